What follows belongs to an exercise in optimizing a design on an open flow for small area and a short achievable clock period; a production flow would make more cautious choices. RTL that was checked went through simulation tests only; none was proved equivalent to the original. Order is by start time. A run may have started before the one above it ended, and the first run may already hold edits. Some runs may be left out. An edit can pass the tests and still lose a function that they never use. Function not checked in runs 2 to 6: the RTL went through the layout flow alone. No activity file was given, so power comes from the tool's default toggle rates.

<file path="config.mk">
export PLATFORM = sky130hd
export DESIGN_NAME = fc2
export DESIGN_NICKNAME = fc2
export VERILOG_FILES = /design/flow/design.v
export SDC_FILE = /design/flow/constraint.sdc
export NUM_CORES = 8
export LEC_CHECK = 0
export CAP_MARGIN = 20
export CORE_MARGIN = 2
export CORE_UTILIZATION = 45
export SLEW_MARGIN = 20
</file>
<file path="constraint.sdc">
create_clock -name core_clock -period 8.0 [get_ports {clk}]
set_input_delay 1.6000 -clock core_clock [delete_from_list [all_inputs] [get_ports {clk}]]
set_output_delay 1.6000 -clock core_clock [all_outputs]
set_load 0.01 [all_outputs]
</file>
<file path="design.v">
module fc2_column (
    input clk,
    input rst_n,
    input out_valid,
    input logic signed [7:0] weight,
    input  logic signed [10:0] in_data,
    input  logic signed [7:0] bias,
    input logic [8:0] in_count,
    output logic signed [24:0] sum
);
logic signed[17:0] mul_reg, mul;
logic signed[24:0] sum_n;
logic signed [15:0] bias_extended;
logic signed [10:0] in_data_reg;
logic signed [7:0] weight_reg;
logic signed [7:0] bias_reg;
logic signed [23:0] sum_first, sum_first_n;
assign bias_extended = {bias_reg, 8'b0} ;
always_comb begin
    mul = in_data_reg * weight_reg;
    sum_n = sum;
    if(in_count < 257)begin
        if(in_count == 5 && sum_first)begin
            sum_n = sum_first + mul_reg;
        end else begin
            sum_n = sum + mul_reg;
        end
    end else if(in_count == 257)begin
        sum_n = sum + bias_extended; 
    end else if(in_count == 258)begin
        sum_n = sum>>>8;
        if(sum[7])begin
            if(sum[6:0] || sum[8])begin
                sum_n = (sum>>>8) + 1;
            end
        end
    end else if(in_count == 259)begin
        sum_n = sum;
    end else begin
        sum_n = 0;
    end
end
always_comb begin
    sum_first_n = 0;
    if(in_count >= 257)begin
        sum_first_n = sum_first + mul_reg;
    end
end
always_ff @(posedge clk or negedge rst_n)begin
    if(!rst_n)begin
        mul_reg <= 0;
        sum <= 0;
        in_data_reg <= 0;
        weight_reg <= 0;
        bias_reg <= 0;
        sum_first <= 0;
    end else begin
        mul_reg <= mul;
        sum <= sum_n;
        in_data_reg <= in_data;
        weight_reg <= weight;
        bias_reg <= bias;
        sum_first <= sum_first_n;
    end
end
endmodule
module fc2 (
    input clk,
    input rst_n,
    input logic [511:0] weight ,
    input  logic [10:0] in_data,
    input in_valid,
    output logic out_valid,
    output logic [15:0] sum
);
logic signed [15:0] sum_temp [0:63], sum_temp_n[0:63];
logic signed [24:0] sum_wire [0:63];
logic signed [15:0] sum_n;
logic out_valid_n;
logic [8:0] in_count, in_count_n;    
logic [8:0] count[0:63], count_n[0:63];  
logic [7:0] out_count, out_count_n;  
localparam logic [511:0] BIAS_FLAT = {
    8'h24, 8'h0E, 8'h01, 8'h02, 8'h1F, 8'h12, 8'hFE, 8'hEF,
    8'h1A, 8'hE5, 8'h08, 8'h19, 8'h3E, 8'hD0, 8'h25, 8'h07,
    8'h12, 8'hF0, 8'hBC, 8'hF6, 8'hFF, 8'h06, 8'hF7, 8'hFD,
    8'h0E, 8'h01, 8'hD4, 8'hE7, 8'hF4, 8'hE0, 8'hD1, 8'h3E,
    8'h09, 8'h20, 8'hC6, 8'hFA, 8'hFD, 8'h17, 8'hF4, 8'hF0,
    8'h12, 8'h17, 8'hF3, 8'h12, 8'h01, 8'h12, 8'h01, 8'h19,
    8'h23, 8'hB9, 8'hFB, 8'h12, 8'hD8, 8'hB2, 8'h19, 8'hE9,
    8'hE9, 8'h16, 8'h11, 8'hC5, 8'h1C, 8'h01, 8'h26, 8'hD8
};
typedef enum logic [1:0] {
    IDLE,
    INPUT,
    OUTPUT
} state_t;
state_t state, state_n;
genvar i;
generate
    for (i = 0; i < 64; i = i + 1) begin          
        fc2_column fc (
            .clk(clk),
            .rst_n (rst_n),
            .weight (weight[(8*i)+7:8*i]),
            .in_data (in_data),
            .out_valid (out_valid),
            .bias(BIAS_FLAT[(63-i)*8 +: 8]),
            .in_count(count[i]),
            .sum (sum_wire[i])
        );    
    end
endgenerate
always_comb begin
    if(in_count==260 )begin
        for (int k=0;k<=63;k=k+1) begin
            sum_temp_n[k]=sum_wire[k];
        end
    end else begin
        for (int k=0;k<63;k=k+1) begin
            sum_temp_n[k]=sum_temp[k+1];
        end
        sum_temp_n[63] = 25'b0;
    end
end
always_comb begin
    case (state)
        IDLE:  state_n = (in_valid)?        INPUT : state;
        INPUT: state_n = (in_count == 260)?  OUTPUT : state;
        OUTPUT: state_n = (out_count == 64)? INPUT : state;
        default: state_n = IDLE;
    endcase
end
always_comb begin
    in_count_n = in_count;
    for (int j=0;j<64;j=j+1) begin
        count_n[j]=count[j];
    end
    out_count_n = out_count;
    out_valid_n = out_valid; 
    sum_n = 0;
    case (state)
        IDLE: begin
            in_count_n = 0;
            out_count_n = 0;
            out_valid_n = 0;
            sum_n = 0;
            for (int j=0;j<64;j=j+1) begin
                count_n[j]=0;
            end
        end
        INPUT: begin
            if (in_count == 260) begin
                out_valid_n = 0;
                in_count_n = 5;
                for (int j=0;j<64;j=j+1) begin
                    count_n[j]=5;
                end
            end else begin
                in_count_n = in_count + 1;
                for (int j=0;j<64;j=j+1) begin
                    count_n[j]=count[j]+1;
                end
            end
        end
        OUTPUT: begin
            in_count_n = in_count + 1;
            out_valid_n = 1'b1;
            out_count_n = out_count + 1;
            sum_n = sum_temp[0];
            for (int j=0;j<64;j=j+1) begin
                count_n[j]=count[j] + 1;
            end
            if (out_count == 64) begin
                out_count_n = 0;
                out_valid_n = 0;
            end 
        end
    endcase
end
always_ff @(posedge clk or negedge rst_n) begin
    if (!rst_n) begin
        state <= IDLE;
        in_count <= 0;
        for (int j=0;j<64;j=j+1) begin
            count[j]<=0;
        end
        out_count <= 0;
        out_valid <= 1'b0; 
        sum<=0;
        for (int j=0;j<64;j=j+1) begin
            sum_temp[j]<=0;
        end
    end else begin
        state <= state_n;
        in_count <= in_count_n;
        for (int j=0;j<64;j=j+1) begin
            count[j]<=count_n[j];
        end
        out_count <= out_count_n;
        out_valid <= out_valid_n;
        sum <= sum_n;
        for (int j=0;j<64;j=j+1) begin
            sum_temp[j] <= sum_temp_n[j];
        end
    end
end
endmodule
</file>
<file path="run.sh">
#!/bin/bash
# synth_recipe.tcl (not shown) runs the flow's synth.tcl, then flattens the netlist and writes it again
# the make line also repeats each setting of config.mk as NAME=value (left out here)
make -C /OpenROAD-flow-scripts/flow DESIGN_CONFIG=/design/flow/config.mk WORK_HOME=/design/flow/orfs CLKGATE_MAP_FILE= SYNTH_SCRIPT=/design/flow/synth_recipe.tcl finish
</file>
==> results of run 1 <==
routing by layer:
metal,wire length [microns],GRT usage (%)
met5,147,0
met4,80720,10.15
met3,85950,2.705
met2,864100,42.58
met1,811500,34.68
cells by family after synthesis:
group / synth area share, %
AOI/OAI and AO/OA: 13.01
xor gates and xnor gates: 7.752
adders and majority gates: 26.43
buffers and inverters: 6.168
DFF: 25.62
muxes: 3.236
other: 0.0005953
and+or+nand+nor: 17.79
power groups by stage:
stage                     combinational [mW]  sequential (mW)  clock (mW)
after floorplan                          121             48.0           0
after global placement                   146             57.5           0
after detailed placement                 147             57.3           0
after CTS                                148             56.8        41.4
after global routing                     168             58.1        42.6
final                                    148             57.1        40.4
path summary, 6_finish.rpt:
| kind | start | endpoint | depth (start not counted) |
|---|---|---|---|
| min | sum_temp[43][13] | sum_temp[42][13] | 2 |
| max | genblk1[51].fc.in_data_reg[4] | genblk1[25].fc.mul_reg[17] | 22 |
| min in group asynchronous | rst_n | genblk1[27].fc.sum_first[20] | 1 |
| min reg2reg | sum_temp[43][13] | sum_temp[42][13] | 2 |
| max in group asynchronous | rst_n | genblk1[37].fc.sum_first[23] | 4 |
| max reg2reg | genblk1[51].fc.in_data_reg[4] | genblk1[25].fc.mul_reg[17] | 22 |
worst max-delay path, stage by stage (launching register included):
cell      delay (ns)
dfrtp_4         1.01
buf_12          0.28
buf_12          0.24
buf_4           0.23
nand2_1         0.09
fa_1            0.57
inv_1           0.04
ha_1            0.28
inv_1           0.07
fa_1            0.42
fa_1            0.50
inv_1           0.05
ha_1            0.31
a21oi_1         0.23
o21bai_1        0.09
a21oi_1         0.23
o21bai_1        0.09
a21oi_1         0.20
o21ai_0         0.13
or4_1           0.43
a41o_1          0.24
a21oi_1         0.23
xnor2_1         0.14
final cells by class:
| class | instances | area (sq um) |
|---|---|---|
| timing repair buffer | 1176 | 11950 |
| inverter | 7609 | 28570 |
| sequential | 6448 | 161400 |
| multi-input combinational | 54250 | 430500 |
| antenna | 658 | 1647 |
| fill | 132900 | 709800 |
| clock buffer | 1077 | 22920 |
| tap | 18530 | 23180 |
| clock inverter | 422 | 6143 |
layout by cell type (no fill, tap or decap), types with 238 or more instances in the layout:
master,synthesis,routed
xnor2_1,3109,3109
mux2_2,1619,1619
diode_2,0,658
fa_1,4636,4636
nand3_1,1170,1170
a21o_1,1271,1271
dfrtp_1,6448,6436
xor2_1,2466,2466
o221ai_1,243,243
o21bai_1,365,365
o21a_1,543,543
buf_4,2,494
a21oi_1,3539,3535
inv_1,7552,7551
a211oi_1,334,334
nor3_1,1209,1206
nand2b_1,678,677
o21ai_0,3091,3090
nand4_1,614,614
nor4_1,550,550
o22ai_1,317,317
nor2b_1,747,747
and2_1,3712,3709
or3_1,366,366
and3_1,567,567
nand2_1,7624,7620
a22oi_1,326,326
o211ai_1,238,238
clkbuf_16,0,815
clkdlybuf4s50_1,0,541
ha_1,5890,5889
a31oi_1,445,422
nor2_1,5472,5471
==> results_dict.tcl, run 1 <==
set metrics [dict create \
    maxSlewHeadroom_pct 5.375 \
    start_kind "flop" \
    synth_top_area_share_pct 25.62 \
    grt_overflow 0 \
    ys.warnings.count 11 \
    antenna_found_initial 179 \
    rows 434 \
    tightest_slew_ns 1.415 \
    clkPwrFrac_pct 16.5 \
    synth_cells 71040 \
    cts_tree "built" \
    ctsHoldBuffers 0 \
    holdCritPathClass "flop to flop" \
    cts_setup_buffers 0 \
    io_pins 543 \
    grt_max_degree 165 \
    clk_pin_slew_ns 0.06 \
    cts_buffers 808 \
    dieWidth_microns 1187 \
    fin_ws_ns 1.546 \
    vias 496000 \
    start_util_pct 45.12 \
    required_ns 9.10 \
    syn_area_sq_um 629900 \
    crit_fanout 46 \
    fin_area_sq_um 686300 \
    whs_ns 0.3903 \
    cts-resized-gates 0 \
    crit_type "flop to flop" \
    synth_area_leaders "dfrtp_1, fa_1, ha_1, nand2_1, inv_1" \
    critPathArrivalTime_ns 7.55 \
    die_h_microns 1187 \
    yosys_most_used_dff "dfrtp_1" \
    drtIter0Drc 34710 \
    largest_reg_flops 1600 \
    finalNonFillerCells 90170 \
    drtPass1Iterations 9 \
    synth_edf_count 0 \
    max_cap_violations 0 \
    pre_cts_ws_ns 1.643 \
    post-route-drc-count 0 \
    hpwlAfterDp_microns 1415000 \
    fin_skew_ns 0.1379 \
    grt_pass1_wl_microns 2897000 \
    wl_microns 1842000 \
    status "complete, no violations" \
    clock_path_buffers 5 \
    dp_cells 88010 \
    p_comb_share_pct 60.3 \
    htreeDepth 6 \
    core_area_sq_um 1396000 \
    wl_per_cell_microns 20.43 \
    placed_area_sq_um 655500 \
    grt_pass1_vias 494100 \
    ant_nets 0 \
    via_per_inst 5.500 \
    switching_share_pct 45.34 \
    max_freq_ghz 0.1549 \
    grtUsageTotal_pct 25.72 \
    drive_above_1_share_pct 5.876 \
    syn_avg_cell_area_sq_um 8.867 \
    synthArstFlopShare_pct 100.0 \
    endpoint_kind "flop" \
    r2r_setup_slack_ns 1.55 \
    synth_top_area_cell "dfrtp_1" \
    io_buffer_count 542 \
    yosysMostFrequentCell "nand2_1" \
    clock_latency_ns 1.29 \
    finalCritPeriodShare_pct 80.67 \
    p_sw_mw 111.3 \
    period_minus_slack_ns 6.454 \
    p_leak_nw 327.6 \
    clock-root-buffer "clkbuf_16" \
    power-per-cell-area_nw_per_um2 357.6 \
    globalplace.congestion 0.9150 \
    setup_viol 0 \
    utilization_pct 49.16 \
    tns_ns 0 \
    cts.sinks 6448 \
    ys_top_cells_by_count "nand2_1, inv_1, dfrtp_1" \
    fin_nets 81340 \
    synth-seq-area-share_pct 25.62 \
    fp.dieArea_sq_um 1409000 \
    total_power_mw 245.4 \
    synthDistinctLibCells 113 \
    finalHoldViolCount 0 \
    ys_ff_latch 6448 \
    rsz0062_at_grt "no" \
    cellInternalPower_mw 134.1 \
    p_seq_share_pct 23.3 \
    syn2layout_area_growth_pct 8.950 \
    ir_worst_vdd_mv 0.2561 \
    slew_viol_final 0 \
]
==> inputs of run 2 (changes only) <==
==> design.v (replaced) <==
module fc2_column #(
    parameter logic [7:0] BIAS = 8'h00
) (
    input  logic              clk,
    input  logic [7:0]        weight,
    input  logic signed [10:0] x,
    input  logic              first,
    output logic [15:0]       res
);
    localparam logic [23:0] INIT = {{8{BIAS[7]}}, BIAS, 8'h80};
    logic signed [7:0] w_r;
    logic [17:0] p_r;
    logic [23:0] acc;
    logic signed [18:0] prod;
    assign prod = x * w_r;
    always_ff @(posedge clk) begin
        w_r <= weight;
        p_r <= {~prod[17], prod[16:0]};
        acc <= (first ? INIT : acc) + {6'd0, p_r};
    end
    assign res = {acc[23:9], acc[8] & (|acc[7:0])};
endmodule
module fc2 (
    input clk,
    input rst_n,
    input logic [511:0] weight ,
    input  logic [10:0] in_data,
    input in_valid,
    output logic out_valid,
    output logic [15:0] sum
);
localparam logic [511:0] BIAS_FLAT = {
    8'h24, 8'h0E, 8'h01, 8'h02, 8'h1F, 8'h12, 8'hFE, 8'hEF,
    8'h1A, 8'hE5, 8'h08, 8'h19, 8'h3E, 8'hD0, 8'h25, 8'h07,
    8'h12, 8'hF0, 8'hBC, 8'hF6, 8'hFF, 8'h06, 8'hF7, 8'hFD,
    8'h0E, 8'h01, 8'hD4, 8'hE7, 8'hF4, 8'hE0, 8'hD1, 8'h3E,
    8'h09, 8'h20, 8'hC6, 8'hFA, 8'hFD, 8'h17, 8'hF4, 8'hF0,
    8'h12, 8'h17, 8'hF3, 8'h12, 8'h01, 8'h12, 8'h01, 8'h19,
    8'h23, 8'hB9, 8'hFB, 8'h12, 8'hD8, 8'hB2, 8'h19, 8'hE9,
    8'hE9, 8'h16, 8'h11, 8'hC5, 8'h1C, 8'h01, 8'h26, 8'hD8
};
logic       run, primed;
logic [7:0] ph;
logic       load;
always_ff @(posedge clk or negedge rst_n) begin
    if (!rst_n) begin
        run <= 1'b0;
        ph <= 8'd0;
        primed <= 1'b0;
        out_valid <= 1'b0;
    end else begin
        if (in_valid) run <= 1'b1;
        if (run) ph <= ph + 8'd1;
        if (run && ph == 8'd255) primed <= 1'b1;
        out_valid <= primed && (ph >= 8'd5) && (ph <= 8'd68);
    end
end
assign load = (ph == 8'd1);
logic signed [10:0] x_r;
always_ff @(posedge clk) x_r <= in_data;
logic [15:0] res [0:63];
genvar i;
generate
    for (i = 0; i < 64; i = i + 1) begin : col
        fc2_column #(.BIAS(BIAS_FLAT[(63-i)*8 +: 8])) fc (
            .clk(clk),
            .weight(weight[8*i +: 8]),
            .x(x_r),
            .first(load),
            .res(res[i])
        );
    end
endgenerate
logic [15:0] sr [0:67];
always_ff @(posedge clk) begin
    for (int k = 0; k < 4; k = k + 1) sr[k] <= sr[k+1];
    for (int k = 4; k < 67; k = k + 1) sr[k] <= load ? res[k-4] : sr[k+1];
    sr[67] <= load ? res[63] : 16'd0;
end
assign sum = sr[0];
endmodule
==> run 2 against run 1 <==
First-iteration DRC count fell by 62%; clock skew fell by 0.072 ns; via count fell by 47%; hold slack got worse by 0.072 ns; die area fell by 42%; routed wire length fell by 50%; final cell count fell by 43%; flip-flop and latch count fell by 2138; clock-buffer cell count fell by 370; synthesized area fell by 42%; design area fell by 42%; still clean on timing, DRC and antenna; critical path depth fell by 2.
==> results_dict.tcl, run 2 <==
set metrics [dict create \
    rsz0062_at_grt "no" \
    wl_microns 914900 \
    ys_top_cells_by_count "inv_1, nand2_1, fa_1" \
    slew_viol_final 0 \
    grtUsageTotal_pct 22.52 \
    crit_fanout 42 \
    clock_path_buffers 4 \
    grt_pass1_wl_microns 1482000 \
    cts.sinks 4310 \
    htreeDepth 6 \
    cts_setup_buffers 0 \
    finalCritPeriodShare_pct 74.42 \
    period_minus_slack_ns 5.953 \
    ys_ff_latch 4310 \
    cp_slowest_cell "dfxtp_4" \
    maxSlewHeadroom_pct 27.59 \
    clock_latency_ns 1.11 \
    synth_area_leaders "fa_1, dfxtp_1, ha_1, and2_1, inv_1" \
    antenna_found_initial 90 \
    synth-seq-area-share_pct 23.71 \
    dieWidth_microns 903.5 \
    layout_commonest_cell "inv_1" \
    setup_viol 0 \
    io_buffer_count 542 \
    synth_cells 40600 \
    max_stage_delay_ns 1.00 \
    ir_worst_vdd_mv 0.2914 \
    critPathTopFamily "adder cells" \
    grt_pass1_vias 273300 \
    syn2layout_area_growth_pct 9.751 \
    drive_above_1_share_pct 3.450 \
    status "complete, no violations" \
    num-fill-cells 76050 \
    wl_per_cell_microns 17.67 \
    synth_top_area_share_pct 24.98 \
    grt_max_degree 206 \
    yosys_most_used_dff "dfxtp_1" \
    clock-root-buffer "clkbuf_16" \
    tns_ns 0 \
    crit_type "flop to flop" \
    largest-register "col.fc.acc" \
    cts_tree "built" \
    multi_input_area_sq_um 247300 \
    start_util_pct 45.13 \
    crit_path_cell_trace "buf_12 -> buf_4 -> nand2_1 -> fa_1 -> inv_1 -> fa_1 -> inv_1 -> fa_1 -> fa_1 -> inv_1 -> ha_1 -> nor2b_1 -> o21ai_0 -> a21boi_0 -> o21a_1 -> o21ai_0 -> nand2b_1 -> a41oi_1 -> a21oi_1 -> xor2_1" \
    globalplace.congestion 0.8672 \
    synthArstFlopShare_pct 0.2552 \
    start_kind "flop" \
    yosysMostFrequentCell "inv_1" \
    fp.dieArea_sq_um 816300 \
    synthDistinctLibCells 96 \
    total_power_mw 165.2 \
    drtPass1Iterations 6 \
    synth_top_area_cell "fa_1" \
    drtIter0Drc 13300 \
    critPathArrivalTime_ns 6.94 \
    syn_area_sq_um 364100 \
    hpwlAfterDp_microns 708500 \
    via_per_inst 5.029 \
    syn_avg_cell_area_sq_um 8.968 \
    finalHoldViolCount 0 \
    register_area_sq_um 86380 \
    tightest_slew_ns 1.086 \
    cts-resized-gates 0 \
    endpoint_kind "flop" \
    timing.critical_path.mode_cell "fa_1" \
    power-per-cell-area_nw_per_um2 413.4 \
    crit_buf_inv 5 \
    synth_edf_count 0 \
    required_ns 8.99 \
    p_leak_nw 192.0 \
    core_area_sq_um 806800 \
    ys.warnings.count 49 \
    clk_pin_slew_ns 0.07 \
    ant_nets 0 \
    grt_overflow 0 \
    max_cap_violations 0 \
    fin_nets 48770 \
    fin_skew_ns 0.06546 \
    largest_reg_flops 1536 \
    cts_buffers 535 \
    ctsHoldBuffers 0 \
    die_h_microns 903.5 \
    max_freq_ghz 0.1680 \
    post-route-drc-count 0 \
    vias 260500 \
    final_cell_mix "inv_1, nand2_1, fa_1, and2_1, dfxtp_1" \
    rows 330 \
    io_pins 543 \
    holdCritPathClass "flop to flop" \
]
[run 2: cell types whose count changed after synthesis, moves of 1902 or more]
cell	delta
xor2_1	-1902
nand2_1	-2379
nor2_1	-3552
a21oi_1	-2207
ha_1	-2623
dfrtp_1	-6437
o21ai_0	-2277
dfxtp_1	+4299
[run 2: worst paths after layout]
kind,start,to,slack (ns),depth (start not counted)
worst min register to register,sr[3][8],sr[2][8],0.32,0
min in group asynchronous,rst_n,ph[3],0.89,1
worst min-delay path,sr[3][8],sr[2][8],0.32,0
max in group asynchronous,rst_n,ph[0],6.76,1
worst max-delay path,x_r[3],col[35].fc.p_r[16],2.05,20
worst max register to register,x_r[3],col[35].fc.p_r[16],2.05,20
[run 2: worst reg2reg max path, cell delays in order (launching register included)]
cell	delay, ns
dfxtp_4	1.00
buf_12	0.44
buf_4	0.31
nand2_1	0.12
fa_1	0.43
inv_1	0.07
fa_1	0.40
inv_1	0.09
fa_1	0.41
fa_1	0.50
inv_1	0.04
ha_1	0.30
nor2b_1	0.14
o21ai_0	0.20
a21boi_0	0.17
o21a_1	0.20
o21ai_0	0.26
nand2b_1	0.13
a41oi_1	0.29
a21oi_1	0.12
xor2_1	0.24
[run 2: logic make-up after synthesis]
kind of cell	Yosys count	synth area share [%]
adder cells (fa/ha/maj)	7811	36.21
XOR/XNOR	2202	5.297
buffers and inverters	8101	8.380
AO/OA/AOI/OAI	4244	7.543
flip-flops	4310	23.71
multiplexers	19	0.05258
AND/OR/NAND/NOR	13910	18.80
[run 2: where the power goes]
group	total (mW)	internal, mW	leakage [nW]	switching, mW
registers	38.1	32.6	36.2	5.53
clock network	25.7	15.1	9.11	10.6
logic	101	45.8	147	55.6
[run 2: metal layers]
layer	vias to the layer above	GRT usage (%)	share of wire, %
met5	-	0	0.012
met4	16	6.662	3.0
met3	1146	2.607	4.4
met2	4819	37.75	47
met1	129000	30.73	46
li1	125500	-	-
[run 2: final cells by class]
cell class	count	share of cell area (%)
timing repair buffer	805	2.137
tap	10790	3.378
sequential	4310	21.62
clock inverter	265	0.9412
multi-input combinational	28190	61.88
clock buffer	707	3.774
inverter	6592	6.192
antenna	134	0.08391
[run 2: through the flow]
step | cell area [sq um] | hold slack, ns | worst slack, ns | util [%] | instances
final | 399600 | 0.3181 | 2.047 | 49.53 | 51790
after global routing | 399500 | 0.3255 | 1.614 | 49.52 | 51760
after CTS | 399300 | 0.3205 | 2.031 | 49.49 | 51660
after detailed placement | 380400 | 0.3121 | 2.075 | 47.15 | 50690
after global placement | 380400 | 0.3144 | 2.015 | 47.15 | 50680
after floorplan | 364100 | 0.3096 | 2.471 | - | 40600
==> inputs of run 3 (changes only) <==
==> design.v (replaced) <==
module fc2_column #(
    parameter logic [7:0] BIAS = 8'h00
) (
    input  logic        clk,
    input  logic [7:0]  weight,
    input  logic [10:0] x,
    input  logic        xmin,
    input  logic        first,
    output logic [15:0] res
);
    localparam logic [23:0] INIT = {{8{BIAS[7]}}, BIAS, 8'h80} + 24'd5767168;
    logic [7:0] w;
    logic [23:0] acc_s, acc_c;
    logic [23:0] s_in, c_in, sa, sb, r;
    logic ovf;
    logic one0, two0, neg0;
    logic pp1;
    logic pp2;
    logic pp3;
    logic pp4;
    logic pp5;
    logic pp6;
    logic pp7;
    logic pp8;
    logic pp9;
    logic pp10;
    logic pp11;
    logic pp12;
    logic one1, two1, neg1;
    logic pp13;
    logic pp14;
    logic pp15;
    logic pp16;
    logic pp17;
    logic pp18;
    logic pp19;
    logic pp20;
    logic pp21;
    logic pp22;
    logic pp23;
    logic pp24;
    logic one2, two2, neg2;
    logic pp25;
    logic pp26;
    logic pp27;
    logic pp28;
    logic pp29;
    logic pp30;
    logic pp31;
    logic pp32;
    logic pp33;
    logic pp34;
    logic pp35;
    logic pp36;
    logic one3, two3, neg3;
    logic pp37;
    logic pp38;
    logic pp39;
    logic pp40;
    logic pp41;
    logic pp42;
    logic pp43;
    logic pp44;
    logic pp45;
    logic pp46;
    logic pp47;
    logic pp48;
    logic s49;
    logic c50;
    logic s51;
    logic c52;
    logic s53;
    logic c54;
    logic s55;
    logic c56;
    logic s57;
    logic c58;
    logic s59;
    logic c60;
    logic s61;
    logic c62;
    logic s63;
    logic c64;
    logic s65;
    logic c66;
    logic s67;
    logic c68;
    logic s69;
    logic c70;
    logic s71;
    logic c72;
    logic s73;
    logic c74;
    logic s75;
    logic c76;
    logic s77;
    logic c78;
    logic s79;
    logic c80;
    logic s81;
    logic c82;
    logic s83;
    logic c84;
    logic s85;
    logic c86;
    logic s87;
    logic c88;
    logic s89;
    logic c90;
    logic s91;
    logic c92;
    logic s93;
    logic c94;
    logic s95;
    logic c96;
    logic s97;
    logic c98;
    logic s99;
    logic c100;
    logic s101;
    logic c102;
    logic s103;
    logic c104;
    logic s105;
    logic c106;
    logic s107;
    logic c108;
    logic s109;
    logic c110;
    logic s111;
    logic c112;
    logic s113;
    logic c114;
    logic s115;
    logic c116;
    logic s117;
    logic c118;
    logic s119;
    logic c120;
    logic s121;
    logic c122;
    logic s123;
    logic c124;
    logic s125;
    logic c126;
    logic s127;
    logic c128;
    logic s129;
    logic c130;
    logic s131;
    logic c132;
    logic s133;
    logic c134;
    logic s135;
    logic c136;
    logic s137;
    logic c138;
    logic s139;
    logic c140;
    logic s141;
    logic c142;
    logic s143;
    logic c144;
    logic s145;
    logic c146;
    logic s147;
    logic c148;
    logic s149;
    logic c150;
    logic s151;
    logic c152;
    logic s153;
    logic c154;
    logic s155;
    logic c156;
    logic s157;
    logic c158;
    logic s159;
    logic c160;
    logic s161;
    logic c162;
    logic s163;
    logic c164;
    logic s165;
    logic c166;
    logic s167;
    logic c168;
    logic s169;
    logic c170;
    logic s171;
    logic c172;
    logic s173;
    logic c174;
    logic s175;
    logic c176;
    logic s177;
    logic c178;
    logic s179;
    logic c180;
    logic s181;
    logic c182;
    logic s183;
    logic c184;
    logic s185;
    logic c186;
    logic s187;
    logic c188;
    logic s189;
    logic c190;
    logic s191;
    logic c192;
    logic s193;
    logic p194;
    logic p195;
    logic p196;
    logic p197;
    logic p198;
    logic p199;
    logic p200;
    logic p201;
    logic p202;
    logic p203;
    logic p204;
    logic p205;
    logic p206;
    logic p207;
    logic p208;
    logic p209;
    logic p210;
    logic p211;
    logic p212;
    logic p213;
    logic p214;
    logic p215;
    logic p216;
    logic p217;
    logic g218;
    logic g219;
    logic g220;
    logic g221;
    logic g222;
    logic g223;
    logic g224;
    logic g225;
    logic g226;
    logic g227;
    logic g228;
    logic g229;
    logic g230;
    logic g231;
    logic g232;
    logic g233;
    logic g234;
    logic g235;
    logic g236;
    logic g237;
    logic g238;
    logic g239;
    logic g240;
    logic g241;
    logic gg242;
    logic pp_243;
    logic gg244;
    logic pp_245;
    logic gg246;
    logic pp_247;
    logic gg248;
    logic pp_249;
    logic gg250;
    logic pp_251;
    logic gg252;
    logic pp_253;
    logic gg254;
    logic pp_255;
    logic gg256;
    logic pp_257;
    logic gg258;
    logic pp_259;
    logic gg260;
    logic pp_261;
    logic gg262;
    logic pp_263;
    logic gg264;
    logic pp_265;
    logic gg266;
    logic pp_267;
    logic gg268;
    logic pp_269;
    logic gg270;
    logic pp_271;
    logic gg272;
    logic pp_273;
    logic gg274;
    logic pp_275;
    logic gg276;
    logic pp_277;
    logic gg278;
    logic pp_279;
    logic gg280;
    logic pp_281;
    logic gg282;
    logic pp_283;
    logic gg284;
    logic pp_285;
    logic gg286;
    logic pp_287;
    logic gg288;
    logic pp_289;
    logic gg290;
    logic pp_291;
    logic gg292;
    logic pp_293;
    logic gg294;
    logic pp_295;
    logic gg296;
    logic pp_297;
    logic gg298;
    logic pp_299;
    logic gg300;
    logic pp_301;
    logic gg302;
    logic pp_303;
    logic gg304;
    logic pp_305;
    logic gg306;
    logic pp_307;
    logic gg308;
    logic pp_309;
    logic gg310;
    logic pp_311;
    logic gg312;
    logic pp_313;
    logic gg314;
    logic pp_315;
    logic gg316;
    logic pp_317;
    logic gg318;
    logic pp_319;
    logic gg320;
    logic pp_321;
    logic gg322;
    logic pp_323;
    logic gg324;
    logic pp_325;
    logic gg326;
    logic pp_327;
    logic gg328;
    logic pp_329;
    logic gg330;
    logic pp_331;
    logic gg332;
    logic pp_333;
    logic gg334;
    logic pp_335;
    logic gg336;
    logic pp_337;
    logic ys338;
    logic ys339;
    logic ys340;
    logic ys341;
    logic ys342;
    logic ys343;
    logic ys344;
    logic ys345;
    logic ys346;
    logic ys347;
    logic ys348;
    logic ys349;
    logic ys350;
    logic ys351;
    logic ys352;
    logic ys353;
    logic ys354;
    logic ys355;
    logic ys356;
    logic ys357;
    logic ys358;
    logic ys359;
    logic ys360;
    assign one0 = w[0];
    assign two0 = w[1] & ~w[0];
    assign neg0 = w[1];
    assign pp1 = ((one0 & x[0]) ^ neg0);
    assign pp2 = (((one0 & x[1]) | (two0 & x[0])) ^ neg0);
    assign pp3 = (((one0 & x[2]) | (two0 & x[1])) ^ neg0);
    assign pp4 = (((one0 & x[3]) | (two0 & x[2])) ^ neg0);
    assign pp5 = (((one0 & x[4]) | (two0 & x[3])) ^ neg0);
    assign pp6 = (((one0 & x[5]) | (two0 & x[4])) ^ neg0);
    assign pp7 = (((one0 & x[6]) | (two0 & x[5])) ^ neg0);
    assign pp8 = (((one0 & x[7]) | (two0 & x[6])) ^ neg0);
    assign pp9 = (((one0 & x[8]) | (two0 & x[7])) ^ neg0);
    assign pp10 = (((one0 & x[9]) | (two0 & x[8])) ^ neg0);
    assign pp11 = (((one0 & x[10]) | (two0 & x[9])) ^ neg0);
    assign pp12 = ~(((one0 & x[10]) | (two0 & x[10])) ^ neg0);
    assign one1 = w[2] ^ w[1];
    assign two1 = (w[3] & ~w[2] & ~w[1]) | (~w[3] & w[2] & w[1]);
    assign neg1 = w[3];
    assign pp13 = ((one1 & x[0]) ^ neg1);
    assign pp14 = (((one1 & x[1]) | (two1 & x[0])) ^ neg1);
    assign pp15 = (((one1 & x[2]) | (two1 & x[1])) ^ neg1);
    assign pp16 = (((one1 & x[3]) | (two1 & x[2])) ^ neg1);
    assign pp17 = (((one1 & x[4]) | (two1 & x[3])) ^ neg1);
    assign pp18 = (((one1 & x[5]) | (two1 & x[4])) ^ neg1);
    assign pp19 = (((one1 & x[6]) | (two1 & x[5])) ^ neg1);
    assign pp20 = (((one1 & x[7]) | (two1 & x[6])) ^ neg1);
    assign pp21 = (((one1 & x[8]) | (two1 & x[7])) ^ neg1);
    assign pp22 = (((one1 & x[9]) | (two1 & x[8])) ^ neg1);
    assign pp23 = (((one1 & x[10]) | (two1 & x[9])) ^ neg1);
    assign pp24 = ~(((one1 & x[10]) | (two1 & x[10])) ^ neg1);
    assign one2 = w[4] ^ w[3];
    assign two2 = (w[5] & ~w[4] & ~w[3]) | (~w[5] & w[4] & w[3]);
    assign neg2 = w[5];
    assign pp25 = ((one2 & x[0]) ^ neg2);
    assign pp26 = (((one2 & x[1]) | (two2 & x[0])) ^ neg2);
    assign pp27 = (((one2 & x[2]) | (two2 & x[1])) ^ neg2);
    assign pp28 = (((one2 & x[3]) | (two2 & x[2])) ^ neg2);
    assign pp29 = (((one2 & x[4]) | (two2 & x[3])) ^ neg2);
    assign pp30 = (((one2 & x[5]) | (two2 & x[4])) ^ neg2);
    assign pp31 = (((one2 & x[6]) | (two2 & x[5])) ^ neg2);
    assign pp32 = (((one2 & x[7]) | (two2 & x[6])) ^ neg2);
    assign pp33 = (((one2 & x[8]) | (two2 & x[7])) ^ neg2);
    assign pp34 = (((one2 & x[9]) | (two2 & x[8])) ^ neg2);
    assign pp35 = (((one2 & x[10]) | (two2 & x[9])) ^ neg2);
    assign pp36 = ~(((one2 & x[10]) | (two2 & x[10])) ^ neg2);
    assign one3 = w[6] ^ w[5];
    assign two3 = (w[7] & ~w[6] & ~w[5]) | (~w[7] & w[6] & w[5]);
    assign neg3 = w[7];
    assign pp37 = ((one3 & x[0]) ^ neg3);
    assign pp38 = (((one3 & x[1]) | (two3 & x[0])) ^ neg3);
    assign pp39 = (((one3 & x[2]) | (two3 & x[1])) ^ neg3);
    assign pp40 = (((one3 & x[3]) | (two3 & x[2])) ^ neg3);
    assign pp41 = (((one3 & x[4]) | (two3 & x[3])) ^ neg3);
    assign pp42 = (((one3 & x[5]) | (two3 & x[4])) ^ neg3);
    assign pp43 = (((one3 & x[6]) | (two3 & x[5])) ^ neg3);
    assign pp44 = (((one3 & x[7]) | (two3 & x[6])) ^ neg3);
    assign pp45 = (((one3 & x[8]) | (two3 & x[7])) ^ neg3);
    assign pp46 = (((one3 & x[9]) | (two3 & x[8])) ^ neg3);
    assign pp47 = (((one3 & x[10]) | (two3 & x[9])) ^ neg3);
    assign pp48 = ~(((one3 & x[10]) | (two3 & x[10])) ^ neg3);
    assign ovf = xmin & (w == 8'h80);
    assign s_in = first ? INIT : acc_s;
    assign c_in = first ? 24'd0 : acc_c;
    assign s49 = neg3 ^ s_in[6];
    assign c50 = neg3 & s_in[6];
    assign s51 = s_in[7] ^ c_in[7];
    assign c52 = s_in[7] & c_in[7];
    assign s53 = s_in[8] ^ c_in[8];
    assign c54 = s_in[8] & c_in[8];
    assign s55 = s_in[9] ^ c_in[9];
    assign c56 = s_in[9] & c_in[9];
    assign s57 = s_in[10] ^ c_in[10];
    assign c58 = s_in[10] & c_in[10];
    assign s59 = s_in[11] ^ c_in[11];
    assign c60 = s_in[11] & c_in[11];
    assign s61 = neg1 ^ s_in[2];
    assign c62 = neg1 & s_in[2];
    assign s63 = s_in[3] ^ c_in[3];
    assign c64 = s_in[3] & c_in[3];
    assign s65 = neg2 ^ s_in[4] ^ c_in[4];
    assign c66 = (neg2 & s_in[4]) | (c_in[4] & (neg2 ^ s_in[4]));
    assign s67 = pp5 ^ pp15;
    assign c68 = pp5 & pp15;
    assign s69 = s_in[5] ^ c_in[5] ^ pp6;
    assign c70 = (s_in[5] & c_in[5]) | (pp6 & (s_in[5] ^ c_in[5]));
    assign s71 = pp16 ^ pp26;
    assign c72 = pp16 & pp26;
    assign s73 = c_in[6] ^ pp7 ^ pp17;
    assign c74 = (c_in[6] & pp7) | (pp17 & (c_in[6] ^ pp7));
    assign s75 = pp27 ^ pp37 ^ s49;
    assign c76 = (pp27 & pp37) | (s49 & (pp27 ^ pp37));
    assign s77 = c50 ^ pp8 ^ pp18;
    assign c78 = (c50 & pp8) | (pp18 & (c50 ^ pp8));
    assign s79 = pp28 ^ pp38 ^ s51;
    assign c80 = (pp28 & pp38) | (s51 & (pp28 ^ pp38));
    assign s81 = c52 ^ pp9 ^ pp19;
    assign c82 = (c52 & pp9) | (pp19 & (c52 ^ pp9));
    assign s83 = pp29 ^ pp39 ^ s53;
    assign c84 = (pp29 & pp39) | (s53 & (pp29 ^ pp39));
    assign s85 = c54 ^ pp10 ^ pp20;
    assign c86 = (c54 & pp10) | (pp20 & (c54 ^ pp10));
    assign s87 = pp30 ^ pp40 ^ s55;
    assign c88 = (pp30 & pp40) | (s55 & (pp30 ^ pp40));
    assign s89 = c56 ^ pp11 ^ pp21;
    assign c90 = (c56 & pp11) | (pp21 & (c56 ^ pp11));
    assign s91 = pp31 ^ pp41 ^ s57;
    assign c92 = (pp31 & pp41) | (s57 & (pp31 ^ pp41));
    assign s93 = c58 ^ pp12 ^ pp22;
    assign c94 = (c58 & pp12) | (pp22 & (c58 ^ pp12));
    assign s95 = pp32 ^ pp42 ^ s59;
    assign c96 = (pp32 & pp42) | (s59 & (pp32 ^ pp42));
    assign s97 = s_in[12] ^ c_in[12] ^ c60;
    assign c98 = (s_in[12] & c_in[12]) | (c60 & (s_in[12] ^ c_in[12]));
    assign s99 = pp23 ^ pp33 ^ pp43;
    assign c100 = (pp23 & pp33) | (pp43 & (pp23 ^ pp33));
    assign s101 = s_in[13] ^ c_in[13] ^ pp24;
    assign c102 = (s_in[13] & c_in[13]) | (pp24 & (s_in[13] ^ c_in[13]));
    assign s103 = pp34 ^ pp44;
    assign c104 = pp34 & pp44;
    assign s105 = s_in[14] ^ c_in[14] ^ pp35;
    assign c106 = (s_in[14] & c_in[14]) | (pp35 & (s_in[14] ^ c_in[14]));
    assign s107 = s_in[15] ^ c_in[15];
    assign c108 = s_in[15] & c_in[15];
    assign s109 = neg0 ^ s_in[0];
    assign c110 = neg0 & s_in[0];
    assign s111 = s_in[1] ^ c_in[1];
    assign c112 = s_in[1] & c_in[1];
    assign s113 = c_in[2] ^ pp3 ^ pp13;
    assign c114 = (c_in[2] & pp3) | (pp13 & (c_in[2] ^ pp3));
    assign s115 = c62 ^ pp4 ^ pp14;
    assign c116 = (c62 & pp4) | (pp14 & (c62 ^ pp4));
    assign s117 = c64 ^ pp25 ^ s65;
    assign c118 = (c64 & pp25) | (s65 & (c64 ^ pp25));
    assign s119 = c66 ^ c68 ^ s71;
    assign c120 = (c66 & c68) | (s71 & (c66 ^ c68));
    assign s121 = c72 ^ c70 ^ s73;
    assign c122 = (c72 & c70) | (s73 & (c72 ^ c70));
    assign s123 = c74 ^ s77 ^ c76;
    assign c124 = (c74 & s77) | (c76 & (c74 ^ s77));
    assign s125 = c78 ^ s81 ^ c80;
    assign c126 = (c78 & s81) | (c80 & (c78 ^ s81));
    assign s127 = c82 ^ s85 ^ c84;
    assign c128 = (c82 & s85) | (c84 & (c82 ^ s85));
    assign s129 = c86 ^ s89 ^ c88;
    assign c130 = (c86 & s89) | (c88 & (c86 ^ s89));
    assign s131 = c90 ^ s93 ^ c92;
    assign c132 = (c90 & s93) | (c92 & (c90 ^ s93));
    assign s133 = c94 ^ s97 ^ s99;
    assign c134 = (c94 & s97) | (s99 & (c94 ^ s97));
    assign s135 = s103 ^ c98 ^ c100;
    assign c136 = (s103 & c98) | (c100 & (s103 ^ c98));
    assign s137 = pp45 ^ c104 ^ c102;
    assign c138 = (pp45 & c104) | (c102 & (pp45 ^ c104));
    assign s139 = pp36 ^ pp46 ^ s107;
    assign c140 = (pp36 & pp46) | (s107 & (pp36 ^ pp46));
    assign s141 = s_in[16] ^ c_in[16] ^ c108;
    assign c142 = (s_in[16] & c_in[16]) | (c108 & (s_in[16] ^ c_in[16]));
    assign s143 = s_in[17] ^ c_in[17];
    assign c144 = s_in[17] & c_in[17];
    assign s145 = s_in[18] ^ c_in[18];
    assign c146 = s_in[18] & c_in[18];
    assign s147 = c_in[0] ^ pp1;
    assign c148 = c_in[0] & pp1;
    assign s149 = c110 ^ pp2 ^ s111;
    assign c150 = (c110 & pp2) | (s111 & (c110 ^ pp2));
    assign s151 = c112 ^ s61 ^ s113;
    assign c152 = (c112 & s61) | (s113 & (c112 ^ s61));
    assign s153 = s63 ^ c114 ^ s115;
    assign c154 = (s63 & c114) | (s115 & (s63 ^ c114));
    assign s155 = s67 ^ c116 ^ s117;
    assign c156 = (s67 & c116) | (s117 & (s67 ^ c116));
    assign s157 = s69 ^ c118 ^ s119;
    assign c158 = (s69 & c118) | (s119 & (s69 ^ c118));
    assign s159 = s75 ^ c120 ^ s121;
    assign c160 = (s75 & c120) | (s121 & (s75 ^ c120));
    assign s161 = s79 ^ c122 ^ s123;
    assign c162 = (s79 & c122) | (s123 & (s79 ^ c122));
    assign s163 = s83 ^ c124 ^ s125;
    assign c164 = (s83 & c124) | (s125 & (s83 ^ c124));
    assign s165 = s87 ^ c126 ^ s127;
    assign c166 = (s87 & c126) | (s127 & (s87 ^ c126));
    assign s167 = s91 ^ c128 ^ s129;
    assign c168 = (s91 & c128) | (s129 & (s91 ^ c128));
    assign s169 = s95 ^ c130 ^ s131;
    assign c170 = (s95 & c130) | (s131 & (s95 ^ c130));
    assign s171 = c96 ^ c132 ^ s133;
    assign c172 = (c96 & c132) | (s133 & (c96 ^ c132));
    assign s173 = s101 ^ c134 ^ s135;
    assign c174 = (s101 & c134) | (s135 & (s101 ^ c134));
    assign s175 = s105 ^ c136 ^ s137;
    assign c176 = (s105 & c136) | (s137 & (s105 ^ c136));
    assign s177 = c106 ^ s139 ^ c138;
    assign c178 = (c106 & s139) | (c138 & (c106 ^ s139));
    assign s179 = pp47 ^ s141 ^ c140;
    assign c180 = (pp47 & s141) | (c140 & (pp47 ^ s141));
    assign s181 = pp48 ^ s143 ^ c142;
    assign c182 = (pp48 & s143) | (c142 & (pp48 ^ s143));
    assign s183 = ~ovf ^ c144 ^ s145;
    assign c184 = (~ovf & c144) | (s145 & (~ovf ^ c144));
    assign s185 = s_in[19] ^ c_in[19] ^ c146;
    assign c186 = (s_in[19] & c_in[19]) | (c146 & (s_in[19] ^ c_in[19]));
    assign s187 = s_in[20] ^ c_in[20];
    assign c188 = s_in[20] & c_in[20];
    assign s189 = s_in[21] ^ c_in[21];
    assign c190 = s_in[21] & c_in[21];
    assign s191 = s_in[22] ^ c_in[22];
    assign c192 = s_in[22] & c_in[22];
    assign s193 = s_in[23] ^ c_in[23];
    assign sa = {c192, c190, c188, c186, c184, c182, c180, c178, c176, c174, c172, c170, c168, c166, c164, c162, c160, c158, c156, c154, c152, c150, c148, s109};
    assign sb = {s193, s191, s189, s187, s185, s183, s181, s179, s177, s175, s173, s171, s169, s167, s165, s163, s161, s159, s157, s155, s153, s151, s149, s147};
    assign p194 = acc_s[0] ^ acc_c[0];
    assign p195 = acc_s[1] ^ acc_c[1];
    assign p196 = acc_s[2] ^ acc_c[2];
    assign p197 = acc_s[3] ^ acc_c[3];
    assign p198 = acc_s[4] ^ acc_c[4];
    assign p199 = acc_s[5] ^ acc_c[5];
    assign p200 = acc_s[6] ^ acc_c[6];
    assign p201 = acc_s[7] ^ acc_c[7];
    assign p202 = acc_s[8] ^ acc_c[8];
    assign p203 = acc_s[9] ^ acc_c[9];
    assign p204 = acc_s[10] ^ acc_c[10];
    assign p205 = acc_s[11] ^ acc_c[11];
    assign p206 = acc_s[12] ^ acc_c[12];
    assign p207 = acc_s[13] ^ acc_c[13];
    assign p208 = acc_s[14] ^ acc_c[14];
    assign p209 = acc_s[15] ^ acc_c[15];
    assign p210 = acc_s[16] ^ acc_c[16];
    assign p211 = acc_s[17] ^ acc_c[17];
    assign p212 = acc_s[18] ^ acc_c[18];
    assign p213 = acc_s[19] ^ acc_c[19];
    assign p214 = acc_s[20] ^ acc_c[20];
    assign p215 = acc_s[21] ^ acc_c[21];
    assign p216 = acc_s[22] ^ acc_c[22];
    assign p217 = acc_s[23] ^ acc_c[23];
    assign g218 = acc_s[0] & acc_c[0];
    assign g219 = acc_s[1] & acc_c[1];
    assign g220 = acc_s[2] & acc_c[2];
    assign g221 = acc_s[3] & acc_c[3];
    assign g222 = acc_s[4] & acc_c[4];
    assign g223 = acc_s[5] & acc_c[5];
    assign g224 = acc_s[6] & acc_c[6];
    assign g225 = acc_s[7] & acc_c[7];
    assign g226 = acc_s[8] & acc_c[8];
    assign g227 = acc_s[9] & acc_c[9];
    assign g228 = acc_s[10] & acc_c[10];
    assign g229 = acc_s[11] & acc_c[11];
    assign g230 = acc_s[12] & acc_c[12];
    assign g231 = acc_s[13] & acc_c[13];
    assign g232 = acc_s[14] & acc_c[14];
    assign g233 = acc_s[15] & acc_c[15];
    assign g234 = acc_s[16] & acc_c[16];
    assign g235 = acc_s[17] & acc_c[17];
    assign g236 = acc_s[18] & acc_c[18];
    assign g237 = acc_s[19] & acc_c[19];
    assign g238 = acc_s[20] & acc_c[20];
    assign g239 = acc_s[21] & acc_c[21];
    assign g240 = acc_s[22] & acc_c[22];
    assign g241 = acc_s[23] & acc_c[23];
    assign gg242 = g219 | (p195 & g218);
    assign pp_243 = p195 & p194;
    assign gg244 = g221 | (p197 & g220);
    assign pp_245 = p197 & p196;
    assign gg246 = g223 | (p199 & g222);
    assign pp_247 = p199 & p198;
    assign gg248 = g225 | (p201 & g224);
    assign pp_249 = p201 & p200;
    assign gg250 = g227 | (p203 & g226);
    assign pp_251 = p203 & p202;
    assign gg252 = g229 | (p205 & g228);
    assign pp_253 = p205 & p204;
    assign gg254 = g231 | (p207 & g230);
    assign pp_255 = p207 & p206;
    assign gg256 = g233 | (p209 & g232);
    assign pp_257 = p209 & p208;
    assign gg258 = g235 | (p211 & g234);
    assign pp_259 = p211 & p210;
    assign gg260 = g237 | (p213 & g236);
    assign pp_261 = p213 & p212;
    assign gg262 = g239 | (p215 & g238);
    assign pp_263 = p215 & p214;
    assign gg264 = g220 | (p196 & gg242);
    assign pp_265 = p196 & pp_243;
    assign gg266 = gg244 | (pp_245 & gg242);
    assign pp_267 = pp_245 & pp_243;
    assign gg268 = g224 | (p200 & gg246);
    assign pp_269 = p200 & pp_247;
    assign gg270 = gg248 | (pp_249 & gg246);
    assign pp_271 = pp_249 & pp_247;
    assign gg272 = g228 | (p204 & gg250);
    assign pp_273 = p204 & pp_251;
    assign gg274 = gg252 | (pp_253 & gg250);
    assign pp_275 = pp_253 & pp_251;
    assign gg276 = g232 | (p208 & gg254);
    assign pp_277 = p208 & pp_255;
    assign gg278 = gg256 | (pp_257 & gg254);
    assign pp_279 = pp_257 & pp_255;
    assign gg280 = g236 | (p212 & gg258);
    assign pp_281 = p212 & pp_259;
    assign gg282 = gg260 | (pp_261 & gg258);
    assign pp_283 = pp_261 & pp_259;
    assign gg284 = g240 | (p216 & gg262);
    assign pp_285 = p216 & pp_263;
    assign gg286 = g222 | (p198 & gg266);
    assign pp_287 = p198 & pp_267;
    assign gg288 = gg246 | (pp_247 & gg266);
    assign pp_289 = pp_247 & pp_267;
    assign gg290 = gg268 | (pp_269 & gg266);
    assign pp_291 = pp_269 & pp_267;
    assign gg292 = gg270 | (pp_271 & gg266);
    assign pp_293 = pp_271 & pp_267;
    assign gg294 = g230 | (p206 & gg274);
    assign pp_295 = p206 & pp_275;
    assign gg296 = gg254 | (pp_255 & gg274);
    assign pp_297 = pp_255 & pp_275;
    assign gg298 = gg276 | (pp_277 & gg274);
    assign pp_299 = pp_277 & pp_275;
    assign gg300 = gg278 | (pp_279 & gg274);
    assign pp_301 = pp_279 & pp_275;
    assign gg302 = g238 | (p214 & gg282);
    assign pp_303 = p214 & pp_283;
    assign gg304 = gg262 | (pp_263 & gg282);
    assign pp_305 = pp_263 & pp_283;
    assign gg306 = gg284 | (pp_285 & gg282);
    assign pp_307 = pp_285 & pp_283;
    assign gg308 = g226 | (p202 & gg292);
    assign pp_309 = p202 & pp_293;
    assign gg310 = gg250 | (pp_251 & gg292);
    assign pp_311 = pp_251 & pp_293;
    assign gg312 = gg272 | (pp_273 & gg292);
    assign pp_313 = pp_273 & pp_293;
    assign gg314 = gg274 | (pp_275 & gg292);
    assign pp_315 = pp_275 & pp_293;
    assign gg316 = gg294 | (pp_295 & gg292);
    assign pp_317 = pp_295 & pp_293;
    assign gg318 = gg296 | (pp_297 & gg292);
    assign pp_319 = pp_297 & pp_293;
    assign gg320 = gg298 | (pp_299 & gg292);
    assign pp_321 = pp_299 & pp_293;
    assign gg322 = gg300 | (pp_301 & gg292);
    assign pp_323 = pp_301 & pp_293;
    assign gg324 = g234 | (p210 & gg322);
    assign pp_325 = p210 & pp_323;
    assign gg326 = gg258 | (pp_259 & gg322);
    assign pp_327 = pp_259 & pp_323;
    assign gg328 = gg280 | (pp_281 & gg322);
    assign pp_329 = pp_281 & pp_323;
    assign gg330 = gg282 | (pp_283 & gg322);
    assign pp_331 = pp_283 & pp_323;
    assign gg332 = gg302 | (pp_303 & gg322);
    assign pp_333 = pp_303 & pp_323;
    assign gg334 = gg304 | (pp_305 & gg322);
    assign pp_335 = pp_305 & pp_323;
    assign gg336 = gg306 | (pp_307 & gg322);
    assign pp_337 = pp_307 & pp_323;
    assign ys338 = p195 ^ g218;
    assign ys339 = p196 ^ gg242;
    assign ys340 = p197 ^ gg264;
    assign ys341 = p198 ^ gg266;
    assign ys342 = p199 ^ gg286;
    assign ys343 = p200 ^ gg288;
    assign ys344 = p201 ^ gg290;
    assign ys345 = p202 ^ gg292;
    assign ys346 = p203 ^ gg308;
    assign ys347 = p204 ^ gg310;
    assign ys348 = p205 ^ gg312;
    assign ys349 = p206 ^ gg314;
    assign ys350 = p207 ^ gg316;
    assign ys351 = p208 ^ gg318;
    assign ys352 = p209 ^ gg320;
    assign ys353 = p210 ^ gg322;
    assign ys354 = p211 ^ gg324;
    assign ys355 = p212 ^ gg326;
    assign ys356 = p213 ^ gg328;
    assign ys357 = p214 ^ gg330;
    assign ys358 = p215 ^ gg332;
    assign ys359 = p216 ^ gg334;
    assign ys360 = p217 ^ gg336;
    assign r = {ys360, ys359, ys358, ys357, ys356, ys355, ys354, ys353, ys352, ys351, ys350, ys349, ys348, ys347, ys346, ys345, ys344, ys343, ys342, ys341, ys340, ys339, ys338, p194};
    always_ff @(posedge clk) begin
        w <= weight;
        acc_s <= sa;
        acc_c <= sb;
    end
    assign res = {r[23:9], r[8] & (|r[7:0])};
endmodule
module fc2 (
    input clk,
    input rst_n,
    input logic [511:0] weight ,
    input  logic [10:0] in_data,
    input in_valid,
    output logic out_valid,
    output logic [15:0] sum
);
localparam logic [511:0] BIAS_FLAT = {
    8'h24, 8'h0E, 8'h01, 8'h02, 8'h1F, 8'h12, 8'hFE, 8'hEF,
    8'h1A, 8'hE5, 8'h08, 8'h19, 8'h3E, 8'hD0, 8'h25, 8'h07,
    8'h12, 8'hF0, 8'hBC, 8'hF6, 8'hFF, 8'h06, 8'hF7, 8'hFD,
    8'h0E, 8'h01, 8'hD4, 8'hE7, 8'hF4, 8'hE0, 8'hD1, 8'h3E,
    8'h09, 8'h20, 8'hC6, 8'hFA, 8'hFD, 8'h17, 8'hF4, 8'hF0,
    8'h12, 8'h17, 8'hF3, 8'h12, 8'h01, 8'h12, 8'h01, 8'h19,
    8'h23, 8'hB9, 8'hFB, 8'h12, 8'hD8, 8'hB2, 8'h19, 8'hE9,
    8'hE9, 8'h16, 8'h11, 8'hC5, 8'h1C, 8'h01, 8'h26, 8'hD8
};
logic       run, primed;
logic [7:0] ph;
logic       load;
always_ff @(posedge clk or negedge rst_n) begin
    if (!rst_n) begin
        run <= 1'b0;
        ph <= 8'd255;
        primed <= 1'b0;
        out_valid <= 1'b0;
    end else begin
        if (in_valid) run <= 1'b1;
        if (run || in_valid) ph <= ph + 8'd1;
        if (run && ph == 8'd255) primed <= 1'b1;
        out_valid <= primed && (ph >= 8'd5) && (ph <= 8'd68);
    end
end
assign load = (ph == 8'd0);
logic [10:0] x_r;
logic        xmin_r;
always_ff @(posedge clk) begin
    x_r <= in_data;
    xmin_r <= (in_data == 11'h400);
end
logic [15:0] res [0:63];
genvar i;
generate
    for (i = 0; i < 64; i = i + 1) begin : col
        fc2_column #(.BIAS(BIAS_FLAT[(63-i)*8 +: 8])) fc (
            .clk(clk),
            .weight(weight[8*i +: 8]),
            .x(x_r),
            .xmin(xmin_r),
            .first(load),
            .res(res[i])
        );
    end
endgenerate
logic [15:0] sr [0:68];
always_ff @(posedge clk) begin
    for (int k = 0; k < 5; k = k + 1) sr[k] <= sr[k+1];
    for (int k = 5; k < 68; k = k + 1) sr[k] <= load ? res[k-5] : sr[k+1];
    sr[68] <= load ? res[63] : 16'd0;
end
assign sum = sr[0];
endmodule
==> run 3 against run 2 <==
Combinational power about the same; non-clock buffer count rose by 163; clock power grew 8%; setup slack gained 1.1 ns; hold slack got worse by 0.0043 ns; synthesized area decreased by 1.7%; fmax increased by 22%; critical path depth is 8 lower; flip-flop and latch count rose by 401; routed wire length up 8.1%; critical path type unchanged.
==> results_dict.tcl, run 3 <==
set metrics [dict create \
    placed_area_sq_um 368900 \
    period_minus_slack_ns 4.892 \
    p_seq_share_pct 25.1 \
    clock_latency_ns 1.14 \
    cts-resized-gates 0 \
    clkPwrFrac_pct 16.1 \
    fin_nets 45910 \
    layout_commonest_cell "nand2_1" \
    dieWidth_microns 895.9 \
    rows 327 \
    post-route-drc-count 0 \
    tightest_slew_ns 1.199 \
    cts_tree "built" \
    p_comb_share_pct 58.8 \
    p_sw_mw 74.08 \
    cts_buffers 576 \
    maxSlewHeadroom_pct 20.09 \
    slew_viol_final 0 \
    power-per-cell-area_nw_per_um2 440.5 \
    synth_area_leaders "dfxtp_1, fa_1, ha_1, nand2_1, inv_1" \
    status "complete, no violations" \
    fin_skew_ns 0.07407 \
    synth_cells 40740 \
    fp.dieArea_sq_um 802600 \
    max_cap_violations 0 \
    ctsHoldBuffers 0 \
    finalHoldViolCount 0 \
    ys.warnings.count 49 \
    start_util_pct 45.14 \
    io_pins 543 \
    ir_worst_vdd_mv 0.2549 \
    ys_top_cells_by_count "nand2_1, dfxtp_1, inv_1" \
    finalCritPeriodShare_pct 61.14 \
    required_ns 8.98 \
    syn_avg_cell_area_sq_um 8.785 \
    rsz0062_at_grt "no" \
    endpoint_kind "flop" \
    tns_ns 0 \
    fin_area_sq_um 389500 \
    drtIter0Drc 20890 \
    setup_viol 0 \
    clk_pin_slew_ns 0.06 \
    crit_type "flop to flop" \
    yosysMostFrequentCell "nand2_1" \
    ant_nets 0 \
    io_buffer_count 542 \
    synthDistinctLibCells 89 \
    synth_top_area_cell "dfxtp_1" \
    yosys_most_used_dff "dfxtp_1" \
    synthArstFlopShare_pct 0.2335 \
    grt_pass1_vias 274800 \
    die_h_microns 895.9 \
    clock-root-buffer "clkbuf_16" \
    clock_path_buffers 4 \
    core_area_sq_um 792900 \
    critPathArrivalTime_ns 5.87 \
    globalplace.congestion 0.8694 \
    ys_ff_latch 4711 \
    dp_cells 48990 \
    cts_setup_buffers 0 \
    final_cell_mix "nand2_1, dfxtp_1, inv_1, fa_1, ha_1" \
    p_leak_nw 174.5 \
    max_freq_ghz 0.2044 \
    synth_edf_count 0 \
    via_per_inst 5.458 \
    hpwlAfterDp_microns 723500 \
    vias 274000 \
    start_kind "flop" \
    grt_overflow 0 \
    grt_pass1_wl_microns 1565000 \
    cts.sinks 4711 \
    syn2layout_area_growth_pct 8.817 \
    antenna_found_initial 100 \
    switching_share_pct 43.18 \
    grt_max_degree 175 \
    drtPass1Iterations 9 \
    holdCritPathClass "flop to flop" \
    total_power_mw 171.6 \
    htreeDepth 6 \
    wl_microns 988700 \
    cellInternalPower_mw 97.49 \
    drive_above_1_share_pct 4.161 \
    synth-seq-area-share_pct 26.37 \
    syn_area_sq_um 358000 \
    synth_top_area_share_pct 26.29 \
    wl_per_cell_microns 19.70 \
    grtUsageTotal_pct 24.21 \
    crit_fanout 137 \
    finalNonFillerCells 50190 \
    r2r_setup_slack_ns 3.11 \
]
## run 3: cell count changes in the layout (fill, tap and decap cells not counted), moves of 758 or more
cell / before / now
xnor2_1: 1638 / 807
mux2i_1: 18 / 776
fa_1: 4544 / 3648
inv_1: 6539 / 3889
and2_1: 4321 / 2205
a21oi_1: 1332 / 2360
a22oi_1: 5 / 1201
o21ai_0: 814 / 1887
a221oi_1: 7 / 1133
## run 3: cell families after synthesis
family,after synthesis,synth area share [%]
AOI/OAI and AO/OA,8189,14.76
adders and majority gates,6523,30.32
DFF,4711,26.37
buffers and inverters,7142,7.494
and+or+nand+nor,11890,15.14
xor gates and xnor gates,1436,3.514
muxes,850,2.403
## run 3: through the flow
stage               util, %  hold WS (ns)  setup slack [ns]
CTS                   49.05        0.3174             3.118
finish                49.12        0.3139             3.108
floorplan                 -        0.3096             3.813
global placement      46.51        0.3104             2.825
global route          49.11        0.3184             2.873
detailed placement    46.52        0.3121             3.136
## run 3: final timing paths
path	startpoint	endpoint	depth (start not counted)
max in group asynchronous	rst_n	ph[6]	1
min in group asynchronous	rst_n	run	1
worst max register to register	ph[4]	col[19].fc.acc_c[7]	12
worst min-delay path	sr[2][2]	sr[1][2]	0
worst max-delay path	ph[4]	col[19].fc.acc_c[7]	12
worst min register to register	sr[2][2]	sr[1][2]	0
## run 3: critical path, stage by stage, from the launching register on
cell     delay (ns)
dfstp_2        0.39
or3_1          0.43
or4_4          0.77
buf_16         0.27
buf_12         0.27
buf_12         0.33
and2_1         0.27
ha_1           0.19
inv_1          0.07
fa_1           0.41
fa_1           0.53
inv_1          0.05
fa_1           0.43
## run 3: power by group through the flow
| stage | logic (mW) | clock network [mW] | registers, mW |
|---|---|---|---|
| floorplan | 77.4 | 0 | 40.5 |
| global placement | 96.4 | 0 | 43.4 |
| detailed placement | 102 | 0 | 43.4 |
| CTS | 103 | 28.4 | 43.1 |
| global route | 119 | 29.3 | 44.3 |
| finish | 101 | 27.7 | 43.1 |
## run 3: layout make-up
cell class                 count  area [sq um]
fill                       73630        403400
multi-input combinational  28890        237000
sequential                  4711         94420
clock buffer                 783         16280
inverter                    3891         14610
tap                        10530         13170
timing repair buffer         968          9861
clock inverter               265          3799
antenna                      154         385.4
## run 3: layer usage
| layer | vias to the layer above | track usage, % | routed length, microns |
|---|---|---|---|
| met1 | 133900 | 32.97 | 438000 |
| met3 | 1534 | 2.790 | 52810 |
| met5 | - | 0 | 137 |
| met2 | 7619 | 39.60 | 456800 |
| li1 | 130900 | - | - |
| met4 | 22 | 9.307 | 40990 |
==> inputs of run 4 (changes only) <==
==> design.v (replaced) <==
module fc2_column #(
    parameter logic [7:0] BIAS = 8'h00
) (
    input  logic        clk,
    input  logic [7:0]  weight,
    input  logic [10:0] x,
    input  logic        xmin,
    input  logic        first,
    output logic [15:0] res
);
    localparam logic [23:0] INIT = {{8{BIAS[7]}}, BIAS, 8'h80} + 24'd294912;
    logic [7:0] w;
    logic [23:0] acc;
    logic [23:0] acc_in, sa, sb, acc_d;
    logic ovf;
    logic pp1;
    logic pp2;
    logic pp3;
    logic pp4;
    logic pp5;
    logic pp6;
    logic pp7;
    logic pp8;
    logic pp9;
    logic pp10;
    logic pp11;
    logic pp12;
    logic pp13;
    logic pp14;
    logic pp15;
    logic pp16;
    logic pp17;
    logic pp18;
    logic pp19;
    logic pp20;
    logic pp21;
    logic pp22;
    logic pp23;
    logic pp24;
    logic pp25;
    logic pp26;
    logic pp27;
    logic pp28;
    logic pp29;
    logic pp30;
    logic pp31;
    logic pp32;
    logic pp33;
    logic pp34;
    logic pp35;
    logic pp36;
    logic pp37;
    logic pp38;
    logic pp39;
    logic pp40;
    logic pp41;
    logic pp42;
    logic pp43;
    logic pp44;
    logic pp45;
    logic pp46;
    logic pp47;
    logic pp48;
    logic pp49;
    logic pp50;
    logic pp51;
    logic pp52;
    logic pp53;
    logic pp54;
    logic pp55;
    logic pp56;
    logic pp57;
    logic pp58;
    logic pp59;
    logic pp60;
    logic pp61;
    logic pp62;
    logic pp63;
    logic pp64;
    logic pp65;
    logic pp66;
    logic pp67;
    logic pp68;
    logic pp69;
    logic pp70;
    logic pp71;
    logic pp72;
    logic pp73;
    logic pp74;
    logic pp75;
    logic pp76;
    logic pp77;
    logic pp78;
    logic pp79;
    logic pp80;
    logic pp81;
    logic pp82;
    logic pp83;
    logic pp84;
    logic pp85;
    logic pp86;
    logic pp87;
    logic pp88;
    logic s89;
    logic c90;
    logic s91;
    logic c92;
    logic s93;
    logic c94;
    logic s95;
    logic c96;
    logic s97;
    logic c98;
    logic s99;
    logic c100;
    logic s101;
    logic c102;
    logic s103;
    logic c104;
    logic s105;
    logic c106;
    logic s107;
    logic c108;
    logic s109;
    logic c110;
    logic s111;
    logic c112;
    logic s113;
    logic c114;
    logic s115;
    logic c116;
    logic s117;
    logic c118;
    logic s119;
    logic c120;
    logic s121;
    logic c122;
    logic s123;
    logic c124;
    logic s125;
    logic c126;
    logic s127;
    logic c128;
    logic s129;
    logic c130;
    logic s131;
    logic c132;
    logic s133;
    logic c134;
    logic s135;
    logic c136;
    logic s137;
    logic c138;
    logic s139;
    logic c140;
    logic s141;
    logic c142;
    logic s143;
    logic c144;
    logic s145;
    logic c146;
    logic s147;
    logic c148;
    logic s149;
    logic c150;
    logic s151;
    logic c152;
    logic s153;
    logic c154;
    logic s155;
    logic c156;
    logic s157;
    logic c158;
    logic s159;
    logic c160;
    logic s161;
    logic c162;
    logic s163;
    logic c164;
    logic s165;
    logic c166;
    logic s167;
    logic c168;
    logic s169;
    logic c170;
    logic s171;
    logic c172;
    logic s173;
    logic c174;
    logic s175;
    logic c176;
    logic s177;
    logic c178;
    logic s179;
    logic c180;
    logic s181;
    logic c182;
    logic s183;
    logic c184;
    logic s185;
    logic c186;
    logic s187;
    logic c188;
    logic s189;
    logic c190;
    logic s191;
    logic c192;
    logic s193;
    logic c194;
    logic s195;
    logic c196;
    logic s197;
    logic c198;
    logic s199;
    logic c200;
    logic s201;
    logic c202;
    logic s203;
    logic c204;
    logic s205;
    logic c206;
    logic s207;
    logic c208;
    logic s209;
    logic c210;
    logic s211;
    logic c212;
    logic s213;
    logic c214;
    logic s215;
    logic c216;
    logic s217;
    logic c218;
    logic s219;
    logic c220;
    logic s221;
    logic c222;
    logic s223;
    logic c224;
    logic s225;
    logic c226;
    logic s227;
    logic c228;
    logic s229;
    logic c230;
    logic s231;
    logic c232;
    logic s233;
    logic c234;
    logic s235;
    logic c236;
    logic s237;
    logic c238;
    logic s239;
    logic c240;
    logic s241;
    logic c242;
    logic s243;
    logic c244;
    logic p245;
    logic p246;
    logic p247;
    logic p248;
    logic p249;
    logic p250;
    logic p251;
    logic p252;
    logic p253;
    logic p254;
    logic p255;
    logic p256;
    logic p257;
    logic p258;
    logic p259;
    logic p260;
    logic p261;
    logic p262;
    logic p263;
    logic p264;
    logic p265;
    logic p266;
    logic p267;
    logic p268;
    logic g269;
    logic g270;
    logic g271;
    logic g272;
    logic g273;
    logic g274;
    logic g275;
    logic g276;
    logic g277;
    logic g278;
    logic g279;
    logic g280;
    logic g281;
    logic g282;
    logic g283;
    logic g284;
    logic g285;
    logic g286;
    logic g287;
    logic g288;
    logic g289;
    logic g290;
    logic g291;
    logic g292;
    logic gg293;
    logic pp_294;
    logic gg295;
    logic pp_296;
    logic gg297;
    logic pp_298;
    logic gg299;
    logic pp_300;
    logic gg301;
    logic pp_302;
    logic gg303;
    logic pp_304;
    logic gg305;
    logic pp_306;
    logic gg307;
    logic pp_308;
    logic gg309;
    logic pp_310;
    logic gg311;
    logic pp_312;
    logic gg313;
    logic pp_314;
    logic gg315;
    logic pp_316;
    logic gg317;
    logic pp_318;
    logic gg319;
    logic pp_320;
    logic gg321;
    logic pp_322;
    logic gg323;
    logic pp_324;
    logic gg325;
    logic pp_326;
    logic gg327;
    logic pp_328;
    logic gg329;
    logic pp_330;
    logic gg331;
    logic pp_332;
    logic gg333;
    logic pp_334;
    logic gg335;
    logic pp_336;
    logic gg337;
    logic pp_338;
    logic gg339;
    logic pp_340;
    logic gg341;
    logic pp_342;
    logic gg343;
    logic pp_344;
    logic gg345;
    logic pp_346;
    logic gg347;
    logic pp_348;
    logic gg349;
    logic pp_350;
    logic gg351;
    logic pp_352;
    logic gg353;
    logic pp_354;
    logic gg355;
    logic pp_356;
    logic gg357;
    logic pp_358;
    logic gg359;
    logic pp_360;
    logic gg361;
    logic pp_362;
    logic gg363;
    logic pp_364;
    logic gg365;
    logic pp_366;
    logic gg367;
    logic pp_368;
    logic gg369;
    logic pp_370;
    logic gg371;
    logic pp_372;
    logic gg373;
    logic pp_374;
    logic gg375;
    logic pp_376;
    logic gg377;
    logic pp_378;
    logic gg379;
    logic pp_380;
    logic gg381;
    logic pp_382;
    logic gg383;
    logic pp_384;
    logic gg385;
    logic pp_386;
    logic gg387;
    logic pp_388;
    logic ys389;
    logic ys390;
    logic ys391;
    logic ys392;
    logic ys393;
    logic ys394;
    logic ys395;
    logic ys396;
    logic ys397;
    logic ys398;
    logic ys399;
    logic ys400;
    logic ys401;
    logic ys402;
    logic ys403;
    logic ys404;
    logic ys405;
    logic ys406;
    logic ys407;
    logic ys408;
    logic ys409;
    logic ys410;
    logic ys411;
    assign w = weight;
    assign pp1 = x[0] & w[0];
    assign pp2 = x[0] & w[1];
    assign pp3 = x[0] & w[2];
    assign pp4 = x[0] & w[3];
    assign pp5 = x[0] & w[4];
    assign pp6 = x[0] & w[5];
    assign pp7 = x[0] & w[6];
    assign pp8 = ~(x[0] & w[7]);
    assign pp9 = x[1] & w[0];
    assign pp10 = x[1] & w[1];
    assign pp11 = x[1] & w[2];
    assign pp12 = x[1] & w[3];
    assign pp13 = x[1] & w[4];
    assign pp14 = x[1] & w[5];
    assign pp15 = x[1] & w[6];
    assign pp16 = ~(x[1] & w[7]);
    assign pp17 = x[2] & w[0];
    assign pp18 = x[2] & w[1];
    assign pp19 = x[2] & w[2];
    assign pp20 = x[2] & w[3];
    assign pp21 = x[2] & w[4];
    assign pp22 = x[2] & w[5];
    assign pp23 = x[2] & w[6];
    assign pp24 = ~(x[2] & w[7]);
    assign pp25 = x[3] & w[0];
    assign pp26 = x[3] & w[1];
    assign pp27 = x[3] & w[2];
    assign pp28 = x[3] & w[3];
    assign pp29 = x[3] & w[4];
    assign pp30 = x[3] & w[5];
    assign pp31 = x[3] & w[6];
    assign pp32 = ~(x[3] & w[7]);
    assign pp33 = x[4] & w[0];
    assign pp34 = x[4] & w[1];
    assign pp35 = x[4] & w[2];
    assign pp36 = x[4] & w[3];
    assign pp37 = x[4] & w[4];
    assign pp38 = x[4] & w[5];
    assign pp39 = x[4] & w[6];
    assign pp40 = ~(x[4] & w[7]);
    assign pp41 = x[5] & w[0];
    assign pp42 = x[5] & w[1];
    assign pp43 = x[5] & w[2];
    assign pp44 = x[5] & w[3];
    assign pp45 = x[5] & w[4];
    assign pp46 = x[5] & w[5];
    assign pp47 = x[5] & w[6];
    assign pp48 = ~(x[5] & w[7]);
    assign pp49 = x[6] & w[0];
    assign pp50 = x[6] & w[1];
    assign pp51 = x[6] & w[2];
    assign pp52 = x[6] & w[3];
    assign pp53 = x[6] & w[4];
    assign pp54 = x[6] & w[5];
    assign pp55 = x[6] & w[6];
    assign pp56 = ~(x[6] & w[7]);
    assign pp57 = x[7] & w[0];
    assign pp58 = x[7] & w[1];
    assign pp59 = x[7] & w[2];
    assign pp60 = x[7] & w[3];
    assign pp61 = x[7] & w[4];
    assign pp62 = x[7] & w[5];
    assign pp63 = x[7] & w[6];
    assign pp64 = ~(x[7] & w[7]);
    assign pp65 = x[8] & w[0];
    assign pp66 = x[8] & w[1];
    assign pp67 = x[8] & w[2];
    assign pp68 = x[8] & w[3];
    assign pp69 = x[8] & w[4];
    assign pp70 = x[8] & w[5];
    assign pp71 = x[8] & w[6];
    assign pp72 = ~(x[8] & w[7]);
    assign pp73 = x[9] & w[0];
    assign pp74 = x[9] & w[1];
    assign pp75 = x[9] & w[2];
    assign pp76 = x[9] & w[3];
    assign pp77 = x[9] & w[4];
    assign pp78 = x[9] & w[5];
    assign pp79 = x[9] & w[6];
    assign pp80 = ~(x[9] & w[7]);
    assign pp81 = ~(x[10] & w[0]);
    assign pp82 = ~(x[10] & w[1]);
    assign pp83 = ~(x[10] & w[2]);
    assign pp84 = ~(x[10] & w[3]);
    assign pp85 = ~(x[10] & w[4]);
    assign pp86 = ~(x[10] & w[5]);
    assign pp87 = ~(x[10] & w[6]);
    assign pp88 = x[10] & w[7];
    assign ovf = xmin & (w == 8'h80);
    assign acc_in = first ? INIT : acc;
    assign s89 = pp6 ^ pp13;
    assign c90 = pp6 & pp13;
    assign s91 = pp7 ^ pp14 ^ pp21;
    assign c92 = (pp7 & pp14) | (pp21 & (pp7 ^ pp14));
    assign s93 = pp28 ^ pp35;
    assign c94 = pp28 & pp35;
    assign s95 = pp8 ^ pp15 ^ pp22;
    assign c96 = (pp8 & pp15) | (pp22 & (pp8 ^ pp15));
    assign s97 = pp29 ^ pp36 ^ pp43;
    assign c98 = (pp29 & pp36) | (pp43 & (pp29 ^ pp36));
    assign s99 = pp50 ^ pp57;
    assign c100 = pp50 & pp57;
    assign s101 = pp16 ^ pp23 ^ pp30;
    assign c102 = (pp16 & pp23) | (pp30 & (pp16 ^ pp23));
    assign s103 = pp37 ^ pp44 ^ pp51;
    assign c104 = (pp37 & pp44) | (pp51 & (pp37 ^ pp44));
    assign s105 = pp58 ^ pp65 ^ acc_in[8];
    assign c106 = (pp58 & pp65) | (acc_in[8] & (pp58 ^ pp65));
    assign s107 = pp24 ^ pp31 ^ pp38;
    assign c108 = (pp24 & pp31) | (pp38 & (pp24 ^ pp31));
    assign s109 = pp45 ^ pp52 ^ pp59;
    assign c110 = (pp45 & pp52) | (pp59 & (pp45 ^ pp52));
    assign s111 = pp66 ^ pp73 ^ acc_in[9];
    assign c112 = (pp66 & pp73) | (acc_in[9] & (pp66 ^ pp73));
    assign s113 = pp32 ^ pp39 ^ pp46;
    assign c114 = (pp32 & pp39) | (pp46 & (pp32 ^ pp39));
    assign s115 = pp53 ^ pp60 ^ pp67;
    assign c116 = (pp53 & pp60) | (pp67 & (pp53 ^ pp60));
    assign s117 = pp74 ^ pp81 ^ acc_in[10];
    assign c118 = (pp74 & pp81) | (acc_in[10] & (pp74 ^ pp81));
    assign s119 = pp40 ^ pp47 ^ pp54;
    assign c120 = (pp40 & pp47) | (pp54 & (pp40 ^ pp47));
    assign s121 = pp61 ^ pp68 ^ pp75;
    assign c122 = (pp61 & pp68) | (pp75 & (pp61 ^ pp68));
    assign s123 = pp82 ^ acc_in[11];
    assign c124 = pp82 & acc_in[11];
    assign s125 = pp48 ^ pp55 ^ pp62;
    assign c126 = (pp48 & pp55) | (pp62 & (pp48 ^ pp55));
    assign s127 = pp69 ^ pp76 ^ pp83;
    assign c128 = (pp69 & pp76) | (pp83 & (pp69 ^ pp76));
    assign s129 = pp56 ^ pp63 ^ pp70;
    assign c130 = (pp56 & pp63) | (pp70 & (pp56 ^ pp63));
    assign s131 = pp4 ^ pp11;
    assign c132 = pp4 & pp11;
    assign s133 = pp5 ^ pp12 ^ pp19;
    assign c134 = (pp5 & pp12) | (pp19 & (pp5 ^ pp12));
    assign s135 = pp26 ^ pp33;
    assign c136 = pp26 & pp33;
    assign s137 = pp20 ^ pp27 ^ pp34;
    assign c138 = (pp20 & pp27) | (pp34 & (pp20 ^ pp27));
    assign s139 = pp41 ^ acc_in[5] ^ s89;
    assign c140 = (pp41 & acc_in[5]) | (s89 & (pp41 ^ acc_in[5]));
    assign s141 = pp42 ^ pp49 ^ acc_in[6];
    assign c142 = (pp42 & pp49) | (acc_in[6] & (pp42 ^ pp49));
    assign s143 = c90 ^ s93 ^ s91;
    assign c144 = (c90 & s93) | (s91 & (c90 ^ s93));
    assign s145 = acc_in[7] ^ c94 ^ s99;
    assign c146 = (acc_in[7] & c94) | (s99 & (acc_in[7] ^ c94));
    assign s147 = c92 ^ s95 ^ s97;
    assign c148 = (c92 & s95) | (s97 & (c92 ^ s95));
    assign s149 = c100 ^ c96 ^ c98;
    assign c150 = (c100 & c96) | (c98 & (c100 ^ c96));
    assign s151 = s101 ^ s103 ^ s105;
    assign c152 = (s101 & s103) | (s105 & (s101 ^ s103));
    assign s153 = c102 ^ c104 ^ c106;
    assign c154 = (c102 & c104) | (c106 & (c102 ^ c104));
    assign s155 = s107 ^ s109 ^ s111;
    assign c156 = (s107 & s109) | (s111 & (s107 ^ s109));
    assign s157 = c108 ^ c110 ^ c112;
    assign c158 = (c108 & c110) | (c112 & (c108 ^ c110));
    assign s159 = s113 ^ s115 ^ s117;
    assign c160 = (s113 & s115) | (s117 & (s113 ^ s115));
    assign s161 = s123 ^ c114 ^ c116;
    assign c162 = (s123 & c114) | (c116 & (s123 ^ c114));
    assign s163 = c118 ^ s119 ^ s121;
    assign c164 = (c118 & s119) | (s121 & (c118 ^ s119));
    assign s165 = acc_in[12] ^ c124 ^ c120;
    assign c166 = (acc_in[12] & c124) | (c120 & (acc_in[12] ^ c124));
    assign s167 = c122 ^ s125 ^ s127;
    assign c168 = (c122 & s125) | (s127 & (c122 ^ s125));
    assign s169 = pp77 ^ pp84 ^ acc_in[13];
    assign c170 = (pp77 & pp84) | (acc_in[13] & (pp77 ^ pp84));
    assign s171 = c126 ^ c128 ^ s129;
    assign c172 = (c126 & c128) | (s129 & (c126 ^ c128));
    assign s173 = pp64 ^ pp71 ^ pp78;
    assign c174 = (pp64 & pp71) | (pp78 & (pp64 ^ pp71));
    assign s175 = pp85 ^ acc_in[14] ^ c130;
    assign c176 = (pp85 & acc_in[14]) | (c130 & (pp85 ^ acc_in[14]));
    assign s177 = pp72 ^ pp79 ^ pp86;
    assign c178 = (pp72 & pp79) | (pp86 & (pp72 ^ pp79));
    assign s179 = pp3 ^ pp10;
    assign c180 = pp3 & pp10;
    assign s181 = pp18 ^ pp25 ^ acc_in[3];
    assign c182 = (pp18 & pp25) | (acc_in[3] & (pp18 ^ pp25));
    assign s183 = acc_in[4] ^ c132 ^ s135;
    assign c184 = (acc_in[4] & c132) | (s135 & (acc_in[4] ^ c132));
    assign s185 = c136 ^ c134 ^ s137;
    assign c186 = (c136 & c134) | (s137 & (c136 ^ c134));
    assign s187 = c138 ^ s141 ^ c140;
    assign c188 = (c138 & s141) | (c140 & (c138 ^ s141));
    assign s189 = c142 ^ s145 ^ c144;
    assign c190 = (c142 & s145) | (c144 & (c142 ^ s145));
    assign s191 = c146 ^ s149 ^ c148;
    assign c192 = (c146 & s149) | (c148 & (c146 ^ s149));
    assign s193 = c150 ^ s153 ^ c152;
    assign c194 = (c150 & s153) | (c152 & (c150 ^ s153));
    assign s195 = c154 ^ s157 ^ c156;
    assign c196 = (c154 & s157) | (c156 & (c154 ^ s157));
    assign s197 = c158 ^ s161 ^ c160;
    assign c198 = (c158 & s161) | (c160 & (c158 ^ s161));
    assign s199 = c162 ^ s165 ^ c164;
    assign c200 = (c162 & s165) | (c164 & (c162 ^ s165));
    assign s201 = s169 ^ c166 ^ c168;
    assign c202 = (s169 & c166) | (c168 & (s169 ^ c166));
    assign s203 = c170 ^ s173 ^ s175;
    assign c204 = (c170 & s173) | (s175 & (c170 ^ s173));
    assign s205 = acc_in[15] ^ c174 ^ s177;
    assign c206 = (acc_in[15] & c174) | (s177 & (acc_in[15] ^ c174));
    assign s207 = pp80 ^ pp87 ^ acc_in[16];
    assign c208 = (pp80 & pp87) | (acc_in[16] & (pp80 ^ pp87));
    assign s209 = pp2 ^ pp9;
    assign c210 = pp2 & pp9;
    assign s211 = pp17 ^ acc_in[2] ^ s179;
    assign c212 = (pp17 & acc_in[2]) | (s179 & (pp17 ^ acc_in[2]));
    assign s213 = c180 ^ s131 ^ s181;
    assign c214 = (c180 & s131) | (s181 & (c180 ^ s131));
    assign s215 = c182 ^ s133 ^ s183;
    assign c216 = (c182 & s133) | (s183 & (c182 ^ s133));
    assign s217 = c184 ^ s139 ^ s185;
    assign c218 = (c184 & s139) | (s185 & (c184 ^ s139));
    assign s219 = c186 ^ s143 ^ s187;
    assign c220 = (c186 & s143) | (s187 & (c186 ^ s143));
    assign s221 = s147 ^ c188 ^ s189;
    assign c222 = (s147 & c188) | (s189 & (s147 ^ c188));
    assign s223 = s151 ^ c190 ^ s191;
    assign c224 = (s151 & c190) | (s191 & (s151 ^ c190));
    assign s225 = s155 ^ c192 ^ s193;
    assign c226 = (s155 & c192) | (s193 & (s155 ^ c192));
    assign s227 = s159 ^ c194 ^ s195;
    assign c228 = (s159 & c194) | (s195 & (s159 ^ c194));
    assign s229 = s163 ^ c196 ^ s197;
    assign c230 = (s163 & c196) | (s197 & (s163 ^ c196));
    assign s231 = s167 ^ c198 ^ s199;
    assign c232 = (s167 & c198) | (s199 & (s167 ^ c198));
    assign s233 = s171 ^ c200 ^ s201;
    assign c234 = (s171 & c200) | (s201 & (s171 ^ c200));
    assign s235 = c172 ^ c202 ^ s203;
    assign c236 = (c172 & c202) | (s203 & (c172 ^ c202));
    assign s237 = c176 ^ s205 ^ c204;
    assign c238 = (c176 & s205) | (c204 & (c176 ^ s205));
    assign s239 = c178 ^ s207 ^ c206;
    assign c240 = (c178 & s207) | (c206 & (c178 ^ s207));
    assign s241 = pp88 ^ acc_in[17] ^ c208;
    assign c242 = (pp88 & acc_in[17]) | (c208 & (pp88 ^ acc_in[17]));
    assign s243 = acc_in[18] ^ ~ovf;
    assign c244 = acc_in[18] & ~ovf;
    assign sa = {acc_in[23], acc_in[22], acc_in[21], acc_in[20], acc_in[19], c242, c240, c238, c236, c234, c232, c230, c228, c226, c224, c222, c220, c218, c216, c214, c212, c210, acc_in[1], pp1};
    assign sb = {1'b0, 1'b0, 1'b0, 1'b0, c244, s243, s241, s239, s237, s235, s233, s231, s229, s227, s225, s223, s221, s219, s217, s215, s213, s211, s209, acc_in[0]};
    assign p245 = sa[0] ^ sb[0];
    assign p246 = sa[1] ^ sb[1];
    assign p247 = sa[2] ^ sb[2];
    assign p248 = sa[3] ^ sb[3];
    assign p249 = sa[4] ^ sb[4];
    assign p250 = sa[5] ^ sb[5];
    assign p251 = sa[6] ^ sb[6];
    assign p252 = sa[7] ^ sb[7];
    assign p253 = sa[8] ^ sb[8];
    assign p254 = sa[9] ^ sb[9];
    assign p255 = sa[10] ^ sb[10];
    assign p256 = sa[11] ^ sb[11];
    assign p257 = sa[12] ^ sb[12];
    assign p258 = sa[13] ^ sb[13];
    assign p259 = sa[14] ^ sb[14];
    assign p260 = sa[15] ^ sb[15];
    assign p261 = sa[16] ^ sb[16];
    assign p262 = sa[17] ^ sb[17];
    assign p263 = sa[18] ^ sb[18];
    assign p264 = sa[19] ^ sb[19];
    assign p265 = sa[20] ^ sb[20];
    assign p266 = sa[21] ^ sb[21];
    assign p267 = sa[22] ^ sb[22];
    assign p268 = sa[23] ^ sb[23];
    assign g269 = sa[0] & sb[0];
    assign g270 = sa[1] & sb[1];
    assign g271 = sa[2] & sb[2];
    assign g272 = sa[3] & sb[3];
    assign g273 = sa[4] & sb[4];
    assign g274 = sa[5] & sb[5];
    assign g275 = sa[6] & sb[6];
    assign g276 = sa[7] & sb[7];
    assign g277 = sa[8] & sb[8];
    assign g278 = sa[9] & sb[9];
    assign g279 = sa[10] & sb[10];
    assign g280 = sa[11] & sb[11];
    assign g281 = sa[12] & sb[12];
    assign g282 = sa[13] & sb[13];
    assign g283 = sa[14] & sb[14];
    assign g284 = sa[15] & sb[15];
    assign g285 = sa[16] & sb[16];
    assign g286 = sa[17] & sb[17];
    assign g287 = sa[18] & sb[18];
    assign g288 = sa[19] & sb[19];
    assign g289 = sa[20] & sb[20];
    assign g290 = sa[21] & sb[21];
    assign g291 = sa[22] & sb[22];
    assign g292 = sa[23] & sb[23];
    assign gg293 = g270 | (p246 & g269);
    assign pp_294 = p246 & p245;
    assign gg295 = g272 | (p248 & g271);
    assign pp_296 = p248 & p247;
    assign gg297 = g274 | (p250 & g273);
    assign pp_298 = p250 & p249;
    assign gg299 = g276 | (p252 & g275);
    assign pp_300 = p252 & p251;
    assign gg301 = g278 | (p254 & g277);
    assign pp_302 = p254 & p253;
    assign gg303 = g280 | (p256 & g279);
    assign pp_304 = p256 & p255;
    assign gg305 = g282 | (p258 & g281);
    assign pp_306 = p258 & p257;
    assign gg307 = g284 | (p260 & g283);
    assign pp_308 = p260 & p259;
    assign gg309 = g286 | (p262 & g285);
    assign pp_310 = p262 & p261;
    assign gg311 = g288 | (p264 & g287);
    assign pp_312 = p264 & p263;
    assign gg313 = g290 | (p266 & g289);
    assign pp_314 = p266 & p265;
    assign gg315 = g271 | (p247 & gg293);
    assign pp_316 = p247 & pp_294;
    assign gg317 = gg295 | (pp_296 & gg293);
    assign pp_318 = pp_296 & pp_294;
    assign gg319 = g275 | (p251 & gg297);
    assign pp_320 = p251 & pp_298;
    assign gg321 = gg299 | (pp_300 & gg297);
    assign pp_322 = pp_300 & pp_298;
    assign gg323 = g279 | (p255 & gg301);
    assign pp_324 = p255 & pp_302;
    assign gg325 = gg303 | (pp_304 & gg301);
    assign pp_326 = pp_304 & pp_302;
    assign gg327 = g283 | (p259 & gg305);
    assign pp_328 = p259 & pp_306;
    assign gg329 = gg307 | (pp_308 & gg305);
    assign pp_330 = pp_308 & pp_306;
    assign gg331 = g287 | (p263 & gg309);
    assign pp_332 = p263 & pp_310;
    assign gg333 = gg311 | (pp_312 & gg309);
    assign pp_334 = pp_312 & pp_310;
    assign gg335 = g291 | (p267 & gg313);
    assign pp_336 = p267 & pp_314;
    assign gg337 = g273 | (p249 & gg317);
    assign pp_338 = p249 & pp_318;
    assign gg339 = gg297 | (pp_298 & gg317);
    assign pp_340 = pp_298 & pp_318;
    assign gg341 = gg319 | (pp_320 & gg317);
    assign pp_342 = pp_320 & pp_318;
    assign gg343 = gg321 | (pp_322 & gg317);
    assign pp_344 = pp_322 & pp_318;
    assign gg345 = g281 | (p257 & gg325);
    assign pp_346 = p257 & pp_326;
    assign gg347 = gg305 | (pp_306 & gg325);
    assign pp_348 = pp_306 & pp_326;
    assign gg349 = gg327 | (pp_328 & gg325);
    assign pp_350 = pp_328 & pp_326;
    assign gg351 = gg329 | (pp_330 & gg325);
    assign pp_352 = pp_330 & pp_326;
    assign gg353 = g289 | (p265 & gg333);
    assign pp_354 = p265 & pp_334;
    assign gg355 = gg313 | (pp_314 & gg333);
    assign pp_356 = pp_314 & pp_334;
    assign gg357 = gg335 | (pp_336 & gg333);
    assign pp_358 = pp_336 & pp_334;
    assign gg359 = g277 | (p253 & gg343);
    assign pp_360 = p253 & pp_344;
    assign gg361 = gg301 | (pp_302 & gg343);
    assign pp_362 = pp_302 & pp_344;
    assign gg363 = gg323 | (pp_324 & gg343);
    assign pp_364 = pp_324 & pp_344;
    assign gg365 = gg325 | (pp_326 & gg343);
    assign pp_366 = pp_326 & pp_344;
    assign gg367 = gg345 | (pp_346 & gg343);
    assign pp_368 = pp_346 & pp_344;
    assign gg369 = gg347 | (pp_348 & gg343);
    assign pp_370 = pp_348 & pp_344;
    assign gg371 = gg349 | (pp_350 & gg343);
    assign pp_372 = pp_350 & pp_344;
    assign gg373 = gg351 | (pp_352 & gg343);
    assign pp_374 = pp_352 & pp_344;
    assign gg375 = g285 | (p261 & gg373);
    assign pp_376 = p261 & pp_374;
    assign gg377 = gg309 | (pp_310 & gg373);
    assign pp_378 = pp_310 & pp_374;
    assign gg379 = gg331 | (pp_332 & gg373);
    assign pp_380 = pp_332 & pp_374;
    assign gg381 = gg333 | (pp_334 & gg373);
    assign pp_382 = pp_334 & pp_374;
    assign gg383 = gg353 | (pp_354 & gg373);
    assign pp_384 = pp_354 & pp_374;
    assign gg385 = gg355 | (pp_356 & gg373);
    assign pp_386 = pp_356 & pp_374;
    assign gg387 = gg357 | (pp_358 & gg373);
    assign pp_388 = pp_358 & pp_374;
    assign ys389 = p246 ^ g269;
    assign ys390 = p247 ^ gg293;
    assign ys391 = p248 ^ gg315;
    assign ys392 = p249 ^ gg317;
    assign ys393 = p250 ^ gg337;
    assign ys394 = p251 ^ gg339;
    assign ys395 = p252 ^ gg341;
    assign ys396 = p253 ^ gg343;
    assign ys397 = p254 ^ gg359;
    assign ys398 = p255 ^ gg361;
    assign ys399 = p256 ^ gg363;
    assign ys400 = p257 ^ gg365;
    assign ys401 = p258 ^ gg367;
    assign ys402 = p259 ^ gg369;
    assign ys403 = p260 ^ gg371;
    assign ys404 = p261 ^ gg373;
    assign ys405 = p262 ^ gg375;
    assign ys406 = p263 ^ gg377;
    assign ys407 = p264 ^ gg379;
    assign ys408 = p265 ^ gg381;
    assign ys409 = p266 ^ gg383;
    assign ys410 = p267 ^ gg385;
    assign ys411 = p268 ^ gg387;
    assign acc_d = {ys411, ys410, ys409, ys408, ys407, ys406, ys405, ys404, ys403, ys402, ys401, ys400, ys399, ys398, ys397, ys396, ys395, ys394, ys393, ys392, ys391, ys390, ys389, p245};
    always_ff @(posedge clk) begin
        acc <= acc_d;
    end
    assign res = {acc[23:9], acc[8] & (|acc[7:0])};
endmodule
module fc2 (
    input clk,
    input rst_n,
    input logic [511:0] weight ,
    input  logic [10:0] in_data,
    input in_valid,
    output logic out_valid,
    output logic [15:0] sum
);
localparam logic [511:0] BIAS_FLAT = {
    8'h24, 8'h0E, 8'h01, 8'h02, 8'h1F, 8'h12, 8'hFE, 8'hEF,
    8'h1A, 8'hE5, 8'h08, 8'h19, 8'h3E, 8'hD0, 8'h25, 8'h07,
    8'h12, 8'hF0, 8'hBC, 8'hF6, 8'hFF, 8'h06, 8'hF7, 8'hFD,
    8'h0E, 8'h01, 8'hD4, 8'hE7, 8'hF4, 8'hE0, 8'hD1, 8'h3E,
    8'h09, 8'h20, 8'hC6, 8'hFA, 8'hFD, 8'h17, 8'hF4, 8'hF0,
    8'h12, 8'h17, 8'hF3, 8'h12, 8'h01, 8'h12, 8'h01, 8'h19,
    8'h23, 8'hB9, 8'hFB, 8'h12, 8'hD8, 8'hB2, 8'h19, 8'hE9,
    8'hE9, 8'h16, 8'h11, 8'hC5, 8'h1C, 8'h01, 8'h26, 8'hD8
};
logic       run, primed;
logic [7:0] ph;
logic       load;
always_ff @(posedge clk or negedge rst_n) begin
    if (!rst_n) begin
        run <= 1'b0;
        ph <= 8'd255;
        primed <= 1'b0;
        out_valid <= 1'b0;
    end else begin
        if (in_valid) run <= 1'b1;
        if (run || in_valid) ph <= ph + 8'd1;
        if (run && ph == 8'd255) primed <= 1'b1;
        out_valid <= primed && (ph >= 8'd5) && (ph <= 8'd68);
    end
end
assign load = (ph == 8'd255);
logic [15:0] res [0:63];
genvar i;
generate
    for (i = 0; i < 64; i = i + 1) begin : col
        fc2_column #(.BIAS(BIAS_FLAT[(63-i)*8 +: 8])) fc (
            .clk(clk),
            .weight(weight[8*i +: 8]),
            .x(in_data),
            .xmin((in_data == 11'h400)),
            .first(load),
            .res(res[i])
        );
    end
endgenerate
logic [15:0] sr [0:69];
always_ff @(posedge clk) begin
    for (int k = 0; k < 6; k = k + 1) sr[k] <= sr[k+1];
    for (int k = 6; k < 69; k = k + 1) sr[k] <= load ? res[k-6] : sr[k+1];
    sr[69] <= load ? res[63] : 16'd0;
end
assign sum = sr[0];
endmodule
==> run 4 against run 3 <==
Non-clock buffer count up 55; fmax down 26%; design area down 25%; flip-flop and latch count down 2044; setup slack worse by 1.8 ns; synthesized area down 25%; die area down 25%; critical path depth up 10; clock skew down 0.00099 ns; final cell count down 25%; sequential share of layout area down 6.0 points; via count down 29%; still clean on timing, DRC and antenna.
==> results_dict.tcl, run 4 <==
set metrics [dict create \
    r2r-end "col[41].fc.acc[23]" \
    synth_edf_count 0 \
    synth-seq-area-share_pct 20.02 \
    finalHoldViolCount 0 \
    cts_buffers 338 \
    final_cell_mix "nand2_1, fa_1, inv_1, dfxtp_1, and2_1" \
    r2r_setup_slack_ns 1.36 \
    max_cap_violations 0 \
    tightest_slew_ns 0.9614 \
    utilization_pct 49.77 \
    ant_nets 0 \
    finalCritPeriodShare_pct 83.04 \
    cts-resized-gates 0 \
    setup_viol 0 \
    wl_microns 732300 \
    syn_area_sq_um 267000 \
    clk_pin_slew_ns 0.06 \
    cts_tree "built" \
    crit_fanout 31 \
    drive_above_1_share_pct 3.740 \
    grtUsageTotal_pct 24.74 \
    clock-root-buffer "clkbuf_16" \
    crit_type "flop to flop" \
    start_util_pct 45.23 \
    maxSlewHeadroom_pct 35.91 \
    post-route-drc-count 0 \
    grt_overflow 0 \
    status "complete, no violations" \
    grt_max_degree 89 \
    synth_cells 29820 \
    synthArstFlopShare_pct 0.4124 \
    largest_reg_flops 1536 \
    dp_cells 37110 \
    wl_per_cell_microns 19.37 \
    vias 193400 \
    period_minus_slack_ns 6.643 \
    layout_commonest_cell "nand2_1" \
    holdCritPathClass "flop to flop" \
    r2r-start "ph[0]" \
    yosys_most_used_dff "dfxtp_1" \
    hold_path_end "sr[0][5]" \
    die_h_microns 774.2 \
    ys.warnings.count 49 \
    synth_top_area_cell "fa_1" \
    num-fill-cells 55440 \
    clock_path_buffers 4 \
    required_ns 8.84 \
    cts.sinks 2667 \
    synth_fa_ha_area_share_pct 43.93 \
    synth_top_family_by_area "adder cells" \
    via_per_inst 5.115 \
    clock_latency_ns 1.02 \
    core_area_sq_um 590300 \
    dieWidth_microns 774.2 \
    holdPathStages 0 \
    fp.dieArea_sq_um 599400 \
    tns_ns 0 \
    drtPass1Iterations 6 \
    fin_area_sq_um 293800 \
    synthDistinctLibCells 80 \
    fin_nets 36700 \
    largest-register "col.fc.acc" \
    io_buffer_count 542 \
    antenna_found_initial 168 \
    htreeDepth 5 \
    ys_ff_latch 2667 \
    min_from "sr[1][5]" \
    synth_area_leaders "fa_1, dfxtp_1, nand2_1, ha_1, inv_1" \
    globalplace.congestion 0.8720 \
    placed_area_sq_um 281600 \
    ff2ff_path_depth 22 \
    drtIter0Drc 10740 \
    syn2layout_area_growth_pct 10.05 \
    grt_pass1_vias 208800 \
    synth_simple_gate_area_share_pct 20.52 \
    synth-compound-area-share_pct 4.080 \
    grt_pass1_wl_microns 1177000 \
    synth-xor-area-share_pct 3.366 \
    rows 282 \
    endpoint_kind "flop" \
    slew_viol_final 0 \
    ctsHoldBuffers 0 \
    start_kind "flop" \
    finalNonFillerCells 37820 \
    syn_avg_cell_area_sq_um 8.953 \
    multi_input_area_sq_um 191900 \
    ys_top_cells_by_count "nand2_1, fa_1, inv_1" \
    synth_top_area_share_pct 35.51 \
    cts_setup_buffers 0 \
    yosysMostFrequentCell "nand2_1" \
    critPathArrivalTime_ns 7.49 \
    rsz0062_at_grt "no" \
    max_freq_ghz 0.1505 \
    hpwlAfterDp_microns 561200 \
    io_pins 543 \
    register_area_sq_um 53460 \
    synth_mux_area_share_pct 0.003749 \
    fin_skew_ns 0.07308 \
]
[run 4: changes by cell type in the layout (fill, tap and decap cells not counted), sizes merged, moves of 339 or more]
cell and change:
mux2i -775, clkbuf -339, nand2 +1808, nor2 -1364
dfxtp -2044, fa +1088, a21oi -1822, a22oi -1197
o21ai -1685, nand2b -393, a221oi -1118, ha -897
[run 4: layer usage]
layer / vias to the layer above / global-route usage (%) / wire length [microns] / share of wire [%]
met2: 5012 / 42.00 / 352900 / 48
met5: - / 0 / 486 / 0.066
met4: 78 / 7.593 / 23380 / 3.2
met1: 97590 / 32.63 / 310900 / 42
li1: 89540 / - / - / -
met3: 1219 / 3.787 / 44570 / 6.1
[run 4: layout make-up]
| cell class | instances | share of cell area, % |
|---|---|---|
| clock buffer | 444 | 3.182 |
| antenna | 84 | 0.07155 |
| inverter | 4206 | 5.374 |
| tap | 7810 | 3.326 |
| sequential | 2667 | 18.20 |
| clock inverter | 179 | 0.8973 |
| timing repair buffer | 1023 | 3.621 |
| multi-input combinational | 21400 | 65.33 |
[run 4: per-stage QoR]
stage          setup slack, ns  hold WS [ns]
3_3_place_gp            0.5105        0.3119
6_report                 1.357        0.3202
5_1_grt                  1.001        0.3265
4_1_cts                  1.331        0.3184
3_5_place_dp            0.5291        0.3121
2_1_floorplan            1.443        0.3096
[run 4: kinds of logic after synthesis]
kind of cell | Yosys count
fa+ha+maj | 6531
flops | 2667
compound gates | 1663
mux | 1
simple gates | 12180
buf+inv | 5749
xor+xnor | 1026
[run 4: how the worst max path moves through the flow]
stage / end / startpoint / slack [ns]
floorplan: col[1].fc.acc[21] / in_data[4] / 1.44
global placement: col[4].fc.acc[23] / weight[38] / 0.51
detailed placement: col[4].fc.acc[23] / weight[38] / 0.53
CTS: col[59].fc.acc[22] / ph[0] / 1.33
global route: col[59].fc.acc[22] / ph[0] / 1.00
finish: col[41].fc.acc[23] / ph[0] / 1.36
[run 4: worst max-delay path, cell delays in order (launching register included)]
cell,delay (ns)
dfstp_2,0.56
ha_1,0.18
nand3_1,0.15
nor2_4,0.58
buf_12,0.27
buf_12,0.28
buf_4,0.25
nor2_1,0.08
fa_1,0.39
fa_1,0.49
fa_1,0.54
inv_1,0.06
fa_1,0.37
ha_1,0.36
a21oi_1,0.17
o21ai_0,0.13
a21oi_1,0.15
o21ai_1,0.15
a211oi_1,0.58
o21ai_1,0.26
nand4_1,0.16
xor2_1,0.16
nor2_1,0.05
Power of run 4 is not shown: the default activity estimate is doubtful for this run.
==> inputs of run 5 (changes only) <==
==> design.v (replaced) <==
module fc2_column #(
    parameter logic [7:0] BIAS = 8'h00
) (
    input  logic        clk,
    input  logic [7:0]  weight,
    input  logic [10:0] x,
    input  logic        xmin,
    input  logic        first,
    output logic [15:0] res
);
    localparam logic [23:0] INIT = {{8{BIAS[7]}}, BIAS, 8'h80} + 24'd294912;
    logic [7:0] w;
    logic [23:0] acc;    
    logic [23:0] acc_in, sa, sb, acc_d, r;
    logic ovf;
    logic pp1;
    logic pp2;
    logic pp3;
    logic pp4;
    logic pp5;
    logic pp6;
    logic pp7;
    logic pp8;
    logic pp9;
    logic pp10;
    logic pp11;
    logic pp12;
    logic pp13;
    logic pp14;
    logic pp15;
    logic pp16;
    logic pp17;
    logic pp18;
    logic pp19;
    logic pp20;
    logic pp21;
    logic pp22;
    logic pp23;
    logic pp24;
    logic pp25;
    logic pp26;
    logic pp27;
    logic pp28;
    logic pp29;
    logic pp30;
    logic pp31;
    logic pp32;
    logic pp33;
    logic pp34;
    logic pp35;
    logic pp36;
    logic pp37;
    logic pp38;
    logic pp39;
    logic pp40;
    logic pp41;
    logic pp42;
    logic pp43;
    logic pp44;
    logic pp45;
    logic pp46;
    logic pp47;
    logic pp48;
    logic pp49;
    logic pp50;
    logic pp51;
    logic pp52;
    logic pp53;
    logic pp54;
    logic pp55;
    logic pp56;
    logic pp57;
    logic pp58;
    logic pp59;
    logic pp60;
    logic pp61;
    logic pp62;
    logic pp63;
    logic pp64;
    logic pp65;
    logic pp66;
    logic pp67;
    logic pp68;
    logic pp69;
    logic pp70;
    logic pp71;
    logic pp72;
    logic pp73;
    logic pp74;
    logic pp75;
    logic pp76;
    logic pp77;
    logic pp78;
    logic pp79;
    logic pp80;
    logic pp81;
    logic pp82;
    logic pp83;
    logic pp84;
    logic pp85;
    logic pp86;
    logic pp87;
    logic pp88;
    logic s89;
    logic c90;
    logic s92;
    logic c93;
    logic s95;
    logic c96;
    logic s98;
    logic c99;
    logic s101;
    logic c102;
    logic s104;
    logic c105;
    logic s107;
    logic c108;
    logic s110;
    logic c111;
    logic s113;
    logic c114;
    logic s116;
    logic c117;
    logic s119;
    logic c120;
    logic s122;
    logic c123;
    logic s125;
    logic c126;
    logic s128;
    logic c129;
    logic s131;
    logic c132;
    logic s134;
    logic c135;
    logic s137;
    logic c138;
    logic s140;
    logic c141;
    logic s143;
    logic c144;
    logic s146;
    logic c147;
    logic s149;
    logic c150;
    logic s152;
    logic c153;
    logic s155;
    logic c156;
    logic s158;
    logic c159;
    logic s161;
    logic c162;
    logic s164;
    logic c165;
    logic s167;
    logic c168;
    logic s170;
    logic c171;
    logic s173;
    logic c174;
    logic s176;
    logic c177;
    logic s179;
    logic c180;
    logic s182;
    logic c183;
    logic s185;
    logic c186;
    logic s188;
    logic c189;
    logic s191;
    logic c192;
    logic s194;
    logic c195;
    logic s197;
    logic c198;
    logic s200;
    logic c201;
    logic s203;
    logic c204;
    logic s206;
    logic c207;
    logic s209;
    logic c210;
    logic s212;
    logic c213;
    logic s215;
    logic c216;
    logic s218;
    logic c219;
    logic s221;
    logic c222;
    logic s224;
    logic c225;
    logic s227;
    logic c228;
    logic s230;
    logic c231;
    logic s233;
    logic c234;
    logic s236;
    logic c237;
    logic s239;
    logic c240;
    logic s242;
    logic c243;
    logic s245;
    logic c246;
    logic s248;
    logic c249;
    logic s251;
    logic c252;
    logic s254;
    logic c255;
    logic s257;
    logic c258;
    logic s260;
    logic c261;
    logic s263;
    logic c264;
    logic s266;
    logic c267;
    logic s269;
    logic c270;
    logic s272;
    logic c273;
    logic s275;
    logic c276;
    logic s278;
    logic c279;
    logic s281;
    logic c282;
    logic s284;
    logic c285;
    logic s287;
    logic c288;
    logic s290;
    logic c291;
    logic s293;
    logic c294;
    logic s296;
    logic c297;
    logic s299;
    logic c300;
    logic s302;
    logic c303;
    logic s305;
    logic c306;
    logic s308;
    logic c309;
    logic s311;
    logic c312;
    logic s314;
    logic c315;
    logic s317;
    logic c318;
    logic s320;
    logic c321;
    logic p323;
    logic p324;
    logic p325;
    logic p326;
    logic p327;
    logic p328;
    logic p329;
    logic p330;
    logic p331;
    logic p332;
    logic p333;
    logic p334;
    logic p335;
    logic p336;
    logic p337;
    logic p338;
    logic p339;
    logic p340;
    logic p341;
    logic p342;
    logic p343;
    logic p344;
    logic p345;
    logic p346;
    logic g347;
    logic g348;
    logic g349;
    logic g350;
    logic g351;
    logic g352;
    logic g353;
    logic g354;
    logic g355;
    logic g356;
    logic g357;
    logic g358;
    logic g359;
    logic g360;
    logic g361;
    logic g362;
    logic g363;
    logic g364;
    logic g365;
    logic g366;
    logic g367;
    logic g368;
    logic g369;
    logic g370;
    logic gg371;
    logic pq372;
    logic gg373;
    logic pq374;
    logic gg375;
    logic pq376;
    logic gg377;
    logic pq378;
    logic gg379;
    logic pq380;
    logic gg381;
    logic pq382;
    logic gg383;
    logic pq384;
    logic gg385;
    logic pq386;
    logic gg387;
    logic pq388;
    logic gg389;
    logic pq390;
    logic gg391;
    logic pq392;
    logic gg393;
    logic pq394;
    logic gg395;
    logic pq396;
    logic gg397;
    logic pq398;
    logic gg399;
    logic pq400;
    logic gg401;
    logic pq402;
    logic gg403;
    logic pq404;
    logic gg405;
    logic pq406;
    logic gg407;
    logic pq408;
    logic gg409;
    logic pq410;
    logic gg411;
    logic pq412;
    logic gg413;
    logic pq414;
    logic gg415;
    logic pq416;
    logic gg417;
    logic pq418;
    logic gg419;
    logic pq420;
    logic gg421;
    logic pq422;
    logic gg423;
    logic pq424;
    logic gg425;
    logic pq426;
    logic gg427;
    logic pq428;
    logic gg429;
    logic pq430;
    logic gg431;
    logic pq432;
    logic gg433;
    logic pq434;
    logic gg435;
    logic pq436;
    logic gg437;
    logic pq438;
    logic gg439;
    logic pq440;
    logic gg441;
    logic pq442;
    logic gg443;
    logic pq444;
    logic gg445;
    logic pq446;
    logic gg447;
    logic pq448;
    logic gg449;
    logic pq450;
    logic gg451;
    logic pq452;
    logic gg453;
    logic pq454;
    logic gg455;
    logic pq456;
    logic gg457;
    logic pq458;
    logic gg459;
    logic pq460;
    logic gg461;
    logic pq462;
    logic gg463;
    logic pq464;
    logic gg465;
    logic pq466;
    logic ys467;
    logic ys468;
    logic ys469;
    logic ys470;
    logic ys471;
    logic ys472;
    logic ys473;
    logic ys474;
    logic ys475;
    logic ys476;
    logic ys477;
    logic ys478;
    logic ys479;
    logic ys480;
    logic ys481;
    logic ys482;
    logic ys483;
    logic ys484;
    logic ys485;
    logic ys486;
    logic ys487;
    logic ys488;
    logic ys489;
    assign pp1 = ~(x[0] & w[0]);
    assign pp2 = ~(x[0] & w[1]);
    assign pp3 = ~(x[0] & w[2]);
    assign pp4 = ~(x[0] & w[3]);
    assign pp5 = ~(x[0] & w[4]);
    assign pp6 = ~(x[0] & w[5]);
    assign pp7 = ~(x[0] & w[6]);
    assign pp8 = ~(~(x[0] & w[7]));
    assign pp9 = ~(x[1] & w[0]);
    assign pp10 = ~(x[1] & w[1]);
    assign pp11 = ~(x[1] & w[2]);
    assign pp12 = ~(x[1] & w[3]);
    assign pp13 = ~(x[1] & w[4]);
    assign pp14 = ~(x[1] & w[5]);
    assign pp15 = ~(x[1] & w[6]);
    assign pp16 = ~(~(x[1] & w[7]));
    assign pp17 = ~(x[2] & w[0]);
    assign pp18 = ~(x[2] & w[1]);
    assign pp19 = ~(x[2] & w[2]);
    assign pp20 = ~(x[2] & w[3]);
    assign pp21 = ~(x[2] & w[4]);
    assign pp22 = ~(x[2] & w[5]);
    assign pp23 = ~(x[2] & w[6]);
    assign pp24 = ~(~(x[2] & w[7]));
    assign pp25 = ~(x[3] & w[0]);
    assign pp26 = ~(x[3] & w[1]);
    assign pp27 = ~(x[3] & w[2]);
    assign pp28 = ~(x[3] & w[3]);
    assign pp29 = ~(x[3] & w[4]);
    assign pp30 = ~(x[3] & w[5]);
    assign pp31 = ~(x[3] & w[6]);
    assign pp32 = ~(~(x[3] & w[7]));
    assign pp33 = ~(x[4] & w[0]);
    assign pp34 = ~(x[4] & w[1]);
    assign pp35 = ~(x[4] & w[2]);
    assign pp36 = ~(x[4] & w[3]);
    assign pp37 = ~(x[4] & w[4]);
    assign pp38 = ~(x[4] & w[5]);
    assign pp39 = ~(x[4] & w[6]);
    assign pp40 = ~(~(x[4] & w[7]));
    assign pp41 = ~(x[5] & w[0]);
    assign pp42 = ~(x[5] & w[1]);
    assign pp43 = ~(x[5] & w[2]);
    assign pp44 = ~(x[5] & w[3]);
    assign pp45 = ~(x[5] & w[4]);
    assign pp46 = ~(x[5] & w[5]);
    assign pp47 = ~(x[5] & w[6]);
    assign pp48 = ~(~(x[5] & w[7]));
    assign pp49 = ~(x[6] & w[0]);
    assign pp50 = ~(x[6] & w[1]);
    assign pp51 = ~(x[6] & w[2]);
    assign pp52 = ~(x[6] & w[3]);
    assign pp53 = ~(x[6] & w[4]);
    assign pp54 = ~(x[6] & w[5]);
    assign pp55 = ~(x[6] & w[6]);
    assign pp56 = ~(~(x[6] & w[7]));
    assign pp57 = ~(x[7] & w[0]);
    assign pp58 = ~(x[7] & w[1]);
    assign pp59 = ~(x[7] & w[2]);
    assign pp60 = ~(x[7] & w[3]);
    assign pp61 = ~(x[7] & w[4]);
    assign pp62 = ~(x[7] & w[5]);
    assign pp63 = ~(x[7] & w[6]);
    assign pp64 = ~(~(x[7] & w[7]));
    assign pp65 = ~(x[8] & w[0]);
    assign pp66 = ~(x[8] & w[1]);
    assign pp67 = ~(x[8] & w[2]);
    assign pp68 = ~(x[8] & w[3]);
    assign pp69 = ~(x[8] & w[4]);
    assign pp70 = ~(x[8] & w[5]);
    assign pp71 = ~(x[8] & w[6]);
    assign pp72 = ~(~(x[8] & w[7]));
    assign pp73 = ~(x[9] & w[0]);
    assign pp74 = ~(x[9] & w[1]);
    assign pp75 = ~(x[9] & w[2]);
    assign pp76 = ~(x[9] & w[3]);
    assign pp77 = ~(x[9] & w[4]);
    assign pp78 = ~(x[9] & w[5]);
    assign pp79 = ~(x[9] & w[6]);
    assign pp80 = ~(~(x[9] & w[7]));
    assign pp81 = ~(~(x[10] & w[0]));
    assign pp82 = ~(~(x[10] & w[1]));
    assign pp83 = ~(~(x[10] & w[2]));
    assign pp84 = ~(~(x[10] & w[3]));
    assign pp85 = ~(~(x[10] & w[4]));
    assign pp86 = ~(~(x[10] & w[5]));
    assign pp87 = ~(~(x[10] & w[6]));
    assign pp88 = ~(x[10] & w[7]);
    assign ovf = xmin & (w == 8'h80);
    assign acc_in = first ? ~INIT : acc;
    fc2_han ha91 (.a(pp6), .b(pp13), .sn(s89), .con(c90));
    fc2_fa fa94 (.a(pp7), .b(pp14), .c(pp21), .s(s92), .co(c93));
    fc2_han ha97 (.a(pp28), .b(pp35), .sn(s95), .con(c96));
    fc2_fa fa100 (.a(pp8), .b(pp15), .c(pp22), .s(s98), .co(c99));
    fc2_fa fa103 (.a(pp29), .b(pp36), .c(pp43), .s(s101), .co(c102));
    fc2_han ha106 (.a(pp50), .b(pp57), .sn(s104), .con(c105));
    fc2_fa fa109 (.a(pp16), .b(pp23), .c(pp30), .s(s107), .co(c108));
    fc2_fa fa112 (.a(pp37), .b(pp44), .c(pp51), .s(s110), .co(c111));
    fc2_fa fa115 (.a(pp58), .b(pp65), .c(acc_in[8]), .s(s113), .co(c114));
    fc2_fa fa118 (.a(pp24), .b(pp31), .c(pp38), .s(s116), .co(c117));
    fc2_fa fa121 (.a(pp45), .b(pp52), .c(pp59), .s(s119), .co(c120));
    fc2_fa fa124 (.a(pp66), .b(pp73), .c(acc_in[9]), .s(s122), .co(c123));
    fc2_fa fa127 (.a(pp32), .b(pp39), .c(pp46), .s(s125), .co(c126));
    fc2_fa fa130 (.a(pp53), .b(pp60), .c(pp67), .s(s128), .co(c129));
    fc2_fa fa133 (.a(pp74), .b(pp81), .c(acc_in[10]), .s(s131), .co(c132));
    fc2_fa fa136 (.a(pp40), .b(pp47), .c(pp54), .s(s134), .co(c135));
    fc2_fa fa139 (.a(pp61), .b(pp68), .c(pp75), .s(s137), .co(c138));
    fc2_han ha142 (.a(pp82), .b(acc_in[11]), .sn(s140), .con(c141));
    fc2_fa fa145 (.a(pp48), .b(pp55), .c(pp62), .s(s143), .co(c144));
    fc2_fa fa148 (.a(pp69), .b(pp76), .c(pp83), .s(s146), .co(c147));
    fc2_fa fa151 (.a(pp56), .b(pp63), .c(pp70), .s(s149), .co(c150));
    fc2_han ha154 (.a(pp4), .b(pp11), .sn(s152), .con(c153));
    fc2_fa fa157 (.a(pp5), .b(pp12), .c(pp19), .s(s155), .co(c156));
    fc2_han ha160 (.a(pp26), .b(pp33), .sn(s158), .con(c159));
    fc2_fa fa163 (.a(pp20), .b(pp27), .c(pp34), .s(s161), .co(c162));
    fc2_fa fa166 (.a(pp41), .b(acc_in[5]), .c(s89), .s(s164), .co(c165));
    fc2_fa fa169 (.a(pp42), .b(pp49), .c(acc_in[6]), .s(s167), .co(c168));
    fc2_fa fa172 (.a(c90), .b(s95), .c(s92), .s(s170), .co(c171));
    fc2_fa fa175 (.a(acc_in[7]), .b(c96), .c(s104), .s(s173), .co(c174));
    fc2_fa fa178 (.a(c93), .b(s98), .c(s101), .s(s176), .co(c177));
    fc2_fa fa181 (.a(c105), .b(c99), .c(c102), .s(s179), .co(c180));
    fc2_fa fa184 (.a(s107), .b(s110), .c(s113), .s(s182), .co(c183));
    fc2_fa fa187 (.a(c108), .b(c111), .c(c114), .s(s185), .co(c186));
    fc2_fa fa190 (.a(s116), .b(s119), .c(s122), .s(s188), .co(c189));
    fc2_fa fa193 (.a(c117), .b(c120), .c(c123), .s(s191), .co(c192));
    fc2_fa fa196 (.a(s125), .b(s128), .c(s131), .s(s194), .co(c195));
    fc2_fa fa199 (.a(s140), .b(c126), .c(c129), .s(s197), .co(c198));
    fc2_fa fa202 (.a(c132), .b(s134), .c(s137), .s(s200), .co(c201));
    fc2_fa fa205 (.a(acc_in[12]), .b(c141), .c(c135), .s(s203), .co(c204));
    fc2_fa fa208 (.a(c138), .b(s143), .c(s146), .s(s206), .co(c207));
    fc2_fa fa211 (.a(pp77), .b(pp84), .c(acc_in[13]), .s(s209), .co(c210));
    fc2_fa fa214 (.a(c144), .b(c147), .c(s149), .s(s212), .co(c213));
    fc2_fa fa217 (.a(pp64), .b(pp71), .c(pp78), .s(s215), .co(c216));
    fc2_fa fa220 (.a(pp85), .b(acc_in[14]), .c(c150), .s(s218), .co(c219));
    fc2_fa fa223 (.a(pp72), .b(pp79), .c(pp86), .s(s221), .co(c222));
    fc2_han ha226 (.a(pp3), .b(pp10), .sn(s224), .con(c225));
    fc2_fa fa229 (.a(pp18), .b(pp25), .c(acc_in[3]), .s(s227), .co(c228));
    fc2_fa fa232 (.a(acc_in[4]), .b(c153), .c(s158), .s(s230), .co(c231));
    fc2_fa fa235 (.a(c159), .b(c156), .c(s161), .s(s233), .co(c234));
    fc2_fa fa238 (.a(c162), .b(s167), .c(c165), .s(s236), .co(c237));
    fc2_fa fa241 (.a(c168), .b(s173), .c(c171), .s(s239), .co(c240));
    fc2_fa fa244 (.a(c174), .b(s179), .c(c177), .s(s242), .co(c243));
    fc2_fa fa247 (.a(c180), .b(s185), .c(c183), .s(s245), .co(c246));
    fc2_fa fa250 (.a(c186), .b(s191), .c(c189), .s(s248), .co(c249));
    fc2_fa fa253 (.a(c192), .b(s197), .c(c195), .s(s251), .co(c252));
    fc2_fa fa256 (.a(c198), .b(s203), .c(c201), .s(s254), .co(c255));
    fc2_fa fa259 (.a(s209), .b(c204), .c(c207), .s(s257), .co(c258));
    fc2_fa fa262 (.a(c210), .b(s215), .c(s218), .s(s260), .co(c261));
    fc2_fa fa265 (.a(acc_in[15]), .b(c216), .c(s221), .s(s263), .co(c264));
    fc2_fa fa268 (.a(pp80), .b(pp87), .c(acc_in[16]), .s(s266), .co(c267));
    fc2_han ha271 (.a(pp2), .b(pp9), .sn(s269), .con(c270));
    fc2_fa fa274 (.a(pp17), .b(acc_in[2]), .c(s224), .s(s272), .co(c273));
    fc2_fa fa277 (.a(c225), .b(s152), .c(s227), .s(s275), .co(c276));
    fc2_fa fa280 (.a(c228), .b(s155), .c(s230), .s(s278), .co(c279));
    fc2_fa fa283 (.a(c231), .b(s164), .c(s233), .s(s281), .co(c282));
    fc2_fa fa286 (.a(c234), .b(s170), .c(s236), .s(s284), .co(c285));
    fc2_fa fa289 (.a(s176), .b(c237), .c(s239), .s(s287), .co(c288));
    fc2_fa fa292 (.a(s182), .b(c240), .c(s242), .s(s290), .co(c291));
    fc2_fa fa295 (.a(s188), .b(c243), .c(s245), .s(s293), .co(c294));
    fc2_fa fa298 (.a(s194), .b(c246), .c(s248), .s(s296), .co(c297));
    fc2_fa fa301 (.a(s200), .b(c249), .c(s251), .s(s299), .co(c300));
    fc2_fa fa304 (.a(s206), .b(c252), .c(s254), .s(s302), .co(c303));
    fc2_fa fa307 (.a(s212), .b(c255), .c(s257), .s(s305), .co(c306));
    fc2_fa fa310 (.a(c213), .b(c258), .c(s260), .s(s308), .co(c309));
    fc2_fa fa313 (.a(c219), .b(s263), .c(c261), .s(s311), .co(c312));
    fc2_fa fa316 (.a(c222), .b(s266), .c(c264), .s(s314), .co(c315));
    fc2_fa fa319 (.a(pp88), .b(acc_in[17]), .c(c267), .s(s317), .co(c318));
    fc2_han ha322 (.a(acc_in[18]), .b(~(~ovf)), .sn(s320), .con(c321));
    assign sa = {acc_in[23], acc_in[22], acc_in[21], acc_in[20], acc_in[19], c318, c315, c312, c309, c306, c303, c300, c297, c294, c291, c288, c285, c282, c279, c276, c273, c270, acc_in[1], pp1};
    assign sb = {1'b1, 1'b1, 1'b1, 1'b1, c321, s320, s317, s314, s311, s308, s305, s302, s299, s296, s293, s290, s287, s284, s281, s278, s275, s272, s269, acc_in[0]};
    assign p323 = sa[0] ^ sb[0];
    assign p324 = sa[1] ^ sb[1];
    assign p325 = sa[2] ^ sb[2];
    assign p326 = sa[3] ^ sb[3];
    assign p327 = sa[4] ^ sb[4];
    assign p328 = sa[5] ^ sb[5];
    assign p329 = sa[6] ^ sb[6];
    assign p330 = sa[7] ^ sb[7];
    assign p331 = sa[8] ^ sb[8];
    assign p332 = sa[9] ^ sb[9];
    assign p333 = sa[10] ^ sb[10];
    assign p334 = sa[11] ^ sb[11];
    assign p335 = sa[12] ^ sb[12];
    assign p336 = sa[13] ^ sb[13];
    assign p337 = sa[14] ^ sb[14];
    assign p338 = sa[15] ^ sb[15];
    assign p339 = sa[16] ^ sb[16];
    assign p340 = sa[17] ^ sb[17];
    assign p341 = sa[18] ^ sb[18];
    assign p342 = sa[19] ^ sb[19];
    assign p343 = sa[20] ^ sb[20];
    assign p344 = sa[21] ^ sb[21];
    assign p345 = sa[22] ^ sb[22];
    assign p346 = sa[23] ^ sb[23];
    assign g347 = sa[0] | sb[0];
    assign g348 = sa[1] & sb[1];
    assign g349 = sa[2] & sb[2];
    assign g350 = sa[3] & sb[3];
    assign g351 = sa[4] & sb[4];
    assign g352 = sa[5] & sb[5];
    assign g353 = sa[6] & sb[6];
    assign g354 = sa[7] & sb[7];
    assign g355 = sa[8] & sb[8];
    assign g356 = sa[9] & sb[9];
    assign g357 = sa[10] & sb[10];
    assign g358 = sa[11] & sb[11];
    assign g359 = sa[12] & sb[12];
    assign g360 = sa[13] & sb[13];
    assign g361 = sa[14] & sb[14];
    assign g362 = sa[15] & sb[15];
    assign g363 = sa[16] & sb[16];
    assign g364 = sa[17] & sb[17];
    assign g365 = sa[18] & sb[18];
    assign g366 = sa[19] & sb[19];
    assign g367 = sa[20] & sb[20];
    assign g368 = sa[21] & sb[21];
    assign g369 = sa[22] & sb[22];
    assign g370 = sa[23] & sb[23];
    assign gg371 = g348 | (p324 & g347);
    assign pq372 = p324 & p323;
    assign gg373 = g350 | (p326 & g349);
    assign pq374 = p326 & p325;
    assign gg375 = g352 | (p328 & g351);
    assign pq376 = p328 & p327;
    assign gg377 = g354 | (p330 & g353);
    assign pq378 = p330 & p329;
    assign gg379 = g356 | (p332 & g355);
    assign pq380 = p332 & p331;
    assign gg381 = g358 | (p334 & g357);
    assign pq382 = p334 & p333;
    assign gg383 = g360 | (p336 & g359);
    assign pq384 = p336 & p335;
    assign gg385 = g362 | (p338 & g361);
    assign pq386 = p338 & p337;
    assign gg387 = g364 | (p340 & g363);
    assign pq388 = p340 & p339;
    assign gg389 = g366 | (p342 & g365);
    assign pq390 = p342 & p341;
    assign gg391 = g368 | (p344 & g367);
    assign pq392 = p344 & p343;
    assign gg393 = g349 | (p325 & gg371);
    assign pq394 = p325 & pq372;
    assign gg395 = gg373 | (pq374 & gg371);
    assign pq396 = pq374 & pq372;
    assign gg397 = g353 | (p329 & gg375);
    assign pq398 = p329 & pq376;
    assign gg399 = gg377 | (pq378 & gg375);
    assign pq400 = pq378 & pq376;
    assign gg401 = g357 | (p333 & gg379);
    assign pq402 = p333 & pq380;
    assign gg403 = gg381 | (pq382 & gg379);
    assign pq404 = pq382 & pq380;
    assign gg405 = g361 | (p337 & gg383);
    assign pq406 = p337 & pq384;
    assign gg407 = gg385 | (pq386 & gg383);
    assign pq408 = pq386 & pq384;
    assign gg409 = g365 | (p341 & gg387);
    assign pq410 = p341 & pq388;
    assign gg411 = gg389 | (pq390 & gg387);
    assign pq412 = pq390 & pq388;
    assign gg413 = g369 | (p345 & gg391);
    assign pq414 = p345 & pq392;
    assign gg415 = g351 | (p327 & gg395);
    assign pq416 = p327 & pq396;
    assign gg417 = gg375 | (pq376 & gg395);
    assign pq418 = pq376 & pq396;
    assign gg419 = gg397 | (pq398 & gg395);
    assign pq420 = pq398 & pq396;
    assign gg421 = gg399 | (pq400 & gg395);
    assign pq422 = pq400 & pq396;
    assign gg423 = g359 | (p335 & gg403);
    assign pq424 = p335 & pq404;
    assign gg425 = gg383 | (pq384 & gg403);
    assign pq426 = pq384 & pq404;
    assign gg427 = gg405 | (pq406 & gg403);
    assign pq428 = pq406 & pq404;
    assign gg429 = gg407 | (pq408 & gg403);
    assign pq430 = pq408 & pq404;
    assign gg431 = g367 | (p343 & gg411);
    assign pq432 = p343 & pq412;
    assign gg433 = gg391 | (pq392 & gg411);
    assign pq434 = pq392 & pq412;
    assign gg435 = gg413 | (pq414 & gg411);
    assign pq436 = pq414 & pq412;
    assign gg437 = g355 | (p331 & gg421);
    assign pq438 = p331 & pq422;
    assign gg439 = gg379 | (pq380 & gg421);
    assign pq440 = pq380 & pq422;
    assign gg441 = gg401 | (pq402 & gg421);
    assign pq442 = pq402 & pq422;
    assign gg443 = gg403 | (pq404 & gg421);
    assign pq444 = pq404 & pq422;
    assign gg445 = gg423 | (pq424 & gg421);
    assign pq446 = pq424 & pq422;
    assign gg447 = gg425 | (pq426 & gg421);
    assign pq448 = pq426 & pq422;
    assign gg449 = gg427 | (pq428 & gg421);
    assign pq450 = pq428 & pq422;
    assign gg451 = gg429 | (pq430 & gg421);
    assign pq452 = pq430 & pq422;
    assign gg453 = g363 | (p339 & gg451);
    assign pq454 = p339 & pq452;
    assign gg455 = gg387 | (pq388 & gg451);
    assign pq456 = pq388 & pq452;
    assign gg457 = gg409 | (pq410 & gg451);
    assign pq458 = pq410 & pq452;
    assign gg459 = gg411 | (pq412 & gg451);
    assign pq460 = pq412 & pq452;
    assign gg461 = gg431 | (pq432 & gg451);
    assign pq462 = pq432 & pq452;
    assign gg463 = gg433 | (pq434 & gg451);
    assign pq464 = pq434 & pq452;
    assign gg465 = gg435 | (pq436 & gg451);
    assign pq466 = pq436 & pq452;
    assign ys467 = p324 ^ g347;
    assign ys468 = p325 ^ gg371;
    assign ys469 = p326 ^ gg393;
    assign ys470 = p327 ^ gg395;
    assign ys471 = p328 ^ gg415;
    assign ys472 = p329 ^ gg417;
    assign ys473 = p330 ^ gg419;
    assign ys474 = p331 ^ gg421;
    assign ys475 = p332 ^ gg437;
    assign ys476 = p333 ^ gg439;
    assign ys477 = p334 ^ gg441;
    assign ys478 = p335 ^ gg443;
    assign ys479 = p336 ^ gg445;
    assign ys480 = p337 ^ gg447;
    assign ys481 = p338 ^ gg449;
    assign ys482 = p339 ^ gg451;
    assign ys483 = p340 ^ gg453;
    assign ys484 = p341 ^ gg455;
    assign ys485 = p342 ^ gg457;
    assign ys486 = p343 ^ gg459;
    assign ys487 = p344 ^ gg461;
    assign ys488 = p345 ^ gg463;
    assign ys489 = p346 ^ gg465;
    assign acc_d = {ys489, ys488, ys487, ys486, ys485, ys484, ys483, ys482, ys481, ys480, ys479, ys478, ys477, ys476, ys475, ys474, ys473, ys472, ys471, ys470, ys469, ys468, ys467, ~p323};
    assign r = ~acc;
    always_ff @(posedge clk) begin
        w <= weight;
        acc <= acc_d;
    end
    assign res = {r[23:9], r[8] & (|r[7:0])};
endmodule
module fc2_fa (
    input  logic a, b, c,
    output logic s, co
);
    assign s = a ^ b ^ c;
    assign co = (a & b) | (c & (a ^ b));
endmodule
module fc2_ha (
    input  logic a, b,
    output logic s, co
);
    assign s = a ^ b;
    assign co = a & b;
endmodule
module fc2_han (
    input  logic a, b,
    output logic sn, con
);
    assign sn = ~(a ^ b);
    assign con = a | b;
endmodule
module fc2 (
    input clk,
    input rst_n,
    input logic [511:0] weight ,
    input  logic [10:0] in_data,
    input in_valid,
    output logic out_valid,
    output logic [15:0] sum
);
localparam logic [511:0] BIAS_FLAT = {
    8'h24, 8'h0E, 8'h01, 8'h02, 8'h1F, 8'h12, 8'hFE, 8'hEF,
    8'h1A, 8'hE5, 8'h08, 8'h19, 8'h3E, 8'hD0, 8'h25, 8'h07,
    8'h12, 8'hF0, 8'hBC, 8'hF6, 8'hFF, 8'h06, 8'hF7, 8'hFD,
    8'h0E, 8'h01, 8'hD4, 8'hE7, 8'hF4, 8'hE0, 8'hD1, 8'h3E,
    8'h09, 8'h20, 8'hC6, 8'hFA, 8'hFD, 8'h17, 8'hF4, 8'hF0,
    8'h12, 8'h17, 8'hF3, 8'h12, 8'h01, 8'h12, 8'h01, 8'h19,
    8'h23, 8'hB9, 8'hFB, 8'h12, 8'hD8, 8'hB2, 8'h19, 8'hE9,
    8'hE9, 8'h16, 8'h11, 8'hC5, 8'h1C, 8'h01, 8'h26, 8'hD8
};
logic       run, primed;
logic [7:0] ph, ph_n;
logic       load;
assign ph_n = (run || in_valid) ? ph + 8'd1 : ph;
always_ff @(posedge clk or negedge rst_n) begin
    if (!rst_n) begin
        run <= 1'b0;
        ph <= 8'd255;
        load <= 1'b0;
        primed <= 1'b0;
        out_valid <= 1'b0;
    end else begin
        if (in_valid) run <= 1'b1;
        ph <= ph_n;
        load <= (ph_n == 8'd0);
        if (run && ph == 8'd255) primed <= 1'b1;
        out_valid <= primed && (ph >= 8'd5) && (ph <= 8'd68);
    end
end
logic [10:0] x_r;
logic        xmin_r;
always_ff @(posedge clk) begin
    x_r <= in_data;
    xmin_r <= (in_data == 11'h400);
end
logic [15:0] res [0:63];
genvar i;
generate
    for (i = 0; i < 64; i = i + 1) begin : col
        fc2_column #(.BIAS(BIAS_FLAT[(63-i)*8 +: 8])) fc (
            .clk(clk),
            .weight(weight[8*i +: 8]),
            .x(x_r),
            .xmin(xmin_r),
            .first(load),
            .res(res[i])
        );
    end
endgenerate
logic [15:0] sr [0:68];
always_ff @(posedge clk) begin
    for (int k = 0; k < 5; k = k + 1) sr[k] <= sr[k+1];
    for (int k = 5; k < 68; k = k + 1) sr[k] <= load ? res[k-5] : sr[k+1];
    sr[68] <= load ? res[63] : 16'd0;
end
assign sum = sr[0];
endmodule
--- a/config.mk
+++ b/config.mk
@@ -8,4 +8,6 @@
 export CAP_MARGIN = 20
 export CORE_MARGIN = 2
 export CORE_UTILIZATION = 45
+export SETUP_SLACK_MARGIN = 3.5
 export SLEW_MARGIN = 20
+export SYNTH_HIERARCHICAL = 1
==> run 5 against run 4 <==
Still clean on timing, DRC and antenna; final cell count increased by 2.9%; synthesized area increased by 3.2%; register-to-register slack improved by 1.2 ns; critical path type unchanged; critical endpoint is now col[10].fc.acc[21]; highest routed layer unchanged.
==> results_dict.tcl, run 5 <==
set metrics [dict create \
    finalHoldViolCount 0 \
    largest_reg_flops 1536 \
    clk_pin_slew_ns 0.06 \
    vias 207800 \
    start_kind "flop" \
    tightest_slew_ns 0.8809 \
    maxSlewHeadroom_pct 40.44 \
    synth-seq-area-share_pct 23.11 \
    crit_type "flop to flop" \
    drtPass1Iterations 7 \
    holdCritPathClass "flop to flop" \
    fp.dieArea_sq_um 618300 \
    fin_ws_ns 2.582 \
    critPathTopFamily "adder cells" \
    ys_top_cells_by_count "nand2_1, fa_1, inv_1" \
    cp.depth 19 \
    cts.sinks 3176 \
    grt_pass1_vias 223000 \
    globalplace.congestion 0.8768 \
    core_area_sq_um 610500 \
    ys.warnings.count 55 \
    finalCritPeriodShare_pct 67.73 \
    synth_area_leaders "fa_1, dfxtp_1, ha_1, nand2_1, inv_1" \
    final_cell_mix "nand2_1, inv_1, fa_1, dfxtp_1, buf_4" \
    antenna_found_initial 84 \
    status "complete, no violations" \
    tns_ns 0 \
    finalNonFillerCells 38900 \
    ant_nets 0 \
    rsz0062_at_grt "yes" \
    syn2layout_area_growth_pct 28.87 \
    pre_cts_ws_ns 1.924 \
    rows 287 \
    synth_edf_count 0 \
    clock_latency_ns 1.05 \
    grt_pass1_wl_microns 1349000 \
    grt_overflow 0 \
    cp_slowest_cell "fa_1" \
    fin_skew_ns 0.08172 \
    post-route-drc-count 0 \
    wl_per_cell_microns 23.76 \
    cts_buffers 388 \
    cts_tree "built" \
    yosys_most_used_dff "dfxtp_1" \
    dp_cells 35860 \
    max_cap_violations 0 \
    crit_path_cell_trace "buf_4 -> buf_6 -> buf_12 -> buf_16 -> buf_8 -> buf_16 -> or2_4 -> fa_2 -> fa_1 -> fa_1 -> fa_1 -> ha_4 -> a21oi_4 -> o21ai_2 -> a221oi_2 -> o221ai_2 -> o32a_1 -> o21ai_1 -> or3b_1" \
    required_ns 8.90 \
    synth_cells 28150 \
    max_freq_ghz 0.1846 \
    critPathArrivalTime_ns 6.32 \
    ys_ff_latch 3176 \
    drtIter0Drc 13200 \
    syn_avg_cell_area_sq_um 9.785 \
    slew_viol_final 0 \
    clock_path_buffers 4 \
    grtUsageTotal_pct 28.67 \
    timing.critical_path.mode_cell "fa_1" \
    synthArstFlopShare_pct 0.3778 \
    largest-register "col.fc.acc" \
    layout_commonest_cell "nand2_1" \
    die_h_microns 786.3 \
    wl_microns 924200 \
    synth_top_area_cell "fa_1" \
    period_minus_slack_ns 5.418 \
    grt_max_degree 93 \
    ff2ff_path_depth 19 \
    dieWidth_microns 786.3 \
    synth_top_area_share_pct 34.43 \
    endpoint_kind "flop" \
    synthDistinctLibCells 68 \
    num-fill-cells 49830 \
    start_util_pct 45.11 \
    holdPathStages 0 \
    via_per_inst 5.343 \
    max_stage_delay_ns 0.56 \
    crit_buf_inv 6 \
    clock-root-buffer "clkbuf_16" \
    setup_viol 0 \
    crit_fanout 6 \
    fin_nets 37450 \
    yosysMostFrequentCell "nand2_1" \
    hpwlAfterDp_microns 544000 \
    drive_above_1_share_pct 27.77 \
    io_buffer_count 542 \
    io_pins 543 \
    htreeDepth 5 \
    syn_area_sq_um 275400 \
]
==> run 5: cell types whose count changed after synthesis, sizes merged, moves of 130 or more <==
| cell | previous run | this run |
|---|---|---|
| nand2b | 144 | 2 |
| clkbuf | 1536 | 1058 |
| o21ai | 285 | 449 |
| nor4 | 199 | 69 |
| and2 | 2465 | 1234 |
| mux2 | 0 | 1008 |
| or2 | 12 | 549 |
| xnor2 | 650 | 520 |
| nor3 | 146 | 321 |
| nand2 | 7491 | 5228 |
| dfxtp | 2656 | 3164 |
==> run 5: final timing paths <==
path / start / to / slack (ns)
max in group asynchronous: rst_n / load / 6.43
worst min register to register: sr[3][1] / sr[2][1] / 0.32
worst max-delay path: load / col[10].fc.acc[21] / 2.58
worst min-delay path: sr[3][1] / sr[2][1] / 0.32
worst max register to register: load / col[10].fc.acc[21] / 2.58
min in group asynchronous: rst_n / run / 1.01
==> run 5: routing by layer <==
| metal | global-route usage, % | vias up | share of wire, % |
|---|---|---|---|
| met4 | 15.44 | 32 | 7.1 |
| met3 | 4.829 | 2381 | 6.9 |
| met1 | 34.86 | 106300 | 38 |
| met5 | 0 | - | 0.020 |
| met2 | 48.70 | 7330 | 48 |
| li1 | - | 91840 | - |
==> run 5: cell type report <==
cell class / instances / area (sq um) / area share, %
sequential: 3176 / 63700 / 17.95
clock inverter: 221 / 2826 / 0.7964
inverter: 4226 / 16190 / 4.562
clock buffer: 493 / 10700 / 3.016
timing repair buffer: 3026 / 37940 / 10.69
antenna: 90 / 225.2 / 0.06346
multi-input combinational: 19570 / 213200 / 60.07
tap: 8092 / 10120 / 2.853
==> run 5: timing repair <==
action	CTS	global route
cloned	231	52
setup endpoints to repair	1032	1027
hold buffers	0	0
resized for setup	3698	1993
setup buffers	1230	715
pin swaps	1614	1840
==> run 5: cell families (layout without fill, tap and decap cells) <==
group	after synthesis	after routing	synth area share [%]
flops	3176	3176	23.11
mux	1008	1008	4.121
buf+inv	5399	7966	7.449
other cells	0	90	0
fa+ha+maj	6531	6531	42.58
simple gates	9323	9323	15.48
compound gates	1932	1932	4.780
xor+xnor	778	778	2.474
==> run 5: modules after synthesis (local to each module, per instance), excerpt <==
module / area (sq um) / cells
fc2: 35150 / 2320
fc2_fa: 20.02 / 1
fc2_han: 27.53 / 5
==> run 5: metrics by stage <==
stage,area (sq um),hold slack (ns),utilization (%)
detailed placement,291100,0.3121,47.69
global route,354800,0.3277,58.12
finish,354900,0.3219,58.14
global placement,291100,0.3097,47.68
CTS,339100,0.3260,55.54
floorplan,277100,0.3096,-
Power of run 5 is left out: the tool's default activity adds up to more than one toggle a clock period on the data nets, which glitch-free logic cannot reach.
==> inputs of run 6 (changes only) <==
==> design.v (replaced) <==
module fc2_column #(
    parameter logic [7:0] BIAS = 8'h00
) (
    input  logic        clk,
    input  logic [7:0]  weight,
    input  logic [12:0] m1, m2, m3, n1, n2,
    input  logic        xmin,
    input  logic        first,
    output logic [17:0] res
);
    localparam logic [23:0] INIT = {{8{BIAS[7]}}, BIAS, 8'h80} + 24'd11534336;
    logic [7:0] w;
    logic [23:0] acc, acc_in, acc_d;    
    logic [1:0] cb, cb_in, cb_d;    
    logic ovf;
    logic sel0_0, sel0_1, sel0_2;
    logic sn1;
    logic sn3;
    logic sn5;
    logic sn7;
    logic sn9;
    logic sn11;
    logic sn13;
    logic sn15;
    logic sn17;
    logic sn19;
    logic sn21;
    logic sn23;
    logic sn25;
    logic pp27;
    logic sel1_0, sel1_1, sel1_2;
    logic sn28;
    logic sn30;
    logic sn32;
    logic sn34;
    logic sn36;
    logic sn38;
    logic sn40;
    logic sn42;
    logic sn44;
    logic sn46;
    logic sn48;
    logic sn50;
    logic sn52;
    logic pp54;
    logic sel2_0, sel2_1, sel2_2;
    logic sn55;
    logic sn57;
    logic sn59;
    logic sn61;
    logic sn63;
    logic sn65;
    logic sn67;
    logic sn69;
    logic sn71;
    logic sn73;
    logic sn75;
    logic sn77;
    logic sn79;
    logic pp81;
    logic sel3_0, sel3_1, sel3_2;
    logic sn82;
    logic sn84;
    logic sn86;
    logic sn88;
    logic sn90;
    logic sn92;
    logic sn94;
    logic sn96;
    logic sn98;
    logic sn100;
    logic sn102;
    logic sn104;
    logic sn106;
    logic pp108;
    logic s109;
    logic c110;
    logic s112;
    logic c113;
    logic s115;
    logic c116;
    logic s118;
    logic c119;
    logic s121;
    logic c122;
    logic s124;
    logic c125;
    logic s127;
    logic c128;
    logic s130;
    logic c131;
    logic s133;
    logic c134;
    logic s136;
    logic c137;
    logic s139;
    logic c140;
    logic s142;
    logic c143;
    logic s145;
    logic c146;
    logic s148;
    logic c149;
    logic s151;
    logic c152;
    logic s154;
    logic c155;
    logic s157;
    logic c158;
    logic s160;
    logic c161;
    logic s163;
    logic c164;
    logic s166;
    logic c167;
    logic s169;
    logic c170;
    logic s172;
    logic c173;
    logic s175;
    logic c176;
    logic s178;
    logic c179;
    logic s181;
    logic c182;
    logic s184;
    logic c185;
    logic s187;
    logic c188;
    logic s190;
    logic c191;
    logic s193;
    logic c194;
    logic s196;
    logic c197;
    logic s199;
    logic c200;
    logic s202;
    logic c203;
    logic s205;
    logic c206;
    logic s208;
    logic c209;
    logic s211;
    logic c212;
    logic s214;
    logic c215;
    logic s217;
    logic c218;
    logic s220;
    logic c221;
    logic s223;
    logic c224;
    logic s226;
    logic c227;
    logic s229;
    logic c230;
    logic s232;
    logic c233;
    logic s235;
    logic c236;
    logic s238;
    logic c239;
    logic s241;
    logic c242;
    logic s244;
    logic c245;
    logic p247;
    logic p248;
    logic p249;
    logic p250;
    logic p251;
    logic p252;
    logic p253;
    logic p254;
    logic p255;
    logic g256;
    logic g257;
    logic g258;
    logic g259;
    logic g260;
    logic g261;
    logic g262;
    logic g263;
    logic g264;
    logic gg265;
    logic pq266;
    logic gg267;
    logic pq268;
    logic gg269;
    logic pq270;
    logic gg271;
    logic pq272;
    logic gg273;
    logic pq274;
    logic gg275;
    logic pq276;
    logic gg277;
    logic pq278;
    logic gg279;
    logic pq280;
    logic gg281;
    logic pq282;
    logic gg283;
    logic pq284;
    logic gg285;
    logic pq286;
    logic gg287;
    logic pq288;
    logic gg289;
    logic pq290;
    logic p291;
    logic p292;
    logic p293;
    logic p294;
    logic p295;
    logic p296;
    logic p297;
    logic p298;
    logic g299;
    logic g300;
    logic g301;
    logic g302;
    logic g303;
    logic g304;
    logic g305;
    logic g306;
    logic gg307;
    logic pq308;
    logic gg309;
    logic pq310;
    logic gg311;
    logic pq312;
    logic gg313;
    logic pq314;
    logic gg315;
    logic pq316;
    logic gg317;
    logic pq318;
    logic gg319;
    logic pq320;
    logic gg321;
    logic pq322;
    logic gg323;
    logic pq324;
    logic gg325;
    logic pq326;
    logic gg327;
    logic pq328;
    logic gg329;
    logic pq330;
    logic p331;
    logic p332;
    logic p333;
    logic p334;
    logic p335;
    logic p336;
    logic p337;
    logic g338;
    logic g339;
    logic g340;
    logic g341;
    logic g342;
    logic g343;
    logic g344;
    logic gg345;
    logic pq346;
    logic gg347;
    logic pq348;
    logic gg349;
    logic pq350;
    logic gg351;
    logic pq352;
    logic gg353;
    logic pq354;
    logic gg355;
    logic pq356;
    logic gg357;
    logic pq358;
    logic gg359;
    logic pq360;
    logic gg361;
    logic pq362;
    assign sel0_0 = ~w[1] & w[0];
    assign sel0_1 = w[1] & ~w[0];
    assign sel0_2 = w[1] & w[0];
    fc2_sel sl2 (.s0(sel0_0), .s1(sel0_1), .s2(sel0_2), .a(m1[0]), .b(m2[0]), .c(m3[0]), .yn(sn1));
    fc2_sel sl4 (.s0(sel0_0), .s1(sel0_1), .s2(sel0_2), .a(m1[1]), .b(m2[1]), .c(m3[1]), .yn(sn3));
    fc2_sel sl6 (.s0(sel0_0), .s1(sel0_1), .s2(sel0_2), .a(m1[2]), .b(m2[2]), .c(m3[2]), .yn(sn5));
    fc2_sel sl8 (.s0(sel0_0), .s1(sel0_1), .s2(sel0_2), .a(m1[3]), .b(m2[3]), .c(m3[3]), .yn(sn7));
    fc2_sel sl10 (.s0(sel0_0), .s1(sel0_1), .s2(sel0_2), .a(m1[4]), .b(m2[4]), .c(m3[4]), .yn(sn9));
    fc2_sel sl12 (.s0(sel0_0), .s1(sel0_1), .s2(sel0_2), .a(m1[5]), .b(m2[5]), .c(m3[5]), .yn(sn11));
    fc2_sel sl14 (.s0(sel0_0), .s1(sel0_1), .s2(sel0_2), .a(m1[6]), .b(m2[6]), .c(m3[6]), .yn(sn13));
    fc2_sel sl16 (.s0(sel0_0), .s1(sel0_1), .s2(sel0_2), .a(m1[7]), .b(m2[7]), .c(m3[7]), .yn(sn15));
    fc2_sel sl18 (.s0(sel0_0), .s1(sel0_1), .s2(sel0_2), .a(m1[8]), .b(m2[8]), .c(m3[8]), .yn(sn17));
    fc2_sel sl20 (.s0(sel0_0), .s1(sel0_1), .s2(sel0_2), .a(m1[9]), .b(m2[9]), .c(m3[9]), .yn(sn19));
    fc2_sel sl22 (.s0(sel0_0), .s1(sel0_1), .s2(sel0_2), .a(m1[10]), .b(m2[10]), .c(m3[10]), .yn(sn21));
    fc2_sel sl24 (.s0(sel0_0), .s1(sel0_1), .s2(sel0_2), .a(m1[11]), .b(m2[11]), .c(m3[11]), .yn(sn23));
    fc2_sel sl26 (.s0(sel0_0), .s1(sel0_1), .s2(sel0_2), .a(m1[12]), .b(m2[12]), .c(m3[12]), .yn(sn25));
    assign pp27 = ~sn25;
    assign sel1_0 = ~w[3] & w[2];
    assign sel1_1 = w[3] & ~w[2];
    assign sel1_2 = w[3] & w[2];
    fc2_sel sl29 (.s0(sel1_0), .s1(sel1_1), .s2(sel1_2), .a(m1[0]), .b(m2[0]), .c(m3[0]), .yn(sn28));
    fc2_sel sl31 (.s0(sel1_0), .s1(sel1_1), .s2(sel1_2), .a(m1[1]), .b(m2[1]), .c(m3[1]), .yn(sn30));
    fc2_sel sl33 (.s0(sel1_0), .s1(sel1_1), .s2(sel1_2), .a(m1[2]), .b(m2[2]), .c(m3[2]), .yn(sn32));
    fc2_sel sl35 (.s0(sel1_0), .s1(sel1_1), .s2(sel1_2), .a(m1[3]), .b(m2[3]), .c(m3[3]), .yn(sn34));
    fc2_sel sl37 (.s0(sel1_0), .s1(sel1_1), .s2(sel1_2), .a(m1[4]), .b(m2[4]), .c(m3[4]), .yn(sn36));
    fc2_sel sl39 (.s0(sel1_0), .s1(sel1_1), .s2(sel1_2), .a(m1[5]), .b(m2[5]), .c(m3[5]), .yn(sn38));
    fc2_sel sl41 (.s0(sel1_0), .s1(sel1_1), .s2(sel1_2), .a(m1[6]), .b(m2[6]), .c(m3[6]), .yn(sn40));
    fc2_sel sl43 (.s0(sel1_0), .s1(sel1_1), .s2(sel1_2), .a(m1[7]), .b(m2[7]), .c(m3[7]), .yn(sn42));
    fc2_sel sl45 (.s0(sel1_0), .s1(sel1_1), .s2(sel1_2), .a(m1[8]), .b(m2[8]), .c(m3[8]), .yn(sn44));
    fc2_sel sl47 (.s0(sel1_0), .s1(sel1_1), .s2(sel1_2), .a(m1[9]), .b(m2[9]), .c(m3[9]), .yn(sn46));
    fc2_sel sl49 (.s0(sel1_0), .s1(sel1_1), .s2(sel1_2), .a(m1[10]), .b(m2[10]), .c(m3[10]), .yn(sn48));
    fc2_sel sl51 (.s0(sel1_0), .s1(sel1_1), .s2(sel1_2), .a(m1[11]), .b(m2[11]), .c(m3[11]), .yn(sn50));
    fc2_sel sl53 (.s0(sel1_0), .s1(sel1_1), .s2(sel1_2), .a(m1[12]), .b(m2[12]), .c(m3[12]), .yn(sn52));
    assign pp54 = ~sn52;
    assign sel2_0 = ~w[5] & w[4];
    assign sel2_1 = w[5] & ~w[4];
    assign sel2_2 = w[5] & w[4];
    fc2_sel sl56 (.s0(sel2_0), .s1(sel2_1), .s2(sel2_2), .a(m1[0]), .b(m2[0]), .c(m3[0]), .yn(sn55));
    fc2_sel sl58 (.s0(sel2_0), .s1(sel2_1), .s2(sel2_2), .a(m1[1]), .b(m2[1]), .c(m3[1]), .yn(sn57));
    fc2_sel sl60 (.s0(sel2_0), .s1(sel2_1), .s2(sel2_2), .a(m1[2]), .b(m2[2]), .c(m3[2]), .yn(sn59));
    fc2_sel sl62 (.s0(sel2_0), .s1(sel2_1), .s2(sel2_2), .a(m1[3]), .b(m2[3]), .c(m3[3]), .yn(sn61));
    fc2_sel sl64 (.s0(sel2_0), .s1(sel2_1), .s2(sel2_2), .a(m1[4]), .b(m2[4]), .c(m3[4]), .yn(sn63));
    fc2_sel sl66 (.s0(sel2_0), .s1(sel2_1), .s2(sel2_2), .a(m1[5]), .b(m2[5]), .c(m3[5]), .yn(sn65));
    fc2_sel sl68 (.s0(sel2_0), .s1(sel2_1), .s2(sel2_2), .a(m1[6]), .b(m2[6]), .c(m3[6]), .yn(sn67));
    fc2_sel sl70 (.s0(sel2_0), .s1(sel2_1), .s2(sel2_2), .a(m1[7]), .b(m2[7]), .c(m3[7]), .yn(sn69));
    fc2_sel sl72 (.s0(sel2_0), .s1(sel2_1), .s2(sel2_2), .a(m1[8]), .b(m2[8]), .c(m3[8]), .yn(sn71));
    fc2_sel sl74 (.s0(sel2_0), .s1(sel2_1), .s2(sel2_2), .a(m1[9]), .b(m2[9]), .c(m3[9]), .yn(sn73));
    fc2_sel sl76 (.s0(sel2_0), .s1(sel2_1), .s2(sel2_2), .a(m1[10]), .b(m2[10]), .c(m3[10]), .yn(sn75));
    fc2_sel sl78 (.s0(sel2_0), .s1(sel2_1), .s2(sel2_2), .a(m1[11]), .b(m2[11]), .c(m3[11]), .yn(sn77));
    fc2_sel sl80 (.s0(sel2_0), .s1(sel2_1), .s2(sel2_2), .a(m1[12]), .b(m2[12]), .c(m3[12]), .yn(sn79));
    assign pp81 = ~sn79;
    assign sel3_0 = ~w[7] & w[6];
    assign sel3_1 = w[7] & ~w[6];
    assign sel3_2 = w[7] & w[6];
    fc2_sel sl83 (.s0(sel3_0), .s1(sel3_1), .s2(sel3_2), .a(m1[0]), .b(n2[0]), .c(n1[0]), .yn(sn82));
    fc2_sel sl85 (.s0(sel3_0), .s1(sel3_1), .s2(sel3_2), .a(m1[1]), .b(n2[1]), .c(n1[1]), .yn(sn84));
    fc2_sel sl87 (.s0(sel3_0), .s1(sel3_1), .s2(sel3_2), .a(m1[2]), .b(n2[2]), .c(n1[2]), .yn(sn86));
    fc2_sel sl89 (.s0(sel3_0), .s1(sel3_1), .s2(sel3_2), .a(m1[3]), .b(n2[3]), .c(n1[3]), .yn(sn88));
    fc2_sel sl91 (.s0(sel3_0), .s1(sel3_1), .s2(sel3_2), .a(m1[4]), .b(n2[4]), .c(n1[4]), .yn(sn90));
    fc2_sel sl93 (.s0(sel3_0), .s1(sel3_1), .s2(sel3_2), .a(m1[5]), .b(n2[5]), .c(n1[5]), .yn(sn92));
    fc2_sel sl95 (.s0(sel3_0), .s1(sel3_1), .s2(sel3_2), .a(m1[6]), .b(n2[6]), .c(n1[6]), .yn(sn94));
    fc2_sel sl97 (.s0(sel3_0), .s1(sel3_1), .s2(sel3_2), .a(m1[7]), .b(n2[7]), .c(n1[7]), .yn(sn96));
    fc2_sel sl99 (.s0(sel3_0), .s1(sel3_1), .s2(sel3_2), .a(m1[8]), .b(n2[8]), .c(n1[8]), .yn(sn98));
    fc2_sel sl101 (.s0(sel3_0), .s1(sel3_1), .s2(sel3_2), .a(m1[9]), .b(n2[9]), .c(n1[9]), .yn(sn100));
    fc2_sel sl103 (.s0(sel3_0), .s1(sel3_1), .s2(sel3_2), .a(m1[10]), .b(n2[10]), .c(n1[10]), .yn(sn102));
    fc2_sel sl105 (.s0(sel3_0), .s1(sel3_1), .s2(sel3_2), .a(m1[11]), .b(n2[11]), .c(n1[11]), .yn(sn104));
    fc2_sel sl107 (.s0(sel3_0), .s1(sel3_1), .s2(sel3_2), .a(m1[12]), .b(n2[12]), .c(n1[12]), .yn(sn106));
    assign pp108 = ~sn106;
    assign ovf = xmin & (w == 8'h80);
    assign acc_in = first ? ~INIT : acc;
    assign cb_in = first ? ~2'd0 : cb;
    fc2_xnor hx111 (.a(acc_in[6]), .b(sn13), .y(s109));
    fc2_or ho111 (.a(acc_in[6]), .b(sn13), .y(c110));
    fc2_fa fa114 (.a(acc_in[7]), .b(sn15), .c(sn38), .s(s112), .co(c113));
    fc2_fa fa117 (.a(acc_in[8]), .b(sn17), .c(sn40), .s(s115), .co(c116));
    fc2_fa fa120 (.a(acc_in[9]), .b(cb_in[0]), .c(sn19), .s(s118), .co(c119));
    fc2_xnor hx123 (.a(sn42), .b(sn65), .y(s121));
    fc2_or ho123 (.a(sn42), .b(sn65), .y(c122));
    fc2_fa fa126 (.a(acc_in[10]), .b(sn21), .c(sn44), .s(s124), .co(c125));
    fc2_xnor hx129 (.a(sn67), .b(sn90), .y(s127));
    fc2_or ho129 (.a(sn67), .b(sn90), .y(c128));
    fc2_fa fa132 (.a(acc_in[11]), .b(sn23), .c(sn46), .s(s130), .co(c131));
    fc2_xnor hx135 (.a(sn69), .b(sn92), .y(s133));
    fc2_or ho135 (.a(sn69), .b(sn92), .y(c134));
    fc2_fa fa138 (.a(acc_in[12]), .b(pp27), .c(sn48), .s(s136), .co(c137));
    fc2_xnor hx141 (.a(sn71), .b(sn94), .y(s139));
    fc2_or ho141 (.a(sn71), .b(sn94), .y(c140));
    fc2_fa fa144 (.a(acc_in[13]), .b(sn50), .c(sn73), .s(s142), .co(c143));
    fc2_xnor hx147 (.a(acc_in[14]), .b(pp54), .y(s145));
    fc2_or ho147 (.a(acc_in[14]), .b(pp54), .y(c146));
    fc2_xnor hx150 (.a(acc_in[4]), .b(sn9), .y(s148));
    fc2_or ho150 (.a(acc_in[4]), .b(sn9), .y(c149));
    fc2_fa fa153 (.a(acc_in[5]), .b(sn11), .c(sn34), .s(s151), .co(c152));
    fc2_fa fa156 (.a(sn36), .b(sn59), .c(sn82), .s(s154), .co(c155));
    fc2_fa fa159 (.a(sn61), .b(sn84), .c(c110), .s(s157), .co(c158));
    fc2_fa fa162 (.a(sn63), .b(sn86), .c(c113), .s(s160), .co(c161));
    fc2_fa fa165 (.a(sn88), .b(s121), .c(c116), .s(s163), .co(c164));
    fc2_fa fa168 (.a(c122), .b(s127), .c(c119), .s(s166), .co(c167));
    fc2_fa fa171 (.a(c128), .b(s133), .c(c125), .s(s169), .co(c170));
    fc2_fa fa174 (.a(c134), .b(s139), .c(c131), .s(s172), .co(c173));
    fc2_fa fa177 (.a(sn96), .b(c140), .c(c137), .s(s175), .co(c176));
    fc2_fa fa180 (.a(sn75), .b(sn98), .c(s145), .s(s178), .co(c179));
    fc2_fa fa183 (.a(acc_in[15]), .b(sn77), .c(sn100), .s(s181), .co(c182));
    fc2_xnor hx186 (.a(acc_in[16]), .b(pp81), .y(s184));
    fc2_or ho186 (.a(acc_in[16]), .b(pp81), .y(c185));
    fc2_xnor hx189 (.a(acc_in[17]), .b(cb_in[1]), .y(s187));
    fc2_or ho189 (.a(acc_in[17]), .b(cb_in[1]), .y(c188));
    fc2_xnor hx192 (.a(acc_in[18]), .b(pp108), .y(s190));
    fc2_or ho192 (.a(acc_in[18]), .b(pp108), .y(c191));
    fc2_xnor hx195 (.a(acc_in[2]), .b(sn5), .y(s193));
    fc2_or ho195 (.a(acc_in[2]), .b(sn5), .y(c194));
    fc2_fa fa198 (.a(acc_in[3]), .b(sn7), .c(sn30), .s(s196), .co(c197));
    fc2_fa fa201 (.a(sn32), .b(sn55), .c(s148), .s(s199), .co(c200));
    fc2_fa fa204 (.a(sn57), .b(c149), .c(s151), .s(s202), .co(c203));
    fc2_fa fa207 (.a(s109), .b(c152), .c(s154), .s(s205), .co(c206));
    fc2_fa fa210 (.a(c155), .b(s112), .c(s157), .s(s208), .co(c209));
    fc2_fa fa213 (.a(s115), .b(c158), .c(s160), .s(s211), .co(c212));
    fc2_fa fa216 (.a(s118), .b(c161), .c(s163), .s(s214), .co(c215));
    fc2_fa fa219 (.a(s124), .b(c164), .c(s166), .s(s217), .co(c218));
    fc2_fa fa222 (.a(s130), .b(c167), .c(s169), .s(s220), .co(c221));
    fc2_fa fa225 (.a(s136), .b(c170), .c(s172), .s(s223), .co(c224));
    fc2_fa fa228 (.a(s142), .b(c173), .c(s175), .s(s226), .co(c227));
    fc2_fa fa231 (.a(c143), .b(s178), .c(c176), .s(s229), .co(c230));
    fc2_fa fa234 (.a(c146), .b(s181), .c(c179), .s(s232), .co(c233));
    fc2_fa fa237 (.a(sn102), .b(s184), .c(c182), .s(s235), .co(c236));
    fc2_fa fa240 (.a(sn104), .b(s187), .c(c185), .s(s238), .co(c239));
    fc2_fa fa243 (.a(c188), .b(~(~ovf)), .c(s190), .s(s241), .co(c242));
    fc2_xnor hx246 (.a(acc_in[19]), .b(c191), .y(s244));
    fc2_or ho246 (.a(acc_in[19]), .b(c191), .y(c245));
    assign p247 = acc_in[0] ^ sn1;
    assign p248 = acc_in[1] ^ sn3;
    assign p249 = sn28 ^ s193;
    assign p250 = c194 ^ s196;
    assign p251 = c197 ^ s199;
    assign p252 = c200 ^ s202;
    assign p253 = c203 ^ s205;
    assign p254 = c206 ^ s208;
    assign p255 = c209 ^ s211;
    assign g256 = acc_in[0] | sn1;
    assign g257 = acc_in[1] & sn3;
    assign g258 = sn28 & s193;
    assign g259 = c194 & s196;
    assign g260 = c197 & s199;
    assign g261 = c200 & s202;
    assign g262 = c203 & s205;
    assign g263 = c206 & s208;
    assign g264 = c209 & s211;
    assign gg265 = g257 | (p248 & g256);
    assign pq266 = p248 & p247;
    assign gg267 = g259 | (p250 & g258);
    assign pq268 = p250 & p249;
    assign gg269 = g261 | (p252 & g260);
    assign pq270 = p252 & p251;
    assign gg271 = g263 | (p254 & g262);
    assign pq272 = p254 & p253;
    assign gg273 = g258 | (p249 & gg265);
    assign pq274 = p249 & pq266;
    assign gg275 = gg267 | (pq268 & gg265);
    assign pq276 = pq268 & pq266;
    assign gg277 = g262 | (p253 & gg269);
    assign pq278 = p253 & pq270;
    assign gg279 = gg271 | (pq272 & gg269);
    assign pq280 = pq272 & pq270;
    assign gg281 = g260 | (p251 & gg275);
    assign pq282 = p251 & pq276;
    assign gg283 = gg269 | (pq270 & gg275);
    assign pq284 = pq270 & pq276;
    assign gg285 = gg277 | (pq278 & gg275);
    assign pq286 = pq278 & pq276;
    assign gg287 = gg279 | (pq280 & gg275);
    assign pq288 = pq280 & pq276;
    assign gg289 = g264 | (p255 & gg287);
    assign pq290 = p255 & pq288;
    assign p291 = c212 ^ s214;
    assign p292 = c215 ^ s217;
    assign p293 = c218 ^ s220;
    assign p294 = c221 ^ s223;
    assign p295 = c224 ^ s226;
    assign p296 = c227 ^ s229;
    assign p297 = c230 ^ s232;
    assign p298 = c233 ^ s235;
    assign g299 = c212 | s214;
    assign g300 = c215 & s217;
    assign g301 = c218 & s220;
    assign g302 = c221 & s223;
    assign g303 = c224 & s226;
    assign g304 = c227 & s229;
    assign g305 = c230 & s232;
    assign g306 = c233 & s235;
    assign gg307 = g300 | (p292 & g299);
    assign pq308 = p292 & p291;
    assign gg309 = g302 | (p294 & g301);
    assign pq310 = p294 & p293;
    assign gg311 = g304 | (p296 & g303);
    assign pq312 = p296 & p295;
    assign gg313 = g306 | (p298 & g305);
    assign pq314 = p298 & p297;
    assign gg315 = g301 | (p293 & gg307);
    assign pq316 = p293 & pq308;
    assign gg317 = gg309 | (pq310 & gg307);
    assign pq318 = pq310 & pq308;
    assign gg319 = g305 | (p297 & gg311);
    assign pq320 = p297 & pq312;
    assign gg321 = gg313 | (pq314 & gg311);
    assign pq322 = pq314 & pq312;
    assign gg323 = g303 | (p295 & gg317);
    assign pq324 = p295 & pq318;
    assign gg325 = gg311 | (pq312 & gg317);
    assign pq326 = pq312 & pq318;
    assign gg327 = gg319 | (pq320 & gg317);
    assign pq328 = pq320 & pq318;
    assign gg329 = gg321 | (pq322 & gg317);
    assign pq330 = pq322 & pq318;
    assign p331 = c236 ^ s238;
    assign p332 = c239 ^ s241;
    assign p333 = c242 ^ s244;
    assign p334 = acc_in[20] ^ c245;
    assign p335 = acc_in[21] ^ 1'b1;
    assign p336 = acc_in[22] ^ 1'b1;
    assign p337 = acc_in[23] ^ 1'b1;
    assign g338 = c236 | s238;
    assign g339 = c239 & s241;
    assign g340 = c242 & s244;
    assign g341 = acc_in[20] & c245;
    assign g342 = acc_in[21] & 1'b1;
    assign g343 = acc_in[22] & 1'b1;
    assign g344 = acc_in[23] & 1'b1;
    assign gg345 = g339 | (p332 & g338);
    assign pq346 = p332 & p331;
    assign gg347 = g341 | (p334 & g340);
    assign pq348 = p334 & p333;
    assign gg349 = g343 | (p336 & g342);
    assign pq350 = p336 & p335;
    assign gg351 = g340 | (p333 & gg345);
    assign pq352 = p333 & pq346;
    assign gg353 = gg347 | (pq348 & gg345);
    assign pq354 = pq348 & pq346;
    assign gg355 = g344 | (p337 & gg349);
    assign pq356 = p337 & pq350;
    assign gg357 = g342 | (p335 & gg353);
    assign pq358 = p335 & pq354;
    assign gg359 = gg349 | (pq350 & gg353);
    assign pq360 = pq350 & pq354;
    assign gg361 = gg355 | (pq356 & gg353);
    assign pq362 = pq356 & pq354;
    assign acc_d = {p337 ^ gg359, p336 ^ gg357, p335 ^ gg353, p334 ^ gg351, p333 ^ gg345, p332 ^ g338, ~p331, p298 ^ gg327, p297 ^ gg325, p296 ^ gg323, p295 ^ gg317, p294 ^ gg315, p293 ^ gg307, p292 ^ g299, ~p291, p255 ^ gg287, p254 ^ gg285, p253 ^ gg283, p252 ^ gg281, p251 ^ gg275, p250 ^ gg273, p249 ^ gg265, p248 ^ g256, ~p247};
    assign cb_d = {gg329, gg289};
    always_ff @(posedge clk) begin
        w <= weight;
        acc <= acc_d;
        cb <= cb_d;
    end
    assign res = {acc[23:9], cb, ~acc[8] & ~(&acc[7:0])};
endmodule
module fc2_fa (
    input  logic a, b, c,
    output logic s, co
);
    assign s = a ^ b ^ c;
    assign co = (a & b) | (c & (a ^ b));
endmodule
module fc2_ha (
    input  logic a, b,
    output logic s, co
);
    assign s = a ^ b;
    assign co = a & b;
endmodule
module fc2_sel (
    input  logic s0, s1, s2, a, b, c,
    output logic yn
);
    assign yn = ~((s0 & a) | (s1 & b) | (s2 & c));
endmodule
module fc2_xnor (
    input  logic a, b,
    output logic y
);
    assign y = ~(a ^ b);
endmodule
module fc2_or (
    input  logic a, b,
    output logic y
);
    assign y = a | b;
endmodule
module fc2 (
    input clk,
    input rst_n,
    input logic [511:0] weight ,
    input  logic [10:0] in_data,
    input in_valid,
    output logic out_valid,
    output logic [15:0] sum
);
localparam logic [511:0] BIAS_FLAT = {
    8'h24, 8'h0E, 8'h01, 8'h02, 8'h1F, 8'h12, 8'hFE, 8'hEF,
    8'h1A, 8'hE5, 8'h08, 8'h19, 8'h3E, 8'hD0, 8'h25, 8'h07,
    8'h12, 8'hF0, 8'hBC, 8'hF6, 8'hFF, 8'h06, 8'hF7, 8'hFD,
    8'h0E, 8'h01, 8'hD4, 8'hE7, 8'hF4, 8'hE0, 8'hD1, 8'h3E,
    8'h09, 8'h20, 8'hC6, 8'hFA, 8'hFD, 8'h17, 8'hF4, 8'hF0,
    8'h12, 8'h17, 8'hF3, 8'h12, 8'h01, 8'h12, 8'h01, 8'h19,
    8'h23, 8'hB9, 8'hFB, 8'h12, 8'hD8, 8'hB2, 8'h19, 8'hE9,
    8'hE9, 8'h16, 8'h11, 8'hC5, 8'h1C, 8'h01, 8'h26, 8'hD8
};
logic       run, primed;
logic [7:0] ph, ph_n;
logic       load;
assign ph_n = (run || in_valid) ? ph + 8'd1 : ph;
always_ff @(posedge clk or negedge rst_n) begin
    if (!rst_n) begin
        run <= 1'b0;
        ph <= 8'd255;
        load <= 1'b0;
        primed <= 1'b0;
        out_valid <= 1'b0;
    end else begin
        if (in_valid) run <= 1'b1;
        ph <= ph_n;
        load <= (ph_n == 8'd0);
        if (run && ph == 8'd255) primed <= 1'b1;
        out_valid <= primed && (ph >= 8'd5) && (ph <= 8'd68);
    end
end
logic [12:0] xe, x1, x3, xn1;
logic        xmin;
assign xe = {{2{in_data[10]}}, in_data};
always_ff @(posedge clk) begin
    x1 <= xe;
    x3 <= xe + {xe[11:0], 1'b0};
    xn1 <= -xe;
    xmin <= (in_data == 11'h400);
end
logic [17:0] res [0:63];
genvar i;
generate
    for (i = 0; i < 64; i = i + 1) begin : col
        fc2_column #(.BIAS(BIAS_FLAT[(63-i)*8 +: 8])) fc (
            .clk(clk),
            .weight(weight[8*i +: 8]),
            .m1(x1),
            .m2({x1[11:0], 1'b0}),
            .m3(x3),
            .n1(xn1),
            .n2({xn1[11:0], 1'b0}),
            .xmin(xmin),
            .first(load),
            .res(res[i])
        );
    end
endgenerate
logic [17:0] sr [1:68];
logic [15:0] sr0;
logic [14:0] hi, t;
logic [1:0] cbt;
assign hi = ~sr[1][17:3];
assign cbt = ~sr[1][2:1];
assign t = hi + ({14'd0, cbt[0]} << 0) + ({14'd0, cbt[1]} << 8);
always_ff @(posedge clk) begin
    for (int k = 1; k < 5; k = k + 1) sr[k] <= sr[k+1];
    for (int k = 5; k < 68; k = k + 1) sr[k] <= load ? res[k-5] : sr[k+1];
    sr[68] <= load ? res[63] : 18'd0;
    sr0 <= {t, sr[1][0]};
end
assign sum = sr0;
endmodule
--- a/config.mk
+++ b/config.mk
@@ -7,7 +7,7 @@
 export LEC_CHECK = 0
 export CAP_MARGIN = 20
 export CORE_MARGIN = 2
-export CORE_UTILIZATION = 45
-export SETUP_SLACK_MARGIN = 3.5
+export CORE_UTILIZATION = 50
+export SETUP_SLACK_MARGIN = 4.0
 export SLEW_MARGIN = 20
 export SYNTH_HIERARCHICAL = 1
==> run 6 against run 5 <==
Still clean; register-to-register slack gained 0.93 ns; hold slack lost 0.0063 ns; non-clock buffer count shrank 806; critical path depth shrank 4; fmax grew 21%; synthesized cell count shrank 22%; setup slack gained 0.93 ns; clock skew shrank 0.012 ns; core utilization grew 2.6 points; final cell count shrank 21%; critical path type unchanged; critical endpoint is now col[35].fc.acc[14].
==> results_dict.tcl, run 6 <==
set metrics [dict create \
    syn2layout_area_growth_pct 21.29 \
    largest_reg_flops 1536 \
    clock-root-buffer "clkbuf_16" \
    vias 202200 \
    wl_per_cell_microns 30.65 \
    top_usage_layer "met2" \
    hold_path_end "sr0[0]" \
    gr-usage-met1_pct 43.33 \
    tightest_slew_ns 1.233 \
    max_freq_ghz 0.2227 \
    crit_fanout 7 \
    r2r-start "load" \
    grtUsageTotal_pct 34.61 \
    largest-register "col.fc.acc" \
    clock_latency_ns 1.06 \
    ys.warnings.count 55 \
    htreeDepth 5 \
    synthDistinctLibCells 52 \
    finalCritPeriodShare_pct 56.13 \
    ant_nets 0 \
    hpwlAfterDp_microns 526200 \
    cts.sinks 3462 \
    grt_max_degree 154 \
    yosys_most_used_dff "dfxtp_1" \
    ff2ff_path_depth 15 \
    grt_pass1_vias 199900 \
    synth_edf_count 0 \
    status "complete, no violations" \
    synth_mux_area_share_pct 5.178 \
    setup_viol 0 \
    layout_commonest_cell "dfxtp_1" \
    min_from "sr[1][0]" \
    max_cap_violations 0 \
    r2r-end "col[35].fc.acc[14]" \
    synth-compound-area-share_pct 17.25 \
    pre_cts_ws_ns 2.759 \
    slew_viol_final 0 \
    holdPathStages 0 \
    crit_type "flop to flop" \
    synth-xor-area-share_pct 5.091 \
    drtIter0Drc 41710 \
    synth_cells 22020 \
    r2r_setup_slack_ns 3.51 \
    die_h_microns 709.4 \
    fin_skew_ns 0.07016 \
    ys_top_cells_by_count "dfxtp_1, a222oi_1, fa_1" \
    synth-seq-area-share_pct 27.89 \
    syn_area_sq_um 248800 \
    rows 259 \
    clock_path_buffers 4 \
    cts_buffers 403 \
    wl_microns 943300 \
    drive_above_1_share_pct 26.62 \
    critPathArrivalTime_ns 5.41 \
    cts_tree "built" \
    rsz0062_at_grt "yes" \
    antenna_found_initial 97 \
    via_per_inst 6.568 \
    synth_top_area_cell "dfxtp_1" \
    fin_ws_ns 3.509 \
    core_area_sq_um 496500 \
    synth_fa_ha_area_share_pct 28.08 \
    grt_overflow 0 \
    fp.dieArea_sq_um 503200 \
    final_cell_mix "dfxtp_1, a222oi_1, fa_1, inv_1, mux2_2" \
    globalplace.congestion 0.8875 \
    holdCritPathClass "flop to flop" \
    yosysMostFrequentCell "dfxtp_1" \
    io_pins 543 \
    synth_area_leaders "dfxtp_1, fa_1, a222oi_1, ha_1, mux2_2" \
    use_met3_pct 9.425 \
    synth_simple_gate_area_share_pct 10.29 \
    io_buffer_count 542 \
    period_minus_slack_ns 4.491 \
    maxSlewHeadroom_pct 17.04 \
    clk_pin_slew_ns 0.06 \
    fin_nets 28140 \
    start_kind "flop" \
    start_util_pct 50.11 \
    finalHoldViolCount 0 \
    use_met2_pct 53.22 \
    endpoint_kind "flop" \
    post-route-drc-count 0 \
    required_ns 8.92 \
    drtPass1Iterations 19 \
    syn_avg_cell_area_sq_um 11.30 \
    synthArstFlopShare_pct 0.3466 \
    ys_ff_latch 3462 \
    synth_top_family_by_area "adder cells" \
    synth_top_area_share_pct 27.76 \
    grt_pass1_wl_microns 1313000 \
    dieWidth_microns 709.4 \
]
==> run 6: changes by cell type after synthesis, moves of 617 or more <==
cell      delta
or2_1      +706
fa_1      -1983
buf_4      +954
and2_1     -958
nand2_1   -5010
nor2b_1    +885
ha_1       -617
a222oi_1  +3328
clkbuf_1   -921
inv_1     -2328
==> run 6: critical path, stage by stage (launching register included) <==
cell       delay (ns)
dfrtp_4          0.58
buf_12           0.19
clkbuf_16        0.19
buf_8            0.13
buf_6            0.12
buf_8            0.12
buf_16           0.13
or2_4            0.25
fa_2             0.40
fa_1             0.55
fa_1             0.43
fa_2             0.38
a21o_1           0.18
a21o_1           0.18
fa_2             0.34
xor2_1           0.16
==> run 6: logic make-up (layout without fill, tap and decap cells) <==
| logic type | Yosys count | in the layout |
|---|---|---|
| xor gates and xnor gates | 1446 | 1446 |
| DFF | 3462 | 3462 |
| buffers and inverters | 3102 | 4851 |
| AOI/OAI and AO/OA | 4611 | 4611 |
| adders and majority gates | 3931 | 3931 |
| other | 1 | 354 |
| muxes | 1145 | 1145 |
| and+or+nand+nor | 4324 | 4324 |
==> run 6: worst max-delay path by stage <==
stage | end | startpoint | cells after the start | slack (ns)
floorplan | col[0].fc.acc[14] | x1[10] | 9 | -2.36
global placement | col[62].fc.acc[14] | load | 12 | 2.81
detailed placement | col[62].fc.acc[14] | load | 12 | 2.76
CTS | col[31].fc.acc[14] | load | 15 | 3.50
global route | col[35].fc.acc[14] | load | 17 | 3.42
finish | col[35].fc.acc[14] | load | 15 | 3.51
==> run 6: per-module statistics from Yosys, one instance, submodules excluded, excerpt <==
module	flops+latches	cell area, sq um	cells inside
fc2_sel	0	10.01	1
fc2_xnor	0	8.758	1
fc2_or	0	6.256	1
fc2	1286	40710	2747
fc2_fa	0	20.02	1
==> run 6: cell type report <==
| cell class | instances | area [sq um] |
|---|---|---|
| diodes | 98 | 245.2 |
| clock buffers | 519 | 11320 |
| well taps | 6655 | 8327 |
| flip-flops and latches | 3462 | 69520 |
| fillers | 40070 | 194700 |
| clock inverters | 228 | 3193 |
| repair buffers | 2220 | 27970 |
| inverters | 1884 | 7114 |
| multi-input cells | 15710 | 174000 |
==> run 6: per-stage QoR <==
step | area (sq um) | setup TNS (ns) | std cells | hold slack (ns) | util, %
final | 301700 | 0 | 30780 | 0.3156 | 60.77
after detailed placement | 260700 | 0 | 28810 | 0.3121 | 52.51
after global placement | 260700 | 0 | 28810 | 0.3102 | 52.50
after global routing | 301600 | 0 | 30730 | 0.3299 | 60.75
after floorplan | 249700 | -2418.03 | 22280 | 0.3096 | -
after CTS | 288200 | 0 | 30100 | 0.3219 | 58.04
==> run 6: metal layers <==
layer  part of all wire [%]  wire length [microns]
met5                  0.054                    507
met2                     44                 413000
met4                    7.5                  70970
met3                     13                 119600
met1                     36                 339300
==> run 6: repair_timing <==
item / 4_1_cts / 5_1_grt
buffers inserted: 424 / 477
resized for setup: 1225 / 1811
pin swaps: 399 / 1555
gates cloned: 119 / 101
setup endpoints to repair: 1038 / 751
hold buffers: 0 / 0
Power of run 6 is not shown: the default activity estimate is doubtful for this run.
==> inputs of run 7 (changes only) <==
--- a/design.v
+++ b/design.v
@@ -6,12 +6,12 @@
     input  logic [12:0] m1, m2, m3, n1, n2,
     input  logic        xmin,
     input  logic        first,
-    output logic [17:0] res
+    output logic [19:0] res
 );
     localparam logic [23:0] INIT = {{8{BIAS[7]}}, BIAS, 8'h80} + 24'd11534336;
     logic [7:0] w;
     logic [23:0] acc, acc_in, acc_d;    
-    logic [1:0] cb, cb_in, cb_d;    
+    logic [3:0] cb, cb_in, cb_d;    
     logic ovf;
     logic sel0_0, sel0_1, sel0_2;
     logic sn1;
@@ -165,122 +165,110 @@
     logic c242;
     logic s244;
     logic c245;
-    logic p247;
-    logic p248;
-    logic p249;
+    logic s247;
+    logic c248;
     logic p250;
     logic p251;
     logic p252;
     logic p253;
     logic p254;
     logic p255;
-    logic g256;
-    logic g257;
-    logic g258;
+    logic p256;
+    logic p257;
+    logic p258;
     logic g259;
     logic g260;
     logic g261;
     logic g262;
     logic g263;
     logic g264;
-    logic gg265;
-    logic pq266;
-    logic gg267;
-    logic pq268;
-    logic gg269;
-    logic pq270;
-    logic gg271;
-    logic pq272;
-    logic gg273;
-    logic pq274;
-    logic gg275;
-    logic pq276;
-    logic gg277;
-    logic pq278;
-    logic gg279;
-    logic pq280;
-    logic gg281;
-    logic pq282;
-    logic gg283;
-    logic pq284;
-    logic gg285;
-    logic pq286;
-    logic gg287;
-    logic pq288;
-    logic gg289;
-    logic pq290;
-    logic p291;
-    logic p292;
-    logic p293;
+    logic g265;
+    logic g266;
+    logic g267;
+    logic gg268;
+    logic pq269;
+    logic gg270;
+    logic pq271;
+    logic gg272;
+    logic pq273;
+    logic gg274;
+    logic pq275;
+    logic gg276;
+    logic pq277;
+    logic gg278;
+    logic pq279;
+    logic gg280;
+    logic pq281;
+    logic gg282;
+    logic pq283;
+    logic gg284;
+    logic pq285;
+    logic gg286;
+    logic pq287;
+    logic gg288;
+    logic pq289;
+    logic gg290;
+    logic pq291;
+    logic gg292;
+    logic pq293;
     logic p294;
     logic p295;
     logic p296;
     logic p297;
-    logic p298;
+    logic g298;
     logic g299;
     logic g300;
     logic g301;
-    logic g302;
-    logic g303;
-    logic g304;
-    logic g305;
-    logic g306;
-    logic gg307;
-    logic pq308;
-    logic gg309;
-    logic pq310;
-    logic gg311;
-    logic pq312;
-    logic gg313;
-    logic pq314;
-    logic gg315;
-    logic pq316;
-    logic gg317;
-    logic pq318;
-    logic gg319;
-    logic pq320;
-    logic gg321;
-    logic pq322;
-    logic gg323;
-    logic pq324;
-    logic gg325;
-    logic pq326;
-    logic gg327;
-    logic pq328;
-    logic gg329;
-    logic pq330;
-    logic p331;
-    logic p332;
-    logic p333;
-    logic p334;
-    logic p335;
-    logic p336;
-    logic p337;
-    logic g338;
-    logic g339;
-    logic g340;
-    logic g341;
-    logic g342;
-    logic g343;
-    logic g344;
-    logic gg345;
-    logic pq346;
-    logic gg347;
-    logic pq348;
-    logic gg349;
-    logic pq350;
-    logic gg351;
-    logic pq352;
-    logic gg353;
-    logic pq354;
-    logic gg355;
-    logic pq356;
-    logic gg357;
-    logic pq358;
-    logic gg359;
-    logic pq360;
-    logic gg361;
-    logic pq362;
+    logic gg302;
+    logic pq303;
+    logic gg304;
+    logic pq305;
+    logic gg306;
+    logic pq307;
+    logic gg308;
+    logic pq309;
+    logic p310;
+    logic p311;
+    logic p312;
+    logic p313;
+    logic g314;
+    logic g315;
+    logic g316;
+    logic g317;
+    logic gg318;
+    logic pq319;
+    logic gg320;
+    logic pq321;
+    logic gg322;
+    logic pq323;
+    logic gg324;
+    logic pq325;
+    logic p326;
+    logic p327;
+    logic p328;
+    logic p329;
+    logic g330;
+    logic g331;
+    logic g332;
+    logic g333;
+    logic gg334;
+    logic pq335;
+    logic gg336;
+    logic pq337;
+    logic gg338;
+    logic pq339;
+    logic gg340;
+    logic pq341;
+    logic p342;
+    logic p343;
+    logic p344;
+    logic g345;
+    logic g346;
+    logic g347;
+    logic gg348;
+    logic pq349;
+    logic gg350;
+    logic pq351;
     assign sel0_0 = ~w[1] & w[0];
     assign sel0_1 = w[1] & ~w[0];
     assign sel0_2 = w[1] & w[0];
@@ -351,7 +339,7 @@
     assign pp108 = ~sn106;
     assign ovf = xmin & (w == 8'h80);
     assign acc_in = first ? ~INIT : acc;
-    assign cb_in = first ? ~2'd0 : cb;
+    assign cb_in = first ? ~4'd0 : cb;
     fc2_xnor hx111 (.a(acc_in[6]), .b(sn13), .y(s109));
     fc2_or ho111 (.a(acc_in[6]), .b(sn13), .y(c110));
     fc2_fa fa114 (.a(acc_in[7]), .b(sn15), .c(sn38), .s(s112), .co(c113));
@@ -368,166 +356,153 @@
     fc2_fa fa138 (.a(acc_in[12]), .b(pp27), .c(sn48), .s(s136), .co(c137));
     fc2_xnor hx141 (.a(sn71), .b(sn94), .y(s139));
     fc2_or ho141 (.a(sn71), .b(sn94), .y(c140));
-    fc2_fa fa144 (.a(acc_in[13]), .b(sn50), .c(sn73), .s(s142), .co(c143));
-    fc2_xnor hx147 (.a(acc_in[14]), .b(pp54), .y(s145));
-    fc2_or ho147 (.a(acc_in[14]), .b(pp54), .y(c146));
-    fc2_xnor hx150 (.a(acc_in[4]), .b(sn9), .y(s148));
-    fc2_or ho150 (.a(acc_in[4]), .b(sn9), .y(c149));
-    fc2_fa fa153 (.a(acc_in[5]), .b(sn11), .c(sn34), .s(s151), .co(c152));
-    fc2_fa fa156 (.a(sn36), .b(sn59), .c(sn82), .s(s154), .co(c155));
-    fc2_fa fa159 (.a(sn61), .b(sn84), .c(c110), .s(s157), .co(c158));
-    fc2_fa fa162 (.a(sn63), .b(sn86), .c(c113), .s(s160), .co(c161));
-    fc2_fa fa165 (.a(sn88), .b(s121), .c(c116), .s(s163), .co(c164));
-    fc2_fa fa168 (.a(c122), .b(s127), .c(c119), .s(s166), .co(c167));
-    fc2_fa fa171 (.a(c128), .b(s133), .c(c125), .s(s169), .co(c170));
-    fc2_fa fa174 (.a(c134), .b(s139), .c(c131), .s(s172), .co(c173));
-    fc2_fa fa177 (.a(sn96), .b(c140), .c(c137), .s(s175), .co(c176));
-    fc2_fa fa180 (.a(sn75), .b(sn98), .c(s145), .s(s178), .co(c179));
-    fc2_fa fa183 (.a(acc_in[15]), .b(sn77), .c(sn100), .s(s181), .co(c182));
-    fc2_xnor hx186 (.a(acc_in[16]), .b(pp81), .y(s184));
-    fc2_or ho186 (.a(acc_in[16]), .b(pp81), .y(c185));
-    fc2_xnor hx189 (.a(acc_in[17]), .b(cb_in[1]), .y(s187));
-    fc2_or ho189 (.a(acc_in[17]), .b(cb_in[1]), .y(c188));
-    fc2_xnor hx192 (.a(acc_in[18]), .b(pp108), .y(s190));
-    fc2_or ho192 (.a(acc_in[18]), .b(pp108), .y(c191));
-    fc2_xnor hx195 (.a(acc_in[2]), .b(sn5), .y(s193));
-    fc2_or ho195 (.a(acc_in[2]), .b(sn5), .y(c194));
-    fc2_fa fa198 (.a(acc_in[3]), .b(sn7), .c(sn30), .s(s196), .co(c197));
-    fc2_fa fa201 (.a(sn32), .b(sn55), .c(s148), .s(s199), .co(c200));
-    fc2_fa fa204 (.a(sn57), .b(c149), .c(s151), .s(s202), .co(c203));
-    fc2_fa fa207 (.a(s109), .b(c152), .c(s154), .s(s205), .co(c206));
-    fc2_fa fa210 (.a(c155), .b(s112), .c(s157), .s(s208), .co(c209));
-    fc2_fa fa213 (.a(s115), .b(c158), .c(s160), .s(s211), .co(c212));
-    fc2_fa fa216 (.a(s118), .b(c161), .c(s163), .s(s214), .co(c215));
-    fc2_fa fa219 (.a(s124), .b(c164), .c(s166), .s(s217), .co(c218));
-    fc2_fa fa222 (.a(s130), .b(c167), .c(s169), .s(s220), .co(c221));
-    fc2_fa fa225 (.a(s136), .b(c170), .c(s172), .s(s223), .co(c224));
-    fc2_fa fa228 (.a(s142), .b(c173), .c(s175), .s(s226), .co(c227));
-    fc2_fa fa231 (.a(c143), .b(s178), .c(c176), .s(s229), .co(c230));
-    fc2_fa fa234 (.a(c146), .b(s181), .c(c179), .s(s232), .co(c233));
-    fc2_fa fa237 (.a(sn102), .b(s184), .c(c182), .s(s235), .co(c236));
-    fc2_fa fa240 (.a(sn104), .b(s187), .c(c185), .s(s238), .co(c239));
-    fc2_fa fa243 (.a(c188), .b(~(~ovf)), .c(s190), .s(s241), .co(c242));
-    fc2_xnor hx246 (.a(acc_in[19]), .b(c191), .y(s244));
-    fc2_or ho246 (.a(acc_in[19]), .b(c191), .y(c245));
-    assign p247 = acc_in[0] ^ sn1;
-    assign p248 = acc_in[1] ^ sn3;
-    assign p249 = sn28 ^ s193;
-    assign p250 = c194 ^ s196;
-    assign p251 = c197 ^ s199;
-    assign p252 = c200 ^ s202;
-    assign p253 = c203 ^ s205;
-    assign p254 = c206 ^ s208;
-    assign p255 = c209 ^ s211;
-    assign g256 = acc_in[0] | sn1;
-    assign g257 = acc_in[1] & sn3;
-    assign g258 = sn28 & s193;
-    assign g259 = c194 & s196;
-    assign g260 = c197 & s199;
-    assign g261 = c200 & s202;
-    assign g262 = c203 & s205;
-    assign g263 = c206 & s208;
-    assign g264 = c209 & s211;
-    assign gg265 = g257 | (p248 & g256);
-    assign pq266 = p248 & p247;
-    assign gg267 = g259 | (p250 & g258);
-    assign pq268 = p250 & p249;
-    assign gg269 = g261 | (p252 & g260);
-    assign pq270 = p252 & p251;
-    assign gg271 = g263 | (p254 & g262);
-    assign pq272 = p254 & p253;
-    assign gg273 = g258 | (p249 & gg265);
-    assign pq274 = p249 & pq266;
-    assign gg275 = gg267 | (pq268 & gg265);
-    assign pq276 = pq268 & pq266;
-    assign gg277 = g262 | (p253 & gg269);
-    assign pq278 = p253 & pq270;
-    assign gg279 = gg271 | (pq272 & gg269);
-    assign pq280 = pq272 & pq270;
-    assign gg281 = g260 | (p251 & gg275);
-    assign pq282 = p251 & pq276;
-    assign gg283 = gg269 | (pq270 & gg275);
-    assign pq284 = pq270 & pq276;
-    assign gg285 = gg277 | (pq278 & gg275);
-    assign pq286 = pq278 & pq276;
-    assign gg287 = gg279 | (pq280 & gg275);
-    assign pq288 = pq280 & pq276;
-    assign gg289 = g264 | (p255 & gg287);
-    assign pq290 = p255 & pq288;
-    assign p291 = c212 ^ s214;
-    assign p292 = c215 ^ s217;
-    assign p293 = c218 ^ s220;
-    assign p294 = c221 ^ s223;
-    assign p295 = c224 ^ s226;
-    assign p296 = c227 ^ s229;
-    assign p297 = c230 ^ s232;
-    assign p298 = c233 ^ s235;
-    assign g299 = c212 | s214;
-    assign g300 = c215 & s217;
-    assign g301 = c218 & s220;
-    assign g302 = c221 & s223;
-    assign g303 = c224 & s226;
-    assign g304 = c227 & s229;
-    assign g305 = c230 & s232;
-    assign g306 = c233 & s235;
-    assign gg307 = g300 | (p292 & g299);
-    assign pq308 = p292 & p291;
-    assign gg309 = g302 | (p294 & g301);
-    assign pq310 = p294 & p293;
-    assign gg311 = g304 | (p296 & g303);
-    assign pq312 = p296 & p295;
-    assign gg313 = g306 | (p298 & g305);
-    assign pq314 = p298 & p297;
-    assign gg315 = g301 | (p293 & gg307);
-    assign pq316 = p293 & pq308;
-    assign gg317 = gg309 | (pq310 & gg307);
-    assign pq318 = pq310 & pq308;
-    assign gg319 = g305 | (p297 & gg311);
-    assign pq320 = p297 & pq312;
-    assign gg321 = gg313 | (pq314 & gg311);
-    assign pq322 = pq314 & pq312;
-    assign gg323 = g303 | (p295 & gg317);
-    assign pq324 = p295 & pq318;
-    assign gg325 = gg311 | (pq312 & gg317);
-    assign pq326 = pq312 & pq318;
-    assign gg327 = gg319 | (pq320 & gg317);
-    assign pq328 = pq320 & pq318;
-    assign gg329 = gg321 | (pq322 & gg317);
-    assign pq330 = pq322 & pq318;
-    assign p331 = c236 ^ s238;
-    assign p332 = c239 ^ s241;
-    assign p333 = c242 ^ s244;
-    assign p334 = acc_in[20] ^ c245;
-    assign p335 = acc_in[21] ^ 1'b1;
-    assign p336 = acc_in[22] ^ 1'b1;
-    assign p337 = acc_in[23] ^ 1'b1;
-    assign g338 = c236 | s238;
-    assign g339 = c239 & s241;
-    assign g340 = c242 & s244;
-    assign g341 = acc_in[20] & c245;
-    assign g342 = acc_in[21] & 1'b1;
-    assign g343 = acc_in[22] & 1'b1;
-    assign g344 = acc_in[23] & 1'b1;
-    assign gg345 = g339 | (p332 & g338);
-    assign pq346 = p332 & p331;
-    assign gg347 = g341 | (p334 & g340);
-    assign pq348 = p334 & p333;
-    assign gg349 = g343 | (p336 & g342);
-    assign pq350 = p336 & p335;
-    assign gg351 = g340 | (p333 & gg345);
-    assign pq352 = p333 & pq346;
-    assign gg353 = gg347 | (pq348 & gg345);
-    assign pq354 = pq348 & pq346;
-    assign gg355 = g344 | (p337 & gg349);
-    assign pq356 = p337 & pq350;
-    assign gg357 = g342 | (p335 & gg353);
-    assign pq358 = p335 & pq354;
-    assign gg359 = gg349 | (pq350 & gg353);
-    assign pq360 = pq350 & pq354;
-    assign gg361 = gg355 | (pq356 & gg353);
-    assign pq362 = pq356 & pq354;
-    assign acc_d = {p337 ^ gg359, p336 ^ gg357, p335 ^ gg353, p334 ^ gg351, p333 ^ gg345, p332 ^ g338, ~p331, p298 ^ gg327, p297 ^ gg325, p296 ^ gg323, p295 ^ gg317, p294 ^ gg315, p293 ^ gg307, p292 ^ g299, ~p291, p255 ^ gg287, p254 ^ gg285, p253 ^ gg283, p252 ^ gg281, p251 ^ gg275, p250 ^ gg273, p249 ^ gg265, p248 ^ g256, ~p247};
-    assign cb_d = {gg329, gg289};
+    fc2_fa fa144 (.a(acc_in[13]), .b(cb_in[1]), .c(sn50), .s(s142), .co(c143));
+    fc2_xnor hx147 (.a(sn73), .b(sn96), .y(s145));
+    fc2_or ho147 (.a(sn73), .b(sn96), .y(c146));
+    fc2_fa fa150 (.a(acc_in[14]), .b(pp54), .c(sn75), .s(s148), .co(c149));
+    fc2_xnor hx153 (.a(acc_in[4]), .b(sn9), .y(s151));
+    fc2_or ho153 (.a(acc_in[4]), .b(sn9), .y(c152));
+    fc2_fa fa156 (.a(acc_in[5]), .b(sn11), .c(sn34), .s(s154), .co(c155));
+    fc2_fa fa159 (.a(sn36), .b(sn59), .c(sn82), .s(s157), .co(c158));
+    fc2_fa fa162 (.a(sn61), .b(sn84), .c(c110), .s(s160), .co(c161));
+    fc2_fa fa165 (.a(sn63), .b(sn86), .c(c113), .s(s163), .co(c164));
+    fc2_fa fa168 (.a(sn88), .b(s121), .c(c116), .s(s166), .co(c167));
+    fc2_fa fa171 (.a(c122), .b(s127), .c(c119), .s(s169), .co(c170));
+    fc2_fa fa174 (.a(c128), .b(s133), .c(c125), .s(s172), .co(c173));
+    fc2_fa fa177 (.a(c134), .b(s139), .c(c131), .s(s175), .co(c176));
+    fc2_fa fa180 (.a(c140), .b(s145), .c(c137), .s(s178), .co(c179));
+    fc2_fa fa183 (.a(sn98), .b(c146), .c(c143), .s(s181), .co(c182));
+    fc2_fa fa186 (.a(acc_in[15]), .b(sn77), .c(sn100), .s(s184), .co(c185));
+    fc2_xnor hx189 (.a(acc_in[16]), .b(pp81), .y(s187));
+    fc2_or ho189 (.a(acc_in[16]), .b(pp81), .y(c188));
+    fc2_xnor hx192 (.a(acc_in[17]), .b(cb_in[2]), .y(s190));
+    fc2_or ho192 (.a(acc_in[17]), .b(cb_in[2]), .y(c191));
+    fc2_xnor hx195 (.a(acc_in[18]), .b(pp108), .y(s193));
+    fc2_or ho195 (.a(acc_in[18]), .b(pp108), .y(c194));
+    fc2_xnor hx198 (.a(acc_in[2]), .b(sn5), .y(s196));
+    fc2_or ho198 (.a(acc_in[2]), .b(sn5), .y(c197));
+    fc2_fa fa201 (.a(acc_in[3]), .b(sn7), .c(sn30), .s(s199), .co(c200));
+    fc2_fa fa204 (.a(sn32), .b(sn55), .c(s151), .s(s202), .co(c203));
+    fc2_fa fa207 (.a(sn57), .b(c152), .c(s154), .s(s205), .co(c206));
+    fc2_fa fa210 (.a(s109), .b(c155), .c(s157), .s(s208), .co(c209));
+    fc2_fa fa213 (.a(c158), .b(s112), .c(s160), .s(s211), .co(c212));
+    fc2_fa fa216 (.a(s115), .b(c161), .c(s163), .s(s214), .co(c215));
+    fc2_fa fa219 (.a(s118), .b(c164), .c(s166), .s(s217), .co(c218));
+    fc2_fa fa222 (.a(s124), .b(c167), .c(s169), .s(s220), .co(c221));
+    fc2_fa fa225 (.a(s130), .b(c170), .c(s172), .s(s223), .co(c224));
+    fc2_fa fa228 (.a(s136), .b(c173), .c(s175), .s(s226), .co(c227));
+    fc2_fa fa231 (.a(s142), .b(c176), .c(s178), .s(s229), .co(c230));
+    fc2_fa fa234 (.a(s148), .b(c179), .c(s181), .s(s232), .co(c233));
+    fc2_fa fa237 (.a(c149), .b(s184), .c(c182), .s(s235), .co(c236));
+    fc2_fa fa240 (.a(sn102), .b(s187), .c(c185), .s(s238), .co(c239));
+    fc2_fa fa243 (.a(sn104), .b(s190), .c(c188), .s(s241), .co(c242));
+    fc2_fa fa246 (.a(c191), .b(~(~ovf)), .c(s193), .s(s244), .co(c245));
+    fc2_xnor hx249 (.a(acc_in[19]), .b(c194), .y(s247));
+    fc2_or ho249 (.a(acc_in[19]), .b(c194), .y(c248));
+    assign p250 = acc_in[0] ^ sn1;
+    assign p251 = acc_in[1] ^ sn3;
+    assign p252 = sn28 ^ s196;
+    assign p253 = c197 ^ s199;
+    assign p254 = c200 ^ s202;
+    assign p255 = c203 ^ s205;
+    assign p256 = c206 ^ s208;
+    assign p257 = c209 ^ s211;
+    assign p258 = c212 ^ s214;
+    assign g259 = acc_in[0] | sn1;
+    assign g260 = acc_in[1] & sn3;
+    assign g261 = sn28 & s196;
+    assign g262 = c197 & s199;
+    assign g263 = c200 & s202;
+    assign g264 = c203 & s205;
+    assign g265 = c206 & s208;
+    assign g266 = c209 & s211;
+    assign g267 = c212 & s214;
+    assign gg268 = g260 | (p251 & g259);
+    assign pq269 = p251 & p250;
+    assign gg270 = g262 | (p253 & g261);
+    assign pq271 = p253 & p252;
+    assign gg272 = g264 | (p255 & g263);
+    assign pq273 = p255 & p254;
+    assign gg274 = g266 | (p257 & g265);
+    assign pq275 = p257 & p256;
+    assign gg276 = g261 | (p252 & gg268);
+    assign pq277 = p252 & pq269;
+    assign gg278 = gg270 | (pq271 & gg268);
+    assign pq279 = pq271 & pq269;
+    assign gg280 = g265 | (p256 & gg272);
+    assign pq281 = p256 & pq273;
+    assign gg282 = gg274 | (pq275 & gg272);
+    assign pq283 = pq275 & pq273;
+    assign gg284 = g263 | (p254 & gg278);
+    assign pq285 = p254 & pq279;
+    assign gg286 = gg272 | (pq273 & gg278);
+    assign pq287 = pq273 & pq279;
+    assign gg288 = gg280 | (pq281 & gg278);
+    assign pq289 = pq281 & pq279;
+    assign gg290 = gg282 | (pq283 & gg278);
+    assign pq291 = pq283 & pq279;
+    assign gg292 = g267 | (p258 & gg290);
+    assign pq293 = p258 & pq291;
+    assign p294 = c215 ^ s217;
+    assign p295 = c218 ^ s220;
+    assign p296 = c221 ^ s223;
+    assign p297 = c224 ^ s226;
+    assign g298 = c215 | s217;
+    assign g299 = c218 & s220;
+    assign g300 = c221 & s223;
+    assign g301 = c224 & s226;
+    assign gg302 = g299 | (p295 & g298);
+    assign pq303 = p295 & p294;
+    assign gg304 = g301 | (p297 & g300);
+    assign pq305 = p297 & p296;
+    assign gg306 = g300 | (p296 & gg302);
+    assign pq307 = p296 & pq303;
+    assign gg308 = gg304 | (pq305 & gg302);
+    assign pq309 = pq305 & pq303;
+    assign p310 = c227 ^ s229;
+    assign p311 = c230 ^ s232;
+    assign p312 = c233 ^ s235;
+    assign p313 = c236 ^ s238;
+    assign g314 = c227 | s229;
+    assign g315 = c230 & s232;
+    assign g316 = c233 & s235;
+    assign g317 = c236 & s238;
+    assign gg318 = g315 | (p311 & g314);
+    assign pq319 = p311 & p310;
+    assign gg320 = g317 | (p313 & g316);
+    assign pq321 = p313 & p312;
+    assign gg322 = g316 | (p312 & gg318);
+    assign pq323 = p312 & pq319;
+    assign gg324 = gg320 | (pq321 & gg318);
+    assign pq325 = pq321 & pq319;
+    assign p326 = c239 ^ s241;
+    assign p327 = c242 ^ s244;
+    assign p328 = c245 ^ s247;
+    assign p329 = acc_in[20] ^ c248;
+    assign g330 = c239 | s241;
+    assign g331 = c242 & s244;
+    assign g332 = c245 & s247;
+    assign g333 = acc_in[20] & c248;
+    assign gg334 = g331 | (p327 & g330);
+    assign pq335 = p327 & p326;
+    assign gg336 = g333 | (p329 & g332);
+    assign pq337 = p329 & p328;
+    assign gg338 = g332 | (p328 & gg334);
+    assign pq339 = p328 & pq335;
+    assign gg340 = gg336 | (pq337 & gg334);
+    assign pq341 = pq337 & pq335;
+    assign p342 = acc_in[21] ^ cb_in[3];
+    assign p343 = acc_in[22] ^ 1'b1;
+    assign p344 = acc_in[23] ^ 1'b1;
+    assign g345 = acc_in[21] | cb_in[3];
+    assign g346 = acc_in[22] & 1'b1;
+    assign g347 = acc_in[23] & 1'b1;
+    assign gg348 = g346 | (p343 & g345);
+    assign pq349 = p343 & p342;
+    assign gg350 = g347 | (p344 & gg348);
+    assign pq351 = p344 & pq349;
+    assign acc_d = {p344 ^ gg348, p343 ^ g345, ~p342, p329 ^ gg338, p328 ^ gg334, p327 ^ g330, ~p326, p313 ^ gg322, p312 ^ gg318, p311 ^ g314, ~p310, p297 ^ gg306, p296 ^ gg302, p295 ^ g298, ~p294, p258 ^ gg290, p257 ^ gg288, p256 ^ gg286, p255 ^ gg284, p254 ^ gg278, p253 ^ gg276, p252 ^ gg268, p251 ^ g259, ~p250};
+    assign cb_d = {gg340, gg324, gg308, gg292};
     always_ff @(posedge clk) begin
         w <= weight;
         acc <= acc_d;
@@ -614,7 +589,7 @@
     xn1 <= -xe;
     xmin <= (in_data == 11'h400);
 end
-logic [17:0] res [0:63];
+logic [19:0] res [0:63];
 genvar i;
 generate
     for (i = 0; i < 64; i = i + 1) begin : col
@@ -632,17 +607,17 @@
         );
     end
 endgenerate
-logic [17:0] sr [1:68];
+logic [19:0] sr [1:68];
 logic [15:0] sr0;
 logic [14:0] hi, t;
-logic [1:0] cbt;
-assign hi = ~sr[1][17:3];
-assign cbt = ~sr[1][2:1];
-assign t = hi + ({14'd0, cbt[0]} << 0) + ({14'd0, cbt[1]} << 8);
+logic [3:0] cbt;
+assign hi = ~sr[1][19:5];
+assign cbt = ~sr[1][4:1];
+assign t = hi + ({14'd0, cbt[0]} << 0) + ({14'd0, cbt[1]} << 4) + ({14'd0, cbt[2]} << 8) + ({14'd0, cbt[3]} << 12);
 always_ff @(posedge clk) begin
     for (int k = 1; k < 5; k = k + 1) sr[k] <= sr[k+1];
     for (int k = 5; k < 68; k = k + 1) sr[k] <= load ? res[k-5] : sr[k+1];
-    sr[68] <= load ? res[63] : 18'd0;
+    sr[68] <= load ? res[63] : 20'd0;
     sr0 <= {t, sr[1][0]};
 end
 assign sum = sr0;
==> run 7 against run 6 <==
Synthesized area is 2.4% higher; clock-buffer cell count is 47 higher; register-to-register slack better by 0.20 ns; routed wire length is 1.5% lower; first-iteration DRC count is 1.5% lower; core utilization is 1.2 points lower; final cell count hardly changed; die area is 2.4% higher; still clean on timing, DRC and antenna; critical path depth is 4 lower; critical endpoint is now col[28].fc.acc[8]; global-route usage is 1.7 points lower; synthesized cell count is 0.44% higher; clock skew is 0.014 ns higher.
==> results_dict.tcl, run 7 <==
set metrics [dict create \
    max_freq_ghz 0.2329 \
    grt_overflow 0 \
    antenna_found_initial 91 \
    register_area_sq_um 74790 \
    period_minus_slack_ns 4.294 \
    fp.dieArea_sq_um 515200 \
    post-route-drc-count 0 \
    clock_latency_ns 1.08 \
    synth_area_leaders "dfxtp_1, fa_1, a222oi_1, ha_1, mux2_2" \
    maxSlewHeadroom_pct 15.02 \
    drtIter0Drc 41080 \
    grt_max_degree 142 \
    rows 262 \
    synth_cells 22120 \
    drive_above_1_share_pct 25.77 \
    whs_ns 0.3202 \
    critPathArrivalTime_ns 5.23 \
    synthArstFlopShare_pct 0.3221 \
    setup_viol 0 \
    clock-root-buffer "clkbuf_16" \
    ys.warnings.count 55 \
    start_kind "flop" \
    multi_input_area_sq_um 172200 \
    grtUsageTotal_pct 32.89 \
    largest-register "col.fc.acc" \
    clk_pin_slew_ns 0.06 \
    max_cap_violations 0 \
    num-fill-cells 41570 \
    tightest_slew_ns 1.263 \
    max_stage_delay_ns 0.76 \
    yosys_most_used_dff "dfxtp_1" \
    cts_buffers 427 \
    drtPass1Iterations 17 \
    ys_ff_latch 3726 \
    globalplace.congestion 0.8610 \
    syn_area_sq_um 254700 \
    syn_avg_cell_area_sq_um 11.52 \
    power-per-cell-area_nw_per_um2 475.5 \
    yosysMostFrequentCell "dfxtp_1" \
    endpoint_kind "flop" \
    ant_nets 0 \
    start_util_pct 50.10 \
    ir_worst_vdd_mv 0.3094 \
    grt_pass1_wl_microns 1293000 \
    layout_commonest_cell "dfxtp_1" \
    crit_fanout 68 \
    slew_viol_final 0 \
    grt_pass1_vias 200400 \
    finalHoldViolCount 0 \
    required_ns 8.94 \
    via_per_inst 6.515 \
    finalCritPeriodShare_pct 53.67 \
    fin_skew_ns 0.08457 \
    fin_area_sq_um 303100 \
    synthDistinctLibCells 57 \
    cts.sinks 3726 \
    synth_top_area_share_pct 29.19 \
    tns_ns 0 \
    core_area_sq_um 508400 \
    timing.critical_path.mode_cell "fa_1" \
    ys_top_cells_by_count "dfxtp_1, a222oi_1, fa_1" \
    wl_per_cell_microns 30.17 \
    p_leak_nw 121.7 \
    rsz0062_at_grt "yes" \
    crit_type "flop to flop" \
    wl_microns 929200 \
    die_h_microns 717.8 \
    synth_top_area_cell "dfxtp_1" \
    vias 200700 \
    crit_path_cell_trace "buf_12 -> a222oi_1 -> fa_1 -> fa_1 -> ha_4 -> o211ai_2 -> a21oi_2 -> nor2_2 -> o21a_1 -> fa_1 -> inv_1" \
    htreeDepth 5 \
    placed_area_sq_um 266100 \
    syn2layout_area_growth_pct 18.98 \
    largest_reg_flops 1536 \
    cp_slowest_cell "a222oi_1" \
    clock_path_buffers 4 \
    final_cell_mix "dfxtp_1, a222oi_1, fa_1, inv_1, mux2_2" \
    hpwlAfterDp_microns 524600 \
    io_buffer_count 542 \
    dieWidth_microns 717.8 \
    cts_tree "built" \
    ctsHoldBuffers 0 \
    holdCritPathClass "flop to flop" \
    io_pins 543 \
    fin_nets 27990 \
    status "complete, no violations" \
    synth-seq-area-share_pct 29.31 \
    synth_edf_count 0 \
]
==> run 7: where the power goes <==
part	leakage [nW]	switching, mW	internal, mW
combinational	83.3	45.8	44.9
sequential	31.0	4.05	28.1
clock	7.35	8.80	12.5
==> run 7: per-module statistics from Yosys, one instance, submodules excluded, a selection <==
module	cell area, sq um	copies in the design	flops+latches
fc2_or	6.256	768	0
fc2_sel	10.01	3328	0
fc2_fa	20.02	2240	0
fc2	44890	1	1422
fc2_xnor	8.758	768	0
==> run 7: cell families (layout without fill, tap and decap cells) <==
kind of cell / Yosys count / in the layout / share of synthesized area [%]
AOI/OAI and AO/OA: 4290 / 4290 / 15.94
xor gates and xnor gates: 1255 / 1255 / 4.315
adders and majority gates: 4061 / 4061 / 28.44
buffers and inverters: 3183 / 4578 / 6.180
DFF: 3726 / 3726 / 29.31
muxes: 1274 / 1274 / 5.625
other: 1 / 557 / 0.001472
and+or+nand+nor: 4328 / 4328 / 10.19
==> run 7: layer usage <==
metal / up-vias / GRT usage [%] / part of all wire [%]
met5: - / 0 / 0.063
met4: 21 / 18.56 / 6.6
met3: 2829 / 8.842 / 13
met2: 14250 / 49.94 / 44
met1: 99010 / 42.48 / 37
li1: 84560 / - / -
==> run 7: critical path, delay by kind of cell, from the launching register on <==
kind | cells | cell delay, ns
AND/OR/NAND/NOR | 1 | 0.07
flip-flops | 1 | 0.38
buffers and inverters | 2 | 0.22
adder cells (fa/ha/maj) | 4 | 1.85
AO/OA/AOI/OAI | 4 | 1.22
==> run 7: area by class of cell <==
| class | instances | share of cell area, % |
|---|---|---|
| antenna | 301 | 0.2485 |
| clock buffer | 566 | 3.984 |
| clock inverter | 230 | 1.021 |
| inverter | 1951 | 2.416 |
| multi-input combinational | 15460 | 56.83 |
| sequential | 3726 | 24.68 |
| tap | 6732 | 2.779 |
| timing repair buffer | 1831 | 8.043 |
==> run 7: worst paths after layout <==
check,from,slack [ns],cells after the start,endpoint
worst min-delay path,sr[5][1],0.32,0,sr[4][1]
worst min register to register,sr[5][1],0.32,0,sr[4][1]
min in group asynchronous,rst_n,0.95,1,out_valid
worst max register to register,x3[5],3.71,11,col[28].fc.acc[8]
worst max-delay path,x3[5],3.71,11,col[28].fc.acc[8]
max in group asynchronous,rst_n,6.59,1,load
==> run 7: stage by stage <==
stage	std cells	util (%)	power, mW	setup slack [ns]
floorplan	22370	-	95.31	-2.231
global placement	28830	52.33	108.3	3.027
detailed placement	28830	52.34	110.7	3.221
CTS	29970	57.08	135.6	3.712
global route	30760	59.59	157.6	3.656
finish	30800	59.61	144.1	3.706
==> run 7: repair_timing <==
action,CTS,global route
endpoints found under the hold margin,0,0
setup buffers,225,414
gates resized for setup,680,1620
pin swaps,135,915
gates cloned,112,119
endpoints found under the setup margin,847,551
==> inputs of run 8 (changes only) <==
--- a/design.v
+++ b/design.v
@@ -6,12 +6,14 @@
     input  logic [12:0] m1, m2, m3, n1, n2,
     input  logic        xmin,
     input  logic        first,
-    output logic [19:0] res
+    output logic [23:0] acc,    
+    output logic [3:0] cb,    
+    output logic        rb     
 );
     localparam logic [23:0] INIT = {{8{BIAS[7]}}, BIAS, 8'h80} + 24'd11534336;
     logic [7:0] w;
-    logic [23:0] acc, acc_in, acc_d;    
-    logic [3:0] cb, cb_in, cb_d;    
+    logic [23:0] acc_in, acc_d;
+    logic [3:0] cb_in, cb_d;
     logic ovf;
     logic sel0_0, sel0_1, sel0_2;
     logic sn1;
@@ -167,108 +169,108 @@
     logic c245;
     logic s247;
     logic c248;
-    logic p250;
-    logic p251;
-    logic p252;
-    logic p253;
+    logic g250;
+    logic ys251;
     logic p254;
-    logic p255;
-    logic p256;
+    logic g255;
     logic p257;
-    logic p258;
-    logic g259;
-    logic g260;
+    logic g258;
+    logic p260;
     logic g261;
-    logic g262;
-    logic g263;
+    logic p263;
     logic g264;
-    logic g265;
-    logic g266;
+    logic p266;
     logic g267;
-    logic gg268;
-    logic pq269;
-    logic gg270;
-    logic pq271;
-    logic gg272;
-    logic pq273;
-    logic gg274;
-    logic pq275;
-    logic gg276;
-    logic pq277;
+    logic p269;
+    logic g270;
+    logic p272;
+    logic g273;
+    logic p275;
+    logic g276;
     logic gg278;
-    logic pq279;
     logic gg280;
     logic pq281;
-    logic gg282;
-    logic pq283;
-    logic gg284;
-    logic pq285;
+    logic gg283;
+    logic pq284;
     logic gg286;
     logic pq287;
-    logic gg288;
-    logic pq289;
-    logic gg290;
-    logic pq291;
-    logic gg292;
-    logic pq293;
-    logic p294;
-    logic p295;
-    logic p296;
-    logic p297;
-    logic g298;
-    logic g299;
-    logic g300;
-    logic g301;
-    logic gg302;
-    logic pq303;
-    logic gg304;
-    logic pq305;
-    logic gg306;
-    logic pq307;
-    logic gg308;
-    logic pq309;
-    logic p310;
-    logic p311;
-    logic p312;
-    logic p313;
-    logic g314;
-    logic g315;
-    logic g316;
-    logic g317;
-    logic gg318;
-    logic pq319;
-    logic gg320;
-    logic pq321;
-    logic gg322;
-    logic pq323;
-    logic gg324;
-    logic pq325;
-    logic p326;
-    logic p327;
-    logic p328;
+    logic gg289;
+    logic gg291;
+    logic gg293;
+    logic pq294;
+    logic gg296;
+    logic pq297;
+    logic gg299;
+    logic gg301;
+    logic gg303;
+    logic gg305;
+    logic gg307;
+    logic ys309;
+    logic ys311;
+    logic ys313;
+    logic ys315;
+    logic ys317;
+    logic ys319;
+    logic ys321;
+    logic ys323;
+    logic g325;
+    logic ys326;
     logic p329;
     logic g330;
-    logic g331;
-    logic g332;
+    logic p332;
     logic g333;
-    logic gg334;
-    logic pq335;
-    logic gg336;
-    logic pq337;
+    logic p335;
+    logic g336;
     logic gg338;
-    logic pq339;
     logic gg340;
     logic pq341;
-    logic p342;
-    logic p343;
-    logic p344;
-    logic g345;
-    logic g346;
-    logic g347;
-    logic gg348;
-    logic pq349;
-    logic gg350;
-    logic pq351;
+    logic gg343;
+    logic gg345;
+    logic ys347;
+    logic ys349;
+    logic ys351;
+    logic g353;
+    logic ys354;
+    logic p357;
+    logic g358;
+    logic p360;
+    logic g361;
+    logic p363;
+    logic g364;
+    logic gg366;
+    logic gg368;
+    logic pq369;
+    logic gg371;
+    logic gg373;
+    logic ys375;
+    logic ys377;
+    logic ys379;
+    logic g381;
+    logic ys382;
+    logic p385;
+    logic g386;
+    logic p388;
+    logic g389;
+    logic p391;
+    logic g392;
+    logic gg394;
+    logic gg396;
+    logic pq397;
+    logic gg399;
+    logic gg401;
+    logic ys403;
+    logic ys405;
+    logic ys407;
+    logic g409;
+    logic ys410;
+    logic p413;
+    logic g414;
+    logic p416;
+    logic g417;
+    logic gg419;
+    logic gg421;
+    logic ys423;
+    logic ys425;
     assign sel0_0 = ~w[1] & w[0];
     assign sel0_1 = w[1] & ~w[0];
     assign sel0_2 = w[1] & w[0];
@@ -399,116 +401,132 @@
     fc2_fa fa246 (.a(c191), .b(~(~ovf)), .c(s193), .s(s244), .co(c245));
     fc2_xnor hx249 (.a(acc_in[19]), .b(c194), .y(s247));
     fc2_or ho249 (.a(acc_in[19]), .b(c194), .y(c248));
-    assign p250 = acc_in[0] ^ sn1;
-    assign p251 = acc_in[1] ^ sn3;
-    assign p252 = sn28 ^ s196;
-    assign p253 = c197 ^ s199;
-    assign p254 = c200 ^ s202;
-    assign p255 = c203 ^ s205;
-    assign p256 = c206 ^ s208;
-    assign p257 = c209 ^ s211;
-    assign p258 = c212 ^ s214;
-    assign g259 = acc_in[0] | sn1;
-    assign g260 = acc_in[1] & sn3;
-    assign g261 = sn28 & s196;
-    assign g262 = c197 & s199;
-    assign g263 = c200 & s202;
-    assign g264 = c203 & s205;
-    assign g265 = c206 & s208;
-    assign g266 = c209 & s211;
-    assign g267 = c212 & s214;
-    assign gg268 = g260 | (p251 & g259);
-    assign pq269 = p251 & p250;
-    assign gg270 = g262 | (p253 & g261);
-    assign pq271 = p253 & p252;
-    assign gg272 = g264 | (p255 & g263);
-    assign pq273 = p255 & p254;
-    assign gg274 = g266 | (p257 & g265);
-    assign pq275 = p257 & p256;
-    assign gg276 = g261 | (p252 & gg268);
-    assign pq277 = p252 & pq269;
-    assign gg278 = gg270 | (pq271 & gg268);
-    assign pq279 = pq271 & pq269;
-    assign gg280 = g265 | (p256 & gg272);
-    assign pq281 = p256 & pq273;
-    assign gg282 = gg274 | (pq275 & gg272);
-    assign pq283 = pq275 & pq273;
-    assign gg284 = g263 | (p254 & gg278);
-    assign pq285 = p254 & pq279;
-    assign gg286 = gg272 | (pq273 & gg278);
-    assign pq287 = pq273 & pq279;
-    assign gg288 = gg280 | (pq281 & gg278);
-    assign pq289 = pq281 & pq279;
-    assign gg290 = gg282 | (pq283 & gg278);
-    assign pq291 = pq283 & pq279;
-    assign gg292 = g267 | (p258 & gg290);
-    assign pq293 = p258 & pq291;
-    assign p294 = c215 ^ s217;
-    assign p295 = c218 ^ s220;
-    assign p296 = c221 ^ s223;
-    assign p297 = c224 ^ s226;
-    assign g298 = c215 | s217;
-    assign g299 = c218 & s220;
-    assign g300 = c221 & s223;
-    assign g301 = c224 & s226;
-    assign gg302 = g299 | (p295 & g298);
-    assign pq303 = p295 & p294;
-    assign gg304 = g301 | (p297 & g300);
-    assign pq305 = p297 & p296;
-    assign gg306 = g300 | (p296 & gg302);
-    assign pq307 = p296 & pq303;
-    assign gg308 = gg304 | (pq305 & gg302);
-    assign pq309 = pq305 & pq303;
-    assign p310 = c227 ^ s229;
-    assign p311 = c230 ^ s232;
-    assign p312 = c233 ^ s235;
-    assign p313 = c236 ^ s238;
-    assign g314 = c227 | s229;
-    assign g315 = c230 & s232;
-    assign g316 = c233 & s235;
-    assign g317 = c236 & s238;
-    assign gg318 = g315 | (p311 & g314);
-    assign pq319 = p311 & p310;
-    assign gg320 = g317 | (p313 & g316);
-    assign pq321 = p313 & p312;
-    assign gg322 = g316 | (p312 & gg318);
-    assign pq323 = p312 & pq319;
-    assign gg324 = gg320 | (pq321 & gg318);
-    assign pq325 = pq321 & pq319;
-    assign p326 = c239 ^ s241;
-    assign p327 = c242 ^ s244;
-    assign p328 = c245 ^ s247;
-    assign p329 = acc_in[20] ^ c248;
-    assign g330 = c239 | s241;
-    assign g331 = c242 & s244;
-    assign g332 = c245 & s247;
-    assign g333 = acc_in[20] & c248;
-    assign gg334 = g331 | (p327 & g330);
-    assign pq335 = p327 & p326;
-    assign gg336 = g333 | (p329 & g332);
-    assign pq337 = p329 & p328;
-    assign gg338 = g332 | (p328 & gg334);
-    assign pq339 = p328 & pq335;
-    assign gg340 = gg336 | (pq337 & gg334);
-    assign pq341 = pq337 & pq335;
-    assign p342 = acc_in[21] ^ cb_in[3];
-    assign p343 = acc_in[22] ^ 1'b1;
-    assign p344 = acc_in[23] ^ 1'b1;
-    assign g345 = acc_in[21] | cb_in[3];
-    assign g346 = acc_in[22] & 1'b1;
-    assign g347 = acc_in[23] & 1'b1;
-    assign gg348 = g346 | (p343 & g345);
-    assign pq349 = p343 & p342;
-    assign gg350 = g347 | (p344 & gg348);
-    assign pq351 = p344 & pq349;
-    assign acc_d = {p344 ^ gg348, p343 ^ g345, ~p342, p329 ^ gg338, p328 ^ gg334, p327 ^ g330, ~p326, p313 ^ gg322, p312 ^ gg318, p311 ^ g314, ~p310, p297 ^ gg306, p296 ^ gg302, p295 ^ g298, ~p294, p258 ^ gg290, p257 ^ gg288, p256 ^ gg286, p255 ^ gg284, p254 ^ gg278, p253 ^ gg276, p252 ^ gg268, p251 ^ g259, ~p250};
-    assign cb_d = {gg340, gg324, gg308, gg292};
+    fc2_or u252 (.a(acc_in[0]), .b(sn1), .y(g250));
+    fc2_xnor u253 (.a(acc_in[0]), .b(sn1), .y(ys251));
+    fc2_ha u256 (.a(acc_in[1]), .b(sn3), .s(p254), .co(g255));
+    fc2_ha u259 (.a(sn28), .b(s196), .s(p257), .co(g258));
+    fc2_ha u262 (.a(c197), .b(s199), .s(p260), .co(g261));
+    fc2_ha u265 (.a(c200), .b(s202), .s(p263), .co(g264));
+    fc2_ha u268 (.a(c203), .b(s205), .s(p266), .co(g267));
+    fc2_ha u271 (.a(c206), .b(s208), .s(p269), .co(g270));
+    fc2_ha u274 (.a(c209), .b(s211), .s(p272), .co(g273));
+    fc2_ha u277 (.a(c212), .b(s214), .s(p275), .co(g276));
+    fc2_g u279 (.gh(g255), .ph(p254), .gl(g250), .g(gg278));
+    fc2_gp u282 (.gh(g261), .ph(p260), .gl(g258), .pl(p257), .g(gg280), .p(pq281));
+    fc2_gp u285 (.gh(g267), .ph(p266), .gl(g264), .pl(p263), .g(gg283), .p(pq284));
+    fc2_gp u288 (.gh(g273), .ph(p272), .gl(g270), .pl(p269), .g(gg286), .p(pq287));
+    fc2_g u290 (.gh(g258), .ph(p257), .gl(gg278), .g(gg289));
+    fc2_g u292 (.gh(gg280), .ph(pq281), .gl(gg278), .g(gg291));
+    fc2_gp u295 (.gh(g270), .ph(p269), .gl(gg283), .pl(pq284), .g(gg293), .p(pq294));
+    fc2_gp u298 (.gh(gg286), .ph(pq287), .gl(gg283), .pl(pq284), .g(gg296), .p(pq297));
+    fc2_g u300 (.gh(g264), .ph(p263), .gl(gg291), .g(gg299));
+    fc2_g u302 (.gh(gg283), .ph(pq284), .gl(gg291), .g(gg301));
+    fc2_g u304 (.gh(gg293), .ph(pq294), .gl(gg291), .g(gg303));
+    fc2_g u306 (.gh(gg296), .ph(pq297), .gl(gg291), .g(gg305));
+    fc2_g u308 (.gh(g276), .ph(p275), .gl(gg305), .g(gg307));
+    fc2_xor u310 (.a(p254), .b(g250), .y(ys309));
+    fc2_xor u312 (.a(p257), .b(gg278), .y(ys311));
+    fc2_xor u314 (.a(p260), .b(gg289), .y(ys313));
+    fc2_xor u316 (.a(p263), .b(gg291), .y(ys315));
+    fc2_xor u318 (.a(p266), .b(gg299), .y(ys317));
+    fc2_xor u320 (.a(p269), .b(gg301), .y(ys319));
+    fc2_xor u322 (.a(p272), .b(gg303), .y(ys321));
+    fc2_xor u324 (.a(p275), .b(gg305), .y(ys323));
+    fc2_or u327 (.a(c215), .b(s217), .y(g325));
+    fc2_xnor u328 (.a(c215), .b(s217), .y(ys326));
+    fc2_ha u331 (.a(c218), .b(s220), .s(p329), .co(g330));
+    fc2_ha u334 (.a(c221), .b(s223), .s(p332), .co(g333));
+    fc2_ha u337 (.a(c224), .b(s226), .s(p335), .co(g336));
+    fc2_g u339 (.gh(g330), .ph(p329), .gl(g325), .g(gg338));
+    fc2_gp u342 (.gh(g336), .ph(p335), .gl(g333), .pl(p332), .g(gg340), .p(pq341));
+    fc2_g u344 (.gh(g333), .ph(p332), .gl(gg338), .g(gg343));
+    fc2_g u346 (.gh(gg340), .ph(pq341), .gl(gg338), .g(gg345));
+    fc2_xor u348 (.a(p329), .b(g325), .y(ys347));
+    fc2_xor u350 (.a(p332), .b(gg338), .y(ys349));
+    fc2_xor u352 (.a(p335), .b(gg343), .y(ys351));
+    fc2_or u355 (.a(c227), .b(s229), .y(g353));
+    fc2_xnor u356 (.a(c227), .b(s229), .y(ys354));
+    fc2_ha u359 (.a(c230), .b(s232), .s(p357), .co(g358));
+    fc2_ha u362 (.a(c233), .b(s235), .s(p360), .co(g361));
+    fc2_ha u365 (.a(c236), .b(s238), .s(p363), .co(g364));
+    fc2_g u367 (.gh(g358), .ph(p357), .gl(g353), .g(gg366));
+    fc2_gp u370 (.gh(g364), .ph(p363), .gl(g361), .pl(p360), .g(gg368), .p(pq369));
+    fc2_g u372 (.gh(g361), .ph(p360), .gl(gg366), .g(gg371));
+    fc2_g u374 (.gh(gg368), .ph(pq369), .gl(gg366), .g(gg373));
+    fc2_xor u376 (.a(p357), .b(g353), .y(ys375));
+    fc2_xor u378 (.a(p360), .b(gg366), .y(ys377));
+    fc2_xor u380 (.a(p363), .b(gg371), .y(ys379));
+    fc2_or u383 (.a(c239), .b(s241), .y(g381));
+    fc2_xnor u384 (.a(c239), .b(s241), .y(ys382));
+    fc2_ha u387 (.a(c242), .b(s244), .s(p385), .co(g386));
+    fc2_ha u390 (.a(c245), .b(s247), .s(p388), .co(g389));
+    fc2_ha u393 (.a(acc_in[20]), .b(c248), .s(p391), .co(g392));
+    fc2_g u395 (.gh(g386), .ph(p385), .gl(g381), .g(gg394));
+    fc2_gp u398 (.gh(g392), .ph(p391), .gl(g389), .pl(p388), .g(gg396), .p(pq397));
+    fc2_g u400 (.gh(g389), .ph(p388), .gl(gg394), .g(gg399));
+    fc2_g u402 (.gh(gg396), .ph(pq397), .gl(gg394), .g(gg401));
+    fc2_xor u404 (.a(p385), .b(g381), .y(ys403));
+    fc2_xor u406 (.a(p388), .b(gg394), .y(ys405));
+    fc2_xor u408 (.a(p391), .b(gg399), .y(ys407));
+    fc2_or u411 (.a(acc_in[21]), .b(cb_in[3]), .y(g409));
+    fc2_xnor u412 (.a(acc_in[21]), .b(cb_in[3]), .y(ys410));
+    fc2_ha u415 (.a(acc_in[22]), .b(1'b1), .s(p413), .co(g414));
+    fc2_ha u418 (.a(acc_in[23]), .b(1'b1), .s(p416), .co(g417));
+    fc2_g u420 (.gh(g414), .ph(p413), .gl(g409), .g(gg419));
+    fc2_g u422 (.gh(g417), .ph(p416), .gl(gg419), .g(gg421));
+    fc2_xor u424 (.a(p413), .b(g409), .y(ys423));
+    fc2_xor u426 (.a(p416), .b(gg419), .y(ys425));
+    assign acc_d = {ys425, ys423, ys410, ys407, ys405, ys403, ys382, ys379, ys377, ys375, ys354, ys351, ys349, ys347, ys326, ys323, ys321, ys319, ys317, ys315, ys313, ys311, ys309, ys251};
+    assign cb_d = {gg401, gg373, gg345, gg307};
     always_ff @(posedge clk) begin
         w <= weight;
         acc <= acc_d;
         cb <= cb_d;
     end
-    assign res = {acc[23:9], cb, ~acc[8] & ~(&acc[7:0])};
+    assign rb = ~acc[8] & ~(&acc[7:0]);
+endmodule
+module fc2_group #(
+    parameter logic [63:0] BIASES = '0    
+) (
+    input  logic        clk,
+    input  logic [63:0] weight,
+    input  logic [10:0] in_data,
+    input  logic        load_n,
+    output logic [159:0] res
+);
+    logic [12:0] xe, x1, x3, xn1;
+    logic        xmin, load;
+    logic [23:0] acc [0:7];
+    logic [3:0] cb [0:7];
+    logic [7:0] rb;
+    assign xe = {{2{in_data[10]}}, in_data};
+    always_ff @(posedge clk) begin
+        x1 <= xe;
+        x3 <= xe + {xe[11:0], 1'b0};
+        xn1 <= -xe;
+        xmin <= (in_data == 11'h400);
+        load <= load_n;
+    end
+    genvar j;
+    generate
+        for (j = 0; j < 8; j = j + 1) begin : col
+            fc2_column #(.BIAS(BIASES[(7-j)*8 +: 8])) fc (
+                .clk(clk),
+                .weight(weight[8*j +: 8]),
+                .m1(x1),
+                .m2({x1[11:0], 1'b0}),
+                .m3(x3),
+                .n1(xn1),
+                .n2({xn1[11:0], 1'b0}),
+                .xmin(xmin),
+                .first(load),
+                .acc(acc[j]),
+                .cb(cb[j]),
+                .rb(rb[j])
+            );
+            assign res[20*j +: 20] = {acc[j][23:9], cb[j], rb[j]};
+        end
+    endgenerate
 endmodule
 module fc2_fa (
     input  logic a, b, c,
@@ -524,6 +542,25 @@
     assign s = a ^ b;
     assign co = a & b;
 endmodule
+module fc2_xor (
+    input  logic a, b,
+    output logic y
+);
+    assign y = a ^ b;
+endmodule
+module fc2_gp (
+    input  logic gh, ph, gl, pl,
+    output logic g, p
+);
+    assign g = gh | (ph & gl);
+    assign p = ph & pl;
+endmodule
+module fc2_g (
+    input  logic gh, ph, gl,
+    output logic g
+);
+    assign g = gh | (ph & gl);
+endmodule
 module fc2_sel (
     input  logic s0, s1, s2, a, b, c,
     output logic yn
@@ -580,31 +617,21 @@
         out_valid <= primed && (ph >= 8'd5) && (ph <= 8'd68);
     end
 end
-logic [12:0] xe, x1, x3, xn1;
-logic        xmin;
-assign xe = {{2{in_data[10]}}, in_data};
-always_ff @(posedge clk) begin
-    x1 <= xe;
-    x3 <= xe + {xe[11:0], 1'b0};
-    xn1 <= -xe;
-    xmin <= (in_data == 11'h400);
-end
 logic [19:0] res [0:63];
-genvar i;
+genvar g;
 generate
-    for (i = 0; i < 64; i = i + 1) begin : col
-        fc2_column #(.BIAS(BIAS_FLAT[(63-i)*8 +: 8])) fc (
+    for (g = 0; g < 8; g = g + 1) begin : grp
+        logic [159:0] gres;
+        fc2_group #(.BIASES(BIAS_FLAT[(7 - g)*64 +: 64])) fg (
             .clk(clk),
-            .weight(weight[8*i +: 8]),
-            .m1(x1),
-            .m2({x1[11:0], 1'b0}),
-            .m3(x3),
-            .n1(xn1),
-            .n2({xn1[11:0], 1'b0}),
-            .xmin(xmin),
-            .first(load),
-            .res(res[i])
+            .weight(weight[64*g +: 64]),
+            .in_data(in_data),
+            .load_n(ph_n == 8'd0),
+            .res(gres)
         );
+        for (genvar j = 0; j < 8; j = j + 1) begin : ch
+            assign res[8*g + j] = gres[20*j +: 20];
+        end
     end
 endgenerate
 logic [19:0] sr [1:68];
@@ -616,8 +643,8 @@
 assign t = hi + ({14'd0, cbt[0]} << 0) + ({14'd0, cbt[1]} << 4) + ({14'd0, cbt[2]} << 8) + ({14'd0, cbt[3]} << 12);
 always_ff @(posedge clk) begin
     for (int k = 1; k < 5; k = k + 1) sr[k] <= sr[k+1];
-    for (int k = 5; k < 68; k = k + 1) sr[k] <= load ? res[k-5] : sr[k+1];
-    sr[68] <= load ? res[63] : 20'd0;
+    for (int k = 5; k < 68; k = k + 1) sr[k] <= ({20{load}} & res[k-5]) | sr[k+1];
+    sr[68] <= {20{load}} & res[63];
     sr0 <= {t, sr[1][0]};
 end
 assign sum = sr0;
--- a/config.mk
+++ b/config.mk
@@ -7,7 +7,7 @@
 export LEC_CHECK = 0
 export CAP_MARGIN = 20
 export CORE_MARGIN = 2
-export CORE_UTILIZATION = 50
-export SETUP_SLACK_MARGIN = 4.0
+export CORE_UTILIZATION = 45
+export SETUP_SLACK_MARGIN = 4.3
 export SLEW_MARGIN = 20
 export SYNTH_HIERARCHICAL = 1
==> run 8 against run 7 <==
Fmax rose by 17%; die area rose by 11%; core utilization fell by 8.0 points; synthesized cell count fell by 0.56%; routed wire length fell by 12%; clock skew fell by 0.020 ns; via count fell by 2.7%; global-route usage fell by 5.6 points; sequential share of layout area rose by 2.8 points; critical path depth fell by 3.
==> results_dict.tcl, run 8 <==
set metrics [dict create \
    synth_top_area_cell "dfxtp_1" \
    register_area_sq_um 79960 \
    grt_pass1_wl_microns 1225000 \
    drive_above_1_share_pct 9.135 \
    yosys_most_used_dff "dfxtp_1" \
    finalCritPeriodShare_pct 45.94 \
    rows 276 \
    clock_latency_ns 1.06 \
    max_freq_ghz 0.2721 \
    critPathArrivalTime_ns 4.58 \
    r2r_setup_slack_ns 4.33 \
    tightest_slew_ns 1.177 \
    fin_skew_ns 0.06487 \
    vias 195200 \
    core_area_sq_um 564600 \
    crit_fanout 24 \
    start_util_pct 45.15 \
    max_cap_violations 0 \
    holdCritPathClass "flop to flop" \
    slew_viol_final 0 \
    start_kind "flop" \
    num-fill-cells 49760 \
    globalplace.congestion 0.8914 \
    synth_cells 21990 \
    hold_path_end "sr[4][14]" \
    use_met3_pct 6.116 \
    layout_commonest_cell "dfxtp_1" \
    wl_microns 813300 \
    largest-register "grp.fg.col.fc.acc" \
    grt_overflow 0 \
    drtPass1Iterations 17 \
    yosysMostFrequentCell "dfxtp_1" \
    endpoint_kind "flop" \
    multi_input_area_sq_um 175000 \
    syn_avg_cell_area_sq_um 11.59 \
    status "complete, no violations" \
    cts.sinks 3972 \
    gr-usage-met1_pct 35.80 \
    maxSlewHeadroom_pct 21.41 \
    dieWidth_microns 756.7 \
    r2r-end "grp[6].fg.col[3].fc.acc[12]" \
    via_per_inst 6.231 \
    hpwlAfterDp_microns 533300 \
    cts_buffers 452 \
    clk_pin_slew_ns 0.07 \
    critPathLaunch "grp[6].fg.x3[8]" \
    ys_top_cells_by_count "dfxtp_1, a222oi_1, a21o_1" \
    ys_ff_latch 3972 \
    synthArstFlopShare_pct 0.3021 \
    antenna_found_initial 68 \
    die_h_microns 756.7 \
    cts_tree "built" \
    ff2ff_path_depth 8 \
    top_usage_layer "met2" \
    synth_area_leaders "dfxtp_1, fa_1, a222oi_1, a21o_1, ha_1" \
    ant_nets 0 \
    io_buffer_count 542 \
    ctsHoldBuffers 0 \
    synth_top_area_share_pct 31.09 \
    grt_pass1_vias 201100 \
    fin_nets 27500 \
    grt_max_degree 167 \
    tns_ns 0 \
    clock-root-buffer "clkbuf_16" \
    synth-seq-area-share_pct 31.22 \
    synthDistinctLibCells 62 \
    io_pins 543 \
    crit_type "flop to flop" \
    fp.dieArea_sq_um 572600 \
    min_from "sr[5][14]" \
    finalHoldViolCount 0 \
    largest_reg_flops 1536 \
    wl_per_cell_microns 25.96 \
    post-route-drc-count 0 \
    synth_edf_count 0 \
    final_cell_mix "dfxtp_1, a222oi_1, a21o_1, fa_1, or2_1" \
    htreeDepth 5 \
    ys.warnings.count 78 \
    required_ns 8.90 \
    syn_area_sq_um 254900 \
    drtIter0Drc 33890 \
    syn2layout_area_growth_pct 14.22 \
    holdPathStages 0 \
    rsz0062_at_grt "yes" \
    setup_viol 0 \
    period_minus_slack_ns 3.675 \
    r2r-start "grp[6].fg.x3[8]" \
    grtUsageTotal_pct 27.31 \
    clock_path_buffers 4 \
    use_met2_pct 43.13 \
]
-- run 8: cell count changes after synthesis, moves of 898 or more --
cell	delta
mux2_2	-1260
xor2_1	+925
or2_1	+1474
inv_1	-1564
or2_2	-898
a21o_1	+2495
buf_4	-960
-- run 8: cells by family (layout without fill, tap and decap cells) --
group	Yosys count	in the layout	share of synthesized area, %
XOR/XNOR	2466	2466	8.472
adder cells (fa/ha/maj)	3632	3632	24.44
flip-flops	3972	3972	31.22
AND/OR/NAND/NOR	4715	4715	12.09
other	72	488	0.1060
buffers and inverters	658	2074	1.407
AO/OA/AOI/OAI	6479	6479	22.27
-- run 8: per-module statistics from Yosys (local to each module, per instance), a selection --
module    cells inside  area (sq um)  flip-flops and latches
fc2_sel              1         10.01                       0
fc2               2910         38820                    1388
fc2_g                1         7.507                       0
fc2_xnor             1         8.758                       0
fc2_fa               1         20.02                       0
fc2_gp               2         13.76                       0
-- run 8: cell type report --
cell class                 instances  share of cell area (%)
clock buffer                     596                   4.384
multi-input combinational      17680                   60.11
antenna                          104                 0.08937
sequential                      3972                   27.46
inverter                         387                  0.4989
timing repair buffer             852                   3.117
clock inverter                   239                   1.113
tap                             7506                   3.225
-- run 8: worst max path at each step --
stage               slack (ns)  cells after the start                           to
floorplan                 4.31                      8  grp[0].fg.col[0].fc.acc[12]
global placement          3.66                      9  grp[1].fg.col[0].fc.acc[12]
detailed placement        3.63                      9  grp[1].fg.col[0].fc.acc[12]
CTS                       4.26                      9  grp[0].fg.col[5].fc.acc[12]
global route              4.27                      9  grp[5].fg.col[2].fc.acc[16]
finish                    4.33                      8  grp[6].fg.col[3].fc.acc[12]
-- run 8: repair_timing --
action	4_1_cts	5_1_grt
endpoints found under the hold margin	0	0
gates resized for setup	408	441
endpoints found under the setup margin	574	376
buffers inserted	16	38
pin swaps	0	4
gates cloned	5	7
-- run 8: routing by layer --
layer | share of wire (%) | vias up
met5 | 0.032 | -
met4 | 4.6 | 34
met3 | 10 | 1853
met2 | 45 | 10620
met1 | 40 | 95620
li1 | - | 87110
-- run 8: per-stage QoR --
step                std cells  cell area [sq um]  hold slack (ns)  util, %  worst slack [ns]
finish                  31330             291200           0.2791    51.57             4.325
detailed placement      30330             271100           0.3121    48.01             3.629
floorplan               22310             256200           0.3096        -             4.306
global placement        30330             271000           0.3119    48.00             3.659
global route            31310             291100           0.2971    51.56             4.267
CTS                     31180             288700           0.2918    51.13             4.260
-- run 8: critical path, stage by stage (launching register included) --
cell,delay (ns)
dfxtp_2,0.96
a222oi_1,0.27
fa_1,0.49
fa_1,0.55
fa_1,0.46
or2_1,0.27
a21o_1,0.20
a21o_1,0.17
xor2_1,0.15
Power of run 8 is not shown: the default activity estimate is doubtful for this run.
==> inputs of run 9 (changes only) <==
--- a/design.v
+++ b/design.v
@@ -11,11 +11,10 @@
     output logic        rb     
 );
     localparam logic [23:0] INIT = {{8{BIAS[7]}}, BIAS, 8'h80} + 24'd11534336;
-    logic [7:0] w;
+    logic [11:0] sel, sel_d;
     logic [23:0] acc_in, acc_d;
     logic [3:0] cb_in, cb_d;
     logic ovf;
-    logic sel0_0, sel0_1, sel0_2;
     logic sn1;
     logic sn3;
     logic sn5;
@@ -30,7 +29,6 @@
     logic sn23;
     logic sn25;
     logic pp27;
-    logic sel1_0, sel1_1, sel1_2;
     logic sn28;
     logic sn30;
     logic sn32;
@@ -45,7 +43,6 @@
     logic sn50;
     logic sn52;
     logic pp54;
-    logic sel2_0, sel2_1, sel2_2;
     logic sn55;
     logic sn57;
     logic sn59;
@@ -60,7 +57,6 @@
     logic sn77;
     logic sn79;
     logic pp81;
-    logic sel3_0, sel3_1, sel3_2;
     logic sn82;
     logic sn84;
     logic sn86;
@@ -271,75 +267,68 @@
     logic gg421;
     logic ys423;
     logic ys425;
-    assign sel0_0 = ~w[1] & w[0];
-    assign sel0_1 = w[1] & ~w[0];
-    assign sel0_2 = w[1] & w[0];
-    fc2_sel sl2 (.s0(sel0_0), .s1(sel0_1), .s2(sel0_2), .a(m1[0]), .b(m2[0]), .c(m3[0]), .yn(sn1));
-    fc2_sel sl4 (.s0(sel0_0), .s1(sel0_1), .s2(sel0_2), .a(m1[1]), .b(m2[1]), .c(m3[1]), .yn(sn3));
-    fc2_sel sl6 (.s0(sel0_0), .s1(sel0_1), .s2(sel0_2), .a(m1[2]), .b(m2[2]), .c(m3[2]), .yn(sn5));
-    fc2_sel sl8 (.s0(sel0_0), .s1(sel0_1), .s2(sel0_2), .a(m1[3]), .b(m2[3]), .c(m3[3]), .yn(sn7));
-    fc2_sel sl10 (.s0(sel0_0), .s1(sel0_1), .s2(sel0_2), .a(m1[4]), .b(m2[4]), .c(m3[4]), .yn(sn9));
-    fc2_sel sl12 (.s0(sel0_0), .s1(sel0_1), .s2(sel0_2), .a(m1[5]), .b(m2[5]), .c(m3[5]), .yn(sn11));
-    fc2_sel sl14 (.s0(sel0_0), .s1(sel0_1), .s2(sel0_2), .a(m1[6]), .b(m2[6]), .c(m3[6]), .yn(sn13));
-    fc2_sel sl16 (.s0(sel0_0), .s1(sel0_1), .s2(sel0_2), .a(m1[7]), .b(m2[7]), .c(m3[7]), .yn(sn15));
-    fc2_sel sl18 (.s0(sel0_0), .s1(sel0_1), .s2(sel0_2), .a(m1[8]), .b(m2[8]), .c(m3[8]), .yn(sn17));
-    fc2_sel sl20 (.s0(sel0_0), .s1(sel0_1), .s2(sel0_2), .a(m1[9]), .b(m2[9]), .c(m3[9]), .yn(sn19));
-    fc2_sel sl22 (.s0(sel0_0), .s1(sel0_1), .s2(sel0_2), .a(m1[10]), .b(m2[10]), .c(m3[10]), .yn(sn21));
-    fc2_sel sl24 (.s0(sel0_0), .s1(sel0_1), .s2(sel0_2), .a(m1[11]), .b(m2[11]), .c(m3[11]), .yn(sn23));
-    fc2_sel sl26 (.s0(sel0_0), .s1(sel0_1), .s2(sel0_2), .a(m1[12]), .b(m2[12]), .c(m3[12]), .yn(sn25));
+    for (genvar k = 0; k < 4; k = k + 1) begin : dig
+        assign sel_d[3*k]     = ~weight[2*k+1] &  weight[2*k];
+        assign sel_d[3*k + 1] =  weight[2*k+1] & ~weight[2*k];
+        assign sel_d[3*k + 2] =  weight[2*k+1] &  weight[2*k];
+    end
+    fc2_sel sl2 (.s0(sel[0]), .s1(sel[1]), .s2(sel[2]), .a(m1[0]), .b(m2[0]), .c(m3[0]), .yn(sn1));
+    fc2_sel sl4 (.s0(sel[0]), .s1(sel[1]), .s2(sel[2]), .a(m1[1]), .b(m2[1]), .c(m3[1]), .yn(sn3));
+    fc2_sel sl6 (.s0(sel[0]), .s1(sel[1]), .s2(sel[2]), .a(m1[2]), .b(m2[2]), .c(m3[2]), .yn(sn5));
+    fc2_sel sl8 (.s0(sel[0]), .s1(sel[1]), .s2(sel[2]), .a(m1[3]), .b(m2[3]), .c(m3[3]), .yn(sn7));
+    fc2_sel sl10 (.s0(sel[0]), .s1(sel[1]), .s2(sel[2]), .a(m1[4]), .b(m2[4]), .c(m3[4]), .yn(sn9));
+    fc2_sel sl12 (.s0(sel[0]), .s1(sel[1]), .s2(sel[2]), .a(m1[5]), .b(m2[5]), .c(m3[5]), .yn(sn11));
+    fc2_sel sl14 (.s0(sel[0]), .s1(sel[1]), .s2(sel[2]), .a(m1[6]), .b(m2[6]), .c(m3[6]), .yn(sn13));
+    fc2_sel sl16 (.s0(sel[0]), .s1(sel[1]), .s2(sel[2]), .a(m1[7]), .b(m2[7]), .c(m3[7]), .yn(sn15));
+    fc2_sel sl18 (.s0(sel[0]), .s1(sel[1]), .s2(sel[2]), .a(m1[8]), .b(m2[8]), .c(m3[8]), .yn(sn17));
+    fc2_sel sl20 (.s0(sel[0]), .s1(sel[1]), .s2(sel[2]), .a(m1[9]), .b(m2[9]), .c(m3[9]), .yn(sn19));
+    fc2_sel sl22 (.s0(sel[0]), .s1(sel[1]), .s2(sel[2]), .a(m1[10]), .b(m2[10]), .c(m3[10]), .yn(sn21));
+    fc2_sel sl24 (.s0(sel[0]), .s1(sel[1]), .s2(sel[2]), .a(m1[11]), .b(m2[11]), .c(m3[11]), .yn(sn23));
+    fc2_sel sl26 (.s0(sel[0]), .s1(sel[1]), .s2(sel[2]), .a(m1[12]), .b(m2[12]), .c(m3[12]), .yn(sn25));
     assign pp27 = ~sn25;
-    assign sel1_0 = ~w[3] & w[2];
-    assign sel1_1 = w[3] & ~w[2];
-    assign sel1_2 = w[3] & w[2];
-    fc2_sel sl29 (.s0(sel1_0), .s1(sel1_1), .s2(sel1_2), .a(m1[0]), .b(m2[0]), .c(m3[0]), .yn(sn28));
-    fc2_sel sl31 (.s0(sel1_0), .s1(sel1_1), .s2(sel1_2), .a(m1[1]), .b(m2[1]), .c(m3[1]), .yn(sn30));
-    fc2_sel sl33 (.s0(sel1_0), .s1(sel1_1), .s2(sel1_2), .a(m1[2]), .b(m2[2]), .c(m3[2]), .yn(sn32));
-    fc2_sel sl35 (.s0(sel1_0), .s1(sel1_1), .s2(sel1_2), .a(m1[3]), .b(m2[3]), .c(m3[3]), .yn(sn34));
-    fc2_sel sl37 (.s0(sel1_0), .s1(sel1_1), .s2(sel1_2), .a(m1[4]), .b(m2[4]), .c(m3[4]), .yn(sn36));
-    fc2_sel sl39 (.s0(sel1_0), .s1(sel1_1), .s2(sel1_2), .a(m1[5]), .b(m2[5]), .c(m3[5]), .yn(sn38));
-    fc2_sel sl41 (.s0(sel1_0), .s1(sel1_1), .s2(sel1_2), .a(m1[6]), .b(m2[6]), .c(m3[6]), .yn(sn40));
-    fc2_sel sl43 (.s0(sel1_0), .s1(sel1_1), .s2(sel1_2), .a(m1[7]), .b(m2[7]), .c(m3[7]), .yn(sn42));
-    fc2_sel sl45 (.s0(sel1_0), .s1(sel1_1), .s2(sel1_2), .a(m1[8]), .b(m2[8]), .c(m3[8]), .yn(sn44));
-    fc2_sel sl47 (.s0(sel1_0), .s1(sel1_1), .s2(sel1_2), .a(m1[9]), .b(m2[9]), .c(m3[9]), .yn(sn46));
-    fc2_sel sl49 (.s0(sel1_0), .s1(sel1_1), .s2(sel1_2), .a(m1[10]), .b(m2[10]), .c(m3[10]), .yn(sn48));
-    fc2_sel sl51 (.s0(sel1_0), .s1(sel1_1), .s2(sel1_2), .a(m1[11]), .b(m2[11]), .c(m3[11]), .yn(sn50));
-    fc2_sel sl53 (.s0(sel1_0), .s1(sel1_1), .s2(sel1_2), .a(m1[12]), .b(m2[12]), .c(m3[12]), .yn(sn52));
+    fc2_sel sl29 (.s0(sel[3]), .s1(sel[4]), .s2(sel[5]), .a(m1[0]), .b(m2[0]), .c(m3[0]), .yn(sn28));
+    fc2_sel sl31 (.s0(sel[3]), .s1(sel[4]), .s2(sel[5]), .a(m1[1]), .b(m2[1]), .c(m3[1]), .yn(sn30));
+    fc2_sel sl33 (.s0(sel[3]), .s1(sel[4]), .s2(sel[5]), .a(m1[2]), .b(m2[2]), .c(m3[2]), .yn(sn32));
+    fc2_sel sl35 (.s0(sel[3]), .s1(sel[4]), .s2(sel[5]), .a(m1[3]), .b(m2[3]), .c(m3[3]), .yn(sn34));
+    fc2_sel sl37 (.s0(sel[3]), .s1(sel[4]), .s2(sel[5]), .a(m1[4]), .b(m2[4]), .c(m3[4]), .yn(sn36));
+    fc2_sel sl39 (.s0(sel[3]), .s1(sel[4]), .s2(sel[5]), .a(m1[5]), .b(m2[5]), .c(m3[5]), .yn(sn38));
+    fc2_sel sl41 (.s0(sel[3]), .s1(sel[4]), .s2(sel[5]), .a(m1[6]), .b(m2[6]), .c(m3[6]), .yn(sn40));
+    fc2_sel sl43 (.s0(sel[3]), .s1(sel[4]), .s2(sel[5]), .a(m1[7]), .b(m2[7]), .c(m3[7]), .yn(sn42));
+    fc2_sel sl45 (.s0(sel[3]), .s1(sel[4]), .s2(sel[5]), .a(m1[8]), .b(m2[8]), .c(m3[8]), .yn(sn44));
+    fc2_sel sl47 (.s0(sel[3]), .s1(sel[4]), .s2(sel[5]), .a(m1[9]), .b(m2[9]), .c(m3[9]), .yn(sn46));
+    fc2_sel sl49 (.s0(sel[3]), .s1(sel[4]), .s2(sel[5]), .a(m1[10]), .b(m2[10]), .c(m3[10]), .yn(sn48));
+    fc2_sel sl51 (.s0(sel[3]), .s1(sel[4]), .s2(sel[5]), .a(m1[11]), .b(m2[11]), .c(m3[11]), .yn(sn50));
+    fc2_sel sl53 (.s0(sel[3]), .s1(sel[4]), .s2(sel[5]), .a(m1[12]), .b(m2[12]), .c(m3[12]), .yn(sn52));
     assign pp54 = ~sn52;
-    assign sel2_0 = ~w[5] & w[4];
-    assign sel2_1 = w[5] & ~w[4];
-    assign sel2_2 = w[5] & w[4];
-    fc2_sel sl56 (.s0(sel2_0), .s1(sel2_1), .s2(sel2_2), .a(m1[0]), .b(m2[0]), .c(m3[0]), .yn(sn55));
-    fc2_sel sl58 (.s0(sel2_0), .s1(sel2_1), .s2(sel2_2), .a(m1[1]), .b(m2[1]), .c(m3[1]), .yn(sn57));
-    fc2_sel sl60 (.s0(sel2_0), .s1(sel2_1), .s2(sel2_2), .a(m1[2]), .b(m2[2]), .c(m3[2]), .yn(sn59));
-    fc2_sel sl62 (.s0(sel2_0), .s1(sel2_1), .s2(sel2_2), .a(m1[3]), .b(m2[3]), .c(m3[3]), .yn(sn61));
-    fc2_sel sl64 (.s0(sel2_0), .s1(sel2_1), .s2(sel2_2), .a(m1[4]), .b(m2[4]), .c(m3[4]), .yn(sn63));
-    fc2_sel sl66 (.s0(sel2_0), .s1(sel2_1), .s2(sel2_2), .a(m1[5]), .b(m2[5]), .c(m3[5]), .yn(sn65));
-    fc2_sel sl68 (.s0(sel2_0), .s1(sel2_1), .s2(sel2_2), .a(m1[6]), .b(m2[6]), .c(m3[6]), .yn(sn67));
-    fc2_sel sl70 (.s0(sel2_0), .s1(sel2_1), .s2(sel2_2), .a(m1[7]), .b(m2[7]), .c(m3[7]), .yn(sn69));
-    fc2_sel sl72 (.s0(sel2_0), .s1(sel2_1), .s2(sel2_2), .a(m1[8]), .b(m2[8]), .c(m3[8]), .yn(sn71));
-    fc2_sel sl74 (.s0(sel2_0), .s1(sel2_1), .s2(sel2_2), .a(m1[9]), .b(m2[9]), .c(m3[9]), .yn(sn73));
-    fc2_sel sl76 (.s0(sel2_0), .s1(sel2_1), .s2(sel2_2), .a(m1[10]), .b(m2[10]), .c(m3[10]), .yn(sn75));
-    fc2_sel sl78 (.s0(sel2_0), .s1(sel2_1), .s2(sel2_2), .a(m1[11]), .b(m2[11]), .c(m3[11]), .yn(sn77));
-    fc2_sel sl80 (.s0(sel2_0), .s1(sel2_1), .s2(sel2_2), .a(m1[12]), .b(m2[12]), .c(m3[12]), .yn(sn79));
+    fc2_sel sl56 (.s0(sel[6]), .s1(sel[7]), .s2(sel[8]), .a(m1[0]), .b(m2[0]), .c(m3[0]), .yn(sn55));
+    fc2_sel sl58 (.s0(sel[6]), .s1(sel[7]), .s2(sel[8]), .a(m1[1]), .b(m2[1]), .c(m3[1]), .yn(sn57));
+    fc2_sel sl60 (.s0(sel[6]), .s1(sel[7]), .s2(sel[8]), .a(m1[2]), .b(m2[2]), .c(m3[2]), .yn(sn59));
+    fc2_sel sl62 (.s0(sel[6]), .s1(sel[7]), .s2(sel[8]), .a(m1[3]), .b(m2[3]), .c(m3[3]), .yn(sn61));
+    fc2_sel sl64 (.s0(sel[6]), .s1(sel[7]), .s2(sel[8]), .a(m1[4]), .b(m2[4]), .c(m3[4]), .yn(sn63));
+    fc2_sel sl66 (.s0(sel[6]), .s1(sel[7]), .s2(sel[8]), .a(m1[5]), .b(m2[5]), .c(m3[5]), .yn(sn65));
+    fc2_sel sl68 (.s0(sel[6]), .s1(sel[7]), .s2(sel[8]), .a(m1[6]), .b(m2[6]), .c(m3[6]), .yn(sn67));
+    fc2_sel sl70 (.s0(sel[6]), .s1(sel[7]), .s2(sel[8]), .a(m1[7]), .b(m2[7]), .c(m3[7]), .yn(sn69));
+    fc2_sel sl72 (.s0(sel[6]), .s1(sel[7]), .s2(sel[8]), .a(m1[8]), .b(m2[8]), .c(m3[8]), .yn(sn71));
+    fc2_sel sl74 (.s0(sel[6]), .s1(sel[7]), .s2(sel[8]), .a(m1[9]), .b(m2[9]), .c(m3[9]), .yn(sn73));
+    fc2_sel sl76 (.s0(sel[6]), .s1(sel[7]), .s2(sel[8]), .a(m1[10]), .b(m2[10]), .c(m3[10]), .yn(sn75));
+    fc2_sel sl78 (.s0(sel[6]), .s1(sel[7]), .s2(sel[8]), .a(m1[11]), .b(m2[11]), .c(m3[11]), .yn(sn77));
+    fc2_sel sl80 (.s0(sel[6]), .s1(sel[7]), .s2(sel[8]), .a(m1[12]), .b(m2[12]), .c(m3[12]), .yn(sn79));
     assign pp81 = ~sn79;
-    assign sel3_0 = ~w[7] & w[6];
-    assign sel3_1 = w[7] & ~w[6];
-    assign sel3_2 = w[7] & w[6];
-    fc2_sel sl83 (.s0(sel3_0), .s1(sel3_1), .s2(sel3_2), .a(m1[0]), .b(n2[0]), .c(n1[0]), .yn(sn82));
-    fc2_sel sl85 (.s0(sel3_0), .s1(sel3_1), .s2(sel3_2), .a(m1[1]), .b(n2[1]), .c(n1[1]), .yn(sn84));
-    fc2_sel sl87 (.s0(sel3_0), .s1(sel3_1), .s2(sel3_2), .a(m1[2]), .b(n2[2]), .c(n1[2]), .yn(sn86));
-    fc2_sel sl89 (.s0(sel3_0), .s1(sel3_1), .s2(sel3_2), .a(m1[3]), .b(n2[3]), .c(n1[3]), .yn(sn88));
-    fc2_sel sl91 (.s0(sel3_0), .s1(sel3_1), .s2(sel3_2), .a(m1[4]), .b(n2[4]), .c(n1[4]), .yn(sn90));
-    fc2_sel sl93 (.s0(sel3_0), .s1(sel3_1), .s2(sel3_2), .a(m1[5]), .b(n2[5]), .c(n1[5]), .yn(sn92));
-    fc2_sel sl95 (.s0(sel3_0), .s1(sel3_1), .s2(sel3_2), .a(m1[6]), .b(n2[6]), .c(n1[6]), .yn(sn94));
-    fc2_sel sl97 (.s0(sel3_0), .s1(sel3_1), .s2(sel3_2), .a(m1[7]), .b(n2[7]), .c(n1[7]), .yn(sn96));
-    fc2_sel sl99 (.s0(sel3_0), .s1(sel3_1), .s2(sel3_2), .a(m1[8]), .b(n2[8]), .c(n1[8]), .yn(sn98));
-    fc2_sel sl101 (.s0(sel3_0), .s1(sel3_1), .s2(sel3_2), .a(m1[9]), .b(n2[9]), .c(n1[9]), .yn(sn100));
-    fc2_sel sl103 (.s0(sel3_0), .s1(sel3_1), .s2(sel3_2), .a(m1[10]), .b(n2[10]), .c(n1[10]), .yn(sn102));
-    fc2_sel sl105 (.s0(sel3_0), .s1(sel3_1), .s2(sel3_2), .a(m1[11]), .b(n2[11]), .c(n1[11]), .yn(sn104));
-    fc2_sel sl107 (.s0(sel3_0), .s1(sel3_1), .s2(sel3_2), .a(m1[12]), .b(n2[12]), .c(n1[12]), .yn(sn106));
+    fc2_sel sl83 (.s0(sel[9]), .s1(sel[10]), .s2(sel[11]), .a(m1[0]), .b(n2[0]), .c(n1[0]), .yn(sn82));
+    fc2_sel sl85 (.s0(sel[9]), .s1(sel[10]), .s2(sel[11]), .a(m1[1]), .b(n2[1]), .c(n1[1]), .yn(sn84));
+    fc2_sel sl87 (.s0(sel[9]), .s1(sel[10]), .s2(sel[11]), .a(m1[2]), .b(n2[2]), .c(n1[2]), .yn(sn86));
+    fc2_sel sl89 (.s0(sel[9]), .s1(sel[10]), .s2(sel[11]), .a(m1[3]), .b(n2[3]), .c(n1[3]), .yn(sn88));
+    fc2_sel sl91 (.s0(sel[9]), .s1(sel[10]), .s2(sel[11]), .a(m1[4]), .b(n2[4]), .c(n1[4]), .yn(sn90));
+    fc2_sel sl93 (.s0(sel[9]), .s1(sel[10]), .s2(sel[11]), .a(m1[5]), .b(n2[5]), .c(n1[5]), .yn(sn92));
+    fc2_sel sl95 (.s0(sel[9]), .s1(sel[10]), .s2(sel[11]), .a(m1[6]), .b(n2[6]), .c(n1[6]), .yn(sn94));
+    fc2_sel sl97 (.s0(sel[9]), .s1(sel[10]), .s2(sel[11]), .a(m1[7]), .b(n2[7]), .c(n1[7]), .yn(sn96));
+    fc2_sel sl99 (.s0(sel[9]), .s1(sel[10]), .s2(sel[11]), .a(m1[8]), .b(n2[8]), .c(n1[8]), .yn(sn98));
+    fc2_sel sl101 (.s0(sel[9]), .s1(sel[10]), .s2(sel[11]), .a(m1[9]), .b(n2[9]), .c(n1[9]), .yn(sn100));
+    fc2_sel sl103 (.s0(sel[9]), .s1(sel[10]), .s2(sel[11]), .a(m1[10]), .b(n2[10]), .c(n1[10]), .yn(sn102));
+    fc2_sel sl105 (.s0(sel[9]), .s1(sel[10]), .s2(sel[11]), .a(m1[11]), .b(n2[11]), .c(n1[11]), .yn(sn104));
+    fc2_sel sl107 (.s0(sel[9]), .s1(sel[10]), .s2(sel[11]), .a(m1[12]), .b(n2[12]), .c(n1[12]), .yn(sn106));
     assign pp108 = ~sn106;
-    assign ovf = xmin & (w == 8'h80);
+    assign ovf = xmin & sel[10] & ~(|sel[8:0]);
     assign acc_in = first ? ~INIT : acc;
     assign cb_in = first ? ~4'd0 : cb;
     fc2_xnor hx111 (.a(acc_in[6]), .b(sn13), .y(s109));
@@ -479,7 +468,7 @@
     assign acc_d = {ys425, ys423, ys410, ys407, ys405, ys403, ys382, ys379, ys377, ys375, ys354, ys351, ys349, ys347, ys326, ys323, ys321, ys319, ys317, ys315, ys313, ys311, ys309, ys251};
     assign cb_d = {gg401, gg373, gg345, gg307};
     always_ff @(posedge clk) begin
-        w <= weight;
+        sel <= sel_d;
         acc <= acc_d;
         cb <= cb_d;
     end
--- a/config.mk
+++ b/config.mk
@@ -8,6 +8,6 @@
 export CAP_MARGIN = 20
 export CORE_MARGIN = 2
 export CORE_UTILIZATION = 45
-export SETUP_SLACK_MARGIN = 4.3
+export SETUP_SLACK_MARGIN = 4.5
 export SLEW_MARGIN = 20
 export SYNTH_HIERARCHICAL = 1
==> run 9 against run 8 <==
Still clean; sequential share of layout area rose by 1.2 points; via count rose by 2.8%; flip-flop and latch count rose by 256; setup slack improved by 0.20 ns; clock skew rose by 0.0042 ns; routed wire length rose by 5.7%; critical path depth rose by 1; global-route usage rose by 0.68 points; synthesized cell count rose by 1.5%.
==> results_dict.tcl, run 9 <==
set metrics [dict create \
    status "complete, no violations" \
    yosysMostFrequentCell "dfxtp_1" \
    crit_fanout 56 \
    fin_ws_ns 4.530 \
    multi_input_area_sq_um 173200 \
    crit_buf_inv 1 \
    largest_reg_flops 1536 \
    required_ns 8.90 \
    layout_commonest_cell "dfxtp_1" \
    core_area_sq_um 576700 \
    synth_top_area_cell "dfxtp_1" \
    synth-seq-area-share_pct 32.55 \
    grt_pass1_vias 204600 \
    drtIter0Drc 37750 \
    synth_cells 22320 \
    tns_ns 0 \
    cts_tree "built" \
    ys_top_cells_by_count "dfxtp_1, a222oi_1, a21o_1" \
    slew_viol_final 0 \
    cp_slowest_cell "fa_1" \
    ys.warnings.count 78 \
    maxSlewHeadroom_pct 23.24 \
    dieWidth_microns 764.5 \
    rsz0062_at_grt "yes" \
    drtPass1Iterations 29 \
    htreeDepth 5 \
    crit_path_cell_trace "clkbuf_8 -> a222oi_1 -> fa_1 -> fa_1 -> fa_1 -> ha_1 -> a21o_1 -> a21o_1 -> xor2_1" \
    wl_microns 859400 \
    fp.dieArea_sq_um 584400 \
    max_cap_violations 0 \
    num-fill-cells 51320 \
    ctsHoldBuffers 0 \
    timing.critical_path.mode_cell "fa_1" \
    fin_area_sq_um 297300 \
    start_kind "flop" \
    clk_pin_slew_ns 0.06 \
    met1_length_microns 344400 \
    endpoint_kind "flop" \
    critPathTopFamily "adder cells" \
    clock_path_buffers 4 \
    cts.sinks 4228 \
    io_pins 543 \
    wl_per_cell_microns 26.92 \
    die_h_microns 764.5 \
    finalHoldViolCount 0 \
    dp_cells 30810 \
    setup_viol 0 \
    synth_top_area_share_pct 32.43 \
    final_cell_mix "dfxtp_1, a222oi_1, a21o_1, or2_1, fa_1" \
    cts_buffers 473 \
    drive_above_1_share_pct 7.281 \
    grtUsageTotal_pct 27.99 \
    synth_area_leaders "dfxtp_1, fa_1, a222oi_1, a21o_1, ha_1" \
    start_util_pct 45.13 \
    fin_skew_ns 0.06906 \
    io_buffer_count 542 \
    finalNonFillerCells 31920 \
    grt_overflow 0 \
    yosys_most_used_dff "dfxtp_1" \
    grt_pass1_wl_microns 1273000 \
    max_freq_ghz 0.2882 \
    ant_nets 0 \
    critPathArrivalTime_ns 4.37 \
    crit_type "flop to flop" \
    max_stage_delay_ns 0.51 \
    pre_cts_ws_ns 3.683 \
    vias 200800 \
    route.met3.wl_microns 99230 \
    rows 279 \
    globalplace.congestion 0.8713 \
    post-route-drc-count 0 \
    ys_ff_latch 4228 \
    hpwlAfterDp_microns 537400 \
    synthArstFlopShare_pct 0.2838 \
    syn_avg_cell_area_sq_um 11.66 \
    synth_edf_count 0 \
    wl_met2_microns 374100 \
    via_per_inst 6.289 \
    synthDistinctLibCells 60 \
    grt_max_degree 166 \
    clock_latency_ns 1.07 \
    holdCritPathClass "flop to flop" \
    largest-register "grp.fg.col.fc.acc" \
    period_minus_slack_ns 3.470 \
    placed_area_sq_um 276200 \
    clock-root-buffer "clkbuf_16" \
    syn2layout_area_growth_pct 14.22 \
    register_area_sq_um 85250 \
    finalCritPeriodShare_pct 43.38 \
    top_layer "met5" \
    syn_area_sq_um 260200 \
    fin_nets 27890 \
    antenna_found_initial 118 \
    tightest_slew_ns 1.150 \
]
-- run 9: cell count changes in the layout (fill, tap and decap cells not counted), sizes merged, moves of 19 or more --
cell / before / now
buf: 307 / 327
dfxtp: 3960 / 4216
nor4b: 67 / 3
nor4bb: 0 / 64
clkbuf: 605 / 669
clkinv: 127 / 108
diode: 104 / 67
nor4: 2 / 66
-- run 9: cell families (layout without fill, tap and decap cells) --
kind of cell    after synthesis  after routing  synth area share [%]
compound gates             6479           6479                 21.82
simple gates               4778           4778                 11.90
flops                      4228           4228                 32.55
fa+ha+maj                  3632           3632                 23.95
xor+xnor                   2466           2466                 8.299
buf+inv                     660           2163                 1.381
other cells                  72            451                0.1038
-- run 9: timing repair --
item / 4_1_cts / 5_1_grt
pin swaps: 0 / 47
resized for setup: 218 / 192
setup buffers: 55 / 79
endpoints found under the hold margin: 0 / 0
endpoints found under the setup margin: 821 / 277
cloned: 20 / 16
-- run 9: metal layers --
layer | track usage (%) | up-vias
met1 | 37.31 | 98500
met4 | 12.60 | 46
met2 | 43.06 | 12060
li1 | - | 88330
met3 | 6.832 | 1829
met5 | 0 | -
-- run 9: per-stage QoR --
stage               utilization, %  hold WS, ns
floorplan                        -       0.3096
CTS                          51.21       0.2737
finish                       51.55       0.2781
global placement             47.90       0.3122
detailed placement           47.90       0.3121
global route                 51.53       0.2779
-- run 9: path summary, 6_finish.rpt --
kind | from | to | slack, ns | depth (start not counted)
setup / recovery | grp[3].fg.x1[9] | grp[3].fg.col[0].fc.acc[12] | 4.53 | 9
hold / removal | sr[4][14] | sr[3][14] | 0.28 | 0
setup reg to reg | grp[3].fg.x1[9] | grp[3].fg.col[0].fc.acc[12] | 4.53 | 9
hold reg to reg | sr[4][14] | sr[3][14] | 0.28 | 0
max in group asynchronous | rst_n | load | 6.58 | 1
min in group asynchronous | rst_n | primed | 0.97 | 1
-- run 9: worst reg2reg max path: cells and delay by family, from the launching register on --
kind	cells	cell delay (ns)
fa+ha+maj	4	1.68
compound gates	3	0.73
buf+inv	1	0.44
flops	1	0.32
xor+xnor	1	0.15
-- run 9: cell type report --
cell class	instances	share of cell area (%)
inverter	389	0.4912
antenna	67	0.05640
timing repair buffer	897	3.560
tap	7727	3.252
sequential	4228	28.68
multi-input combinational	17740	58.28
clock inverter	233	1.116
clock buffer	644	4.562
-- run 9: per-module statistics from Yosys, one instance, submodules excluded, excerpt --
module	cells inside	flops+latches
fc2	2910	1388
fc2_fa	1	0
fc2_gp	2	0
fc2_sel	1	0
fc2_xnor	1	0
fc2_xor	1	0
fc2_g	1	0
fc2_or	1	0
Power of run 9 is not shown: the default activity estimate is doubtful for this run.
==> inputs of run 10 (changes only) <==
--- a/design.v
+++ b/design.v
@@ -344,13 +344,13 @@
     fc2_fa fa132 (.a(acc_in[11]), .b(sn23), .c(sn46), .s(s130), .co(c131));
     fc2_xnor hx135 (.a(sn69), .b(sn92), .y(s133));
     fc2_or ho135 (.a(sn69), .b(sn92), .y(c134));
-    fc2_fa fa138 (.a(acc_in[12]), .b(pp27), .c(sn48), .s(s136), .co(c137));
-    fc2_xnor hx141 (.a(sn71), .b(sn94), .y(s139));
-    fc2_or ho141 (.a(sn71), .b(sn94), .y(c140));
+    fc2_fa fa138 (.a(acc_in[12]), .b(sn48), .c(sn71), .s(s136), .co(c137));
+    fc2_xnor hx141 (.a(sn94), .b(pp27), .y(s139));
+    fc2_or ho141 (.a(sn94), .b(pp27), .y(c140));
     fc2_fa fa144 (.a(acc_in[13]), .b(cb_in[1]), .c(sn50), .s(s142), .co(c143));
     fc2_xnor hx147 (.a(sn73), .b(sn96), .y(s145));
     fc2_or ho147 (.a(sn73), .b(sn96), .y(c146));
-    fc2_fa fa150 (.a(acc_in[14]), .b(pp54), .c(sn75), .s(s148), .co(c149));
+    fc2_fa fa150 (.a(acc_in[14]), .b(sn75), .c(sn98), .s(s148), .co(c149));
     fc2_xnor hx153 (.a(acc_in[4]), .b(sn9), .y(s151));
     fc2_or ho153 (.a(acc_in[4]), .b(sn9), .y(c152));
     fc2_fa fa156 (.a(acc_in[5]), .b(sn11), .c(sn34), .s(s154), .co(c155));
@@ -360,16 +360,16 @@
     fc2_fa fa168 (.a(sn88), .b(s121), .c(c116), .s(s166), .co(c167));
     fc2_fa fa171 (.a(c122), .b(s127), .c(c119), .s(s169), .co(c170));
     fc2_fa fa174 (.a(c128), .b(s133), .c(c125), .s(s172), .co(c173));
-    fc2_fa fa177 (.a(c134), .b(s139), .c(c131), .s(s175), .co(c176));
-    fc2_fa fa180 (.a(c140), .b(s145), .c(c137), .s(s178), .co(c179));
-    fc2_fa fa183 (.a(sn98), .b(c146), .c(c143), .s(s181), .co(c182));
+    fc2_fa fa177 (.a(c134), .b(c131), .c(s136), .s(s175), .co(c176));
+    fc2_fa fa180 (.a(s145), .b(c140), .c(c137), .s(s178), .co(c179));
+    fc2_fa fa183 (.a(pp54), .b(c146), .c(c143), .s(s181), .co(c182));
     fc2_fa fa186 (.a(acc_in[15]), .b(sn77), .c(sn100), .s(s184), .co(c185));
-    fc2_xnor hx189 (.a(acc_in[16]), .b(pp81), .y(s187));
-    fc2_or ho189 (.a(acc_in[16]), .b(pp81), .y(c188));
+    fc2_xnor hx189 (.a(acc_in[16]), .b(sn102), .y(s187));
+    fc2_or ho189 (.a(acc_in[16]), .b(sn102), .y(c188));
     fc2_xnor hx192 (.a(acc_in[17]), .b(cb_in[2]), .y(s190));
     fc2_or ho192 (.a(acc_in[17]), .b(cb_in[2]), .y(c191));
-    fc2_xnor hx195 (.a(acc_in[18]), .b(pp108), .y(s193));
-    fc2_or ho195 (.a(acc_in[18]), .b(pp108), .y(c194));
+    fc2_xnor hx195 (.a(acc_in[18]), .b(~(~ovf)), .y(s193));
+    fc2_or ho195 (.a(acc_in[18]), .b(~(~ovf)), .y(c194));
     fc2_xnor hx198 (.a(acc_in[2]), .b(sn5), .y(s196));
     fc2_or ho198 (.a(acc_in[2]), .b(sn5), .y(c197));
     fc2_fa fa201 (.a(acc_in[3]), .b(sn7), .c(sn30), .s(s199), .co(c200));
@@ -381,13 +381,13 @@
     fc2_fa fa219 (.a(s118), .b(c164), .c(s166), .s(s217), .co(c218));
     fc2_fa fa222 (.a(s124), .b(c167), .c(s169), .s(s220), .co(c221));
     fc2_fa fa225 (.a(s130), .b(c170), .c(s172), .s(s223), .co(c224));
-    fc2_fa fa228 (.a(s136), .b(c173), .c(s175), .s(s226), .co(c227));
+    fc2_fa fa228 (.a(s139), .b(c173), .c(s175), .s(s226), .co(c227));
     fc2_fa fa231 (.a(s142), .b(c176), .c(s178), .s(s229), .co(c230));
     fc2_fa fa234 (.a(s148), .b(c179), .c(s181), .s(s232), .co(c233));
     fc2_fa fa237 (.a(c149), .b(s184), .c(c182), .s(s235), .co(c236));
-    fc2_fa fa240 (.a(sn102), .b(s187), .c(c185), .s(s238), .co(c239));
+    fc2_fa fa240 (.a(pp81), .b(s187), .c(c185), .s(s238), .co(c239));
     fc2_fa fa243 (.a(sn104), .b(s190), .c(c188), .s(s241), .co(c242));
-    fc2_fa fa246 (.a(c191), .b(~(~ovf)), .c(s193), .s(s244), .co(c245));
+    fc2_fa fa246 (.a(c191), .b(pp108), .c(s193), .s(s244), .co(c245));
     fc2_xnor hx249 (.a(acc_in[19]), .b(c194), .y(s247));
     fc2_or ho249 (.a(acc_in[19]), .b(c194), .y(c248));
     fc2_or u252 (.a(acc_in[0]), .b(sn1), .y(g250));
@@ -475,19 +475,19 @@
     assign rb = ~acc[8] & ~(&acc[7:0]);
 endmodule
 module fc2_group #(
-    parameter logic [63:0] BIASES = '0    
+    parameter logic [31:0] BIASES = '0    
 ) (
     input  logic        clk,
-    input  logic [63:0] weight,
+    input  logic [31:0] weight,
     input  logic [10:0] in_data,
     input  logic        load_n,
-    output logic [159:0] res
+    output logic [79:0] res
 );
     logic [12:0] xe, x1, x3, xn1;
     logic        xmin, load;
-    logic [23:0] acc [0:7];
-    logic [3:0] cb [0:7];
-    logic [7:0] rb;
+    logic [23:0] acc [0:3];
+    logic [3:0] cb [0:3];
+    logic [3:0] rb;
     assign xe = {{2{in_data[10]}}, in_data};
     always_ff @(posedge clk) begin
         x1 <= xe;
@@ -498,8 +498,8 @@
     end
     genvar j;
     generate
-        for (j = 0; j < 8; j = j + 1) begin : col
-            fc2_column #(.BIAS(BIASES[(7-j)*8 +: 8])) fc (
+        for (j = 0; j < 4; j = j + 1) begin : col
+            fc2_column #(.BIAS(BIASES[(3-j)*8 +: 8])) fc (
                 .clk(clk),
                 .weight(weight[8*j +: 8]),
                 .m1(x1),
@@ -609,17 +609,17 @@
 logic [19:0] res [0:63];
 genvar g;
 generate
-    for (g = 0; g < 8; g = g + 1) begin : grp
-        logic [159:0] gres;
-        fc2_group #(.BIASES(BIAS_FLAT[(7 - g)*64 +: 64])) fg (
+    for (g = 0; g < 16; g = g + 1) begin : grp
+        logic [79:0] gres;
+        fc2_group #(.BIASES(BIAS_FLAT[(15 - g)*32 +: 32])) fg (
             .clk(clk),
-            .weight(weight[64*g +: 64]),
+            .weight(weight[32*g +: 32]),
             .in_data(in_data),
             .load_n(ph_n == 8'd0),
             .res(gres)
         );
-        for (genvar j = 0; j < 8; j = j + 1) begin : ch
-            assign res[8*g + j] = gres[20*j +: 20];
+        for (genvar j = 0; j < 4; j = j + 1) begin : ch
+            assign res[4*g + j] = gres[20*j +: 20];
         end
     end
 endgenerate
--- a/config.mk
+++ b/config.mk
@@ -6,8 +6,9 @@
 export NUM_CORES = 8
 export LEC_CHECK = 0
 export CAP_MARGIN = 20
+export CELL_PAD_IN_SITES_DETAIL_PLACEMENT = 1
 export CORE_MARGIN = 2
 export CORE_UTILIZATION = 45
-export SETUP_SLACK_MARGIN = 4.5
+export SETUP_SLACK_MARGIN = 4.7
 export SLEW_MARGIN = 20
 export SYNTH_HIERARCHICAL = 1
==> run 10 against run 9 <==
Routed wire length increased by 8.4%; fmax increased by 2.4%; setup slack improved by 0.081 ns; core utilization increased by 1.3 points; global-route usage increased by 0.70 points; non-clock buffer count increased by 447; clock-buffer cell count increased by 74; design area increased by 7.2%; synthesized cell count increased by 4.8%; flip-flop and latch count increased by 280; synthesized area increased by 4.5%; critical endpoint is now grp[9].fg.col[2].fc.acc[16].
==> results_dict.tcl, run 10 <==
set metrics [dict create \
    rows 285 \
    grt_overflow 0 \
    clock_latency_ns 1.09 \
    critPathArrivalTime_ns 4.35 \
    globalplace.congestion 0.8781 \
    finalCritPeriodShare_pct 42.37 \
    rsz0062_at_grt "yes" \
    synth_area_leaders "dfxtp_1, fa_1, a222oi_1, a21o_1, ha_1" \
    tns_ns 0 \
    drtIter0Drc 34640 \
    layout_commonest_cell "dfxtp_1" \
    fin_skew_ns 0.05525 \
    dieWidth_microns 781.4 \
    ys.warnings.count 102 \
    critPathLaunch "grp[9].fg.load" \
    slew_viol_final 0 \
    ant_nets 0 \
    crit_fanout 5 \
    cts_tree "built" \
    required_ns 8.96 \
    pre_cts_ws_ns 3.399 \
    post-route-drc-count 0 \
    grt_pass1_vias 230600 \
    cts_buffers 535 \
    largest-register "grp.fg.col.fc.acc" \
    period_minus_slack_ns 3.389 \
    synthDistinctLibCells 62 \
    ctsHoldBuffers 0 \
    finalHoldViolCount 0 \
    synth_edf_count 0 \
    min_from "sr[3][9]" \
    clock-root-buffer "clkbuf_16" \
    drtPass1Iterations 20 \
    yosys_most_used_dff "dfxtp_1" \
    hpwlAfterDp_microns 608200 \
    start_kind "flop" \
    synth_cells 23380 \
    die_h_microns 781.4 \
    grt_pass1_wl_microns 1390000 \
    maxSlewHeadroom_pct 27.75 \
    syn_area_sq_um 272000 \
    max_freq_ghz 0.2950 \
    synth_top_area_share_pct 33.09 \
    largest_reg_flops 1536 \
    antenna_found_initial 141 \
    tightest_slew_ns 1.084 \
    clock_path_buffers 4 \
    r2r-start "grp[9].fg.load" \
    fin_ws_ns 4.611 \
    setup_viol 0 \
    clk_pin_slew_ns 0.06 \
    ys_ff_latch 4508 \
    via_per_inst 6.348 \
    endpoint_kind "flop" \
    syn_avg_cell_area_sq_um 11.63 \
    synth-seq-area-share_pct 33.21 \
    ys_top_cells_by_count "dfxtp_1, a222oi_1, a21o_1" \
    core_area_sq_um 602300 \
    synth_top_area_cell "dfxtp_1" \
    status "complete, no violations" \
    wl_per_cell_microns 27.54 \
    ff2ff_path_depth 12 \
    holdPathStages 0 \
    htreeDepth 6 \
    vias 214700 \
    io_pins 543 \
    fin_nets 29620 \
    synthArstFlopShare_pct 0.2662 \
    start_util_pct 45.16 \
    drive_above_1_share_pct 12.93 \
    hold_path_end "sr[2][9]" \
    holdCritPathClass "flop to flop" \
    grt_max_degree 161 \
    grtUsageTotal_pct 28.69 \
    io_buffer_count 542 \
    final_cell_mix "dfxtp_1, a222oi_1, a21o_1, or2_1, fa_1" \
    whs_ns 0.3178 \
    syn2layout_area_growth_pct 17.11 \
    crit_type "flop to flop" \
    wl_microns 931300 \
    r2r_setup_slack_ns 4.61 \
    fp.dieArea_sq_um 610700 \
    r2r-end "grp[9].fg.col[2].fc.acc[16]" \
    max_cap_violations 0 \
    yosysMostFrequentCell "dfxtp_1" \
    cts.sinks 4508 \
]
run 10: changes by cell type after synthesis, sizes merged, moves of 57 or more:
cell / delta
ha: +160
dfxtp: +280
a21oi: +67
nand2: +57
inv: +134
xnor2: +118
run 10: routing by layer:
layer | vias to the layer above | global-route usage [%] | share of wire (%)
li1 | 92720 | - | -
met3 | 2575 | 5.713 | 9.8
met2 | 11730 | 47.61 | 47
met1 | 107500 | 36.36 | 38
met5 | - | 0 | 0.063
met4 | 92 | 12.35 | 4.8
run 10: worst max-delay path by stage:
stage                                        to  slack (ns)  cells past startpoint
floorplan            grp[0].fg.col[0].fc.acc[8]        4.71                      8
global placement                grp[2].fg.x3[9]        3.42                     10
detailed placement              grp[1].fg.x3[9]        3.40                     10
CTS                 grp[7].fg.col[1].fc.acc[16]        4.58                      8
global route        grp[3].fg.col[3].fc.acc[12]        4.56                      9
finish              grp[9].fg.col[2].fc.acc[16]        4.61                     12
run 10: cells by family after synthesis:
group | synth area share (%)
AOI/OAI and AO/OA | 21.32
and+or+nand+nor | 11.74
DFF | 33.21
adders and majority gates | 23.71
xor gates and xnor gates | 8.404
buffers and inverters | 1.506
other | 0.1104
run 10: what timing repair did:
item,CTS,global route
endpoints found under the setup margin,873,391
gates resized for setup,677,987
setup buffers,163,344
pin swaps,195,731
cloned,28,47
run 10: through the flow:
step / util [%] / std cells / instance area, sq um
global route: 52.87 / 33780 / 318400
floorplan: - / 23680 / 273200
detailed placement: 47.90 / 32210 / 288500
CTS: 51.67 / 33360 / 311200
finish: 52.88 / 33820 / 318500
global placement: 47.89 / 32210 / 288400
run 10: worst max-delay path: stages, from the launching register on:
cell and delay [ns]:
dfxtp_4 0.41, buf_12 0.16, buf_6 0.11, buf_6 0.10, buf_16 0.12, and2b_2 0.23, fa_2 0.34, fa_2 0.56
fa_1 0.44, or2_1 0.27, a21o_1 0.19, a21o_1 0.17, xor2_1 0.16
run 10: area by class of cell:
type / instances / area (sq um)
fill: 61900 / 283800
multi-input combinational: 18380 / 181100
sequential: 4508 / 91610
timing repair buffer: 1344 / 15180
clock buffer: 718 / 15150
tap: 8036 / 10050
clock inverter: 244 / 3353
inverter: 523 / 1963
antenna: 61 / 152.6
run 10: Yosys stat by module, one instance, submodules excluded, a selection:
module	flip-flops and latches	copies in the design
fc2	1388	1
fc2_fa	0	2240
fc2_gp	0	512
fc2_sel	0	3328
fc2_ha	0	1216
fc2_g	0	1152
fc2_xnor	0	1088
fc2_or	0	1088
fc2_xor	0	1216
Power of run 10 is not shown: the default activity estimate is doubtful for this run.
==> inputs of run 11 (changes only) <==
--- a/config.mk
+++ b/config.mk
@@ -6,9 +6,8 @@
 export NUM_CORES = 8
 export LEC_CHECK = 0
 export CAP_MARGIN = 20
-export CELL_PAD_IN_SITES_DETAIL_PLACEMENT = 1
 export CORE_MARGIN = 2
 export CORE_UTILIZATION = 45
-export SETUP_SLACK_MARGIN = 4.7
+export SETUP_SLACK_MARGIN = 4.6
 export SLEW_MARGIN = 20
 export SYNTH_HIERARCHICAL = 1
==> run 11 against run 10 <==
Register-to-register slack barely moved; still clean; setup slack better by 0.0065 ns; critical endpoint is now grp[6].fg.col[0].fc.acc[12]; global-route usage is 2.5 points lower; clock-buffer cell count up 3.
==> results_dict.tcl, run 11 <==
set metrics [dict create \
    status "complete, no violations" \
    fin_area_sq_um 311000 \
    crit_path_cell_trace "a222oi_1 -> fa_1 -> fa_1 -> fa_1 -> or2_1 -> a21o_1 -> a21o_1 -> xor2_1" \
    grt_pass1_vias 210700 \
    critPathArrivalTime_ns 4.30 \
    wl_microns 834200 \
    cts_buffers 540 \
    hpwlAfterDp_microns 560900 \
    holdCritPathClass "flop to flop" \
    fin_skew_ns 0.06534 \
    finalCritPeriodShare_pct 42.29 \
    largest_reg_flops 1536 \
    io_pins 543 \
    syn_avg_cell_area_sq_um 11.63 \
    synth-seq-area-share_pct 33.21 \
    htreeDepth 6 \
    synthArstFlopShare_pct 0.2662 \
    dieWidth_microns 781.4 \
    post-route-drc-count 0 \
    cts_tree "built" \
    num-fill-cells 52960 \
    setup_viol 0 \
    die_h_microns 781.4 \
    clk_pin_slew_ns 0.06 \
    synth_top_area_share_pct 33.09 \
    clock_path_buffers 4 \
    largest-register "grp.fg.col.fc.acc" \
    grt_pass1_wl_microns 1269000 \
    crit_fanout 12 \
    required_ns 8.92 \
    placed_area_sq_um 288400 \
    clock-root-buffer "clkbuf_16" \
    syn2layout_area_growth_pct 14.35 \
    synth_cells 23380 \
    period_minus_slack_ns 3.383 \
    layout_commonest_cell "dfxtp_1" \
    io_buffer_count 542 \
    wl_per_cell_microns 24.99 \
    rows 285 \
    rsz0062_at_grt "yes" \
    max_cap_violations 0 \
    grt_max_degree 154 \
    cp_slowest_cell "dfxtp_1" \
    via_per_inst 6.144 \
    tns_ns 0 \
    endpoint_kind "flop" \
    start_kind "flop" \
    tightest_slew_ns 1.051 \
    slew_viol_final 0 \
    maxSlewHeadroom_pct 29.95 \
    grt_overflow 0 \
    final_cell_mix "dfxtp_1, a222oi_1, a21o_1, or2_1, fa_1" \
    utilization_pct 51.64 \
    synth_area_leaders "dfxtp_1, fa_1, a222oi_1, a21o_1, ha_1" \
    ys.warnings.count 102 \
    clock_latency_ns 1.10 \
    globalplace.congestion 0.8794 \
    yosysMostFrequentCell "dfxtp_1" \
    whs_ns 0.3224 \
    finalHoldViolCount 0 \
    drtIter0Drc 34650 \
    drive_above_1_share_pct 8.724 \
    fp.dieArea_sq_um 610700 \
    max_stage_delay_ns 0.83 \
    drtPass1Iterations 17 \
    syn_area_sq_um 272000 \
    synth_edf_count 0 \
    cts.sinks 4508 \
    yosys_most_used_dff "dfxtp_1" \
    ys_ff_latch 4508 \
    timing.critical_path.mode_cell "fa_1" \
    start_util_pct 45.16 \
    crit_type "flop to flop" \
    synthDistinctLibCells 62 \
    fin_nets 29190 \
    vias 205100 \
    ant_nets 0 \
    synth_top_area_cell "dfxtp_1" \
    antenna_found_initial 135 \
    grtUsageTotal_pct 26.15 \
    core_area_sq_um 602300 \
    max_freq_ghz 0.2956 \
    ys_top_cells_by_count "dfxtp_1, a222oi_1, a21o_1" \
]
-- run 11: critical path: cells and delay by family (launching register included) --
family / cells / cell delay (ns)
flip-flops: 1 / 0.83
adder cells (fa/ha/maj): 3 / 1.36
XOR/XNOR: 1 / 0.16
AND/OR/NAND/NOR: 1 / 0.29
AO/OA/AOI/OAI: 3 / 0.61
-- run 11: final timing paths --
kind	from	to	slack [ns]	depth (start not counted)
max in group asynchronous	rst_n	load	6.68	1
worst max-delay path	grp[6].fg.x3[5]	grp[6].fg.col[0].fc.acc[12]	4.62	8
min in group asynchronous	rst_n	run	0.90	1
worst max register to register	grp[6].fg.x3[5]	grp[6].fg.col[0].fc.acc[12]	4.62	8
worst min register to register	sr[2][14]	sr[1][14]	0.32	0
worst min-delay path	sr[2][14]	sr[1][14]	0.32	0
-- run 11: final cells by class --
| type | instances | area, sq um | area share [%] |
|---|---|---|---|
| Sequential cell | 4508 | 91110 | 29.29 |
| Tap cell | 8036 | 10050 | 3.233 |
| Antenna cell | 52 | 130.1 | 0.04184 |
| Timing Repair Buffer | 911 | 10090 | 3.243 |
| Multi-Input combinational cell | 18380 | 178900 | 57.51 |
| Inverter | 523 | 1963 | 0.6312 |
| Clock inverter | 252 | 3487 | 1.121 |
| Clock buffer | 721 | 15320 | 4.926 |
-- run 11: logic make-up (layout without fill, tap and decap cells) --
family	Yosys count	in the layout	synth area share (%)
compound gates	6624	6624	21.32
simple gates	4964	4964	11.74
flops	4508	4508	33.21
fa+ha+maj	3800	3800	23.71
xor+xnor	2610	2610	8.404
buf+inv	794	2407	1.506
other cells	80	436	0.1104
-- run 11: repair_timing --
action,4_1_cts,5_1_grt
setup endpoints to repair,670,266
setup buffers,55,79
hold buffers,0,0
cloned,8,10
resized for setup,208,488
pin swaps,11,196
-- run 11: modules after synthesis, one instance, submodules excluded, a selection --
| module | cell area, sq um | flops+latches | cells inside | times used |
|---|---|---|---|---|
| fc2_xor | 8.758 | 0 | 1 | 1216 |
| fc2_fa | 20.02 | 0 | 1 | 2240 |
| fc2_or | 6.256 | 0 | 1 | 1088 |
| fc2_xnor | 8.758 | 0 | 1 | 1088 |
| fc2_sel | 10.01 | 0 | 1 | 3328 |
| fc2 | 38820 | 1388 | 2910 | 1 |
| fc2_gp | 13.76 | 0 | 2 | 512 |
| fc2_ha | 12.51 | 0 | 1 | 1216 |
| fc2_g | 7.507 | 0 | 1 | 1152 |
-- run 11: stage by stage --
step,worst slack (ns),cells
2_1_floorplan,4.601,23680
3_3_place_gp,3.391,32210
3_5_place_dp,3.370,32210
4_1_cts,4.600,33240
5_1_grt,4.552,33350
6_report,4.617,33390
-- run 11: layer usage --
| layer | share of wire, % | vias to the layer above | GRT usage (%) |
|---|---|---|---|
| met5 | 0.051 | - | 0 |
| met2 | 45 | 11070 | 41.66 |
| met1 | 41 | 100200 | 34.63 |
| li1 | - | 91960 | - |
| met3 | 10 | 1806 | 5.752 |
| met4 | 3.8 | 70 | 10.25 |
Power of run 11 is not shown: the default activity estimate is doubtful for this run.
==> inputs of run 12 (changes only) <==
--- a/config.mk
+++ b/config.mk
@@ -8,6 +8,8 @@
 export CAP_MARGIN = 20
 export CORE_MARGIN = 2
 export CORE_UTILIZATION = 45
-export SETUP_SLACK_MARGIN = 4.6
+export CTS_CLUSTER_DIAMETER = 100
+export CTS_CLUSTER_SIZE = 20
+export SETUP_SLACK_MARGIN = 4.7
 export SLEW_MARGIN = 20
 export SYNTH_HIERARCHICAL = 1
==> run 12 against run 11 <==
Still clean on timing, DRC and antenna; synthesized cell count is the same; via count about the same; flip-flop and latch count did not move; critical endpoint is now grp[2].fg.col[2].fc.acc[16].
==> results_dict.tcl, run 12 <==
set metrics [dict create \
    tightest_slew_ns 1.083 \
    synth_top_area_share_pct 33.09 \
    fin_nets 29200 \
    cp_slowest_cell "fa_1" \
    clock_latency_ns 1.03 \
    status "complete, no violations" \
    final_cell_mix "dfxtp_1, a222oi_1, a21o_1, or2_1, fa_1" \
    clock-root-buffer "clkbuf_16" \
    r2r-start "grp[2].fg.load" \
    largest-register "grp.fg.col.fc.acc" \
    yosysMostFrequentCell "dfxtp_1" \
    cts.sinks 4508 \
    io_pins 543 \
    start_kind "flop" \
    synthDistinctLibCells 62 \
    crit_fanout 8 \
    vias 205100 \
    finalCritPeriodShare_pct 41.77 \
    tns_ns 0 \
    synth-seq-area-share_pct 33.21 \
    multi_input_area_sq_um 180100 \
    grt_pass1_wl_microns 1265000 \
    syn_area_sq_um 272000 \
    crit_path_cell_trace "buf_6 -> clkbuf_16 -> or2_2 -> fa_1 -> fa_1 -> fa_1 -> ha_1 -> a21o_1 -> a21o_1 -> xor2_1" \
    finalHoldViolCount 0 \
    antenna_found_initial 135 \
    dieWidth_microns 781.4 \
    r2r_setup_slack_ns 4.66 \
    crit_type "flop to flop" \
    critPathArrivalTime_ns 4.18 \
    htreeDepth 5 \
    dp_cells 32210 \
    num-fill-cells 53540 \
    io_buffer_count 542 \
    drtIter0Drc 35210 \
    post-route-drc-count 0 \
    setup_viol 0 \
    rows 285 \
    grt_overflow 0 \
    cts_buffers 276 \
    start_util_pct 45.16 \
    hpwlAfterDp_microns 562300 \
    clk_pin_slew_ns 0.09 \
    syn2layout_area_growth_pct 12.19 \
    cts_tree "built" \
    synth_edf_count 0 \
    ff2ff_path_depth 10 \
    via_per_inst 6.203 \
    synth_cells 23380 \
    wl_microns 842800 \
    synth_top_area_cell "dfxtp_1" \
    core_area_sq_um 602300 \
    holdPathStages 0 \
    clock_path_buffers 4 \
    max_stage_delay_ns 0.51 \
    layout_commonest_cell "dfxtp_1" \
    r2r-end "grp[2].fg.col[2].fc.acc[16]" \
    ys.warnings.count 102 \
    maxSlewHeadroom_pct 27.79 \
    slew_viol_final 0 \
    min_from "sr[4][17]" \
    fin_skew_ns 0.08028 \
    synthArstFlopShare_pct 0.2662 \
    ctsHoldBuffers 0 \
    finalNonFillerCells 33070 \
    endpoint_kind "flop" \
    wl_per_cell_microns 25.49 \
    max_cap_violations 0 \
    holdCritPathClass "flop to flop" \
    register_area_sq_um 91540 \
    grt_pass1_vias 208900 \
    required_ns 8.84 \
    synth_area_leaders "dfxtp_1, fa_1, a222oi_1, a21o_1, ha_1" \
    ys_top_cells_by_count "dfxtp_1, a222oi_1, a21o_1" \
    drtPass1Iterations 22 \
    ant_nets 0 \
    critPathLaunch "grp[2].fg.load" \
    rsz0062_at_grt "yes" \
    drive_above_1_share_pct 9.601 \
    yosys_most_used_dff "dfxtp_1" \
    max_freq_ghz 0.2993 \
    grt_max_degree 161 \
    largest_reg_flops 1536 \
    die_h_microns 781.4 \
    grtUsageTotal_pct 26.12 \
    period_minus_slack_ns 3.342 \
    ys_ff_latch 4508 \
    syn_avg_cell_area_sq_um 11.63 \
    fp.dieArea_sq_um 610700 \
    hold_path_end "sr[3][17]" \
    timing.critical_path.mode_cell "fa_1" \
    globalplace.congestion 0.8781 \
]
run 12: cell types whose count changed in the layout (fill, tap and decap cells not counted), sizes merged, moves of 14 or more:
cell,change
buf,+240
bufinv,-55
clkbuf,-379
clkinv,-88
clkinvlp,-38
inv,-14
run 12: cells by family (layout without fill, tap and decap cells):
logic type      count (synthesis)  in the layout  share of synthesized area [%]
compound gates               6624           6624                          21.32
simple gates                 4964           4964                          11.74
flops                        4508           4508                          33.21
fa+ha+maj                    3800           3800                          23.71
xor+xnor                     2610           2610                          8.404
buf+inv                       794           2077                          1.506
other cells                    80            449                         0.1104
run 12: timing repair:
item                                    4_1_cts  5_1_grt
resized for setup                           426      894
gates cloned                                 16       41
endpoints found under the setup margin      861      363
pin swaps                                    98      560
setup buffers                                99      260
run 12: per-layer routing:
layer / routed length, microns / global-route usage [%] / share of wire, %
met3: 83470 / 5.087 / 9.9
met5: 522 / 0.02350 / 0.062
met2: 383000 / 41.96 / 45
met1: 343000 / 34.88 / 41
met4: 32820 / 9.844 / 3.9
run 12: modules after synthesis (local to each module, per instance), a selection:
module | cells inside | copies in the design | flops+latches
fc2_g | 1 | 1152 | 0
fc2_gp | 2 | 512 | 0
fc2_sel | 1 | 3328 | 0
fc2_xor | 1 | 1216 | 0
fc2 | 2910 | 1 | 1388
fc2_or | 1 | 1088 | 0
fc2_fa | 1 | 2240 | 0
fc2_xnor | 1 | 1088 | 0
fc2_ha | 1 | 1216 | 0
run 12: stage by stage:
step	setup slack (ns)	util, %	hold WS [ns]	instance area [sq um]
2_1_floorplan	4.706	-	0.3096	273200
3_3_place_gp	3.418	47.89	0.3096	288400
3_5_place_dp	3.430	47.90	0.3121	288500
4_1_cts	4.645	49.69	0.3293	299300
5_1_grt	4.571	50.64	0.3326	305000
6_report	4.658	50.67	0.3282	305200
run 12: worst max-delay path: cells and delay by family (launching register included):
| family | cells | cell delay [ns] |
|---|---|---|
| compound gates | 2 | 0.41 |
| xor+xnor | 1 | 0.16 |
| fa+ha+maj | 4 | 1.67 |
| buf+inv | 2 | 0.31 |
| flops | 1 | 0.36 |
| simple gates | 1 | 0.31 |
run 12: layout make-up:
class | instances | area share [%]
Antenna cell | 65 | 0.05330
Clock buffer | 319 | 2.388
Clock inverter | 57 | 0.2567
Inverter | 523 | 0.6433
Multi-Input combinational cell | 18380 | 59.01
Sequential cell | 4508 | 30.00
Tap cell | 8036 | 3.295
Timing Repair Buffer | 1178 | 4.351
run 12: how the worst max path moves through the flow:
stage / to / cells after the start / slack, ns
floorplan: grp[0].fg.col[0].fc.acc[8] / 8 / 4.71
global placement: grp[2].fg.x3[9] / 10 / 3.42
detailed placement: grp[13].fg.x3[9] / 10 / 3.43
CTS: grp[8].fg.col[1].fc.acc[16] / 8 / 4.64
global route: grp[10].fg.col[3].fc.acc[16] / 8 / 4.57
finish: grp[2].fg.col[2].fc.acc[16] / 10 / 4.66
Power of run 12 is not shown: the default activity estimate is doubtful for this run.
==> inputs of run 13 (changes only) <==
--- a/design.v
+++ b/design.v
@@ -475,19 +475,19 @@
     assign rb = ~acc[8] & ~(&acc[7:0]);
 endmodule
 module fc2_group #(
-    parameter logic [31:0] BIASES = '0    
+    parameter logic [63:0] BIASES = '0    
 ) (
     input  logic        clk,
-    input  logic [31:0] weight,
+    input  logic [63:0] weight,
     input  logic [10:0] in_data,
     input  logic        load_n,
-    output logic [79:0] res
+    output logic [159:0] res
 );
     logic [12:0] xe, x1, x3, xn1;
     logic        xmin, load;
-    logic [23:0] acc [0:3];
-    logic [3:0] cb [0:3];
-    logic [3:0] rb;
+    logic [23:0] acc [0:7];
+    logic [3:0] cb [0:7];
+    logic [7:0] rb;
     assign xe = {{2{in_data[10]}}, in_data};
     always_ff @(posedge clk) begin
         x1 <= xe;
@@ -498,8 +498,8 @@
     end
     genvar j;
     generate
-        for (j = 0; j < 4; j = j + 1) begin : col
-            fc2_column #(.BIAS(BIASES[(3-j)*8 +: 8])) fc (
+        for (j = 0; j < 8; j = j + 1) begin : col
+            fc2_column #(.BIAS(BIASES[(7-j)*8 +: 8])) fc (
                 .clk(clk),
                 .weight(weight[8*j +: 8]),
                 .m1(x1),
@@ -609,17 +609,17 @@
 logic [19:0] res [0:63];
 genvar g;
 generate
-    for (g = 0; g < 16; g = g + 1) begin : grp
-        logic [79:0] gres;
-        fc2_group #(.BIASES(BIAS_FLAT[(15 - g)*32 +: 32])) fg (
+    for (g = 0; g < 8; g = g + 1) begin : grp
+        logic [159:0] gres;
+        fc2_group #(.BIASES(BIAS_FLAT[(7 - g)*64 +: 64])) fg (
             .clk(clk),
-            .weight(weight[32*g +: 32]),
+            .weight(weight[64*g +: 64]),
             .in_data(in_data),
             .load_n(ph_n == 8'd0),
             .res(gres)
         );
-        for (genvar j = 0; j < 4; j = j + 1) begin : ch
-            assign res[4*g + j] = gres[20*j +: 20];
+        for (genvar j = 0; j < 8; j = j + 1) begin : ch
+            assign res[8*g + j] = gres[20*j +: 20];
         end
     end
 endgenerate
--- a/config.mk
+++ b/config.mk
@@ -10,6 +10,6 @@
 export CORE_UTILIZATION = 45
 export CTS_CLUSTER_DIAMETER = 100
 export CTS_CLUSTER_SIZE = 20
-export SETUP_SLACK_MARGIN = 4.7
+export SETUP_SLACK_MARGIN = 4.6
 export SLEW_MARGIN = 20
 export SYNTH_HIERARCHICAL = 1
==> run 13 against run 12 <==
Clock skew up 0.012 ns; core utilization rose by 0.71 points; via count shrank 1.1%; clock-buffer cell count fell by 12.
==> results_dict.tcl, run 13 <==
set metrics [dict create \
    largest-register "grp.fg.col.fc.acc" \
    grt_pass1_wl_microns 1273000 \
    status "complete, no violations" \
    max_freq_ghz 0.2906 \
    tightest_slew_ns 1.161 \
    ys.warnings.count 78 \
    grtUsageTotal_pct 28.05 \
    drtIter0Drc 37020 \
    hold_path_end "sr[1][19]" \
    cts.sinks 4228 \
    drive_above_1_share_pct 9.280 \
    endpoint_kind "flop" \
    grt_overflow 0 \
    critPathArrivalTime_ns 4.30 \
    drtPass1Iterations 23 \
    via_per_inst 6.372 \
    crit_fanout 5 \
    start_kind "flop" \
    synth_top_area_share_pct 32.43 \
    antenna_found_initial 122 \
    ff2ff_path_depth 10 \
    maxSlewHeadroom_pct 22.46 \
    num-fill-cells 51350 \
    htreeDepth 5 \
    setup_viol 0 \
    top_usage_layer "met2" \
    cts_buffers 265 \
    holdPathStages 0 \
    use_met2_pct 44.59 \
    syn2layout_area_growth_pct 13.83 \
    max_cap_violations 0 \
    period_minus_slack_ns 3.441 \
    fp.dieArea_sq_um 584500 \
    use_met3_pct 7.087 \
    clock_path_buffers 4 \
    grt_max_degree 157 \
    wl_microns 891400 \
    dieWidth_microns 764.5 \
    r2r-end "grp[3].fg.col[1].fc.acc[16]" \
    wl_per_cell_microns 28.01 \
    post-route-drc-count 0 \
    io_pins 543 \
    synth_edf_count 0 \
    yosysMostFrequentCell "dfxtp_1" \
    fin_skew_ns 0.09277 \
    synthArstFlopShare_pct 0.2838 \
    fin_nets 28060 \
    synth_cells 22320 \
    yosys_most_used_dff "dfxtp_1" \
    cts_tree "built" \
    globalplace.congestion 0.8573 \
    rsz0062_at_grt "yes" \
    ys_ff_latch 4228 \
    min_from "sr[2][19]" \
    finalCritPeriodShare_pct 43.01 \
    core_area_sq_um 576700 \
    r2r_setup_slack_ns 4.56 \
    die_h_microns 764.5 \
    slew_viol_final 0 \
    clock-root-buffer "clkbuf_16" \
    holdCritPathClass "flop to flop" \
    grt_pass1_vias 203100 \
    layout_commonest_cell "dfxtp_1" \
    synth-seq-area-share_pct 32.55 \
    gr-usage-met1_pct 35.89 \
    synth_top_area_cell "dfxtp_1" \
    crit_type "flop to flop" \
    clock_latency_ns 1.04 \
    ant_nets 0 \
    largest_reg_flops 1536 \
    rows 279 \
    required_ns 8.86 \
    tns_ns 0 \
    clk_pin_slew_ns 0.09 \
    hpwlAfterDp_microns 540600 \
    r2r-start "grp[3].fg.x1[10]" \
    syn_avg_cell_area_sq_um 11.66 \
    finalHoldViolCount 0 \
    syn_area_sq_um 260300 \
    ys_top_cells_by_count "dfxtp_1, a222oi_1, a21o_1" \
    start_util_pct 45.13 \
    final_cell_mix "dfxtp_1, a222oi_1, a21o_1, or2_1, fa_1" \
    io_buffer_count 542 \
    synthDistinctLibCells 61 \
    synth_area_leaders "dfxtp_1, fa_1, a222oi_1, a21o_1, ha_1" \
    vias 202800 \
]
run 13: timing repair:
item,in CTS,in global routing
pin swaps,50,517
hold buffers,0,0
gates cloned,31,86
setup endpoints to repair,857,294
buffers inserted,128,300
resized for setup,318,470
endpoints found under the hold margin,0,0
run 13: worst max-delay path by stage:
stage	from	to
floorplan	grp[0].fg.x1[10]	grp[0].fg.col[7].fc.acc[16]
global placement	grp[5].fg.load	grp[5].fg.col[5].fc.acc[12]
detailed placement	grp[5].fg.load	grp[5].fg.col[7].fc.acc[12]
CTS	grp[3].fg.load	grp[3].fg.col[0].fc.acc[12]
global route	grp[3].fg.load	grp[3].fg.col[6].fc.acc[12]
finish	grp[3].fg.x1[10]	grp[3].fg.col[1].fc.acc[16]
run 13: per-layer routing:
metal / routed length (microns) / vias to the layer above
met3: 104600 / 2229
met5: 731 / -
met4: 46360 / 78
li1: - / 88430
met1: 340600 / 99750
met2: 399200 / 12280
run 13: final cells by class:
type	instances	area [sq um]	share of cell area, %
Multi-Input combinational cell	17740	175800	59.35
Timing Repair Buffer	1272	15790	5.330
Antenna cell	96	240.2	0.08108
Clock inverter	62	823.3	0.2779
Clock buffer	307	7061	2.383
Tap cell	7727	9668	3.263
Inverter	389	1460	0.4928
Sequential cell	4228	85400	28.82
run 13: kinds of logic after synthesis:
family | count (synthesis) | share of synthesized area (%)
xor+xnor | 2466 | 8.298
flops | 4228 | 32.55
buf+inv | 660 | 1.381
simple gates | 4780 | 11.91
compound gates | 6479 | 21.82
fa+ha+maj | 3632 | 23.94
other cells | 72 | 0.1038
run 13: per-stage QoR:
step                      area (sq um)  util (%)  std cells  setup WS, ns  hold WS (ns)
final                           296300     51.38      31820         4.559        0.3058
after global placement          277700     48.15      30810         3.550        0.3096
after floorplan                 263000         -      22630         4.391        0.3096
after CTS                       289400     50.18      31340         4.474        0.3201
after detailed placement        277700     48.15      30810         3.512        0.3121
after global routing            296200     51.35      31770         4.504        0.3197
run 13: critical path: stages, from the launching register on:
cell and delay [ns]:
dfxtp_4 0.38, buf_12 0.15, buf_4 0.17, a222oi_1 0.43, fa_2 0.53, fa_2 0.35, fa_1 0.50, or2_1 0.26
a21o_1 0.21, a21o_1 0.17, xor2_1 0.16
run 13: Yosys stat by module (local to each module, per instance), a selection:
module / cells / cell area [sq um] / flops+latches / times used
fc2_g: 1 / 7.507 / 0 / 1152
fc2_gp: 2 / 13.76 / 0 / 512
fc2: 2910 / 38820 / 1388 / 1
fc2_sel: 1 / 10.01 / 0 / 3328
fc2_ha: 1 / 12.51 / 0 / 1216
fc2_xor: 1 / 8.758 / 0 / 1216
fc2_or: 1 / 6.256 / 0 / 1088
fc2_xnor: 1 / 8.758 / 0 / 1088
fc2_fa: 1 / 20.02 / 0 / 2240
Power of run 13 is not shown: the default activity estimate is doubtful for this run.
==> inputs of run 14 (changes only) <==
--- a/config.mk
+++ b/config.mk
@@ -10,6 +10,6 @@
 export CORE_UTILIZATION = 45
 export CTS_CLUSTER_DIAMETER = 100
 export CTS_CLUSTER_SIZE = 20
-export SETUP_SLACK_MARGIN = 4.6
+export SETUP_SLACK_MARGIN = 4.75
 export SLEW_MARGIN = 20
 export SYNTH_HIERARCHICAL = 1
==> run 14 against run 13 <==
Still clean on timing, DRC and antenna; largest cell class unchanged; core utilization up 2.2 points; fmax decreased by 2.5%; hold slack better by 0.0079 ns; first-iteration DRC count rose by 6.6%; synthesized area unchanged; non-clock buffer count rose by 620; synthesized cell count unchanged; critical path depth increased by 1; clock-buffer cell count grew 9; flip-flop and latch count is the same.
==> results_dict.tcl, run 14 <==
set metrics [dict create \
    clock_path_buffers 4 \
    syn2layout_area_growth_pct 18.76 \
    required_ns 8.92 \
    drtIter0Drc 39490 \
    wl_microns 976500 \
    grtUsageTotal_pct 30.27 \
    ctsHoldBuffers 0 \
    syn_area_sq_um 260300 \
    dieWidth_microns 764.5 \
    multi_input_area_sq_um 179500 \
    core_area_sq_um 576700 \
    critPathArrivalTime_ns 4.44 \
    largest_reg_flops 1536 \
    antenna_found_initial 116 \
    start_util_pct 45.13 \
    drtPass1Iterations 23 \
    fp.dieArea_sq_um 584500 \
    crit_fanout 5 \
    synth_cells 22320 \
    ys.warnings.count 78 \
    globalplace.congestion 0.8569 \
    synth_edf_count 0 \
    post-route-drc-count 0 \
    layout_commonest_cell "dfxtp_1" \
    synthArstFlopShare_pct 0.2838 \
    num-fill-cells 49760 \
    cts_buffers 262 \
    grt_pass1_vias 210700 \
    io_buffer_count 542 \
    drive_above_1_share_pct 14.58 \
    syn_avg_cell_area_sq_um 11.66 \
    critPathTopFamily "adder cells" \
    ant_nets 0 \
    period_minus_slack_ns 3.528 \
    ys_ff_latch 4228 \
    clock_latency_ns 1.02 \
    clock-root-buffer "clkbuf_16" \
    wl_per_cell_microns 30.12 \
    tightest_slew_ns 1.124 \
    via_per_inst 6.464 \
    grt_pass1_wl_microns 1356000 \
    cts_tree "built" \
    start_kind "flop" \
    synth_top_area_share_pct 32.43 \
    crit_type "flop to flop" \
    rsz0062_at_grt "yes" \
    cp_slowest_cell "a222oi_1" \
    yosys_most_used_dff "dfxtp_1" \
    max_freq_ghz 0.2835 \
    final_cell_mix "dfxtp_1, a222oi_1, a21o_1, or2_1, fa_1" \
    rows 279 \
    finalCritPeriodShare_pct 44.09 \
    maxSlewHeadroom_pct 24.97 \
    grt_overflow 0 \
    ys_top_cells_by_count "dfxtp_1, a222oi_1, a21o_1" \
    yosysMostFrequentCell "dfxtp_1" \
    setup_viol 0 \
    synth-seq-area-share_pct 32.55 \
    max_stage_delay_ns 0.55 \
    io_pins 543 \
    vias 209600 \
    htreeDepth 5 \
    finalHoldViolCount 0 \
    crit_path_cell_trace "buf_12 -> clkbuf_16 -> buf_12 -> a222oi_1 -> fa_2 -> fa_1 -> fa_1 -> ha_4 -> a21o_1 -> a21o_1 -> xor2_1" \
    clk_pin_slew_ns 0.08 \
    status "complete, no violations" \
    fin_skew_ns 0.06095 \
    largest-register "grp.fg.col.fc.acc" \
    holdCritPathClass "flop to flop" \
    endpoint_kind "flop" \
    max_cap_violations 0 \
    slew_viol_final 0 \
    tns_ns 0 \
    die_h_microns 764.5 \
    hpwlAfterDp_microns 545900 \
    grt_max_degree 149 \
    cts.sinks 4228 \
    register_area_sq_um 85640 \
    synth_top_area_cell "dfxtp_1" \
    synthDistinctLibCells 61 \
    crit_buf_inv 3 \
    synth_area_leaders "dfxtp_1, fa_1, a222oi_1, a21o_1, ha_1" \
    fin_nets 28670 \
]
-- run 14: cell count changes in the layout (fill, tap and decap cells not counted), moves of 82 or more --
cell	previous run	this run
or2_4	34	147
ha_4	143	354
fa_1	1927	1709
or2_1	2210	2104
fa_2	321	539
ha_1	1241	1030
dfxtp_1	3892	3759
buf_12	127	230
buf_4	366	631
buf_16	65	147
dfxtp_2	212	314
buf_6	66	175
-- run 14: worst reg2reg max path, delay by kind of cell (launching register included) --
kind | cells | cell delay, ns
adders and majority gates | 4 | 1.52
AOI/OAI and AO/OA | 3 | 0.90
buffers and inverters | 3 | 0.47
DFF | 1 | 0.38
xor gates and xnor gates | 1 | 0.16
-- run 14: final cells by class --
| cell class | instances | area share, % |
|---|---|---|
| timing repair buffer | 1892 | 8.064 |
| antenna | 76 | 0.06153 |
| inverter | 389 | 0.4724 |
| tap | 7727 | 3.128 |
| clock buffer | 316 | 2.264 |
| multi-input combinational | 17740 | 58.08 |
| sequential | 4228 | 27.71 |
| clock inverter | 55 | 0.2263 |
-- run 14: through the flow --
stage	hold WS (ns)	cell area, sq um	util [%]	setup WS, ns	std cells
5_1_grt	0.3169	309000	53.57	4.428	32370
2_1_floorplan	0.3096	264000	-	4.391	22630
6_report	0.3137	309100	53.60	4.472	32420
3_3_place_gp	0.3103	278500	48.30	3.801	30790
4_1_cts	0.3162	298600	51.78	4.593	31780
3_5_place_dp	0.3121	278500	48.30	3.737	30790
-- run 14: timing repair --
item	in CTS	in global routing
cloned	119	124
pin swaps	552	1070
endpoints found under the setup margin	1009	553
gates resized for setup	885	807
hold endpoints to repair	0	0
setup buffers	496	448
-- run 14: cells by family (layout without fill, tap and decap cells) --
family | after synthesis | after routing | synth area share (%)
AO/OA/AOI/OAI | 6479 | 6479 | 21.82
XOR/XNOR | 2466 | 2466 | 8.298
adder cells (fa/ha/maj) | 3632 | 3632 | 23.94
buffers and inverters | 660 | 2652 | 1.381
flip-flops | 4228 | 4228 | 32.55
other | 72 | 460 | 0.1038
AND/OR/NAND/NOR | 4780 | 4780 | 11.91
-- run 14: per-module statistics from Yosys, one instance, submodules excluded, excerpt --
module,cells inside,times used
fc2_or,1,1088
fc2_xnor,1,1088
fc2_ha,1,1216
fc2_xor,1,1216
fc2_gp,2,512
fc2_sel,1,3328
fc2_fa,1,2240
-- run 14: layer usage --
metal	GRT usage (%)	share of wire, %
met1	37.95	37
met2	48.69	44
met3	7.134	12
met4	15.58	7.2
met5	0	0.063
-- run 14: final timing paths --
check / start / to / slack [ns] / cells past startpoint
max: grp[2].fg.x1[9] / grp[2].fg.col[0].fc.acc[12] / 4.47 / 11
min: sr[2][6] / sr[1][6] / 0.31 / 0
max reg2reg: grp[2].fg.x1[9] / grp[2].fg.col[0].fc.acc[12] / 4.47 / 11
min reg2reg: sr[2][6] / sr[1][6] / 0.31 / 0
max in group asynchronous: rst_n / load / 6.68 / 1
min in group asynchronous: rst_n / run / 0.92 / 1
Power of run 14 is not shown: the default activity estimate is doubtful for this run.
==> inputs of run 15 (changes only) <==
--- a/config.mk
+++ b/config.mk
@@ -8,8 +8,6 @@
 export CAP_MARGIN = 20
 export CORE_MARGIN = 2
 export CORE_UTILIZATION = 45
-export CTS_CLUSTER_DIAMETER = 100
-export CTS_CLUSTER_SIZE = 20
-export SETUP_SLACK_MARGIN = 4.75
+export SETUP_SLACK_MARGIN = 4.65
 export SLEW_MARGIN = 20
 export SYNTH_HIERARCHICAL = 1
==> run 15 against run 14 <==
Flip-flop and latch count unchanged; critical path depth up 1; critical path type unchanged; global-route usage down 1.1 points; register-to-register slack better by 0.07 ns; design area up 0.50%; synthesized area unchanged; clock-buffer cell count up 333; synthesized cell count unchanged; die area unchanged; still clean; via count down 0.84%.
==> results_dict.tcl, run 15 <==
set metrics [dict create \
    clk_pin_slew_ns 0.07 \
    via_per_inst 6.377 \
    ant_nets 0 \
    required_ns 8.95 \
    start_kind "flop" \
    timing.critical_path.mode_cell "a21o_1" \
    syn_avg_cell_area_sq_um 11.66 \
    tns_ns 0 \
    antenna_found_initial 138 \
    ctsHoldBuffers 0 \
    slew_viol_final 0 \
    core_area_sq_um 576700 \
    clock_path_buffers 4 \
    num-fill-cells 49780 \
    layout_commonest_cell "dfxtp_1" \
    holdCritPathClass "flop to flop" \
    synth_area_leaders "dfxtp_1, fa_1, a222oi_1, a21o_1, ha_1" \
    rows 279 \
    fp.dieArea_sq_um 584500 \
    globalplace.congestion 0.8606 \
    largest_reg_flops 1536 \
    htreeDepth 5 \
    fin_skew_ns 0.06597 \
    period_minus_slack_ns 3.460 \
    die_h_microns 764.5 \
    final_cell_mix "dfxtp_1, a222oi_1, a21o_1, or2_1, fa_1" \
    route.met3.wl_microns 115500 \
    synth_top_area_share_pct 32.43 \
    max_freq_ghz 0.2890 \
    wl_microns 939600 \
    synthArstFlopShare_pct 0.2838 \
    cts_tree "built" \
    critPathArrivalTime_ns 4.41 \
    post-route-drc-count 0 \
    crit_type "flop to flop" \
    grt_overflow 0 \
    grtUsageTotal_pct 29.21 \
    fin_nets 28520 \
    wl_per_cell_microns 28.83 \
    finalCritPeriodShare_pct 43.25 \
    rsz0062_at_grt "yes" \
    drtPass1Iterations 23 \
    drtIter0Drc 39310 \
    clock-root-buffer "clkbuf_16" \
    hpwlAfterDp_microns 543400 \
    crit_fanout 6 \
    grt_pass1_wl_microns 1319000 \
    dieWidth_microns 764.5 \
    drive_above_1_share_pct 13.11 \
    synth_edf_count 0 \
    crit_path_cell_trace "buf_12 -> buf_6 -> clkbuf_16 -> buf_12 -> or2_1 -> fa_1 -> fa_1 -> ha_1 -> a21o_1 -> a21o_1 -> a21o_1 -> xor2_1" \
    synthDistinctLibCells 61 \
    maxSlewHeadroom_pct 22.74 \
    endpoint_kind "flop" \
    met1_length_microns 348700 \
    status "complete, no violations" \
    critPathTopFamily "adder cells" \
    ys.warnings.count 78 \
    tightest_slew_ns 1.157 \
    wl_met2_microns 415800 \
    cts_buffers 478 \
    io_pins 543 \
    top_layer "met5" \
    synth_top_area_cell "dfxtp_1" \
    cp_slowest_cell "fa_1" \
    grt_max_degree 158 \
    max_stage_delay_ns 0.58 \
    yosys_most_used_dff "dfxtp_1" \
    setup_viol 0 \
    pre_cts_ws_ns 3.673 \
    vias 207800 \
    synth-seq-area-share_pct 32.55 \
    yosysMostFrequentCell "dfxtp_1" \
    syn_area_sq_um 260300 \
    grt_pass1_vias 208200 \
    syn2layout_area_growth_pct 19.35 \
    fin_ws_ns 4.540 \
    max_cap_violations 0 \
    ys_top_cells_by_count "dfxtp_1, a222oi_1, a21o_1" \
    clock_latency_ns 1.09 \
    io_buffer_count 542 \
    cts.sinks 4228 \
    start_util_pct 45.13 \
    synth_cells 22320 \
    finalHoldViolCount 0 \
    ys_ff_latch 4228 \
    largest-register "grp.fg.col.fc.acc" \
    crit_buf_inv 4 \
]
run 15: cell counts after synthesis:
No cell type changed its count.
run 15: kinds of logic (layout without fill, tap and decap cells):
logic type	after synthesis	in the layout	share of synthesized area (%)
AOI/OAI and AO/OA	6479	6479	21.82
buffers and inverters	660	2804	1.381
DFF	4228	4228	32.55
xor gates and xnor gates	2466	2466	8.298
and+or+nand+nor	4780	4780	11.91
adders and majority gates	3632	3632	23.94
other	72	475	0.1038
run 15: per-module statistics from Yosys, one instance, submodules excluded, excerpt:
module / times used / cell area (sq um) / cells
fc2: 1 / 38820 / 2910
fc2_fa: 2240 / 20.02 / 1
fc2_g: 1152 / 7.507 / 1
fc2_gp: 512 / 13.76 / 2
fc2_ha: 1216 / 12.51 / 1
fc2_or: 1088 / 6.256 / 1
fc2_sel: 3328 / 10.01 / 1
fc2_xnor: 1088 / 8.758 / 1
fc2_xor: 1216 / 8.758 / 1
run 15: per-layer routing:
| metal | vias to the layer above | global-route usage, % |
|---|---|---|
| met3 | 2994 | 6.853 |
| li1 | 89750 | - |
| met1 | 101300 | 37.47 |
| met5 | - | 0 |
| met4 | 72 | 13.54 |
| met2 | 13740 | 46.70 |
run 15: cell type report:
| type | count | area (sq um) | share of cell area, % |
|---|---|---|---|
| well taps | 7727 | 9668 | 3.112 |
| diodes | 91 | 227.7 | 0.07331 |
| clock inverters | 246 | 3133 | 1.009 |
| flip-flops and latches | 4228 | 85570 | 27.55 |
| multi-input cells | 17740 | 177100 | 57.00 |
| inverters | 389 | 1460 | 0.4701 |
| clock buffers | 649 | 13780 | 4.436 |
| repair buffers | 1520 | 19720 | 6.350 |
run 15: repair_timing:
item / 4_1_cts / 5_1_grt
cloned: 58 / 105
pin swaps: 164 / 816
endpoints found under the setup margin: 926 / 358
buffers inserted: 225 / 416
resized for setup: 394 / 792
run 15: through the flow:
step	instance area [sq um]	utilization (%)	instances	hold slack, ns
after floorplan	263000	-	22630	0.3096
after detailed placement	277600	48.14	30800	0.3121
final	310600	53.87	32590	0.2902
after global placement	277600	48.14	30800	0.3099
after CTS	300500	52.10	31980	0.2847
after global routing	310500	53.84	32530	0.2986
run 15: path summary, 6_finish.rpt:
path / start / end / slack [ns] / cells past startpoint
worst max-delay path: grp[0].fg.load / grp[0].fg.col[2].fc.acc[8] / 4.54 / 12
worst min-delay path: sr[4][17] / sr[3][17] / 0.29 / 0
worst max register to register: grp[0].fg.load / grp[0].fg.col[2].fc.acc[8] / 4.54 / 12
worst min register to register: sr[4][17] / sr[3][17] / 0.29 / 0
max in group asynchronous: rst_n / load / 6.67 / 1
min in group asynchronous: rst_n / run / 0.92 / 1
Power of run 15 is not shown: the default activity estimate is doubtful for this run.
==> inputs of run 16 (changes only) <==
--- a/design.v
+++ b/design.v
@@ -260,19 +260,17 @@
     logic g409;
     logic ys410;
     logic p413;
-    logic g414;
-    logic p416;
-    logic g417;
-    logic gg419;
-    logic gg421;
-    logic ys423;
-    logic ys425;
+    logic p414;
+    logic gg415;
+    logic gg417;
+    logic ys419;
+    logic ys421;
     for (genvar k = 0; k < 4; k = k + 1) begin : dig
         assign sel_d[3*k]     = ~weight[2*k+1] &  weight[2*k];
         assign sel_d[3*k + 1] =  weight[2*k+1] & ~weight[2*k];
         assign sel_d[3*k + 2] =  weight[2*k+1] &  weight[2*k];
     end
-    fc2_sel sl2 (.s0(sel[0]), .s1(sel[1]), .s2(sel[2]), .a(m1[0]), .b(m2[0]), .c(m3[0]), .yn(sn1));
+    fc2_sel2 sl2 (.s0(sel[0]), .s2(sel[2]), .a(m1[0]), .c(m3[0]), .yn(sn1));
     fc2_sel sl4 (.s0(sel[0]), .s1(sel[1]), .s2(sel[2]), .a(m1[1]), .b(m2[1]), .c(m3[1]), .yn(sn3));
     fc2_sel sl6 (.s0(sel[0]), .s1(sel[1]), .s2(sel[2]), .a(m1[2]), .b(m2[2]), .c(m3[2]), .yn(sn5));
     fc2_sel sl8 (.s0(sel[0]), .s1(sel[1]), .s2(sel[2]), .a(m1[3]), .b(m2[3]), .c(m3[3]), .yn(sn7));
@@ -286,7 +284,7 @@
     fc2_sel sl24 (.s0(sel[0]), .s1(sel[1]), .s2(sel[2]), .a(m1[11]), .b(m2[11]), .c(m3[11]), .yn(sn23));
     fc2_sel sl26 (.s0(sel[0]), .s1(sel[1]), .s2(sel[2]), .a(m1[12]), .b(m2[12]), .c(m3[12]), .yn(sn25));
     assign pp27 = ~sn25;
-    fc2_sel sl29 (.s0(sel[3]), .s1(sel[4]), .s2(sel[5]), .a(m1[0]), .b(m2[0]), .c(m3[0]), .yn(sn28));
+    fc2_sel2 sl29 (.s0(sel[3]), .s2(sel[5]), .a(m1[0]), .c(m3[0]), .yn(sn28));
     fc2_sel sl31 (.s0(sel[3]), .s1(sel[4]), .s2(sel[5]), .a(m1[1]), .b(m2[1]), .c(m3[1]), .yn(sn30));
     fc2_sel sl33 (.s0(sel[3]), .s1(sel[4]), .s2(sel[5]), .a(m1[2]), .b(m2[2]), .c(m3[2]), .yn(sn32));
     fc2_sel sl35 (.s0(sel[3]), .s1(sel[4]), .s2(sel[5]), .a(m1[3]), .b(m2[3]), .c(m3[3]), .yn(sn34));
@@ -300,7 +298,7 @@
     fc2_sel sl51 (.s0(sel[3]), .s1(sel[4]), .s2(sel[5]), .a(m1[11]), .b(m2[11]), .c(m3[11]), .yn(sn50));
     fc2_sel sl53 (.s0(sel[3]), .s1(sel[4]), .s2(sel[5]), .a(m1[12]), .b(m2[12]), .c(m3[12]), .yn(sn52));
     assign pp54 = ~sn52;
-    fc2_sel sl56 (.s0(sel[6]), .s1(sel[7]), .s2(sel[8]), .a(m1[0]), .b(m2[0]), .c(m3[0]), .yn(sn55));
+    fc2_sel2 sl56 (.s0(sel[6]), .s2(sel[8]), .a(m1[0]), .c(m3[0]), .yn(sn55));
     fc2_sel sl58 (.s0(sel[6]), .s1(sel[7]), .s2(sel[8]), .a(m1[1]), .b(m2[1]), .c(m3[1]), .yn(sn57));
     fc2_sel sl60 (.s0(sel[6]), .s1(sel[7]), .s2(sel[8]), .a(m1[2]), .b(m2[2]), .c(m3[2]), .yn(sn59));
     fc2_sel sl62 (.s0(sel[6]), .s1(sel[7]), .s2(sel[8]), .a(m1[3]), .b(m2[3]), .c(m3[3]), .yn(sn61));
@@ -314,7 +312,7 @@
     fc2_sel sl78 (.s0(sel[6]), .s1(sel[7]), .s2(sel[8]), .a(m1[11]), .b(m2[11]), .c(m3[11]), .yn(sn77));
     fc2_sel sl80 (.s0(sel[6]), .s1(sel[7]), .s2(sel[8]), .a(m1[12]), .b(m2[12]), .c(m3[12]), .yn(sn79));
     assign pp81 = ~sn79;
-    fc2_sel sl83 (.s0(sel[9]), .s1(sel[10]), .s2(sel[11]), .a(m1[0]), .b(n2[0]), .c(n1[0]), .yn(sn82));
+    fc2_sel2 sl83 (.s0(sel[9]), .s2(sel[11]), .a(m1[0]), .c(n1[0]), .yn(sn82));
     fc2_sel sl85 (.s0(sel[9]), .s1(sel[10]), .s2(sel[11]), .a(m1[1]), .b(n2[1]), .c(n1[1]), .yn(sn84));
     fc2_sel sl87 (.s0(sel[9]), .s1(sel[10]), .s2(sel[11]), .a(m1[2]), .b(n2[2]), .c(n1[2]), .yn(sn86));
     fc2_sel sl89 (.s0(sel[9]), .s1(sel[10]), .s2(sel[11]), .a(m1[3]), .b(n2[3]), .c(n1[3]), .yn(sn88));
@@ -459,13 +457,13 @@
     fc2_xor u408 (.a(p391), .b(gg399), .y(ys407));
     fc2_or u411 (.a(acc_in[21]), .b(cb_in[3]), .y(g409));
     fc2_xnor u412 (.a(acc_in[21]), .b(cb_in[3]), .y(ys410));
-    fc2_ha u415 (.a(acc_in[22]), .b(1'b1), .s(p413), .co(g414));
-    fc2_ha u418 (.a(acc_in[23]), .b(1'b1), .s(p416), .co(g417));
-    fc2_g u420 (.gh(g414), .ph(p413), .gl(g409), .g(gg419));
-    fc2_g u422 (.gh(g417), .ph(p416), .gl(gg419), .g(gg421));
-    fc2_xor u424 (.a(p413), .b(g409), .y(ys423));
-    fc2_xor u426 (.a(p416), .b(gg419), .y(ys425));
-    assign acc_d = {ys425, ys423, ys410, ys407, ys405, ys403, ys382, ys379, ys377, ys375, ys354, ys351, ys349, ys347, ys326, ys323, ys321, ys319, ys317, ys315, ys313, ys311, ys309, ys251};
+    assign p413 = ~acc_in[22];
+    assign p414 = ~acc_in[23];
+    fc2_g u416 (.gh(acc_in[22]), .ph(p413), .gl(g409), .g(gg415));
+    fc2_g u418 (.gh(acc_in[23]), .ph(p414), .gl(gg415), .g(gg417));
+    fc2_xor u420 (.a(p413), .b(g409), .y(ys419));
+    fc2_xor u422 (.a(p414), .b(gg415), .y(ys421));
+    assign acc_d = {ys421, ys419, ys410, ys407, ys405, ys403, ys382, ys379, ys377, ys375, ys354, ys351, ys349, ys347, ys326, ys323, ys321, ys319, ys317, ys315, ys313, ys311, ys309, ys251};
     assign cb_d = {gg401, gg373, gg345, gg307};
     always_ff @(posedge clk) begin
         sel <= sel_d;
@@ -475,19 +473,19 @@
     assign rb = ~acc[8] & ~(&acc[7:0]);
 endmodule
 module fc2_group #(
-    parameter logic [63:0] BIASES = '0    
+    parameter logic [31:0] BIASES = '0    
 ) (
     input  logic        clk,
-    input  logic [63:0] weight,
+    input  logic [31:0] weight,
     input  logic [10:0] in_data,
     input  logic        load_n,
-    output logic [159:0] res
+    output logic [79:0] res
 );
     logic [12:0] xe, x1, x3, xn1;
     logic        xmin, load;
-    logic [23:0] acc [0:7];
-    logic [3:0] cb [0:7];
-    logic [7:0] rb;
+    logic [23:0] acc [0:3];
+    logic [3:0] cb [0:3];
+    logic [3:0] rb;
     assign xe = {{2{in_data[10]}}, in_data};
     always_ff @(posedge clk) begin
         x1 <= xe;
@@ -498,8 +496,8 @@
     end
     genvar j;
     generate
-        for (j = 0; j < 8; j = j + 1) begin : col
-            fc2_column #(.BIAS(BIASES[(7-j)*8 +: 8])) fc (
+        for (j = 0; j < 4; j = j + 1) begin : col
+            fc2_column #(.BIAS(BIASES[(3-j)*8 +: 8])) fc (
                 .clk(clk),
                 .weight(weight[8*j +: 8]),
                 .m1(x1),
@@ -550,6 +548,12 @@
 );
     assign g = gh | (ph & gl);
 endmodule
+module fc2_sel2 (
+    input  logic s0, s2, a, c,
+    output logic yn
+);
+    assign yn = ~((s0 & a) | (s2 & c));
+endmodule
 module fc2_sel (
     input  logic s0, s1, s2, a, b, c,
     output logic yn
@@ -609,17 +613,17 @@
 logic [19:0] res [0:63];
 genvar g;
 generate
-    for (g = 0; g < 8; g = g + 1) begin : grp
-        logic [159:0] gres;
-        fc2_group #(.BIASES(BIAS_FLAT[(7 - g)*64 +: 64])) fg (
+    for (g = 0; g < 16; g = g + 1) begin : grp
+        logic [79:0] gres;
+        fc2_group #(.BIASES(BIAS_FLAT[(15 - g)*32 +: 32])) fg (
             .clk(clk),
-            .weight(weight[64*g +: 64]),
+            .weight(weight[32*g +: 32]),
             .in_data(in_data),
             .load_n(ph_n == 8'd0),
             .res(gres)
         );
-        for (genvar j = 0; j < 8; j = j + 1) begin : ch
-            assign res[8*g + j] = gres[20*j +: 20];
+        for (genvar j = 0; j < 4; j = j + 1) begin : ch
+            assign res[4*g + j] = gres[20*j +: 20];
         end
     end
 endgenerate
--- a/config.mk
+++ b/config.mk
@@ -8,6 +8,8 @@
 export CAP_MARGIN = 20
 export CORE_MARGIN = 2
 export CORE_UTILIZATION = 45
-export SETUP_SLACK_MARGIN = 4.65
+export CTS_CLUSTER_DIAMETER = 100
+export CTS_CLUSTER_SIZE = 20
+export SETUP_SLACK_MARGIN = 4.75
 export SLEW_MARGIN = 20
 export SYNTH_HIERARCHICAL = 1
==> run 16 against run 15 <==
Fmax increased by 3.1%; synthesized area up 4.1%; die area is 4.0% higher; non-clock buffer count is 38 lower; first-iteration DRC count down 9.5%; final cell count increased by 0.98%; synthesized cell count increased by 4.1%; clock-buffer cell count is 335 lower; design area decreased by 0.62%; core utilization down 2.3 points; setup slack improved by 0.10 ns; largest cell class unchanged; highest routed layer unchanged.
==> results_dict.tcl, run 16 <==
set metrics [dict create \
    cp_slowest_cell "fa_2" \
    r2r_setup_slack_ns 4.64 \
    max_stage_delay_ns 0.55 \
    clk_pin_slew_ns 0.08 \
    status "complete, no violations" \
    required_ns 8.88 \
    syn2layout_area_growth_pct 13.98 \
    fin_area_sq_um 308700 \
    die_h_microns 779.8 \
    grtUsageTotal_pct 26.12 \
    num-fill-cells 52710 \
    grt_max_degree 165 \
    timing.critical_path.mode_cell "fa_2" \
    critPathTopFamily "adder cells" \
    final_cell_mix "dfxtp_1, a222oi_1, a21o_1, or2_1, fa_1" \
    post-route-drc-count 0 \
    hold_path_end "sr[4][18]" \
    r2r-start "grp[13].fg.x1[10]" \
    setup_viol 0 \
    whs_ns 0.3247 \
    cts_tree "built" \
    largest-register "grp.fg.col.fc.acc" \
    period_minus_slack_ns 3.356 \
    dieWidth_microns 779.8 \
    utilization_pct 51.56 \
    ys.warnings.count 102 \
    drtPass1Iterations 17 \
    clock_path_buffers 4 \
    synth_cells 23230 \
    wl_microns 850600 \
    tightest_slew_ns 1.153 \
    cts_buffers 275 \
    rows 284 \
    min_from "sr[5][18]" \
    largest_reg_flops 1536 \
    max_freq_ghz 0.2979 \
    ctsHoldBuffers 0 \
    fp.dieArea_sq_um 608100 \
    finalCritPeriodShare_pct 41.95 \
    io_buffer_count 542 \
    cts.sinks 4508 \
    holdPathStages 0 \
    globalplace.congestion 0.8590 \
    crit_path_cell_trace "buf_8 -> a222oi_1 -> fa_2 -> fa_2 -> fa_2 -> ha_1 -> and2_1 -> a21o_1" \
    clock_latency_ns 1.02 \
    drive_above_1_share_pct 13.20 \
    max_cap_violations 0 \
    start_util_pct 45.23 \
    maxSlewHeadroom_pct 23.11 \
    io_pins 543 \
    hpwlAfterDp_microns 555900 \
    critPathArrivalTime_ns 4.24 \
    rsz0062_at_grt "yes" \
    crit_type "flop to flop" \
    core_area_sq_um 598700 \
    syn_area_sq_um 270800 \
    slew_viol_final 0 \
    syn_avg_cell_area_sq_um 11.66 \
    grt_overflow 0 \
    via_per_inst 6.220 \
    start_kind "flop" \
    clock-root-buffer "clkbuf_16" \
    fin_skew_ns 0.05084 \
    crit_buf_inv 1 \
    antenna_found_initial 139 \
    crit_fanout 4 \
    htreeDepth 5 \
    vias 204700 \
    wl_per_cell_microns 25.85 \
    placed_area_sq_um 286100 \
    endpoint_kind "flop" \
    tns_ns 0 \
    drtIter0Drc 35590 \
    grt_pass1_vias 206900 \
    fin_nets 28920 \
    critPathLaunch "grp[13].fg.x1[10]" \
    grt_pass1_wl_microns 1262000 \
    ant_nets 0 \
    layout_commonest_cell "dfxtp_1" \
    ff2ff_path_depth 8 \
    holdCritPathClass "flop to flop" \
    finalHoldViolCount 0 \
    r2r-end "grp[13].fg.col[3].fc.cb[1]" \
]
-- run 16: changes by cell type in the layout (fill, tap and decap cells not counted), sizes merged, moves of 66 or more --
cell,change
a222oi,-256
a22oi,+256
and2b,-66
clkbuf,-362
clkinv,-102
conb,-384
dfxtp,+280
inv,+200
nand2b,+74
xnor2,+118
-- run 16: worst max-delay path by stage --
stage / end / slack, ns / cells past startpoint
final: grp[13].fg.col[3].fc.cb[1] / 4.64 / 8
after global routing: grp[1].fg.col[1].fc.acc[16] / 4.59 / 10
after CTS: grp[6].fg.col[0].fc.acc[16] / 4.66 / 10
after detailed placement: grp[9].fg.x3[9] / 3.50 / 10
after global placement: grp[9].fg.x3[9] / 3.51 / 10
after floorplan: grp[0].fg.col[0].fc.acc[8] / 4.81 / 9
-- run 16: area by class of cell --
class                   count  area (sq um)  area share [%]
clock buffers             314          7183           2.327
diodes                     86         215.2         0.06971
well taps                8008         10020           3.246
repair buffers           1482         16930           5.485
inverters                 586          2200          0.7125
multi-input cells       17870        179600           58.18
clock inverters            60         909.6          0.2946
flip-flops and latches   4508         91640           29.68
-- run 16: timing repair --
action                     CTS  global route
gates cloned                24            74
setup endpoints to repair  825           437
resized for setup          857          1019
pin swaps                  235           909
buffers inserted           194           429
-- run 16: through the flow --
| step | setup WS (ns) | instances |
|---|---|---|
| 2_1_floorplan | 4.813 | 23230 |
| 3_3_place_gp | 3.508 | 31730 |
| 3_5_place_dp | 3.500 | 31730 |
| 4_1_cts | 4.662 | 32320 |
| 5_1_grt | 4.586 | 32860 |
| 6_report | 4.644 | 32910 |
-- run 16: layer usage --
| layer | share of wire (%) | global-route usage, % |
|---|---|---|
| met1 | 40 | 34.55 |
| met4 | 4.0 | 9.935 |
| met2 | 45 | 41.70 |
| met3 | 10 | 5.934 |
| met5 | 0.048 | 0.01566 |
Power of run 16 is not shown: the default activity estimate is doubtful for this run.
==> inputs of run 17 (changes only) <==
--- a/design.v
+++ b/design.v
@@ -329,52 +329,52 @@
     assign ovf = xmin & sel[10] & ~(|sel[8:0]);
     assign acc_in = first ? ~INIT : acc;
     assign cb_in = first ? ~4'd0 : cb;
-    fc2_xnor hx111 (.a(acc_in[6]), .b(sn13), .y(s109));
-    fc2_or ho111 (.a(acc_in[6]), .b(sn13), .y(c110));
-    fc2_fa fa114 (.a(acc_in[7]), .b(sn15), .c(sn38), .s(s112), .co(c113));
-    fc2_fa fa117 (.a(acc_in[8]), .b(sn17), .c(sn40), .s(s115), .co(c116));
-    fc2_fa fa120 (.a(acc_in[9]), .b(cb_in[0]), .c(sn19), .s(s118), .co(c119));
-    fc2_xnor hx123 (.a(sn42), .b(sn65), .y(s121));
-    fc2_or ho123 (.a(sn42), .b(sn65), .y(c122));
-    fc2_fa fa126 (.a(acc_in[10]), .b(sn21), .c(sn44), .s(s124), .co(c125));
-    fc2_xnor hx129 (.a(sn67), .b(sn90), .y(s127));
-    fc2_or ho129 (.a(sn67), .b(sn90), .y(c128));
-    fc2_fa fa132 (.a(acc_in[11]), .b(sn23), .c(sn46), .s(s130), .co(c131));
-    fc2_xnor hx135 (.a(sn69), .b(sn92), .y(s133));
-    fc2_or ho135 (.a(sn69), .b(sn92), .y(c134));
-    fc2_fa fa138 (.a(acc_in[12]), .b(sn48), .c(sn71), .s(s136), .co(c137));
-    fc2_xnor hx141 (.a(sn94), .b(pp27), .y(s139));
-    fc2_or ho141 (.a(sn94), .b(pp27), .y(c140));
-    fc2_fa fa144 (.a(acc_in[13]), .b(cb_in[1]), .c(sn50), .s(s142), .co(c143));
-    fc2_xnor hx147 (.a(sn73), .b(sn96), .y(s145));
-    fc2_or ho147 (.a(sn73), .b(sn96), .y(c146));
-    fc2_fa fa150 (.a(acc_in[14]), .b(sn75), .c(sn98), .s(s148), .co(c149));
-    fc2_xnor hx153 (.a(acc_in[4]), .b(sn9), .y(s151));
-    fc2_or ho153 (.a(acc_in[4]), .b(sn9), .y(c152));
-    fc2_fa fa156 (.a(acc_in[5]), .b(sn11), .c(sn34), .s(s154), .co(c155));
-    fc2_fa fa159 (.a(sn36), .b(sn59), .c(sn82), .s(s157), .co(c158));
-    fc2_fa fa162 (.a(sn61), .b(sn84), .c(c110), .s(s160), .co(c161));
-    fc2_fa fa165 (.a(sn63), .b(sn86), .c(c113), .s(s163), .co(c164));
-    fc2_fa fa168 (.a(sn88), .b(s121), .c(c116), .s(s166), .co(c167));
-    fc2_fa fa171 (.a(c122), .b(s127), .c(c119), .s(s169), .co(c170));
-    fc2_fa fa174 (.a(c128), .b(s133), .c(c125), .s(s172), .co(c173));
+    fc2_xnor hx111 (.a(sn13), .b(sn36), .y(s109));
+    fc2_or ho111 (.a(sn13), .b(sn36), .y(c110));
+    fc2_fa fa114 (.a(sn15), .b(sn38), .c(sn61), .s(s112), .co(c113));
+    fc2_fa fa117 (.a(sn17), .b(sn40), .c(sn63), .s(s115), .co(c116));
+    fc2_fa fa120 (.a(sn19), .b(sn42), .c(sn65), .s(s118), .co(c119));
+    fc2_xnor hx123 (.a(sn88), .b(acc_in[9]), .y(s121));
+    fc2_or ho123 (.a(sn88), .b(acc_in[9]), .y(c122));
+    fc2_fa fa126 (.a(sn21), .b(sn44), .c(sn67), .s(s124), .co(c125));
+    fc2_xnor hx129 (.a(sn90), .b(acc_in[10]), .y(s127));
+    fc2_or ho129 (.a(sn90), .b(acc_in[10]), .y(c128));
+    fc2_fa fa132 (.a(sn23), .b(sn46), .c(sn69), .s(s130), .co(c131));
+    fc2_xnor hx135 (.a(sn92), .b(acc_in[11]), .y(s133));
+    fc2_or ho135 (.a(sn92), .b(acc_in[11]), .y(c134));
+    fc2_fa fa138 (.a(sn48), .b(sn71), .c(sn94), .s(s136), .co(c137));
+    fc2_xnor hx141 (.a(acc_in[12]), .b(pp27), .y(s139));
+    fc2_or ho141 (.a(acc_in[12]), .b(pp27), .y(c140));
+    fc2_fa fa144 (.a(sn50), .b(sn73), .c(sn96), .s(s142), .co(c143));
+    fc2_xnor hx147 (.a(acc_in[13]), .b(cb_in[1]), .y(s145));
+    fc2_or ho147 (.a(acc_in[13]), .b(cb_in[1]), .y(c146));
+    fc2_fa fa150 (.a(sn75), .b(sn98), .c(acc_in[14]), .s(s148), .co(c149));
+    fc2_xnor hx153 (.a(sn9), .b(sn32), .y(s151));
+    fc2_or ho153 (.a(sn9), .b(sn32), .y(c152));
+    fc2_fa fa156 (.a(sn11), .b(sn34), .c(sn57), .s(s154), .co(c155));
+    fc2_fa fa159 (.a(sn59), .b(sn82), .c(acc_in[6]), .s(s157), .co(c158));
+    fc2_fa fa162 (.a(sn84), .b(acc_in[7]), .c(c110), .s(s160), .co(c161));
+    fc2_fa fa165 (.a(sn86), .b(acc_in[8]), .c(c113), .s(s163), .co(c164));
+    fc2_fa fa168 (.a(cb_in[0]), .b(c116), .c(s121), .s(s166), .co(c167));
+    fc2_fa fa171 (.a(c122), .b(c119), .c(s127), .s(s169), .co(c170));
+    fc2_fa fa174 (.a(c128), .b(c125), .c(s133), .s(s172), .co(c173));
     fc2_fa fa177 (.a(c134), .b(c131), .c(s136), .s(s175), .co(c176));
-    fc2_fa fa180 (.a(s145), .b(c140), .c(c137), .s(s178), .co(c179));
+    fc2_fa fa180 (.a(c140), .b(c137), .c(s145), .s(s178), .co(c179));
     fc2_fa fa183 (.a(pp54), .b(c146), .c(c143), .s(s181), .co(c182));
-    fc2_fa fa186 (.a(acc_in[15]), .b(sn77), .c(sn100), .s(s184), .co(c185));
-    fc2_xnor hx189 (.a(acc_in[16]), .b(sn102), .y(s187));
-    fc2_or ho189 (.a(acc_in[16]), .b(sn102), .y(c188));
-    fc2_xnor hx192 (.a(acc_in[17]), .b(cb_in[2]), .y(s190));
-    fc2_or ho192 (.a(acc_in[17]), .b(cb_in[2]), .y(c191));
-    fc2_xnor hx195 (.a(acc_in[18]), .b(~(~ovf)), .y(s193));
-    fc2_or ho195 (.a(acc_in[18]), .b(~(~ovf)), .y(c194));
-    fc2_xnor hx198 (.a(acc_in[2]), .b(sn5), .y(s196));
-    fc2_or ho198 (.a(acc_in[2]), .b(sn5), .y(c197));
-    fc2_fa fa201 (.a(acc_in[3]), .b(sn7), .c(sn30), .s(s199), .co(c200));
-    fc2_fa fa204 (.a(sn32), .b(sn55), .c(s151), .s(s202), .co(c203));
-    fc2_fa fa207 (.a(sn57), .b(c152), .c(s154), .s(s205), .co(c206));
+    fc2_fa fa186 (.a(sn77), .b(sn100), .c(acc_in[15]), .s(s184), .co(c185));
+    fc2_xnor hx189 (.a(sn102), .b(acc_in[16]), .y(s187));
+    fc2_or ho189 (.a(sn102), .b(acc_in[16]), .y(c188));
+    fc2_xnor hx192 (.a(sn104), .b(acc_in[17]), .y(s190));
+    fc2_or ho192 (.a(sn104), .b(acc_in[17]), .y(c191));
+    fc2_xnor hx195 (.a(~(~ovf)), .b(acc_in[18]), .y(s193));
+    fc2_or ho195 (.a(~(~ovf)), .b(acc_in[18]), .y(c194));
+    fc2_xnor hx198 (.a(sn5), .b(sn28), .y(s196));
+    fc2_or ho198 (.a(sn5), .b(sn28), .y(c197));
+    fc2_fa fa201 (.a(sn7), .b(sn30), .c(acc_in[3]), .s(s199), .co(c200));
+    fc2_fa fa204 (.a(sn55), .b(acc_in[4]), .c(s151), .s(s202), .co(c203));
+    fc2_fa fa207 (.a(acc_in[5]), .b(c152), .c(s154), .s(s205), .co(c206));
     fc2_fa fa210 (.a(s109), .b(c155), .c(s157), .s(s208), .co(c209));
-    fc2_fa fa213 (.a(c158), .b(s112), .c(s160), .s(s211), .co(c212));
+    fc2_fa fa213 (.a(s112), .b(c158), .c(s160), .s(s211), .co(c212));
     fc2_fa fa216 (.a(s115), .b(c161), .c(s163), .s(s214), .co(c215));
     fc2_fa fa219 (.a(s118), .b(c164), .c(s166), .s(s217), .co(c218));
     fc2_fa fa222 (.a(s124), .b(c167), .c(s169), .s(s220), .co(c221));
@@ -384,14 +384,14 @@
     fc2_fa fa234 (.a(s148), .b(c179), .c(s181), .s(s232), .co(c233));
     fc2_fa fa237 (.a(c149), .b(s184), .c(c182), .s(s235), .co(c236));
     fc2_fa fa240 (.a(pp81), .b(s187), .c(c185), .s(s238), .co(c239));
-    fc2_fa fa243 (.a(sn104), .b(s190), .c(c188), .s(s241), .co(c242));
-    fc2_fa fa246 (.a(c191), .b(pp108), .c(s193), .s(s244), .co(c245));
+    fc2_fa fa243 (.a(cb_in[2]), .b(c188), .c(s190), .s(s241), .co(c242));
+    fc2_fa fa246 (.a(pp108), .b(c191), .c(s193), .s(s244), .co(c245));
     fc2_xnor hx249 (.a(acc_in[19]), .b(c194), .y(s247));
     fc2_or ho249 (.a(acc_in[19]), .b(c194), .y(c248));
-    fc2_or u252 (.a(acc_in[0]), .b(sn1), .y(g250));
-    fc2_xnor u253 (.a(acc_in[0]), .b(sn1), .y(ys251));
-    fc2_ha u256 (.a(acc_in[1]), .b(sn3), .s(p254), .co(g255));
-    fc2_ha u259 (.a(sn28), .b(s196), .s(p257), .co(g258));
+    fc2_or u252 (.a(sn1), .b(acc_in[0]), .y(g250));
+    fc2_xnor u253 (.a(sn1), .b(acc_in[0]), .y(ys251));
+    fc2_ha u256 (.a(sn3), .b(acc_in[1]), .s(p254), .co(g255));
+    fc2_ha u259 (.a(acc_in[2]), .b(s196), .s(p257), .co(g258));
     fc2_ha u262 (.a(c197), .b(s199), .s(p260), .co(g261));
     fc2_ha u265 (.a(c200), .b(s202), .s(p263), .co(g264));
     fc2_ha u268 (.a(c203), .b(s205), .s(p266), .co(g267));
==> run 17 against run 16 <==
Via count decreased by 0.62%; clock skew grew 0.026 ns; synthesized cell count unchanged.
==> results_dict.tcl, run 17 <==
set metrics [dict create \
    status "complete, no violations" \
    grt_pass1_vias 206700 \
    ys.warnings.count 102 \
    holdCritPathClass "flop to flop" \
    clk_pin_slew_ns 0.08 \
    dieWidth_microns 779.8 \
    synth_cells 23230 \
    fin_ws_ns 4.647 \
    top_layer "met5" \
    largest-register "grp.fg.col.fc.acc" \
    utilization_pct 51.17 \
    finalCritPeriodShare_pct 41.91 \
    ctsHoldBuffers 0 \
    max_freq_ghz 0.2982 \
    route.met3.wl_microns 83510 \
    final_cell_mix "dfxtp_1, a222oi_1, a21o_1, or2_1, fa_1" \
    tns_ns 0 \
    crit_fanout 6 \
    fin_nets 28760 \
    core_area_sq_um 598700 \
    start_kind "flop" \
    ant_nets 0 \
    rows 284 \
    drtIter0Drc 34020 \
    maxSlewHeadroom_pct 29.41 \
    clock-root-buffer "clkbuf_16" \
    vias 203500 \
    clock_path_buffers 4 \
    drtPass1Iterations 17 \
    fin_skew_ns 0.07696 \
    htreeDepth 5 \
    met1_length_microns 330200 \
    syn_avg_cell_area_sq_um 11.66 \
    cts_buffers 274 \
    layout_commonest_cell "dfxtp_1" \
    period_minus_slack_ns 3.353 \
    wl_per_cell_microns 25.49 \
    crit_type "flop to flop" \
    drive_above_1_share_pct 12.87 \
    syn2layout_area_growth_pct 13.12 \
    globalplace.congestion 0.8704 \
    hpwlAfterDp_microns 552100 \
    io_pins 543 \
    syn_area_sq_um 270800 \
    slew_viol_final 0 \
    num-fill-cells 53010 \
    pre_cts_ws_ns 3.704 \
    required_ns 8.92 \
    via_per_inst 6.207 \
    wl_met2_microns 382700 \
    fp.dieArea_sq_um 608100 \
    post-route-drc-count 0 \
    grt_overflow 0 \
    cts.sinks 4508 \
    critPathArrivalTime_ns 4.27 \
    endpoint_kind "flop" \
    cts_tree "built" \
    wl_microns 835600 \
    finalHoldViolCount 0 \
    max_cap_violations 0 \
    start_util_pct 45.23 \
    io_buffer_count 542 \
    grt_pass1_wl_microns 1247000 \
    largest_reg_flops 1536 \
    holdPathStages 0 \
    whs_ns 0.3273 \
    grtUsageTotal_pct 25.81 \
    antenna_found_initial 149 \
    tightest_slew_ns 1.059 \
    rsz0062_at_grt "yes" \
    die_h_microns 779.8 \
    setup_viol 0 \
    grt_max_degree 183 \
    ff2ff_path_depth 9 \
    clock_latency_ns 1.04 \
]
[run 17: worst max-delay path, cell delays in order (launching register included)]
cell      delay, ns
dfxtp_4        0.41
buf_8          0.16
a222oi_1       0.62
fa_2           0.35
fa_1           0.42
fa_1           0.54
ha_4           0.21
a21o_1         0.19
a21o_1         0.17
xor2_1         0.17
[run 17: cell type report]
class / count / area [sq um] / share of cell area, %
multi-input combinational: 17870 / 178400 / 58.23
sequential: 4508 / 92210 / 30.09
timing repair buffer: 1320 / 15270 / 4.985
tap: 8008 / 10020 / 3.270
clock buffer: 322 / 7254 / 2.368
inverter: 586 / 2200 / 0.7179
clock inverter: 53 / 728.2 / 0.2377
antenna: 115 / 287.8 / 0.09393
[run 17: per-stage QoR]
step	instances	cell area, sq um
finish	32780	306400
global route	32720	306200
floorplan	23230	271000
global placement	31670	285700
detailed placement	31670	285800
CTS	32250	298400
[run 17: path summary, 6_finish.rpt]
path	start	endpoint	slack (ns)
worst max-delay path	grp[0].fg.x1[10]	grp[0].fg.col[1].fc.acc[16]	4.65
worst min-delay path	sr[4][18]	sr[3][18]	0.33
worst max register to register	grp[0].fg.x1[10]	grp[0].fg.col[1].fc.acc[16]	4.65
worst min register to register	sr[4][18]	sr[3][18]	0.33
max in group asynchronous	rst_n	load	6.63
min in group asynchronous	rst_n	out_valid	0.95
[run 17: per-layer routing]
| metal | track usage (%) | vias up |
|---|---|---|
| li1 | - | 90770 |
| met1 | 33.19 | 99460 |
| met2 | 42.11 | 11050 |
| met3 | 5.552 | 2113 |
| met4 | 10.73 | 58 |
| met5 | 0.2193 | - |
[run 17: repair_timing]
item,CTS,global route
resized for setup,1051,851
endpoints found under the hold margin,0,0
pin swaps,261,867
gates cloned,8,37
setup buffers,190,381
endpoints found under the setup margin,748,393
Power of run 17 is not shown: the default activity estimate is doubtful for this run.
==> inputs of run 18 (changes only) <==
--- a/design.v
+++ b/design.v
@@ -473,19 +473,19 @@
     assign rb = ~acc[8] & ~(&acc[7:0]);
 endmodule
 module fc2_group #(
-    parameter logic [31:0] BIASES = '0    
+    parameter logic [63:0] BIASES = '0    
 ) (
     input  logic        clk,
-    input  logic [31:0] weight,
+    input  logic [63:0] weight,
     input  logic [10:0] in_data,
     input  logic        load_n,
-    output logic [79:0] res
+    output logic [159:0] res
 );
     logic [12:0] xe, x1, x3, xn1;
     logic        xmin, load;
-    logic [23:0] acc [0:3];
-    logic [3:0] cb [0:3];
-    logic [3:0] rb;
+    logic [23:0] acc [0:7];
+    logic [3:0] cb [0:7];
+    logic [7:0] rb;
     assign xe = {{2{in_data[10]}}, in_data};
     always_ff @(posedge clk) begin
         x1 <= xe;
@@ -496,8 +496,8 @@
     end
     genvar j;
     generate
-        for (j = 0; j < 4; j = j + 1) begin : col
-            fc2_column #(.BIAS(BIASES[(3-j)*8 +: 8])) fc (
+        for (j = 0; j < 8; j = j + 1) begin : col
+            fc2_column #(.BIAS(BIASES[(7-j)*8 +: 8])) fc (
                 .clk(clk),
                 .weight(weight[8*j +: 8]),
                 .m1(x1),
@@ -613,17 +613,17 @@
 logic [19:0] res [0:63];
 genvar g;
 generate
-    for (g = 0; g < 16; g = g + 1) begin : grp
-        logic [79:0] gres;
-        fc2_group #(.BIASES(BIAS_FLAT[(15 - g)*32 +: 32])) fg (
+    for (g = 0; g < 8; g = g + 1) begin : grp
+        logic [159:0] gres;
+        fc2_group #(.BIASES(BIAS_FLAT[(7 - g)*64 +: 64])) fg (
             .clk(clk),
-            .weight(weight[32*g +: 32]),
+            .weight(weight[64*g +: 64]),
             .in_data(in_data),
             .load_n(ph_n == 8'd0),
             .res(gres)
         );
-        for (genvar j = 0; j < 4; j = j + 1) begin : ch
-            assign res[4*g + j] = gres[20*j +: 20];
+        for (genvar j = 0; j < 8; j = j + 1) begin : ch
+            assign res[8*g + j] = gres[20*j +: 20];
         end
     end
 endgenerate
--- a/config.mk
+++ b/config.mk
@@ -10,6 +10,6 @@
 export CORE_UTILIZATION = 45
 export CTS_CLUSTER_DIAMETER = 100
 export CTS_CLUSTER_SIZE = 20
-export SETUP_SLACK_MARGIN = 4.75
+export SETUP_SLACK_MARGIN = 4.6
 export SLEW_MARGIN = 20
 export SYNTH_HIERARCHICAL = 1
==> run 18 against run 17 <==
Synthesized area fell by 4.3%; design area fell by 4.1%; clock skew fell by 0.013 ns; clock-buffer cell count fell by 18; sequential share of layout area fell by 0.91 points; via count fell by 2.0%; global-route usage rose by 2.0 points; synthesized cell count fell by 4.5%; die area fell by 4.3%; core utilization rose by 0.057 points; critical endpoint is now grp[5].fg.col[0].fc.acc[16]; largest cell class unchanged.
==> results_dict.tcl, run 18 <==
set metrics [dict create \
    cts_buffers 262 \
    grt_overflow 0 \
    vias 199300 \
    dp_cells 30200 \
    clock_path_buffers 4 \
    rsz0062_at_grt "yes" \
    start_kind "flop" \
    crit_fanout 13 \
    drtIter0Drc 37990 \
    critPathArrivalTime_ns 4.37 \
    largest-register "grp.fg.col.fc.acc" \
    syn2layout_area_growth_pct 13.38 \
    holdPathStages 0 \
    register_area_sq_um 85750 \
    holdCritPathClass "flop to flop" \
    start_util_pct 45.18 \
    tns_ns 0 \
    core_area_sq_um 573600 \
    finalHoldViolCount 0 \
    layout_commonest_cell "dfxtp_1" \
    synth_cells 22180 \
    ys.warnings.count 78 \
    fin_ws_ns 4.513 \
    via_per_inst 6.393 \
    max_cap_violations 0 \
    clock-root-buffer "clkbuf_16" \
    cts.sinks 4228 \
    placed_area_sq_um 276000 \
    max_freq_ghz 0.2868 \
    clock_latency_ns 1.01 \
    rows 278 \
    clk_pin_slew_ns 0.09 \
    htreeDepth 5 \
    grt_pass1_wl_microns 1261000 \
    die_h_microns 762.9 \
    num-fill-cells 50880 \
    syn_area_sq_um 259200 \
    globalplace.congestion 0.8512 \
    multi_input_area_sq_um 173600 \
    final_cell_mix "dfxtp_1, a222oi_1, a21o_1, or2_1, fa_1" \
    cts_tree "built" \
    tightest_slew_ns 1.139 \
    post-route-drc-count 0 \
    io_pins 543 \
    endpoint_kind "flop" \
    wl_per_cell_microns 28.02 \
    required_ns 8.89 \
    grtUsageTotal_pct 27.79 \
    status "complete, no violations" \
    finalCritPeriodShare_pct 43.59 \
    syn_avg_cell_area_sq_um 11.68 \
    setup_viol 0 \
    slew_viol_final 0 \
    fp.dieArea_sq_um 582000 \
    dieWidth_microns 762.9 \
    grt_pass1_vias 201800 \
    largest_reg_flops 1536 \
    ant_nets 0 \
    pre_cts_ws_ns 3.664 \
    wl_microns 873500 \
    drive_above_1_share_pct 11.39 \
    hpwlAfterDp_microns 536700 \
    fin_skew_ns 0.06432 \
    grt_max_degree 168 \
    fin_area_sq_um 293800 \
    ff2ff_path_depth 9 \
    drtPass1Iterations 15 \
    antenna_found_initial 90 \
    period_minus_slack_ns 3.487 \
    maxSlewHeadroom_pct 23.94 \
    finalNonFillerCells 31170 \
    crit_type "flop to flop" \
    fin_nets 27440 \
    io_buffer_count 542 \
]
[run 18: per-stage QoR]
step / hold WS (ns) / utilization (%)
after floorplan: 0.3096 / -
after global placement: 0.3108 / 48.11
after detailed placement: 0.3121 / 48.11
after CTS: 0.3259 / 50.22
after global routing: 0.3300 / 51.21
final: 0.3223 / 51.23
[run 18: area by class of cell]
class,instances,share of cell area [%]
Clock buffer,304,2.349
Inverter,454,0.5800
Sequential cell,4228,29.18
Clock inverter,60,0.2589
Antenna cell,99,0.08431
Timing Repair Buffer,1239,5.253
Multi-Input combinational cell,17230,59.07
Tap cell,7560,3.219
[run 18: what timing repair did]
item	4_1_cts	5_1_grt
setup buffers	136	289
resized for setup	392	629
pin swaps	135	636
setup endpoints to repair	969	326
hold buffers	0	0
gates cloned	38	49
[run 18: critical path, stage by stage, from the launching register on]
cell	delay [ns]
dfxtp_4	0.50
buf_16	0.24
a222oi_1	0.42
fa_2	0.54
fa_1	0.39
fa_1	0.48
or2_1	0.27
a21o_1	0.20
a21o_1	0.17
xor2_1	0.15
[run 18: final timing paths]
check | slack (ns) | start | to
setup reg to reg | 4.51 | grp[5].fg.x3[8] | grp[5].fg.col[0].fc.acc[16]
max in group asynchronous | 6.62 | rst_n | load
min in group asynchronous | 0.96 | rst_n | out_valid
setup / recovery | 4.51 | grp[5].fg.x3[8] | grp[5].fg.col[0].fc.acc[16]
hold / removal | 0.32 | sr[2][11] | sr[1][11]
hold reg to reg | 0.32 | sr[2][11] | sr[1][11]
[run 18: routing by layer]
layer  vias to the layer above  GRT usage, %  wire length [microns]
li1                      87140             -                      -
met3                      2446         6.289                  95840
met5                         -       0.02457                    260
met4                        40         12.81                  49880
met1                     97750         35.74                 336100
met2                     11930         44.51                 391400
Power of run 18 is not shown: the default activity estimate is doubtful for this run.
==> inputs of run 19 (changes only) <==
--- a/design.v
+++ b/design.v
@@ -473,19 +473,19 @@
     assign rb = ~acc[8] & ~(&acc[7:0]);
 endmodule
 module fc2_group #(
-    parameter logic [63:0] BIASES = '0    
+    parameter logic [31:0] BIASES = '0    
 ) (
     input  logic        clk,
-    input  logic [63:0] weight,
+    input  logic [31:0] weight,
     input  logic [10:0] in_data,
     input  logic        load_n,
-    output logic [159:0] res
+    output logic [79:0] res
 );
     logic [12:0] xe, x1, x3, xn1;
     logic        xmin, load;
-    logic [23:0] acc [0:7];
-    logic [3:0] cb [0:7];
-    logic [7:0] rb;
+    logic [23:0] acc [0:3];
+    logic [3:0] cb [0:3];
+    logic [3:0] rb;
     assign xe = {{2{in_data[10]}}, in_data};
     always_ff @(posedge clk) begin
         x1 <= xe;
@@ -496,8 +496,8 @@
     end
     genvar j;
     generate
-        for (j = 0; j < 8; j = j + 1) begin : col
-            fc2_column #(.BIAS(BIASES[(7-j)*8 +: 8])) fc (
+        for (j = 0; j < 4; j = j + 1) begin : col
+            fc2_column #(.BIAS(BIASES[(3-j)*8 +: 8])) fc (
                 .clk(clk),
                 .weight(weight[8*j +: 8]),
                 .m1(x1),
@@ -613,17 +613,17 @@
 logic [19:0] res [0:63];
 genvar g;
 generate
-    for (g = 0; g < 8; g = g + 1) begin : grp
-        logic [159:0] gres;
-        fc2_group #(.BIASES(BIAS_FLAT[(7 - g)*64 +: 64])) fg (
+    for (g = 0; g < 16; g = g + 1) begin : grp
+        logic [79:0] gres;
+        fc2_group #(.BIASES(BIAS_FLAT[(15 - g)*32 +: 32])) fg (
             .clk(clk),
-            .weight(weight[64*g +: 64]),
+            .weight(weight[32*g +: 32]),
             .in_data(in_data),
             .load_n(ph_n == 8'd0),
             .res(gres)
         );
-        for (genvar j = 0; j < 8; j = j + 1) begin : ch
-            assign res[8*g + j] = gres[20*j +: 20];
+        for (genvar j = 0; j < 4; j = j + 1) begin : ch
+            assign res[4*g + j] = gres[20*j +: 20];
         end
     end
 endgenerate
--- a/config.mk
+++ b/config.mk
@@ -10,6 +10,6 @@
 export CORE_UTILIZATION = 45
 export CTS_CLUSTER_DIAMETER = 100
 export CTS_CLUSTER_SIZE = 20
-export SETUP_SLACK_MARGIN = 4.6
+export SETUP_SLACK_MARGIN = 4.65
 export SLEW_MARGIN = 20
 export SYNTH_HIERARCHICAL = 1
==> run 19 against run 18 <==
Flip-flop and latch count grew 280; critical path depth is the same; critical endpoint is now grp[0].fg.col[1].fc.acc[16]; first-iteration DRC count shrank 9.5%; highest routed layer unchanged; via count grew 0.73%; largest cell class unchanged; critical path type unchanged.
==> results_dict.tcl, run 19 <==
set metrics [dict create \
    status "complete, no violations" \
    hpwlAfterDp_microns 555200 \
    start_kind "flop" \
    tightest_slew_ns 1.088 \
    grt_pass1_vias 205500 \
    die_h_microns 779.8 \
    slew_viol_final 0 \
    final_cell_mix "dfxtp_1, a222oi_1, a21o_1, or2_1, fa_1" \
    fin_nets 28450 \
    core_area_sq_um 598700 \
    largest_reg_flops 1536 \
    cp_slowest_cell "fa_1" \
    drive_above_1_share_pct 10.19 \
    syn2layout_area_growth_pct 10.92 \
    antenna_found_initial 161 \
    whs_ns 0.3228 \
    drtIter0Drc 34380 \
    tns_ns 0 \
    clk_pin_slew_ns 0.09 \
    grtUsageTotal_pct 25.48 \
    cts.sinks 4508 \
    layout_commonest_cell "dfxtp_1" \
    critPathTopFamily "adder cells" \
    drtPass1Iterations 20 \
    maxSlewHeadroom_pct 27.46 \
    post-route-drc-count 0 \
    required_ns 8.90 \
    crit_path_cell_trace "buf_12 -> a222oi_1 -> fa_1 -> fa_2 -> fa_1 -> or2_1 -> a21o_1 -> a21o_1 -> xor2_1" \
    holdCritPathClass "flop to flop" \
    cts_buffers 276 \
    holdPathStages 0 \
    vias 200700 \
    io_pins 543 \
    grt_pass1_wl_microns 1234000 \
    fp.dieArea_sq_um 608100 \
    clock_path_buffers 4 \
    setup_viol 0 \
    cp.depth 9 \
    crit_fanout 5 \
    wl_per_cell_microns 25.23 \
    finalCritPeriodShare_pct 41.88 \
    ant_nets 0 \
    utilization_pct 50.18 \
    period_minus_slack_ns 3.350 \
    max_stage_delay_ns 0.53 \
    ff2ff_path_depth 9 \
    clock-root-buffer "clkbuf_16" \
    largest-register "grp.fg.col.fc.acc" \
    endpoint_kind "flop" \
    grt_overflow 0 \
    clock_latency_ns 1.05 \
    fin_ws_ns 4.650 \
    htreeDepth 5 \
    ys.warnings.count 102 \
    rows 284 \
    cts_tree "built" \
    wl_microns 819000 \
    max_freq_ghz 0.2985 \
    globalplace.congestion 0.8791 \
    dieWidth_microns 779.8 \
    synth_cells 23230 \
    syn_avg_cell_area_sq_um 11.66 \
    crit_type "flop to flop" \
    syn_area_sq_um 270800 \
    finalHoldViolCount 0 \
    max_cap_violations 0 \
    rsz0062_at_grt "yes" \
    critPathArrivalTime_ns 4.25 \
    crit_buf_inv 1 \
    grt_max_degree 162 \
    io_buffer_count 542 \
    fin_skew_ns 0.06943 \
    via_per_inst 6.185 \
    pre_cts_ws_ns 3.816 \
    start_util_pct 45.23 \
]
==> run 19: cell count changes in the layout (fill, tap and decap cells not counted), moves of 117 or more <==
cell	delta
dfxtp_2	+379
ha_1	+309
fa_1	+287
fa_2	-279
ha_4	-149
buf_4	-134
inv_1	+132
xnor2_1	+117
==> run 19: final timing paths <==
check | startpoint | end | slack (ns)
worst max-delay path | grp[0].fg.x1[10] | grp[0].fg.col[1].fc.acc[16] | 4.65
min in group asynchronous | rst_n | primed | 0.93
worst min-delay path | sr[5][16] | sr[4][16] | 0.32
worst min register to register | sr[5][16] | sr[4][16] | 0.32
max in group asynchronous | rst_n | load | 6.66
worst max register to register | grp[0].fg.x1[10] | grp[0].fg.col[1].fc.acc[16] | 4.65
==> run 19: timing repair <==
| item | in CTS | in global routing |
|---|---|---|
| setup endpoints to repair | 708 | 344 |
| pin swaps | 54 | 375 |
| cloned | 6 | 12 |
| gates resized for setup | 450 | 831 |
| buffers inserted | 61 | 218 |
| hold buffers | 0 | 0 |
==> run 19: metrics by stage <==
stage,std cells,area (sq um)
finish,32460,300400
global route,32410,300300
CTS,32130,296000
detailed placement,31680,285800
global placement,31680,285800
floorplan,23230,270900
==> run 19: layer usage <==
layer  share of wire (%)  GRT usage (%)  vias to the layer above
met1                  40          32.95                    98230
met4                 4.2          10.55                       60
met5               0.047         0.1801                        -
li1                    -              -                    90120
met2                  46          41.64                    10530
met3                 9.6          5.167                     1813
==> run 19: cell type report <==
class / count / area, sq um
Clock buffer: 321 / 7272
Antenna cell: 102 / 255.2
Timing Repair Buffer: 1009 / 11390
Tap cell: 8008 / 10020
Fill cell: 53310 / 298300
Sequential cell: 4508 / 91850
Inverter: 586 / 2200
Multi-Input combinational cell: 17870 / 176600
Clock inverter: 59 / 864.6
Power of run 19 is not shown: the default activity estimate is doubtful for this run.
==> inputs of run 20 (changes only) <==
--- a/design.v
+++ b/design.v
@@ -473,19 +473,19 @@
     assign rb = ~acc[8] & ~(&acc[7:0]);
 endmodule
 module fc2_group #(
-    parameter logic [31:0] BIASES = '0    
+    parameter logic [63:0] BIASES = '0    
 ) (
     input  logic        clk,
-    input  logic [31:0] weight,
+    input  logic [63:0] weight,
     input  logic [10:0] in_data,
     input  logic        load_n,
-    output logic [79:0] res
+    output logic [159:0] res
 );
     logic [12:0] xe, x1, x3, xn1;
     logic        xmin, load;
-    logic [23:0] acc [0:3];
-    logic [3:0] cb [0:3];
-    logic [3:0] rb;
+    logic [23:0] acc [0:7];
+    logic [3:0] cb [0:7];
+    logic [7:0] rb;
     assign xe = {{2{in_data[10]}}, in_data};
     always_ff @(posedge clk) begin
         x1 <= xe;
@@ -496,8 +496,8 @@
     end
     genvar j;
     generate
-        for (j = 0; j < 4; j = j + 1) begin : col
-            fc2_column #(.BIAS(BIASES[(3-j)*8 +: 8])) fc (
+        for (j = 0; j < 8; j = j + 1) begin : col
+            fc2_column #(.BIAS(BIASES[(7-j)*8 +: 8])) fc (
                 .clk(clk),
                 .weight(weight[8*j +: 8]),
                 .m1(x1),
@@ -613,17 +613,17 @@
 logic [19:0] res [0:63];
 genvar g;
 generate
-    for (g = 0; g < 16; g = g + 1) begin : grp
-        logic [79:0] gres;
-        fc2_group #(.BIASES(BIAS_FLAT[(15 - g)*32 +: 32])) fg (
+    for (g = 0; g < 8; g = g + 1) begin : grp
+        logic [159:0] gres;
+        fc2_group #(.BIASES(BIAS_FLAT[(7 - g)*64 +: 64])) fg (
             .clk(clk),
-            .weight(weight[32*g +: 32]),
+            .weight(weight[64*g +: 64]),
             .in_data(in_data),
             .load_n(ph_n == 8'd0),
             .res(gres)
         );
-        for (genvar j = 0; j < 4; j = j + 1) begin : ch
-            assign res[4*g + j] = gres[20*j +: 20];
+        for (genvar j = 0; j < 8; j = j + 1) begin : ch
+            assign res[8*g + j] = gres[20*j +: 20];
         end
     end
 endgenerate
--- a/config.mk
+++ b/config.mk
@@ -10,6 +10,6 @@
 export CORE_UTILIZATION = 45
 export CTS_CLUSTER_DIAMETER = 100
 export CTS_CLUSTER_SIZE = 20
-export SETUP_SLACK_MARGIN = 4.65
+export SETUP_SLACK_MARGIN = 4.55
 export SLEW_MARGIN = 20
 export SYNTH_HIERARCHICAL = 1
==> run 20 against run 19 <==
Critical endpoint is now grp[3].fg.col[6].fc.acc[16]; critical path type unchanged; final cell count shrank 4.6%; setup slack got worse by 0.11 ns; largest cell class unchanged; die area fell by 4.3%.
==> results_dict.tcl, run 20 <==
set metrics [dict create \
    period_minus_slack_ns 3.459 \
    rows 278 \
    drtIter0Drc 36050 \
    endpoint_kind "flop" \
    syn2layout_area_growth_pct 11.86 \
    fp.dieArea_sq_um 582000 \
    start_util_pct 45.18 \
    rsz0062_at_grt "yes" \
    cts.sinks 4228 \
    finalCritPeriodShare_pct 43.24 \
    largest-register "grp.fg.col.fc.acc" \
    globalplace.congestion 0.8494 \
    largest_reg_flops 1536 \
    cp_slowest_cell "a222oi_1" \
    io_pins 543 \
    syn_area_sq_um 259200 \
    io_buffer_count 542 \
    grt_pass1_wl_microns 1250000 \
    r2r-start "grp[3].fg.x1[8]" \
    clock_latency_ns 1.01 \
    fin_nets 27240 \
    gr-usage-met1_pct 35.60 \
    ctsHoldBuffers 0 \
    drive_above_1_share_pct 9.523 \
    layout_commonest_cell "dfxtp_1" \
    final_cell_mix "dfxtp_1, a222oi_1, a21o_1, or2_1, fa_1" \
    required_ns 8.85 \
    pre_cts_ws_ns 3.688 \
    max_stage_delay_ns 0.56 \
    hold_path_end "sr[2][12]" \
    crit_fanout 14 \
    crit_path_cell_trace "buf_12 -> a222oi_1 -> fa_2 -> fa_2 -> fa_1 -> or2_1 -> a21o_1 -> a21o_1 -> xor2_1" \
    fin_ws_ns 4.541 \
    cts_buffers 266 \
    setup_viol 0 \
    ant_nets 0 \
    max_cap_violations 0 \
    dieWidth_microns 762.9 \
    slew_viol_final 0 \
    critPathArrivalTime_ns 4.31 \
    start_kind "flop" \
    maxSlewHeadroom_pct 24.11 \
    htreeDepth 5 \
    clock-root-buffer "clkbuf_16" \
    finalHoldViolCount 0 \
    cts_tree "built" \
    holdPathStages 0 \
    fin_skew_ns 0.05550 \
    tightest_slew_ns 1.137 \
    vias 197600 \
    wl_microns 859900 \
    hpwlAfterDp_microns 538400 \
    grt_pass1_vias 199900 \
    ys.warnings.count 78 \
    grt_overflow 0 \
    synth_cells 22180 \
    drtPass1Iterations 17 \
    top_usage_layer "met2" \
    die_h_microns 762.9 \
    grtUsageTotal_pct 27.54 \
    ff2ff_path_depth 9 \
    use_met3_pct 6.478 \
    antenna_found_initial 107 \
    use_met2_pct 44.14 \
    via_per_inst 6.383 \
    post-route-drc-count 0 \
    wl_per_cell_microns 27.77 \
    utilization_pct 50.54 \
    core_area_sq_um 573600 \
    tns_ns 0 \
    r2r_setup_slack_ns 4.54 \
    min_from "sr[3][12]" \
    grt_max_degree 143 \
    r2r-end "grp[3].fg.col[6].fc.acc[16]" \
    holdCritPathClass "flop to flop" \
    crit_type "flop to flop" \
    max_freq_ghz 0.2891 \
    clock_path_buffers 4 \
    clk_pin_slew_ns 0.09 \
    syn_avg_cell_area_sq_um 11.68 \
    status "complete, no violations" \
]
-- run 20: changes by cell type in the layout (fill, tap and decap cells not counted), sizes merged, moves of 27 or more --
cell and delta:
dfxtp -280, ha -160, inv -129, xnor2 -117
a21oi -64, nand2 -55, nand3 -46, and3 -36
o21ai -27
-- run 20: worst max-delay path: cells and delay by family, from the launching register on --
kind	cells	cell delay (ns)
flops	1	0.38
simple gates	1	0.25
buf+inv	1	0.18
xor+xnor	1	0.16
compound gates	3	0.97
fa+ha+maj	3	1.38
-- run 20: stage by stage --
stage / instances / area, sq um / hold slack [ns]
after floorplan: 22180 / 260800 / 0.3096
after global placement: 30190 / 275100 / 0.3096
after detailed placement: 30190 / 275100 / 0.3121
after CTS: 30680 / 285900 / 0.3220
after global routing: 30930 / 289800 / 0.3268
final: 30960 / 289900 / 0.3225
-- run 20: worst max-delay path by stage --
stage / from / endpoint / slack (ns) / cells past startpoint
2_1_floorplan: grp[1].fg.x1[10] / grp[1].fg.col[0].fc.acc[16] / 4.33 / 8
4_1_cts: grp[2].fg.col[2].fc.sel[6] / grp[2].fg.col[2].fc.acc[16] / 4.55 / 8
3_5_place_dp: grp[1].fg.x1[10] / grp[1].fg.col[3].fc.acc[16] / 3.69 / 9
6_report: grp[3].fg.x1[8] / grp[3].fg.col[6].fc.acc[16] / 4.54 / 9
5_1_grt: grp[1].fg.x1[10] / grp[1].fg.col[3].fc.acc[16] / 4.44 / 9
3_3_place_gp: grp[4].fg.x1[10] / grp[4].fg.col[1].fc.acc[16] / 3.76 / 9
-- run 20: cell type report --
| class | count | area [sq um] |
|---|---|---|
| Fill cell | 50970 | 283700 |
| Multi-Input combinational cell | 17230 | 172300 |
| Sequential cell | 4228 | 85590 |
| Timing Repair Buffer | 1033 | 12840 |
| Tap cell | 7560 | 9459 |
| Clock buffer | 310 | 7009 |
| Inverter | 454 | 1704 |
| Clock inverter | 69 | 762.0 |
| Antenna cell | 78 | 195.2 |
-- run 20: what timing repair did --
| action | 4_1_cts | 5_1_grt |
|---|---|---|
| setup buffers | 91 | 173 |
| resized for setup | 300 | 427 |
| pin swaps | 56 | 381 |
| endpoints found under the setup margin | 849 | 292 |
| cloned | 19 | 34 |
-- run 20: per-layer routing --
metal / up-vias / wire length, microns
met5: - / 723
met4: 74 / 42890
met3: 2100 / 93680
met2: 11590 / 386900
met1: 97150 / 335600
li1: 86690 / -
Power of run 20 is not shown: the default activity estimate is doubtful for this run.

==> separate check: timing with driven ports <==
The results above use ideal ports. As a check the final layouts listed here were re-extracted and re-timed, cells and wires unchanged.
Step 1: set_driving_cell puts a clkbuf_16 on clk and a buf_2 on each other input, an assumption about the parent block.
Step 2 times the ports against the registers' clock, not the clock port: input delays grow and output delays shrink by t, the midpoint of the rising clock arrivals with the driver on.
Slacks: ideal ports / drivers / drivers and shift; pairs: ideal ports / drivers.
run | t, ns | setup WS [ns] | latest minus earliest clock arrival (ns) | worst register clock-pin slew, ns
run 1 | 1.404 | 1.546 / 1.546 / 1.546 | 0.138 / 0.138 | 0.08 / 0.08
run 2 | 1.220 | 2.047 / 2.047 / 2.047 | 0.067 / 0.067 | 0.07 / 0.07
run 3 | 1.248 | 3.108 / 3.108 / 3.108 | 0.080 / 0.079 | 0.07 / 0.07
run 4 | 1.113 | 1.357 / 1.357 / 0.385 | 0.082 / 0.082 | 0.07 / 0.07
run 5 | 1.147 | 2.582 / 2.582 / 2.582 | 0.093 / 0.093 | 0.07 / 0.07
run 6 | 1.155 | 3.509 / 3.509 / 3.509 | 0.081 / 0.081 | 0.07 / 0.07
run 7 | 1.175 | 3.706 / 3.706 / 3.706 | 0.088 / 0.088 | 0.07 / 0.07
run 8 | 1.148 | 4.325 / 4.325 / 3.775 | 0.070 / 0.070 | 0.07 / 0.07
run 9 | 1.167 | 4.530 / 4.530 / 3.695 | 0.083 / 0.083 | 0.07 / 0.07
run 10 | 1.216 | 4.611 / 4.611 / 3.573 | 0.075 / 0.075 | 0.07 / 0.07
run 11 | 1.195 | 4.617 / 4.595 / 3.501 | 0.083 / 0.083 | 0.07 / 0.07
run 12 | 1.124 | 4.658 / 4.658 / 3.792 | 0.096 / 0.096 | 0.11 / 0.11
run 13 | 1.137 | 4.559 / 4.559 / 3.652 | 0.104 / 0.105 | 0.10 / 0.10
run 14 | 1.128 | 4.472 / 4.472 / 3.757 | 0.071 / 0.071 | 0.10 / 0.10
run 15 | 1.183 | 4.540 / 4.540 / 3.725 | 0.088 / 0.087 | 0.07 / 0.07
run 16 | 1.135 | 4.644 / 4.644 / 3.724 | 0.065 / 0.065 | 0.10 / 0.10
run 17 | 1.142 | 4.647 / 4.647 / 3.754 | 0.078 / 0.078 | 0.10 / 0.10
run 18 | 1.115 | 4.513 / 4.513 / 3.800 | 0.072 / 0.071 | 0.10 / 0.10
run 19 | 1.139 | 4.650 / 4.650 / 3.752 | 0.095 / 0.095 | 0.10 / 0.10
run 20 | 1.119 | 4.541 / 4.541 / 3.771 | 0.061 / 0.062 | 0.10 / 0.10
After both steps setup and hold are still met in every run listed. The setup slack of run 11, which loses most, moves by -0.022 ns with the drivers and by -1.116 ns with both steps.
